Background: an optimization exercise with open tools, aiming at small area. Do not read the settings as production practice. Function was checked by simulation only, so behaviour that the tests miss may differ from the original. Order is by start time. A run may have started before the one above it ended, and the first run may already hold edits. Some runs may be left out. An edit can pass the tests and still lose a function that they never use. Power and IR drop assume default switching activity.

[design/flow/config.mk]
export PLATFORM = sky130hd
export DESIGN_NAME = lcd
export DESIGN_NICKNAME = lcd
export VERILOG_FILES = /design/flow/design.v
export SDC_FILE = /design/flow/constraint.sdc
export NUM_CORES = 4
export LEC_CHECK = 0
export ABC_AREA = 1
export CAP_MARGIN = 20
export CORE_MARGIN = 2
export CORE_UTILIZATION = 70
export PLACE_DENSITY = 0.8
export SLEW_MARGIN = 20
[design/flow/constraint.sdc]
create_clock -name core_clock -period 10.0 [get_ports {clk}]
set_input_delay 2.0000 -clock core_clock [delete_from_list [all_inputs] [get_ports {clk}]]
set_output_delay 2.0000 -clock core_clock [all_outputs]
set_load 0.01 [all_outputs]
[design/flow/design.v]
module piano(clk, reset, song_sel, led, speakers, digit, mode, a, b, push);
  input clk;
  wire clk;
  input reset;
  wire reset;
  input song_sel;
  wire song_sel;
  output [6:0] led;
  wire [6:0] led;
  output speakers;
  reg speakers;
  output [3:0] digit;
  wire [3:0] digit;
  input mode;
  wire mode;
  input a;
  wire a;
  input b;
  wire b;
  input push;
  wire push;
  wire _0000_;
  wire _0001_;
  wire _0002_;
  wire _0003_;
  wire _0004_;
  wire _0005_;
  wire _0006_;
  wire _0007_;
  wire _0008_;
  wire _0009_;
  wire _0010_;
  wire _0011_;
  wire _0012_;
  wire _0013_;
  wire _0014_;
  wire _0015_;
  wire _0016_;
  wire _0017_;
  wire _0018_;
  wire _0019_;
  wire _0020_;
  wire _0021_;
  wire _0022_;
  wire _0023_;
  wire _0024_;
  wire _0025_;
  wire _0026_;
  wire _0027_;
  wire _0028_;
  wire _0029_;
  wire _0030_;
  wire _0031_;
  wire _0032_;
  wire _0033_;
  wire _0034_;
  wire _0035_;
  wire _0036_;
  wire _0037_;
  wire _0038_;
  wire _0039_;
  wire _0040_;
  wire _0041_;
  wire _0042_;
  wire _0043_;
  wire _0044_;
  wire _0045_;
  wire _0046_;
  wire _0047_;
  wire _0048_;
  wire _0049_;
  wire _0050_;
  wire _0051_;
  wire _0052_;
  wire _0053_;
  wire _0054_;
  wire _0055_;
  wire _0056_;
  wire _0057_;
  wire _0058_;
  wire _0059_;
  wire _0060_;
  wire _0061_;
  wire _0062_;
  wire _0063_;
  wire _0064_;
  wire _0065_;
  wire _0066_;
  wire _0067_;
  wire _0068_;
  wire _0069_;
  wire _0070_;
  wire _0071_;
  wire _0072_;
  wire _0073_;
  wire _0074_;
  wire _0075_;
  wire _0076_;
  wire _0077_;
  wire _0078_;
  wire _0079_;
  wire _0080_;
  wire _0081_;
  wire _0082_;
  wire _0083_;
  wire _0084_;
  wire _0085_;
  wire _0086_;
  wire _0087_;
  wire _0088_;
  wire _0089_;
  wire _0090_;
  wire _0091_;
  wire _0092_;
  wire _0093_;
  wire _0094_;
  wire _0095_;
  wire _0096_;
  wire _0097_;
  wire _0098_;
  wire _0099_;
  wire _0100_;
  wire _0101_;
  wire _0102_;
  wire _0103_;
  wire _0104_;
  wire _0105_;
  wire _0106_;
  wire _0107_;
  wire _0108_;
  wire _0109_;
  wire _0110_;
  wire _0111_;
  wire _0112_;
  wire _0113_;
  wire _0114_;
  wire _0115_;
  wire _0116_;
  wire _0117_;
  wire _0118_;
  wire _0119_;
  wire _0120_;
  wire _0121_;
  wire _0122_;
  wire _0123_;
  wire _0124_;
  wire _0125_;
  wire _0126_;
  wire _0127_;
  wire _0128_;
  wire _0129_;
  wire _0130_;
  wire _0131_;
  wire _0132_;
  wire _0133_;
  wire _0134_;
  wire _0135_;
  wire _0136_;
  wire _0137_;
  wire _0138_;
  wire _0139_;
  wire _0140_;
  wire _0141_;
  wire _0142_;
  wire _0143_;
  wire _0144_;
  wire _0145_;
  wire _0146_;
  wire _0147_;
  wire _0148_;
  wire _0149_;
  wire _0150_;
  wire _0151_;
  wire _0152_;
  wire _0153_;
  wire _0154_;
  wire _0155_;
  wire _0156_;
  wire _0157_;
  wire _0158_;
  wire _0159_;
  wire _0160_;
  wire _0161_;
  wire _0162_;
  wire _0163_;
  wire _0164_;
  wire _0165_;
  wire _0166_;
  wire _0167_;
  wire _0168_;
  wire _0169_;
  wire _0170_;
  wire _0171_;
  wire _0172_;
  wire _0173_;
  wire _0174_;
  wire _0175_;
  wire _0176_;
  wire _0177_;
  wire _0178_;
  wire _0179_;
  wire _0180_;
  wire _0181_;
  wire _0182_;
  wire _0183_;
  wire _0184_;
  wire _0185_;
  wire _0186_;
  wire _0187_;
  wire _0188_;
  wire _0189_;
  wire _0190_;
  wire _0191_;
  wire _0192_;
  wire _0193_;
  wire _0194_;
  wire _0195_;
  wire _0196_;
  wire _0197_;
  wire _0198_;
  wire _0199_;
  wire _0200_;
  wire _0201_;
  wire _0202_;
  wire _0203_;
  wire _0204_;
  wire _0205_;
  wire _0206_;
  wire _0207_;
  wire _0208_;
  wire _0209_;
  wire _0210_;
  wire _0211_;
  wire _0212_;
  wire _0213_;
  wire _0214_;
  wire _0215_;
  wire _0216_;
  wire _0217_;
  wire _0218_;
  wire _0219_;
  wire _0220_;
  wire _0221_;
  wire _0222_;
  wire _0223_;
  wire _0224_;
  wire _0225_;
  wire _0226_;
  wire _0227_;
  wire _0228_;
  wire _0229_;
  wire _0230_;
  wire _0231_;
  wire _0232_;
  wire _0233_;
  wire _0234_;
  wire _0235_;
  wire _0236_;
  wire _0237_;
  wire _0238_;
  wire _0239_;
  wire _0240_;
  wire _0241_;
  wire _0242_;
  wire _0243_;
  wire _0244_;
  wire _0245_;
  wire _0246_;
  wire _0247_;
  wire _0248_;
  wire _0249_;
  wire _0250_;
  wire _0251_;
  wire _0252_;
  wire _0253_;
  wire _0254_;
  wire _0255_;
  wire _0256_;
  wire _0257_;
  wire _0258_;
  wire _0259_;
  wire _0260_;
  wire _0261_;
  wire _0262_;
  wire _0263_;
  wire _0264_;
  wire _0265_;
  wire _0266_;
  wire _0267_;
  wire _0268_;
  wire _0269_;
  wire _0270_;
  wire _0271_;
  wire _0272_;
  wire _0273_;
  wire _0274_;
  wire _0275_;
  wire _0276_;
  wire _0277_;
  wire _0278_;
  wire _0279_;
  wire _0280_;
  wire _0281_;
  wire _0282_;
  wire _0283_;
  wire _0284_;
  wire _0285_;
  wire _0286_;
  wire _0287_;
  wire _0288_;
  wire _0289_;
  wire _0290_;
  wire _0291_;
  wire _0292_;
  wire _0293_;
  wire _0294_;
  wire _0295_;
  wire _0296_;
  wire _0297_;
  wire _0298_;
  wire _0299_;
  wire _0300_;
  wire _0301_;
  wire _0302_;
  wire _0303_;
  wire _0304_;
  wire _0305_;
  wire _0306_;
  wire _0307_;
  wire _0308_;
  wire _0309_;
  wire _0310_;
  wire _0311_;
  wire _0312_;
  wire _0313_;
  wire _0314_;
  wire _0315_;
  wire _0316_;
  wire _0317_;
  wire _0318_;
  wire _0319_;
  wire _0320_;
  wire _0321_;
  wire _0322_;
  wire _0323_;
  wire _0324_;
  wire _0325_;
  wire _0326_;
  wire _0327_;
  wire _0328_;
  wire _0329_;
  wire _0330_;
  wire _0331_;
  wire _0332_;
  wire _0333_;
  wire _0334_;
  wire _0335_;
  wire _0336_;
  wire _0337_;
  wire _0338_;
  wire _0339_;
  wire _0340_;
  wire _0341_;
  wire _0342_;
  wire _0343_;
  wire _0344_;
  wire _0345_;
  wire _0346_;
  wire _0347_;
  wire _0348_;
  wire _0349_;
  wire _0350_;
  wire _0351_;
  wire _0352_;
  wire _0353_;
  wire _0354_;
  wire _0355_;
  wire _0356_;
  wire _0357_;
  wire _0358_;
  wire _0359_;
  wire _0360_;
  wire _0361_;
  wire _0362_;
  wire _0363_;
  wire _0364_;
  wire _0365_;
  wire _0366_;
  wire _0367_;
  wire _0368_;
  wire _0369_;
  wire _0370_;
  wire _0371_;
  wire _0372_;
  wire _0373_;
  wire _0374_;
  wire _0375_;
  wire _0376_;
  wire _0377_;
  wire _0378_;
  wire _0379_;
  wire _0380_;
  wire _0381_;
  wire _0382_;
  wire _0383_;
  wire _0384_;
  wire _0385_;
  wire _0386_;
  wire _0387_;
  wire _0388_;
  wire _0389_;
  wire _0390_;
  wire _0391_;
  wire _0392_;
  wire _0393_;
  wire _0394_;
  wire _0395_;
  wire _0396_;
  wire _0397_;
  wire _0398_;
  wire _0399_;
  wire _0400_;
  wire _0401_;
  wire _0402_;
  wire _0403_;
  wire _0404_;
  wire _0405_;
  wire _0406_;
  wire _0407_;
  wire _0408_;
  wire _0409_;
  wire _0410_;
  wire _0411_;
  wire _0412_;
  wire _0413_;
  wire _0414_;
  wire _0415_;
  wire _0416_;
  wire _0417_;
  wire _0418_;
  wire _0419_;
  wire _0420_;
  wire _0421_;
  wire _0422_;
  wire _0423_;
  wire _0424_;
  wire _0425_;
  wire _0426_;
  wire _0427_;
  wire _0428_;
  wire _0429_;
  wire _0430_;
  wire _0431_;
  wire _0432_;
  wire _0433_;
  wire _0434_;
  wire _0435_;
  wire _0436_;
  wire _0437_;
  wire _0438_;
  wire _0439_;
  wire _0440_;
  wire _0441_;
  wire _0442_;
  wire _0443_;
  wire _0444_;
  wire _0445_;
  wire _0446_;
  wire _0447_;
  wire _0448_;
  wire _0449_;
  wire _0450_;
  wire _0451_;
  wire _0452_;
  wire _0453_;
  wire _0454_;
  wire _0455_;
  wire _0456_;
  wire _0457_;
  wire _0458_;
  wire _0459_;
  wire _0460_;
  wire _0461_;
  wire _0462_;
  wire _0463_;
  wire _0464_;
  wire _0465_;
  wire _0466_;
  wire _0467_;
  wire _0468_;
  wire _0469_;
  wire _0470_;
  wire _0471_;
  wire _0472_;
  wire _0473_;
  wire _0474_;
  wire _0475_;
  wire _0476_;
  wire _0477_;
  wire _0478_;
  wire _0479_;
  wire _0480_;
  wire _0481_;
  wire _0482_;
  wire _0483_;
  wire _0484_;
  wire _0485_;
  wire _0486_;
  wire _0487_;
  wire _0488_;
  wire _0489_;
  wire _0490_;
  wire _0491_;
  wire _0492_;
  wire _0493_;
  wire _0494_;
  wire _0495_;
  wire _0496_;
  wire _0497_;
  wire _0498_;
  wire _0499_;
  wire _0500_;
  wire _0501_;
  wire _0502_;
  wire _0503_;
  wire _0504_;
  wire _0505_;
  wire _0506_;
  wire _0507_;
  wire _0508_;
  wire _0509_;
  wire _0510_;
  wire _0511_;
  wire _0512_;
  wire _0513_;
  wire _0514_;
  wire _0515_;
  wire _0516_;
  wire _0517_;
  wire _0518_;
  wire _0519_;
  wire _0520_;
  wire _0521_;
  wire _0522_;
  wire _0523_;
  wire _0524_;
  wire _0525_;
  wire _0526_;
  wire _0527_;
  wire _0528_;
  wire _0529_;
  wire _0530_;
  wire _0531_;
  wire _0532_;
  wire _0533_;
  wire _0534_;
  wire _0535_;
  wire _0536_;
  wire _0537_;
  wire _0538_;
  wire _0539_;
  wire _0540_;
  wire _0541_;
  wire _0542_;
  wire _0543_;
  wire _0544_;
  wire _0545_;
  wire _0546_;
  wire _0547_;
  wire _0548_;
  wire _0549_;
  wire _0550_;
  wire _0551_;
  wire _0552_;
  wire _0553_;
  wire _0554_;
  wire _0555_;
  wire _0556_;
  wire _0557_;
  wire _0558_;
  wire _0559_;
  wire _0560_;
  wire _0561_;
  wire _0562_;
  wire _0563_;
  wire _0564_;
  wire _0565_;
  wire _0566_;
  wire _0567_;
  wire _0568_;
  wire _0569_;
  wire _0570_;
  wire _0571_;
  wire _0572_;
  wire _0573_;
  wire _0574_;
  wire _0575_;
  wire _0576_;
  wire _0577_;
  wire _0578_;
  wire _0579_;
  wire _0580_;
  wire _0581_;
  wire _0582_;
  wire _0583_;
  wire _0584_;
  wire _0585_;
  wire _0586_;
  wire _0587_;
  wire _0588_;
  wire _0589_;
  wire _0590_;
  wire _0591_;
  wire _0592_;
  wire _0593_;
  wire _0594_;
  wire _0595_;
  wire _0596_;
  wire _0597_;
  wire _0598_;
  wire _0599_;
  wire _0600_;
  wire _0601_;
  wire _0602_;
  wire _0603_;
  wire _0604_;
  wire _0605_;
  wire _0606_;
  wire _0607_;
  wire _0608_;
  wire _0609_;
  wire _0610_;
  wire _0611_;
  wire _0612_;
  wire _0613_;
  wire _0614_;
  wire _0615_;
  wire _0616_;
  wire _0617_;
  wire _0618_;
  wire _0619_;
  wire _0620_;
  wire _0621_;
  wire _0622_;
  wire _0623_;
  wire _0624_;
  wire _0625_;
  wire _0626_;
  wire _0627_;
  wire _0628_;
  wire _0629_;
  wire _0630_;
  wire _0631_;
  wire _0632_;
  wire _0633_;
  wire _0634_;
  wire _0635_;
  wire _0636_;
  wire _0637_;
  wire _0638_;
  wire _0639_;
  wire _0640_;
  wire _0641_;
  wire _0642_;
  wire _0643_;
  wire _0644_;
  wire _0645_;
  wire _0646_;
  wire _0647_;
  wire _0648_;
  wire _0649_;
  wire _0650_;
  wire _0651_;
  wire _0652_;
  wire _0653_;
  wire _0654_;
  wire _0655_;
  wire _0656_;
  wire _0657_;
  wire _0658_;
  wire _0659_;
  wire _0660_;
  wire _0661_;
  wire _0662_;
  wire _0663_;
  wire _0664_;
  wire _0665_;
  wire _0666_;
  wire _0667_;
  wire _0668_;
  wire _0669_;
  wire _0670_;
  wire _0671_;
  wire _0672_;
  wire _0673_;
  wire _0674_;
  wire _0675_;
  wire _0676_;
  wire _0677_;
  wire _0678_;
  wire _0679_;
  wire _0680_;
  wire _0681_;
  wire _0682_;
  wire _0683_;
  wire _0684_;
  wire _0685_;
  wire _0686_;
  wire _0687_;
  wire _0688_;
  wire _0689_;
  wire _0690_;
  wire _0691_;
  wire _0692_;
  wire _0693_;
  wire _0694_;
  wire _0695_;
  wire _0696_;
  wire _0697_;
  wire _0698_;
  wire _0699_;
  wire _0700_;
  wire _0701_;
  wire _0702_;
  wire _0703_;
  wire _0704_;
  wire _0705_;
  wire _0706_;
  wire _0707_;
  wire _0708_;
  wire _0709_;
  wire _0710_;
  wire _0711_;
  wire _0712_;
  wire _0713_;
  wire _0714_;
  wire _0715_;
  wire _0716_;
  wire _0717_;
  wire _0718_;
  wire _0719_;
  wire _0720_;
  wire _0721_;
  wire _0722_;
  wire _0723_;
  wire _0724_;
  wire _0725_;
  wire _0726_;
  wire _0727_;
  wire _0728_;
  wire _0729_;
  wire _0730_;
  wire _0731_;
  wire _0732_;
  wire _0733_;
  wire _0734_;
  wire _0735_;
  wire _0736_;
  wire _0737_;
  wire _0738_;
  wire _0739_;
  wire _0740_;
  wire _0741_;
  wire _0742_;
  wire _0743_;
  wire _0744_;
  wire _0745_;
  wire _0746_;
  wire _0747_;
  wire _0748_;
  wire _0749_;
  wire _0750_;
  wire _0751_;
  wire _0752_;
  wire _0753_;
  wire _0754_;
  wire _0755_;
  wire _0756_;
  wire _0757_;
  wire _0758_;
  wire _0759_;
  wire _0760_;
  wire _0761_;
  wire _0762_;
  wire _0763_;
  wire _0764_;
  wire _0765_;
  wire _0766_;
  wire _0767_;
  wire _0768_;
  wire _0769_;
  wire _0770_;
  wire _0771_;
  wire _0772_;
  wire _0773_;
  wire _0774_;
  wire _0775_;
  wire _0776_;
  wire _0777_;
  wire _0778_;
  wire _0779_;
  wire _0780_;
  wire _0781_;
  wire _0782_;
  wire _0783_;
  wire _0784_;
  wire _0785_;
  wire _0786_;
  wire _0787_;
  wire _0788_;
  wire _0789_;
  wire _0790_;
  wire _0791_;
  wire _0792_;
  wire _0793_;
  wire _0794_;
  wire _0795_;
  wire _0796_;
  wire _0797_;
  wire _0798_;
  wire _0799_;
  wire _0800_;
  wire _0801_;
  wire _0802_;
  wire _0803_;
  wire _0804_;
  wire _0805_;
  wire _0806_;
  wire _0807_;
  wire _0808_;
  wire _0809_;
  wire _0810_;
  wire _0811_;
  wire _0812_;
  wire _0813_;
  wire _0814_;
  wire _0815_;
  wire _0816_;
  wire _0817_;
  wire _0818_;
  wire _0819_;
  wire _0820_;
  wire _0821_;
  wire _0822_;
  wire _0823_;
  wire _0824_;
  wire _0825_;
  wire _0826_;
  wire _0827_;
  wire _0828_;
  wire _0829_;
  wire _0830_;
  wire _0831_;
  wire _0832_;
  wire _0833_;
  wire _0834_;
  wire _0835_;
  wire _0836_;
  wire _0837_;
  wire _0838_;
  wire _0839_;
  wire _0840_;
  wire _0841_;
  wire _0842_;
  wire _0843_;
  wire _0844_;
  wire _0845_;
  wire _0846_;
  wire _0847_;
  wire _0848_;
  wire _0849_;
  wire _0850_;
  wire _0851_;
  wire _0852_;
  wire _0853_;
  wire _0854_;
  wire _0855_;
  wire _0856_;
  wire _0857_;
  wire _0858_;
  wire _0859_;
  wire _0860_;
  wire _0861_;
  wire _0862_;
  wire _0863_;
  wire _0864_;
  wire _0865_;
  wire _0866_;
  wire _0867_;
  wire _0868_;
  wire _0869_;
  wire _0870_;
  wire _0871_;
  wire _0872_;
  wire _0873_;
  wire _0874_;
  wire _0875_;
  wire _0876_;
  wire _0877_;
  wire _0878_;
  wire _0879_;
  wire _0880_;
  wire _0881_;
  wire _0882_;
  wire _0883_;
  wire _0884_;
  wire _0885_;
  wire _0886_;
  wire _0887_;
  wire _0888_;
  wire _0889_;
  wire _0890_;
  wire _0891_;
  wire _0892_;
  wire _0893_;
  wire _0894_;
  wire _0895_;
  wire _0896_;
  wire _0897_;
  wire _0898_;
  wire _0899_;
  wire _0900_;
  wire _0901_;
  wire _0902_;
  wire _0903_;
  wire _0904_;
  wire _0905_;
  wire _0906_;
  wire _0907_;
  wire _0908_;
  wire _0909_;
  wire _0910_;
  wire _0911_;
  wire _0912_;
  wire _0913_;
  wire _0914_;
  wire _0915_;
  wire _0916_;
  wire _0917_;
  wire _0918_;
  wire _0919_;
  wire _0920_;
  wire _0921_;
  wire _0922_;
  wire _0923_;
  wire _0924_;
  wire _0925_;
  wire _0926_;
  wire _0927_;
  wire _0928_;
  wire _0929_;
  wire _0930_;
  wire _0931_;
  wire _0932_;
  wire _0933_;
  wire _0934_;
  wire _0935_;
  wire _0936_;
  wire _0937_;
  wire _0938_;
  wire _0939_;
  wire _0940_;
  wire _0941_;
  wire _0942_;
  wire _0943_;
  wire _0944_;
  wire _0945_;
  wire _0946_;
  wire _0947_;
  wire _0948_;
  wire _0949_;
  wire _0950_;
  wire _0951_;
  wire _0952_;
  wire _0953_;
  wire _0954_;
  wire _0955_;
  wire _0956_;
  wire _0957_;
  wire _0958_;
  wire _0959_;
  wire _0960_;
  wire _0961_;
  wire _0962_;
  wire _0963_;
  wire _0964_;
  wire _0965_;
  wire _0966_;
  wire _0967_;
  wire _0968_;
  wire _0969_;
  wire [11:0] _0970_;
  wire [11:0] _0971_;
  reg [10:0] Count11;
  reg \D.x0 ;
  reg \D.x1 ;
  reg \D.x2 ;
  reg \D.x3 ;
  reg FullSpkS;
  reg \R1.x0 ;
  reg \R1.x1 ;
  reg \R1.x2 ;
  reg \R1.x3 ;
  reg \R1.x4 ;
  reg \R1.x5 ;
  reg \R1.x6 ;
  reg \R1.x7 ;
  reg \R2.x0 ;
  reg \R2.x1 ;
  reg \R2.x2 ;
  reg \R2.x3 ;
  reg \R2.x4 ;
  reg \R2.x5 ;
  reg \R2.x6 ;
  reg \R2.x7 ;
  reg [9:0] cnt;
  reg dn;
  wire [3:0] flag4;
  reg ledv;
  wire [11:0] p;
  reg qa;
  reg qa_dly;
  reg qb;
  wire [31:0] s;
  wire [27:0] s_hi;
  reg st1;
  reg st2;
  reg tick_pre;
  reg up;
  assign _0201_ = 4'h8 >> { p[1], tick_pre };
  assign _0202_ = 4'h8 >> { _0201_, p[2] };
  assign _0203_ = 4'h1 >> { _0201_, p[2] };
  assign _0971_[2] = 4'h1 >> { _0203_, _0202_ };
  assign _0204_ = 4'h8 >> { _0202_, p[3] };
  assign _0205_ = 4'h8 >> { _0204_, p[4] };
  assign _0206_ = 4'h8 >> { _0205_, p[5] };
  assign _0207_ = 4'h8 >> { _0206_, p[6] };
  assign _0208_ = 4'h8 >> { _0207_, p[7] };
  assign _0209_ = 4'h1 >> { _0207_, p[7] };
  assign _0971_[7] = 4'h1 >> { _0209_, _0208_ };
  assign _0210_ = 4'h2 >> { flag4[0], s[1] };
  assign _0211_ = 4'h4 >> { flag4[0], s[1] };
  assign _0212_ = 4'h1 >> { _0211_, _0210_ };
  assign _0213_ = 4'h1 >> { flag4[0], dn };
  assign _0214_ = 4'h8 >> { flag4[0], dn };
  assign _0215_ = 4'h1 >> { _0214_, _0213_ };
  assign _0216_ = 4'h2 >> { _0215_, _0212_ };
  assign _0217_ = 4'h2 >> { _0216_, s[2] };
  assign _0218_ = 4'h4 >> { _0216_, s[2] };
  assign _0968_ = 4'h1 >> { _0218_, _0217_ };
  assign _0219_ = 4'h1 >> { _0215_, s[1] };
  assign _0220_ = 4'h8 >> { _0215_, s[1] };
  assign _0967_ = 4'he >> { _0220_, _0219_ };
  assign _0221_ = 4'h8 >> { cnt[0], cnt[1] };
  assign _0222_ = 4'h8 >> { _0221_, cnt[2] };
  assign _0223_ = 4'h8 >> { _0222_, cnt[3] };
  assign _0224_ = 4'h8 >> { _0223_, cnt[4] };
  assign _0225_ = 4'h8 >> { _0224_, cnt[5] };
  assign _0226_ = 4'h8 >> { _0225_, cnt[6] };
  assign _0227_ = 4'h4 >> { _0226_, cnt[7] };
  assign _0228_ = 4'h1 >> cnt[9:8];
  assign _0229_ = 4'h8 >> { _0228_, _0227_ };
  assign _0230_ = 4'h4 >> { _0229_, song_sel };
  assign _0231_ = 4'h4 >> { st2, song_sel };
  assign _0232_ = 4'h4 >> { cnt[7], cnt[8] };
  assign _0233_ = 4'h4 >> { cnt[0], cnt[1] };
  assign _0234_ = 4'h4 >> { cnt[2], cnt[3] };
  assign _0235_ = 4'h2 >> cnt[5:4];
  assign _0236_ = 4'h4 >> { cnt[6], cnt[9] };
  assign _0237_ = 4'h8 >> { _0236_, _0235_ };
  assign _0238_ = 4'h8 >> { _0234_, _0232_ };
  assign _0239_ = 4'h8 >> { _0238_, _0233_ };
  assign _0240_ = 4'h8 >> { _0239_, _0237_ };
  assign _0241_ = 4'h8 >> { st1, song_sel };
  assign _0242_ = 4'h4 >> { _0241_, _0240_ };
  assign _0243_ = 4'h1 >> { _0242_, _0231_ };
  assign _0244_ = 4'h1 >> { _0243_, _0230_ };
  assign _0245_ = 4'h8 >> { _0232_, _0226_ };
  assign _0246_ = 4'h8 >> { cnt[7], cnt[8] };
  assign _0247_ = 4'h8 >> { _0246_, _0226_ };
  assign _0248_ = 4'h2 >> { _0247_, cnt[8] };
  assign _0249_ = 4'h1 >> { _0248_, _0245_ };
  assign _0962_ = 4'h2 >> { _0249_, _0244_ };
  assign _0250_ = 4'h2 >> { _0226_, cnt[7] };
  assign _0251_ = 4'h1 >> { _0250_, _0227_ };
  assign _0961_ = 4'h2 >> { _0251_, _0244_ };
  assign _0252_ = 4'h1 >> { _0225_, cnt[6] };
  assign _0253_ = 4'h1 >> { _0243_, _0226_ };
  assign _0960_ = 4'h4 >> { _0253_, _0252_ };
  assign _0254_ = 4'h1 >> { _0224_, cnt[5] };
  assign _0255_ = 4'h1 >> { _0254_, _0225_ };
  assign _0959_ = 4'h8 >> { _0255_, _0244_ };
  assign _0256_ = 4'h1 >> { _0223_, cnt[4] };
  assign _0257_ = 4'h1 >> { _0256_, _0224_ };
  assign _0958_ = 4'h8 >> { _0257_, _0244_ };
  assign _0258_ = 4'h1 >> { _0222_, cnt[3] };
  assign _0259_ = 4'h1 >> { _0258_, _0223_ };
  assign _0957_ = 4'h8 >> { _0259_, _0244_ };
  assign _0260_ = 4'h1 >> { _0221_, cnt[2] };
  assign _0261_ = 4'h1 >> { _0260_, _0222_ };
  assign _0956_ = 4'h8 >> { _0261_, _0244_ };
  assign _0262_ = 4'h2 >> { cnt[0], cnt[1] };
  assign _0263_ = 4'h1 >> { _0262_, _0233_ };
  assign _0955_ = 4'h2 >> { _0263_, _0244_ };
  assign _0954_ = 4'h4 >> { _0244_, cnt[0] };
  assign _0264_ = 4'h8 >> { \R1.x5 , \R1.x6  };
  assign _0265_ = 4'h8 >> { _0264_, \R1.x7  };
  assign _0266_ = 4'h8 >> { _0265_, \R1.x4  };
  assign _0267_ = 4'h8 >> { _0266_, \R1.x3  };
  assign _0268_ = 4'h8 >> { _0267_, \R1.x2  };
  assign _0269_ = 4'h8 >> { _0268_, \R1.x1  };
  assign _0270_ = 4'h1 >> { _0268_, \R1.x1  };
  assign _0271_ = 4'h2 >> { _0269_, st1 };
  assign _0952_ = 4'h4 >> { _0271_, _0270_ };
  assign _0272_ = 4'h1 >> { _0267_, \R1.x2  };
  assign _0273_ = 4'h2 >> { _0268_, st1 };
  assign _0951_ = 4'h4 >> { _0273_, _0272_ };
  assign _0274_ = 4'h1 >> { _0266_, \R1.x3  };
  assign _0275_ = 4'h2 >> { _0267_, st1 };
  assign _0950_ = 4'h4 >> { _0275_, _0274_ };
  assign _0276_ = 4'h1 >> { _0265_, \R1.x4  };
  assign _0277_ = 4'h2 >> { _0266_, st1 };
  assign _0949_ = 4'h4 >> { _0277_, _0276_ };
  assign _0278_ = 4'h2 >> { \R1.x7 , \R1.x6  };
  assign _0279_ = 4'h4 >> { \R1.x7 , \R1.x6  };
  assign _0280_ = 4'h1 >> { _0279_, _0278_ };
  assign _0281_ = 4'h1 >> { _0280_, \R1.x5  };
  assign _0282_ = 4'h1 >> { \R1.x5 , \R1.x6  };
  assign _0283_ = 4'h2 >> { _0282_, st1 };
  assign _0284_ = 4'h4 >> { _0283_, _0265_ };
  assign _0948_ = 4'h4 >> { _0284_, _0281_ };
  assign _0947_ = 4'h2 >> { _0280_, st1 };
  assign _0946_ = 4'h4 >> { st1, \R1.x7  };
  assign _0285_ = 4'h8 >> { \R2.x7 , \R2.x6  };
  assign _0286_ = 4'h8 >> { _0285_, \R2.x5  };
  assign _0287_ = 4'h8 >> { _0286_, \R2.x4  };
  assign _0288_ = 4'h8 >> { _0287_, \R2.x3  };
  assign _0289_ = 4'h8 >> { _0288_, \R2.x2  };
  assign _0290_ = 4'h1 >> { _0289_, \R2.x1  };
  assign _0291_ = 4'h4 >> { st2, \R2.x0  };
  assign _0292_ = 4'h8 >> { _0289_, \R2.x1  };
  assign _0293_ = 4'h2 >> { _0292_, _0291_ };
  assign _0944_ = 4'h4 >> { _0293_, _0290_ };
  assign _0294_ = 4'h1 >> { _0288_, \R2.x2  };
  assign _0295_ = 4'h4 >> { _0291_, _0289_ };
  assign _0943_ = 4'h4 >> { _0295_, _0294_ };
  assign _0296_ = 4'h1 >> { _0287_, \R2.x3  };
  assign _0297_ = 4'h4 >> { _0291_, _0288_ };
  assign _0942_ = 4'h4 >> { _0297_, _0296_ };
  assign _0298_ = 4'h1 >> { _0286_, \R2.x4  };
  assign _0299_ = 4'h4 >> { _0291_, _0287_ };
  assign _0941_ = 4'h4 >> { _0299_, _0298_ };
  assign _0300_ = 4'h1 >> { _0285_, \R2.x5  };
  assign _0301_ = 4'h4 >> { _0291_, _0286_ };
  assign _0940_ = 4'h4 >> { _0301_, _0300_ };
  assign _0302_ = 4'h1 >> { \R2.x7 , \R2.x6  };
  assign _0303_ = 4'h4 >> { _0291_, _0285_ };
  assign _0939_ = 4'h4 >> { _0303_, _0302_ };
  assign _0938_ = 4'h4 >> { _0291_, \R2.x7  };
  assign _0304_ = 4'h2 >> { \R1.x6 , \R1.x2  };
  assign _0305_ = 4'h1 >> { \R1.x1 , \R1.x2  };
  assign _0306_ = 4'h8 >> { _0305_, \R1.x6  };
  assign _0307_ = 4'h1 >> { _0306_, _0304_ };
  assign _0308_ = 4'h2 >> { _0307_, \R1.x3  };
  assign _0309_ = 4'h1 >> { \R1.x5 , \R1.x1  };
  assign _0310_ = 4'h8 >> { \R1.x5 , \R1.x1  };
  assign _0311_ = 4'h1 >> { _0310_, _0309_ };
  assign _0312_ = 4'h4 >> { _0311_, \R1.x2  };
  assign _0313_ = 4'h2 >> { _0311_, \R1.x2  };
  assign _0314_ = 4'h1 >> { _0312_, \R1.x3  };
  assign _0315_ = 4'h4 >> { _0314_, _0313_ };
  assign _0316_ = 4'h2 >> { _0308_, \R1.x4  };
  assign _0317_ = 4'h4 >> { _0316_, _0315_ };
  assign _0318_ = 4'h1 >> { _0279_, \R1.x5  };
  assign _0319_ = 4'h1 >> { _0318_, \R1.x0  };
  assign _0320_ = 4'h4 >> { \R1.x3 , \R1.x2  };
  assign _0321_ = 4'h8 >> { _0320_, \R1.x1  };
  assign _0322_ = 4'h1 >> { _0321_, _0304_ };
  assign _0323_ = 4'h4 >> { _0322_, _0319_ };
  assign _0324_ = 4'h2 >> { _0323_, _0317_ };
  assign _0325_ = 4'h2 >> { \R1.x4 , \R1.x6  };
  assign _0326_ = 4'h2 >> { _0278_, \R1.x4  };
  assign _0327_ = 4'h1 >> { _0326_, _0325_ };
  assign _0328_ = 4'h8 >> { \R1.x7 , \R1.x3  };
  assign _0329_ = 4'h1 >> { _0281_, \R1.x3  };
  assign _0330_ = 4'h1 >> { _0329_, _0328_ };
  assign _0331_ = 4'h2 >> { _0330_, _0305_ };
  assign _0332_ = 4'h4 >> { \R1.x4 , \R1.x3  };
  assign _0333_ = 4'h1 >> { \R1.x4 , \R1.x7  };
  assign _0334_ = 4'h1 >> { \R1.x0 , \R1.x2  };
  assign _0335_ = 4'h8 >> { \R1.x0 , \R1.x2  };
  assign _0336_ = 4'h1 >> { _0335_, _0334_ };
  assign _0337_ = 4'h1 >> { _0336_, _0333_ };
  assign _0338_ = 4'h4 >> { \R1.x0 , \R1.x3  };
  assign _0339_ = 4'h4 >> { \R1.x1 , \R1.x3  };
  assign _0340_ = 4'h1 >> { _0339_, _0335_ };
  assign _0341_ = 4'h1 >> { _0340_, _0338_ };
  assign _0342_ = 4'h1 >> { _0341_, _0337_ };
  assign _0343_ = 4'h1 >> { _0332_, \R1.x5  };
  assign _0344_ = 4'h4 >> { _0343_, _0342_ };
  assign _0345_ = 4'h1 >> { _0344_, _0331_ };
  assign _0346_ = 4'h2 >> { _0345_, _0327_ };
  assign _0347_ = 4'h1 >> { \R1.x7 , \R1.x6  };
  assign _0348_ = 4'h1 >> { _0347_, \R1.x2  };
  assign _0349_ = 4'h4 >> { \R1.x7 , \R1.x3  };
  assign _0350_ = 4'h8 >> { _0349_, _0282_ };
  assign _0351_ = 4'h2 >> { _0350_, _0317_ };
  assign _0352_ = 4'h1 >> { _0351_, \R1.x2  };
  assign _0353_ = 4'h1 >> { _0350_, \R1.x1  };
  assign _0354_ = 4'h1 >> { _0353_, _0352_ };
  assign _0355_ = 4'h4 >> { \R1.x5 , \R1.x4  };
  assign _0356_ = 4'h1 >> { _0355_, _0264_ };
  assign _0357_ = 4'h1 >> { _0356_, \R1.x3  };
  assign _0358_ = 4'h1 >> { _0357_, _0354_ };
  assign _0359_ = 4'h2 >> { _0348_, \R1.x0  };
  assign _0360_ = 4'h4 >> { _0359_, _0358_ };
  assign _0361_ = 4'h8 >> { \R1.x0 , \R1.x1  };
  assign _0362_ = 4'h8 >> { _0361_, \R1.x6  };
  assign _0363_ = 4'h4 >> { _0305_, \R1.x6  };
  assign _0364_ = 4'h8 >> { _0334_, \R1.x3  };
  assign _0365_ = 4'h4 >> { _0364_, _0363_ };
  assign _0366_ = 4'h1 >> { _0365_, _0362_ };
  assign _0367_ = 4'h4 >> { _0355_, _0279_ };
  assign _0368_ = 4'h4 >> { _0367_, _0366_ };
  assign _0369_ = 4'h1 >> { _0368_, _0324_ };
  assign _0370_ = 4'h4 >> { _0369_, _0346_ };
  assign _0371_ = 4'h4 >> { _0370_, _0360_ };
  assign _0372_ = 4'h8 >> { _0371_, song_sel };
  assign _0373_ = 4'h1 >> { song_sel, \R2.x0  };
  assign _0374_ = 4'h1 >> { \R2.x3 , \R2.x2  };
  assign _0375_ = 4'h2 >> { \R2.x5 , \R2.x4  };
  assign _0376_ = 4'h4 >> { _0375_, _0374_ };
  assign _0377_ = 4'h8 >> { _0374_, \R2.x1  };
  assign _0378_ = 4'h1 >> { _0377_, _0376_ };
  assign _0379_ = 4'h4 >> { \R2.x4 , \R2.x2  };
  assign _0380_ = 4'h1 >> { _0379_, \R2.x1  };
  assign _0381_ = 4'h2 >> { _0380_, \R2.x5  };
  assign _0382_ = 4'h8 >> { \R2.x3 , \R2.x2  };
  assign _0383_ = 4'h4 >> { _0382_, \R2.x4  };
  assign _0384_ = 4'h2 >> { _0383_, _0378_ };
  assign _0385_ = 4'h4 >> { _0384_, _0381_ };
  assign _0386_ = 4'h2 >> { _0385_, _0373_ };
  assign _0936_ = 4'h1 >> { _0386_, _0372_ };
  assign _0387_ = 4'h8 >> { \R1.x5 , \R1.x4  };
  assign _0388_ = 4'h1 >> { \R1.x5 , \R1.x4  };
  assign _0389_ = 4'h1 >> { _0387_, \R1.x6  };
  assign _0390_ = 4'h4 >> { _0389_, _0388_ };
  assign _0391_ = 4'h8 >> { _0335_, _0325_ };
  assign _0392_ = 4'h1 >> { _0325_, \R1.x2  };
  assign _0393_ = 4'h8 >> { _0279_, \R1.x0  };
  assign _0394_ = 4'h1 >> { _0392_, _0391_ };
  assign _0395_ = 4'h4 >> { _0394_, _0393_ };
  assign _0396_ = 4'h4 >> { _0395_, _0390_ };
  assign _0397_ = 4'h1 >> { _0396_, \R1.x3  };
  assign _0398_ = 4'h4 >> { \R1.x4 , \R1.x2  };
  assign _0399_ = 4'h4 >> { \R1.x4 , \R1.x7  };
  assign _0400_ = 4'h1 >> { _0399_, \R1.x5  };
  assign _0401_ = 4'h1 >> { _0400_, \R1.x6  };
  assign _0402_ = 4'h2 >> { _0325_, \R1.x3  };
  assign _0403_ = 4'h4 >> { _0402_, _0398_ };
  assign _0404_ = 4'h4 >> { _0403_, _0401_ };
  assign _0405_ = 4'h1 >> { _0404_, _0397_ };
  assign _0406_ = 4'h1 >> { _0405_, \R1.x1  };
  assign _0407_ = 4'h1 >> { _0264_, \R1.x2  };
  assign _0408_ = 4'h2 >> { _0279_, \R1.x1  };
  assign _0409_ = 4'h8 >> { _0278_, \R1.x3  };
  assign _0410_ = 4'h1 >> { _0408_, _0393_ };
  assign _0411_ = 4'h4 >> { _0410_, _0409_ };
  assign _0412_ = 4'h4 >> { _0407_, \R1.x4  };
  assign _0413_ = 4'h4 >> { _0412_, _0411_ };
  assign _0414_ = 4'h1 >> { _0282_, _0264_ };
  assign _0415_ = 4'h4 >> { _0336_, \R1.x3  };
  assign _0416_ = 4'h2 >> { _0414_, _0408_ };
  assign _0417_ = 4'h8 >> { _0416_, _0415_ };
  assign _0418_ = 4'h2 >> { _0414_, \R1.x2  };
  assign _0419_ = 4'h2 >> { _0407_, \R1.x3  };
  assign _0420_ = 4'h4 >> { _0419_, _0418_ };
  assign _0421_ = 4'h4 >> { _0420_, _0395_ };
  assign _0422_ = 4'h4 >> { _0388_, \R1.x3  };
  assign _0423_ = 4'h8 >> { _0422_, _0307_ };
  assign _0424_ = 4'h1 >> { _0423_, _0421_ };
  assign _0425_ = 4'h1 >> { _0424_, \R1.x1  };
  assign _0426_ = 4'h4 >> { _0327_, \R1.x3  };
  assign _0427_ = 4'h1 >> { _0347_, \R1.x4  };
  assign _0428_ = 4'h2 >> { _0427_, _0400_ };
  assign _0429_ = 4'h1 >> { _0428_, _0426_ };
  assign _0430_ = 4'h1 >> { _0429_, \R1.x1  };
  assign _0431_ = 4'h1 >> { _0318_, _0280_ };
  assign _0432_ = 4'h4 >> { _0431_, _0327_ };
  assign _0433_ = 4'h4 >> { _0432_, _0329_ };
  assign _0434_ = 4'h1 >> { _0433_, _0430_ };
  assign _0435_ = 4'h8 >> { _0434_, _0305_ };
  assign _0436_ = 4'h2 >> { _0387_, \R1.x0  };
  assign _0437_ = 4'h2 >> { _0436_, _0435_ };
  assign _0438_ = 4'h1 >> { _0387_, \R1.x3  };
  assign _0439_ = 4'h2 >> { _0355_, \R1.x3  };
  assign _0440_ = 4'h1 >> { _0439_, \R1.x6  };
  assign _0441_ = 4'h8 >> { _0264_, \R1.x2  };
  assign _0442_ = 4'h2 >> { _0388_, \R1.x3  };
  assign _0443_ = 4'h4 >> { _0442_, _0441_ };
  assign _0444_ = 4'h2 >> { _0443_, \R1.x1  };
  assign _0445_ = 4'h1 >> { _0444_, _0440_ };
  assign _0446_ = 4'h1 >> { _0304_, _0281_ };
  assign _0447_ = 4'h1 >> { _0446_, _0445_ };
  assign _0448_ = 4'h1 >> { _0438_, \R1.x0  };
  assign _0449_ = 4'h4 >> { _0448_, _0447_ };
  assign _0450_ = 4'h1 >> { _0449_, _0437_ };
  assign _0451_ = 4'h1 >> { _0450_, _0425_ };
  assign _0452_ = 4'h1 >> { _0361_, \R1.x3  };
  assign _0453_ = 4'h4 >> { _0452_, _0371_ };
  assign _0454_ = 4'h1 >> { _0417_, _0413_ };
  assign _0455_ = 4'h4 >> { _0454_, _0406_ };
  assign _0456_ = 4'h4 >> { _0455_, _0451_ };
  assign _0457_ = 4'h4 >> { _0456_, _0453_ };
  assign _0458_ = 4'h2 >> { _0457_, song_sel };
  assign _0459_ = 4'h1 >> { _0379_, _0374_ };
  assign _0460_ = 4'h1 >> { _0459_, \R2.x1  };
  assign _0461_ = 4'h4 >> { \R2.x5 , \R2.x4  };
  assign _0462_ = 4'h1 >> { _0461_, _0382_ };
  assign _0463_ = 4'h2 >> { _0462_, \R2.x1  };
  assign _0464_ = 4'h8 >> { _0463_, _0378_ };
  assign _0465_ = 4'h4 >> { _0376_, \R2.x3  };
  assign _0466_ = 4'h2 >> { _0460_, _0373_ };
  assign _0467_ = 4'h4 >> { _0466_, _0465_ };
  assign _0468_ = 4'h4 >> { _0467_, _0464_ };
  assign _0935_ = 4'he >> { _0468_, _0458_ };
  assign _0469_ = 4'h8 >> { _0386_, _0375_ };
  assign _0470_ = 4'h2 >> { \R1.x5 , \R1.x2  };
  assign _0471_ = 4'h4 >> { _0470_, _0333_ };
  assign _0472_ = 4'h2 >> { _0471_, _0339_ };
  assign _0473_ = 4'h1 >> { _0472_, _0325_ };
  assign _0474_ = 4'h2 >> { _0330_, _0327_ };
  assign _0475_ = 4'h2 >> { _0474_, _0390_ };
  assign _0476_ = 4'h2 >> { _0475_, _0473_ };
  assign _0477_ = 4'h8 >> { _0326_, _0318_ };
  assign _0478_ = 4'h4 >> { _0339_, _0264_ };
  assign _0479_ = 4'h4 >> { _0478_, _0477_ };
  assign _0480_ = 4'h1 >> { _0479_, \R1.x2  };
  assign _0481_ = 4'h1 >> { _0480_, _0476_ };
  assign _0482_ = 4'h4 >> { _0445_, _0435_ };
  assign _0483_ = 4'h1 >> { _0482_, _0481_ };
  assign _0484_ = 4'h4 >> { _0390_, \R1.x2  };
  assign _0485_ = 4'h8 >> { _0484_, _0338_ };
  assign _0486_ = 4'h4 >> { _0485_, _0483_ };
  assign _0487_ = 4'h8 >> { _0355_, _0349_ };
  assign _0488_ = 4'h4 >> { _0487_, _0484_ };
  assign _0489_ = 4'h2 >> { _0488_, \R1.x0  };
  assign _0490_ = 4'h2 >> { _0489_, _0483_ };
  assign _0491_ = 4'h8 >> { _0278_, \R1.x1  };
  assign _0492_ = 4'h1 >> { _0491_, _0363_ };
  assign _0493_ = 4'h2 >> { _0492_, _0355_ };
  assign _0494_ = 4'h1 >> { _0493_, _0354_ };
  assign _0495_ = 4'h2 >> { _0494_, \R1.x0  };
  assign _0496_ = 4'h1 >> { _0473_, _0310_ };
  assign _0497_ = 4'h8 >> { _0496_, _0315_ };
  assign _0498_ = 4'h2 >> { _0434_, _0334_ };
  assign _0499_ = 4'h4 >> { _0278_, \R1.x0  };
  assign _0500_ = 4'h1 >> { _0499_, _0445_ };
  assign _0501_ = 4'h2 >> { _0500_, _0321_ };
  assign _0502_ = 4'h1 >> { _0501_, _0497_ };
  assign _0503_ = 4'h4 >> { _0502_, _0498_ };
  assign _0504_ = 4'h4 >> { _0503_, _0495_ };
  assign _0505_ = 4'h2 >> { _0278_, \R1.x5  };
  assign _0506_ = 4'h2 >> { _0505_, \R1.x3  };
  assign _0507_ = 4'h2 >> { _0387_, _0335_ };
  assign _0508_ = 4'h4 >> { _0507_, _0506_ };
  assign _0509_ = 4'h8 >> { _0508_, _0504_ };
  assign _0510_ = 4'h1 >> { _0486_, _0425_ };
  assign _0511_ = 4'h4 >> { _0510_, _0490_ };
  assign _0512_ = 4'h4 >> { _0511_, _0509_ };
  assign _0513_ = 4'h2 >> { _0512_, song_sel };
  assign _0514_ = 4'h1 >> { \R2.x5 , \R2.x1  };
  assign _0515_ = 4'h4 >> { _0514_, _0376_ };
  assign _0516_ = 4'h8 >> { _0285_, \R2.x1  };
  assign _0517_ = 4'h2 >> { _0516_, \R2.x4  };
  assign _0518_ = 4'h1 >> { _0463_, _0459_ };
  assign _0519_ = 4'h4 >> { _0518_, _0517_ };
  assign _0520_ = 4'h2 >> { _0515_, _0373_ };
  assign _0521_ = 4'h4 >> { _0520_, _0519_ };
  assign _0522_ = 4'h1 >> { _0521_, _0469_ };
  assign _0934_ = 4'hb >> { _0522_, _0513_ };
  assign _0523_ = 4'h8 >> { Count11[0], Count11[1] };
  assign _0524_ = 4'h8 >> { _0523_, Count11[2] };
  assign _0525_ = 4'h8 >> { _0524_, Count11[3] };
  assign _0526_ = 4'h8 >> { _0525_, Count11[4] };
  assign _0527_ = 4'h8 >> { _0526_, Count11[5] };
  assign _0528_ = 4'h8 >> { _0527_, Count11[6] };
  assign _0529_ = 4'h8 >> { _0528_, Count11[7] };
  assign _0530_ = 4'h8 >> { _0529_, Count11[8] };
  assign _0531_ = 4'h8 >> { _0530_, Count11[9] };
  assign _0532_ = 4'h1 >> { _0530_, Count11[9] };
  assign _0533_ = 4'h1 >> { _0532_, _0531_ };
  assign _0534_ = 4'h1 >> { mode, flag4[0] };
  assign _0535_ = 4'h2 >> { \D.x2 , \D.x3  };
  assign _0536_ = 4'h1 >> { \D.x0 , \D.x1  };
  assign _0537_ = 4'h4 >> { _0536_, _0535_ };
  assign _0538_ = 4'h8 >> { \D.x3 , \D.x1  };
  assign _0539_ = 4'h2 >> { _0538_, \D.x0  };
  assign _0540_ = 4'h2 >> { _0539_, \D.x2  };
  assign _0541_ = 4'h1 >> { \D.x2 , \D.x1  };
  assign _0542_ = 4'h1 >> { _0541_, _0540_ };
  assign _0543_ = 4'h2 >> { _0542_, mode };
  assign _0544_ = 4'h8 >> { \D.x0 , \D.x2  };
  assign _0545_ = 4'h1 >> { \D.x3 , \D.x1  };
  assign _0546_ = 4'h4 >> { _0545_, \D.x0  };
  assign _0547_ = 4'h4 >> { _0546_, \D.x2  };
  assign _0548_ = 4'h1 >> { _0547_, _0544_ };
  assign _0549_ = 4'h1 >> { \D.x0 , \D.x2  };
  assign _0550_ = 4'h2 >> { _0536_, \D.x3  };
  assign _0551_ = 4'h4 >> { _0550_, _0549_ };
  assign _0552_ = 4'h2 >> { _0551_, _0548_ };
  assign _0553_ = 4'h4 >> { _0552_, _0537_ };
  assign _0554_ = 4'h2 >> { _0553_, _0543_ };
  assign _0555_ = 4'h8 >> { _0538_, \D.x0  };
  assign _0556_ = 4'h4 >> { \D.x2 , \D.x3  };
  assign _0557_ = 4'h1 >> { _0556_, _0555_ };
  assign _0558_ = 4'h8 >> { _0557_, mode };
  assign _0559_ = 4'h1 >> { _0558_, _0554_ };
  assign _0560_ = 4'h1 >> { _0559_, _0537_ };
  assign _0561_ = 4'h1 >> { _0560_, _0534_ };
  assign _0562_ = 4'h1 >> { _0545_, _0540_ };
  assign _0563_ = 4'h1 >> { _0562_, _0546_ };
  assign _0564_ = 4'h2 >> { _0563_, mode };
  assign _0565_ = 4'h1 >> { mode, s[1] };
  assign _0566_ = 4'h1 >> { _0565_, _0564_ };
  assign _0567_ = 4'h2 >> { mode, s[3] };
  assign _0568_ = 4'h1 >> { _0567_, _0554_ };
  assign _0569_ = 4'h1 >> { s[5], mode };
  assign _0570_ = 4'h1 >> { _0569_, _0558_ };
  assign _0571_ = 4'h2 >> { \D.x0 , \D.x3  };
  assign _0572_ = 4'h2 >> { _0571_, _0543_ };
  assign _0573_ = 4'h2 >> { mode, s[6] };
  assign _0574_ = 4'h1 >> { _0573_, _0572_ };
  assign _0575_ = 4'h4 >> { s[7], mode };
  assign _0576_ = 4'h2 >> { _0571_, \D.x1  };
  assign _0577_ = 4'h1 >> { _0557_, _0544_ };
  assign _0578_ = 4'h2 >> { _0577_, _0576_ };
  assign _0579_ = 4'h8 >> { _0549_, \D.x3  };
  assign _0580_ = 4'h1 >> { _0579_, _0578_ };
  assign _0581_ = 4'h8 >> { \D.x3 , mode };
  assign _0582_ = 4'h4 >> { _0581_, _0541_ };
  assign _0583_ = 4'h8 >> { _0582_, _0580_ };
  assign _0584_ = 4'h1 >> { _0583_, _0575_ };
  assign _0585_ = 4'h4 >> { _0584_, _0574_ };
  assign _0586_ = 4'h1 >> { _0585_, _0570_ };
  assign _0587_ = 4'h8 >> { _0586_, _0568_ };
  assign _0588_ = 4'h2 >> { _0584_, _0570_ };
  assign _0589_ = 4'h4 >> { _0584_, _0570_ };
  assign _0590_ = 4'h1 >> { _0589_, _0588_ };
  assign _0591_ = 4'h8 >> { _0590_, _0574_ };
  assign _0592_ = 4'h8 >> { _0584_, _0570_ };
  assign _0593_ = 4'h1 >> { _0592_, _0574_ };
  assign _0594_ = 4'h4 >> { _0544_, \D.x1  };
  assign _0595_ = 4'h1 >> { _0594_, _0537_ };
  assign _0596_ = 4'h1 >> { _0595_, _0556_ };
  assign _0597_ = 4'h1 >> { _0596_, _0555_ };
  assign _0598_ = 4'h8 >> { _0594_, mode };
  assign _0599_ = 4'h1 >> { _0598_, _0554_ };
  assign _0600_ = 4'h2 >> { _0599_, _0597_ };
  assign _0601_ = 4'h4 >> { s[4], mode };
  assign _0602_ = 4'h1 >> { _0601_, _0600_ };
  assign _0603_ = 4'h2 >> { _0584_, _0574_ };
  assign _0604_ = 4'h1 >> { _0603_, _0602_ };
  assign _0605_ = 4'h8 >> { _0604_, _0586_ };
  assign _0606_ = 4'h1 >> { _0593_, _0591_ };
  assign _0607_ = 4'h4 >> { _0606_, _0605_ };
  assign _0608_ = 4'h1 >> { _0607_, _0587_ };
  assign _0609_ = 4'h8 >> { _0604_, _0568_ };
  assign _0610_ = 4'h1 >> { _0609_, _0608_ };
  assign _0611_ = 4'h1 >> { mode, s[2] };
  assign _0612_ = 4'h2 >> { _0594_, mode };
  assign _0613_ = 4'h8 >> { _0612_, _0597_ };
  assign _0614_ = 4'h1 >> { _0613_, _0611_ };
  assign _0615_ = 4'h8 >> { _0614_, _0610_ };
  assign _0616_ = 4'h4 >> { _0602_, _0588_ };
  assign _0617_ = 4'h4 >> { _0616_, _0584_ };
  assign _0618_ = 4'h1 >> { _0617_, _0593_ };
  assign _0619_ = 4'h2 >> { _0602_, _0570_ };
  assign _0620_ = 4'h2 >> { _0619_, _0618_ };
  assign _0621_ = 4'h4 >> { _0620_, _0568_ };
  assign _0622_ = 4'h2 >> { _0617_, _0568_ };
  assign _0623_ = 4'h8 >> { _0602_, _0574_ };
  assign _0624_ = 4'h1 >> { _0623_, _0586_ };
  assign _0625_ = 4'h2 >> { _0624_, _0622_ };
  assign _0626_ = 4'h1 >> { _0625_, _0621_ };
  assign _0627_ = 4'h1 >> { _0626_, _0614_ };
  assign _0628_ = 4'h1 >> { _0627_, _0615_ };
  assign _0629_ = 4'h1 >> { _0628_, _0566_ };
  assign _0630_ = 4'h8 >> { _0574_, _0570_ };
  assign _0631_ = 4'h1 >> { _0630_, _0589_ };
  assign _0632_ = 4'h2 >> { _0631_, _0602_ };
  assign _0633_ = 4'h1 >> { _0574_, _0570_ };
  assign _0634_ = 4'h1 >> { _0633_, _0630_ };
  assign _0635_ = 4'h1 >> { _0634_, _0592_ };
  assign _0636_ = 4'h1 >> { _0635_, _0589_ };
  assign _0637_ = 4'h1 >> { _0636_, _0632_ };
  assign _0638_ = 4'h1 >> { _0602_, _0574_ };
  assign _0639_ = 4'h2 >> { _0638_, _0586_ };
  assign _0640_ = 4'h8 >> { _0639_, _0568_ };
  assign _0641_ = 4'h2 >> { _0640_, _0637_ };
  assign _0642_ = 4'h4 >> { _0633_, _0602_ };
  assign _0643_ = 4'h1 >> { _0642_, _0630_ };
  assign _0644_ = 4'h1 >> { _0643_, _0584_ };
  assign _0645_ = 4'h8 >> { _0602_, _0592_ };
  assign _0646_ = 4'h1 >> { _0645_, _0644_ };
  assign _0647_ = 4'h2 >> { _0637_, _0602_ };
  assign _0648_ = 4'h8 >> { _0647_, _0646_ };
  assign _0649_ = 4'h8 >> { _0648_, _0568_ };
  assign _0650_ = 4'h1 >> { _0649_, _0641_ };
  assign _0651_ = 4'h1 >> { _0650_, _0614_ };
  assign _0652_ = 4'h2 >> { _0623_, _0570_ };
  assign _0653_ = 4'h4 >> { _0652_, _0638_ };
  assign _0654_ = 4'h1 >> { _0653_, _0589_ };
  assign _0655_ = 4'h2 >> { _0654_, _0568_ };
  assign _0656_ = 4'h1 >> { _0604_, _0570_ };
  assign _0657_ = 4'h1 >> { _0656_, _0619_ };
  assign _0658_ = 4'h4 >> { _0657_, _0568_ };
  assign _0659_ = 4'h1 >> { _0658_, _0655_ };
  assign _0660_ = 4'h2 >> { _0659_, _0614_ };
  assign _0661_ = 4'h1 >> { _0660_, _0651_ };
  assign _0662_ = 4'h2 >> { _0661_, _0566_ };
  assign _0663_ = 4'h1 >> { _0662_, _0629_ };
  assign _0664_ = 4'h8 >> { _0663_, _0561_ };
  assign _0665_ = 4'h8 >> { _0623_, _0588_ };
  assign _0666_ = 4'h1 >> { _0642_, _0589_ };
  assign _0667_ = 4'h4 >> { _0666_, _0665_ };
  assign _0668_ = 4'h8 >> { _0604_, _0590_ };
  assign _0669_ = 4'h2 >> { _0668_, _0622_ };
  assign _0670_ = 4'h2 >> { _0634_, _0604_ };
  assign _0671_ = 4'h2 >> { _0670_, _0618_ };
  assign _0672_ = 4'h8 >> { _0671_, _0667_ };
  assign _0673_ = 4'h2 >> { _0672_, _0568_ };
  assign _0674_ = 4'h1 >> { _0673_, _0669_ };
  assign _0675_ = 4'h2 >> { _0674_, _0667_ };
  assign _0676_ = 4'h1 >> { _0605_, _0568_ };
  assign _0677_ = 4'h8 >> { _0589_, _0574_ };
  assign _0678_ = 4'h2 >> { _0677_, _0616_ };
  assign _0679_ = 4'h2 >> { _0678_, _0676_ };
  assign _0680_ = 4'h1 >> { _0679_, _0675_ };
  assign _0681_ = 4'h8 >> { _0680_, _0614_ };
  assign _0682_ = 4'h4 >> { _0619_, _0593_ };
  assign _0683_ = 4'h1 >> { _0603_, _0585_ };
  assign _0684_ = 4'h8 >> { _0683_, _0602_ };
  assign _0685_ = 4'h4 >> { _0684_, _0592_ };
  assign _0686_ = 4'h1 >> { _0685_, _0682_ };
  assign _0687_ = 4'h4 >> { _0686_, _0568_ };
  assign _0688_ = 4'h2 >> { _0630_, _0584_ };
  assign _0689_ = 4'h1 >> { _0688_, _0602_ };
  assign _0690_ = 4'h2 >> { _0689_, _0568_ };
  assign _0691_ = 4'h4 >> { _0690_, _0648_ };
  assign _0692_ = 4'h1 >> { _0687_, _0614_ };
  assign _0693_ = 4'h4 >> { _0692_, _0691_ };
  assign _0694_ = 4'h1 >> { _0693_, _0681_ };
  assign _0695_ = 4'h1 >> { _0694_, _0566_ };
  assign _0696_ = 4'h4 >> { _0623_, _0589_ };
  assign _0697_ = 4'h1 >> { _0616_, _0591_ };
  assign _0698_ = 4'h1 >> { _0697_, _0696_ };
  assign _0699_ = 4'h1 >> { _0698_, _0665_ };
  assign _0700_ = 4'h2 >> { _0699_, _0568_ };
  assign _0701_ = 4'h4 >> { _0672_, _0568_ };
  assign _0702_ = 4'h1 >> { _0701_, _0700_ };
  assign _0703_ = 4'h1 >> { _0702_, _0614_ };
  assign _0704_ = 4'h1 >> { _0684_, _0674_ };
  assign _0705_ = 4'h1 >> { _0668_, _0568_ };
  assign _0706_ = 4'h1 >> { _0705_, _0704_ };
  assign _0707_ = 4'h1 >> { _0706_, _0617_ };
  assign _0708_ = 4'h2 >> { _0707_, _0614_ };
  assign _0709_ = 4'h1 >> { _0708_, _0703_ };
  assign _0710_ = 4'h2 >> { _0709_, _0566_ };
  assign _0711_ = 4'h1 >> { _0710_, _0695_ };
  assign _0712_ = 4'h4 >> { _0711_, _0561_ };
  assign _0009_ = 4'h8 >> { _0531_, Count11[10] };
  assign _0713_ = 4'h1 >> s[29:28];
  assign _0714_ = 4'h1 >> s[23:22];
  assign _0715_ = 4'h1 >> s[17:16];
  assign _0716_ = 4'h1 >> s[13:12];
  assign _0717_ = 4'h1 >> s[19:18];
  assign _0718_ = 4'h1 >> s[15:14];
  assign _0719_ = 4'h1 >> s[11:10];
  assign _0720_ = 4'h1 >> s[21:20];
  assign _0721_ = 4'h1 >> s[27:26];
  assign _0722_ = 4'h1 >> s[25:24];
  assign _0723_ = 4'h1 >> s[9:8];
  assign _0724_ = 4'h1 >> s[31:30];
  assign _0725_ = 4'h8 >> { _0724_, _0713_ };
  assign _0726_ = 4'h8 >> { _0715_, _0714_ };
  assign _0727_ = 4'h8 >> { _0717_, _0716_ };
  assign _0728_ = 4'h8 >> { _0719_, _0718_ };
  assign _0729_ = 4'h8 >> { _0721_, _0720_ };
  assign _0730_ = 4'h8 >> { _0723_, _0722_ };
  assign _0731_ = 4'h8 >> { _0730_, _0729_ };
  assign _0732_ = 4'h8 >> { _0728_, _0727_ };
  assign _0733_ = 4'h8 >> { _0726_, _0725_ };
  assign _0734_ = 4'h8 >> { _0733_, _0732_ };
  assign _0735_ = 4'h8 >> { _0734_, _0731_ };
  assign _0736_ = 4'h1 >> { _0735_, mode };
  assign _0737_ = 4'h2 >> { _0736_, _0009_ };
  assign _0738_ = 4'h4 >> { _0737_, _0664_ };
  assign _0739_ = 4'h4 >> { _0738_, _0712_ };
  assign _0933_ = 4'he >> { _0739_, _0533_ };
  assign _0740_ = 4'h1 >> { _0529_, Count11[8] };
  assign _0741_ = 4'h1 >> { _0740_, _0530_ };
  assign _0742_ = 4'h4 >> { _0663_, _0561_ };
  assign _0743_ = 4'h2 >> { _0688_, _0602_ };
  assign _0744_ = 4'h1 >> { _0743_, _0668_ };
  assign _0745_ = 4'h1 >> { _0744_, _0568_ };
  assign _0746_ = 4'h2 >> { _0686_, _0568_ };
  assign _0747_ = 4'h1 >> { _0746_, _0745_ };
  assign _0748_ = 4'h2 >> { _0747_, _0614_ };
  assign _0749_ = 4'h4 >> { _0680_, _0614_ };
  assign _0750_ = 4'h1 >> { _0749_, _0748_ };
  assign _0751_ = 4'h2 >> { _0750_, _0566_ };
  assign _0752_ = 4'h1 >> { _0709_, _0566_ };
  assign _0753_ = 4'h1 >> { _0752_, _0751_ };
  assign _0754_ = 4'h8 >> { _0753_, _0561_ };
  assign _0755_ = 4'h2 >> { _0742_, _0737_ };
  assign _0756_ = 4'h4 >> { _0755_, _0754_ };
  assign _0932_ = 4'he >> { _0756_, _0741_ };
  assign _0757_ = 4'h1 >> { _0528_, Count11[7] };
  assign _0758_ = 4'h1 >> { _0757_, _0529_ };
  assign _0759_ = 4'h2 >> { _0620_, _0568_ };
  assign _0760_ = 4'h1 >> { _0639_, _0568_ };
  assign _0761_ = 4'h1 >> { _0760_, _0759_ };
  assign _0762_ = 4'h2 >> { _0761_, _0614_ };
  assign _0763_ = 4'h1 >> { _0614_, _0610_ };
  assign _0764_ = 4'h1 >> { _0763_, _0762_ };
  assign _0765_ = 4'h2 >> { _0764_, _0566_ };
  assign _0766_ = 4'h4 >> { _0661_, _0566_ };
  assign _0767_ = 4'h1 >> { _0766_, _0765_ };
  assign _0768_ = 4'h2 >> { _0767_, _0561_ };
  assign _0769_ = 4'h4 >> { _0753_, _0561_ };
  assign _0770_ = 4'h2 >> { _0768_, _0737_ };
  assign _0771_ = 4'h4 >> { _0770_, _0769_ };
  assign _0931_ = 4'he >> { _0771_, _0758_ };
  assign _0772_ = 4'h1 >> { _0527_, Count11[6] };
  assign _0773_ = 4'h1 >> { _0772_, _0528_ };
  assign _0774_ = 4'h1 >> { _0767_, _0561_ };
  assign _0775_ = 4'h4 >> { _0654_, _0568_ };
  assign _0776_ = 4'h8 >> { _0638_, _0584_ };
  assign _0777_ = 4'h1 >> { _0603_, _0568_ };
  assign _0778_ = 4'h4 >> { _0777_, _0776_ };
  assign _0779_ = 4'h1 >> { _0778_, _0775_ };
  assign _0780_ = 4'h1 >> { _0779_, _0591_ };
  assign _0781_ = 4'h1 >> { _0780_, _0673_ };
  assign _0782_ = 4'h2 >> { _0781_, _0614_ };
  assign _0783_ = 4'h4 >> { _0707_, _0614_ };
  assign _0784_ = 4'h1 >> { _0783_, _0782_ };
  assign _0785_ = 4'h2 >> { _0784_, _0566_ };
  assign _0786_ = 4'h4 >> { _0750_, _0566_ };
  assign _0787_ = 4'h1 >> { _0786_, _0785_ };
  assign _0788_ = 4'h2 >> { _0787_, _0561_ };
  assign _0789_ = 4'h2 >> { _0774_, _0737_ };
  assign _0790_ = 4'h4 >> { _0789_, _0788_ };
  assign _0930_ = 4'he >> { _0790_, _0773_ };
  assign _0791_ = 4'h1 >> { _0526_, Count11[5] };
  assign _0792_ = 4'h1 >> { _0791_, _0527_ };
  assign _0793_ = 4'h8 >> { _0635_, _0602_ };
  assign _0794_ = 4'h2 >> { _0793_, _0705_ };
  assign _0795_ = 4'h2 >> { _0637_, _0568_ };
  assign _0796_ = 4'h1 >> { _0795_, _0794_ };
  assign _0797_ = 4'h2 >> { _0796_, _0614_ };
  assign _0798_ = 4'h4 >> { _0659_, _0614_ };
  assign _0799_ = 4'h1 >> { _0798_, _0797_ };
  assign _0800_ = 4'h2 >> { _0799_, _0566_ };
  assign _0801_ = 4'h1 >> { _0764_, _0566_ };
  assign _0802_ = 4'h1 >> { _0801_, _0800_ };
  assign _0803_ = 4'h2 >> { _0802_, _0561_ };
  assign _0804_ = 4'h1 >> { _0787_, _0561_ };
  assign _0805_ = 4'h2 >> { _0803_, _0737_ };
  assign _0806_ = 4'h4 >> { _0805_, _0804_ };
  assign _0929_ = 4'he >> { _0806_, _0792_ };
  assign _0807_ = 4'h1 >> { _0525_, Count11[4] };
  assign _0808_ = 4'h1 >> { _0807_, _0526_ };
  assign _0809_ = 4'h1 >> { _0802_, _0561_ };
  assign _0810_ = 4'h1 >> { _0747_, _0614_ };
  assign _0811_ = 4'h1 >> { _0698_, _0568_ };
  assign _0812_ = 4'h2 >> { _0605_, _0568_ };
  assign _0813_ = 4'h4 >> { _0812_, _0678_ };
  assign _0814_ = 4'h1 >> { _0813_, _0811_ };
  assign _0815_ = 4'h8 >> { _0814_, _0614_ };
  assign _0816_ = 4'h1 >> { _0815_, _0810_ };
  assign _0817_ = 4'h2 >> { _0816_, _0566_ };
  assign _0818_ = 4'h4 >> { _0784_, _0566_ };
  assign _0819_ = 4'h1 >> { _0818_, _0817_ };
  assign _0820_ = 4'h8 >> { _0819_, _0561_ };
  assign _0821_ = 4'h2 >> { _0809_, _0737_ };
  assign _0822_ = 4'h4 >> { _0821_, _0820_ };
  assign _0928_ = 4'he >> { _0822_, _0808_ };
  assign _0823_ = 4'h1 >> { _0524_, Count11[3] };
  assign _0824_ = 4'h1 >> { _0823_, _0525_ };
  assign _0825_ = 4'h2 >> { _0607_, _0568_ };
  assign _0826_ = 4'h1 >> { _0825_, _0778_ };
  assign _0827_ = 4'h2 >> { _0826_, _0614_ };
  assign _0828_ = 4'h1 >> { _0761_, _0614_ };
  assign _0829_ = 4'h1 >> { _0828_, _0827_ };
  assign _0830_ = 4'h2 >> { _0829_, _0566_ };
  assign _0831_ = 4'h1 >> { _0799_, _0566_ };
  assign _0832_ = 4'h1 >> { _0831_, _0830_ };
  assign _0833_ = 4'h2 >> { _0832_, _0561_ };
  assign _0834_ = 4'h4 >> { _0819_, _0561_ };
  assign _0835_ = 4'h2 >> { _0833_, _0737_ };
  assign _0836_ = 4'h4 >> { _0835_, _0834_ };
  assign _0927_ = 4'he >> { _0836_, _0824_ };
  assign _0837_ = 4'h1 >> { _0523_, Count11[2] };
  assign _0838_ = 4'h1 >> { _0837_, _0524_ };
  assign _0839_ = 4'h1 >> { _0832_, _0561_ };
  assign _0840_ = 4'h4 >> { _0816_, _0566_ };
  assign _0841_ = 4'h4 >> { _0781_, _0614_ };
  assign _0842_ = 4'h2 >> { _0683_, _0652_ };
  assign _0843_ = 4'h2 >> { _0842_, _0676_ };
  assign _0844_ = 4'h2 >> { _0669_, _0614_ };
  assign _0845_ = 4'h4 >> { _0844_, _0843_ };
  assign _0846_ = 4'h1 >> { _0845_, _0841_ };
  assign _0847_ = 4'h8 >> { _0846_, _0566_ };
  assign _0848_ = 4'h1 >> { _0847_, _0840_ };
  assign _0849_ = 4'h2 >> { _0848_, _0561_ };
  assign _0850_ = 4'h2 >> { _0839_, _0737_ };
  assign _0851_ = 4'h4 >> { _0850_, _0849_ };
  assign _0926_ = 4'he >> { _0851_, _0838_ };
  assign _0852_ = 4'h1 >> { Count11[0], Count11[1] };
  assign _0853_ = 4'h1 >> { _0852_, _0523_ };
  assign _0854_ = 4'h2 >> { _0657_, _0568_ };
  assign _0855_ = 4'h1 >> { _0632_, _0568_ };
  assign _0856_ = 4'h4 >> { _0855_, _0670_ };
  assign _0857_ = 4'h1 >> { _0856_, _0854_ };
  assign _0858_ = 4'h2 >> { _0857_, _0614_ };
  assign _0859_ = 4'h1 >> { _0796_, _0614_ };
  assign _0860_ = 4'h1 >> { _0859_, _0858_ };
  assign _0861_ = 4'h2 >> { _0860_, _0566_ };
  assign _0862_ = 4'h1 >> { _0829_, _0566_ };
  assign _0863_ = 4'h1 >> { _0862_, _0861_ };
  assign _0864_ = 4'h2 >> { _0863_, _0561_ };
  assign _0865_ = 4'h1 >> { _0848_, _0561_ };
  assign _0866_ = 4'h2 >> { _0864_, _0737_ };
  assign _0867_ = 4'h4 >> { _0866_, _0865_ };
  assign _0925_ = 4'he >> { _0867_, _0853_ };
  assign _0868_ = 4'h4 >> { _0646_, _0568_ };
  assign _0869_ = 4'h8 >> { _0744_, _0568_ };
  assign _0870_ = 4'h1 >> { _0869_, _0868_ };
  assign _0871_ = 4'h2 >> { _0870_, _0614_ };
  assign _0872_ = 4'h1 >> { _0814_, _0614_ };
  assign _0873_ = 4'h1 >> { _0872_, _0871_ };
  assign _0874_ = 4'h2 >> { _0873_, _0566_ };
  assign _0875_ = 4'h4 >> { _0846_, _0566_ };
  assign _0876_ = 4'h1 >> { _0875_, _0874_ };
  assign _0877_ = 4'h2 >> { _0876_, _0561_ };
  assign _0878_ = 4'h1 >> { _0863_, _0561_ };
  assign _0879_ = 4'h2 >> { _0878_, _0737_ };
  assign _0880_ = 4'h4 >> { _0879_, _0877_ };
  assign _0923_ = 4'hd >> { _0880_, Count11[0] };
  assign _0881_ = 4'h1 >> { _0210_, s[2] };
  assign _0882_ = 4'h8 >> { _0210_, s[2] };
  assign _0883_ = 4'h1 >> { _0881_, mode };
  assign _0884_ = 4'h4 >> { _0883_, _0882_ };
  assign _0885_ = 4'h1 >> { _0576_, _0535_ };
  assign _0886_ = 4'h8 >> { _0885_, mode };
  assign digit[2] = 4'he >> { _0886_, _0884_ };
  assign _0887_ = 4'h1 >> { _0212_, mode };
  assign _0888_ = 4'h2 >> { _0563_, _0548_ };
  assign _0889_ = 4'h1 >> { _0888_, _0594_ };
  assign _0890_ = 4'h8 >> { _0889_, mode };
  assign digit[1] = 4'he >> { _0890_, _0887_ };
  assign _0891_ = 4'h8 >> { _0552_, mode };
  assign digit[0] = 4'h1 >> { _0891_, _0534_ };
  assign _0892_ = 4'h8 >> { _0552_, ledv };
  assign led[5] = 4'h8 >> { _0892_, _0557_ };
  assign _0893_ = 4'h2 >> { _0580_, _0548_ };
  assign _0894_ = 4'h1 >> { _0893_, _0594_ };
  assign led[4] = 4'h2 >> { _0894_, ledv };
  assign led[3] = 4'h4 >> { _0892_, _0889_ };
  assign led[2] = 4'h2 >> { _0580_, ledv };
  assign led[1] = 4'h4 >> { _0892_, _0885_ };
  assign _0895_ = 4'h2 >> { \D.x2 , ledv };
  assign led[0] = 4'h4 >> { _0895_, _0545_ };
  assign _0896_ = 4'h1 >> { b, a };
  assign _0897_ = 4'h8 >> { b, a };
  assign _0007_ = 4'h1 >> { _0897_, _0896_ };
  assign _0898_ = 4'h8 >> { _0208_, p[8] };
  assign _0899_ = 4'h8 >> { _0898_, p[9] };
  assign _0900_ = 4'h8 >> { _0899_, p[10] };
  assign _0008_ = 4'hb >> { _0900_, p[11] };
  assign _0901_ = 4'h1 >> { _0204_, p[4] };
  assign _0971_[4] = 4'h1 >> { _0901_, _0205_ };
  assign _0902_ = 4'h1 >> { _0898_, p[9] };
  assign _0971_[9] = 4'h1 >> { _0902_, _0899_ };
  assign _0002_ = 4'h2 >> { _0008_, song_sel };
  assign _0003_ = 4'h1 >> { _0008_, song_sel };
  assign _0903_ = 4'h1 >> { _0208_, p[8] };
  assign _0971_[8] = 4'h1 >> { _0903_, _0898_ };
  assign _0904_ = 4'h1 >> { _0202_, p[3] };
  assign _0971_[3] = 4'h1 >> { _0904_, _0204_ };
  assign _0905_ = 4'h1 >> { p[1], tick_pre };
  assign _0971_[1] = 4'h1 >> { _0905_, _0201_ };
  assign _0906_ = 4'h1 >> { _0206_, p[6] };
  assign _0971_[6] = 4'h1 >> { _0906_, _0207_ };
  assign _0907_ = 4'h2 >> { _0900_, p[11] };
  assign _0971_[11] = 4'hd >> { _0907_, _0008_ };
  assign _0908_ = 4'h1 >> { _0899_, p[10] };
  assign _0971_[10] = 4'h1 >> { _0908_, _0900_ };
  assign _0909_ = 4'h1 >> { _0216_, s[2] };
  assign _0910_ = 4'h2 >> { _0909_, dn };
  assign _0911_ = 4'h1 >> { _0217_, dn };
  assign _0912_ = 4'h1 >> { _0911_, _0910_ };
  assign _0913_ = 4'h2 >> { _0912_, s[3] };
  assign _0914_ = 4'h4 >> { _0912_, s[3] };
  assign _0969_ = 4'h1 >> { _0914_, _0913_ };
  assign _0965_ = 4'h7 >> { _0240_, st1 };
  assign _0964_ = 4'h7 >> { _0229_, st2 };
  assign _0915_ = 4'h2 >> { FullSpkS, tick_pre };
  assign _0001_ = 4'h8 >> { _0915_, _0009_ };
  assign _0916_ = 4'h1 >> { _0247_, cnt[9] };
  assign _0917_ = 4'h8 >> { _0247_, cnt[9] };
  assign _0918_ = 4'h1 >> { _0917_, _0916_ };
  assign _0963_ = 4'h8 >> { _0918_, _0244_ };
  assign _0919_ = 4'h1 >> { _0269_, \R1.x0  };
  assign _0920_ = 4'h8 >> { _0361_, _0268_ };
  assign _0921_ = 4'h2 >> { _0920_, st1 };
  assign _0953_ = 4'h4 >> { _0921_, _0919_ };
  assign _0012_ = 4'h1 >> { _0920_, _0240_ };
  assign _0013_ = 4'h2 >> { _0012_, st1 };
  assign _0004_ = 4'h2 >> { _0013_, _0002_ };
  assign _0945_ = 4'h2 >> { _0293_, st2 };
  assign _0014_ = 4'h4 >> { _0304_, \R1.x0  };
  assign _0015_ = 4'h8 >> { _0014_, _0317_ };
  assign _0016_ = 4'h2 >> { _0015_, song_sel };
  assign _0017_ = 4'h8 >> { _0016_, _0504_ };
  assign _0937_ = 4'he >> { _0017_, _0521_ };
  assign _0006_ = 4'h8 >> { _0964_, _0003_ };
  assign _0018_ = 4'h8 >> { st2, \R2.x0  };
  assign _0005_ = 4'h2 >> { _0018_, _0006_ };
  assign _0019_ = 4'h1 >> { _0531_, Count11[10] };
  assign _0020_ = 4'h1 >> { _0019_, _0009_ };
  assign _0021_ = 4'h8 >> { _0711_, _0561_ };
  assign _0022_ = 4'h2 >> { _0628_, _0566_ };
  assign _0023_ = 4'h2 >> { _0650_, _0614_ };
  assign _0024_ = 4'h1 >> { _0759_, _0704_ };
  assign _0025_ = 4'h1 >> { _0024_, _0652_ };
  assign _0026_ = 4'h1 >> { _0775_, _0614_ };
  assign _0027_ = 4'h4 >> { _0026_, _0025_ };
  assign _0028_ = 4'h1 >> { _0027_, _0023_ };
  assign _0029_ = 4'h1 >> { _0028_, _0566_ };
  assign _0030_ = 4'h1 >> { _0022_, _0561_ };
  assign _0031_ = 4'h4 >> { _0030_, _0029_ };
  assign _0032_ = 4'h2 >> { _0031_, _0737_ };
  assign _0033_ = 4'h4 >> { _0032_, _0021_ };
  assign _0924_ = 4'he >> { _0033_, _0020_ };
  assign _0000_ = 4'he >> { up, dn };
  assign _0034_ = 4'h2 >> { _0881_, s[3] };
  assign _0035_ = 4'h4 >> { _0881_, s[3] };
  assign _0036_ = 4'h1 >> { _0035_, _0034_ };
  assign _0037_ = 4'h1 >> { _0036_, s[1] };
  assign _0038_ = 4'h8 >> { _0036_, s[1] };
  assign _0039_ = 4'h1 >> { _0037_, mode };
  assign digit[3] = 4'h4 >> { _0039_, _0038_ };
  assign _0040_ = 4'h8 >> { _0557_, \D.x1  };
  assign _0041_ = 4'h1 >> { _0040_, _0549_ };
  assign led[6] = 4'h2 >> { _0041_, ledv };
  assign _0042_ = 4'h4 >> { s[29], dn };
  assign _0043_ = 4'h1 >> { _0042_, _0713_ };
  assign _0044_ = 4'h1 >> { s[28], dn };
  assign _0045_ = 4'h4 >> { s[27], dn };
  assign _0046_ = 4'h1 >> { _0045_, _0721_ };
  assign _0047_ = 4'h1 >> { s[26], dn };
  assign _0048_ = 4'h4 >> { s[25], dn };
  assign _0049_ = 4'h1 >> { _0048_, _0722_ };
  assign _0050_ = 4'h1 >> { s[24], dn };
  assign _0051_ = 4'h4 >> { s[23], dn };
  assign _0052_ = 4'h1 >> { _0051_, _0714_ };
  assign _0053_ = 4'h1 >> { s[22], dn };
  assign _0054_ = 4'h4 >> { s[21], dn };
  assign _0055_ = 4'h1 >> { _0054_, _0720_ };
  assign _0056_ = 4'h1 >> { s[20], dn };
  assign _0057_ = 4'h4 >> { s[19], dn };
  assign _0058_ = 4'h1 >> { _0057_, _0717_ };
  assign _0059_ = 4'h1 >> { s[18], dn };
  assign _0060_ = 4'h4 >> { s[17], dn };
  assign _0061_ = 4'h1 >> { _0060_, _0715_ };
  assign _0062_ = 4'h1 >> { s[16], dn };
  assign _0063_ = 4'h4 >> { s[15], dn };
  assign _0064_ = 4'h1 >> { _0063_, _0718_ };
  assign _0065_ = 4'h1 >> { s[14], dn };
  assign _0066_ = 4'h4 >> { s[13], dn };
  assign _0067_ = 4'h1 >> { _0066_, _0716_ };
  assign _0068_ = 4'h1 >> { s[12], dn };
  assign _0069_ = 4'h4 >> { s[11], dn };
  assign _0070_ = 4'h1 >> { _0069_, _0719_ };
  assign _0071_ = 4'h1 >> { s[8], dn };
  assign _0072_ = 4'h2 >> { s[4], dn };
  assign _0073_ = 4'h4 >> { s[4], dn };
  assign _0074_ = 4'h1 >> { _0073_, _0072_ };
  assign _0075_ = 4'h4 >> { _0911_, s[3] };
  assign _0076_ = 4'h8 >> { _0910_, s[3] };
  assign _0077_ = 4'h2 >> { _0075_, _0000_ };
  assign _0078_ = 4'h4 >> { _0077_, _0076_ };
  assign _0079_ = 4'h4 >> { _0078_, _0074_ };
  assign _0080_ = 4'h4 >> { s[4], s[5] };
  assign _0081_ = 4'h2 >> { s[4], s[5] };
  assign _0082_ = 4'h1 >> { _0081_, _0080_ };
  assign _0083_ = 4'h8 >> { _0082_, _0079_ };
  assign _0084_ = 4'h4 >> { s[6], dn };
  assign _0085_ = 4'h2 >> { _0084_, s[7] };
  assign _0086_ = 4'h2 >> { s[6], dn };
  assign _0087_ = 4'h1 >> { _0086_, s[7] };
  assign _0088_ = 4'h1 >> { _0087_, _0085_ };
  assign _0089_ = 4'h8 >> { _0088_, _0083_ };
  assign _0090_ = 4'h4 >> { _0089_, _0071_ };
  assign _0091_ = 4'h4 >> { s[9], dn };
  assign _0092_ = 4'h1 >> { _0091_, _0723_ };
  assign _0093_ = 4'h2 >> { _0092_, _0090_ };
  assign _0094_ = 4'h1 >> { s[10], dn };
  assign _0095_ = 4'h2 >> { _0094_, _0093_ };
  assign _0096_ = 4'h4 >> { _0095_, _0070_ };
  assign _0097_ = 4'h4 >> { _0096_, _0068_ };
  assign _0098_ = 4'h4 >> { _0097_, _0067_ };
  assign _0099_ = 4'h4 >> { _0098_, _0065_ };
  assign _0100_ = 4'h4 >> { _0099_, _0064_ };
  assign _0101_ = 4'h4 >> { _0100_, _0062_ };
  assign _0102_ = 4'h4 >> { _0101_, _0061_ };
  assign _0103_ = 4'h4 >> { _0102_, _0059_ };
  assign _0104_ = 4'h4 >> { _0103_, _0058_ };
  assign _0105_ = 4'h4 >> { _0104_, _0056_ };
  assign _0106_ = 4'h4 >> { _0105_, _0055_ };
  assign _0107_ = 4'h4 >> { _0106_, _0053_ };
  assign _0108_ = 4'h4 >> { _0107_, _0052_ };
  assign _0109_ = 4'h4 >> { _0108_, _0050_ };
  assign _0110_ = 4'h4 >> { _0109_, _0049_ };
  assign _0111_ = 4'h4 >> { _0110_, _0047_ };
  assign _0112_ = 4'h4 >> { _0111_, _0046_ };
  assign _0113_ = 4'h4 >> { _0112_, _0044_ };
  assign _0114_ = 4'h4 >> { _0113_, _0043_ };
  assign _0115_ = 4'h2 >> { s[30], dn };
  assign _0116_ = 4'h4 >> { s[30], dn };
  assign _0117_ = 4'h1 >> { _0116_, _0115_ };
  assign _0118_ = 4'h2 >> { _0117_, _0114_ };
  assign _0119_ = 4'h2 >> { _0118_, s[31] };
  assign _0120_ = 4'h4 >> { _0118_, s[31] };
  assign s_hi[27] = 4'he >> { _0120_, _0119_ };
  assign _0121_ = 4'h2 >> { _0114_, s[30] };
  assign _0122_ = 4'h4 >> { _0114_, s[30] };
  assign s_hi[26] = 4'he >> { _0122_, _0121_ };
  assign _0123_ = 4'h8 >> { s[28], dn };
  assign _0124_ = 4'h2 >> { _0123_, _0113_ };
  assign _0125_ = 4'h2 >> { _0124_, s[29] };
  assign _0126_ = 4'h4 >> { _0124_, s[29] };
  assign s_hi[25] = 4'he >> { _0126_, _0125_ };
  assign _0127_ = 4'h1 >> { _0112_, s[28] };
  assign _0128_ = 4'h8 >> { _0112_, s[28] };
  assign s_hi[24] = 4'h1 >> { _0128_, _0127_ };
  assign _0129_ = 4'h8 >> { s[26], dn };
  assign _0130_ = 4'h2 >> { _0129_, _0111_ };
  assign _0131_ = 4'h2 >> { _0130_, s[27] };
  assign _0132_ = 4'h4 >> { _0130_, s[27] };
  assign s_hi[23] = 4'he >> { _0132_, _0131_ };
  assign _0133_ = 4'h2 >> { _0110_, s[26] };
  assign _0134_ = 4'h4 >> { _0110_, s[26] };
  assign s_hi[22] = 4'he >> { _0134_, _0133_ };
  assign _0135_ = 4'h8 >> { s[24], dn };
  assign _0136_ = 4'h2 >> { _0135_, _0109_ };
  assign _0137_ = 4'h2 >> { _0136_, s[25] };
  assign _0138_ = 4'h4 >> { _0136_, s[25] };
  assign s_hi[21] = 4'he >> { _0138_, _0137_ };
  assign _0139_ = 4'h1 >> { _0108_, s[24] };
  assign _0140_ = 4'h8 >> { _0108_, s[24] };
  assign s_hi[20] = 4'h1 >> { _0140_, _0139_ };
  assign _0141_ = 4'h8 >> { s[22], dn };
  assign _0142_ = 4'h2 >> { _0141_, _0107_ };
  assign _0143_ = 4'h2 >> { _0142_, s[23] };
  assign _0144_ = 4'h4 >> { _0142_, s[23] };
  assign s_hi[19] = 4'he >> { _0144_, _0143_ };
  assign _0145_ = 4'h2 >> { _0106_, s[22] };
  assign _0146_ = 4'h4 >> { _0106_, s[22] };
  assign s_hi[18] = 4'he >> { _0146_, _0145_ };
  assign _0147_ = 4'h8 >> { s[20], dn };
  assign _0148_ = 4'h2 >> { _0147_, _0105_ };
  assign _0149_ = 4'h2 >> { _0148_, s[21] };
  assign _0150_ = 4'h4 >> { _0148_, s[21] };
  assign s_hi[17] = 4'he >> { _0150_, _0149_ };
  assign _0151_ = 4'h1 >> { _0104_, s[20] };
  assign _0152_ = 4'h8 >> { _0104_, s[20] };
  assign s_hi[16] = 4'h1 >> { _0152_, _0151_ };
  assign _0153_ = 4'h8 >> { s[18], dn };
  assign _0154_ = 4'h2 >> { _0153_, _0103_ };
  assign _0155_ = 4'h2 >> { _0154_, s[19] };
  assign _0156_ = 4'h4 >> { _0154_, s[19] };
  assign s_hi[15] = 4'he >> { _0156_, _0155_ };
  assign _0157_ = 4'h1 >> { _0102_, s[18] };
  assign _0158_ = 4'h8 >> { _0102_, s[18] };
  assign s_hi[14] = 4'h1 >> { _0158_, _0157_ };
  assign _0159_ = 4'h8 >> { s[16], dn };
  assign _0160_ = 4'h2 >> { _0159_, _0101_ };
  assign _0161_ = 4'h2 >> { _0160_, s[17] };
  assign _0162_ = 4'h4 >> { _0160_, s[17] };
  assign s_hi[13] = 4'he >> { _0162_, _0161_ };
  assign _0163_ = 4'h1 >> { _0100_, s[16] };
  assign _0164_ = 4'h8 >> { _0100_, s[16] };
  assign s_hi[12] = 4'h1 >> { _0164_, _0163_ };
  assign _0165_ = 4'h8 >> { s[14], dn };
  assign _0166_ = 4'h2 >> { _0165_, _0099_ };
  assign _0167_ = 4'h2 >> { _0166_, s[15] };
  assign _0168_ = 4'h4 >> { _0166_, s[15] };
  assign s_hi[11] = 4'he >> { _0168_, _0167_ };
  assign _0169_ = 4'h2 >> { _0098_, s[14] };
  assign _0170_ = 4'h4 >> { _0098_, s[14] };
  assign s_hi[10] = 4'he >> { _0170_, _0169_ };
  assign _0171_ = 4'h8 >> { s[12], dn };
  assign _0172_ = 4'h2 >> { _0171_, _0097_ };
  assign _0173_ = 4'h2 >> { _0172_, s[13] };
  assign _0174_ = 4'h4 >> { _0172_, s[13] };
  assign s_hi[9] = 4'he >> { _0174_, _0173_ };
  assign _0175_ = 4'h2 >> { _0096_, s[12] };
  assign _0176_ = 4'h4 >> { _0096_, s[12] };
  assign s_hi[8] = 4'he >> { _0176_, _0175_ };
  assign _0177_ = 4'h8 >> { s[10], dn };
  assign _0178_ = 4'h2 >> { _0177_, _0095_ };
  assign _0179_ = 4'h2 >> { _0178_, s[11] };
  assign _0180_ = 4'h4 >> { _0178_, s[11] };
  assign s_hi[7] = 4'he >> { _0180_, _0179_ };
  assign _0181_ = 4'h1 >> { _0093_, s[10] };
  assign _0182_ = 4'h8 >> { _0093_, s[10] };
  assign s_hi[6] = 4'h1 >> { _0182_, _0181_ };
  assign _0183_ = 4'h8 >> { s[8], dn };
  assign _0184_ = 4'h2 >> { _0183_, _0090_ };
  assign _0185_ = 4'h2 >> { _0184_, s[9] };
  assign _0186_ = 4'h4 >> { _0184_, s[9] };
  assign s_hi[5] = 4'he >> { _0186_, _0185_ };
  assign _0187_ = 4'h1 >> { _0089_, s[8] };
  assign _0188_ = 4'h8 >> { _0089_, s[8] };
  assign s_hi[4] = 4'h1 >> { _0188_, _0187_ };
  assign _0189_ = 4'h1 >> { _0086_, _0084_ };
  assign _0190_ = 4'h2 >> { _0189_, _0083_ };
  assign _0191_ = 4'h2 >> { _0190_, s[7] };
  assign _0192_ = 4'h4 >> { _0190_, s[7] };
  assign s_hi[3] = 4'he >> { _0192_, _0191_ };
  assign _0193_ = 4'h2 >> { _0083_, s[6] };
  assign _0194_ = 4'h4 >> { _0083_, s[6] };
  assign s_hi[2] = 4'he >> { _0194_, _0193_ };
  assign _0195_ = 4'h1 >> { _0079_, s[5] };
  assign _0196_ = 4'h8 >> { _0079_, s[5] };
  assign s_hi[1] = 4'h1 >> { _0196_, _0195_ };
  assign _0197_ = 4'h1 >> { _0078_, s[4] };
  assign _0198_ = 4'h8 >> { _0078_, s[4] };
  assign s_hi[0] = 4'h1 >> { _0198_, _0197_ };
  assign _0199_ = 4'h1 >> { _0205_, p[5] };
  assign _0971_[5] = 4'h1 >> { _0199_, _0206_ };
  assign _0200_ = 4'h2 >> { qa_dly, qa };
  assign _0011_ = 4'h8 >> { _0200_, qb };
  assign _0010_ = 4'h4 >> { _0200_, qb };
  assign _0970_[0] = 2'h1 >> tick_pre;
  assign _0966_ = 2'h1 >> flag4[0];
  assign _0922_ = 2'h1 >> speakers;
  always @(posedge clk)
    if (reset) tick_pre <= 1'h0;
    else tick_pre <= _0970_[0];
  reg \p_reg[1] ;
  always @(posedge clk)
    if (reset) \p_reg[1]  <= 1'h0;
    else \p_reg[1]  <= _0971_[1];
  assign p[1] = \p_reg[1] ;
  reg \p_reg[2] ;
  always @(posedge clk)
    if (reset) \p_reg[2]  <= 1'h0;
    else \p_reg[2]  <= _0971_[2];
  assign p[2] = \p_reg[2] ;
  reg \p_reg[3] ;
  always @(posedge clk)
    if (reset) \p_reg[3]  <= 1'h0;
    else \p_reg[3]  <= _0971_[3];
  assign p[3] = \p_reg[3] ;
  reg \p_reg[4] ;
  always @(posedge clk)
    if (reset) \p_reg[4]  <= 1'h0;
    else \p_reg[4]  <= _0971_[4];
  assign p[4] = \p_reg[4] ;
  reg \p_reg[5] ;
  always @(posedge clk)
    if (reset) \p_reg[5]  <= 1'h0;
    else \p_reg[5]  <= _0971_[5];
  assign p[5] = \p_reg[5] ;
  reg \p_reg[6] ;
  always @(posedge clk)
    if (reset) \p_reg[6]  <= 1'h0;
    else \p_reg[6]  <= _0971_[6];
  assign p[6] = \p_reg[6] ;
  reg \p_reg[7] ;
  always @(posedge clk)
    if (reset) \p_reg[7]  <= 1'h0;
    else \p_reg[7]  <= _0971_[7];
  assign p[7] = \p_reg[7] ;
  reg \p_reg[8] ;
  always @(posedge clk)
    if (reset) \p_reg[8]  <= 1'h0;
    else \p_reg[8]  <= _0971_[8];
  assign p[8] = \p_reg[8] ;
  reg \p_reg[9] ;
  always @(posedge clk)
    if (reset) \p_reg[9]  <= 1'h0;
    else \p_reg[9]  <= _0971_[9];
  assign p[9] = \p_reg[9] ;
  reg \p_reg[10] ;
  always @(posedge clk)
    if (reset) \p_reg[10]  <= 1'h0;
    else \p_reg[10]  <= _0971_[10];
  assign p[10] = \p_reg[10] ;
  reg \p_reg[11] ;
  always @(posedge clk)
    if (reset) \p_reg[11]  <= 1'h0;
    else \p_reg[11]  <= _0971_[11];
  assign p[11] = \p_reg[11] ;
  always @(posedge clk)
    if (reset) dn <= 1'h0;
    else dn <= _0011_;
  always @(posedge clk)
    if (reset) up <= 1'h0;
    else up <= _0010_;
  always @(posedge clk)
    if (reset) qa_dly <= 1'h0;
    else qa_dly <= qa;
  always @(posedge clk)
    if (reset) qb <= 1'h0;
    else if (_0007_) qb <= b;
  always @(posedge clk)
    if (reset) qa <= 1'h0;
    else if (!_0007_) qa <= a;
  reg \s_reg[4] ;
  always @(posedge clk)
    if (reset) \s_reg[4]  <= 1'h0;
    else \s_reg[4]  <= s_hi[0];
  assign s[4] = \s_reg[4] ;
  reg \s_reg[5] ;
  always @(posedge clk)
    if (reset) \s_reg[5]  <= 1'h0;
    else \s_reg[5]  <= s_hi[1];
  assign s[5] = \s_reg[5] ;
  reg \s_reg[6] ;
  always @(posedge clk)
    if (reset) \s_reg[6]  <= 1'h0;
    else \s_reg[6]  <= s_hi[2];
  assign s[6] = \s_reg[6] ;
  reg \s_reg[7] ;
  always @(posedge clk)
    if (reset) \s_reg[7]  <= 1'h0;
    else \s_reg[7]  <= s_hi[3];
  assign s[7] = \s_reg[7] ;
  reg \s_reg[8] ;
  always @(posedge clk)
    if (reset) \s_reg[8]  <= 1'h0;
    else \s_reg[8]  <= s_hi[4];
  assign s[8] = \s_reg[8] ;
  reg \s_reg[9] ;
  always @(posedge clk)
    if (reset) \s_reg[9]  <= 1'h0;
    else \s_reg[9]  <= s_hi[5];
  assign s[9] = \s_reg[9] ;
  reg \s_reg[10] ;
  always @(posedge clk)
    if (reset) \s_reg[10]  <= 1'h0;
    else \s_reg[10]  <= s_hi[6];
  assign s[10] = \s_reg[10] ;
  reg \s_reg[11] ;
  always @(posedge clk)
    if (reset) \s_reg[11]  <= 1'h0;
    else \s_reg[11]  <= s_hi[7];
  assign s[11] = \s_reg[11] ;
  reg \s_reg[12] ;
  always @(posedge clk)
    if (reset) \s_reg[12]  <= 1'h0;
    else \s_reg[12]  <= s_hi[8];
  assign s[12] = \s_reg[12] ;
  reg \s_reg[13] ;
  always @(posedge clk)
    if (reset) \s_reg[13]  <= 1'h0;
    else \s_reg[13]  <= s_hi[9];
  assign s[13] = \s_reg[13] ;
  reg \s_reg[14] ;
  always @(posedge clk)
    if (reset) \s_reg[14]  <= 1'h0;
    else \s_reg[14]  <= s_hi[10];
  assign s[14] = \s_reg[14] ;
  reg \s_reg[15] ;
  always @(posedge clk)
    if (reset) \s_reg[15]  <= 1'h0;
    else \s_reg[15]  <= s_hi[11];
  assign s[15] = \s_reg[15] ;
  reg \s_reg[16] ;
  always @(posedge clk)
    if (reset) \s_reg[16]  <= 1'h0;
    else \s_reg[16]  <= s_hi[12];
  assign s[16] = \s_reg[16] ;
  reg \s_reg[17] ;
  always @(posedge clk)
    if (reset) \s_reg[17]  <= 1'h0;
    else \s_reg[17]  <= s_hi[13];
  assign s[17] = \s_reg[17] ;
  reg \s_reg[18] ;
  always @(posedge clk)
    if (reset) \s_reg[18]  <= 1'h0;
    else \s_reg[18]  <= s_hi[14];
  assign s[18] = \s_reg[18] ;
  reg \s_reg[19] ;
  always @(posedge clk)
    if (reset) \s_reg[19]  <= 1'h0;
    else \s_reg[19]  <= s_hi[15];
  assign s[19] = \s_reg[19] ;
  reg \s_reg[20] ;
  always @(posedge clk)
    if (reset) \s_reg[20]  <= 1'h0;
    else \s_reg[20]  <= s_hi[16];
  assign s[20] = \s_reg[20] ;
  reg \s_reg[21] ;
  always @(posedge clk)
    if (reset) \s_reg[21]  <= 1'h0;
    else \s_reg[21]  <= s_hi[17];
  assign s[21] = \s_reg[21] ;
  reg \s_reg[22] ;
  always @(posedge clk)
    if (reset) \s_reg[22]  <= 1'h0;
    else \s_reg[22]  <= s_hi[18];
  assign s[22] = \s_reg[22] ;
  reg \s_reg[23] ;
  always @(posedge clk)
    if (reset) \s_reg[23]  <= 1'h0;
    else \s_reg[23]  <= s_hi[19];
  assign s[23] = \s_reg[23] ;
  reg \s_reg[24] ;
  always @(posedge clk)
    if (reset) \s_reg[24]  <= 1'h0;
    else \s_reg[24]  <= s_hi[20];
  assign s[24] = \s_reg[24] ;
  reg \s_reg[25] ;
  always @(posedge clk)
    if (reset) \s_reg[25]  <= 1'h0;
    else \s_reg[25]  <= s_hi[21];
  assign s[25] = \s_reg[25] ;
  reg \s_reg[26] ;
  always @(posedge clk)
    if (reset) \s_reg[26]  <= 1'h0;
    else \s_reg[26]  <= s_hi[22];
  assign s[26] = \s_reg[26] ;
  reg \s_reg[27] ;
  always @(posedge clk)
    if (reset) \s_reg[27]  <= 1'h0;
    else \s_reg[27]  <= s_hi[23];
  assign s[27] = \s_reg[27] ;
  reg \s_reg[28] ;
  always @(posedge clk)
    if (reset) \s_reg[28]  <= 1'h0;
    else \s_reg[28]  <= s_hi[24];
  assign s[28] = \s_reg[28] ;
  reg \s_reg[29] ;
  always @(posedge clk)
    if (reset) \s_reg[29]  <= 1'h0;
    else \s_reg[29]  <= s_hi[25];
  assign s[29] = \s_reg[29] ;
  reg \s_reg[30] ;
  always @(posedge clk)
    if (reset) \s_reg[30]  <= 1'h0;
    else \s_reg[30]  <= s_hi[26];
  assign s[30] = \s_reg[30] ;
  reg \s_reg[31] ;
  always @(posedge clk)
    if (reset) \s_reg[31]  <= 1'h0;
    else \s_reg[31]  <= s_hi[27];
  assign s[31] = \s_reg[31] ;
  reg \flag4_reg[0] ;
  always @(posedge clk)
    if (reset) \flag4_reg[0]  <= 1'h0;
    else if (_0000_) \flag4_reg[0]  <= _0966_;
  assign flag4[0] = \flag4_reg[0] ;
  reg \s_reg[1] ;
  always @(posedge clk)
    if (reset) \s_reg[1]  <= 1'h0;
    else if (_0000_) \s_reg[1]  <= _0967_;
  assign s[1] = \s_reg[1] ;
  reg \s_reg[2] ;
  always @(posedge clk)
    if (reset) \s_reg[2]  <= 1'h0;
    else if (_0000_) \s_reg[2]  <= _0968_;
  assign s[2] = \s_reg[2] ;
  reg \s_reg[3] ;
  always @(posedge clk)
    if (reset) \s_reg[3]  <= 1'h0;
    else if (_0000_) \s_reg[3]  <= _0969_;
  assign s[3] = \s_reg[3] ;
  always @(posedge clk)
    if (reset) \D.x3  <= 1'h0;
    else if (!_0008_) \D.x3  <= _0934_;
  always @(posedge clk)
    if (reset) \D.x2  <= 1'h0;
    else if (!_0008_) \D.x2  <= _0935_;
  always @(posedge clk)
    if (reset) \D.x1  <= 1'h1;
    else if (!_0008_) \D.x1  <= _0936_;
  always @(posedge clk)
    if (reset) \D.x0  <= 1'h0;
    else if (!_0008_) \D.x0  <= _0937_;
  always @(posedge clk)
    if (reset) \R2.x0  <= 1'h1;
    else if (_0006_) \R2.x0  <= _0945_;
  always @(posedge clk)
    if (reset) \R2.x7  <= 1'h0;
    else if (_0005_) \R2.x7  <= _0938_;
  always @(posedge clk)
    if (reset) \R2.x6  <= 1'h0;
    else if (_0005_) \R2.x6  <= _0939_;
  always @(posedge clk)
    if (reset) \R2.x5  <= 1'h0;
    else if (_0005_) \R2.x5  <= _0940_;
  always @(posedge clk)
    if (reset) \R2.x4  <= 1'h0;
    else if (_0005_) \R2.x4  <= _0941_;
  always @(posedge clk)
    if (reset) \R2.x3  <= 1'h0;
    else if (_0005_) \R2.x3  <= _0942_;
  always @(posedge clk)
    if (reset) \R2.x2  <= 1'h0;
    else if (_0005_) \R2.x2  <= _0943_;
  always @(posedge clk)
    if (reset) \R2.x1  <= 1'h0;
    else if (_0005_) \R2.x1  <= _0944_;
  always @(posedge clk)
    if (reset) \R1.x7  <= 1'h1;
    else if (_0004_) \R1.x7  <= _0946_;
  always @(posedge clk)
    if (reset) \R1.x6  <= 1'h1;
    else if (_0004_) \R1.x6  <= _0947_;
  always @(posedge clk)
    if (reset) \R1.x5  <= 1'h1;
    else if (_0004_) \R1.x5  <= _0948_;
  always @(posedge clk)
    if (reset) \R1.x4  <= 1'h1;
    else if (_0004_) \R1.x4  <= _0949_;
  always @(posedge clk)
    if (reset) \R1.x3  <= 1'h1;
    else if (_0004_) \R1.x3  <= _0950_;
  always @(posedge clk)
    if (reset) \R1.x2  <= 1'h1;
    else if (_0004_) \R1.x2  <= _0951_;
  always @(posedge clk)
    if (reset) \R1.x1  <= 1'h1;
    else if (_0004_) \R1.x1  <= _0952_;
  always @(posedge clk)
    if (reset) \R1.x0  <= 1'h1;
    else if (_0004_) \R1.x0  <= _0953_;
  always @(posedge clk)
    if (reset) cnt[0] <= 1'h0;
    else if (!_0008_) cnt[0] <= _0954_;
  always @(posedge clk)
    if (reset) cnt[1] <= 1'h0;
    else if (!_0008_) cnt[1] <= _0955_;
  always @(posedge clk)
    if (reset) cnt[2] <= 1'h0;
    else if (!_0008_) cnt[2] <= _0956_;
  always @(posedge clk)
    if (reset) cnt[3] <= 1'h0;
    else if (!_0008_) cnt[3] <= _0957_;
  always @(posedge clk)
    if (reset) cnt[4] <= 1'h0;
    else if (!_0008_) cnt[4] <= _0958_;
  always @(posedge clk)
    if (reset) cnt[5] <= 1'h0;
    else if (!_0008_) cnt[5] <= _0959_;
  always @(posedge clk)
    if (reset) cnt[6] <= 1'h0;
    else if (!_0008_) cnt[6] <= _0960_;
  always @(posedge clk)
    if (reset) cnt[7] <= 1'h0;
    else if (!_0008_) cnt[7] <= _0961_;
  always @(posedge clk)
    if (reset) cnt[8] <= 1'h0;
    else if (!_0008_) cnt[8] <= _0962_;
  always @(posedge clk)
    if (reset) cnt[9] <= 1'h0;
    else if (!_0008_) cnt[9] <= _0963_;
  always @(posedge clk)
    if (reset) ledv <= 1'h0;
    else if (!_0008_) ledv <= 1'h1;
  always @(posedge clk)
    if (reset) st2 <= 1'h0;
    else if (_0003_) st2 <= _0964_;
  always @(posedge clk)
    if (reset) st1 <= 1'h0;
    else if (_0002_) st1 <= _0965_;
  always @(posedge clk)
    if (reset) speakers <= 1'h0;
    else if (_0001_) speakers <= _0922_;
  always @(posedge clk)
    if (reset) FullSpkS <= 1'h0;
    else if (tick_pre) FullSpkS <= _0009_;
  always @(posedge clk)
    if (reset) Count11[0] <= 1'h0;
    else if (tick_pre) Count11[0] <= _0923_;
  always @(posedge clk)
    if (reset) Count11[1] <= 1'h0;
    else if (tick_pre) Count11[1] <= _0925_;
  always @(posedge clk)
    if (reset) Count11[2] <= 1'h0;
    else if (tick_pre) Count11[2] <= _0926_;
  always @(posedge clk)
    if (reset) Count11[3] <= 1'h0;
    else if (tick_pre) Count11[3] <= _0927_;
  always @(posedge clk)
    if (reset) Count11[4] <= 1'h0;
    else if (tick_pre) Count11[4] <= _0928_;
  always @(posedge clk)
    if (reset) Count11[5] <= 1'h0;
    else if (tick_pre) Count11[5] <= _0929_;
  always @(posedge clk)
    if (reset) Count11[6] <= 1'h0;
    else if (tick_pre) Count11[6] <= _0930_;
  always @(posedge clk)
    if (reset) Count11[7] <= 1'h0;
    else if (tick_pre) Count11[7] <= _0931_;
  always @(posedge clk)
    if (reset) Count11[8] <= 1'h0;
    else if (tick_pre) Count11[8] <= _0932_;
  always @(posedge clk)
    if (reset) Count11[9] <= 1'h0;
    else if (tick_pre) Count11[9] <= _0933_;
  always @(posedge clk)
    if (reset) Count11[10] <= 1'h0;
    else if (tick_pre) Count11[10] <= _0924_;
  assign _0971_[0] = _0970_[0];
  assign _0970_[11:1] = p[11:1];
  assign s[0] = flag4[0];
  assign p[0] = tick_pre;
endmodule
module VGA(clk, rst2, hsync, vsync, vga_r, vga_g, vga_b, a, b);
  input clk;
  wire clk;
  input rst2;
  wire rst2;
  output hsync;
  reg hsync;
  output vsync;
  reg vsync;
  output vga_r;
  wire vga_r;
  output vga_g;
  wire vga_g;
  output vga_b;
  reg vga_b;
  input a;
  wire a;
  input b;
  wire b;
  wire _0000_;
  wire _0001_;
  wire _0002_;
  wire _0003_;
  wire _0004_;
  wire [10:0] _0005_;
  wire [31:0] _0006_;
  wire [9:0] _0007_;
  wire _0008_;
  wire _0009_;
  wire _0010_;
  wire _0011_;
  wire _0012_;
  wire _0013_;
  wire _0014_;
  wire _0015_;
  wire _0016_;
  wire _0017_;
  wire _0018_;
  wire _0019_;
  wire _0020_;
  wire _0021_;
  wire _0022_;
  wire _0023_;
  wire _0024_;
  wire _0025_;
  wire _0026_;
  wire _0027_;
  wire _0028_;
  wire _0029_;
  wire _0030_;
  wire _0031_;
  wire _0032_;
  wire _0033_;
  wire _0034_;
  wire _0035_;
  wire _0036_;
  wire _0037_;
  wire _0038_;
  wire _0039_;
  wire _0040_;
  wire _0041_;
  wire _0042_;
  wire _0043_;
  wire _0044_;
  wire _0045_;
  wire _0046_;
  wire _0047_;
  wire _0048_;
  wire _0049_;
  wire _0050_;
  wire _0051_;
  wire _0052_;
  wire _0053_;
  wire _0054_;
  wire _0055_;
  wire _0056_;
  wire _0057_;
  wire _0058_;
  wire _0059_;
  wire _0060_;
  wire _0061_;
  wire _0062_;
  wire _0063_;
  wire _0064_;
  wire _0065_;
  wire _0066_;
  wire _0067_;
  wire _0068_;
  wire _0069_;
  wire _0070_;
  wire _0071_;
  wire _0072_;
  wire _0073_;
  wire _0074_;
  wire _0075_;
  wire _0076_;
  wire _0077_;
  wire _0078_;
  wire _0079_;
  wire _0080_;
  wire _0081_;
  wire _0082_;
  wire _0083_;
  wire _0084_;
  wire _0085_;
  wire _0086_;
  wire _0087_;
  wire _0088_;
  wire _0089_;
  wire _0090_;
  wire _0091_;
  wire _0092_;
  wire _0093_;
  wire _0094_;
  wire _0095_;
  wire _0096_;
  wire _0097_;
  wire _0098_;
  wire _0099_;
  wire _0100_;
  wire _0101_;
  wire _0102_;
  wire _0103_;
  wire _0104_;
  wire _0105_;
  wire _0106_;
  wire _0107_;
  wire _0108_;
  wire _0109_;
  wire _0110_;
  wire _0111_;
  wire _0112_;
  wire _0113_;
  wire _0114_;
  wire _0115_;
  wire _0116_;
  wire _0117_;
  wire _0118_;
  wire _0119_;
  wire _0120_;
  wire _0121_;
  wire _0122_;
  wire _0123_;
  wire _0124_;
  wire _0125_;
  wire _0126_;
  wire _0127_;
  wire _0128_;
  wire _0129_;
  wire _0130_;
  wire _0131_;
  wire _0132_;
  wire _0133_;
  wire _0134_;
  wire _0135_;
  wire _0136_;
  wire _0137_;
  wire _0138_;
  wire _0139_;
  wire _0140_;
  wire _0141_;
  wire _0142_;
  wire _0143_;
  wire _0144_;
  wire _0145_;
  wire _0146_;
  wire _0147_;
  wire _0148_;
  wire _0149_;
  wire _0150_;
  wire _0151_;
  wire _0152_;
  wire _0153_;
  wire _0154_;
  wire _0155_;
  wire _0156_;
  wire _0157_;
  wire _0158_;
  wire _0159_;
  wire _0160_;
  wire _0161_;
  wire _0162_;
  wire _0163_;
  wire _0164_;
  wire _0165_;
  wire _0166_;
  wire _0167_;
  wire _0168_;
  wire _0169_;
  wire _0170_;
  wire _0171_;
  wire _0172_;
  wire _0173_;
  wire _0174_;
  wire _0175_;
  wire _0176_;
  wire _0177_;
  wire _0178_;
  wire _0179_;
  wire _0180_;
  wire _0181_;
  wire _0182_;
  wire _0183_;
  wire _0184_;
  wire _0185_;
  wire _0186_;
  wire _0187_;
  wire _0188_;
  wire _0189_;
  wire _0190_;
  wire _0191_;
  wire _0192_;
  wire _0193_;
  wire _0194_;
  wire _0195_;
  wire _0196_;
  wire _0197_;
  wire _0198_;
  wire _0199_;
  wire _0200_;
  wire _0201_;
  wire _0202_;
  wire _0203_;
  wire _0204_;
  wire _0205_;
  wire _0206_;
  wire _0207_;
  wire _0208_;
  wire _0209_;
  wire _0210_;
  wire _0211_;
  wire _0212_;
  wire _0213_;
  wire _0214_;
  wire _0215_;
  wire _0216_;
  wire _0217_;
  wire _0218_;
  wire _0219_;
  wire _0220_;
  wire _0221_;
  wire _0222_;
  wire _0223_;
  wire _0224_;
  wire _0225_;
  wire _0226_;
  wire _0227_;
  wire _0228_;
  wire _0229_;
  wire _0230_;
  wire _0231_;
  wire _0232_;
  wire _0233_;
  wire _0234_;
  wire _0235_;
  wire _0236_;
  wire _0237_;
  wire _0238_;
  wire _0239_;
  wire _0240_;
  wire _0241_;
  wire _0242_;
  wire _0243_;
  wire _0244_;
  wire _0245_;
  wire _0246_;
  wire _0247_;
  wire _0248_;
  wire _0249_;
  wire _0250_;
  wire _0251_;
  wire _0252_;
  wire _0253_;
  wire _0254_;
  wire _0255_;
  wire _0256_;
  wire _0257_;
  wire _0258_;
  wire _0259_;
  wire _0260_;
  wire _0261_;
  wire _0262_;
  wire _0263_;
  wire _0264_;
  wire _0265_;
  wire _0266_;
  wire _0267_;
  wire _0268_;
  wire _0269_;
  wire _0270_;
  wire _0271_;
  wire _0272_;
  wire _0273_;
  wire _0274_;
  wire _0275_;
  wire _0276_;
  wire _0277_;
  wire _0278_;
  wire _0279_;
  wire _0280_;
  wire _0281_;
  wire _0282_;
  wire _0283_;
  wire _0284_;
  wire _0285_;
  wire _0286_;
  wire _0287_;
  wire _0288_;
  wire _0289_;
  wire _0290_;
  wire _0291_;
  wire _0292_;
  wire _0293_;
  wire _0294_;
  wire _0295_;
  wire _0296_;
  wire _0297_;
  wire _0298_;
  wire _0299_;
  wire _0300_;
  wire _0301_;
  wire _0302_;
  wire _0303_;
  wire _0304_;
  wire _0305_;
  wire _0306_;
  wire _0307_;
  wire _0308_;
  wire _0309_;
  wire _0310_;
  wire _0311_;
  wire _0312_;
  wire _0313_;
  wire _0314_;
  wire _0315_;
  wire _0316_;
  wire _0317_;
  wire _0318_;
  wire _0319_;
  wire _0320_;
  wire _0321_;
  wire _0322_;
  wire _0323_;
  wire _0324_;
  wire _0325_;
  wire _0326_;
  wire _0327_;
  wire _0328_;
  wire _0329_;
  wire _0330_;
  wire _0331_;
  wire _0332_;
  wire _0333_;
  wire _0334_;
  wire _0335_;
  wire _0336_;
  wire _0337_;
  wire _0338_;
  wire _0339_;
  wire _0340_;
  wire _0341_;
  wire _0342_;
  wire _0343_;
  wire _0344_;
  wire _0345_;
  wire _0346_;
  wire _0347_;
  wire _0348_;
  wire _0349_;
  wire _0350_;
  wire _0351_;
  wire _0352_;
  wire _0353_;
  wire _0354_;
  wire _0355_;
  wire _0356_;
  wire _0357_;
  wire _0358_;
  wire _0359_;
  wire _0360_;
  wire _0361_;
  wire _0362_;
  wire _0363_;
  wire _0364_;
  wire _0365_;
  wire _0366_;
  wire _0367_;
  wire _0368_;
  wire _0369_;
  wire _0370_;
  wire _0371_;
  wire _0372_;
  wire _0373_;
  wire _0374_;
  wire _0375_;
  wire _0376_;
  wire _0377_;
  wire _0378_;
  wire _0379_;
  wire _0380_;
  wire _0381_;
  wire _0382_;
  wire _0383_;
  wire _0384_;
  wire _0385_;
  wire _0386_;
  wire _0387_;
  wire _0388_;
  wire _0389_;
  wire _0390_;
  wire _0391_;
  wire _0392_;
  wire _0393_;
  wire _0394_;
  wire _0395_;
  wire _0396_;
  wire _0397_;
  wire _0398_;
  wire _0399_;
  wire _0400_;
  wire _0401_;
  wire _0402_;
  wire _0403_;
  wire _0404_;
  wire _0405_;
  wire _0406_;
  wire _0407_;
  wire _0408_;
  wire _0409_;
  wire _0410_;
  wire _0411_;
  wire _0412_;
  wire _0413_;
  wire _0414_;
  wire _0415_;
  wire _0416_;
  wire _0417_;
  wire _0418_;
  wire _0419_;
  wire _0420_;
  wire _0421_;
  wire _0422_;
  wire _0423_;
  wire _0424_;
  wire _0425_;
  wire _0426_;
  wire _0427_;
  wire _0428_;
  wire _0429_;
  wire _0430_;
  wire _0431_;
  wire _0432_;
  wire _0433_;
  wire _0434_;
  wire _0435_;
  wire _0436_;
  wire _0437_;
  wire _0438_;
  wire _0439_;
  wire _0440_;
  wire _0441_;
  wire _0442_;
  wire _0443_;
  wire _0444_;
  wire _0445_;
  wire _0446_;
  wire _0447_;
  wire _0448_;
  wire _0449_;
  wire _0450_;
  wire _0451_;
  wire _0452_;
  wire _0453_;
  wire _0454_;
  wire _0455_;
  wire _0456_;
  wire _0457_;
  wire _0458_;
  wire _0459_;
  wire _0460_;
  wire _0461_;
  wire _0462_;
  wire _0463_;
  wire _0464_;
  wire _0465_;
  wire _0466_;
  wire _0467_;
  wire _0468_;
  wire _0469_;
  wire _0470_;
  wire _0471_;
  wire _0472_;
  wire _0473_;
  wire _0474_;
  wire _0475_;
  wire _0476_;
  wire _0477_;
  wire _0478_;
  wire _0479_;
  wire _0480_;
  wire _0481_;
  wire _0482_;
  wire _0483_;
  wire _0484_;
  wire _0485_;
  wire _0486_;
  wire _0487_;
  wire _0488_;
  wire _0489_;
  wire _0490_;
  wire _0491_;
  wire _0492_;
  wire _0493_;
  wire _0494_;
  wire _0495_;
  wire _0496_;
  wire _0497_;
  wire _0498_;
  wire _0499_;
  wire _0500_;
  wire _0501_;
  wire _0502_;
  wire _0503_;
  wire _0504_;
  wire _0505_;
  wire _0506_;
  wire _0507_;
  wire _0508_;
  wire _0509_;
  wire _0510_;
  wire _0511_;
  wire _0512_;
  wire _0513_;
  wire _0514_;
  wire _0515_;
  wire _0516_;
  wire _0517_;
  wire _0518_;
  wire _0519_;
  wire _0520_;
  wire _0521_;
  wire _0522_;
  wire _0523_;
  wire _0524_;
  wire _0525_;
  wire _0526_;
  wire _0527_;
  wire _0528_;
  wire _0529_;
  wire _0530_;
  wire _0531_;
  reg \P.x0 ;
  reg \P.x1 ;
  reg \P.x10 ;
  reg \P.x2 ;
  reg \P.x3 ;
  reg \P.x4 ;
  reg \P.x5 ;
  reg \P.x6 ;
  reg \P.x7 ;
  reg \P.x8 ;
  reg \P.x9 ;
  reg \Y.x0 ;
  reg \Y.x1 ;
  reg \Y.x2 ;
  reg \Y.x3 ;
  reg \Y.x4 ;
  reg \Y.x5 ;
  reg \Y.x6 ;
  reg \Y.x7 ;
  reg \Y.x8 ;
  reg \Y.x9 ;
  reg dn;
  reg qa;
  reg qa_dly;
  reg qb;
  reg up;
  reg [31:0] xl;
  wire [26:0] xl_hi;
  assign _0013_ = 4'h8 >> { \P.x9 , \P.x10  };
  assign _0014_ = 4'h8 >> { _0013_, \P.x8  };
  assign _0015_ = 4'h8 >> { _0014_, \P.x7  };
  assign _0016_ = 4'h8 >> { _0015_, \P.x0  };
  assign _0017_ = 4'h8 >> { \P.x5 , \P.x4  };
  assign _0018_ = 4'h8 >> { _0017_, \P.x3  };
  assign _0019_ = 4'h8 >> { \P.x6 , \P.x7  };
  assign _0020_ = 4'h8 >> { _0019_, _0014_ };
  assign _0021_ = 4'h8 >> { _0020_, _0018_ };
  assign _0022_ = 4'h8 >> { _0021_, \P.x2  };
  assign _0023_ = 4'h8 >> { _0022_, \P.x1  };
  assign _0024_ = 4'h1 >> { _0022_, \P.x1  };
  assign _0025_ = 4'h1 >> { _0023_, _0016_ };
  assign _0005_[9] = 4'h4 >> { _0025_, _0024_ };
  assign _0026_ = 4'h1 >> { _0021_, \P.x2  };
  assign _0027_ = 4'h1 >> { _0022_, _0016_ };
  assign _0005_[8] = 4'h4 >> { _0027_, _0026_ };
  assign _0028_ = 4'h8 >> { _0020_, _0017_ };
  assign _0029_ = 4'h1 >> { _0028_, \P.x3  };
  assign _0030_ = 4'h1 >> { _0021_, _0016_ };
  assign _0005_[7] = 4'h4 >> { _0030_, _0029_ };
  assign _0031_ = 4'h8 >> { _0020_, \P.x5  };
  assign _0032_ = 4'h1 >> { _0031_, \P.x4  };
  assign _0033_ = 4'h1 >> { _0028_, _0016_ };
  assign _0005_[6] = 4'h4 >> { _0033_, _0032_ };
  assign _0034_ = 4'h1 >> { _0020_, \P.x5  };
  assign _0035_ = 4'h1 >> { _0031_, _0016_ };
  assign _0005_[5] = 4'h4 >> { _0035_, _0034_ };
  assign _0036_ = 4'h1 >> { _0015_, \P.x6  };
  assign _0037_ = 4'h1 >> { _0036_, _0020_ };
  assign _0005_[4] = 4'h4 >> { _0037_, _0016_ };
  assign _0038_ = 4'h1 >> { _0014_, \P.x7  };
  assign _0005_[3] = 4'h1 >> { _0038_, _0015_ };
  assign _0039_ = 4'h1 >> { _0013_, \P.x8  };
  assign _0005_[2] = 4'h1 >> { _0039_, _0014_ };
  assign _0040_ = 4'h1 >> { \P.x9 , \P.x10  };
  assign _0005_[1] = 4'h1 >> { _0040_, _0013_ };
  assign _0041_ = 4'h8 >> { \Y.x6 , \Y.x5  };
  assign _0042_ = 4'h8 >> { \Y.x0 , \Y.x9  };
  assign _0043_ = 4'h8 >> { _0042_, \Y.x2  };
  assign _0044_ = 4'h8 >> { _0043_, _0041_ };
  assign _0045_ = 4'h8 >> { \Y.x3 , \Y.x4  };
  assign _0046_ = 4'h8 >> { \Y.x9 , \Y.x8  };
  assign _0047_ = 4'h8 >> { _0046_, \Y.x7  };
  assign _0048_ = 4'h8 >> { _0047_, _0041_ };
  assign _0049_ = 4'h8 >> { _0048_, _0045_ };
  assign _0050_ = 4'h8 >> { _0049_, \Y.x2  };
  assign _0051_ = 4'h1 >> { _0050_, \Y.x1  };
  assign _0052_ = 4'h8 >> { _0050_, \Y.x1  };
  assign _0053_ = 4'h1 >> { _0051_, _0044_ };
  assign _0007_[8] = 4'h4 >> { _0053_, _0052_ };
  assign _0054_ = 4'h1 >> { _0049_, \Y.x2  };
  assign _0055_ = 4'h1 >> { _0050_, _0044_ };
  assign _0007_[7] = 4'h4 >> { _0055_, _0054_ };
  assign _0056_ = 4'h8 >> { _0048_, \Y.x4  };
  assign _0057_ = 4'h1 >> { _0056_, \Y.x3  };
  assign _0058_ = 4'h1 >> { _0049_, _0044_ };
  assign _0007_[6] = 4'h4 >> { _0058_, _0057_ };
  assign _0059_ = 4'h1 >> { _0048_, \Y.x4  };
  assign _0060_ = 4'h1 >> { _0056_, _0044_ };
  assign _0007_[5] = 4'h4 >> { _0060_, _0059_ };
  assign _0061_ = 4'h8 >> { _0047_, \Y.x6  };
  assign _0062_ = 4'h1 >> { _0061_, \Y.x5  };
  assign _0063_ = 4'h1 >> { _0048_, _0044_ };
  assign _0007_[4] = 4'h4 >> { _0063_, _0062_ };
  assign _0064_ = 4'h1 >> { _0047_, \Y.x6  };
  assign _0065_ = 4'h1 >> { _0061_, _0044_ };
  assign _0007_[3] = 4'h4 >> { _0065_, _0064_ };
  assign _0066_ = 4'h1 >> { _0046_, \Y.x7  };
  assign _0067_ = 4'h1 >> { _0066_, _0047_ };
  assign _0007_[2] = 4'h4 >> { _0067_, _0044_ };
  assign _0068_ = 4'h1 >> { \Y.x9 , \Y.x8  };
  assign _0069_ = 4'h1 >> { _0068_, _0046_ };
  assign _0007_[1] = 4'h4 >> { _0069_, _0044_ };
  assign _0070_ = 4'h4 >> { dn, xl[0] };
  assign _0071_ = 4'h4 >> { _0070_, xl[1] };
  assign _0072_ = 4'h1 >> { _0071_, xl[2] };
  assign _0073_ = 4'h2 >> { dn, xl[0] };
  assign _0074_ = 4'h8 >> { _0073_, xl[1] };
  assign _0075_ = 4'h2 >> { _0074_, xl[2] };
  assign _0076_ = 4'h1 >> { _0075_, _0072_ };
  assign _0077_ = 4'h2 >> { _0076_, xl[3] };
  assign _0078_ = 4'h4 >> { _0076_, xl[3] };
  assign _0006_[3] = 4'h1 >> { _0078_, _0077_ };
  assign _0079_ = 4'h1 >> { _0074_, _0071_ };
  assign _0080_ = 4'h1 >> { _0079_, xl[2] };
  assign _0081_ = 4'h4 >> { _0075_, _0071_ };
  assign _0006_[2] = 4'he >> { _0081_, _0080_ };
  assign _0082_ = 4'h1 >> { _0073_, _0070_ };
  assign _0083_ = 4'h1 >> { _0082_, xl[1] };
  assign _0084_ = 4'h8 >> { _0082_, xl[1] };
  assign _0006_[1] = 4'he >> { _0084_, _0083_ };
  assign _0085_ = 4'h1 >> { b, a };
  assign _0086_ = 4'h8 >> { b, a };
  assign _0012_ = 4'h1 >> { _0086_, _0085_ };
  assign _0087_ = 4'h8 >> { \Y.x7 , \Y.x8  };
  assign _0088_ = 4'h1 >> { \Y.x7 , \Y.x8  };
  assign _0089_ = 4'h1 >> { _0088_, _0087_ };
  assign _0090_ = 4'h1 >> { \Y.x6 , \Y.x5  };
  assign _0091_ = 4'h1 >> { \Y.x0 , \Y.x4  };
  assign _0092_ = 4'h4 >> { _0091_, \Y.x3  };
  assign _0093_ = 4'h1 >> { \Y.x2 , \Y.x1  };
  assign _0094_ = 4'h8 >> { _0093_, _0092_ };
  assign _0095_ = 4'h4 >> { _0090_, \Y.x9  };
  assign _0096_ = 4'h4 >> { _0095_, _0089_ };
  assign _0008_ = 4'h8 >> { _0096_, _0094_ };
  assign _0004_ = 4'hb >> { _0008_, \Y.x8  };
  assign _0097_ = 4'h1 >> { \P.x6 , \P.x7  };
  assign _0098_ = 4'h4 >> { _0097_, \P.x5  };
  assign _0099_ = 4'h1 >> { \P.x6 , \P.x4  };
  assign _0100_ = 4'h4 >> { _0099_, \P.x2  };
  assign _0101_ = 4'h4 >> { _0040_, \P.x8  };
  assign _0102_ = 4'h1 >> { \P.x3 , \P.x1  };
  assign _0103_ = 4'h4 >> { _0102_, \P.x0  };
  assign _0104_ = 4'h8 >> { _0103_, _0101_ };
  assign _0105_ = 4'h8 >> { _0100_, _0098_ };
  assign _0001_ = 4'h7 >> { _0105_, _0104_ };
  assign _0106_ = 4'h1 >> { _0023_, \P.x0  };
  assign _0005_[10] = 4'h1 >> { _0106_, _0016_ };
  assign _0107_ = 4'h1 >> { _0052_, \Y.x0  };
  assign _0007_[9] = 4'h1 >> { _0107_, _0044_ };
  assign _0009_ = 4'he >> { up, dn };
  assign _0108_ = 4'h4 >> { \P.x5 , \P.x4  };
  assign _0109_ = 4'h8 >> { \P.x9 , \P.x8  };
  assign _0110_ = 4'h8 >> { _0109_, _0108_ };
  assign _0111_ = 4'h1 >> { \P.x9 , \P.x8  };
  assign _0112_ = 4'h4 >> { _0111_, \P.x2  };
  assign _0113_ = 4'h2 >> { _0040_, \P.x8  };
  assign _0114_ = 4'h1 >> { _0099_, \P.x5  };
  assign _0115_ = 4'h4 >> { _0114_, _0113_ };
  assign _0116_ = 4'h1 >> { _0112_, _0110_ };
  assign _0117_ = 4'h4 >> { _0116_, _0115_ };
  assign _0118_ = 4'h2 >> { _0117_, \P.x7  };
  assign _0119_ = 4'h8 >> { _0017_, \P.x6  };
  assign _0120_ = 4'h8 >> { _0119_, _0104_ };
  assign _0121_ = 4'h8 >> { _0120_, _0118_ };
  assign _0010_ = 4'hd >> { _0121_, _0001_ };
  assign _0011_ = 4'he >> { _0044_, _0016_ };
  assign _0122_ = 4'h8 >> { dn, xl[3] };
  assign _0123_ = 4'h1 >> { dn, xl[3] };
  assign _0124_ = 4'h1 >> { _0123_, _0122_ };
  assign _0125_ = 4'h1 >> { _0124_, _0076_ };
  assign _0126_ = 4'h4 >> { _0125_, xl[4] };
  assign _0127_ = 4'h2 >> { _0125_, xl[4] };
  assign _0006_[4] = 4'he >> { _0127_, _0126_ };
  assign _0128_ = 4'h1 >> xl[24:23];
  assign _0129_ = 4'h1 >> xl[20:19];
  assign _0130_ = 4'h4 >> { xl[7], \P.x3  };
  assign _0131_ = 4'h2 >> { xl[7], \P.x3  };
  assign _0132_ = 4'h1 >> { _0131_, _0130_ };
  assign _0133_ = 4'h4 >> { xl[5], \P.x5  };
  assign _0134_ = 4'h4 >> { _0133_, xl[6] };
  assign _0135_ = 4'h1 >> { xl[6], \P.x4  };
  assign _0136_ = 4'h8 >> { xl[6], \P.x4  };
  assign _0137_ = 4'h1 >> { _0136_, _0135_ };
  assign _0138_ = 4'h2 >> { _0134_, _0132_ };
  assign _0139_ = 4'h8 >> { _0138_, _0137_ };
  assign _0140_ = 4'h1 >> xl[18:17];
  assign _0141_ = 4'h4 >> { xl[9], \P.x1  };
  assign _0142_ = 4'h2 >> { xl[10], \P.x0  };
  assign _0143_ = 4'h4 >> { _0142_, _0141_ };
  assign _0144_ = 4'h2 >> { xl[8], \P.x2  };
  assign _0145_ = 4'h4 >> { _0144_, _0130_ };
  assign _0146_ = 4'h1 >> { xl[22], xl[26] };
  assign _0147_ = 4'h4 >> { _0146_, xl[27] };
  assign _0148_ = 4'h4 >> { _0147_, xl[28] };
  assign _0149_ = 4'h4 >> { xl[10], \P.x0  };
  assign _0150_ = 4'h1 >> { xl[12], xl[14] };
  assign _0151_ = 4'h2 >> { \P.x6 , xl[4] };
  assign _0152_ = 4'h4 >> { \P.x6 , xl[4] };
  assign _0153_ = 4'h1 >> { _0152_, _0151_ };
  assign _0154_ = 4'h4 >> { xl[2], \P.x8  };
  assign _0155_ = 4'h2 >> { xl[3], \P.x7  };
  assign _0156_ = 4'h4 >> { _0155_, _0154_ };
  assign _0157_ = 4'h4 >> { xl[3], \P.x7  };
  assign _0158_ = 4'h2 >> { xl[2], \P.x8  };
  assign _0159_ = 4'h1 >> { _0158_, _0155_ };
  assign _0160_ = 4'h4 >> { \P.x9 , xl[1] };
  assign _0161_ = 4'h2 >> { \P.x9 , xl[1] };
  assign _0162_ = 4'h4 >> { \P.x10 , xl[0] };
  assign _0163_ = 4'h4 >> { _0162_, _0161_ };
  assign _0164_ = 4'h1 >> { _0163_, _0160_ };
  assign _0165_ = 4'h1 >> { _0159_, _0157_ };
  assign _0166_ = 4'h4 >> { _0165_, _0164_ };
  assign _0167_ = 4'h1 >> { _0166_, _0156_ };
  assign _0168_ = 4'h1 >> { _0167_, _0153_ };
  assign _0169_ = 4'h4 >> { xl[8], \P.x2  };
  assign _0170_ = 4'h8 >> { _0169_, _0130_ };
  assign _0171_ = 4'h2 >> { xl[9], \P.x1  };
  assign _0172_ = 4'h1 >> { _0171_, _0141_ };
  assign _0173_ = 4'h1 >> { _0172_, _0170_ };
  assign _0174_ = 4'h8 >> { _0133_, xl[6] };
  assign _0175_ = 4'h1 >> { _0174_, _0132_ };
  assign _0176_ = 4'h1 >> { _0169_, _0130_ };
  assign _0177_ = 4'h1 >> { _0144_, _0142_ };
  assign _0178_ = 4'h4 >> { _0177_, _0171_ };
  assign _0179_ = 4'h4 >> { _0178_, _0176_ };
  assign _0180_ = 4'h2 >> { _0088_, _0041_ };
  assign _0181_ = 4'h2 >> { xl[5], \P.x5  };
  assign _0182_ = 4'h1 >> { _0181_, _0137_ };
  assign _0183_ = 4'h4 >> { _0157_, _0152_ };
  assign _0184_ = 4'h8 >> { _0183_, _0154_ };
  assign _0185_ = 4'h8 >> { _0184_, _0164_ };
  assign _0186_ = 4'h1 >> { _0185_, _0151_ };
  assign _0187_ = 4'h1 >> { _0186_, _0182_ };
  assign _0188_ = 4'h2 >> { \P.x10 , xl[0] };
  assign _0189_ = 4'h4 >> { _0188_, _0160_ };
  assign _0190_ = 4'h1 >> { _0161_, _0154_ };
  assign _0191_ = 4'h4 >> { _0190_, _0189_ };
  assign _0192_ = 4'h4 >> { _0159_, _0152_ };
  assign _0193_ = 4'h4 >> { _0192_, _0191_ };
  assign _0194_ = 4'h1 >> { _0151_, _0133_ };
  assign _0195_ = 4'h4 >> { _0194_, _0181_ };
  assign _0196_ = 4'h4 >> { _0195_, _0183_ };
  assign _0197_ = 4'h4 >> { _0196_, _0193_ };
  assign _0198_ = 4'h1 >> { _0197_, _0187_ };
  assign _0199_ = 4'h1 >> { xl[29], xl[31] };
  assign _0200_ = 4'h1 >> { xl[25], xl[30] };
  assign _0201_ = 4'h1 >> { xl[15], xl[21] };
  assign _0202_ = 4'h1 >> { xl[13], xl[16] };
  assign _0203_ = 4'h1 >> { \Y.x2 , xl[11] };
  assign _0204_ = 4'h8 >> { _0203_, _0202_ };
  assign _0205_ = 4'h8 >> { _0201_, _0200_ };
  assign _0206_ = 4'h8 >> { _0199_, _0128_ };
  assign _0207_ = 4'h8 >> { _0140_, _0129_ };
  assign _0208_ = 4'h4 >> { _0150_, _0149_ };
  assign _0209_ = 4'h8 >> { _0208_, _0207_ };
  assign _0210_ = 4'h8 >> { _0206_, _0205_ };
  assign _0211_ = 4'h8 >> { _0204_, _0092_ };
  assign _0212_ = 4'h1 >> { _0145_, _0143_ };
  assign _0213_ = 4'h4 >> { _0212_, _0180_ };
  assign _0214_ = 4'h8 >> { _0211_, _0210_ };
  assign _0215_ = 4'h8 >> { _0209_, _0148_ };
  assign _0216_ = 4'h1 >> { _0175_, _0173_ };
  assign _0217_ = 4'h8 >> { _0216_, _0215_ };
  assign _0218_ = 4'h8 >> { _0214_, _0213_ };
  assign _0219_ = 4'h1 >> { _0179_, _0139_ };
  assign _0220_ = 4'h8 >> { _0219_, _0218_ };
  assign _0221_ = 4'h8 >> { _0220_, _0217_ };
  assign _0222_ = 4'h4 >> { _0221_, _0168_ };
  assign _0223_ = 4'h4 >> { _0222_, _0198_ };
  assign _0224_ = 4'h4 >> { _0094_, _0048_ };
  assign _0225_ = 4'h8 >> { _0045_, \Y.x5  };
  assign _0226_ = 4'h4 >> { _0225_, _0064_ };
  assign _0227_ = 4'h2 >> { _0226_, _0093_ };
  assign _0228_ = 4'h2 >> { _0227_, \Y.x0  };
  assign _0229_ = 4'h2 >> { _0090_, _0045_ };
  assign _0230_ = 4'h8 >> { \Y.x4 , \Y.x5  };
  assign _0231_ = 4'h1 >> { _0087_, \Y.x6  };
  assign _0232_ = 4'h2 >> { _0231_, _0230_ };
  assign _0233_ = 4'h1 >> { _0232_, \Y.x3  };
  assign _0234_ = 4'h1 >> { _0113_, _0101_ };
  assign _0235_ = 4'h2 >> { \P.x5 , \P.x4  };
  assign _0236_ = 4'h4 >> { _0235_, \P.x3  };
  assign _0237_ = 4'h1 >> { _0236_, _0113_ };
  assign _0238_ = 4'h4 >> { _0113_, _0108_ };
  assign _0239_ = 4'h2 >> { _0237_, _0097_ };
  assign _0240_ = 4'h4 >> { _0239_, _0238_ };
  assign _0241_ = 4'h4 >> { _0240_, _0234_ };
  assign _0242_ = 4'h2 >> { \P.x6 , \P.x7  };
  assign _0243_ = 4'h8 >> { _0242_, _0017_ };
  assign _0244_ = 4'h4 >> { _0019_, \P.x9  };
  assign _0245_ = 4'h8 >> { _0244_, _0235_ };
  assign _0246_ = 4'h1 >> { _0245_, _0243_ };
  assign _0247_ = 4'h1 >> { _0246_, \P.x8  };
  assign _0248_ = 4'h1 >> { _0247_, _0241_ };
  assign _0249_ = 4'h2 >> { _0248_, _0102_ };
  assign _0250_ = 4'h1 >> { \P.x5 , \P.x4  };
  assign _0251_ = 4'h4 >> { _0250_, \P.x3  };
  assign _0252_ = 4'h4 >> { _0251_, _0005_[2] };
  assign _0253_ = 4'h4 >> { _0252_, _0005_[3] };
  assign _0254_ = 4'h8 >> { _0253_, _0037_ };
  assign _0255_ = 4'h4 >> { _0090_, \Y.x4  };
  assign _0256_ = 4'h8 >> { _0255_, _0066_ };
  assign _0257_ = 4'h1 >> { _0111_, _0109_ };
  assign _0258_ = 4'h8 >> { _0257_, _0236_ };
  assign _0259_ = 4'h1 >> { _0258_, _0110_ };
  assign _0260_ = 4'h2 >> { _0259_, _0019_ };
  assign _0261_ = 4'h2 >> { _0111_, \P.x7  };
  assign _0262_ = 4'h2 >> { _0261_, _0119_ };
  assign _0263_ = 4'h8 >> { _0262_, _0005_[2] };
  assign _0264_ = 4'h2 >> { \P.x8 , \P.x5  };
  assign _0265_ = 4'h2 >> { _0040_, \P.x3  };
  assign _0266_ = 4'h2 >> { _0265_, _0264_ };
  assign _0267_ = 4'h4 >> { \P.x8 , \P.x5  };
  assign _0268_ = 4'h8 >> { _0267_, \P.x3  };
  assign _0269_ = 4'h1 >> { _0268_, _0266_ };
  assign _0270_ = 4'h8 >> { _0099_, \P.x7  };
  assign _0271_ = 4'h4 >> { _0270_, _0269_ };
  assign _0272_ = 4'h1 >> { _0263_, _0240_ };
  assign _0273_ = 4'h1 >> { _0271_, _0260_ };
  assign _0274_ = 4'h8 >> { _0273_, _0272_ };
  assign _0275_ = 4'h2 >> { _0274_, \P.x2  };
  assign _0276_ = 4'h1 >> { _0256_, _0254_ };
  assign _0277_ = 4'h4 >> { _0276_, _0275_ };
  assign _0278_ = 4'h2 >> { \P.x1 , \Y.x9  };
  assign _0279_ = 4'h8 >> { _0278_, \Y.x7  };
  assign _0280_ = 4'h8 >> { _0279_, _0230_ };
  assign _0281_ = 4'h1 >> { _0280_, _0277_ };
  assign _0282_ = 4'h1 >> { _0281_, _0249_ };
  assign _0283_ = 4'h2 >> { _0282_, _0233_ };
  assign _0284_ = 4'h4 >> { \P.x8 , \P.x7  };
  assign _0285_ = 4'h8 >> { _0284_, \P.x6  };
  assign _0286_ = 4'h8 >> { _0285_, _0235_ };
  assign _0287_ = 4'h8 >> { _0243_, _0113_ };
  assign _0288_ = 4'h4 >> { _0040_, \P.x7  };
  assign _0289_ = 4'h2 >> { _0288_, \P.x6  };
  assign _0290_ = 4'h1 >> { _0289_, _0113_ };
  assign _0291_ = 4'h1 >> { _0290_, _0233_ };
  assign _0292_ = 4'h4 >> { \P.x9 , \P.x4  };
  assign _0293_ = 4'h8 >> { _0292_, _0264_ };
  assign _0294_ = 4'h8 >> { _0235_, _0101_ };
  assign _0295_ = 4'h2 >> { _0293_, _0019_ };
  assign _0296_ = 4'h4 >> { _0295_, _0294_ };
  assign _0297_ = 4'h4 >> { _0251_, _0101_ };
  assign _0298_ = 4'h1 >> { _0297_, \P.x6  };
  assign _0299_ = 4'h8 >> { _0111_, _0017_ };
  assign _0300_ = 4'h8 >> { _0235_, _0013_ };
  assign _0301_ = 4'h1 >> { _0299_, \P.x7  };
  assign _0302_ = 4'h4 >> { _0301_, _0300_ };
  assign _0303_ = 4'h1 >> { _0298_, _0296_ };
  assign _0304_ = 4'h4 >> { _0303_, _0302_ };
  assign _0305_ = 4'h4 >> { _0304_, _0291_ };
  assign _0306_ = 4'h1 >> { _0286_, \P.x2  };
  assign _0307_ = 4'h4 >> { _0306_, _0287_ };
  assign _0308_ = 4'h4 >> { _0307_, _0305_ };
  assign _0309_ = 4'h2 >> { _0308_, \P.x1  };
  assign _0310_ = 4'h8 >> { _0257_, _0097_ };
  assign _0311_ = 4'h2 >> { _0039_, _0019_ };
  assign _0312_ = 4'h1 >> { _0311_, _0310_ };
  assign _0313_ = 4'h8 >> { _0267_, _0013_ };
  assign _0314_ = 4'h1 >> { _0313_, _0264_ };
  assign _0315_ = 4'h8 >> { _0250_, _0113_ };
  assign _0316_ = 4'h2 >> { _0315_, _0314_ };
  assign _0317_ = 4'h1 >> { _0292_, _0111_ };
  assign _0318_ = 4'h2 >> { _0317_, _0097_ };
  assign _0319_ = 4'h1 >> { _0318_, \P.x7  };
  assign _0320_ = 4'h4 >> { _0319_, _0316_ };
  assign _0321_ = 4'h1 >> { _0320_, _0118_ };
  assign _0322_ = 4'h8 >> { _0312_, \P.x2  };
  assign _0323_ = 4'h4 >> { _0322_, _0321_ };
  assign _0324_ = 4'h1 >> { _0323_, \P.x1  };
  assign _0325_ = 4'h2 >> { \P.x9 , \P.x8  };
  assign _0326_ = 4'h8 >> { _0325_, _0243_ };
  assign _0327_ = 4'h2 >> { _0312_, _0108_ };
  assign _0328_ = 4'h1 >> { _0326_, \P.x3  };
  assign _0329_ = 4'h4 >> { _0328_, _0327_ };
  assign _0330_ = 4'h2 >> { _0314_, _0019_ };
  assign _0331_ = 4'h1 >> { _0013_, \P.x3  };
  assign _0332_ = 4'h1 >> { _0331_, \P.x4  };
  assign _0333_ = 4'h2 >> { _0332_, _0289_ };
  assign _0334_ = 4'h1 >> { _0330_, _0018_ };
  assign _0335_ = 4'h4 >> { _0334_, _0333_ };
  assign _0336_ = 4'h1 >> { _0335_, _0329_ };
  assign _0337_ = 4'h4 >> { _0336_, _0324_ };
  assign _0338_ = 4'h1 >> { _0233_, _0100_ };
  assign _0339_ = 4'h4 >> { _0329_, _0286_ };
  assign _0340_ = 4'h1 >> { _0318_, _0019_ };
  assign _0341_ = 4'h4 >> { _0264_, _0013_ };
  assign _0342_ = 4'h1 >> { _0341_, _0267_ };
  assign _0343_ = 4'h1 >> { _0342_, _0340_ };
  assign _0344_ = 4'h8 >> { _0040_, \P.x6  };
  assign _0345_ = 4'h2 >> { _0344_, _0250_ };
  assign _0346_ = 4'h8 >> { _0345_, _0118_ };
  assign _0347_ = 4'h1 >> { _0346_, _0343_ };
  assign _0348_ = 4'h1 >> { _0347_, \P.x2  };
  assign _0349_ = 4'h1 >> { _0113_, \P.x2  };
  assign _0350_ = 4'h2 >> { _0349_, _0262_ };
  assign _0351_ = 4'h2 >> { _0350_, \P.x3  };
  assign _0352_ = 4'h4 >> { _0351_, _0323_ };
  assign _0353_ = 4'h4 >> { _0352_, _0348_ };
  assign _0354_ = 4'h1 >> { _0339_, _0338_ };
  assign _0355_ = 4'h4 >> { _0354_, _0353_ };
  assign _0356_ = 4'h8 >> { \P.x3 , \P.x4  };
  assign _0357_ = 4'h4 >> { _0356_, _0098_ };
  assign _0358_ = 4'h8 >> { _0356_, _0111_ };
  assign _0359_ = 4'h2 >> { _0358_, \P.x2  };
  assign _0360_ = 4'h1 >> { _0357_, \P.x1  };
  assign _0361_ = 4'h4 >> { _0360_, _0359_ };
  assign _0362_ = 4'h1 >> { \P.x0 , \Y.x1  };
  assign _0363_ = 4'h8 >> { _0362_, \Y.x2  };
  assign _0364_ = 4'h4 >> { _0363_, _0229_ };
  assign _0365_ = 4'h4 >> { _0364_, _0361_ };
  assign _0366_ = 4'h4 >> { _0365_, _0309_ };
  assign _0367_ = 4'h4 >> { _0366_, _0337_ };
  assign _0368_ = 4'h4 >> { _0367_, _0355_ };
  assign _0369_ = 4'h4 >> { _0368_, _0283_ };
  assign _0370_ = 4'h1 >> { _0224_, _0016_ };
  assign _0371_ = 4'h4 >> { _0370_, _0228_ };
  assign _0372_ = 4'h4 >> { _0371_, _0223_ };
  assign _0002_ = 4'hb >> { _0372_, _0369_ };
  assign _0373_ = 4'h8 >> { xl[22], xl[26] };
  assign _0374_ = 4'h8 >> { _0373_, xl[27] };
  assign _0375_ = 4'h8 >> { _0374_, xl[28] };
  assign _0376_ = 4'h1 >> { _0375_, _0148_ };
  assign _0377_ = 4'h8 >> xl[20:19];
  assign _0378_ = 4'h1 >> { _0377_, _0129_ };
  assign _0379_ = 4'h1 >> { xl[12], xl[13] };
  assign _0380_ = 4'h8 >> { xl[12], xl[13] };
  assign _0381_ = 4'h1 >> { _0380_, _0379_ };
  assign _0382_ = 4'h2 >> { _0122_, xl[4] };
  assign _0383_ = 4'h1 >> { _0123_, xl[4] };
  assign _0384_ = 4'h1 >> { _0383_, _0382_ };
  assign _0385_ = 4'h4 >> { _0384_, _0076_ };
  assign _0386_ = 4'h2 >> { _0385_, _0009_ };
  assign _0387_ = 4'h2 >> { dn, xl[5] };
  assign _0388_ = 4'h8 >> { _0387_, xl[6] };
  assign _0389_ = 4'h8 >> { _0388_, xl[7] };
  assign _0390_ = 4'h8 >> { _0389_, xl[8] };
  assign _0391_ = 4'h4 >> { dn, xl[5] };
  assign _0392_ = 4'h4 >> { _0391_, xl[6] };
  assign _0393_ = 4'h4 >> { _0392_, xl[7] };
  assign _0394_ = 4'h4 >> { _0393_, xl[8] };
  assign _0395_ = 4'h1 >> { _0394_, _0390_ };
  assign _0396_ = 4'h2 >> { _0395_, _0386_ };
  assign _0397_ = 4'h2 >> { dn, xl[9] };
  assign _0398_ = 4'h8 >> { _0397_, xl[10] };
  assign _0399_ = 4'h8 >> { _0398_, xl[11] };
  assign _0400_ = 4'h8 >> { _0399_, xl[12] };
  assign _0401_ = 4'h4 >> { dn, xl[9] };
  assign _0402_ = 4'h4 >> { _0401_, xl[10] };
  assign _0403_ = 4'h4 >> { _0402_, xl[11] };
  assign _0404_ = 4'h4 >> { _0403_, xl[12] };
  assign _0405_ = 4'h1 >> { _0404_, _0400_ };
  assign _0406_ = 4'h2 >> { _0405_, _0396_ };
  assign _0407_ = 4'h4 >> { _0406_, _0381_ };
  assign _0408_ = 4'h8 >> { xl[12], xl[14] };
  assign _0409_ = 4'h8 >> { _0408_, xl[15] };
  assign _0410_ = 4'h8 >> { _0409_, xl[16] };
  assign _0411_ = 4'h4 >> { _0150_, xl[15] };
  assign _0412_ = 4'h4 >> { _0411_, xl[16] };
  assign _0413_ = 4'h1 >> { _0412_, _0410_ };
  assign _0414_ = 4'h2 >> { _0413_, _0407_ };
  assign _0415_ = 4'h4 >> { xl[17], dn };
  assign _0416_ = 4'h8 >> { _0415_, xl[18] };
  assign _0417_ = 4'h8 >> { _0416_, xl[19] };
  assign _0418_ = 4'h8 >> { _0140_, dn };
  assign _0419_ = 4'h4 >> { _0418_, xl[19] };
  assign _0420_ = 4'h1 >> { _0419_, _0417_ };
  assign _0421_ = 4'h2 >> { _0420_, _0414_ };
  assign _0422_ = 4'h4 >> { _0421_, _0378_ };
  assign _0423_ = 4'h4 >> { xl[21], dn };
  assign _0424_ = 4'h2 >> { _0423_, xl[22] };
  assign _0425_ = 4'h2 >> { xl[21], dn };
  assign _0426_ = 4'h1 >> { _0425_, xl[22] };
  assign _0427_ = 4'h1 >> { _0426_, _0424_ };
  assign _0428_ = 4'h8 >> { _0427_, _0422_ };
  assign _0429_ = 4'h4 >> { xl[23], dn };
  assign _0430_ = 4'h8 >> { _0429_, xl[24] };
  assign _0431_ = 4'h8 >> { _0430_, xl[25] };
  assign _0432_ = 4'h8 >> { _0128_, dn };
  assign _0433_ = 4'h4 >> { _0432_, xl[25] };
  assign _0434_ = 4'h1 >> { _0433_, _0431_ };
  assign _0435_ = 4'h2 >> { _0434_, _0428_ };
  assign _0436_ = 4'h4 >> { _0435_, _0376_ };
  assign _0437_ = 4'h8 >> { xl[22], xl[29] };
  assign _0438_ = 4'h2 >> { _0437_, xl[30] };
  assign _0439_ = 4'h1 >> { xl[22], xl[29] };
  assign _0440_ = 4'h1 >> { _0439_, xl[30] };
  assign _0441_ = 4'h1 >> { _0440_, _0438_ };
  assign _0442_ = 4'h8 >> { _0441_, _0436_ };
  assign _0443_ = 4'h1 >> { _0442_, xl[31] };
  assign _0444_ = 4'h8 >> { _0442_, xl[31] };
  assign xl_hi[26] = 4'h1 >> { _0444_, _0443_ };
  assign _0445_ = 4'h1 >> { _0439_, _0437_ };
  assign _0446_ = 4'h2 >> { _0445_, _0436_ };
  assign _0447_ = 4'h4 >> { _0446_, xl[30] };
  assign _0448_ = 4'h2 >> { _0446_, xl[30] };
  assign xl_hi[25] = 4'he >> { _0448_, _0447_ };
  assign _0449_ = 4'h2 >> { _0436_, xl[29] };
  assign _0450_ = 4'h4 >> { _0436_, xl[29] };
  assign xl_hi[24] = 4'he >> { _0450_, _0449_ };
  assign _0451_ = 4'h1 >> { _0374_, _0147_ };
  assign _0452_ = 4'h2 >> { _0451_, _0435_ };
  assign _0453_ = 4'h1 >> { _0452_, xl[28] };
  assign _0454_ = 4'h8 >> { _0452_, xl[28] };
  assign xl_hi[23] = 4'h1 >> { _0454_, _0453_ };
  assign _0455_ = 4'h1 >> { _0373_, _0146_ };
  assign _0456_ = 4'h2 >> { _0455_, _0435_ };
  assign _0457_ = 4'h4 >> { _0456_, xl[27] };
  assign _0458_ = 4'h2 >> { _0456_, xl[27] };
  assign xl_hi[22] = 4'he >> { _0458_, _0457_ };
  assign _0459_ = 4'h2 >> { _0435_, xl[26] };
  assign _0460_ = 4'h4 >> { _0435_, xl[26] };
  assign xl_hi[21] = 4'he >> { _0460_, _0459_ };
  assign _0461_ = 4'h1 >> { _0432_, _0430_ };
  assign _0462_ = 4'h2 >> { _0461_, _0428_ };
  assign _0463_ = 4'h2 >> { _0462_, xl[25] };
  assign _0464_ = 4'h4 >> { _0462_, xl[25] };
  assign xl_hi[20] = 4'he >> { _0464_, _0463_ };
  assign _0465_ = 4'h2 >> { xl[23], dn };
  assign _0466_ = 4'h1 >> { _0465_, _0429_ };
  assign _0467_ = 4'h2 >> { _0466_, _0428_ };
  assign _0468_ = 4'h4 >> { _0467_, xl[24] };
  assign _0469_ = 4'h2 >> { _0467_, xl[24] };
  assign xl_hi[19] = 4'he >> { _0469_, _0468_ };
  assign _0470_ = 4'h1 >> { _0428_, xl[23] };
  assign _0471_ = 4'h8 >> { _0428_, xl[23] };
  assign xl_hi[18] = 4'h1 >> { _0471_, _0470_ };
  assign _0472_ = 4'h1 >> { _0425_, _0423_ };
  assign _0473_ = 4'h2 >> { _0472_, _0422_ };
  assign _0474_ = 4'h4 >> { _0473_, xl[22] };
  assign _0475_ = 4'h2 >> { _0473_, xl[22] };
  assign xl_hi[17] = 4'he >> { _0475_, _0474_ };
  assign _0476_ = 4'h1 >> { _0422_, xl[21] };
  assign _0477_ = 4'h8 >> { _0422_, xl[21] };
  assign xl_hi[16] = 4'h1 >> { _0477_, _0476_ };
  assign _0478_ = 4'h1 >> { _0421_, xl[20] };
  assign _0479_ = 4'h8 >> { _0421_, xl[20] };
  assign xl_hi[15] = 4'h1 >> { _0479_, _0478_ };
  assign _0480_ = 4'h1 >> { _0418_, _0416_ };
  assign _0481_ = 4'h2 >> { _0480_, _0414_ };
  assign _0482_ = 4'h2 >> { _0481_, xl[19] };
  assign _0483_ = 4'h4 >> { _0481_, xl[19] };
  assign xl_hi[14] = 4'he >> { _0483_, _0482_ };
  assign _0484_ = 4'h2 >> { xl[17], dn };
  assign _0485_ = 4'h1 >> { _0484_, _0415_ };
  assign _0486_ = 4'h2 >> { _0485_, _0414_ };
  assign _0487_ = 4'h8 >> { _0486_, xl[18] };
  assign _0488_ = 4'h1 >> { _0486_, xl[18] };
  assign xl_hi[13] = 4'h1 >> { _0488_, _0487_ };
  assign _0489_ = 4'h2 >> { _0414_, xl[17] };
  assign _0490_ = 4'h4 >> { _0414_, xl[17] };
  assign xl_hi[12] = 4'he >> { _0490_, _0489_ };
  assign _0491_ = 4'h1 >> { _0411_, _0409_ };
  assign _0492_ = 4'h2 >> { _0491_, _0407_ };
  assign _0493_ = 4'h1 >> { _0492_, xl[16] };
  assign _0494_ = 4'h8 >> { _0492_, xl[16] };
  assign xl_hi[11] = 4'h1 >> { _0494_, _0493_ };
  assign _0495_ = 4'h1 >> { _0408_, _0150_ };
  assign _0496_ = 4'h2 >> { _0495_, _0407_ };
  assign _0497_ = 4'h4 >> { _0496_, xl[15] };
  assign _0498_ = 4'h2 >> { _0496_, xl[15] };
  assign xl_hi[10] = 4'he >> { _0498_, _0497_ };
  assign _0499_ = 4'h2 >> { _0407_, xl[14] };
  assign _0500_ = 4'h4 >> { _0407_, xl[14] };
  assign xl_hi[9] = 4'he >> { _0500_, _0499_ };
  assign _0501_ = 4'h1 >> { _0406_, xl[13] };
  assign _0502_ = 4'h8 >> { _0406_, xl[13] };
  assign xl_hi[8] = 4'h1 >> { _0502_, _0501_ };
  assign _0503_ = 4'h1 >> { _0403_, _0399_ };
  assign _0504_ = 4'h2 >> { _0503_, _0396_ };
  assign _0505_ = 4'h2 >> { _0504_, xl[12] };
  assign _0506_ = 4'h4 >> { _0504_, xl[12] };
  assign xl_hi[7] = 4'he >> { _0506_, _0505_ };
  assign _0507_ = 4'h1 >> { _0402_, _0398_ };
  assign _0508_ = 4'h2 >> { _0507_, _0396_ };
  assign _0509_ = 4'h1 >> { _0508_, xl[11] };
  assign _0510_ = 4'h8 >> { _0508_, xl[11] };
  assign xl_hi[6] = 4'h1 >> { _0510_, _0509_ };
  assign _0511_ = 4'h1 >> { _0401_, _0397_ };
  assign _0512_ = 4'h2 >> { _0511_, _0396_ };
  assign _0513_ = 4'h4 >> { _0512_, xl[10] };
  assign _0514_ = 4'h2 >> { _0512_, xl[10] };
  assign xl_hi[5] = 4'he >> { _0514_, _0513_ };
  assign _0515_ = 4'h1 >> { _0396_, xl[9] };
  assign _0516_ = 4'h8 >> { _0396_, xl[9] };
  assign xl_hi[4] = 4'h1 >> { _0516_, _0515_ };
  assign _0517_ = 4'h1 >> { _0393_, _0389_ };
  assign _0518_ = 4'h2 >> { _0517_, _0386_ };
  assign _0519_ = 4'h2 >> { _0518_, xl[8] };
  assign _0520_ = 4'h4 >> { _0518_, xl[8] };
  assign xl_hi[3] = 4'he >> { _0520_, _0519_ };
  assign _0521_ = 4'h1 >> { _0392_, _0388_ };
  assign _0522_ = 4'h2 >> { _0521_, _0386_ };
  assign _0523_ = 4'h1 >> { _0522_, xl[7] };
  assign _0524_ = 4'h8 >> { _0522_, xl[7] };
  assign xl_hi[2] = 4'h1 >> { _0524_, _0523_ };
  assign _0525_ = 4'h1 >> { _0391_, _0387_ };
  assign _0526_ = 4'h2 >> { _0525_, _0386_ };
  assign _0527_ = 4'h4 >> { _0526_, xl[6] };
  assign _0528_ = 4'h2 >> { _0526_, xl[6] };
  assign xl_hi[1] = 4'he >> { _0528_, _0527_ };
  assign _0529_ = 4'h2 >> { _0386_, xl[5] };
  assign _0530_ = 4'h4 >> { _0386_, xl[5] };
  assign xl_hi[0] = 4'he >> { _0530_, _0529_ };
  assign _0531_ = 4'h2 >> { qa_dly, qa };
  assign _0000_ = 4'h8 >> { _0531_, qb };
  assign _0003_ = 4'h4 >> { _0531_, qb };
  assign _0005_[0] = 2'h1 >> \P.x10 ;
  assign _0007_[0] = 2'h1 >> \Y.x9 ;
  assign _0006_[0] = 2'h1 >> xl[0];
  always @(posedge clk, negedge rst2)
    if (!rst2) \Y.x9  <= 1'h0;
    else if (_0011_) \Y.x9  <= _0007_[0];
  always @(posedge clk, negedge rst2)
    if (!rst2) \Y.x8  <= 1'h0;
    else if (_0011_) \Y.x8  <= _0007_[1];
  always @(posedge clk, negedge rst2)
    if (!rst2) \Y.x7  <= 1'h0;
    else if (_0011_) \Y.x7  <= _0007_[2];
  always @(posedge clk, negedge rst2)
    if (!rst2) \Y.x6  <= 1'h0;
    else if (_0011_) \Y.x6  <= _0007_[3];
  always @(posedge clk, negedge rst2)
    if (!rst2) \Y.x5  <= 1'h0;
    else if (_0011_) \Y.x5  <= _0007_[4];
  always @(posedge clk, negedge rst2)
    if (!rst2) \Y.x4  <= 1'h0;
    else if (_0011_) \Y.x4  <= _0007_[5];
  always @(posedge clk, negedge rst2)
    if (!rst2) \Y.x3  <= 1'h0;
    else if (_0011_) \Y.x3  <= _0007_[6];
  always @(posedge clk, negedge rst2)
    if (!rst2) \Y.x2  <= 1'h0;
    else if (_0011_) \Y.x2  <= _0007_[7];
  always @(posedge clk, negedge rst2)
    if (!rst2) \Y.x1  <= 1'h0;
    else if (_0011_) \Y.x1  <= _0007_[8];
  always @(posedge clk, negedge rst2)
    if (!rst2) \Y.x0  <= 1'h0;
    else if (_0011_) \Y.x0  <= _0007_[9];
  always @(posedge clk, negedge rst2)
    if (!rst2) hsync <= 1'h1;
    else if (_0010_) hsync <= _0001_;
  always @(posedge clk, negedge rst2)
    if (!rst2) qb <= 1'h0;
    else if (_0012_) qb <= b;
  always @(posedge clk, negedge rst2)
    if (!rst2) qa <= 1'h0;
    else if (!_0012_) qa <= a;
  always @(posedge clk, negedge rst2)
    if (!rst2) xl[5] <= 1'h0;
    else xl[5] <= xl_hi[0];
  always @(posedge clk, negedge rst2)
    if (!rst2) xl[6] <= 1'h1;
    else xl[6] <= xl_hi[1];
  always @(posedge clk, negedge rst2)
    if (!rst2) xl[7] <= 1'h1;
    else xl[7] <= xl_hi[2];
  always @(posedge clk, negedge rst2)
    if (!rst2) xl[8] <= 1'h0;
    else xl[8] <= xl_hi[3];
  always @(posedge clk, negedge rst2)
    if (!rst2) xl[9] <= 1'h0;
    else xl[9] <= xl_hi[4];
  always @(posedge clk, negedge rst2)
    if (!rst2) xl[10] <= 1'h0;
    else xl[10] <= xl_hi[5];
  always @(posedge clk, negedge rst2)
    if (!rst2) xl[11] <= 1'h0;
    else xl[11] <= xl_hi[6];
  always @(posedge clk, negedge rst2)
    if (!rst2) xl[12] <= 1'h0;
    else xl[12] <= xl_hi[7];
  always @(posedge clk, negedge rst2)
    if (!rst2) xl[13] <= 1'h0;
    else xl[13] <= xl_hi[8];
  always @(posedge clk, negedge rst2)
    if (!rst2) xl[14] <= 1'h0;
    else xl[14] <= xl_hi[9];
  always @(posedge clk, negedge rst2)
    if (!rst2) xl[15] <= 1'h0;
    else xl[15] <= xl_hi[10];
  always @(posedge clk, negedge rst2)
    if (!rst2) xl[16] <= 1'h0;
    else xl[16] <= xl_hi[11];
  always @(posedge clk, negedge rst2)
    if (!rst2) xl[17] <= 1'h0;
    else xl[17] <= xl_hi[12];
  always @(posedge clk, negedge rst2)
    if (!rst2) xl[18] <= 1'h0;
    else xl[18] <= xl_hi[13];
  always @(posedge clk, negedge rst2)
    if (!rst2) xl[19] <= 1'h0;
    else xl[19] <= xl_hi[14];
  always @(posedge clk, negedge rst2)
    if (!rst2) xl[20] <= 1'h0;
    else xl[20] <= xl_hi[15];
  always @(posedge clk, negedge rst2)
    if (!rst2) xl[21] <= 1'h0;
    else xl[21] <= xl_hi[16];
  always @(posedge clk, negedge rst2)
    if (!rst2) xl[22] <= 1'h0;
    else xl[22] <= xl_hi[17];
  always @(posedge clk, negedge rst2)
    if (!rst2) xl[23] <= 1'h0;
    else xl[23] <= xl_hi[18];
  always @(posedge clk, negedge rst2)
    if (!rst2) xl[24] <= 1'h0;
    else xl[24] <= xl_hi[19];
  always @(posedge clk, negedge rst2)
    if (!rst2) xl[25] <= 1'h0;
    else xl[25] <= xl_hi[20];
  always @(posedge clk, negedge rst2)
    if (!rst2) xl[26] <= 1'h0;
    else xl[26] <= xl_hi[21];
  always @(posedge clk, negedge rst2)
    if (!rst2) xl[27] <= 1'h0;
    else xl[27] <= xl_hi[22];
  always @(posedge clk, negedge rst2)
    if (!rst2) xl[28] <= 1'h0;
    else xl[28] <= xl_hi[23];
  always @(posedge clk, negedge rst2)
    if (!rst2) xl[29] <= 1'h0;
    else xl[29] <= xl_hi[24];
  always @(posedge clk, negedge rst2)
    if (!rst2) xl[30] <= 1'h0;
    else xl[30] <= xl_hi[25];
  always @(posedge clk, negedge rst2)
    if (!rst2) xl[31] <= 1'h0;
    else xl[31] <= xl_hi[26];
  always @(posedge clk, negedge rst2)
    if (!rst2) xl[0] <= 1'h0;
    else if (_0009_) xl[0] <= _0006_[0];
  always @(posedge clk, negedge rst2)
    if (!rst2) xl[1] <= 1'h0;
    else if (_0009_) xl[1] <= _0006_[1];
  always @(posedge clk, negedge rst2)
    if (!rst2) xl[2] <= 1'h0;
    else if (_0009_) xl[2] <= _0006_[2];
  always @(posedge clk, negedge rst2)
    if (!rst2) xl[3] <= 1'h1;
    else if (_0009_) xl[3] <= _0006_[3];
  always @(posedge clk, negedge rst2)
    if (!rst2) xl[4] <= 1'h0;
    else if (_0009_) xl[4] <= _0006_[4];
  always @(posedge clk, negedge rst2)
    if (!rst2) vsync <= 1'h1;
    else if (_0008_) vsync <= _0004_;
  always @(posedge clk)
    vga_b <= _0002_;
  always @(posedge clk, negedge rst2)
    if (!rst2) qa_dly <= 1'h0;
    else qa_dly <= qa;
  always @(posedge clk, negedge rst2)
    if (!rst2) up <= 1'h0;
    else up <= _0003_;
  always @(posedge clk, negedge rst2)
    if (!rst2) dn <= 1'h0;
    else dn <= _0000_;
  always @(posedge clk, negedge rst2)
    if (!rst2) \P.x10  <= 1'h0;
    else \P.x10  <= _0005_[0];
  always @(posedge clk, negedge rst2)
    if (!rst2) \P.x9  <= 1'h0;
    else \P.x9  <= _0005_[1];
  always @(posedge clk, negedge rst2)
    if (!rst2) \P.x8  <= 1'h0;
    else \P.x8  <= _0005_[2];
  always @(posedge clk, negedge rst2)
    if (!rst2) \P.x7  <= 1'h0;
    else \P.x7  <= _0005_[3];
  always @(posedge clk, negedge rst2)
    if (!rst2) \P.x6  <= 1'h0;
    else \P.x6  <= _0005_[4];
  always @(posedge clk, negedge rst2)
    if (!rst2) \P.x5  <= 1'h0;
    else \P.x5  <= _0005_[5];
  always @(posedge clk, negedge rst2)
    if (!rst2) \P.x4  <= 1'h0;
    else \P.x4  <= _0005_[6];
  always @(posedge clk, negedge rst2)
    if (!rst2) \P.x3  <= 1'h0;
    else \P.x3  <= _0005_[7];
  always @(posedge clk, negedge rst2)
    if (!rst2) \P.x2  <= 1'h0;
    else \P.x2  <= _0005_[8];
  always @(posedge clk, negedge rst2)
    if (!rst2) \P.x1  <= 1'h0;
    else \P.x1  <= _0005_[9];
  always @(posedge clk, negedge rst2)
    if (!rst2) \P.x0  <= 1'h0;
    else \P.x0  <= _0005_[10];
  assign _0006_[31:5] = xl_hi;
  assign vga_g = vga_b;
  assign vga_r = vga_b;
endmodule
module lcd(clk, LCD_E, reset, rst2, mode, a, b, push, LCD_RS, LCD_RW, SF_D, chg, cal, sw_3, hsync, vsync, vga_r, vga_g, vga_b, song_sel, led
, speakers);
  input clk;
  wire clk;
  output LCD_E;
  reg LCD_E;
  input reset;
  wire reset;
  input rst2;
  wire rst2;
  input mode;
  wire mode;
  input a;
  wire a;
  input b;
  wire b;
  input push;
  wire push;
  output LCD_RS;
  reg LCD_RS;
  output LCD_RW;
  wire LCD_RW;
  output [11:8] SF_D;
  reg [11:8] SF_D;
  input chg;
  wire chg;
  input cal;
  wire cal;
  input sw_3;
  wire sw_3;
  output hsync;
  wire hsync;
  output vsync;
  wire vsync;
  output vga_r;
  wire vga_r;
  output vga_g;
  wire vga_g;
  output vga_b;
  wire vga_b;
  input song_sel;
  wire song_sel;
  output [6:0] led;
  wire [6:0] led;
  output speakers;
  wire speakers;
  wire _000_;
  wire _001_;
  wire _002_;
  wire _003_;
  wire _004_;
  wire _005_;
  wire _006_;
  wire _007_;
  wire _008_;
  wire _009_;
  wire _010_;
  wire _011_;
  wire _012_;
  wire _013_;
  wire _014_;
  wire _015_;
  wire _016_;
  wire _017_;
  wire _018_;
  wire _019_;
  wire _020_;
  wire _021_;
  wire _022_;
  wire _023_;
  wire _024_;
  wire _025_;
  wire _026_;
  wire _027_;
  wire _028_;
  wire _029_;
  wire _030_;
  wire _031_;
  wire _032_;
  wire _033_;
  wire _034_;
  wire _035_;
  wire _036_;
  wire _037_;
  wire _038_;
  wire _039_;
  wire _040_;
  wire _041_;
  wire _042_;
  wire _043_;
  wire _044_;
  wire _045_;
  wire _046_;
  wire _047_;
  wire _048_;
  wire _049_;
  wire _050_;
  wire _051_;
  wire _052_;
  wire _053_;
  wire _054_;
  wire _055_;
  wire _056_;
  wire _057_;
  wire _058_;
  wire _059_;
  wire _060_;
  wire _061_;
  wire _062_;
  wire _063_;
  wire _064_;
  wire _065_;
  wire _066_;
  wire _067_;
  wire _068_;
  wire _069_;
  wire _070_;
  wire _071_;
  wire _072_;
  wire _073_;
  wire _074_;
  wire _075_;
  wire _076_;
  wire _077_;
  wire _078_;
  wire _079_;
  wire _080_;
  wire _081_;
  wire _082_;
  wire _083_;
  wire _084_;
  wire _085_;
  wire _086_;
  wire _087_;
  wire _088_;
  wire _089_;
  wire _090_;
  wire _091_;
  wire _092_;
  wire _093_;
  wire _094_;
  wire _095_;
  wire _096_;
  wire _097_;
  wire _098_;
  wire _099_;
  wire _100_;
  wire _101_;
  wire _102_;
  wire _103_;
  wire _104_;
  wire _105_;
  wire _106_;
  wire _107_;
  wire _108_;
  wire _109_;
  wire _110_;
  wire _111_;
  wire _112_;
  wire _113_;
  wire _114_;
  wire _115_;
  wire _116_;
  wire _117_;
  wire _118_;
  wire _119_;
  wire _120_;
  wire _121_;
  wire _122_;
  wire _123_;
  wire _124_;
  wire _125_;
  wire _126_;
  wire _127_;
  wire _128_;
  wire _129_;
  wire _130_;
  wire _131_;
  wire _132_;
  wire _133_;
  wire _134_;
  wire _135_;
  wire _136_;
  wire _137_;
  wire _138_;
  wire _139_;
  wire _140_;
  wire _141_;
  wire _142_;
  wire _143_;
  wire _144_;
  wire _145_;
  wire _146_;
  wire _147_;
  wire _148_;
  wire _149_;
  wire _150_;
  wire _151_;
  wire _152_;
  wire _153_;
  wire _154_;
  wire _155_;
  wire _156_;
  wire _157_;
  wire _158_;
  wire _159_;
  wire _160_;
  wire _161_;
  wire _162_;
  wire _163_;
  wire _164_;
  wire _165_;
  wire _166_;
  wire _167_;
  wire _168_;
  wire _169_;
  wire _170_;
  wire _171_;
  wire _172_;
  wire _173_;
  wire _174_;
  wire _175_;
  wire _176_;
  wire _177_;
  wire _178_;
  wire _179_;
  wire _180_;
  wire _181_;
  wire _182_;
  wire _183_;
  wire _184_;
  wire _185_;
  wire _186_;
  wire _187_;
  wire _188_;
  wire _189_;
  wire _190_;
  wire _191_;
  wire _192_;
  wire _193_;
  wire _194_;
  wire _195_;
  wire _196_;
  wire _197_;
  wire _198_;
  wire _199_;
  wire _200_;
  wire _201_;
  wire _202_;
  wire _203_;
  wire _204_;
  wire _205_;
  wire _206_;
  wire _207_;
  wire _208_;
  wire _209_;
  wire _210_;
  wire _211_;
  wire _212_;
  wire _213_;
  wire _214_;
  wire _215_;
  wire _216_;
  wire _217_;
  wire _218_;
  wire _219_;
  wire _220_;
  wire _221_;
  wire _222_;
  wire _223_;
  wire _224_;
  wire _225_;
  wire _226_;
  wire _227_;
  wire _228_;
  wire _229_;
  wire _230_;
  wire _231_;
  wire _232_;
  wire _233_;
  wire _234_;
  wire _235_;
  wire _236_;
  wire _237_;
  wire _238_;
  wire _239_;
  wire _240_;
  wire _241_;
  wire _242_;
  wire _243_;
  wire _244_;
  wire _245_;
  wire _246_;
  wire _247_;
  wire _248_;
  wire _249_;
  wire _250_;
  wire _251_;
  wire _252_;
  wire _253_;
  wire _254_;
  wire _255_;
  wire _256_;
  wire _257_;
  wire _258_;
  wire _259_;
  wire _260_;
  wire _261_;
  wire _262_;
  wire _263_;
  wire _264_;
  wire _265_;
  wire _266_;
  wire _267_;
  wire _268_;
  wire _269_;
  wire _270_;
  wire _271_;
  wire _272_;
  wire _273_;
  wire _274_;
  wire _275_;
  wire _276_;
  wire _277_;
  wire _278_;
  wire _279_;
  wire _280_;
  wire _281_;
  wire _282_;
  wire _283_;
  wire _284_;
  wire _285_;
  wire [5:0] _286_;
  wire [5:0] _287_;
  wire G;
  reg \N.x0 ;
  reg \N.x1 ;
  reg \N.x10 ;
  reg \N.x11 ;
  reg \N.x12 ;
  reg \N.x13 ;
  reg \N.x14 ;
  reg \N.x2 ;
  reg \N.x3 ;
  reg \N.x4 ;
  reg \N.x5 ;
  reg \N.x6 ;
  reg \N.x7 ;
  reg \N.x8 ;
  reg \N.x9 ;
  wire [3:0] digit;
  wire [7:0] f;
  wire [5:0] k;
  assign _240_ = 4'h8 >> { \N.x8 , \N.x7  };
  assign _241_ = 4'h1 >> { \N.x6 , \N.x5  };
  assign _242_ = 4'h8 >> { _241_, _240_ };
  assign _243_ = 4'h8 >> { \N.x4 , \N.x9  };
  assign _244_ = 4'h8 >> { _243_, _242_ };
  assign _275_ = 4'hd >> { _244_, \N.x10  };
  assign _245_ = 4'h8 >> { \N.x8 , \N.x9  };
  assign _246_ = 4'h4 >> { _245_, _275_ };
  assign _247_ = 4'h8 >> { \N.x10 , \N.x9  };
  assign _248_ = 4'h1 >> { _247_, \N.x8  };
  assign _277_ = 4'h1 >> { _248_, _246_ };
  assign _249_ = 4'h1 >> { \N.x10 , \N.x9  };
  assign _250_ = 4'h1 >> { _249_, _247_ };
  assign _276_ = 4'he >> { _250_, _244_ };
  assign _251_ = 4'h8 >> { _247_, _240_ };
  assign _252_ = 4'h8 >> { _251_, \N.x6  };
  assign _253_ = 4'h1 >> { _251_, \N.x6  };
  assign _279_ = 4'h1 >> { _253_, _252_ };
  assign _254_ = 4'h1 >> { f[2], f[3] };
  assign _255_ = 4'h4 >> { _254_, \N.x3  };
  assign _256_ = 4'h1 >> f[1:0];
  assign _257_ = 4'h8 >> { _256_, _255_ };
  assign _258_ = 4'h4 >> f[1:0];
  assign _259_ = 4'h2 >> { f[3], \N.x3  };
  assign _260_ = 4'h8 >> { _258_, f[2] };
  assign _261_ = 4'h8 >> { _260_, _259_ };
  assign _005_ = 4'h1 >> { _261_, _257_ };
  assign _006_ = 4'h2 >> { \N.x0 , k[5] };
  assign _007_ = 4'h4 >> { k[3], k[4] };
  assign _008_ = 4'h8 >> { _007_, _006_ };
  assign _009_ = 4'h2 >> { _008_, k[2] };
  assign _010_ = 4'h1 >> { f[7], f[5] };
  assign _011_ = 4'h1 >> { k[4], k[5] };
  assign _012_ = 4'h1 >> { \N.x1 , k[3] };
  assign _013_ = 4'h8 >> { _012_, \N.x0  };
  assign _014_ = 4'h8 >> { _013_, _011_ };
  assign _015_ = 4'h1 >> { _014_, k[2] };
  assign _016_ = 4'h4 >> { _010_, f[6] };
  assign _017_ = 4'h4 >> { _016_, _009_ };
  assign _018_ = 4'h4 >> { _017_, _015_ };
  assign _019_ = 4'h4 >> { _018_, _005_ };
  assign _020_ = 4'h2 >> f[1:0];
  assign _021_ = 4'h8 >> { \N.x2 , \N.x1  };
  assign _022_ = 4'h8 >> { _021_, k[2] };
  assign _023_ = 4'h8 >> { _022_, k[3] };
  assign _024_ = 4'h8 >> { _023_, k[4] };
  assign _025_ = 4'h4 >> { _024_, k[5] };
  assign _026_ = 4'h1 >> { f[5], f[6] };
  assign _027_ = 4'h2 >> { \N.x0 , f[7] };
  assign _028_ = 4'h8 >> { _027_, _026_ };
  assign _029_ = 4'h8 >> { _028_, _020_ };
  assign _030_ = 4'h8 >> { _029_, _255_ };
  assign _031_ = 4'h8 >> { _030_, _025_ };
  assign _032_ = 4'h1 >> { _031_, _019_ };
  assign _033_ = 4'h8 >> f[1:0];
  assign _034_ = 4'h8 >> { _033_, f[2] };
  assign _035_ = 4'h1 >> { k[2], f[6] };
  assign _036_ = 4'h8 >> { \N.x2 , \N.x3  };
  assign _037_ = 4'h8 >> { _036_, _035_ };
  assign _038_ = 4'h2 >> { f[3], \N.x1  };
  assign _039_ = 4'h8 >> { _038_, _010_ };
  assign _040_ = 4'h8 >> { _039_, _008_ };
  assign _041_ = 4'h8 >> { _037_, _034_ };
  assign _042_ = 4'h8 >> { _041_, _040_ };
  assign _043_ = 4'h2 >> { _042_, _032_ };
  assign _044_ = 4'h8 >> { _043_, SF_D[10] };
  assign _045_ = 4'h2 >> { \N.x8 , \N.x3  };
  assign _046_ = 4'h1 >> { \N.x2 , \N.x1  };
  assign _287_[1] = 4'h1 >> { _046_, _021_ };
  assign _047_ = 4'h1 >> { \N.x3 , \N.x4  };
  assign _048_ = 4'h2 >> { _045_, \N.x0  };
  assign _049_ = 4'h4 >> { _048_, _047_ };
  assign _050_ = 4'h4 >> { _049_, _287_[1] };
  assign _051_ = 4'h2 >> { \N.x0 , \N.x3  };
  assign _052_ = 4'h8 >> { _051_, _287_[1] };
  assign _000_ = 4'h8 >> { \N.x0 , \N.x2  };
  assign _053_ = 4'h8 >> { _000_, _241_ };
  assign _054_ = 4'h2 >> { _247_, \N.x14  };
  assign _055_ = 4'h8 >> { \N.x7 , \N.x4  };
  assign _056_ = 4'h4 >> { _055_, _249_ };
  assign _057_ = 4'h4 >> { _056_, _054_ };
  assign _058_ = 4'h2 >> { _057_, _053_ };
  assign _059_ = 4'h4 >> { \N.x10 , \N.x9  };
  assign _060_ = 4'h2 >> { \N.x11 , \N.x3  };
  assign _061_ = 4'h8 >> { _060_, \N.x12  };
  assign _062_ = 4'h8 >> { _061_, _059_ };
  assign _063_ = 4'h2 >> { _062_, _240_ };
  assign _064_ = 4'h8 >> { _250_, \N.x4  };
  assign _065_ = 4'h8 >> { _064_, _245_ };
  assign _066_ = 4'h1 >> { \N.x11 , \N.x8  };
  assign _067_ = 4'h2 >> { _066_, \N.x4  };
  assign _068_ = 4'h4 >> { _249_, \N.x7  };
  assign _069_ = 4'h4 >> { _068_, _067_ };
  assign _070_ = 4'h1 >> { _069_, \N.x3  };
  assign _071_ = 4'h4 >> { _055_, \N.x10  };
  assign _072_ = 4'h1 >> { \N.x8 , \N.x7  };
  assign _073_ = 4'h4 >> { _072_, _064_ };
  assign _074_ = 4'h2 >> { \N.x4 , \N.x10  };
  assign _075_ = 4'h1 >> { _074_, \N.x8  };
  assign _076_ = 4'h4 >> { \N.x8 , \N.x4  };
  assign _077_ = 4'h1 >> { _076_, \N.x9  };
  assign _078_ = 4'h4 >> { _077_, _075_ };
  assign _079_ = 4'h1 >> { _078_, _071_ };
  assign _080_ = 4'h4 >> { _079_, _073_ };
  assign _081_ = 4'h1 >> { _080_, _070_ };
  assign _082_ = 4'h2 >> { _063_, _058_ };
  assign _083_ = 4'h4 >> { _082_, _065_ };
  assign _084_ = 4'h4 >> { _083_, _081_ };
  assign _085_ = 4'h1 >> { _052_, _050_ };
  assign _086_ = 4'h4 >> { _085_, _084_ };
  assign _087_ = 4'h1 >> { _086_, _043_ };
  assign _272_ = 4'he >> { _087_, _044_ };
  assign _088_ = 4'h4 >> { _043_, SF_D[9] };
  assign _089_ = 4'h8 >> { \N.x3 , \N.x9  };
  assign _090_ = 4'h8 >> { _089_, \N.x0  };
  assign _091_ = 4'h4 >> { \N.x0 , \N.x5  };
  assign _092_ = 4'h1 >> { \N.x3 , \N.x1  };
  assign _093_ = 4'h4 >> { _092_, _091_ };
  assign _094_ = 4'h1 >> { _093_, _090_ };
  assign _095_ = 4'h1 >> { _094_, \N.x2  };
  assign _096_ = 4'h1 >> { _021_, k[2] };
  assign _287_[2] = 4'h1 >> { _096_, _022_ };
  assign _097_ = 4'h8 >> { _287_[2], \N.x2  };
  assign _098_ = 4'h8 >> { _097_, _094_ };
  assign _099_ = 4'h4 >> { \N.x7 , \N.x4  };
  assign _100_ = 4'h1 >> { _099_, \N.x3  };
  assign _101_ = 4'h1 >> { _059_, \N.x8  };
  assign _102_ = 4'h8 >> { _059_, \N.x8  };
  assign _103_ = 4'h2 >> { _101_, \N.x4  };
  assign _104_ = 4'h4 >> { _103_, _102_ };
  assign _105_ = 4'h1 >> { _104_, _100_ };
  assign _106_ = 4'h1 >> { _105_, _065_ };
  assign _107_ = 4'h8 >> { _074_, \N.x13  };
  assign _108_ = 4'h2 >> { _107_, \N.x3  };
  assign _109_ = 4'h1 >> { \N.x13 , \N.x12  };
  assign _110_ = 4'h2 >> { _109_, \N.x11  };
  assign _111_ = 4'h1 >> { _110_, \N.x9  };
  assign _112_ = 4'h1 >> { _111_, _249_ };
  assign _113_ = 4'h1 >> { _112_, _108_ };
  assign _114_ = 4'h2 >> { _113_, _240_ };
  assign _115_ = 4'h4 >> { _072_, \N.x10  };
  assign _116_ = 4'h8 >> { _089_, \N.x7  };
  assign _117_ = 4'h2 >> { _115_, _053_ };
  assign _118_ = 4'h4 >> { _117_, _116_ };
  assign _119_ = 4'h4 >> { _118_, _106_ };
  assign _120_ = 4'h4 >> { _119_, _114_ };
  assign _121_ = 4'h1 >> { _095_, _005_ };
  assign _122_ = 4'h4 >> { _121_, _098_ };
  assign _123_ = 4'h4 >> { _122_, _043_ };
  assign _124_ = 4'h4 >> { _123_, _120_ };
  assign _271_ = 4'h1 >> { _124_, _088_ };
  assign _125_ = 4'h8 >> { _043_, SF_D[8] };
  assign _126_ = 4'h1 >> { f[2], f[0] };
  assign _127_ = 4'h1 >> { _076_, _069_ };
  assign _128_ = 4'h8 >> { _111_, \N.x14  };
  assign _129_ = 4'h2 >> { _128_, \N.x7  };
  assign _130_ = 4'h2 >> { _129_, \N.x10  };
  assign _131_ = 4'h1 >> { _130_, _127_ };
  assign _132_ = 4'h2 >> { _075_, \N.x9  };
  assign _133_ = 4'h1 >> { _132_, \N.x7  };
  assign _134_ = 4'h4 >> { _249_, \N.x4  };
  assign _135_ = 4'h1 >> { _134_, _076_ };
  assign _136_ = 4'h4 >> { _135_, _133_ };
  assign _137_ = 4'h2 >> { _136_, _053_ };
  assign _138_ = 4'h4 >> { _137_, _131_ };
  assign _139_ = 4'h2 >> { \N.x2 , \N.x10  };
  assign _140_ = 4'h8 >> { _139_, \N.x0  };
  assign _141_ = 4'h1 >> { _140_, _021_ };
  assign _142_ = 4'h4 >> { _141_, _138_ };
  assign _143_ = 4'h1 >> { _142_, _126_ };
  assign _144_ = 4'h4 >> { _101_, \N.x4  };
  assign _145_ = 4'h1 >> { _072_, \N.x10  };
  assign _146_ = 4'h4 >> { \N.x14 , \N.x8  };
  assign _147_ = 4'h8 >> { _146_, _145_ };
  assign _148_ = 4'h1 >> { _147_, _144_ };
  assign _149_ = 4'h8 >> { _146_, \N.x4  };
  assign _150_ = 4'h2 >> { _149_, \N.x7  };
  assign _151_ = 4'h1 >> { _150_, \N.x9  };
  assign _152_ = 4'h1 >> { _151_, _148_ };
  assign _153_ = 4'h8 >> { _151_, _148_ };
  assign _154_ = 4'h1 >> { _153_, _246_ };
  assign _155_ = 4'h2 >> { _154_, _127_ };
  assign _156_ = 4'h1 >> { _155_, _152_ };
  assign _157_ = 4'h2 >> { _156_, _241_ };
  assign _158_ = 4'h4 >> { \N.x0 , \N.x3  };
  assign _159_ = 4'h1 >> { \N.x2 , \N.x6  };
  assign _160_ = 4'h2 >> { _159_, _158_ };
  assign _161_ = 4'h4 >> { _160_, _157_ };
  assign _162_ = 4'h1 >> { _161_, _143_ };
  assign _163_ = 4'h1 >> { _162_, _032_ };
  assign _270_ = 4'he >> { _163_, _125_ };
  assign _164_ = 4'h8 >> { _034_, f[3] };
  assign _165_ = 4'h8 >> { _164_, \N.x3  };
  assign _166_ = 4'h8 >> { _254_, \N.x3  };
  assign _167_ = 4'h8 >> { f[7], f[5] };
  assign _168_ = 4'h8 >> { _167_, f[6] };
  assign _169_ = 4'h8 >> { _168_, _166_ };
  assign _170_ = 4'h8 >> { _097_, _014_ };
  assign _171_ = 4'h8 >> { _169_, _020_ };
  assign _002_ = 4'h4 >> { _171_, _170_ };
  assign _172_ = 4'h1 >> { _002_, _165_ };
  assign _173_ = 4'h2 >> { _172_, f[5] };
  assign _174_ = 4'h8 >> { _173_, f[6] };
  assign _175_ = 4'h1 >> { _173_, f[6] };
  assign _268_ = 4'h1 >> { _175_, _174_ };
  assign _176_ = 4'h1 >> { _023_, k[4] };
  assign _287_[4] = 4'h1 >> { _176_, _024_ };
  assign _177_ = 4'h4 >> { _172_, f[5] };
  assign _267_ = 4'h1 >> { _177_, _173_ };
  assign _178_ = 4'h1 >> { _022_, k[3] };
  assign _287_[3] = 4'h1 >> { _178_, _023_ };
  assign _179_ = 4'h8 >> { _252_, \N.x5  };
  assign _180_ = 4'h1 >> { \N.x4 , \N.x6  };
  assign _181_ = 4'h2 >> { _180_, _251_ };
  assign _182_ = 4'h1 >> { _181_, \N.x5  };
  assign _280_ = 4'h1 >> { _182_, _179_ };
  assign _183_ = 4'h1 >> { _164_, \N.x3  };
  assign _266_ = 4'h2 >> { _183_, _172_ };
  assign _184_ = 4'h1 >> { _034_, f[3] };
  assign _265_ = 4'h1 >> { _184_, _164_ };
  assign _185_ = 4'h1 >> { _033_, f[2] };
  assign _264_ = 4'h1 >> { _185_, _034_ };
  assign _186_ = 4'h2 >> { k[2], k[4] };
  assign _187_ = 4'h4 >> { \N.x1 , k[3] };
  assign _188_ = 4'h4 >> { _187_, \N.x2  };
  assign _189_ = 4'h8 >> { _186_, _006_ };
  assign _190_ = 4'h8 >> { _189_, _188_ };
  assign _191_ = 4'h8 >> { _190_, _168_ };
  assign _004_ = 4'h8 >> { _191_, _257_ };
  assign _192_ = 4'h1 >> { _033_, _256_ };
  assign _263_ = 4'h4 >> { _192_, _002_ };
  assign _193_ = 4'h2 >> { _024_, k[5] };
  assign _287_[5] = 4'he >> { _193_, _025_ };
  assign _194_ = 4'h8 >> { _134_, _242_ };
  assign _284_ = 4'h8 >> { _194_, digit[2] };
  assign _195_ = 4'h8 >> { _166_, _033_ };
  assign _196_ = 4'h8 >> { f[2], \N.x3  };
  assign _197_ = 4'h1 >> { _196_, _254_ };
  assign _198_ = 4'h2 >> { _259_, _256_ };
  assign _199_ = 4'h4 >> { _198_, _197_ };
  assign _200_ = 4'h1 >> { _199_, _195_ };
  assign _201_ = 4'h2 >> { _200_, _018_ };
  assign _202_ = 4'h4 >> { f[3], \N.x3  };
  assign _203_ = 4'h2 >> { _202_, _020_ };
  assign _204_ = 4'h8 >> { _203_, _197_ };
  assign _205_ = 4'h8 >> { _204_, _018_ };
  assign _206_ = 4'h1 >> { _031_, LCD_E };
  assign _207_ = 4'h4 >> { _206_, _205_ };
  assign _274_ = 4'h1 >> { _207_, _201_ };
  assign _001_ = 4'h8 >> { _018_, _257_ };
  assign _208_ = 4'h8 >> { _043_, SF_D[11] };
  assign _209_ = 4'h4 >> { \N.x0 , \N.x7  };
  assign _210_ = 4'h1 >> { _209_, \N.x2  };
  assign _211_ = 4'h8 >> { \N.x11 , \N.x10  };
  assign _212_ = 4'h8 >> { _211_, _109_ };
  assign _213_ = 4'h2 >> { _212_, _240_ };
  assign _214_ = 4'h4 >> { _076_, \N.x9  };
  assign _215_ = 4'h1 >> { _214_, _145_ };
  assign _216_ = 4'h4 >> { _215_, _104_ };
  assign _217_ = 4'h2 >> { _213_, _058_ };
  assign _218_ = 4'h4 >> { _217_, _216_ };
  assign _219_ = 4'h1 >> { _218_, _210_ };
  assign _220_ = 4'h2 >> { _219_, \N.x3  };
  assign _221_ = 4'h8 >> { _179_, \N.x4  };
  assign _222_ = 4'h2 >> { _194_, \N.x2  };
  assign _223_ = 4'h2 >> { _222_, _158_ };
  assign _224_ = 4'h4 >> { _223_, _221_ };
  assign _225_ = 4'h1 >> { _224_, _220_ };
  assign _226_ = 4'h1 >> { _225_, _043_ };
  assign _273_ = 4'he >> { _226_, _208_ };
  assign _227_ = 4'h8 >> { _258_, \N.x0  };
  assign _228_ = 4'h8 >> { _227_, _169_ };
  assign _229_ = 4'h1 >> { _228_, _004_ };
  assign _003_ = 4'hb >> { _229_, reset };
  assign _230_ = 4'h8 >> { _229_, f[7] };
  assign _231_ = 4'h1 >> { _230_, _174_ };
  assign _232_ = 4'h8 >> { _174_, f[7] };
  assign _269_ = 4'h1 >> { _232_, _231_ };
  assign _285_ = 4'h8 >> { _194_, digit[3] };
  assign _233_ = 4'h1 >> { _246_, \N.x7  };
  assign _234_ = 4'h8 >> { _246_, \N.x7  };
  assign _278_ = 4'h1 >> { _234_, _233_ };
  assign _235_ = 4'h1 >> { _179_, \N.x4  };
  assign _281_ = 4'h1 >> { _235_, _221_ };
  assign _283_ = 4'h8 >> { _194_, digit[1] };
  assign _236_ = 4'h2 >> { _194_, song_sel };
  assign _237_ = 4'h4 >> { _194_, digit[0] };
  assign _282_ = 4'h1 >> { _237_, _236_ };
  assign _238_ = 4'h8 >> { _167_, _037_ };
  assign _239_ = 4'h8 >> { _238_, _014_ };
  assign G = 4'h8 >> { _239_, _204_ };
  assign _286_[0] = 2'h1 >> \N.x2 ;
  assign _262_ = 2'h1 >> f[0];
  always @(posedge clk)
    if (reset) \N.x14  <= 1'h1;
    else if (G) \N.x14  <= _282_;
  always @(posedge clk)
    if (reset) \N.x13  <= 1'h1;
    else if (G) \N.x13  <= _283_;
  always @(posedge clk)
    if (reset) \N.x12  <= 1'h1;
    else if (G) \N.x12  <= _284_;
  always @(posedge clk)
    if (reset) \N.x11  <= 1'h1;
    else if (G) \N.x11  <= _285_;
  always @(posedge clk)
    if (reset) \N.x10  <= 1'h0;
    else if (G) \N.x10  <= _275_;
  always @(posedge clk)
    if (reset) \N.x9  <= 1'h0;
    else if (G) \N.x9  <= _276_;
  always @(posedge clk)
    if (reset) \N.x8  <= 1'h0;
    else if (G) \N.x8  <= _277_;
  always @(posedge clk)
    if (reset) \N.x7  <= 1'h0;
    else if (G) \N.x7  <= _278_;
  always @(posedge clk)
    if (reset) \N.x6  <= 1'h0;
    else if (G) \N.x6  <= _279_;
  always @(posedge clk)
    if (reset) \N.x5  <= 1'h0;
    else if (G) \N.x5  <= _280_;
  always @(posedge clk)
    if (reset) \N.x4  <= 1'h1;
    else if (G) \N.x4  <= _281_;
  always @(posedge clk)
    if (reset) SF_D[8] <= 1'h0;
    else SF_D[8] <= _270_;
  always @(posedge clk)
    if (reset) SF_D[9] <= 1'h0;
    else SF_D[9] <= _271_;
  always @(posedge clk)
    if (reset) SF_D[10] <= 1'h0;
    else SF_D[10] <= _272_;
  always @(posedge clk)
    if (reset) SF_D[11] <= 1'h0;
    else SF_D[11] <= _273_;
  always @(posedge clk)
    if (reset) \N.x0  <= 1'h0;
    else if (_004_) \N.x0  <= 1'h1;
  always @(posedge clk)
    if (_003_) \N.x2  <= 1'h0;
    else if (_002_) \N.x2  <= _286_[0];
  always @(posedge clk)
    if (_003_) \N.x1  <= 1'h0;
    else if (_002_) \N.x1  <= _287_[1];
  reg \k_reg[2] ;
  always @(posedge clk)
    if (_003_) \k_reg[2]  <= 1'h0;
    else if (_002_) \k_reg[2]  <= _287_[2];
  assign k[2] = \k_reg[2] ;
  reg \k_reg[3] ;
  always @(posedge clk)
    if (_003_) \k_reg[3]  <= 1'h0;
    else if (_002_) \k_reg[3]  <= _287_[3];
  assign k[3] = \k_reg[3] ;
  reg \k_reg[4] ;
  always @(posedge clk)
    if (_003_) \k_reg[4]  <= 1'h0;
    else if (_002_) \k_reg[4]  <= _287_[4];
  assign k[4] = \k_reg[4] ;
  reg \k_reg[5] ;
  always @(posedge clk)
    if (_003_) \k_reg[5]  <= 1'h0;
    else if (_002_) \k_reg[5]  <= _287_[5];
  assign k[5] = \k_reg[5] ;
  reg \f_reg[0] ;
  always @(posedge clk)
    if (_003_) \f_reg[0]  <= 1'h0;
    else \f_reg[0]  <= _262_;
  assign f[0] = \f_reg[0] ;
  reg \f_reg[1] ;
  always @(posedge clk)
    if (_003_) \f_reg[1]  <= 1'h0;
    else \f_reg[1]  <= _263_;
  assign f[1] = \f_reg[1] ;
  reg \f_reg[2] ;
  always @(posedge clk)
    if (_003_) \f_reg[2]  <= 1'h0;
    else \f_reg[2]  <= _264_;
  assign f[2] = \f_reg[2] ;
  reg \f_reg[3] ;
  always @(posedge clk)
    if (_003_) \f_reg[3]  <= 1'h0;
    else \f_reg[3]  <= _265_;
  assign f[3] = \f_reg[3] ;
  always @(posedge clk)
    if (_003_) \N.x3  <= 1'h0;
    else \N.x3  <= _266_;
  reg \f_reg[5] ;
  always @(posedge clk)
    if (_003_) \f_reg[5]  <= 1'h0;
    else \f_reg[5]  <= _267_;
  assign f[5] = \f_reg[5] ;
  reg \f_reg[6] ;
  always @(posedge clk)
    if (_003_) \f_reg[6]  <= 1'h0;
    else \f_reg[6]  <= _268_;
  assign f[6] = \f_reg[6] ;
  reg \f_reg[7] ;
  always @(posedge clk)
    if (reset) \f_reg[7]  <= 1'h1;
    else \f_reg[7]  <= _269_;
  assign f[7] = \f_reg[7] ;
  always @(posedge clk)
    if (reset) LCD_RS <= 1'h0;
    else if (_001_) LCD_RS <= _000_;
  always @(posedge clk)
    if (reset) LCD_E <= 1'h0;
    else LCD_E <= _274_;
  VGA U2 (
    .a(a),
    .b(b),
    .clk(clk),
    .hsync(hsync),
    .rst2(rst2),
    .vga_b(vga_b),
    .vga_g(vga_g),
    .vga_r(vga_r),
    .vsync(vsync)
  );
  piano U3 (
    .a(a),
    .b(b),
    .clk(clk),
    .digit(digit),
    .led(led),
    .mode(mode),
    .push(push),
    .reset(reset),
    .song_sel(song_sel),
    .speakers(speakers)
  );
  assign _287_[0] = _286_[0];
  assign _286_[5:1] = { k[5:2], \N.x1  };
  assign k[1:0] = { \N.x1 , \N.x2  };
  assign f[4] = \N.x3 ;
  assign LCD_RW = 1'h0;
endmodule
[design/flow/run.sh]
#!/bin/bash
# synth_recipe.tcl (not shown) runs the flow's synth.tcl, then flattens the netlist and writes it again
# the make line also repeats each setting of config.mk as NAME=value (left out here)
make -C /OpenROAD-flow-scripts/flow DESIGN_CONFIG=/design/flow/config.mk WORK_HOME=/design/flow/orfs CLKGATE_MAP_FILE= SYNTH_SCRIPT=/design/flow/synth_recipe.tcl finish
==> results of run 1 <==
==> power breakdown <==
group | internal, mW | switching [mW] | leakage, nW
Sequential | 0.792 | 0.0405 | 1.82
Combinational | 0.0796 | 0.140 | 3.82
Clock | 0.361 | 0.303 | 0.278
Total | 1.23 | 0.484 | 5.92
==> worst paths after layout <==
path | startpoint | endpoint | slack, ns
min in group asynchronous | rst2 | U2.xl[28]$_DFF_PN0_ | 1.70
worst min-delay path | U2.qa$_DFFE_PN0N_ | U2.qa_dly$_DFF_PN0_ | 0.41
worst max-delay path | mode | U3.Count11[7]$_SDFFE_PP0P_ | 5.00
worst min register to register | U2.qa$_DFFE_PN0N_ | U2.qa_dly$_DFF_PN0_ | 0.41
worst max register to register | U3.tick_pre$_SDFF_PP0_ | U3.R2.x3$_SDFFE_PP0P_ | 5.73
max in group asynchronous | rst2 | U2.P.x4$_DFF_PN0_ | 7.77
==> area by class of cell <==
type	count	area (sq um)	share of cell area, %
Clock buffer	21	462	3.41
Clock inverter	11	109	0.803
Inverter	255	971	7.16
Multi-Input combinational cell	1311	7360	54.3
Sequential cell	188	4070	30.0
Tap cell	229	287	2.11
Timing Repair Buffer	32	293	2.16
==> worst max-delay path: stages <==
cell and delay (ns):
sky130_fd_sc_hd__clkdlybuf4s50_1 0.61, sky130_fd_sc_hd__inv_2 0.30, sky130_fd_sc_hd__nor2_1 0.08, sky130_fd_sc_hd__a21oi_1 0.54
sky130_fd_sc_hd__inv_1 0.19, sky130_fd_sc_hd__ha_1 0.37, sky130_fd_sc_hd__or2_1 0.26, sky130_fd_sc_hd__nand3_1 0.12
sky130_fd_sc_hd__nand2_1 0.08, sky130_fd_sc_hd__nand2_1 0.09, sky130_fd_sc_hd__nand2_1 0.08, sky130_fd_sc_hd__nand2_1 0.09
sky130_fd_sc_hd__nand2_1 0.05, sky130_fd_sc_hd__nand2_1 0.07, sky130_fd_sc_hd__nand2_1 0.06, sky130_fd_sc_hd__nand2_1 0.10
sky130_fd_sc_hd__nand3_1 0.07, sky130_fd_sc_hd__nand3_1 0.11, sky130_fd_sc_hd__a21oi_1 0.07
==> routing by layer <==
metal / vias up / wire length [um]
met3: 83 / 2190
li1: 6105 / -
met5: - / 0
met1: 5704 / 13500
met2: 525 / 14800
met4: 0 / 756
==> through the flow <==
stage | utilization [%] | setup slack (ns)
finish | 76.0 | 5.00
global route | 76.0 | 4.70
CTS | 76.0 | 5.04
detailed placement | 72.8 | 4.59
global placement | 72.8 | 4.65
floorplan | - | 5.55
==> layout by cell type (no fill, tap or decap), drive strengths merged, types with 3 or more instances in the layout <==
cell / count
nand2: 304
a211oi: 14
o21ai: 188
nor3: 38
ha: 91
clkdlybuf4s50: 23
dfrtp: 55
nand3b: 4
xnor2: 6
o211ai: 25
inv: 254
nor4: 16
nand4: 26
nand3: 119
xor2: 36
or2: 8
buf: 9
nor2: 197
clkinv: 9
nor3b: 3
a22oi: 5
o311ai: 4
clkbuf: 21
a221oi: 5
a21oi: 145
dfstp: 5
a32o: 3
dfxtp: 128
o31ai: 4
o22ai: 14
a31oi: 14
o32ai: 4
o21a: 6
o2111ai: 7
==> cell families (layout without fill, tap and decap cells) <==
family | count (synthesis) | in the layout | synth area share [%]
other cells | 1 | 1 | 0.0297
buf+inv | 312 | 319 | 9.59
compound gates | 457 | 457 | 20.7
flops | 188 | 188 | 32.2
xor+xnor | 42 | 42 | 2.91
simple gates | 719 | 719 | 25.5
mux | 1 | 1 | 0.0792
fa+ha+maj | 91 | 91 | 9.00
==> results.txt, run 1 <==
- Total power: 1.72 mW
- Share of the synthesized area in the top cell type: 20.3%
- Distinct cell type count of the synthesized netlist: 70
- Sequential fraction of the synthesis area: 32.2%
- Worst Path Required: 10.33 ns
- Worst Hold Class: flop to flop
- Skew final: 0.0140 ns
- CTS Root Cell: sky130_fd_sc_hd__clkbuf_16
- Estimated wirelength of the detail-placed design: 21800 um
- Met1 GRT Util: 42.8%
- Min Clock Period, post-route: 5.00 ns
- TritonCTS clock tree: yes
- H-tree depth: 4
- Post-CTS setup-driven buffer insertion count: 0
- Clock sink total: 188
- Met3 Usage GRT: 5.68%
- Critical path type: input port to flop
- Vias: 12400
- Clock transition at the register clock pins on the worst setup and hold paths after CTS: 0.07 ns
- Post-route insts no fill: 2047
- Relative area change from synthesis to final layout: 7.18%
- Source-to-sink clock delay at the later pin of the worst-skew pair: 0.44 ns
- Die area: 19200 sq um
- Worst slew margin relative to its limit: 43.1%
- Weighted congestion reported at the end of routability-driven placement: 0.960
- Most common cell in the netlist: sky130_fd_sc_hd__nand2_1
- Effective utilization at floorplan: 70.9%
- Global-route wire length before repair: 53000 um
- Max Transition Viols Final: 0
- Remaining antenna violation count after routing: 0
- Cell total after placement: 2015
- Async set or reset register ratio after synthesis: 31.9%
- Layout fillers: 1379
- Status: finished clean
- Post-cts sizing count: 0
- Tcrit/Tclk final: 50.0%
- Num rows: 49
- Crit path capture type: flop
- # setup viols final: 0
- CTS Buffer Depth: 2
- Inserted Diodes: 0
- Seq cells post-synth: 188
- Number of optimization iterations in the first detailed-route pass: 6
- Highest achievable clock rate: 0.200 GHz
- Largest area contributor in the synthesized netlist: sky130_fd_sc_hd__dfxtp_1
- Number of DRC markers after the initial detailed-route iteration: 1266
- EDFF count, synth: 0
- Slew of the pin with the lowest slew margin: 0.848 ns
- Leakage power figure: 5.92 nW
- Met2 Resource Use GR: 54.1%
- Cell types occupying the most area after synthesis: sky130_fd_sc_hd__dfxtp_1, sky130_fd_sc_hd__dfrtp_1, sky130_fd_sc_hd__ha_1
- Power per Cell Area: 127 nW/um^2
- Post-route DRC: 0
- Number of buffers created by CTS: 17
- Core ar.: 17800 sq um
- Arrival time worst endpoint: 5.34 ns
- Total Neg Setup Slack: 0 ns
- Total global routing overflow: 0
- Via/cell ratio: 6.07
- Ratio of cells with drive above 1 in the final layout: 5.06%
- Boundary pin count: 31
- Number of warning messages in the yosys log: 3
- Count of maximum capacitance violations: 0
- Mapped Avg Cell Area: 6.98 sq um
- Fin area: 13600 sq um
- Maximum number of pins on one net before global-route repair: 68
- Worst r2r path cells: 22
- Final routed wirelength across all metal layers: 31200 um
- Post-Synthesis Cells: 1811
- Via count of the first global-routing pass: 11600
- Flip-flop count of the largest register, all copies and words added: 32
- Routed wire per std cell: 15.2 um
- Largest fanout on the critical path: 14
- Initial antenna violation count: 0
- Global-route usage over all layers: 32.4%
- Instance area at placement: 13000 sq um
- RSZ-0062 raised after global routing: no
- Worst supply voltage drop on vdd: 0.000124 V
- Nets in the synthesized netlist: 1913
- Kind of start point of the critical path: input port
- Worst Hold Path Cells: 0
- Dominant synthesized flop cell: sky130_fd_sc_hd__dfxtp_1
- Die Height: 138 um
- Final Hold Slack: 0.410 ns
- Port Buffer Count: 25
- Count of nets after finishing: 1907
- Post-Synthesis Cell Area: 12600 sq um
- Die W: 138 um
- Busiest metal layer after global routing: met2
- Ranking of synthesized cells by instance count: sky130_fd_sc_hd__nand2_1, sky130_fd_sc_hd__inv_1, sky130_fd_sc_hd__nor2_1, sky130_fd_sc_hd__o21ai_0, sky130_fd_sc_hd__a21oi_1
- Final hold violation count: 0
- Count of hold-fix buffers inserted at cts: 0
==> run 2: changes to the inputs <==
--- a/design/flow/config.mk
+++ b/design/flow/config.mk
@@ -8,6 +8,8 @@
 export ABC_AREA = 1
 export CAP_MARGIN = 20
 export CORE_MARGIN = 2
-export CORE_UTILIZATION = 70
-export PLACE_DENSITY = 0.8
+export CORE_UTILIZATION = 88
+export CTS_BUF_LIST = sky130_fd_sc_hd__clkbuf_8
+export CTS_CLUSTER_SIZE = 10
+export PLACE_DENSITY = 0.95
 export SLEW_MARGIN = 20
==> results.txt, run 2 <==
- Status: did not finish (was finished clean)
- Stage reached: global placement without I/O
- First error: [ERROR GPL-0301] Utilization 105.062 % exceeds 100%.
- Sequential fraction of the synthesis area: 32.2% (unchanged)
- Largest area contributor in the synthesized netlist: sky130_fd_sc_hd__dfxtp_1 (unchanged)
- Most common cell in the netlist: sky130_fd_sc_hd__nand2_1 (unchanged)
- Die Height: 124 um (was 138 um)
- Post-Synthesis Cell Area: 12600 sq um (unchanged)
- Fraction of the mapped netlist area in simple logic gates: 25.5% (unchanged)
- Synth Area in Adders: 9.00% (unchanged)
- Ranking of synthesized cells by instance count: sky130_fd_sc_hd__nand2_1, sky130_fd_sc_hd__inv_1, sky130_fd_sc_hd__nor2_1, sky130_fd_sc_hd__o21ai_0, sky130_fd_sc_hd__a21oi_1 (unchanged)
- Share of the synthesized area in the top cell type: 20.3% (unchanged)
- Multiplexer area fraction after synthesis: 0.0792% (unchanged)
- Cell types occupying the most area after synthesis: sky130_fd_sc_hd__dfxtp_1, sky130_fd_sc_hd__dfrtp_1, sky130_fd_sc_hd__ha_1 (unchanged)
- Distinct cell type count of the synthesized netlist: 70 (unchanged)
- Xor and xnor fraction of the mapped netlist area: 2.91% (unchanged)
- Mapped Avg Cell Area: 6.98 sq um (unchanged)
- Post-Synthesis Cells: 1811 (unchanged)
- Compound-cell area share of the yosys netlist: 20.7% (unchanged)
- Largest family of logic cells by synthesized area: simple AND/OR/NAND/NOR gates (unchanged)
- Die W: 124 um (was 138 um)
- Seq cells post-synth: 188 (unchanged)
- Number of warning messages in the yosys log: 3 (unchanged)
- Dominant synthesized flop cell: sky130_fd_sc_hd__dfxtp_1 (unchanged)
- EDFF count, synth: 0 (unchanged)
- Effective utilization at floorplan: 90.8% (was 70.9%)
- Num rows: 43 (was 49)
- Nets in the synthesized netlist: 1913 (unchanged)
- Async set or reset register ratio after synthesis: 31.9% (unchanged)
## run 2: logic make-up after synthesis
| group | after synthesis |
|---|---|
| compound gates | 457 |
| xor+xnor | 42 |
| flops | 188 |
| simple gates | 719 |
| fa+ha+maj | 91 |
| other cells | 1 |
| mux | 1 |
| buf+inv | 312 |
==> run 3: too many edits to list; what changed since run 2 <==
design/flow/design.v: 4566 -> 4676 lines; modules unchanged: 0
  piano: edited, 2426 -> 2486 lines, shown in part
  VGA: edited, 1347 -> 1382 lines, not shown
  lcd: edited, 793 -> 808 lines
==> module piano, changes in run 3, first 67 of 2471 lines <==
@@ -989,8 +989,26 @@
   wire _0967_;
   wire _0968_;
   wire _0969_;
-  wire [11:0] _0970_;
-  wire [11:0] _0971_;
+  wire _0970_;
+  wire _0971_;
+  wire _0972_;
+  wire _0973_;
+  wire _0974_;
+  wire _0975_;
+  wire _0976_;
+  wire _0977_;
+  wire _0978_;
+  wire _0979_;
+  wire _0980_;
+  wire _0981_;
+  wire _0982_;
+  wire _0983_;
+  wire [7:0] _0984_;
+  wire [7:0] _0985_;
+  wire [9:0] _0986_;
+  wire [9:0] _0987_;
+  wire [11:0] _0988_;
+  wire [11:0] _0989_;
   reg [10:0] Count11;
   reg \D.x0 ;
   reg \D.x1 ;
@@ -1013,10 +1031,12 @@
   reg \R2.x5 ;
   reg \R2.x6 ;
   reg \R2.x7 ;
+  wire c_full;
   reg [9:0] cnt;
   reg dn;
   wire [3:0] flag4;
   reg ledv;
+  wire [4:0] lo;
   wire [11:0] p;
   reg qa;
   reg qa_dly;
@@ -1027,1100 +1047,1156 @@
   reg st2;
   reg tick_pre;
   reg up;
-  assign _0201_ = 4'h8 >> { p[1], tick_pre };
-  assign _0202_ = 4'h8 >> { _0201_, p[2] };
-  assign _0203_ = 4'h1 >> { _0201_, p[2] };
-  assign _0971_[2] = 4'h1 >> { _0203_, _0202_ };
-  assign _0204_ = 4'h8 >> { _0202_, p[3] };
-  assign _0205_ = 4'h8 >> { _0204_, p[4] };
-  assign _0206_ = 4'h8 >> { _0205_, p[5] };
-  assign _0207_ = 4'h8 >> { _0206_, p[6] };
-  assign _0208_ = 4'h8 >> { _0207_, p[7] };
-  assign _0209_ = 4'h1 >> { _0207_, p[7] };
-  assign _0971_[7] = 4'h1 >> { _0209_, _0208_ };
-  assign _0210_ = 4'h2 >> { flag4[0], s[1] };
-  assign _0211_ = 4'h4 >> { flag4[0], s[1] };
-  assign _0212_ = 4'h1 >> { _0211_, _0210_ };
-  assign _0213_ = 4'h1 >> { flag4[0], dn };
-  assign _0214_ = 4'h8 >> { flag4[0], dn };
-  assign _0215_ = 4'h1 >> { _0214_, _0213_ };
-  assign _0216_ = 4'h2 >> { _0215_, _0212_ };
-  assign _0217_ = 4'h2 >> { _0216_, s[2] };
-  assign _0218_ = 4'h4 >> { _0216_, s[2] };
-  assign _0968_ = 4'h1 >> { _0218_, _0217_ };
==> module lcd as of run 3 <==
module lcd(clk, LCD_E, reset, rst2, mode, a, b, push, LCD_RS, LCD_RW, SF_D, chg, cal, sw_3, hsync, vsync, vga_r, vga_g, vga_b, song_sel, led
, speakers);
  input clk;
  wire clk;
  output LCD_E;
  reg LCD_E;
  input reset;
  wire reset;
  input rst2;
  wire rst2;
  input mode;
  wire mode;
  input a;
  wire a;
  input b;
  wire b;
  input push;
  wire push;
  output LCD_RS;
  reg LCD_RS;
  output LCD_RW;
  wire LCD_RW;
  output [11:8] SF_D;
  reg [11:8] SF_D;
  input chg;
  wire chg;
  input cal;
  wire cal;
  input sw_3;
  wire sw_3;
  output hsync;
  wire hsync;
  output vsync;
  wire vsync;
  output vga_r;
  wire vga_r;
  output vga_g;
  wire vga_g;
  output vga_b;
  wire vga_b;
  input song_sel;
  wire song_sel;
  output [6:0] led;
  wire [6:0] led;
  output speakers;
  wire speakers;
  wire _000_;
  wire _001_;
  wire _002_;
  wire _003_;
  wire _004_;
  wire _005_;
  wire _006_;
  wire _007_;
  wire _008_;
  wire _009_;
  wire _010_;
  wire _011_;
  wire _012_;
  wire _013_;
  wire _014_;
  wire _015_;
  wire _016_;
  wire _017_;
  wire _018_;
  wire _019_;
  wire _020_;
  wire _021_;
  wire _022_;
  wire _023_;
  wire _024_;
  wire _025_;
  wire _026_;
  wire _027_;
  wire _028_;
  wire _029_;
  wire _030_;
  wire _031_;
  wire _032_;
  wire _033_;
  wire _034_;
  wire _035_;
  wire _036_;
  wire _037_;
  wire _038_;
  wire _039_;
  wire _040_;
  wire _041_;
  wire _042_;
  wire _043_;
  wire _044_;
  wire _045_;
  wire _046_;
  wire _047_;
  wire _048_;
  wire _049_;
  wire _050_;
  wire _051_;
  wire _052_;
  wire _053_;
  wire _054_;
  wire _055_;
  wire _056_;
  wire _057_;
  wire _058_;
  wire _059_;
  wire _060_;
  wire _061_;
  wire _062_;
  wire _063_;
  wire _064_;
  wire _065_;
  wire _066_;
  wire _067_;
  wire _068_;
  wire _069_;
  wire _070_;
  wire _071_;
  wire _072_;
  wire _073_;
  wire _074_;
  wire _075_;
  wire _076_;
  wire _077_;
  wire _078_;
  wire _079_;
  wire _080_;
  wire _081_;
  wire _082_;
  wire _083_;
  wire _084_;
  wire _085_;
  wire _086_;
  wire _087_;
  wire _088_;
  wire _089_;
  wire _090_;
  wire _091_;
  wire _092_;
  wire _093_;
  wire _094_;
  wire _095_;
  wire _096_;
  wire _097_;
  wire _098_;
  wire _099_;
  wire _100_;
  wire _101_;
  wire _102_;
  wire _103_;
  wire _104_;
  wire _105_;
  wire _106_;
  wire _107_;
  wire _108_;
  wire _109_;
  wire _110_;
  wire _111_;
  wire _112_;
  wire _113_;
  wire _114_;
  wire _115_;
  wire _116_;
  wire _117_;
  wire _118_;
  wire _119_;
  wire _120_;
  wire _121_;
  wire _122_;
  wire _123_;
  wire _124_;
  wire _125_;
  wire _126_;
  wire _127_;
  wire _128_;
  wire _129_;
  wire _130_;
  wire _131_;
  wire _132_;
  wire _133_;
  wire _134_;
  wire _135_;
  wire _136_;
  wire _137_;
  wire _138_;
  wire _139_;
  wire _140_;
  wire _141_;
  wire _142_;
  wire _143_;
  wire _144_;
  wire _145_;
  wire _146_;
  wire _147_;
  wire _148_;
  wire _149_;
  wire _150_;
  wire _151_;
  wire _152_;
  wire _153_;
  wire _154_;
  wire _155_;
  wire _156_;
  wire _157_;
  wire _158_;
  wire _159_;
  wire _160_;
  wire _161_;
  wire _162_;
  wire _163_;
  wire _164_;
  wire _165_;
  wire _166_;
  wire _167_;
  wire _168_;
  wire _169_;
  wire _170_;
  wire _171_;
  wire _172_;
  wire _173_;
  wire _174_;
  wire _175_;
  wire _176_;
  wire _177_;
  wire _178_;
  wire _179_;
  wire _180_;
  wire _181_;
  wire _182_;
  wire _183_;
  wire _184_;
  wire _185_;
  wire _186_;
  wire _187_;
  wire _188_;
  wire _189_;
  wire _190_;
  wire _191_;
  wire _192_;
  wire _193_;
  wire _194_;
  wire _195_;
  wire _196_;
  wire _197_;
  wire _198_;
  wire _199_;
  wire _200_;
  wire _201_;
  wire _202_;
  wire _203_;
  wire _204_;
  wire _205_;
  wire _206_;
  wire _207_;
  wire _208_;
  wire _209_;
  wire _210_;
  wire _211_;
  wire _212_;
  wire _213_;
  wire _214_;
  wire _215_;
  wire _216_;
  wire _217_;
  wire _218_;
  wire _219_;
  wire _220_;
  wire _221_;
  wire _222_;
  wire _223_;
  wire _224_;
  wire _225_;
  wire _226_;
  wire _227_;
  wire _228_;
  wire _229_;
  wire _230_;
  wire _231_;
  wire _232_;
  wire _233_;
  wire _234_;
  wire _235_;
  wire _236_;
  wire _237_;
  wire _238_;
  wire _239_;
  wire _240_;
  wire _241_;
  wire _242_;
  wire _243_;
  wire _244_;
  wire _245_;
  wire _246_;
  wire _247_;
  wire _248_;
  wire _249_;
  wire _250_;
  wire _251_;
  wire _252_;
  wire _253_;
  wire _254_;
  wire _255_;
  wire _256_;
  wire _257_;
  wire _258_;
  wire _259_;
  wire _260_;
  wire _261_;
  wire _262_;
  wire _263_;
  wire _264_;
  wire _265_;
  wire _266_;
  wire _267_;
  wire _268_;
  wire _269_;
  wire _270_;
  wire _271_;
  wire _272_;
  wire _273_;
  wire _274_;
  wire _275_;
  wire _276_;
  wire _277_;
  wire _278_;
  wire _279_;
  wire _280_;
  wire _281_;
  wire _282_;
  wire _283_;
  wire _284_;
  wire _285_;
  wire [6:0] _286_;
  wire [5:0] _287_;
  wire [5:0] _288_;
  wire [7:0] _289_;
  wire [7:0] _290_;
  wire G;
  reg \N.x0 ;
  reg \N.x1 ;
  reg \N.x10 ;
  reg \N.x11 ;
  reg \N.x12 ;
  reg \N.x13 ;
  reg \N.x14 ;
  reg \N.x2 ;
  reg \N.x3 ;
  reg \N.x4 ;
  reg \N.x5 ;
  reg \N.x6 ;
  reg \N.x7 ;
  reg \N.x8 ;
  reg \N.x9 ;
  wire [3:0] digit;
  wire [7:0] f;
  wire [5:0] k;
  wire sw;
  assign _251_ = 4'h1 >> f[6:5];
  assign _252_ = 4'h2 >> { \N.x0 , \N.x1  };
  assign _253_ = 4'h2 >> { f[3], f[0] };
  assign _254_ = 4'h8 >> { \N.x2 , k[3] };
  assign _255_ = 4'h8 >> { _254_, _253_ };
  assign _256_ = 4'h8 >> { _252_, _251_ };
  assign _257_ = 4'h8 >> { _256_, _255_ };
  assign _258_ = 4'h2 >> { k[5], k[2] };
  assign _259_ = 4'h1 >> { f[2], \N.x3  };
  assign _260_ = 4'h4 >> { _259_, f[1] };
  assign _261_ = 4'h8 >> { _260_, k[4] };
  assign _262_ = 4'h8 >> { _258_, f[7] };
  assign _263_ = 4'h8 >> { _262_, _261_ };
  assign _264_ = 4'h4 >> { k[5], k[2] };
  assign _265_ = 4'h8 >> { f[2], \N.x3  };
  assign _266_ = 4'h8 >> { _265_, f[1] };
  assign _267_ = 4'h1 >> { k[4], f[7] };
  assign _268_ = 4'h8 >> { _267_, _264_ };
  assign _269_ = 4'h8 >> { _268_, _266_ };
  assign _270_ = 4'h1 >> { _269_, _263_ };
  assign _271_ = 4'h2 >> { _270_, _257_ };
  assign _272_ = 4'h1 >> { _266_, _260_ };
  assign _273_ = 4'h1 >> { f[3], f[0] };
  assign _274_ = 4'h8 >> k[3:2];
  assign _275_ = 4'h4 >> { _274_, \N.x0  };
  assign _011_ = 4'h1 >> { \N.x1 , k[3] };
  assign _012_ = 4'h4 >> { \N.x0 , k[5] };
  assign _013_ = 4'h8 >> { _012_, _011_ };
  assign _014_ = 4'h1 >> { _013_, _275_ };
  assign _015_ = 4'h1 >> { _014_, _258_ };
  assign _016_ = 4'h8 >> { _267_, _251_ };
  assign _017_ = 4'h8 >> { _016_, _015_ };
  assign _018_ = 4'h4 >> { _273_, _272_ };
  assign _019_ = 4'h8 >> { _018_, _017_ };
  assign _020_ = 4'h1 >> { _019_, _271_ };
  assign _021_ = 4'h1 >> { \N.x9 , \N.x10  };
  assign _022_ = 4'h1 >> { _021_, \N.x14  };
  assign _023_ = 4'h8 >> { \N.x9 , \N.x10  };
  assign _024_ = 4'h1 >> { _023_, _022_ };
  assign _025_ = 4'h8 >> { \N.x7 , \N.x4  };
  assign _026_ = 4'h4 >> { _025_, _024_ };
  assign _027_ = 4'h1 >> { \N.x5 , \N.x6  };
  assign _000_ = 4'h8 >> { \N.x0 , \N.x2  };
  assign _028_ = 4'h8 >> { _000_, _027_ };
  assign _029_ = 4'h4 >> { _028_, _026_ };
  assign _030_ = 4'h8 >> { \N.x9 , \N.x4  };
  assign _031_ = 4'h4 >> { _030_, \N.x10  };
  assign _032_ = 4'h8 >> { _031_, \N.x8  };
  assign _033_ = 4'h8 >> { \N.x8 , \N.x7  };
  assign _034_ = 4'h1 >> { \N.x8 , \N.x7  };
  assign _035_ = 4'h1 >> { _034_, _033_ };
  assign _036_ = 4'h8 >> { \N.x11 , \N.x4  };
  assign _037_ = 4'h2 >> { _036_, _021_ };
  assign _038_ = 4'h4 >> { _037_, _035_ };
  assign _039_ = 4'h1 >> { _038_, _032_ };
  assign _040_ = 4'h8 >> { _039_, _029_ };
  assign _041_ = 4'h4 >> { \N.x8 , \N.x4  };
  assign _042_ = 4'h2 >> { \N.x9 , \N.x10  };
  assign _043_ = 4'h4 >> { \N.x7 , \N.x4  };
  assign _044_ = 4'h8 >> { _043_, _042_ };
  assign _045_ = 4'h8 >> { _034_, _030_ };
  assign _046_ = 4'h8 >> { _025_, _021_ };
  assign _047_ = 4'h1 >> { _041_, _033_ };
  assign _048_ = 4'h4 >> { _047_, _044_ };
  assign _049_ = 4'h1 >> { _046_, _045_ };
  assign _050_ = 4'h8 >> { _049_, _048_ };
  assign _051_ = 4'h8 >> { _050_, _040_ };
  assign _052_ = 4'h8 >> { \N.x0 , \N.x6  };
  assign _053_ = 4'h1 >> { _052_, \N.x2  };
  assign _054_ = 4'h1 >> { \N.x0 , \N.x3  };
  assign _055_ = 4'h2 >> { \N.x1 , \N.x3  };
  assign _056_ = 4'h1 >> { _055_, _054_ };
  assign _057_ = 4'h4 >> { _056_, _053_ };
  assign _058_ = 4'h4 >> { _057_, _257_ };
  assign _059_ = 4'h4 >> { _058_, _051_ };
  assign _060_ = 4'h8 >> { \N.x0 , \N.x3  };
  assign _061_ = 4'h2 >> { _041_, \N.x2  };
  assign _062_ = 4'h1 >> { _061_, \N.x10  };
  assign _063_ = 4'h2 >> { \N.x8 , \N.x4  };
  assign _064_ = 4'h2 >> { _063_, \N.x9  };
  assign _065_ = 4'h1 >> { _064_, \N.x7  };
  assign _066_ = 4'h2 >> { \N.x8 , \N.x10  };
  assign _067_ = 4'h1 >> { _066_, \N.x4  };
  assign _068_ = 4'h1 >> { _067_, _065_ };
  assign _069_ = 4'h2 >> { _068_, _027_ };
  assign _070_ = 4'h8 >> { \N.x11 , \N.x10  };
  assign _071_ = 4'h1 >> { \N.x13 , \N.x12  };
  assign _072_ = 4'h2 >> { _071_, _070_ };
  assign _073_ = 4'h1 >> { _072_, \N.x9  };
  assign _074_ = 4'h4 >> { _073_, _022_ };
  assign _075_ = 4'h2 >> { _074_, \N.x7  };
  assign _076_ = 4'h2 >> { _075_, _069_ };
  assign _077_ = 4'h2 >> { _076_, \N.x2  };
  assign _078_ = 4'h4 >> { _060_, _038_ };
  assign _079_ = 4'h4 >> { _078_, _062_ };
  assign _080_ = 4'h4 >> { _079_, _077_ };
  assign _081_ = 4'h1 >> { _020_, f[7] };
  assign _082_ = 4'h4 >> { _081_, _059_ };
  assign _083_ = 4'h4 >> { _082_, _080_ };
  assign _084_ = 4'h4 >> { _020_, SF_D[8] };
  assign _276_ = 4'h1 >> { _084_, _083_ };
  assign _085_ = 4'h4 >> { _020_, SF_D[9] };
  assign _086_ = 4'h8 >> { \N.x2 , \N.x3  };
  assign _087_ = 4'h1 >> { \N.x0 , \N.x1  };
  assign _088_ = 4'h8 >> { _087_, _086_ };
  assign _089_ = 4'h8 >> { _060_, \N.x9  };
  assign _090_ = 4'h4 >> { \N.x5 , \N.x3  };
  assign _091_ = 4'h1 >> { _090_, _054_ };
  assign _092_ = 4'h1 >> { _091_, \N.x1  };
  assign _093_ = 4'h1 >> { _092_, _089_ };
  assign _094_ = 4'h1 >> { _093_, \N.x2  };
  assign _095_ = 4'h1 >> { _043_, \N.x3  };
  assign _096_ = 4'h8 >> { _034_, _023_ };
  assign _097_ = 4'h2 >> { _063_, _042_ };
  assign _098_ = 4'h4 >> { _097_, _025_ };
  assign _099_ = 4'h8 >> { _021_, \N.x7  };
  assign _100_ = 4'h2 >> { _041_, \N.x3  };
  assign _101_ = 4'h1 >> { _099_, _096_ };
  assign _102_ = 4'h8 >> { _101_, _100_ };
  assign _103_ = 4'h4 >> { _102_, _098_ };
  assign _104_ = 4'h1 >> { _103_, _095_ };
  assign _105_ = 4'h1 >> { _104_, _032_ };
  assign _106_ = 4'h4 >> { _073_, \N.x3  };
  assign _107_ = 4'h4 >> { \N.x13 , \N.x11  };
  assign _108_ = 4'h8 >> { _107_, _042_ };
  assign _109_ = 4'h2 >> { _108_, _033_ };
  assign _110_ = 4'h4 >> { _109_, _106_ };
  assign _111_ = 4'h2 >> { _110_, _028_ };
  assign _112_ = 4'h4 >> { _111_, _105_ };
  assign _113_ = 4'h1 >> { _094_, _088_ };
  assign _114_ = 4'h8 >> { _113_, _019_ };
  assign _115_ = 4'h4 >> { _114_, _112_ };
  assign _277_ = 4'h1 >> { _115_, _085_ };
  assign _116_ = 4'h8 >> { f[5], f[7] };
  assign _117_ = 4'h8 >> { _116_, f[6] };
  assign _118_ = 4'h2 >> { f[3], \N.x3  };
  assign _119_ = 4'h4 >> { _118_, f[2] };
  assign _120_ = 4'h8 >> { _119_, _117_ };
  assign _121_ = 4'h4 >> { _011_, k[4] };
  assign _122_ = 4'h8 >> { _121_, _000_ };
  assign _123_ = 4'h8 >> { _122_, _258_ };
  assign _124_ = 4'h2 >> f[1:0];
  assign _125_ = 4'h8 >> { _124_, _120_ };
  assign _126_ = 4'h4 >> { _125_, _123_ };
  assign _127_ = 4'h8 >> { _126_, \N.x2  };
  assign _128_ = 4'h8 >> { _127_, \N.x1  };
  assign _129_ = 4'h8 >> { _128_, k[2] };
  assign _130_ = 4'h1 >> { _129_, k[3] };
  assign _131_ = 4'h8 >> { _128_, _274_ };
  assign _288_[3] = 4'h1 >> { _131_, _130_ };
  assign _132_ = 4'h8 >> { _033_, _027_ };
  assign _133_ = 4'h4 >> { _021_, \N.x4  };
  assign _134_ = 4'h8 >> { _133_, _132_ };
  assign _284_ = 4'h8 >> { _134_, digit[2] };
  assign _283_ = 4'h8 >> { _134_, digit[1] };
  assign _135_ = 4'h2 >> { _134_, song_sel };
  assign _136_ = 4'h4 >> { _134_, digit[0] };
  assign _282_ = 4'h1 >> { _136_, _135_ };
  assign _137_ = 4'h4 >> { _020_, SF_D[10] };
  assign _138_ = 4'h8 >> { _060_, \N.x8  };
  assign _139_ = 4'h1 >> { \N.x4 , \N.x3  };
  assign _140_ = 4'h2 >> { _139_, _056_ };
  assign _141_ = 4'h1 >> { _140_, _138_ };
  assign _142_ = 4'h1 >> { _141_, \N.x2  };
  assign _143_ = 4'h8 >> { \N.x8 , \N.x9  };
  assign _144_ = 4'h4 >> { _031_, \N.x7  };
  assign _145_ = 4'h1 >> { _043_, _042_ };
  assign _146_ = 4'h1 >> { _145_, _097_ };
  assign _147_ = 4'h2 >> { _143_, _100_ };
  assign _148_ = 4'h4 >> { _147_, _144_ };
  assign _149_ = 4'h4 >> { _148_, _146_ };
  assign _150_ = 4'h2 >> { \N.x9 , \N.x3  };
  assign _151_ = 4'h4 >> { \N.x12 , \N.x11  };
  assign _152_ = 4'h8 >> { _151_, _150_ };
  assign _153_ = 4'h2 >> { _152_, _033_ };
  assign _154_ = 4'h1 >> { _153_, _149_ };
  assign _155_ = 4'h8 >> { _154_, _040_ };
  assign _156_ = 4'h1 >> { _142_, _088_ };
  assign _157_ = 4'h4 >> { _156_, _020_ };
  assign _158_ = 4'h4 >> { _157_, _155_ };
  assign _278_ = 4'h1 >> { _158_, _137_ };
  assign _159_ = 4'h1 >> { _128_, k[2] };
  assign _288_[2] = 4'h1 >> { _159_, _129_ };
  assign _160_ = 4'h8 >> f[1:0];
  assign _161_ = 4'h8 >> { _160_, f[2] };
  assign _162_ = 4'h1 >> { _161_, f[3] };
  assign _163_ = 4'h8 >> { _161_, f[3] };
  assign _290_[3] = 4'h1 >> { _163_, _162_ };
  assign _164_ = 4'h4 >> f[1:0];
  assign _290_[1] = 4'he >> { _164_, _124_ };
  assign _165_ = 4'h8 >> { f[2], f[3] };
  assign _166_ = 4'h4 >> { _124_, _118_ };
  assign _167_ = 4'h4 >> { _166_, _165_ };
  assign _168_ = 4'h2 >> { f[6], \N.x3  };
  assign _169_ = 4'h8 >> { _168_, _116_ };
  assign _170_ = 4'h8 >> { _169_, _122_ };
  assign _171_ = 4'h8 >> { _170_, _167_ };
  assign G = 4'h8 >> { _171_, _015_ };
  assign _172_ = 4'h1 >> { _163_, \N.x3  };
  assign _173_ = 4'h8 >> { _163_, \N.x3  };
  assign _290_[4] = 4'h1 >> { _173_, _172_ };
  assign _174_ = 4'h8 >> { _131_, k[4] };
  assign _175_ = 4'h1 >> { _131_, k[4] };
  assign _288_[4] = 4'h1 >> { _175_, _174_ };
  assign _176_ = 4'h8 >> { _173_, f[5] };
  assign _177_ = 4'h8 >> { _176_, f[6] };
  assign _178_ = 4'h1 >> { _176_, f[6] };
  assign _290_[6] = 4'h1 >> { _178_, _177_ };
  assign _179_ = 4'h1 >> { _173_, f[5] };
  assign _290_[5] = 4'h1 >> { _179_, _176_ };
  assign _180_ = 4'h8 >> { G, _023_ };
  assign _181_ = 4'h8 >> { _180_, _033_ };
  assign _182_ = 4'h1 >> { _181_, \N.x6  };
  assign _183_ = 4'h8 >> { _181_, \N.x6  };
  assign _009_ = 4'h1 >> { _183_, _182_ };
  assign _184_ = 4'h1 >> { _126_, \N.x2  };
  assign _287_[0] = 4'h1 >> { _184_, _127_ };
  assign _185_ = 4'h8 >> { _132_, _030_ };
  assign _186_ = 4'h8 >> { _180_, \N.x8  };
  assign _187_ = 4'h1 >> { _186_, \N.x7  };
  assign _188_ = 4'h1 >> { _187_, _181_ };
  assign _008_ = 4'he >> { _188_, _185_ };
  assign _189_ = 4'h1 >> { _180_, \N.x8  };
  assign _190_ = 4'h1 >> { _189_, _186_ };
  assign _007_ = 4'he >> { _190_, _185_ };
  assign _191_ = 4'h1 >> { _160_, f[2] };
  assign _290_[2] = 4'h1 >> { _191_, _161_ };
  assign _192_ = 4'h8 >> { G, \N.x10  };
  assign _193_ = 4'h1 >> { _192_, \N.x9  };
  assign _194_ = 4'h1 >> { _193_, _180_ };
  assign _006_ = 4'he >> { _194_, _185_ };
  assign _195_ = 4'h8 >> { _183_, \N.x5  };
  assign _196_ = 4'h1 >> { _195_, \N.x4  };
  assign _197_ = 4'h8 >> { _195_, \N.x4  };
  assign _286_[6] = 4'h1 >> { _197_, _196_ };
  assign _198_ = 4'h4 >> { _192_, _185_ };
  assign _199_ = 4'h1 >> { G, \N.x10  };
  assign _005_ = 4'h1 >> { _199_, _198_ };
  assign _200_ = 4'h1 >> { _174_, k[5] };
  assign _201_ = 4'h8 >> { _174_, k[5] };
  assign _288_[5] = 4'h1 >> { _201_, _200_ };
  assign _202_ = 4'h4 >> { _017_, _259_ };
  assign _203_ = 4'h1 >> { _202_, _271_ };
  assign _204_ = 4'h2 >> { _203_, _167_ };
  assign _205_ = 4'h8 >> { _160_, _119_ };
  assign _206_ = 4'h4 >> { f[3], f[0] };
  assign _207_ = 4'h4 >> { _206_, f[1] };
  assign _208_ = 4'h8 >> { _207_, _265_ };
  assign _209_ = 4'h1 >> { _208_, _205_ };
  assign _210_ = 4'h2 >> { _209_, _017_ };
  assign _001_ = 4'h2 >> { _290_[4], _019_ };
  assign _211_ = 4'h2 >> { _210_, LCD_E };
  assign _212_ = 4'h4 >> { _211_, _001_ };
  assign _280_ = 4'he >> { _212_, _204_ };
  assign _213_ = 4'h8 >> { _071_, _070_ };
  assign _214_ = 4'h2 >> { _213_, _086_ };
  assign _215_ = 4'h8 >> { \N.x10 , \N.x6  };
  assign _216_ = 4'h8 >> { _215_, _030_ };
  assign _217_ = 4'h8 >> { _216_, _090_ };
  assign _218_ = 4'h1 >> { _217_, _214_ };
  assign _219_ = 4'h2 >> { _218_, _033_ };
  assign _220_ = 4'h2 >> { _097_, \N.x4  };
  assign _221_ = 4'h4 >> { _067_, _023_ };
  assign _222_ = 4'h1 >> { _221_, _220_ };
  assign _223_ = 4'h2 >> { _042_, _034_ };
  assign _224_ = 4'h2 >> { _223_, \N.x3  };
  assign _225_ = 4'h4 >> { _224_, _222_ };
  assign _226_ = 4'h1 >> { _225_, _134_ };
  assign _227_ = 4'h2 >> { _226_, _029_ };
  assign _228_ = 4'h4 >> { _060_, \N.x7  };
  assign _229_ = 4'h1 >> { _054_, \N.x2  };
  assign _230_ = 4'h4 >> { _229_, _228_ };
  assign _231_ = 4'h1 >> { _230_, _227_ };
  assign _232_ = 4'h1 >> { _219_, _020_ };
  assign _233_ = 4'h4 >> { _232_, _231_ };
  assign _234_ = 4'h8 >> { _020_, SF_D[11] };
  assign _279_ = 4'he >> { _234_, _233_ };
  assign _235_ = 4'h1 >> { \N.x2 , k[3] };
  assign _236_ = 4'h8 >> { _235_, _252_ };
  assign _237_ = 4'h8 >> { _273_, _264_ };
  assign _238_ = 4'h8 >> { _237_, _236_ };
  assign _239_ = 4'h8 >> { _238_, _117_ };
  assign sw = 4'h8 >> { _239_, _261_ };
  assign _240_ = 4'h8 >> { _164_, \N.x0  };
  assign _241_ = 4'h8 >> { _240_, _120_ };
  assign _242_ = 4'h1 >> { _241_, sw };
  assign _003_ = 4'hb >> { _242_, reset };
  assign _002_ = 4'he >> { _003_, _126_ };
  assign _285_ = 4'h8 >> { _134_, digit[3] };
  assign _243_ = 4'h1 >> { _181_, \N.x5  };
  assign _244_ = 4'h1 >> { _243_, _069_ };
  assign _010_ = 4'h4 >> { _244_, _195_ };
  assign _245_ = 4'h8 >> { _192_, _185_ };
  assign _004_ = 4'he >> { _245_, reset };
  assign _246_ = 4'h1 >> { _177_, f[7] };
  assign _247_ = 4'h8 >> { _177_, f[7] };
  assign _248_ = 4'h4 >> { _242_, _126_ };
  assign _249_ = 4'h4 >> { _248_, _246_ };
  assign _281_ = 4'h4 >> { _249_, _247_ };
  assign _250_ = 4'h1 >> { _127_, \N.x1  };
  assign _288_[1] = 4'h1 >> { _250_, _128_ };
  assign _289_[0] = 2'h1 >> f[0];
  always @(posedge clk)
    if (reset) \N.x14  <= 1'h1;
    else if (G) \N.x14  <= _282_;
  always @(posedge clk)
    if (reset) \N.x13  <= 1'h1;
    else if (G) \N.x13  <= _283_;
  always @(posedge clk)
    if (reset) \N.x12  <= 1'h1;
    else if (G) \N.x12  <= _284_;
  always @(posedge clk)
    if (reset) \N.x11  <= 1'h1;
    else if (G) \N.x11  <= _285_;
  always @(posedge clk)
    if (_004_) \N.x4  <= 1'h1;
    else \N.x4  <= _286_[6];
  always @(posedge clk)
    if (reset) \N.x10  <= 1'h0;
    else \N.x10  <= _005_;
  always @(posedge clk)
    if (reset) \N.x9  <= 1'h0;
    else \N.x9  <= _006_;
  always @(posedge clk)
    if (reset) \N.x8  <= 1'h0;
    else \N.x8  <= _007_;
  always @(posedge clk)
    if (reset) \N.x7  <= 1'h0;
    else \N.x7  <= _008_;
  always @(posedge clk)
    if (reset) \N.x6  <= 1'h0;
    else \N.x6  <= _009_;
  always @(posedge clk)
    if (reset) \N.x5  <= 1'h0;
    else \N.x5  <= _010_;
  always @(posedge clk)
    if (reset) SF_D[8] <= 1'h0;
    else SF_D[8] <= _276_;
  always @(posedge clk)
    if (reset) SF_D[9] <= 1'h0;
    else SF_D[9] <= _277_;
  always @(posedge clk)
    if (reset) SF_D[10] <= 1'h0;
    else SF_D[10] <= _278_;
  always @(posedge clk)
    if (reset) SF_D[11] <= 1'h0;
    else SF_D[11] <= _279_;
  always @(posedge clk)
    if (reset) \N.x0  <= 1'h0;
    else if (sw) \N.x0  <= 1'h1;
  always @(posedge clk)
    if (_003_) \N.x2  <= 1'h0;
    else \N.x2  <= _287_[0];
  always @(posedge clk)
    if (_003_) \N.x1  <= 1'h0;
    else \N.x1  <= _288_[1];
  reg \k_reg[2] ;
  always @(posedge clk)
    if (_003_) \k_reg[2]  <= 1'h0;
    else \k_reg[2]  <= _288_[2];
  assign k[2] = \k_reg[2] ;
  reg \k_reg[3] ;
  always @(posedge clk)
    if (_003_) \k_reg[3]  <= 1'h0;
    else \k_reg[3]  <= _288_[3];
  assign k[3] = \k_reg[3] ;
  reg \k_reg[4] ;
  always @(posedge clk)
    if (_003_) \k_reg[4]  <= 1'h0;
    else \k_reg[4]  <= _288_[4];
  assign k[4] = \k_reg[4] ;
  reg \k_reg[5] ;
  always @(posedge clk)
    if (_003_) \k_reg[5]  <= 1'h0;
    else \k_reg[5]  <= _288_[5];
  assign k[5] = \k_reg[5] ;
  reg \f_reg[0] ;
  always @(posedge clk)
    if (_002_) \f_reg[0]  <= 1'h0;
    else \f_reg[0]  <= _289_[0];
  assign f[0] = \f_reg[0] ;
  reg \f_reg[1] ;
  always @(posedge clk)
    if (_002_) \f_reg[1]  <= 1'h0;
    else \f_reg[1]  <= _290_[1];
  assign f[1] = \f_reg[1] ;
  reg \f_reg[2] ;
  always @(posedge clk)
    if (_002_) \f_reg[2]  <= 1'h0;
    else \f_reg[2]  <= _290_[2];
  assign f[2] = \f_reg[2] ;
  reg \f_reg[3] ;
  always @(posedge clk)
    if (_002_) \f_reg[3]  <= 1'h0;
    else \f_reg[3]  <= _290_[3];
  assign f[3] = \f_reg[3] ;
  always @(posedge clk)
    if (_002_) \N.x3  <= 1'h0;
    else \N.x3  <= _290_[4];
  reg \f_reg[5] ;
  always @(posedge clk)
    if (_002_) \f_reg[5]  <= 1'h0;
    else \f_reg[5]  <= _290_[5];
  assign f[5] = \f_reg[5] ;
  reg \f_reg[6] ;
  always @(posedge clk)
    if (_002_) \f_reg[6]  <= 1'h0;
    else \f_reg[6]  <= _290_[6];
  assign f[6] = \f_reg[6] ;
  reg \f_reg[7] ;
  always @(posedge clk)
    if (reset) \f_reg[7]  <= 1'h1;
    else \f_reg[7]  <= _281_;
  assign f[7] = \f_reg[7] ;
  always @(posedge clk)
    if (reset) LCD_RS <= 1'h0;
    else if (_001_) LCD_RS <= _000_;
  always @(posedge clk)
    if (reset) LCD_E <= 1'h0;
    else LCD_E <= _280_;
  VGA U2 (
    .a(a),
    .b(b),
    .clk(clk),
    .hsync(hsync),
    .rst2(rst2),
    .vga_b(vga_b),
    .vga_g(vga_g),
    .vga_r(vga_r),
    .vsync(vsync)
  );
  piano U3 (
    .a(a),
    .b(b),
    .clk(clk),
    .digit(digit),
    .led(led),
    .mode(mode),
    .push(push),
    .reset(reset),
    .song_sel(song_sel),
    .speakers(speakers)
  );
  assign _287_[5:1] = { k[5:2], \N.x1  };
  assign _288_[0] = _287_[0];
  assign _290_[0] = _289_[0];
  assign _289_[7:1] = { f[7:5], \N.x3 , f[3:1] };
  assign k[1:0] = { \N.x1 , \N.x2  };
  assign f[4] = \N.x3 ;
  assign LCD_RW = 1'h0;
endmodule
--- a/design/flow/config.mk
+++ b/design/flow/config.mk
@@ -8,8 +8,8 @@
 export ABC_AREA = 1
 export CAP_MARGIN = 20
 export CORE_MARGIN = 2
-export CORE_UTILIZATION = 88
+export CORE_UTILIZATION = 70
 export CTS_BUF_LIST = sky130_fd_sc_hd__clkbuf_8
 export CTS_CLUSTER_SIZE = 10
-export PLACE_DENSITY = 0.95
+export PLACE_DENSITY = 0.8
 export SLEW_MARGIN = 20
==> results.txt, run 3 <==
- Die Height: 138 um (was 124 um)
- Multiplexer area fraction after synthesis: 0.0794% (was 0.0792%)
- RR Endpoint: U3.cnt[9]$_SDFF_PP0_
- Origin of the worst min-delay path: U3.qb$_SDFFE_PP0P_
- Post-CTS setup-driven buffer insertion count: 0
- Final Hold Slack: 0.422 ns
- Number of buffers created by CTS: 17
- Highest achievable clock rate: 0.208 GHz
- RSZ-0062 raised after global routing: no
- Worst Path Required: 10.43 ns
- Via/cell ratio: 5.95
- Ratio of cells with drive above 1 in the final layout: 6.16%
- Power per Cell Area: 119 nW/um^2
- Number of DRC markers after the initial detailed-route iteration: 1219
- Inserted Diodes: 0
- Total Neg Setup Slack: 0 ns
- Count of maximum capacitance violations: 0
- Global-route wire length before repair: 52400 um
- Number of optimization iterations in the first detailed-route pass: 6
- Mapped Avg Cell Area: 6.82 sq um (was 6.98 sq um)
- Die W: 138 um (was 124 um)
- Setup WS post-layout: 5.20 ns
- Share of the synthesized area in the top cell type: 20.3% (about the same)
- Leading cell types in the layout, fill and taps excluded: sky130_fd_sc_hd__nand2_1, sky130_fd_sc_hd__inv_1, sky130_fd_sc_hd__nor2_1
- Vias: 12500
- Kind of start point of the critical path: input port
- Final hold violation count: 0
- Leading cell type in the layout, fill and taps excluded: sky130_fd_sc_hd__nand2_1
- TritonCTS clock tree: yes
- Boundary pin count: 31
- Xor and xnor fraction of the mapped netlist area: 2.85% (was 2.91%)
- Cell types occupying the most area after synthesis: sky130_fd_sc_hd__dfxtp_1, sky130_fd_sc_hd__dfrtp_1, sky130_fd_sc_hd__nand2_1 (was sky130_fd_sc_hd__dfxtp_1, sky130_fd_sc_hd__dfrtp_1, sky130_fd_sc_hd__ha_1)
- CTS Buffer Depth: 2
- Worst Hold Class: flop to flop
- Cell with the largest stage delay on the worst path: sky130_fd_sc_hd__clkdlybuf4s50_1
- Largest fanout on the critical path: 11
- # setup viols final: 0
- Ranking of synthesized cells by instance count: sky130_fd_sc_hd__nand2_1, sky130_fd_sc_hd__inv_1, sky130_fd_sc_hd__nor2_1, sky130_fd_sc_hd__o21ai_0, sky130_fd_sc_hd__a21oi_1 (unchanged)
- Global-route usage over all layers: 32.1%
- Leakage power figure: 6.01 nW
- Setup slack at placement: 4.79 ns
- Remaining antenna violation count after routing: 0
- Via count of the first global-routing pass: 11600
- Clock transition at the register clock pins on the worst setup and hold paths after CTS: 0.11 ns
- Maximum number of pins on one net before global-route repair: 60
- Origin of the critical flop-to-flop path: U3.tick_pre$_SDFF_PP0_
- Estimated wirelength of the detail-placed design: 22500 um
- Count of nets after finishing: 1941
- Final routed wirelength across all metal layers: 30800 um
- Status: finished clean (was did not finish)
- Effective utilization at floorplan: 70.7% (was 90.8%)
- Die area: 19100 sq um
- Worst r2r path cells: 32
- Crit path capture type: flop
- Source-to-sink clock delay at the later pin of the worst-skew pair: 0.50 ns
- Port Buffer Count: 25
- Cell total after placement: 2065
- Post-cts sizing count: 0
- Relative area change from synthesis to final layout: 6.35%
- Routed wire per std cell: 14.7 um
- Number of warning messages in the yosys log: 3 (unchanged)
- H-tree depth: 4
- Initial antenna violation count: 0
- Fraction of the mapped netlist area in simple logic gates: 28.7% (was 25.5%)
- Worst slew margin relative to its limit: 42.2%
- Post-route DRC: 0
- Highest cell delay on the worst timing path: 0.64 ns
- Endpoint of the worst hold path: U3.up$_SDFF_PP0_
- Post-Synthesis Cell Area: 12600 sq um (about the same)
- Cell with the most instances on the worst path: sky130_fd_sc_hd__nand2_1
- Largest area contributor in the synthesized netlist: sky130_fd_sc_hd__dfxtp_1 (unchanged)
- Distinct cell type count of the synthesized netlist: 69 (was 70)
- Num rows: 49 (was 43)
- Clock sink total: 187
- FF-to-FF setup slack: 5.56 ns
- Core ar.: 17800 sq um
- Min Clock Period, post-route: 4.80 ns
- Worst Hold Path Cells: 1
- Largest family of logic cells by synthesized area: simple AND/OR/NAND/NOR gates (unchanged)
- Arrival time worst endpoint: 5.23 ns
- Weighted congestion reported at the end of routability-driven placement: 1.02
- Compound-cell area share of the yosys netlist: 19.0% (was 20.7%)
- Tcrit/Tclk final: 48.0%
- Most common cell in the netlist: sky130_fd_sc_hd__nand2_1 (unchanged)
- CTS Root Cell: sky130_fd_sc_hd__clkbuf_8
- Post-route insts no fill: 2097
- Sequential fraction of the synthesis area: 32.1% (was 32.2%)
- Critical path type: input port to flop
- Skew final: 0.0228 ns
- Synth Area in Adders: 7.50% (was 9.00%)
- Count of hold-fix buffers inserted at cts: 0
- Worst supply voltage drop on vdd: 0.000122 V
- Max Transition Viols Final: 0
- Async set or reset register ratio after synthesis: 31.6% (was 31.9%)
- Slew of the pin with the lowest slew margin: 0.866 ns
- Nets in the synthesized netlist: 1934 (was 1913)
- Post-Synthesis Cells: 1848 (was 1811)
- Total global routing overflow: 0
- Dominant synthesized flop cell: sky130_fd_sc_hd__dfxtp_1 (unchanged)
- Flip-flop count of the largest register, all copies and words added: 32
- EDFF count, synth: 0 (unchanged)
- Seq cells post-synth: 187 (was 188)
- Worst-path cell chain: clkdlybuf4s50_1 -> inv_2 -> nand2_1 -> o22ai_2 -> inv_2 -> ha_1 -> nand2_1 -> nand2_1 -> nand2_1 -> nand3_1 -> nand3_1 -> nand2_1 -> o21ai_1 -> nand3_1 -> nand2_1 -> nand2_1 -> nand3_1 -> nand3_1 -> a21oi_1
## run 3: cell types whose count changed after synthesis, moves of 17 or more
cell	change
sky130_fd_sc_hd__clkbuf_1	-19
sky130_fd_sc_hd__inv_1	+23
sky130_fd_sc_hd__o21ai_0	-21
sky130_fd_sc_hd__nor2_1	+40
sky130_fd_sc_hd__ha_1	-17
sky130_fd_sc_hd__nand2_1	+41
## run 3: metal layers
metal / track usage (%) / share of wire (%)
met5: 0 / 0
met2: 54.4 / 46
met3: 4.57 / 7.1
met1: 42.1 / 44
met4: 11.2 / 2.4
## run 3: how the worst max path moves through the flow
stage	from	endpoint
final	mode	U3.Count11[3]$_SDFF_PP0_
after global routing	mode	U3.Count11[3]$_SDFF_PP0_
after CTS	mode	U3.Count11[3]$_SDFF_PP0_
after detailed placement	mode	U3.Count11[9]$_SDFF_PP0_
after global placement	mode	U3.Count11[9]$_SDFF_PP0_
after floorplan	mode	U3.Count11[9]$_SDFF_PP0_
## run 3: layout make-up
cell class,instances,area (sq um)
inverter,281,1060
timing repair buffer,30,278
fill,1405,4430
multi-input combinational,1338,7330
clock buffer,17,234
tap,229,287
clock inverter,15,181
sequential,187,4040
## run 3: per-stage QoR
stage,area (sq um),utilization (%),power (mW)
final,13400,75.2,1.60
after global routing,13400,75.2,1.67
after CTS,13400,75.2,1.60
after detailed placement,13000,72.8,1.07
after global placement,13000,72.8,1.06
after floorplan,12600,-,1.01
## run 3: critical path, delay by kind of cell
family          cells  cell delay [ns]
simple gates       12             1.34
fa+ha+maj           1             0.22
buf+inv             3             1.05
compound gates      3             0.60
## run 3: logic make-up after synthesis
family	count (synthesis)
multiplexers	1
adder cells (fa/ha/maj)	75
AND/OR/NAND/NOR	813
AO/OA/AOI/OAI	407
flip-flops	187
buffers and inverters	323
other	1
XOR/XNOR	41
## run 3: power by group
| part | switching [mW] | internal (mW) | total (mW) |
|---|---|---|---|
| clock | 0.302 | 0.231 | 0.534 |
| combinational | 0.153 | 0.0842 | 0.237 |
| sequential | 0.0407 | 0.786 | 0.827 |
==> run 4: changes to the inputs <==
--- a/design/flow/config.mk
+++ b/design/flow/config.mk
@@ -9,7 +9,8 @@
 export CAP_MARGIN = 20
 export CORE_MARGIN = 2
 export CORE_UTILIZATION = 70
-export CTS_BUF_LIST = sky130_fd_sc_hd__clkbuf_8
-export CTS_CLUSTER_SIZE = 10
+export CTS_BUF_LIST = sky130_fd_sc_hd__clkbuf_16
+export CTS_CLUSTER_DIAMETER = 100
+export CTS_CLUSTER_SIZE = 30
 export PLACE_DENSITY = 0.8
 export SLEW_MARGIN = 20
==> results.txt, run 4 <==
- Final hold violation count: 0 (unchanged)
- Dominant synthesized flop cell: sky130_fd_sc_hd__dfxtp_1 (unchanged)
- Worst Path Required: 10.37 ns (was 10.43 ns)
- Post-route DRC: 0 (unchanged)
- Leakage power figure: 6.10 nW (was 6.01 nW)
- Tcrit/Tclk final: 48.3% (was 48.0%)
- Die Height: 138 um (unchanged)
- Post-Synthesis Cell Area: 12600 sq um (unchanged)
- CTS Buffer Depth: 2 (unchanged)
- Async set or reset register ratio after synthesis: 31.6% (unchanged)
- CTS Root Cell: sky130_fd_sc_hd__clkbuf_16 (was sky130_fd_sc_hd__clkbuf_8)
- Die W: 138 um (unchanged)
- Switching Share: 29.5% (was 31.1%)
- Inserted Diodes: 0 (unchanged)
- Number of buffers created by CTS: 17 (unchanged)
- Leading cell types in the layout, fill and taps excluded: sky130_fd_sc_hd__nand2_1, sky130_fd_sc_hd__inv_1, sky130_fd_sc_hd__nor2_1 (unchanged)
- Core ar.: 17800 sq um (unchanged)
- Total global routing overflow: 0 (unchanged)
- Count of hold-fix buffers inserted at cts: 0 (unchanged)
- Ranking of synthesized cells by instance count: sky130_fd_sc_hd__nand2_1, sky130_fd_sc_hd__inv_1, sky130_fd_sc_hd__nor2_1, sky130_fd_sc_hd__o21ai_0, sky130_fd_sc_hd__a21oi_1 (unchanged)
- Skew final: 0.0136 ns (was 0.0228 ns)
- Final Core Density: 76.2% (was 75.2%)
- Post-CTS setup-driven buffer insertion count: 0 (unchanged)
- Cell with the largest stage delay on the worst path: sky130_fd_sc_hd__clkdlybuf4s50_1 (unchanged)
- # setup viols final: 0 (unchanged)
- Largest area contributor in the synthesized netlist: sky130_fd_sc_hd__dfxtp_1 (unchanged)
- Clock transition at the register clock pins on the worst setup and hold paths after CTS: 0.08 ns (was 0.11 ns)
- Global-route wire length before repair: 53200 um (was 52400 um)
- Final routed wirelength across all metal layers: 31400 um (was 30800 um)
- Layout fillers: 1379 (was 1405)
- Initial antenna violation count: 0 (unchanged)
- Share of the synthesized area in the top cell type: 20.3% (unchanged)
- Worst slew margin relative to its limit: 41.3% (was 42.2%)
- Number of DRC markers after the initial detailed-route iteration: 1095 (was 1219)
- Highest achievable clock rate: 0.207 GHz (was 0.208 GHz)
- Cell with the most instances on the worst path: sky130_fd_sc_hd__nand2_1 (unchanged)
- Routed wire per std cell: 15.0 um (was 14.7 um)
- Slew of the pin with the lowest slew margin: 0.879 ns (was 0.866 ns)
- Flip-flop count of the largest register, all copies and words added: 32 (unchanged)
- Sequential fraction of the synthesis area: 32.1% (unchanged)
- Post-cts sizing count: 0 (unchanged)
- Relative contribution of sequential cells to total power: 47.1% (was 51.7%)
- Worst supply voltage drop on vdd: 0.000148 V (was 0.000122 V)
- Crit path capture type: flop (unchanged)
- Vias: 12500 (about the same)
- Min Clock Period, post-route: 4.83 ns (was 4.80 ns)
- Sequential cell area: 4040 sq um (unchanged)
- Post-Synthesis Cells: 1848 (unchanged)
- Cell type group with the largest total delay on the critical path: simple AND/OR/NAND/NOR gates (unchanged)
- Power per Cell Area: 129 nW/um^2 (was 119 nW/um^2)
- Global-route usage over all layers: 32.7% (was 32.1%)
- Arrival time worst endpoint: 5.20 ns (was 5.23 ns)
- EDFF count, synth: 0 (unchanged)
- Remaining antenna violation count after routing: 0 (unchanged)
- Count of maximum capacitance violations: 0 (unchanged)
- Num rows: 49 (unchanged)
- Max Transition Viols Final: 0 (unchanged)
- Source-to-sink clock delay at the later pin of the worst-skew pair: 0.45 ns (was 0.50 ns)
- Maximum number of pins on one net before global-route repair: 60 (unchanged)
- Clock sink total: 187 (unchanged)
- Largest fanout on the critical path: 11 (unchanged)
- Weighted congestion reported at the end of routability-driven placement: 1.02 (unchanged)
- TritonCTS clock tree: yes (unchanged)
- Nets in the synthesized netlist: 1934 (unchanged)
- Total Neg Setup Slack: 0 ns (unchanged)
- Worst Hold Class: flop to flop (unchanged)
- Combined area of the multi-input logic cells: 7330 sq um (unchanged)
- Status: finished clean (unchanged)
- Buffers plus inverters on the worst setup path: 3 (unchanged)
- Count of nets after finishing: 1941 (unchanged)
- Die area: 19100 sq um (unchanged)
- Highest cell delay on the worst timing path: 0.64 ns (about the same)
- Effective utilization at floorplan: 70.7% (unchanged)
- Relative area change from synthesis to final layout: 7.83% (was 6.35%)
- Worst-path cell chain: clkdlybuf4s50_1 -> inv_2 -> nand2_1 -> o22ai_2 -> inv_2 -> ha_1 -> nand2_1 -> nand2_1 -> nand2_1 -> nand3_1 -> nand3_1 -> nand2_1 -> o21ai_1 -> nand3_1 -> nand2_1 -> nand2_1 -> nand3_1 -> nand3_1 -> a21oi_1 (unchanged)
- Seq cells post-synth: 187 (unchanged)
- Estimated wirelength of the detail-placed design: 22500 um (unchanged)
- Cell Int Power: 1.24 mW (was 1.10 mW)
- Via/cell ratio: 5.95 (about the same)
- H-tree depth: 4 (unchanged)
- Ratio of cells with drive above 1 in the final layout: 6.16% (unchanged)
- Port Buffer Count: 25 (unchanged)
- Number of warning messages in the yosys log: 3 (unchanged)
- Boundary pin count: 31 (unchanged)
- Combinational Power Share: 13.6% (was 14.8%)
- Distinct cell type count of the synthesized netlist: 69 (unchanged)
- Via count of the first global-routing pass: 11700 (was 11600)
- Net switching power figure: 519 uW (was 496 uW)
- Number of optimization iterations in the first detailed-route pass: 6 (unchanged)
- Kind of start point of the critical path: input port (unchanged)
- Critical path type: input port to flop (unchanged)
- Leading cell type in the layout, fill and taps excluded: sky130_fd_sc_hd__nand2_1 (unchanged)
- Most common cell in the netlist: sky130_fd_sc_hd__nand2_1 (unchanged)
- Mapped Avg Cell Area: 6.82 sq um (unchanged)
- RSZ-0062 raised after global routing: no (unchanged)
- Clock power frac: 39.3% (was 33.4%)
- Cell types occupying the most area after synthesis: sky130_fd_sc_hd__dfxtp_1, sky130_fd_sc_hd__dfrtp_1, sky130_fd_sc_hd__nand2_1 (unchanged)
-- run 4: cell families after synthesis --
family / share of synthesized area [%]
DFF: 32.1
muxes: 0.0794
adders and majority gates: 7.50
and+or+nand+nor: 28.7
AOI/OAI and AO/OA: 19.0
buffers and inverters: 9.81
xor gates and xnor gates: 2.85
other: 0.0297
-- run 4: path summary, 6_finish.rpt --
kind / start / to / slack [ns] / depth (start not counted)
setup / recovery: mode / U3.Count11[3]$_SDFF_PP0_ / 5.17 / 19
setup reg to reg: U3.tick_pre$_SDFF_PP0_ / U3.cnt[9]$_SDFF_PP0_ / 5.56 / 32
hold / removal: U2.qa$_DFFE_PN0N_ / U2.qa_dly$_DFF_PN0_ / 0.42 / 0
max in group asynchronous: rst2 / U2.Y.x8$_DFF_PN0_ / 7.76 / 2
hold reg to reg: U2.qa$_DFFE_PN0N_ / U2.qa_dly$_DFF_PN0_ / 0.42 / 0
min in group asynchronous: rst2 / U2.xl[25]$_DFF_PN0_ / 1.70 / 2
-- run 4: stage by stage --
stage	power (mW)	setup slack (ns)	area (sq um)	std cells	hold slack (ns)
finish	1.76	5.17	13600	2097	0.421
global placement	1.06	4.79	13000	2065	0.393
detailed placement	1.07	4.79	13000	2065	0.401
CTS	1.76	5.23	13600	2097	0.424
global route	1.83	4.85	13600	2097	0.429
floorplan	1.01	5.94	12600	1848	0.368
-- run 4: layout make-up --
type,instances,area share (%)
clock buffers,18,3.31
multi-input cells,1338,53.9
clock inverters,14,1.11
repair buffers,30,2.04
inverters,281,7.78
well taps,229,2.11
flip-flops and latches,187,29.7
-- run 4: routing by layer --
metal  GRT usage (%)  vias up  share of wire, %
met5               0        -                 0
met4            11.3        0               2.6
met3            5.16       79               6.5
met2            55.2      487                47
met1            42.8     5770                44
li1                -     6145                 -
-- run 4: power groups by stage --
stage               sequential, mW  clock (mW)  combinational, mW
global route                 0.832       0.724              0.271
CTS                          0.827       0.697              0.236
global placement             0.839           0              0.223
floorplan                    0.829           0              0.185
finish                       0.827       0.690              0.240
detailed placement           0.841           0              0.229
## Run 5: large edit since run 4, in outline
design/flow/design.v: 4676 -> 4627 lines; modules unchanged: 0
  piano: edited, 2486 -> 2432 lines, shown in part
  VGA: edited, 1382 -> 1398 lines, not shown
  lcd: edited, 808 -> 797 lines
==> module piano, changes in run 5, first 64 of 2425 lines <==
@@ -993,22 +993,10 @@
   wire _0971_;
   wire _0972_;
   wire _0973_;
-  wire _0974_;
-  wire _0975_;
-  wire _0976_;
-  wire _0977_;
-  wire _0978_;
-  wire _0979_;
-  wire _0980_;
-  wire _0981_;
-  wire _0982_;
-  wire _0983_;
-  wire [7:0] _0984_;
-  wire [7:0] _0985_;
-  wire [9:0] _0986_;
-  wire [9:0] _0987_;
-  wire [11:0] _0988_;
-  wire [11:0] _0989_;
+  wire [7:0] _0974_;
+  wire [7:0] _0975_;
+  wire [9:0] _0976_;
+  wire [9:0] _0977_;
   reg [10:0] Count11;
   reg \D.x0 ;
   reg \D.x1 ;
@@ -1037,7 +1025,8 @@
   wire [3:0] flag4;
   reg ledv;
   wire [4:0] lo;
-  wire [11:0] p;
+  reg [11:0] p;
+  wire p_fb;
   reg qa;
   reg qa_dly;
   reg qb;
@@ -1047,1121 +1036,1081 @@
   reg st2;
   reg tick_pre;
   reg up;
-  assign _0224_ = 4'h8 >> { tick_pre, p[1] };
-  assign _0225_ = 4'h8 >> { _0224_, p[2] };
-  assign _0226_ = 4'h8 >> { _0225_, p[3] };
-  assign _0227_ = 4'h8 >> { _0226_, p[4] };
-  assign _0228_ = 4'h8 >> { _0227_, p[5] };
-  assign _0229_ = 4'h8 >> { _0228_, p[6] };
-  assign _0230_ = 4'h8 >> { _0229_, p[7] };
-  assign _0231_ = 4'h8 >> { _0230_, p[8] };
-  assign _0232_ = 4'h8 >> { _0231_, p[9] };
-  assign _0233_ = 4'h8 >> { _0232_, p[10] };
-  assign _0003_ = 4'hb >> { _0233_, p[11] };
-  assign _0234_ = 4'h1 >> { _0003_, song_sel };
-  assign _0235_ = 4'h2 >> { cnt[8], cnt[0] };
-  assign _0236_ = 4'h8 >> { cnt[2], cnt[6] };
-  assign _0237_ = 4'h4 >> { cnt[4], cnt[9] };
-  assign _0238_ = 4'h8 >> { _0237_, _0236_ };
-  assign _0239_ = 4'h8 >> { _0238_, _0235_ };
-  assign _0240_ = 4'h8 >> { cnt[5], cnt[1] };
-  assign _0241_ = 4'h2 >> { cnt[7], cnt[3] };
-  assign _0242_ = 4'h8 >> { _0241_, _0240_ };
-  assign _0243_ = 4'h8 >> { _0242_, _0239_ };
-  assign _0244_ = 4'h2 >> { _0243_, st2 };
-  assign _0245_ = 4'h8 >> { _0244_, _0234_ };
==> module lcd as of run 5 <==
module lcd(clk, LCD_E, reset, rst2, mode, a, b, push, LCD_RS, LCD_RW, SF_D, chg, cal, sw_3, hsync, vsync, vga_r, vga_g, vga_b, song_sel, led
, speakers);
  input clk;
  wire clk;
  output LCD_E;
  reg LCD_E;
  input reset;
  wire reset;
  input rst2;
  wire rst2;
  input mode;
  wire mode;
  input a;
  wire a;
  input b;
  wire b;
  input push;
  wire push;
  output LCD_RS;
  reg LCD_RS;
  output LCD_RW;
  wire LCD_RW;
  output [11:8] SF_D;
  reg [11:8] SF_D;
  input chg;
  wire chg;
  input cal;
  wire cal;
  input sw_3;
  wire sw_3;
  output hsync;
  wire hsync;
  output vsync;
  wire vsync;
  output vga_r;
  wire vga_r;
  output vga_g;
  wire vga_g;
  output vga_b;
  wire vga_b;
  input song_sel;
  wire song_sel;
  output [6:0] led;
  wire [6:0] led;
  output speakers;
  wire speakers;
  wire _000_;
  wire _001_;
  wire _002_;
  wire _003_;
  wire _004_;
  wire _005_;
  wire _006_;
  wire _007_;
  wire _008_;
  wire _009_;
  wire _010_;
  wire _011_;
  wire _012_;
  wire _013_;
  wire _014_;
  wire _015_;
  wire _016_;
  wire _017_;
  wire _018_;
  wire _019_;
  wire _020_;
  wire _021_;
  wire _022_;
  wire _023_;
  wire _024_;
  wire _025_;
  wire _026_;
  wire _027_;
  wire _028_;
  wire _029_;
  wire _030_;
  wire _031_;
  wire _032_;
  wire _033_;
  wire _034_;
  wire _035_;
  wire _036_;
  wire _037_;
  wire _038_;
  wire _039_;
  wire _040_;
  wire _041_;
  wire _042_;
  wire _043_;
  wire _044_;
  wire _045_;
  wire _046_;
  wire _047_;
  wire _048_;
  wire _049_;
  wire _050_;
  wire _051_;
  wire _052_;
  wire _053_;
  wire _054_;
  wire _055_;
  wire _056_;
  wire _057_;
  wire _058_;
  wire _059_;
  wire _060_;
  wire _061_;
  wire _062_;
  wire _063_;
  wire _064_;
  wire _065_;
  wire _066_;
  wire _067_;
  wire _068_;
  wire _069_;
  wire _070_;
  wire _071_;
  wire _072_;
  wire _073_;
  wire _074_;
  wire _075_;
  wire _076_;
  wire _077_;
  wire _078_;
  wire _079_;
  wire _080_;
  wire _081_;
  wire _082_;
  wire _083_;
  wire _084_;
  wire _085_;
  wire _086_;
  wire _087_;
  wire _088_;
  wire _089_;
  wire _090_;
  wire _091_;
  wire _092_;
  wire _093_;
  wire _094_;
  wire _095_;
  wire _096_;
  wire _097_;
  wire _098_;
  wire _099_;
  wire _100_;
  wire _101_;
  wire _102_;
  wire _103_;
  wire _104_;
  wire _105_;
  wire _106_;
  wire _107_;
  wire _108_;
  wire _109_;
  wire _110_;
  wire _111_;
  wire _112_;
  wire _113_;
  wire _114_;
  wire _115_;
  wire _116_;
  wire _117_;
  wire _118_;
  wire _119_;
  wire _120_;
  wire _121_;
  wire _122_;
  wire _123_;
  wire _124_;
  wire _125_;
  wire _126_;
  wire _127_;
  wire _128_;
  wire _129_;
  wire _130_;
  wire _131_;
  wire _132_;
  wire _133_;
  wire _134_;
  wire _135_;
  wire _136_;
  wire _137_;
  wire _138_;
  wire _139_;
  wire _140_;
  wire _141_;
  wire _142_;
  wire _143_;
  wire _144_;
  wire _145_;
  wire _146_;
  wire _147_;
  wire _148_;
  wire _149_;
  wire _150_;
  wire _151_;
  wire _152_;
  wire _153_;
  wire _154_;
  wire _155_;
  wire _156_;
  wire _157_;
  wire _158_;
  wire _159_;
  wire _160_;
  wire _161_;
  wire _162_;
  wire _163_;
  wire _164_;
  wire _165_;
  wire _166_;
  wire _167_;
  wire _168_;
  wire _169_;
  wire _170_;
  wire _171_;
  wire _172_;
  wire _173_;
  wire _174_;
  wire _175_;
  wire _176_;
  wire _177_;
  wire _178_;
  wire _179_;
  wire _180_;
  wire _181_;
  wire _182_;
  wire _183_;
  wire _184_;
  wire _185_;
  wire _186_;
  wire _187_;
  wire _188_;
  wire _189_;
  wire _190_;
  wire _191_;
  wire _192_;
  wire _193_;
  wire _194_;
  wire _195_;
  wire _196_;
  wire _197_;
  wire _198_;
  wire _199_;
  wire _200_;
  wire _201_;
  wire _202_;
  wire _203_;
  wire _204_;
  wire _205_;
  wire _206_;
  wire _207_;
  wire _208_;
  wire _209_;
  wire _210_;
  wire _211_;
  wire _212_;
  wire _213_;
  wire _214_;
  wire _215_;
  wire _216_;
  wire _217_;
  wire _218_;
  wire _219_;
  wire _220_;
  wire _221_;
  wire _222_;
  wire _223_;
  wire _224_;
  wire _225_;
  wire _226_;
  wire _227_;
  wire _228_;
  wire _229_;
  wire _230_;
  wire _231_;
  wire _232_;
  wire _233_;
  wire _234_;
  wire _235_;
  wire _236_;
  wire _237_;
  wire _238_;
  wire _239_;
  wire _240_;
  wire _241_;
  wire _242_;
  wire _243_;
  wire _244_;
  wire _245_;
  wire _246_;
  wire _247_;
  wire _248_;
  wire _249_;
  wire _250_;
  wire _251_;
  wire _252_;
  wire _253_;
  wire _254_;
  wire _255_;
  wire _256_;
  wire _257_;
  wire _258_;
  wire _259_;
  wire _260_;
  wire _261_;
  wire _262_;
  wire _263_;
  wire _264_;
  wire _265_;
  wire _266_;
  wire _267_;
  wire _268_;
  wire _269_;
  wire _270_;
  wire _271_;
  wire _272_;
  wire _273_;
  wire _274_;
  wire _275_;
  wire _276_;
  wire _277_;
  wire _278_;
  wire _279_;
  wire _280_;
  wire _281_;
  wire _282_;
  wire _283_;
  wire _284_;
  wire _285_;
  wire [6:0] _286_;
  wire [5:0] _287_;
  wire [5:0] _288_;
  wire G;
  reg \N.x0 ;
  reg \N.x1 ;
  reg \N.x10 ;
  reg \N.x11 ;
  reg \N.x12 ;
  reg \N.x13 ;
  reg \N.x14 ;
  reg \N.x2 ;
  reg \N.x3 ;
  reg \N.x4 ;
  reg \N.x5 ;
  reg \N.x6 ;
  reg \N.x7 ;
  reg \N.x8 ;
  reg \N.x9 ;
  wire [3:0] digit;
  wire [7:0] f;
  wire [5:0] k;
  wire sw;
  assign _245_ = 4'h4 >> { k[5], k[2] };
  assign _246_ = 4'h2 >> { f[2], f[0] };
  assign _247_ = 4'h2 >> { \N.x2 , \N.x1  };
  assign _248_ = 4'h1 >> { f[5], \N.x3  };
  assign _249_ = 4'h8 >> { _248_, f[1] };
  assign _250_ = 4'h4 >> { f[4], f[6] };
  assign _251_ = 4'h2 >> { f[3], k[4] };
  assign _252_ = 4'h8 >> { _251_, _250_ };
  assign _253_ = 4'h8 >> { _252_, _249_ };
  assign _254_ = 4'h1 >> { \N.x0 , k[3] };
  assign _255_ = 4'h8 >> { _254_, _245_ };
  assign _256_ = 4'h8 >> { _247_, _246_ };
  assign _257_ = 4'h8 >> { _256_, _255_ };
  assign sw = 4'h8 >> { _257_, _253_ };
  assign _258_ = 4'h4 >> f[2:1];
  assign _259_ = 4'h8 >> { _258_, f[5] };
  assign _260_ = 4'h8 >> { _259_, _250_ };
  assign _261_ = 4'h8 >> { \N.x0 , \N.x3  };
  assign _262_ = 4'h4 >> { f[3], f[0] };
  assign _263_ = 4'h8 >> { _262_, _261_ };
  assign _264_ = 4'h8 >> { _263_, _260_ };
  assign _265_ = 4'h1 >> { _264_, sw };
  assign _266_ = 4'h4 >> { f[2], f[0] };
  assign _267_ = 4'h8 >> f[4:3];
  assign _268_ = 4'h8 >> { _266_, f[6] };
  assign _269_ = 4'h8 >> { _268_, _267_ };
  assign _270_ = 4'h8 >> { _269_, _249_ };
  assign _271_ = 4'h4 >> { \N.x2 , \N.x1  };
  assign _272_ = 4'h1 >> { k[3], k[5] };
  assign _011_ = 4'h8 >> { _272_, \N.x0  };
  assign _012_ = 4'h2 >> { k[4], k[2] };
  assign _013_ = 4'h8 >> { _012_, _271_ };
  assign _014_ = 4'h8 >> { _013_, _011_ };
  assign _015_ = 4'h2 >> { _014_, _270_ };
  assign _016_ = 4'h2 >> { _015_, _265_ };
  assign _279_ = 4'h8 >> { _016_, f[2] };
  assign _278_ = 4'h2 >> { sw, f[0] };
  assign _017_ = 4'h8 >> { \N.x9 , \N.x10  };
  assign _018_ = 4'h1 >> { \N.x1 , k[2] };
  assign _019_ = 4'h8 >> { _018_, _011_ };
  assign _020_ = 4'h2 >> { \N.x0 , k[3] };
  assign _021_ = 4'h8 >> { k[5], k[2] };
  assign _022_ = 4'h8 >> { _021_, _020_ };
  assign _023_ = 4'h1 >> { _022_, _019_ };
  assign _024_ = 4'h1 >> { \N.x3 , k[4] };
  assign _025_ = 4'h4 >> { _024_, f[3] };
  assign _026_ = 4'h4 >> { _025_, _023_ };
  assign _000_ = 4'h8 >> { \N.x0 , \N.x2  };
  assign _027_ = 4'h8 >> { _000_, f[0] };
  assign _028_ = 4'h8 >> { _027_, _260_ };
  assign G = 4'h8 >> { _028_, _026_ };
  assign _029_ = 4'h8 >> { G, _017_ };
  assign _030_ = 4'h8 >> { \N.x7 , \N.x8  };
  assign _031_ = 4'h8 >> { \N.x5 , \N.x6  };
  assign _032_ = 4'h8 >> { _031_, _030_ };
  assign _033_ = 4'h8 >> { _032_, _029_ };
  assign _034_ = 4'h1 >> { _033_, \N.x4  };
  assign _035_ = 4'h8 >> { _033_, \N.x4  };
  assign _286_[6] = 4'h1 >> { _035_, _034_ };
  assign _036_ = 4'h1 >> { \N.x9 , \N.x10  };
  assign _037_ = 4'h1 >> { \N.x5 , \N.x6  };
  assign _038_ = 4'h4 >> { _037_, \N.x4  };
  assign _039_ = 4'h8 >> { _036_, _030_ };
  assign _040_ = 4'h8 >> { _039_, _038_ };
  assign _041_ = 4'h8 >> { _040_, digit[0] };
  assign _042_ = 4'h1 >> { _040_, song_sel };
  assign _281_ = 4'he >> { _042_, _041_ };
  assign _282_ = 4'h8 >> { _040_, digit[1] };
  assign _043_ = 4'h1 >> f[4:3];
  assign _044_ = 4'h1 >> { _043_, _267_ };
  assign _045_ = 4'h4 >> { _246_, f[6] };
  assign _046_ = 4'h4 >> { _045_, _044_ };
  assign _047_ = 4'h1 >> { _046_, _269_ };
  assign _048_ = 4'h1 >> { k[4], f[1] };
  assign _049_ = 4'h8 >> { _048_, _248_ };
  assign _050_ = 4'h4 >> { _049_, _023_ };
  assign _051_ = 4'h4 >> { _050_, _047_ };
  assign _001_ = 4'h4 >> { _051_, f[3] };
  assign _052_ = 4'h1 >> { f[2], f[0] };
  assign _053_ = 4'h8 >> { f[6], \N.x3  };
  assign _054_ = 4'h8 >> { _053_, _052_ };
  assign _055_ = 4'h8 >> { _048_, _043_ };
  assign _056_ = 4'h8 >> { _055_, _054_ };
  assign _057_ = 4'h8 >> { _056_, f[5] };
  assign _058_ = 4'h4 >> { _057_, _023_ };
  assign _059_ = 4'h1 >> { _058_, _001_ };
  assign _060_ = 4'h8 >> { \N.x2 , \N.x1  };
  assign _061_ = 4'h8 >> { _060_, _020_ };
  assign _062_ = 4'h4 >> { _245_, f[5] };
  assign _063_ = 4'h8 >> { _062_, _061_ };
  assign _064_ = 4'h8 >> { _063_, _056_ };
  assign _065_ = 4'h2 >> { _064_, _059_ };
  assign _066_ = 4'h2 >> { k[5], k[2] };
  assign _067_ = 4'h8 >> { _066_, _266_ };
  assign _068_ = 4'h8 >> { _067_, _061_ };
  assign _069_ = 4'h8 >> { _068_, _253_ };
  assign _070_ = 4'h2 >> { _069_, _065_ };
  assign _071_ = 4'h4 >> { _070_, SF_D[9] };
  assign _072_ = 4'h8 >> { _271_, \N.x3  };
  assign _073_ = 4'h4 >> { _072_, \N.x0  };
  assign _074_ = 4'h8 >> { _261_, \N.x9  };
  assign _075_ = 4'h4 >> { \N.x0 , \N.x5  };
  assign _076_ = 4'h1 >> { \N.x3 , \N.x1  };
  assign _077_ = 4'h4 >> { _076_, _075_ };
  assign _078_ = 4'h1 >> { _077_, _074_ };
  assign _079_ = 4'h1 >> { _078_, \N.x2  };
  assign _080_ = 4'h1 >> { \N.x3 , \N.x4  };
  assign _081_ = 4'h1 >> { \N.x8 , \N.x10  };
  assign _082_ = 4'h1 >> { _081_, _080_ };
  assign _083_ = 4'h1 >> { _082_, \N.x7  };
  assign _084_ = 4'h8 >> { \N.x8 , \N.x9  };
  assign _085_ = 4'h2 >> { _084_, _080_ };
  assign _086_ = 4'h2 >> { \N.x8 , \N.x3  };
  assign _087_ = 4'h8 >> { \N.x13 , \N.x10  };
  assign _088_ = 4'h1 >> { _087_, _086_ };
  assign _089_ = 4'h1 >> { _088_, \N.x9  };
  assign _090_ = 4'h2 >> { _085_, \N.x7  };
  assign _091_ = 4'h4 >> { _090_, _089_ };
  assign _092_ = 4'h8 >> { \N.x11 , \N.x7  };
  assign _093_ = 4'h1 >> { \N.x13 , \N.x12  };
  assign _094_ = 4'h2 >> { _093_, _092_ };
  assign _095_ = 4'h2 >> { _094_, \N.x8  };
  assign _096_ = 4'h2 >> { _095_, \N.x10  };
  assign _097_ = 4'h1 >> { _096_, \N.x4  };
  assign _098_ = 4'h8 >> { \N.x10 , \N.x3  };
  assign _099_ = 4'h1 >> { _098_, \N.x7  };
  assign _100_ = 4'h1 >> { _099_, _030_ };
  assign _101_ = 4'h1 >> { _100_, _084_ };
  assign _102_ = 4'h4 >> { _101_, _097_ };
  assign _103_ = 4'h1 >> { \N.x8 , \N.x9  };
  assign _104_ = 4'h1 >> { _103_, _084_ };
  assign _105_ = 4'h8 >> { \N.x10 , \N.x4  };
  assign _106_ = 4'h4 >> { _105_, _104_ };
  assign _107_ = 4'h8 >> { _037_, _000_ };
  assign _108_ = 4'h4 >> { _107_, _083_ };
  assign _109_ = 4'h4 >> { _108_, _106_ };
  assign _110_ = 4'h4 >> { _109_, _091_ };
  assign _111_ = 4'h4 >> { _110_, _102_ };
  assign _112_ = 4'h1 >> { _079_, _073_ };
  assign _113_ = 4'h4 >> { _112_, _111_ };
  assign _114_ = 4'h4 >> { _113_, _059_ };
  assign _274_ = 4'h1 >> { _114_, _071_ };
  assign _115_ = 4'h1 >> { _069_, SF_D[8] };
  assign _116_ = 4'h2 >> { _115_, _065_ };
  assign _117_ = 4'h1 >> { \N.x2 , \N.x6  };
  assign _118_ = 4'h1 >> { _117_, _261_ };
  assign _119_ = 4'h1 >> { \N.x7 , \N.x8  };
  assign _120_ = 4'h1 >> { _036_, \N.x8  };
  assign _121_ = 4'h8 >> { \N.x11 , \N.x4  };
  assign _122_ = 4'h1 >> { _121_, _120_ };
  assign _123_ = 4'h8 >> { _122_, _119_ };
  assign _124_ = 4'h4 >> { \N.x8 , \N.x4  };
  assign _125_ = 4'h1 >> { \N.x7 , \N.x9  };
  assign _126_ = 4'h8 >> { _125_, _124_ };
  assign _127_ = 4'h1 >> { _030_, \N.x10  };
  assign _128_ = 4'h4 >> { _127_, _119_ };
  assign _129_ = 4'h1 >> { _126_, _106_ };
  assign _130_ = 4'h4 >> { _129_, _128_ };
  assign _131_ = 4'h2 >> { _130_, _120_ };
  assign _132_ = 4'h8 >> { \N.x2 , \N.x3  };
  assign _133_ = 4'h4 >> { _132_, _124_ };
  assign _134_ = 4'h4 >> { _133_, _131_ };
  assign _135_ = 4'h1 >> { _134_, _098_ };
  assign _136_ = 4'h1 >> { _135_, _123_ };
  assign _137_ = 4'h1 >> { _136_, _118_ };
  assign _138_ = 4'h8 >> { _119_, \N.x4  };
  assign _139_ = 4'h1 >> { _138_, _125_ };
  assign _140_ = 4'h4 >> { _139_, _097_ };
  assign _141_ = 4'h8 >> { _037_, \N.x0  };
  assign _142_ = 4'h4 >> { _141_, _140_ };
  assign _143_ = 4'h2 >> { _017_, \N.x14  };
  assign _144_ = 4'h2 >> { _036_, \N.x7  };
  assign _145_ = 4'h4 >> { _144_, _143_ };
  assign _146_ = 4'h2 >> { _145_, _142_ };
  assign _147_ = 4'h1 >> { _132_, \N.x0  };
  assign _148_ = 4'h1 >> { _147_, _072_ };
  assign _149_ = 4'h1 >> { _148_, _146_ };
  assign _150_ = 4'h8 >> { _131_, \N.x14  };
  assign _151_ = 4'h4 >> { \N.x9 , \N.x10  };
  assign _152_ = 4'h8 >> { \N.x8 , \N.x4  };
  assign _153_ = 4'h4 >> { _152_, \N.x7  };
  assign _154_ = 4'h4 >> { _153_, _151_ };
  assign _155_ = 4'h4 >> { _125_, _122_ };
  assign _156_ = 4'h2 >> { \N.x9 , \N.x10  };
  assign _157_ = 4'h1 >> { _156_, \N.x4  };
  assign _158_ = 4'h1 >> { _125_, \N.x8  };
  assign _159_ = 4'h8 >> { _158_, _157_ };
  assign _160_ = 4'h1 >> { _159_, _154_ };
  assign _161_ = 4'h4 >> { _160_, _155_ };
  assign _162_ = 4'h4 >> { _161_, _150_ };
  assign _163_ = 4'h4 >> { _037_, \N.x3  };
  assign _164_ = 4'h4 >> { _163_, _162_ };
  assign _165_ = 4'h1 >> { _149_, _059_ };
  assign _166_ = 4'h4 >> { _165_, _164_ };
  assign _167_ = 4'h4 >> { _166_, _137_ };
  assign _273_ = 4'he >> { _167_, _116_ };
  assign _168_ = 4'h8 >> { G, \N.x10  };
  assign _169_ = 4'h8 >> { _168_, _084_ };
  assign _170_ = 4'h1 >> { _169_, \N.x7  };
  assign _171_ = 4'h8 >> { _037_, \N.x4  };
  assign _172_ = 4'h8 >> { _169_, \N.x7  };
  assign _173_ = 4'h4 >> { _172_, _171_ };
  assign _008_ = 4'h1 >> { _173_, _170_ };
  assign _174_ = 4'h1 >> { _029_, \N.x8  };
  assign _175_ = 4'h8 >> { _172_, _171_ };
  assign _176_ = 4'h2 >> { _175_, _169_ };
  assign _007_ = 4'h1 >> { _176_, _174_ };
  assign _177_ = 4'h8 >> { _015_, \N.x2  };
  assign _178_ = 4'h8 >> { _177_, \N.x1  };
  assign _179_ = 4'h8 >> { _178_, k[2] };
  assign _180_ = 4'h8 >> { _179_, k[3] };
  assign _181_ = 4'h8 >> { _180_, k[4] };
  assign _182_ = 4'h1 >> { _180_, k[4] };
  assign _288_[4] = 4'h1 >> { _182_, _181_ };
  assign _183_ = 4'h4 >> { _070_, SF_D[10] };
  assign _184_ = 4'h4 >> { \N.x0 , \N.x2  };
  assign _185_ = 4'h4 >> { _184_, _080_ };
  assign _186_ = 4'h4 >> { _185_, _086_ };
  assign _187_ = 4'h8 >> { _247_, \N.x3  };
  assign _188_ = 4'h8 >> { _145_, \N.x4  };
  assign _189_ = 4'h2 >> { _188_, _107_ };
  assign _190_ = 4'h8 >> { _151_, _138_ };
  assign _191_ = 4'h8 >> { _157_, \N.x7  };
  assign _192_ = 4'h1 >> { _084_, \N.x3  };
  assign _193_ = 4'h1 >> { _192_, _190_ };
  assign _194_ = 4'h4 >> { _193_, _191_ };
  assign _195_ = 4'h4 >> { \N.x12 , \N.x11  };
  assign _196_ = 4'h8 >> { _195_, _194_ };
  assign _197_ = 4'h2 >> { _196_, _030_ };
  assign _198_ = 4'h1 >> { _124_, _106_ };
  assign _199_ = 4'h8 >> { _198_, _194_ };
  assign _200_ = 4'h4 >> { _189_, _123_ };
  assign _201_ = 4'h4 >> { _200_, _199_ };
  assign _202_ = 4'h4 >> { _201_, _197_ };
  assign _203_ = 4'h1 >> { _187_, _073_ };
  assign _204_ = 4'h4 >> { _203_, _186_ };
  assign _205_ = 4'h4 >> { _204_, _202_ };
  assign _206_ = 4'h4 >> { _205_, _070_ };
  assign _275_ = 4'h1 >> { _206_, _183_ };
  assign _207_ = 4'h1 >> { _177_, \N.x1  };
  assign _288_[1] = 4'h1 >> { _207_, _178_ };
  assign _208_ = 4'h2 >> { _175_, _168_ };
  assign _209_ = 4'h2 >> { _208_, \N.x9  };
  assign _210_ = 4'h4 >> { _168_, \N.x9  };
  assign _006_ = 4'he >> { _210_, _209_ };
  assign _211_ = 4'h1 >> { G, \N.x10  };
  assign _005_ = 4'h1 >> { _211_, _208_ };
  assign _212_ = 4'h1 >> { _172_, \N.x6  };
  assign _213_ = 4'h8 >> { _172_, \N.x6  };
  assign _009_ = 4'h1 >> { _213_, _212_ };
  assign _283_ = 4'h8 >> { _040_, digit[2] };
  assign _214_ = 4'h1 >> { _179_, k[3] };
  assign _288_[3] = 4'h1 >> { _214_, _180_ };
  assign _215_ = 4'h1 >> { _181_, k[5] };
  assign _216_ = 4'h8 >> { _181_, k[5] };
  assign _288_[5] = 4'h1 >> { _216_, _215_ };
  assign _217_ = 4'h1 >> { _270_, \N.x2  };
  assign _287_[0] = 4'h1 >> { _217_, _177_ };
  assign _218_ = 4'h1 >> { _178_, k[2] };
  assign _288_[2] = 4'h1 >> { _218_, _179_ };
  assign _219_ = 4'h8 >> { _046_, f[1] };
  assign _220_ = 4'h8 >> { _219_, _026_ };
  assign _221_ = 4'h2 >> { _051_, LCD_E };
  assign _222_ = 4'h1 >> { _220_, _069_ };
  assign _277_ = 4'hb >> { _222_, _221_ };
  assign _223_ = 4'h8 >> { _106_, _032_ };
  assign _224_ = 4'h8 >> { _194_, _092_ };
  assign _225_ = 4'h8 >> { _224_, _142_ };
  assign _226_ = 4'h2 >> { _040_, \N.x2  };
  assign _227_ = 4'h4 >> { \N.x0 , \N.x3  };
  assign _228_ = 4'h4 >> { _227_, _226_ };
  assign _229_ = 4'h1 >> { _228_, _225_ };
  assign _230_ = 4'h1 >> { _229_, _223_ };
  assign _231_ = 4'h4 >> { \N.x0 , \N.x7  };
  assign _232_ = 4'h1 >> { _231_, \N.x2  };
  assign _233_ = 4'h4 >> { _189_, _130_ };
  assign _234_ = 4'h1 >> { _233_, _232_ };
  assign _235_ = 4'h2 >> { _234_, \N.x3  };
  assign _236_ = 4'h1 >> { _235_, _070_ };
  assign _237_ = 4'h4 >> { _236_, _230_ };
  assign _238_ = 4'h4 >> { _070_, SF_D[11] };
  assign _276_ = 4'h1 >> { _238_, _237_ };
  assign _002_ = 4'hb >> { _016_, reset };
  assign _003_ = 4'hb >> { _265_, reset };
  assign _284_ = 4'h8 >> { _040_, digit[3] };
  assign _239_ = 4'h1 >> { _172_, \N.x5  };
  assign _240_ = 4'h1 >> { _038_, _033_ };
  assign _010_ = 4'h4 >> { _240_, _239_ };
  assign _004_ = 4'he >> { _175_, reset };
  assign _280_ = 4'h8 >> { _016_, f[6] };
  assign _241_ = 4'h8 >> { f[5], \N.x3  };
  assign _242_ = 4'h1 >> { _241_, _248_ };
  assign _243_ = 4'h4 >> { _242_, _044_ };
  assign _244_ = 4'h2 >> { _242_, _044_ };
  assign _285_ = 4'he >> { _244_, _243_ };
  always @(posedge clk)
    if (reset) \N.x14  <= 1'h1;
    else if (G) \N.x14  <= _281_;
  always @(posedge clk)
    if (reset) \N.x13  <= 1'h1;
    else if (G) \N.x13  <= _282_;
  always @(posedge clk)
    if (reset) \N.x12  <= 1'h1;
    else if (G) \N.x12  <= _283_;
  always @(posedge clk)
    if (reset) \N.x11  <= 1'h1;
    else if (G) \N.x11  <= _284_;
  always @(posedge clk)
    if (_004_) \N.x4  <= 1'h1;
    else \N.x4  <= _286_[6];
  always @(posedge clk)
    if (reset) \N.x10  <= 1'h0;
    else \N.x10  <= _005_;
  always @(posedge clk)
    if (reset) \N.x9  <= 1'h0;
    else \N.x9  <= _006_;
  always @(posedge clk)
    if (reset) \N.x8  <= 1'h0;
    else \N.x8  <= _007_;
  always @(posedge clk)
    if (reset) \N.x7  <= 1'h0;
    else \N.x7  <= _008_;
  always @(posedge clk)
    if (reset) \N.x6  <= 1'h0;
    else \N.x6  <= _009_;
  always @(posedge clk)
    if (reset) \N.x5  <= 1'h0;
    else \N.x5  <= _010_;
  always @(posedge clk)
    if (reset) SF_D[8] <= 1'h0;
    else SF_D[8] <= _273_;
  always @(posedge clk)
    if (reset) SF_D[9] <= 1'h0;
    else SF_D[9] <= _274_;
  always @(posedge clk)
    if (reset) SF_D[10] <= 1'h0;
    else SF_D[10] <= _275_;
  always @(posedge clk)
    if (reset) SF_D[11] <= 1'h0;
    else SF_D[11] <= _276_;
  always @(posedge clk)
    if (reset) \N.x0  <= 1'h0;
    else if (sw) \N.x0  <= 1'h1;
  always @(posedge clk)
    if (_003_) \N.x2  <= 1'h0;
    else \N.x2  <= _287_[0];
  always @(posedge clk)
    if (_003_) \N.x1  <= 1'h0;
    else \N.x1  <= _288_[1];
  reg \k_reg[2] ;
  always @(posedge clk)
    if (_003_) \k_reg[2]  <= 1'h0;
    else \k_reg[2]  <= _288_[2];
  assign k[2] = \k_reg[2] ;
  reg \k_reg[3] ;
  always @(posedge clk)
    if (_003_) \k_reg[3]  <= 1'h0;
    else \k_reg[3]  <= _288_[3];
  assign k[3] = \k_reg[3] ;
  reg \k_reg[4] ;
  always @(posedge clk)
    if (_003_) \k_reg[4]  <= 1'h0;
    else \k_reg[4]  <= _288_[4];
  assign k[4] = \k_reg[4] ;
  reg \k_reg[5] ;
  always @(posedge clk)
    if (_003_) \k_reg[5]  <= 1'h0;
    else \k_reg[5]  <= _288_[5];
  assign k[5] = \k_reg[5] ;
  reg \f_reg[0] ;
  always @(posedge clk)
    if (_002_) \f_reg[0]  <= 1'h1;
    else \f_reg[0]  <= _285_;
  assign f[0] = \f_reg[0] ;
  reg \f_reg[2] ;
  always @(posedge clk)
    if (_002_) \f_reg[2]  <= 1'h0;
    else \f_reg[2]  <= f[1];
  assign f[2] = \f_reg[2] ;
  reg \f_reg[4] ;
  always @(posedge clk)
    if (_002_) \f_reg[4]  <= 1'h0;
    else \f_reg[4]  <= f[3];
  assign f[4] = \f_reg[4] ;
  reg \f_reg[5] ;
  always @(posedge clk)
    if (_002_) \f_reg[5]  <= 1'h0;
    else \f_reg[5]  <= f[4];
  assign f[5] = \f_reg[5] ;
  reg \f_reg[6] ;
  always @(posedge clk)
    if (_002_) \f_reg[6]  <= 1'h0;
    else \f_reg[6]  <= f[5];
  assign f[6] = \f_reg[6] ;
  reg \f_reg[1] ;
  always @(posedge clk)
    if (reset) \f_reg[1]  <= 1'h1;
    else \f_reg[1]  <= _278_;
  assign f[1] = \f_reg[1] ;
  reg \f_reg[3] ;
  always @(posedge clk)
    if (reset) \f_reg[3]  <= 1'h1;
    else \f_reg[3]  <= _279_;
  assign f[3] = \f_reg[3] ;
  always @(posedge clk)
    if (reset) \N.x3  <= 1'h1;
    else \N.x3  <= _280_;
  always @(posedge clk)
    if (reset) LCD_RS <= 1'h0;
    else if (_001_) LCD_RS <= _000_;
  always @(posedge clk)
    if (reset) LCD_E <= 1'h0;
    else LCD_E <= _277_;
  VGA U2 (
    .a(a),
    .b(b),
    .clk(clk),
    .hsync(hsync),
    .rst2(rst2),
    .vga_b(vga_b),
    .vga_g(vga_g),
    .vga_r(vga_r),
    .vsync(vsync)
  );
  piano U3 (
    .a(a),
    .b(b),
    .clk(clk),
    .digit(digit),
    .led(led),
    .mode(mode),
    .push(push),
    .reset(reset),
    .song_sel(song_sel),
    .speakers(speakers)
  );
  assign _288_[0] = _287_[0];
  assign _287_[5:1] = { k[5:2], \N.x1  };
  assign k[1:0] = { \N.x1 , \N.x2  };
  assign f[7] = \N.x3 ;
  assign LCD_RW = 1'h0;
endmodule
--- a/design/flow/config.mk
+++ b/design/flow/config.mk
@@ -9,8 +9,7 @@
 export CAP_MARGIN = 20
 export CORE_MARGIN = 2
 export CORE_UTILIZATION = 70
-export CTS_BUF_LIST = sky130_fd_sc_hd__clkbuf_16
-export CTS_CLUSTER_DIAMETER = 100
-export CTS_CLUSTER_SIZE = 30
+export CTS_BUF_LIST = sky130_fd_sc_hd__clkbuf_8
+export CTS_CLUSTER_SIZE = 10
 export PLACE_DENSITY = 0.8
 export SLEW_MARGIN = 20
==> results.txt, run 5 <==
- Effective utilization at floorplan: 71.7% (was 70.7%)
- Cell Int Power: 1.10 mW (was 1.24 mW)
- Post-route DRC: 0 (unchanged)
- Endpoint of the worst hold path: U2.qa_dly$_DFF_PN0_ (unchanged)
- Post-Synthesis Cell Area: 12400 sq um (was 12600 sq um)
- Total power: 1.57 mW (was 1.76 mW)
- Worst Path Required: 10.37 ns (about the same)
- Die area: 18800 sq um (was 19100 sq um)
- Relative area change from synthesis to final layout: 6.15% (was 7.83%)
- Number of DRC markers after the initial detailed-route iteration: 952 (was 1095)
- Async set or reset register ratio after synthesis: 31.4% (was 31.6%)
- Final Hold Slack: 0.419 ns (was 0.421 ns)
- Number of optimization iterations in the first detailed-route pass: 6 (unchanged)
- Setup slack at placement: 4.78 ns (was 4.79 ns)
- FF-to-FF setup slack: 4.66 ns (was 5.56 ns)
- Inserted Diodes: 0 (unchanged)
- Clock power frac: 31.5% (was 39.3%)
- Post-cts sizing count: 0 (unchanged)
- CTS Root Cell: sky130_fd_sc_hd__clkbuf_8 (was sky130_fd_sc_hd__clkbuf_16)
- Final hold violation count: 0 (unchanged)
- Worst Hold Path Cells: 0 (unchanged)
- Relative contribution of sequential cells to total power: 52.3% (was 47.1%)
- Crit path capture type: flop (unchanged)
- Worst r2r path cells: 26 (was 32)
- CTS Buffer Depth: 2 (unchanged)
- Worst supply voltage drop on vdd: 0.000106 V (was 0.000148 V)
- RR Endpoint: U2.xl[28]$_DFFE_PN0P_ (was U3.cnt[9]$_SDFF_PP0_)
- Origin of the critical flop-to-flop path: U2.dn$_DFF_PN0_ (was U3.tick_pre$_SDFF_PP0_)
- Dominant synthesized flop cell: sky130_fd_sc_hd__dfxtp_1 (unchanged)
- Clock transition at the register clock pins on the worst setup and hold paths after CTS: 0.09 ns (was 0.08 ns)
- Vias: 12100 (was 12500)
- Slew of the pin with the lowest slew margin: 0.812 ns (was 0.879 ns)
- Worst Hold Class: flop to flop (unchanged)
- Status: finished clean (unchanged)
- Origin of the worst min-delay path: U2.qa$_DFFE_PN0N_ (unchanged)
- Via count of the first global-routing pass: 11500 (was 11700)
- Worst slew margin relative to its limit: 44.5% (was 41.3%)
- Initial antenna violation count: 0 (unchanged)
- Critical path type: flop to flop (was input port to flop)
- Die Height: 137 um (was 138 um)
- TritonCTS clock tree: yes (unchanged)
- Fin area: 13200 sq um (was 13600 sq um)
- Nets in the synthesized netlist: 1877 (was 1934)
- Weighted congestion reported at the end of routability-driven placement: 0.971 (was 1.02)
- Largest fanout on the critical path: 28 (was 11)
- EDFF count, synth: 0 (unchanged)
- Clock sink total: 188 (was 187)
- Estimated wirelength of the detail-placed design: 22900 um (was 22500 um)
- Count of maximum capacitance violations: 0 (unchanged)
- Source-to-sink clock delay at the later pin of the worst-skew pair: 0.49 ns (was 0.45 ns)
- Number of warning messages in the yosys log: 3 (unchanged)
- Max Transition Viols Final: 0 (unchanged)
- Sequential fraction of the synthesis area: 32.8% (was 32.1%)
- Number of buffers created by CTS: 17 (unchanged)
- Combinational Power Share: 16.2% (was 13.6%)
- Global-route wire length before repair: 51800 um (was 53200 um)
- Total global routing overflow: 0 (unchanged)
- Flip-flop count of the largest register, all copies and words added: 32 (unchanged)
- RSZ-0062 raised after global routing: no (unchanged)
- Post-Synthesis Cells: 1797 (was 1848)
- Via/cell ratio: 5.94 (was 5.95)
- Maximum number of pins on one net before global-route repair: 60 (unchanged)
- Min Clock Period, post-route: 5.34 ns (was 4.83 ns)
- Largest area contributor in the synthesized netlist: sky130_fd_sc_hd__dfxtp_1 (unchanged)
- Distinct cell type count of the synthesized netlist: 72 (was 69)
- H-tree depth: 4 (unchanged)
- Die W: 137 um (was 138 um)
- Count of nets after finishing: 1884 (was 1941)
- Num rows: 48 (was 49)
- # setup viols final: 0 (unchanged)
- Most common cell in the netlist: sky130_fd_sc_hd__inv_1 (was sky130_fd_sc_hd__nand2_1)
- Final routed wirelength across all metal layers: 31300 um (was 31400 um)
- Leading cell types in the layout, fill and taps excluded: sky130_fd_sc_hd__inv_1, sky130_fd_sc_hd__nand2_1, sky130_fd_sc_hd__nor2_1 (was sky130_fd_sc_hd__nand2_1, sky130_fd_sc_hd__inv_1, sky130_fd_sc_hd__nor2_1)
- Ranking of synthesized cells by instance count: sky130_fd_sc_hd__inv_1, sky130_fd_sc_hd__nand2_1, sky130_fd_sc_hd__nor2_1, sky130_fd_sc_hd__o21ai_0, sky130_fd_sc_hd__a21oi_1 (was sky130_fd_sc_hd__nand2_1, sky130_fd_sc_hd__inv_1, sky130_fd_sc_hd__nor2_1, sky130_fd_sc_hd__o21ai_0, sky130_fd_sc_hd__a21oi_1)
- Ratio of cells with drive above 1 in the final layout: 5.56% (was 6.16%)
- Post-CTS setup-driven buffer insertion count: 0 (unchanged)
- Arrival time worst endpoint: 5.71 ns (was 5.20 ns)
- Cell types occupying the most area after synthesis: sky130_fd_sc_hd__dfxtp_1, sky130_fd_sc_hd__dfrtp_1, sky130_fd_sc_hd__inv_1 (was sky130_fd_sc_hd__dfxtp_1, sky130_fd_sc_hd__dfrtp_1, sky130_fd_sc_hd__nand2_1)
- Skew final: 0.0153 ns (was 0.0136 ns)
- Core ar.: 17300 sq um (was 17800 sq um)
- Remaining antenna violation count after routing: 0 (unchanged)
- Count of hold-fix buffers inserted at cts: 0 (unchanged)
- Share of the synthesized area in the top cell type: 20.8% (was 20.3%)
- Setup WS post-layout: 4.66 ns (was 5.17 ns)
- Tcrit/Tclk final: 53.4% (was 48.3%)
- Global-route usage over all layers: 34.0% (was 32.7%)
- Leading cell type in the layout, fill and taps excluded: sky130_fd_sc_hd__inv_1 (was sky130_fd_sc_hd__nand2_1)
- Power per Cell Area: 119 nW/um^2 (was 129 nW/um^2)
- Seq cells post-synth: 188 (was 187)
- Boundary pin count: 31 (unchanged)
- Layout fillers: 1282 (was 1379)
- Total Neg Setup Slack: 0 ns (unchanged)
- Post-route insts no fill: 2042 (was 2097)
- Highest achievable clock rate: 0.187 GHz (was 0.207 GHz)
- Instance area at placement: 12800 sq um (was 13000 sq um)
- Leakage power figure: 6.03 nW (was 6.10 nW)
- Final Core Density: 76.1% (was 76.2%)
- Routed wire per std cell: 15.3 um (was 15.0 um)
- Switching Share: 30.3% (was 29.5%)
- Net switching power figure: 475 uW (was 519 uW)
- Cell total after placement: 2010 (was 2065)
- Port Buffer Count: 25 (unchanged)
- Kind of start point of the critical path: flop (was input port)
- Mapped Avg Cell Area: 6.90 sq um (was 6.82 sq um)
run 5: cell count changes in the layout (fill, tap and decap cells not counted), sizes merged, moves of 6 or more:
cell   change
nand2     -45
nor2      -25
inv       +33
o22ai      -6
o31ai      +8
ha         -9
or2        -8
xor2       +7
run 5: power groups by stage:
| stage | Sequential [mW] | Combinational (mW) | Clock, mW |
|---|---|---|---|
| 2_1_floorplan | 0.829 | 0.187 | 0 |
| 3_3_place_gp | 0.837 | 0.230 | 0 |
| 3_5_place_dp | 0.838 | 0.248 | 0 |
| 4_1_cts | 0.822 | 0.252 | 0.499 |
| 5_1_grt | 0.827 | 0.285 | 0.531 |
| 6_report | 0.822 | 0.255 | 0.494 |
run 5: logic make-up after synthesis:
group / count (synthesis) / synth area share (%)
mux: 3 / 0.252
buf+inv: 363 / 11.3
xor+xnor: 45 / 3.24
flops: 188 / 32.8
other cells: 1 / 0.0302
fa+ha+maj: 69 / 7.21
compound gates: 404 / 18.8
simple gates: 724 / 26.4
run 5: worst max path at each step:
stage	start	endpoint	slack, ns	cells past startpoint
2_1_floorplan	mode	U3.Count11[2]$_SDFF_PP0_	5.84	18
3_3_place_gp	mode	U3.Count11[2]$_SDFF_PP0_	4.82	18
3_5_place_dp	mode	U3.Count11[2]$_SDFF_PP0_	4.78	18
4_1_cts	U2.dn$_DFF_PN0_	U2.xl[28]$_DFFE_PN0P_	4.76	26
5_1_grt	U2.dn$_DFF_PN0_	U2.xl[31]$_DFF_PN0_	4.09	27
6_report	U2.dn$_DFF_PN0_	U2.xl[28]$_DFFE_PN0P_	4.66	26
run 5: worst max-delay path: stages, from the launching register on:
cell and delay, ns:
sky130_fd_sc_hd__dfrtp_1 0.89, sky130_fd_sc_hd__inv_1 0.54, sky130_fd_sc_hd__nand2_1 0.16, sky130_fd_sc_hd__ha_1 0.20, sky130_fd_sc_hd__nor2_1 0.06, sky130_fd_sc_hd__a21oi_1 0.22
sky130_fd_sc_hd__nand2_1 0.08, sky130_fd_sc_hd__o21ai_0 0.10, sky130_fd_sc_hd__inv_1 0.08, sky130_fd_sc_hd__fa_1 0.37, sky130_fd_sc_hd__inv_1 0.09, sky130_fd_sc_hd__o21ai_1 0.08
sky130_fd_sc_hd__o21ai_2 0.15, sky130_fd_sc_hd__nand2_2 0.14, sky130_fd_sc_hd__nor2_4 0.13, sky130_fd_sc_hd__nand2_2 0.08, sky130_fd_sc_hd__a21oi_2 0.15, sky130_fd_sc_hd__o2111ai_1 0.18
sky130_fd_sc_hd__nor2_1 0.18, sky130_fd_sc_hd__nand4_1 0.16, sky130_fd_sc_hd__nor2_1 0.21, sky130_fd_sc_hd__nand4_1 0.19, sky130_fd_sc_hd__nor2_1 0.18, sky130_fd_sc_hd__nand4_1 0.15
sky130_fd_sc_hd__nor2_1 0.20, sky130_fd_sc_hd__o21ai_1 0.11, sky130_fd_sc_hd__xor2_1 0.16
run 5: final cells by class:
type	count	area [sq um]	share of cell area (%)
Sequential cell	188	4060	30.9
Tap cell	225	282	2.14
Timing Repair Buffer	33	300	2.28
Clock buffer	19	262	1.99
Multi-Input combinational cell	1246	6940	52.7
Clock inverter	13	120	0.913
Inverter	318	1190	9.08
run 5: per-layer routing:
layer | global-route usage (%) | vias up | wire length, um
li1 | - | 5946 | -
met3 | 7.04 | 94 | 2210
met4 | 13.4 | 0 | 807
met2 | 57.2 | 523 | 15000
met5 | 0 | - | 0
met1 | 42.6 | 5558 | 13200

what the ideal ports hide:
How much do the figures lean on ideal ports? The routed layouts below were timed once more, with nothing changed but the port constraints. Step 1 (the two cells are an assumption about what drives the block):
set clk [get_ports {clk}]
set_driving_cell -lib_cell sky130_fd_sc_hd__clkbuf_16 $clk
set_driving_cell -lib_cell sky130_fd_sc_hd__buf_2 [delete_from_list [all_inputs] $clk]
Step 2 moves the port delays by t, midway between the first and last clock arrival at a register: inputs arrive t later, outputs are due t later. That takes back most of the time a late clock gives input paths. Slacks: ideal ports / drivers / drivers and shift; pairs: ideal ports / drivers.
run | shift t [ns] | setup slack, ns | hold slack, ns | worst data-port slew with drivers (ns)
run 1 | 0.483 | 4.997 / 5.021 / 4.538 | 0.410 / 0.410 / 0.410 | 0.03
run 3 | 0.534 | 5.200 / 5.179 / 4.683 | 0.422 / 0.422 / 0.422 | 0.03
run 4 | 0.490 | 5.174 / 5.194 / 4.704 | 0.421 / 0.421 / 0.421 | 0.03
run 5 | 0.524 | 4.656 / 4.656 / 4.656 | 0.419 / 0.419 / 0.419 | 0.04
After both steps every run listed still meets setup and hold. For run 3, which loses most, drivers alone change the setup slack by -0.021 ns; drivers and shift together by -0.517 ns.
